This design comes from an exercise in tuning for small area on the open sky130 flow, not from production work. At most, simulation tests tie the RTL to the original design; equivalence was not proved. The runs stand in the order in which they began. Some may have run side by side, so a run need not build on the results above it, and the first need not be the original design. Some runs may be left out. An edit can pass the tests and still lose a function that they never use. The RTL of run 20 was laid out without a check of its function. No activity file was given, so power comes from the tool's default toggle rates.

==> flow/design.v <==
`timescale 1ns/1ns
module cpx_multiply #(parameter xi_bits = 12,
		                  parameter xq_bits = 12,
		                  parameter yi_bits = 12,
		                  parameter yq_bits = 12,
		                  parameter i_bits = 24,
		                  parameter q_bits = 24
		                  )
   (input clk,
    input                      rst,
    input                      m_axis_tready,
    input                      m_axis_tvalid,
    input signed [xi_bits-1:0] xi,
    input signed [xq_bits-1:0] xq,
    input signed [yi_bits-1:0] yi,
    input signed [yq_bits-1:0] yq,
    output reg                 s_axis_tready,
    output signed [i_bits-1:0] i,
    output signed [q_bits-1:0] q,
    output reg                 s_axis_tvalid
    );
   reg [2:0]                   pipeline;
   reg signed [(xi_bits + yi_bits)-1:0] 	   i_sub;
   reg signed [(xi_bits + yi_bits)-1:0]      i_sub_out;
   reg signed [(xq_bits + yq_bits)-1:0]      q_add;
   reg signed [(xq_bits + yq_bits)-1:0]      q_add_out;
   reg signed [(xi_bits + yi_bits)-1:0]      xu;
   reg signed [(xi_bits + yi_bits)-1:0]      xu_out;
   reg signed [(xq_bits + yq_bits)-1:0]      yv;
   reg signed [(xq_bits + yq_bits)-1:0]      yv_out;
   reg signed [(xi_bits + yq_bits)-1:0]      xv;
   reg signed [(xi_bits + yq_bits)-1:0]      xv_out;
   reg signed [(xq_bits + yi_bits)-1:0]      yu;
   reg signed [(xq_bits + yi_bits)-1:0]      yu_out;
   assign i = i_sub_out[(xi_bits+yi_bits)-1: (xi_bits+yi_bits-i_bits)];
   assign q = q_add_out[(xq_bits+yq_bits)-1: (xq_bits+yq_bits-q_bits)];
   always @(posedge clk) begin
      if (rst) begin
         xu <= 'd0;
         yv <= 'd0;
         xv <= 'd0;
         yu <= 'd0;
      end else if (m_axis_tvalid & s_axis_tready) begin
         xu <= xi * yi;
         yv <= xq * yq;
         xv <= xi * yq;
         yu <= xq * yi;
      end else begin
         xu <= xu;
         yv <= yv;
         xv <= xv;
         yu <= yu;
      end  
   end
   always @(posedge clk) begin
      if (rst) begin
         xu_out <= 'd0;
         yv_out <= 'd0;
         xv_out <= 'd0;
         yu_out <= 'd0;
         i_sub <= 'd0;
         i_sub_out <= 'd0;
         q_add <= 'd0;
         q_add_out <= 'd0;
      end else if(m_axis_tready) begin
         xu_out <= xu;
         yv_out <= yv;
         xv_out <= xv;
         yu_out <= yu;
         i_sub <= xu_out - yv_out;
         i_sub_out <= i_sub;
         q_add <= xv_out + yu_out;
         q_add_out <= q_add;
      end  
      else begin
         xu_out <= xu_out;
         yv_out <= yv_out;
         xv_out <= xv_out;
         yu_out <= yu_out;
         i_sub <= i_sub;
         i_sub_out <= i_sub_out;
         q_add <= q_add;
         q_add_out <= q_add_out;
      end  
   end  
   always @(posedge clk) begin
      if (rst) begin
         pipeline <= 3'b0;
         s_axis_tvalid <= 1'b0;
      end else begin
         if(m_axis_tvalid & s_axis_tready) begin
            pipeline <= (pipeline << 1) | {2'b00, m_axis_tready};
         end else if (m_axis_tready) begin
            pipeline <= (pipeline << 1);
         end
         s_axis_tvalid <= pipeline[2];
      end
   end  
   always @(posedge clk) begin
      if (rst) begin
         s_axis_tready <= 1'b0;
      end else begin
         s_axis_tready <= m_axis_tready | ~pipeline[0];
      end
   end
endmodule  
`timescale 1ns/1ns
module dot_prod_pip #(parameter xi_bits = 12,
                      parameter xq_bits = 12,
                      parameter yi_bits = 12,
                      parameter yq_bits = 12,
                      parameter i_bits = 24,
                      parameter q_bits = 24,
                      parameter dot_length = 5,
                      parameter dot_length_counter_bits = 3,
                      parameter sum_i_bits = 24,
                      parameter sum_q_bits = 24
                      )
   (input clk,
    input                          rst,
    input                          m_axis_product_tready,
    input                          m_axis_x_tvalid,
    input [xi_bits - 1:0]          xi,
    input [xq_bits - 1:0]          xq,
    input                          m_axis_y_tvalid,
    input [yi_bits - 1:0]          yi,
    input [yq_bits - 1:0]          yq,
    output reg                     s_axis_product_tvalid,
    output reg signed [i_bits-1:0] i,
    output reg signed [q_bits-1:0] q
    );
   wire                            cpx_m_axis_tvalid;
   wire signed [xi_bits + yi_bits -1:0] mult_out_i;
   wire signed [xq_bits + yq_bits -1:0] mult_out_q;
   wire signed [sum_i_bits - 1:0]       mult_out_i_extended;
   wire signed [sum_q_bits - 1:0]       mult_out_q_extended;
   reg signed [sum_i_bits - 1:0]        sum_i;
   reg signed [sum_q_bits - 1:0]        sum_q;
   reg [dot_length_counter_bits:0]      dot_length_counter;
   wire [31:0]                          dot_length_counter_extended;
   wire                                 s_axis_cpx_tvalid;
   wire                                 s_axis_cpx_tready;
   assign cpx_m_axis_tvalid = m_axis_x_tvalid & m_axis_y_tvalid;
   assign mult_out_i_extended = { {(sum_i_bits - (xi_bits + yi_bits)){mult_out_i[xi_bits + yi_bits - 1]}}, mult_out_i};
   assign mult_out_q_extended = { {(sum_q_bits - (xq_bits + yq_bits)){mult_out_q[xq_bits + yq_bits - 1]}}, mult_out_q};
   assign dot_length_counter_extended = { {(31 - dot_length_counter_bits){dot_length_counter[dot_length_counter_bits]}}, dot_length_counter};
   cpx_multiply #(.xi_bits(xi_bits),
                  .xq_bits(xq_bits),
                  .yi_bits(yi_bits),
                  .yq_bits(yq_bits),
                  .i_bits(xi_bits + yi_bits),
                  .q_bits(xq_bits + yq_bits)) cpx_multiply_dot_pip(.clk(clk),
                                                                   .rst(rst),
                                                                   .m_axis_tready(m_axis_product_tready),
                                                                   .m_axis_tvalid(cpx_m_axis_tvalid),
                                                                   .xi(xi),
                                                                   .xq(xq),
                                                                   .yi(yi),
                                                                   .yq(yq),
                                                                   .i(mult_out_i),
                                                                   .q(mult_out_q),
                                                                   .s_axis_tready(s_axis_cpx_tready),
                                                                   .s_axis_tvalid(s_axis_cpx_tvalid));
   always @(posedge clk) begin
      if (rst) begin
         dot_length_counter <= -'d1;
         sum_i <= 'd0;
         sum_q <= 'd0;
      end
      else if (s_axis_cpx_tvalid && m_axis_product_tready) begin
         if (dot_length_counter_extended < (dot_length - 1)) begin
            dot_length_counter <= dot_length_counter + 1'b1;
            sum_i <= sum_i + mult_out_i_extended;
            sum_q <= sum_q + mult_out_q_extended;
         end
         else begin
            dot_length_counter <= 'd0;
            sum_i <= mult_out_i_extended;
            sum_q <= mult_out_q_extended;
         end  
      end  
      else if (m_axis_product_tready) begin
         if(dot_length_counter_extended == (dot_length - 1)) begin
            dot_length_counter <= 'd0;
            sum_i <= 'd0;
            sum_q <= 'd0;
         end
      end
   end  
   always @(posedge clk) begin
      if (rst) begin
         s_axis_product_tvalid <= 1'b0;
         i <= 'd0;
         q <= 'd0;
      end
      else if(dot_length_counter_extended == (dot_length - 1)) begin
         s_axis_product_tvalid <= 1'b1;
         i <= sum_i[sum_i_bits - 1:(sum_i_bits - i_bits)];
         q <= sum_q[sum_q_bits - 1:(sum_q_bits - q_bits)];
      end
      else begin
         s_axis_product_tvalid <= 1'b0;
         i <= i;
         q <= q;
      end
   end
endmodule  
`timescale 1ns/1ns
module arg_max #(parameter buffer_length = 10,
                 parameter index_bits = 4,
                 parameter out_max_bits = 4,
                 parameter i_bits = 12,
                 parameter q_bits = 12
                 )
   (input clk,
    input                           rst,
    input                           m_axis_tvalid,
    input signed [i_bits - 1:0]     xi,
    input signed [q_bits - 1:0]     xq,
    output reg                      s_axis_tready,
    input                           m_axis_tready,
    output reg [out_max_bits - 1:0] out_max,
    output reg [index_bits-1:0]     index,
    output reg                      s_axis_tvalid
    );
   reg signed [index_bits:0]        icounter;
   wire signed [31:0]               icounter_extended;
   reg [i_bits + i_bits - 2:0]      i_square;
   reg [q_bits + q_bits - 2:0]      q_square;
   reg [out_max_bits - 1:0]         argsum;
   reg                              sq_stage_valid;
   reg                              sum_stage_valid;
   reg                              cmp_stage_valid;
   wire                             result_collected;
   reg                              result_collected_buff;
   wire                             result_collected_cond;
   assign icounter_extended = { {(31 - index_bits){icounter[index_bits]}}, icounter};
   assign result_collected = s_axis_tvalid & m_axis_tready;
   assign result_collected_cond = result_collected | result_collected_buff;
   always @(posedge clk) begin
      if (rst) begin
         s_axis_tready <= 1'b0;
      end
      else if (icounter_extended < buffer_length) begin
         s_axis_tready <= 1'b1;
      end
      else if ((icounter_extended == buffer_length) | result_collected_cond) begin
         s_axis_tready <= 1'b1;
      end
      else begin
         s_axis_tready <= 1'b0;
      end
   end
   always @(posedge clk) begin
      if (rst) begin
         i_square <= 'd0;
         q_square <= 'd0;
         sq_stage_valid <= 1'b0;
      end
      else if (m_axis_tvalid & (s_axis_tready)) begin
         i_square <= xi * xi;
         q_square <= xq * xq;
         sq_stage_valid <= 1'b1;
      end else begin
         i_square <= i_square;
         q_square <= q_square;
         sq_stage_valid <= 1'b0;
      end
   end
   always @(posedge clk) begin
      if (rst) begin
         argsum <= 'd0;
         sum_stage_valid <= 1'b0;
      end
      else if (sq_stage_valid) begin
         argsum <= i_square + q_square;
         sum_stage_valid <= 1'b1;
      end
      else if ((icounter_extended == buffer_length -1) && !sq_stage_valid) begin
         argsum <= 'd0;
         sum_stage_valid <= 1'b0;
      end
      else begin
         argsum <= argsum;
         sum_stage_valid <= 1'b0;
      end
   end
   always @(posedge clk) begin
      if (rst) begin
         index <= 'd0;
         out_max <= 'd0;
         cmp_stage_valid <= 1'b0;
      end
      else if ((icounter_extended == 'd0) && !sum_stage_valid && result_collected_cond) begin
         index <= 'd0;
         out_max <= argsum;
         cmp_stage_valid <= 1'b0;
      end
      else if ((argsum > out_max) && sum_stage_valid) begin
         index <= icounter[index_bits - 1:0];
         out_max <= argsum;
         cmp_stage_valid <= 1'b1;
      end
      else if (sum_stage_valid) begin
         index <= index;
         out_max <= out_max;
         cmp_stage_valid <= 1'b1;
      end
      else begin
         index <= index;
         out_max <= out_max;
         cmp_stage_valid <= 1'b0;
      end
   end  
   always @(posedge clk) begin
      if (rst) begin
         icounter <= 'd0;
      end
      else if (icounter_extended < (buffer_length - 1)) begin
         if (sum_stage_valid) begin
            icounter <= icounter + 1'b1;
         end else begin
            icounter <= icounter;
         end
      end
      else if (icounter_extended == (buffer_length - 1)) begin
         icounter <= 'd0;
      end else begin
         icounter <= icounter;
      end
   end  
   always @(posedge clk) begin
      if (rst) begin
         result_collected_buff <= 1'b0;
         s_axis_tvalid <= 1'b0;
      end
      else begin
         result_collected_buff <= result_collected;
         if (result_collected_cond) begin
            s_axis_tvalid <= 1'b0;
         end
         else if (icounter_extended == (buffer_length - 1)) begin
            s_axis_tvalid <= 1'b1;
         end
         else begin
            s_axis_tvalid <= s_axis_tvalid;
         end
      end
   end
endmodule  
`timescale 1ns/1ns
module x_corr #(parameter xi_bits = 12,
                parameter xq_bits = 12,
                parameter yi_bits = 12,
                parameter yq_bits = 12,
                parameter i_bits = 31,
                parameter q_bits = 31,
                parameter length = 102,
                parameter length_counter_bits = 7,
                parameter out_max_bits = 62
                )
   (input clk,
    input                              rst,
    output                             s_axis_tready,
    input [xi_bits - 1:0]              xi,
    input [xq_bits - 1:0]              xq,
    input [yi_bits - 1:0]              yi,
    input [yq_bits - 1:0]              yq,
    input                              m_axis_tvalid,
    input                              m_axis_tready,
    output [out_max_bits - 1:0]        out_max,
    output [length_counter_bits - 1:0] index,
    output                             s_axis_tvalid
    );
   wire                                s_axis_product_tvalid;
   wire                                m_axis_x_tvalid;
   wire                                m_axis_y_tvalid;
   wire                                m_axis_product_tready;
   wire signed [31 - 1:0] i;
   wire signed [31 - 1:0] q;
   assign m_axis_x_tvalid = m_axis_tvalid;
   assign m_axis_y_tvalid = m_axis_tvalid;
   assign m_axis_product_tready = s_axis_tready;
   dot_prod_pip #(.xi_bits(12),
                  .xq_bits(12),
                  .yi_bits(12),
                  .yq_bits(12),
                  .i_bits(31),
                  .q_bits(31),
                  .dot_length(100),
                  .dot_length_counter_bits(7),
                  .sum_i_bits(31),
                  .sum_q_bits(31)
                  ) dp_x_corr (.clk(clk),
                               .rst(rst),
                               .m_axis_product_tready(m_axis_product_tready),
                               .m_axis_x_tvalid(m_axis_x_tvalid),
                               .xi(xi),
                               .xq(xq),
                               .m_axis_y_tvalid(m_axis_y_tvalid),
                               .yi(yi),
                               .yq(yq),
                               .s_axis_product_tvalid(s_axis_product_tvalid),
                               .i(i),
                               .q(q)
                               );
                                  arg_max #(.buffer_length(length),
                                            .index_bits(length_counter_bits),
                                            .out_max_bits(out_max_bits),
                                            .i_bits(31),
                                            .q_bits(31)) arg_max_xc(.clk(clk),
                                                                    .rst(rst),
                                                                    .m_axis_tvalid(s_axis_product_tvalid),
                                                                    .xi(i),
                                                                    .xq(q),
                                                                    .s_axis_tready(s_axis_tready),
                                                                    .m_axis_tready(m_axis_tready),
                                                                    .out_max(out_max),
                                                                    .index(index),
                                                                    .s_axis_tvalid(s_axis_tvalid)
                                                                    );
endmodule  
==> flow/run.sh <==
#!/bin/bash
# synth_recipe.tcl (not shown) runs the flow's synth.tcl, then flattens the netlist and writes it again
# the make line also repeats each setting of config.mk as NAME=value (left out here)
make -C /OpenROAD-flow-scripts/flow DESIGN_CONFIG=/design/flow/config.mk WORK_HOME=/design/flow/orfs CLKGATE_MAP_FILE= SYNTH_SCRIPT=/design/flow/synth_recipe.tcl finish
==> flow/config.mk <==
export PLATFORM = sky130hd
export DESIGN_NAME = x_corr
export DESIGN_NICKNAME = x_corr
export VERILOG_FILES = /design/flow/design.v
export SDC_FILE = /design/flow/constraint.sdc
export NUM_CORES = 4
export LEC_CHECK = 0
export CAP_MARGIN = 20
export CORE_MARGIN = 2
export CORE_UTILIZATION = 40
export SLEW_MARGIN = 20
==> flow/constraint.sdc <==
create_clock -name core_clock -period 10.0 [get_ports {clk}]
set_input_delay 2.0000 -clock core_clock [delete_from_list [all_inputs] [get_ports {clk}]]
set_output_delay 2.0000 -clock core_clock [all_outputs]
set_load 0.01 [all_outputs]
==> flow_results.xml, run 1 <==
<?xml version="1.0" encoding="UTF-8"?>
<metrics>
  <group name="cts">
    <metric name="root_buffer" unit="">clkbuf_16</metric>
    <metric name="clock_tree_from_tritoncts" unit="">yes</metric>
    <metric name="post_cts.resized_instances" unit="">0</metric>
    <metric name="cts-hold-fix-buffers" unit="">0</metric>
    <metric name="worst_skew_pair.late_latency" unit="ns">0.73</metric>
    <metric name="cts.sinks" unit="">690</metric>
    <metric name="cts_max_level" unit="">3</metric>
    <metric name="clockBufferDepth" unit="">3</metric>
    <metric name="total_clock_buffers_created_by_cts" unit="">83</metric>
    <metric name="clock_transition_time_at_the_flip_flop_clock_pins_of_the_worst_setup_and_hold_paths" unit="ns">0.06</metric>
    <metric name="post_cts.repair.setup_buffers" unit="">0</metric>
  </group>
  <group name="final_layout">
    <metric name="nets" unit="">15960</metric>
    <metric name="syn2layout_area_growth" unit="%">7.064</metric>
    <metric name="instances_no_fill" unit="">16520</metric>
    <metric name="nFillCells" unit="">28420</metric>
    <metric name="finish.instance_area" unit="um^2">124000</metric>
    <metric name="fin_util" unit="%">43.03</metric>
    <metric name="layout-drive-gt1-share" unit="%">3.211</metric>
  </group>
  <group name="timing">
    <metric name="max_slew_violations" unit="">0</metric>
    <metric name="final-hold-violation-count" unit="">0</metric>
    <metric name="finalSetupViolations" unit="">0</metric>
    <metric name="period_minus_slack" unit="ns">8.925</metric>
    <metric name="setup-tns-final" unit="ns">0</metric>
    <metric name="worstMarginPinSlew" unit="ns">1.148</metric>
    <metric name="setup_repair_after_global_routing_missed_its_margin" unit="">no</metric>
    <metric name="timing.final.ws_setup" unit="ns">1.075</metric>
    <metric name="finalCritPeriodShare" unit="%">89.25</metric>
    <metric name="finalClockSkew" unit="ns">0.04641</metric>
    <metric name="relSlewSlack" unit="%">23.34</metric>
    <metric name="fmaxAchievable" unit="MHz">112.0</metric>
  </group>
  <group name="critical_path">
    <metric name="worstPathMaxFanout" unit="">9</metric>
    <metric name="setup.worst_path.class" unit="">reg -&gt; reg</metric>
    <metric name="worstPathRequired" unit="ns">10.60</metric>
    <metric name="worst_setup_path_startpoint" unit="">dp_x_corr.q[4]$_SDFFE_PP0P_</metric>
    <metric name="cp.arrival" unit="ns">9.52</metric>
    <metric name="crit-reg2reg-launch" unit="">dp_x_corr.q[4]$_SDFFE_PP0P_</metric>
    <metric name="crit_path_end_kind" unit="">register</metric>
    <metric name="critPathLaunchType" unit="">register</metric>
  </group>
  <group name="grt">
    <metric name="groute.usage.overall" unit="%">20.90</metric>
    <metric name="grt_pass1_vias" unit="">86570</metric>
    <metric name="globalRoute.totalOverflow" unit="">0</metric>
    <metric name="grt_antenna_before_repair" unit="">9</metric>
    <metric name="grt_start_max_net_pins" unit="">155</metric>
    <metric name="grt_pass1_wl" unit="um">486400</metric>
  </group>
  <group name="routing">
    <metric name="drt_drc_violations_left" unit="">0</metric>
    <metric name="drt_pre_antenna_iters" unit="">6</metric>
    <metric name="number_of_nets_with_antenna_violations_after_detailed_routing" unit="">0</metric>
    <metric name="drt-total-wl" unit="um">299300</metric>
    <metric name="post_drt_wl_per_cell" unit="um">18.12</metric>
    <metric name="vias_after_detailed_routing" unit="">81890</metric>
    <metric name="drt_first_iter_violations" unit="">4797</metric>
    <metric name="avgViaCountPerCell" unit="">4.957</metric>
  </group>
  <group name="placed_design">
    <metric name="hpwlAfterDp" unit="um">243900</metric>
    <metric name="place.gp.congestion" unit="">0.9056</metric>
    <metric name="place_ws" unit="ns">1.078</metric>
    <metric name="numPortBuffers" unit="">122</metric>
    <metric name="placed_cell_area" unit="um^2">121100</metric>
    <metric name="numPlacedInstances" unit="">16370</metric>
  </group>
  <group name="floorplan">
    <metric name="die_w" unit="um">542.1</metric>
    <metric name="io_pins" unit="">123</metric>
    <metric name="row_count" unit="">197</metric>
    <metric name="core_area" unit="um^2">288100</metric>
    <metric name="die-area" unit="um^2">293800</metric>
    <metric name="initial_utilization" unit="%">40.19</metric>
    <metric name="die_boundary_height" unit="um">542.1</metric>
  </group>
  <group name="pwr">
    <metric name="power_density" unit="nW/um^2">123.2</metric>
    <metric name="power.leakage" unit="nW">63.98</metric>
    <metric name="worst_ir_drop_vdd" unit="mV">0.2833</metric>
  </group>
  <group name="yosys">
    <metric name="synth_area_leaders" unit="">fa_1 42%, dfxtp_1 12%, inv_1 9.5%</metric>
    <metric name="synth_cells" unit="">12820</metric>
    <metric name="synth_top_area_share" unit="%">41.84</metric>
    <metric name="mappedNetlistArea" unit="um^2">115800</metric>
    <metric name="synth_sequential_area_ratio" unit="%">11.93</metric>
    <metric name="synth.avg_cell_area" unit="um^2">9.032</metric>
    <metric name="synth_enable_flop_cells" unit="">0</metric>
    <metric name="ys_warn_count" unit="">3</metric>
    <metric name="synth_seq_cells" unit="">690</metric>
    <metric name="cell_accounting_for_the_most_synthesized_area" unit="">fa_1</metric>
    <metric name="ys_types" unit="">100</metric>
    <metric name="ys.flop_type" unit="">dfxtp_1</metric>
    <metric name="synth-async-reset-ratio" unit="%">0</metric>
  </group>
  <group name="run">
    <metric name="drv_cap" unit="">0</metric>
  </group>
  <group name="hold_path">
    <metric name="hold_path_class" unit="">reg -&gt; reg</metric>
    <metric name="hold_startpoint" unit="">arg_max_xc.result_collected_buff$_SDFF_PP0_</metric>
  </group>
  <group name="status">
    <metric name="run_status" unit="">timing/DRC/antenna clean</metric>
  </group>
</metrics>
## cell families after synthesis
| group | count (synthesis) | share of synthesized area [%] |
|---|---|---|
| buffers and inverters | 3466 | 11.25 |
| and+or+nand+nor | 3345 | 13.09 |
| adders and majority gates | 3241 | 50.71 |
| AOI/OAI and AO/OA | 1460 | 8.072 |
| DFF | 690 | 11.93 |
| xor gates and xnor gates | 373 | 2.821 |
| muxes | 247 | 2.137 |
## metal layers
metal / share of wire [%] / global-route usage, % / vias to the layer above
met3: 4.7 / 2.473 / 354
met4: 2.8 / 5.334 / 6
met2: 47 / 34.78 / 1714
met5: 0.014 / 0 / -
met1: 45 / 28.84 / 41210
li1: - / - / 38610
## sequential cells by signal, summed over array words and instances, names as in the netlist, 31 cells and up
name                 flops
arg_max_xc.out_max      62
arg_max_xc.i_square     60
arg_max_xc.q_square     60
dp_x_corr.sum_q         31
dp_x_corr.i             31
arg_max_xc.argsum       62
dp_x_corr.sum_i         31
dp_x_corr.q             31
## stage by stage
stage	power (mW)	hold slack, ns
floorplan	9.712	0.3980
global placement	12.07	0.4083
detailed placement	12.11	0.4091
CTS	15.34	0.4205
global route	16.59	0.4477
finish	15.28	0.4176
## critical path, stage by stage (launching register included)
cell       delay (ns)
dfxtp_1          0.33
clkinv_1         0.39
nor2_1           0.49
fa_1             0.46
inv_1            0.23
fa_1             0.50
inv_1            0.20
fa_1             0.48
inv_1            0.09
fa_1             0.62
inv_1            0.43
fa_1             0.53
fa_1             0.42
inv_1            0.08
fa_1             0.43
fa_1             0.49
inv_1            0.04
ha_1             0.35
a21oi_1          0.26
nand2b_1         0.08
o31a_1           0.34
or3_1            0.40
a22oi_2          0.17
nand2_2          0.09
o41ai_4          0.29
o311a_2          0.27
nor2_1           0.06
a2111oi_2        0.31
## cell usage in the layout (no fill, tap or decap), types with 17 or more instances in the layout
cell type        instances
o21bai_1                38
a22oi_1                 44
nand3_1                 88
buf_4                  172
nand2_1               1527
a21oi_1                555
nor3_1                  75
or2_2                   21
clkbuf_16               83
mux2i_1                245
nor2_1                 737
o21ai_0                239
inv_1                 2920
o211ai_1                23
nand2b_1                89
clkbuf_1                23
and3_1                  35
o31ai_1                 20
a211oi_1                59
clkbuf_8                17
o21a_1                  54
nor2b_1                 61
clkdlybuf4s50_1        115
fa_1                  2420
dfxtp_1                686
and2_1                 553
nand4_1                 50
a31oi_1                 40
a21o_1                 172
ha_1                   821
xnor2_1                254
xor2_1                 119
or3_1                   38
## where the power goes
group / switching [mW] / leakage, nW / total [mW] / internal [mW]
Combinational: 5.25 / 57.0 / 9.06 / 3.82
Clock: 1.31 / 1.36 / 3.14 / 1.83
Sequential: 0.139 / 5.58 / 3.07 / 2.93
Total: 6.70 / 64.0 / 15.3 / 8.58
## final cells by class
class | count | area (um^2) | area share (%)
diodes | 1 | 2.502 | 0.002018
well taps | 3781 | 4731 | 3.816
repair buffers | 298 | 2575 | 2.077
clock inverters | 29 | 425.4 | 0.3431
clock buffers | 123 | 2397 | 1.934
inverters | 2931 | 11000 | 8.874
flip-flops and latches | 690 | 13820 | 11.15
multi-input cells | 8666 | 89030 | 71.81
## cells in the mapped netlist, drive strengths merged, types with 11 or more instances
master  count
inv      2922
fa       2420
nand2    1530
ha        821
nor2      739
dfxtp     690
a21oi     560
and2      558
clkbuf    502
xnor2     254
o21ai     250
mux2i     245
a21o      172
xor2      119
nand2b     89
nand3      88
nor3       78
a211oi     63
nor2b      62
o21a       54
nand4      50
a22oi      45
a31oi      41
or3        39
o21bai     38
and3       36
buf        33
o211ai     24
o31ai      24
or2        21
a31o       15
a211o      13
nand3b     13
a21boi     12
a41oi      11
## path summary, 6_finish.rpt
path	slack, ns	cells past startpoint	end
hold reg to reg	0.42	1	arg_max_xc.s_axis_tvalid$_SDFFE_PP0P_
hold / removal	0.42	1	arg_max_xc.s_axis_tvalid$_SDFFE_PP0P_
setup / recovery	1.07	27	arg_max_xc.q_square[60]$_SDFFE_PP0P_
setup reg to reg	1.07	27	arg_max_xc.q_square[60]$_SDFFE_PP0P_
## Run 2: large edit since run 1, in outline
flow/design.v: 422 -> 1860 lines; modules unchanged: 0
  cpx_multiply: edited, 105 -> 1102 lines, shown in part
  dot_prod_pip: edited, 100 -> 632 lines, not shown
  arg_max: edited, 142 -> 53 lines
  x_corr: edited, 71 -> 69 lines
==> module cpx_multiply as of run 2, first 42 of 1102 lines <==
module cpx_multiply
  (input [11:0]  a, input [11:0] b, input [11:0] c, input [11:0] d,
   input         w,
   input [30:0]  bre, input [30:0] bim,
   output [30:0] nre, output [30:0] nim);
   wire rec0_one = c[0] ^ 1'b0;
   wire rec0_two = (c[1] & ~c[0] & ~1'b0) | (~c[1] & c[0] & 1'b0);
   wire rec0_neg = c[1];
   wire rec1_one = c[2] ^ c[1];
   wire rec1_two = (c[3] & ~c[2] & ~c[1]) | (~c[3] & c[2] & c[1]);
   wire rec1_neg = c[3];
   wire rec2_one = c[4] ^ c[3];
   wire rec2_two = (c[5] & ~c[4] & ~c[3]) | (~c[5] & c[4] & c[3]);
   wire rec2_neg = c[5];
   wire rec3_one = c[6] ^ c[5];
   wire rec3_two = (c[7] & ~c[6] & ~c[5]) | (~c[7] & c[6] & c[5]);
   wire rec3_neg = c[7];
   wire rec4_one = c[8] ^ c[7];
   wire rec4_two = (c[9] & ~c[8] & ~c[7]) | (~c[9] & c[8] & c[7]);
   wire rec4_neg = c[9];
   wire rec5_one = c[10] ^ c[9];
   wire rec5_two = (c[11] & ~c[10] & ~c[9]) | (~c[11] & c[10] & c[9]);
   wire rec5_neg = c[11];
   wire red0_one = d[0] ^ 1'b0;
   wire red0_two = (d[1] & ~d[0] & ~1'b0) | (~d[1] & d[0] & 1'b0);
   wire red0_neg = d[1];
   wire red1_one = d[2] ^ d[1];
   wire red1_two = (d[3] & ~d[2] & ~d[1]) | (~d[3] & d[2] & d[1]);
   wire red1_neg = d[3];
   wire red2_one = d[4] ^ d[3];
   wire red2_two = (d[5] & ~d[4] & ~d[3]) | (~d[5] & d[4] & d[3]);
   wire red2_neg = d[5];
   wire red3_one = d[6] ^ d[5];
   wire red3_two = (d[7] & ~d[6] & ~d[5]) | (~d[7] & d[6] & d[5]);
   wire red3_neg = d[7];
   wire red4_one = d[8] ^ d[7];
   wire red4_two = (d[9] & ~d[8] & ~d[7]) | (~d[9] & d[8] & d[7]);
   wire red4_neg = d[9];
   wire red5_one = d[10] ^ d[9];
   wire red5_two = (d[11] & ~d[10] & ~d[9]) | (~d[11] & d[10] & d[9]);
   wire red5_neg = d[11];
   wire rpac0_q0 = (rec0_one & a[0]) ^ rec0_neg;
==> module arg_max as of run 2 <==
module arg_max
  (input             clk,
   input             rst,
   input             sum_valid,
   input [59:0]      mag,
   input             m_axis_tready,
   output [61:0]     out_max,
   output reg [6:0]  index,
   output reg        s_axis_tvalid
   );
   reg [6:0]  icounter;
   reg [59:0] omax;
   reg        result_collected_buff;
   wire       result_collected = s_axis_tvalid & m_axis_tready;
   wire       result_collected_cond = result_collected | result_collected_buff;
   wire       last = (icounter == 7'd101);
   assign out_max = {2'b00, omax};
   always @(posedge clk) begin
      if (rst) begin
         index <= 7'd0;
         omax <= 60'd0;
      end
      else if ((icounter == 7'd0) && !sum_valid && result_collected_cond) begin
         index <= 7'd0;
         omax <= 60'd0;
      end
      else if (sum_valid && (mag > omax)) begin
         index <= icounter;
         omax <= mag;
      end
   end
   always @(posedge clk) begin
      if (rst)
        icounter <= 7'd0;
      else if (last)
        icounter <= 7'd0;
      else if (sum_valid)
        icounter <= icounter + 7'd1;
   end
   always @(posedge clk) begin
      if (rst) begin
         result_collected_buff <= 1'b0;
         s_axis_tvalid <= 1'b0;
      end
      else begin
         result_collected_buff <= result_collected;
         if (result_collected_cond)
           s_axis_tvalid <= 1'b0;
         else if (last)
           s_axis_tvalid <= 1'b1;
      end
   end
endmodule  
==> module x_corr as of run 2 <==
module x_corr #(parameter xi_bits = 12,
                parameter xq_bits = 12,
                parameter yi_bits = 12,
                parameter yq_bits = 12,
                parameter i_bits = 31,
                parameter q_bits = 31,
                parameter length = 102,
                parameter length_counter_bits = 7,
                parameter out_max_bits = 62
                )
   (input clk,
    input                              rst,
    output                             s_axis_tready,
    input [xi_bits - 1:0]              xi,
    input [xq_bits - 1:0]              xq,
    input [yi_bits - 1:0]              yi,
    input [yq_bits - 1:0]              yq,
    input                              m_axis_tvalid,
    input                              m_axis_tready,
    output [out_max_bits - 1:0]        out_max,
    output [length_counter_bits - 1:0] index,
    output                             s_axis_tvalid
    );
   reg rdy;
   always @(posedge clk) rdy <= ~rst;
   assign s_axis_tready = rdy;
   wire v = m_axis_tvalid & rdy;
   reg [6:0]  cnt;
   reg [30:0] sre, sim;
   wire       cnt_lt = (cnt < 7'd99);
   wire       cnt_end = (cnt == 7'd99);
   wire       keep = v ? cnt_lt : ~cnt_end;
   always @(posedge clk) begin
      if (rst)
        cnt <= 7'd127;
      else if (v)
        cnt <= cnt_lt ? cnt + 7'd1 : 7'd0;
      else if (cnt_end)
        cnt <= 7'd0;
   end
   wire [11:0] a = v ? xi : 12'd0;
   wire [11:0] b = v ? xq : 12'd0;
   wire        w = v & (xi == 12'h800) & (xq == 12'h800) &
                   (yi == 12'h800) & (yq == 12'h800);
   wire [30:0] nre, nim;
   cpx_multiply cm (.a(a), .b(b), .c(yi), .d(yq), .w(w),
                    .bre(keep ? sre : 31'd0), .bim(keep ? sim : 31'd0),
                    .nre(nre), .nim(nim));
   always @(posedge clk) begin
      sre <= nre;
      sim <= nim;
   end
   reg [2:0]   st;
   wire [59:0] mag;
   wire        start = cnt_end & ~rst;
   always @(posedge clk) begin
      if (rst)
        st <= 3'd0;
      else if (start)
        st <= 3'd1;
      else if (st != 3'd0)
        st <= st + 3'd1;
   end
   dot_prod_pip mg (.clk(clk), .load(cnt_end), .st(st), .re(sre), .im(sim),
                    .mag(mag));
   arg_max am (.clk(clk), .rst(rst), .sum_valid(st == 3'd7), .mag(mag),
               .m_axis_tready(m_axis_tready), .out_max(out_max),
               .index(index), .s_axis_tvalid(s_axis_tvalid));
endmodule  
==> flow_results.xml, run 2 <==
<?xml version="1.0" encoding="UTF-8"?>
<metrics>
  <group name="cts">
    <metric name="worst_skew_pair.late_latency" unit="ns">0.60</metric>
    <metric name="total_clock_buffers_created_by_cts" unit="">31</metric>
    <metric name="root_buffer" unit="">clkbuf_16</metric>
    <metric name="cts_max_level" unit="">1</metric>
    <metric name="cts-hold-fix-buffers" unit="">0</metric>
    <metric name="clock_transition_time_at_the_flip_flop_clock_pins_of_the_worst_setup_and_hold_paths" unit="ns">0.07</metric>
    <metric name="post_cts.resized_instances" unit="">0</metric>
    <metric name="clock_tree_from_tritoncts" unit="">yes</metric>
    <metric name="cts.sinks" unit="">271</metric>
    <metric name="clockBufferDepth" unit="">3</metric>
    <metric name="post_cts.repair.setup_buffers" unit="">0</metric>
  </group>
  <group name="yosys">
    <metric name="synth.avg_cell_area" unit="um^2">7.605</metric>
    <metric name="mappedNetlistArea" unit="um^2">43470</metric>
    <metric name="yosys.cell_count.top_type" unit="">nand2_1</metric>
    <metric name="synth.top_cells.by_count" unit="">622 x nand2_1, 585 x inv_1, 528 x a21oi_1, 524 x nor2_1, 488 x clkbuf_1</metric>
    <metric name="ys_warn_count" unit="">3</metric>
    <metric name="synth-async-reset-ratio" unit="%">0</metric>
    <metric name="synth_enable_flop_cells" unit="">62</metric>
    <metric name="cell_accounting_for_the_most_synthesized_area" unit="">fa_1</metric>
    <metric name="synth_sequential_area_ratio" unit="%">13.91</metric>
    <metric name="synth_top_area_share" unit="%">19.94</metric>
    <metric name="ys_types" unit="">90</metric>
    <metric name="synth_area_leaders" unit="">fa_1 20%, dfxtp_1 9.6%, ha_1 7.3%</metric>
    <metric name="ys.flop_type" unit="">dfxtp_1</metric>
    <metric name="synth_cells" unit="">5716</metric>
    <metric name="synth_seq_cells" unit="">271</metric>
  </group>
  <group name="critical_path">
    <metric name="reg2reg_setup_slack" unit="ns">1.55</metric>
    <metric name="crit_path_frequent_cell" unit="">fa_1</metric>
    <metric name="crit-reg2reg-launch" unit="">st[0]$_SDFFE_PP0P_</metric>
    <metric name="reg2regPathDepth" unit="">27</metric>
    <metric name="worstPathMaxFanout" unit="">28</metric>
    <metric name="setup.worst_path.class" unit="">in -&gt; reg</metric>
    <metric name="slowest_delay" unit="ns">0.94</metric>
    <metric name="cp.arrival" unit="ns">9.56</metric>
    <metric name="timing.rr.end" unit="">mg.mag[55]$_DFF_P_</metric>
    <metric name="worstPathRequired" unit="ns">10.52</metric>
    <metric name="crit_chain" unit="">clkdlybuf4s50_1 &gt; and3_2 &gt; buf_4 &gt; o221ai_1 &gt; a222oi_1 &gt; fa_1 &gt; inv_1 &gt; fa_1 &gt; fa_1 &gt; inv_1 &gt; fa_1 &gt; fa_1 &gt; ha_1 &gt; o21a_1 &gt; o21ai_0 &gt; o31ai_2 &gt; a211oi_2 &gt; o21ai_1 &gt; a21oi_1 &gt; nand3b_1 &gt; or3_1 &gt; a311oi_1</metric>
    <metric name="critPathLaunchType" unit="">input port</metric>
    <metric name="crit_path_end_kind" unit="">register</metric>
    <metric name="crit_slowest_cell" unit="">clkdlybuf4s50_1</metric>
  </group>
  <group name="final_layout">
    <metric name="diodes" unit="">0</metric>
    <metric name="mostFrequentLayoutCell" unit="">nand2_1</metric>
    <metric name="finish.instance_area" unit="um^2">46460</metric>
    <metric name="registers_with_the_most_flip_flops" unit="">am.omax x60, mg.mag x60</metric>
    <metric name="nets" unit="">6175</metric>
    <metric name="layout-drive-gt1-share" unit="%">6.409</metric>
    <metric name="nFillCells" unit="">10930</metric>
    <metric name="instances_no_fill" unit="">6864</metric>
    <metric name="layout_common_cells" unit="">621 x nand2_1, 584 x inv_1, 528 x a21oi_1, 514 x nor2_1, 433 x fa_1</metric>
    <metric name="syn2layout_area_growth" unit="%">6.868</metric>
  </group>
  <group name="timing">
    <metric name="worstMarginPinSlew" unit="ns">1.176</metric>
    <metric name="finalClockSkew" unit="ns">0.01768</metric>
    <metric name="relSlewSlack" unit="%">21.00</metric>
    <metric name="fin_worst_hold_slack" unit="ns">0.4322</metric>
    <metric name="period_minus_slack" unit="ns">9.047</metric>
    <metric name="setup_repair_after_global_routing_missed_its_margin" unit="">no</metric>
    <metric name="finalSetupViolations" unit="">0</metric>
    <metric name="max_slew_violations" unit="">0</metric>
    <metric name="final-hold-violation-count" unit="">0</metric>
    <metric name="fmaxAchievable" unit="MHz">110.5</metric>
    <metric name="finalCritPeriodShare" unit="%">90.47</metric>
    <metric name="setup-tns-final" unit="ns">0</metric>
  </group>
  <group name="routing">
    <metric name="number_of_nets_with_antenna_violations_after_detailed_routing" unit="">0</metric>
    <metric name="drt_first_iter_violations" unit="">5211</metric>
    <metric name="vias_after_detailed_routing" unit="">41620</metric>
    <metric name="post_drt_wl_per_cell" unit="um">21.59</metric>
    <metric name="drt-total-wl" unit="um">148200</metric>
    <metric name="drt_pre_antenna_iters" unit="">8</metric>
    <metric name="avgViaCountPerCell" unit="">6.064</metric>
    <metric name="drt_drc_violations_left" unit="">0</metric>
  </group>
  <group name="grt">
    <metric name="grt_start_max_net_pins" unit="">73</metric>
    <metric name="grt_pass1_vias" unit="">38300</metric>
    <metric name="groute.usage.overall" unit="%">25.89</metric>
    <metric name="grt_antenna_before_repair" unit="">2</metric>
    <metric name="grt_pass1_wl" unit="um">229900</metric>
    <metric name="globalRoute.totalOverflow" unit="">0</metric>
  </group>
  <group name="placed_design">
    <metric name="place.gp.congestion" unit="">0.9440</metric>
    <metric name="hpwlAfterDp" unit="um">111600</metric>
    <metric name="numPortBuffers" unit="">120</metric>
    <metric name="placed_cell_area" unit="um^2">45350</metric>
    <metric name="numPlacedInstances" unit="">6806</metric>
  </group>
  <group name="floorplan">
    <metric name="initial_utilization" unit="%">40.44</metric>
    <metric name="die_w" unit="um">333.7</metric>
    <metric name="die-area" unit="um^2">111300</metric>
    <metric name="die_boundary_height" unit="um">333.7</metric>
    <metric name="io_pins" unit="">123</metric>
    <metric name="row_count" unit="">120</metric>
    <metric name="core_area" unit="um^2">107500</metric>
  </group>
  <group name="hold_path">
    <metric name="hold-path-cell-count" unit="">0</metric>
    <metric name="hold_startpoint" unit="">sre[17]$_DFF_P_</metric>
    <metric name="whs_endpoint" unit="">mg.ore[17]$_DFFE_PP_</metric>
    <metric name="hold_path_class" unit="">reg -&gt; reg</metric>
  </group>
  <group name="status">
    <metric name="run_status" unit="">timing/DRC/antenna clean</metric>
  </group>
  <group name="run">
    <metric name="drv_cap" unit="">0</metric>
  </group>
</metrics>
==> run 2: layer usage <==
layer,wire length (um),part of all wire [%],global-route usage (%)
met5,26,0.018,0
met4,4647,3.1,7.054
met3,15070,10,3.948
met2,64940,44,40.82
met1,63520,43,36.77
==> run 2: area by class of cell <==
cell class | count | area (um^2) | area share (%)
well taps | 1403 | 1755 | 3.779
clock buffers | 35 | 820.8 | 1.767
repair buffers | 273 | 2335 | 5.026
inverters | 587 | 2203 | 4.743
flip-flops and latches | 271 | 6046 | 13.01
multi-input cells | 4273 | 33030 | 71.10
clock inverters | 22 | 265.3 | 0.5710
==> run 2: cell families (layout without fill, tap and decap cells) <==
family                     after synthesis  in the layout  synth area share, %
buffers and inverters                 1173            917                10.34
adders and majority gates              729            729                28.21
muxes                                  130            130                3.134
other                                    1              2             0.008627
AOI/OAI and AO/OA                     1832           1832                27.36
and+or+nand+nor                       1416           1416                13.70
DFF                                    271            271                13.91
xor gates and xnor gates               164            164                3.336
==> run 2: metrics by stage <==
stage,worst slack (ns),util [%]
2_1_floorplan,1.385,-
3_3_place_gp,0.5678,42.18
3_5_place_dp,0.4494,42.18
4_1_cts,1.070,43.19
5_1_grt,0.5654,43.21
6_report,0.9526,43.21
==> run 2: worst max-delay path by stage <==
stage             startpoint              end
2_1_floorplan  m_axis_tvalid  sre[30]$_DFF_P_
3_3_place_gp   m_axis_tvalid  sre[30]$_DFF_P_
3_5_place_dp   m_axis_tvalid  sre[30]$_DFF_P_
4_1_cts        m_axis_tvalid  sre[30]$_DFF_P_
5_1_grt        m_axis_tvalid  sre[30]$_DFF_P_
6_report       m_axis_tvalid  sim[27]$_DFF_P_
==> run 2: worst max-delay path, delay by kind of cell <==
| kind | cells | cell delay, ns |
|---|---|---|
| adder cells (fa/ha/maj) | 6 | 2.69 |
| AO/OA/AOI/OAI | 9 | 2.20 |
| buffers and inverters | 4 | 1.39 |
| AND/OR/NAND/NOR | 3 | 1.26 |
Power of run 2 is not shown: the default activity estimate is doubtful for this run.
==> inputs of run 3 (changes only) <==
--- a/flow/design.v
+++ b/flow/design.v
@@ -553,7 +553,171 @@
    wire rs175 = bre[30] ^ 1'b1;
    wire rc175 = bre[30] & 1'b1;
-   wire [30:0] rra = {rc174, rc173, rc172, rc171, rc170, rc169, rc168, rc167, rc166, rc165, rc164, rc163, rc162, rc161, rc160, rc159, rc158, rc157, rc156, rc155, rc154, rc153, rc152, rc151, rc150, rc149, rc148, rc147, rc146, rc145, rs145};
-   wire [30:0] rrb = {rs175, rs174, rs173, rs172, rs171, rs170, rs169, rs168, rs167, rs166, rs165, rs164, rs163, rs162, rs161, rs160, rs159, rs158, rs157, rs156, rs155, rs154, rs153, rs152, rs151, rs150, rs149, rs148, rs147, rs146, rpbd0_nneg};
-   assign nre = rra + rrb;
+   wire rkg0_0 = rs145 & rpbd0_nneg;
+   wire rkp0_0 = rs145 ^ rpbd0_nneg;
+   wire rkg1_0 = rc145 & rs146;
+   wire rkp1_0 = rc145 ^ rs146;
+   wire rkg2_0 = rc146 & rs147;
+   wire rkp2_0 = rc146 ^ rs147;
+   wire rkg3_0 = rc147 & rs148;
+   wire rkp3_0 = rc147 ^ rs148;
+   wire rkg4_0 = rc148 & rs149;
+   wire rkp4_0 = rc148 ^ rs149;
+   wire rkg5_0 = rc149 & rs150;
+   wire rkp5_0 = rc149 ^ rs150;
+   wire rkg6_0 = rc150 & rs151;
+   wire rkp6_0 = rc150 ^ rs151;
+   wire rkg7_0 = rc151 & rs152;
+   wire rkp7_0 = rc151 ^ rs152;
+   wire rkg8_0 = rc152 & rs153;
+   wire rkp8_0 = rc152 ^ rs153;
+   wire rkg9_0 = rc153 & rs154;
+   wire rkp9_0 = rc153 ^ rs154;
+   wire rkg10_0 = rc154 & rs155;
+   wire rkp10_0 = rc154 ^ rs155;
+   wire rkg11_0 = rc155 & rs156;
+   wire rkp11_0 = rc155 ^ rs156;
+   wire rkg12_0 = rc156 & rs157;
+   wire rkp12_0 = rc156 ^ rs157;
+   wire rkg13_0 = rc157 & rs158;
+   wire rkp13_0 = rc157 ^ rs158;
+   wire rkg14_0 = rc158 & rs159;
+   wire rkp14_0 = rc158 ^ rs159;
+   wire rkg15_0 = rc159 & rs160;
+   wire rkp15_0 = rc159 ^ rs160;
+   wire rkg16_0 = rc160 & rs161;
+   wire rkp16_0 = rc160 ^ rs161;
+   wire rkg17_0 = rc161 & rs162;
+   wire rkp17_0 = rc161 ^ rs162;
+   wire rkg18_0 = rc162 & rs163;
+   wire rkp18_0 = rc162 ^ rs163;
+   wire rkg19_0 = rc163 & rs164;
+   wire rkp19_0 = rc163 ^ rs164;
+   wire rkg20_0 = rc164 & rs165;
+   wire rkp20_0 = rc164 ^ rs165;
+   wire rkg21_0 = rc165 & rs166;
+   wire rkp21_0 = rc165 ^ rs166;
+   wire rkg22_0 = rc166 & rs167;
+   wire rkp22_0 = rc166 ^ rs167;
+   wire rkg23_0 = rc167 & rs168;
+   wire rkp23_0 = rc167 ^ rs168;
+   wire rkg24_0 = rc168 & rs169;
+   wire rkp24_0 = rc168 ^ rs169;
+   wire rkg25_0 = rc169 & rs170;
+   wire rkp25_0 = rc169 ^ rs170;
+   wire rkg26_0 = rc170 & rs171;
+   wire rkp26_0 = rc170 ^ rs171;
+   wire rkg27_0 = rc171 & rs172;
+   wire rkp27_0 = rc171 ^ rs172;
+   wire rkg28_0 = rc172 & rs173;
+   wire rkp28_0 = rc172 ^ rs173;
+   wire rkg29_0 = rc173 & rs174;
+   wire rkp29_0 = rc173 ^ rs174;
+   wire rkg30_0 = rc174 & rs175;
+   wire rkp30_0 = rc174 ^ rs175;
+   wire rkG1 = rkg1_0 | (rkp1_0 & rkg0_0);
+   wire rkP1 = rkp1_0 & rkp0_0;
+   wire rkG2 = rkg3_0 | (rkp3_0 & rkg2_0);
+   wire rkP2 = rkp3_0 & rkp2_0;
+   wire rkG3 = rkg5_0 | (rkp5_0 & rkg4_0);
+   wire rkP3 = rkp5_0 & rkp4_0;
+   wire rkG4 = rkg7_0 | (rkp7_0 & rkg6_0);
+   wire rkP4 = rkp7_0 & rkp6_0;
+   wire rkG5 = rkg9_0 | (rkp9_0 & rkg8_0);
+   wire rkP5 = rkp9_0 & rkp8_0;
+   wire rkG6 = rkg11_0 | (rkp11_0 & rkg10_0);
+   wire rkP6 = rkp11_0 & rkp10_0;
+   wire rkG7 = rkg13_0 | (rkp13_0 & rkg12_0);
+   wire rkP7 = rkp13_0 & rkp12_0;
+   wire rkG8 = rkg15_0 | (rkp15_0 & rkg14_0);
+   wire rkP8 = rkp15_0 & rkp14_0;
+   wire rkG9 = rkg17_0 | (rkp17_0 & rkg16_0);
+   wire rkP9 = rkp17_0 & rkp16_0;
+   wire rkG10 = rkg19_0 | (rkp19_0 & rkg18_0);
+   wire rkP10 = rkp19_0 & rkp18_0;
+   wire rkG11 = rkg21_0 | (rkp21_0 & rkg20_0);
+   wire rkP11 = rkp21_0 & rkp20_0;
+   wire rkG12 = rkg23_0 | (rkp23_0 & rkg22_0);
+   wire rkP12 = rkp23_0 & rkp22_0;
+   wire rkG13 = rkg25_0 | (rkp25_0 & rkg24_0);
+   wire rkP13 = rkp25_0 & rkp24_0;
+   wire rkG14 = rkg27_0 | (rkp27_0 & rkg26_0);
+   wire rkP14 = rkp27_0 & rkp26_0;
+   wire rkG15 = rkg29_0 | (rkp29_0 & rkg28_0);
+   wire rkP15 = rkp29_0 & rkp28_0;
+   wire rkG16 = rkG2 | (rkP2 & rkG1);
+   wire rkP16 = rkP2 & rkP1;
+   wire rkG17 = rkG4 | (rkP4 & rkG3);
+   wire rkP17 = rkP4 & rkP3;
+   wire rkG18 = rkG6 | (rkP6 & rkG5);
+   wire rkP18 = rkP6 & rkP5;
+   wire rkG19 = rkG8 | (rkP8 & rkG7);
+   wire rkP19 = rkP8 & rkP7;
+   wire rkG20 = rkG10 | (rkP10 & rkG9);
+   wire rkP20 = rkP10 & rkP9;
+   wire rkG21 = rkG12 | (rkP12 & rkG11);
+   wire rkP21 = rkP12 & rkP11;
+   wire rkG22 = rkG14 | (rkP14 & rkG13);
+   wire rkP22 = rkP14 & rkP13;
+   wire rkG23 = rkG17 | (rkP17 & rkG16);
+   wire rkP23 = rkP17 & rkP16;
+   wire rkG24 = rkG19 | (rkP19 & rkG18);
+   wire rkP24 = rkP19 & rkP18;
+   wire rkG25 = rkG21 | (rkP21 & rkG20);
+   wire rkP25 = rkP21 & rkP20;
+   wire rkG26 = rkG24 | (rkP24 & rkG23);
+   wire rkP26 = rkP24 & rkP23;
+   wire rkG27 = rkG25 | (rkP25 & rkG26);
+   wire rkP27 = rkP25 & rkP26;
+   wire rkG28 = rkG18 | (rkP18 & rkG23);
+   wire rkP28 = rkP18 & rkP23;
+   wire rkG29 = rkG20 | (rkP20 & rkG26);
+   wire rkP29 = rkP20 & rkP26;
+   wire rkG30 = rkG22 | (rkP22 & rkG27);
+   wire rkP30 = rkP22 & rkP27;
+   wire rkG31 = rkG3 | (rkP3 & rkG16);
+   wire rkP31 = rkP3 & rkP16;
+   wire rkG32 = rkG5 | (rkP5 & rkG23);
+   wire rkP32 = rkP5 & rkP23;
+   wire rkG33 = rkG7 | (rkP7 & rkG28);
+   wire rkP33 = rkP7 & rkP28;
+   wire rkG34 = rkG9 | (rkP9 & rkG26);
+   wire rkP34 = rkP9 & rkP26;
+   wire rkG35 = rkG11 | (rkP11 & rkG29);
+   wire rkP35 = rkP11 & rkP29;
+   wire rkG36 = rkG13 | (rkP13 & rkG27);
+   wire rkP36 = rkP13 & rkP27;
+   wire rkG37 = rkG15 | (rkP15 & rkG30);
+   wire rkP37 = rkP15 & rkP30;
+   wire rkG38 = rkg2_0 | (rkp2_0 & rkG1);
+   wire rkP38 = rkp2_0 & rkP1;
+   wire rkG39 = rkg4_0 | (rkp4_0 & rkG16);
+   wire rkP39 = rkp4_0 & rkP16;
+   wire rkG40 = rkg6_0 | (rkp6_0 & rkG31);
+   wire rkP40 = rkp6_0 & rkP31;
+   wire rkG41 = rkg8_0 | (rkp8_0 & rkG23);
+   wire rkP41 = rkp8_0 & rkP23;
+   wire rkG42 = rkg10_0 | (rkp10_0 & rkG32);
+   wire rkP42 = rkp10_0 & rkP32;
+   wire rkG43 = rkg12_0 | (rkp12_0 & rkG28);
+   wire rkP43 = rkp12_0 & rkP28;
+   wire rkG44 = rkg14_0 | (rkp14_0 & rkG33);
+   wire rkP44 = rkp14_0 & rkP33;
+   wire rkG45 = rkg16_0 | (rkp16_0 & rkG26);
+   wire rkP45 = rkp16_0 & rkP26;
+   wire rkG46 = rkg18_0 | (rkp18_0 & rkG34);
+   wire rkP46 = rkp18_0 & rkP34;
+   wire rkG47 = rkg20_0 | (rkp20_0 & rkG29);
+   wire rkP47 = rkp20_0 & rkP29;
+   wire rkG48 = rkg22_0 | (rkp22_0 & rkG35);
+   wire rkP48 = rkp22_0 & rkP35;
+   wire rkG49 = rkg24_0 | (rkp24_0 & rkG27);
+   wire rkP49 = rkp24_0 & rkP27;
+   wire rkG50 = rkg26_0 | (rkp26_0 & rkG36);
+   wire rkP50 = rkp26_0 & rkP36;
+   wire rkG51 = rkg28_0 | (rkp28_0 & rkG30);
+   wire rkP51 = rkp28_0 & rkP30;
+   wire rkG52 = rkg30_0 | (rkp30_0 & rkG37);
+   wire rkP52 = rkp30_0 & rkP37;
+   assign nre = {(rkp30_0 ^ rkG37), (rkp29_0 ^ rkG51), (rkp28_0 ^ rkG30), (rkp27_0 ^ rkG50), (rkp26_0 ^ rkG36), (rkp25_0 ^ rkG49), (rkp24_0 ^ rkG27), (rkp23_0 ^ rkG48), (rkp22_0 ^ rkG35), (rkp21_0 ^ rkG47), (rkp20_0 ^ rkG29), (rkp19_0 ^ rkG46), (rkp18_0 ^ rkG34), (rkp17_0 ^ rkG45), (rkp16_0 ^ rkG26), (rkp15_0 ^ rkG44), (rkp14_0 ^ rkG33), (rkp13_0 ^ rkG43), (rkp12_0 ^ rkG28), (rkp11_0 ^ rkG42), (rkp10_0 ^ rkG32), (rkp9_0 ^ rkG41), (rkp8_0 ^ rkG23), (rkp7_0 ^ rkG40), (rkp6_0 ^ rkG31), (rkp5_0 ^ rkG39), (rkp4_0 ^ rkG16), (rkp3_0 ^ rkG38), (rkp2_0 ^ rkG1), (rkp1_0 ^ rkg0_0), rkp0_0};
    wire iec0_one = c[0] ^ 1'b0;
    wire iec0_two = (c[1] & ~c[0] & ~1'b0) | (~c[1] & c[0] & 1'b0);
@@ -1098,7 +1262,171 @@
    wire is175 = bim[30] ^ w ^ 1'b1;
    wire ic175 = (bim[30] & w) | (bim[30] & 1'b1) | (w & 1'b1);
-   wire [30:0] ira = {ic174, ic173, ic172, ic171, ic170, ic169, ic168, ic167, ic166, ic165, ic164, ic163, ic162, ic161, ic160, ic159, ic158, ic157, ic156, ic155, ic154, ic153, ic152, ic151, ic150, ic149, ic148, ic147, ic146, ic145, is145};
-   wire [30:0] irb = {is175, is174, is173, is172, is171, is170, is169, is168, is167, is166, is165, is164, is163, is162, is161, is160, is159, is158, is157, is156, is155, is154, is153, is152, is151, is150, is149, is148, is147, is146, iec0_neg};
-   assign nim = ira + irb;
+   wire ikg0_0 = is145 & iec0_neg;
+   wire ikp0_0 = is145 ^ iec0_neg;
+   wire ikg1_0 = ic145 & is146;
+   wire ikp1_0 = ic145 ^ is146;
+   wire ikg2_0 = ic146 & is147;
+   wire ikp2_0 = ic146 ^ is147;
+   wire ikg3_0 = ic147 & is148;
+   wire ikp3_0 = ic147 ^ is148;
+   wire ikg4_0 = ic148 & is149;
+   wire ikp4_0 = ic148 ^ is149;
+   wire ikg5_0 = ic149 & is150;
+   wire ikp5_0 = ic149 ^ is150;
+   wire ikg6_0 = ic150 & is151;
+   wire ikp6_0 = ic150 ^ is151;
+   wire ikg7_0 = ic151 & is152;
+   wire ikp7_0 = ic151 ^ is152;
+   wire ikg8_0 = ic152 & is153;
+   wire ikp8_0 = ic152 ^ is153;
+   wire ikg9_0 = ic153 & is154;
+   wire ikp9_0 = ic153 ^ is154;
+   wire ikg10_0 = ic154 & is155;
+   wire ikp10_0 = ic154 ^ is155;
+   wire ikg11_0 = ic155 & is156;
+   wire ikp11_0 = ic155 ^ is156;
+   wire ikg12_0 = ic156 & is157;
+   wire ikp12_0 = ic156 ^ is157;
+   wire ikg13_0 = ic157 & is158;
+   wire ikp13_0 = ic157 ^ is158;
+   wire ikg14_0 = ic158 & is159;
+   wire ikp14_0 = ic158 ^ is159;
+   wire ikg15_0 = ic159 & is160;
+   wire ikp15_0 = ic159 ^ is160;
+   wire ikg16_0 = ic160 & is161;
+   wire ikp16_0 = ic160 ^ is161;
+   wire ikg17_0 = ic161 & is162;
+   wire ikp17_0 = ic161 ^ is162;
+   wire ikg18_0 = ic162 & is163;
+   wire ikp18_0 = ic162 ^ is163;
+   wire ikg19_0 = ic163 & is164;
+   wire ikp19_0 = ic163 ^ is164;
+   wire ikg20_0 = ic164 & is165;
+   wire ikp20_0 = ic164 ^ is165;
+   wire ikg21_0 = ic165 & is166;
+   wire ikp21_0 = ic165 ^ is166;
+   wire ikg22_0 = ic166 & is167;
+   wire ikp22_0 = ic166 ^ is167;
+   wire ikg23_0 = ic167 & is168;
+   wire ikp23_0 = ic167 ^ is168;
+   wire ikg24_0 = ic168 & is169;
+   wire ikp24_0 = ic168 ^ is169;
+   wire ikg25_0 = ic169 & is170;
+   wire ikp25_0 = ic169 ^ is170;
+   wire ikg26_0 = ic170 & is171;
+   wire ikp26_0 = ic170 ^ is171;
+   wire ikg27_0 = ic171 & is172;
+   wire ikp27_0 = ic171 ^ is172;
+   wire ikg28_0 = ic172 & is173;
+   wire ikp28_0 = ic172 ^ is173;
+   wire ikg29_0 = ic173 & is174;
+   wire ikp29_0 = ic173 ^ is174;
+   wire ikg30_0 = ic174 & is175;
+   wire ikp30_0 = ic174 ^ is175;
+   wire ikG1 = ikg1_0 | (ikp1_0 & ikg0_0);
+   wire ikP1 = ikp1_0 & ikp0_0;
+   wire ikG2 = ikg3_0 | (ikp3_0 & ikg2_0);
+   wire ikP2 = ikp3_0 & ikp2_0;
+   wire ikG3 = ikg5_0 | (ikp5_0 & ikg4_0);
+   wire ikP3 = ikp5_0 & ikp4_0;
+   wire ikG4 = ikg7_0 | (ikp7_0 & ikg6_0);
+   wire ikP4 = ikp7_0 & ikp6_0;
+   wire ikG5 = ikg9_0 | (ikp9_0 & ikg8_0);
+   wire ikP5 = ikp9_0 & ikp8_0;
+   wire ikG6 = ikg11_0 | (ikp11_0 & ikg10_0);
+   wire ikP6 = ikp11_0 & ikp10_0;
+   wire ikG7 = ikg13_0 | (ikp13_0 & ikg12_0);
+   wire ikP7 = ikp13_0 & ikp12_0;
+   wire ikG8 = ikg15_0 | (ikp15_0 & ikg14_0);
+   wire ikP8 = ikp15_0 & ikp14_0;
+   wire ikG9 = ikg17_0 | (ikp17_0 & ikg16_0);
+   wire ikP9 = ikp17_0 & ikp16_0;
+   wire ikG10 = ikg19_0 | (ikp19_0 & ikg18_0);
+   wire ikP10 = ikp19_0 & ikp18_0;
+   wire ikG11 = ikg21_0 | (ikp21_0 & ikg20_0);
+   wire ikP11 = ikp21_0 & ikp20_0;
+   wire ikG12 = ikg23_0 | (ikp23_0 & ikg22_0);
+   wire ikP12 = ikp23_0 & ikp22_0;
+   wire ikG13 = ikg25_0 | (ikp25_0 & ikg24_0);
+   wire ikP13 = ikp25_0 & ikp24_0;
+   wire ikG14 = ikg27_0 | (ikp27_0 & ikg26_0);
+   wire ikP14 = ikp27_0 & ikp26_0;
+   wire ikG15 = ikg29_0 | (ikp29_0 & ikg28_0);
+   wire ikP15 = ikp29_0 & ikp28_0;
+   wire ikG16 = ikG2 | (ikP2 & ikG1);
+   wire ikP16 = ikP2 & ikP1;
+   wire ikG17 = ikG4 | (ikP4 & ikG3);
+   wire ikP17 = ikP4 & ikP3;
+   wire ikG18 = ikG6 | (ikP6 & ikG5);
+   wire ikP18 = ikP6 & ikP5;
+   wire ikG19 = ikG8 | (ikP8 & ikG7);
+   wire ikP19 = ikP8 & ikP7;
+   wire ikG20 = ikG10 | (ikP10 & ikG9);
+   wire ikP20 = ikP10 & ikP9;
+   wire ikG21 = ikG12 | (ikP12 & ikG11);
+   wire ikP21 = ikP12 & ikP11;
+   wire ikG22 = ikG14 | (ikP14 & ikG13);
+   wire ikP22 = ikP14 & ikP13;
+   wire ikG23 = ikG17 | (ikP17 & ikG16);
+   wire ikP23 = ikP17 & ikP16;
+   wire ikG24 = ikG19 | (ikP19 & ikG18);
+   wire ikP24 = ikP19 & ikP18;
+   wire ikG25 = ikG21 | (ikP21 & ikG20);
+   wire ikP25 = ikP21 & ikP20;
+   wire ikG26 = ikG24 | (ikP24 & ikG23);
+   wire ikP26 = ikP24 & ikP23;
+   wire ikG27 = ikG25 | (ikP25 & ikG26);
+   wire ikP27 = ikP25 & ikP26;
+   wire ikG28 = ikG18 | (ikP18 & ikG23);
+   wire ikP28 = ikP18 & ikP23;
+   wire ikG29 = ikG20 | (ikP20 & ikG26);
+   wire ikP29 = ikP20 & ikP26;
+   wire ikG30 = ikG22 | (ikP22 & ikG27);
+   wire ikP30 = ikP22 & ikP27;
+   wire ikG31 = ikG3 | (ikP3 & ikG16);
+   wire ikP31 = ikP3 & ikP16;
+   wire ikG32 = ikG5 | (ikP5 & ikG23);
+   wire ikP32 = ikP5 & ikP23;
+   wire ikG33 = ikG7 | (ikP7 & ikG28);
+   wire ikP33 = ikP7 & ikP28;
+   wire ikG34 = ikG9 | (ikP9 & ikG26);
+   wire ikP34 = ikP9 & ikP26;
+   wire ikG35 = ikG11 | (ikP11 & ikG29);
+   wire ikP35 = ikP11 & ikP29;
+   wire ikG36 = ikG13 | (ikP13 & ikG27);
+   wire ikP36 = ikP13 & ikP27;
+   wire ikG37 = ikG15 | (ikP15 & ikG30);
+   wire ikP37 = ikP15 & ikP30;
+   wire ikG38 = ikg2_0 | (ikp2_0 & ikG1);
+   wire ikP38 = ikp2_0 & ikP1;
+   wire ikG39 = ikg4_0 | (ikp4_0 & ikG16);
+   wire ikP39 = ikp4_0 & ikP16;
+   wire ikG40 = ikg6_0 | (ikp6_0 & ikG31);
+   wire ikP40 = ikp6_0 & ikP31;
+   wire ikG41 = ikg8_0 | (ikp8_0 & ikG23);
+   wire ikP41 = ikp8_0 & ikP23;
+   wire ikG42 = ikg10_0 | (ikp10_0 & ikG32);
+   wire ikP42 = ikp10_0 & ikP32;
+   wire ikG43 = ikg12_0 | (ikp12_0 & ikG28);
+   wire ikP43 = ikp12_0 & ikP28;
+   wire ikG44 = ikg14_0 | (ikp14_0 & ikG33);
+   wire ikP44 = ikp14_0 & ikP33;
+   wire ikG45 = ikg16_0 | (ikp16_0 & ikG26);
+   wire ikP45 = ikp16_0 & ikP26;
+   wire ikG46 = ikg18_0 | (ikp18_0 & ikG34);
+   wire ikP46 = ikp18_0 & ikP34;
+   wire ikG47 = ikg20_0 | (ikp20_0 & ikG29);
+   wire ikP47 = ikp20_0 & ikP29;
+   wire ikG48 = ikg22_0 | (ikp22_0 & ikG35);
+   wire ikP48 = ikp22_0 & ikP35;
+   wire ikG49 = ikg24_0 | (ikp24_0 & ikG27);
+   wire ikP49 = ikp24_0 & ikP27;
+   wire ikG50 = ikg26_0 | (ikp26_0 & ikG36);
+   wire ikP50 = ikp26_0 & ikP36;
+   wire ikG51 = ikg28_0 | (ikp28_0 & ikG30);
+   wire ikP51 = ikp28_0 & ikP30;
+   wire ikG52 = ikg30_0 | (ikp30_0 & ikG37);
+   wire ikP52 = ikp30_0 & ikP37;
+   assign nim = {(ikp30_0 ^ ikG37), (ikp29_0 ^ ikG51), (ikp28_0 ^ ikG30), (ikp27_0 ^ ikG50), (ikp26_0 ^ ikG36), (ikp25_0 ^ ikG49), (ikp24_0 ^ ikG27), (ikp23_0 ^ ikG48), (ikp22_0 ^ ikG35), (ikp21_0 ^ ikG47), (ikp20_0 ^ ikG29), (ikp19_0 ^ ikG46), (ikp18_0 ^ ikG34), (ikp17_0 ^ ikG45), (ikp16_0 ^ ikG26), (ikp15_0 ^ ikG44), (ikp14_0 ^ ikG33), (ikp13_0 ^ ikG43), (ikp12_0 ^ ikG28), (ikp11_0 ^ ikG42), (ikp10_0 ^ ikG32), (ikp9_0 ^ ikG41), (ikp8_0 ^ ikG23), (ikp7_0 ^ ikG40), (ikp6_0 ^ ikG31), (ikp5_0 ^ ikG39), (ikp4_0 ^ ikG16), (ikp3_0 ^ ikG38), (ikp2_0 ^ ikG1), (ikp1_0 ^ ikg0_0), ikp0_0};
 endmodule  
 `timescale 1ns/1ns
@@ -1729,7 +2057,345 @@
    wire ms189 = mag[53] ^ 1'b1;
    wire mc189 = mag[53] & 1'b1;
-   wire [59:0] mra = {mc188, mc187, mc186, mc185, mc184, mc183, mc182, mc181, mc180, mc179, mc178, mc177, mc176, mc175, mc174, mc173, mc172, mc171, mc170, mc169, mc168, mc167, mc166, mc165, mc164, mc163, mc162, mc161, mc160, mc159, mc158, mc157, mc156, mc155, mc154, mc153, mc152, mc151, mc150, mc149, mc148, mc147, mc146, mc145, mc144, mc143, mc142, mc141, mc140, mc139, mc138, mc137, mc136, mc135, mc134, mc133, mc132, mc131, mc130, ms130};
-   wire [59:0] mrb = {ms189, ms188, ms187, ms186, ms185, ms184, ms183, ms182, ms181, ms180, ms179, ms178, ms177, ms176, ms175, ms174, ms173, ms172, ms171, ms170, ms169, ms168, ms167, ms166, ms165, ms164, ms163, ms162, ms161, ms160, ms159, ms158, ms157, ms156, ms155, ms154, ms153, ms152, ms151, ms150, ms149, ms148, ms147, ms146, ms145, ms144, ms143, ms142, ms141, ms140, ms139, ms138, ms137, ms136, ms135, ms134, ms133, ms132, ms131, oime0_neg};
-   assign nmag = mra + mrb;
+   wire mkg0_0 = ms130 & oime0_neg;
+   wire mkp0_0 = ms130 ^ oime0_neg;
+   wire mkg1_0 = mc130 & ms131;
+   wire mkp1_0 = mc130 ^ ms131;
+   wire mkg2_0 = mc131 & ms132;
+   wire mkp2_0 = mc131 ^ ms132;
+   wire mkg3_0 = mc132 & ms133;
+   wire mkp3_0 = mc132 ^ ms133;
+   wire mkg4_0 = mc133 & ms134;
+   wire mkp4_0 = mc133 ^ ms134;
+   wire mkg5_0 = mc134 & ms135;
+   wire mkp5_0 = mc134 ^ ms135;
+   wire mkg6_0 = mc135 & ms136;
+   wire mkp6_0 = mc135 ^ ms136;
+   wire mkg7_0 = mc136 & ms137;
+   wire mkp7_0 = mc136 ^ ms137;
+   wire mkg8_0 = mc137 & ms138;
+   wire mkp8_0 = mc137 ^ ms138;
+   wire mkg9_0 = mc138 & ms139;
+   wire mkp9_0 = mc138 ^ ms139;
+   wire mkg10_0 = mc139 & ms140;
+   wire mkp10_0 = mc139 ^ ms140;
+   wire mkg11_0 = mc140 & ms141;
+   wire mkp11_0 = mc140 ^ ms141;
+   wire mkg12_0 = mc141 & ms142;
+   wire mkp12_0 = mc141 ^ ms142;
+   wire mkg13_0 = mc142 & ms143;
+   wire mkp13_0 = mc142 ^ ms143;
+   wire mkg14_0 = mc143 & ms144;
+   wire mkp14_0 = mc143 ^ ms144;
+   wire mkg15_0 = mc144 & ms145;
+   wire mkp15_0 = mc144 ^ ms145;
+   wire mkg16_0 = mc145 & ms146;
+   wire mkp16_0 = mc145 ^ ms146;
+   wire mkg17_0 = mc146 & ms147;
+   wire mkp17_0 = mc146 ^ ms147;
+   wire mkg18_0 = mc147 & ms148;
+   wire mkp18_0 = mc147 ^ ms148;
+   wire mkg19_0 = mc148 & ms149;
+   wire mkp19_0 = mc148 ^ ms149;
+   wire mkg20_0 = mc149 & ms150;
+   wire mkp20_0 = mc149 ^ ms150;
+   wire mkg21_0 = mc150 & ms151;
+   wire mkp21_0 = mc150 ^ ms151;
+   wire mkg22_0 = mc151 & ms152;
+   wire mkp22_0 = mc151 ^ ms152;
+   wire mkg23_0 = mc152 & ms153;
+   wire mkp23_0 = mc152 ^ ms153;
+   wire mkg24_0 = mc153 & ms154;
+   wire mkp24_0 = mc153 ^ ms154;
+   wire mkg25_0 = mc154 & ms155;
+   wire mkp25_0 = mc154 ^ ms155;
+   wire mkg26_0 = mc155 & ms156;
+   wire mkp26_0 = mc155 ^ ms156;
+   wire mkg27_0 = mc156 & ms157;
+   wire mkp27_0 = mc156 ^ ms157;
+   wire mkg28_0 = mc157 & ms158;
+   wire mkp28_0 = mc157 ^ ms158;
+   wire mkg29_0 = mc158 & ms159;
+   wire mkp29_0 = mc158 ^ ms159;
+   wire mkg30_0 = mc159 & ms160;
+   wire mkp30_0 = mc159 ^ ms160;
+   wire mkg31_0 = mc160 & ms161;
+   wire mkp31_0 = mc160 ^ ms161;
+   wire mkg32_0 = mc161 & ms162;
+   wire mkp32_0 = mc161 ^ ms162;
+   wire mkg33_0 = mc162 & ms163;
+   wire mkp33_0 = mc162 ^ ms163;
+   wire mkg34_0 = mc163 & ms164;
+   wire mkp34_0 = mc163 ^ ms164;
+   wire mkg35_0 = mc164 & ms165;
+   wire mkp35_0 = mc164 ^ ms165;
+   wire mkg36_0 = mc165 & ms166;
+   wire mkp36_0 = mc165 ^ ms166;
+   wire mkg37_0 = mc166 & ms167;
+   wire mkp37_0 = mc166 ^ ms167;
+   wire mkg38_0 = mc167 & ms168;
+   wire mkp38_0 = mc167 ^ ms168;
+   wire mkg39_0 = mc168 & ms169;
+   wire mkp39_0 = mc168 ^ ms169;
+   wire mkg40_0 = mc169 & ms170;
+   wire mkp40_0 = mc169 ^ ms170;
+   wire mkg41_0 = mc170 & ms171;
+   wire mkp41_0 = mc170 ^ ms171;
+   wire mkg42_0 = mc171 & ms172;
+   wire mkp42_0 = mc171 ^ ms172;
+   wire mkg43_0 = mc172 & ms173;
+   wire mkp43_0 = mc172 ^ ms173;
+   wire mkg44_0 = mc173 & ms174;
+   wire mkp44_0 = mc173 ^ ms174;
+   wire mkg45_0 = mc174 & ms175;
+   wire mkp45_0 = mc174 ^ ms175;
+   wire mkg46_0 = mc175 & ms176;
+   wire mkp46_0 = mc175 ^ ms176;
+   wire mkg47_0 = mc176 & ms177;
+   wire mkp47_0 = mc176 ^ ms177;
+   wire mkg48_0 = mc177 & ms178;
+   wire mkp48_0 = mc177 ^ ms178;
+   wire mkg49_0 = mc178 & ms179;
+   wire mkp49_0 = mc178 ^ ms179;
+   wire mkg50_0 = mc179 & ms180;
+   wire mkp50_0 = mc179 ^ ms180;
+   wire mkg51_0 = mc180 & ms181;
+   wire mkp51_0 = mc180 ^ ms181;
+   wire mkg52_0 = mc181 & ms182;
+   wire mkp52_0 = mc181 ^ ms182;
+   wire mkg53_0 = mc182 & ms183;
+   wire mkp53_0 = mc182 ^ ms183;
+   wire mkg54_0 = mc183 & ms184;
+   wire mkp54_0 = mc183 ^ ms184;
+   wire mkg55_0 = mc184 & ms185;
+   wire mkp55_0 = mc184 ^ ms185;
+   wire mkg56_0 = mc185 & ms186;
+   wire mkp56_0 = mc185 ^ ms186;
+   wire mkg57_0 = mc186 & ms187;
+   wire mkp57_0 = mc186 ^ ms187;
+   wire mkg58_0 = mc187 & ms188;
+   wire mkp58_0 = mc187 ^ ms188;
+   wire mkg59_0 = mc188 & ms189;
+   wire mkp59_0 = mc188 ^ ms189;
+   wire mkG1 = mkg1_0 | (mkp1_0 & mkg0_0);
+   wire mkP1 = mkp1_0 & mkp0_0;
+   wire mkG2 = mkg3_0 | (mkp3_0 & mkg2_0);
+   wire mkP2 = mkp3_0 & mkp2_0;
+   wire mkG3 = mkg5_0 | (mkp5_0 & mkg4_0);
+   wire mkP3 = mkp5_0 & mkp4_0;
+   wire mkG4 = mkg7_0 | (mkp7_0 & mkg6_0);
+   wire mkP4 = mkp7_0 & mkp6_0;
+   wire mkG5 = mkg9_0 | (mkp9_0 & mkg8_0);
+   wire mkP5 = mkp9_0 & mkp8_0;
+   wire mkG6 = mkg11_0 | (mkp11_0 & mkg10_0);
+   wire mkP6 = mkp11_0 & mkp10_0;
+   wire mkG7 = mkg13_0 | (mkp13_0 & mkg12_0);
+   wire mkP7 = mkp13_0 & mkp12_0;
+   wire mkG8 = mkg15_0 | (mkp15_0 & mkg14_0);
+   wire mkP8 = mkp15_0 & mkp14_0;
+   wire mkG9 = mkg17_0 | (mkp17_0 & mkg16_0);
+   wire mkP9 = mkp17_0 & mkp16_0;
+   wire mkG10 = mkg19_0 | (mkp19_0 & mkg18_0);
+   wire mkP10 = mkp19_0 & mkp18_0;
+   wire mkG11 = mkg21_0 | (mkp21_0 & mkg20_0);
+   wire mkP11 = mkp21_0 & mkp20_0;
+   wire mkG12 = mkg23_0 | (mkp23_0 & mkg22_0);
+   wire mkP12 = mkp23_0 & mkp22_0;
+   wire mkG13 = mkg25_0 | (mkp25_0 & mkg24_0);
+   wire mkP13 = mkp25_0 & mkp24_0;
+   wire mkG14 = mkg27_0 | (mkp27_0 & mkg26_0);
+   wire mkP14 = mkp27_0 & mkp26_0;
+   wire mkG15 = mkg29_0 | (mkp29_0 & mkg28_0);
+   wire mkP15 = mkp29_0 & mkp28_0;
+   wire mkG16 = mkg31_0 | (mkp31_0 & mkg30_0);
+   wire mkP16 = mkp31_0 & mkp30_0;
+   wire mkG17 = mkg33_0 | (mkp33_0 & mkg32_0);
+   wire mkP17 = mkp33_0 & mkp32_0;
+   wire mkG18 = mkg35_0 | (mkp35_0 & mkg34_0);
+   wire mkP18 = mkp35_0 & mkp34_0;
+   wire mkG19 = mkg37_0 | (mkp37_0 & mkg36_0);
+   wire mkP19 = mkp37_0 & mkp36_0;
+   wire mkG20 = mkg39_0 | (mkp39_0 & mkg38_0);
+   wire mkP20 = mkp39_0 & mkp38_0;
+   wire mkG21 = mkg41_0 | (mkp41_0 & mkg40_0);
+   wire mkP21 = mkp41_0 & mkp40_0;
+   wire mkG22 = mkg43_0 | (mkp43_0 & mkg42_0);
+   wire mkP22 = mkp43_0 & mkp42_0;
+   wire mkG23 = mkg45_0 | (mkp45_0 & mkg44_0);
+   wire mkP23 = mkp45_0 & mkp44_0;
+   wire mkG24 = mkg47_0 | (mkp47_0 & mkg46_0);
+   wire mkP24 = mkp47_0 & mkp46_0;
+   wire mkG25 = mkg49_0 | (mkp49_0 & mkg48_0);
+   wire mkP25 = mkp49_0 & mkp48_0;
+   wire mkG26 = mkg51_0 | (mkp51_0 & mkg50_0);
+   wire mkP26 = mkp51_0 & mkp50_0;
+   wire mkG27 = mkg53_0 | (mkp53_0 & mkg52_0);
+   wire mkP27 = mkp53_0 & mkp52_0;
+   wire mkG28 = mkg55_0 | (mkp55_0 & mkg54_0);
+   wire mkP28 = mkp55_0 & mkp54_0;
+   wire mkG29 = mkg57_0 | (mkp57_0 & mkg56_0);
+   wire mkP29 = mkp57_0 & mkp56_0;
+   wire mkG30 = mkg59_0 | (mkp59_0 & mkg58_0);
+   wire mkP30 = mkp59_0 & mkp58_0;
+   wire mkG31 = mkG2 | (mkP2 & mkG1);
+   wire mkP31 = mkP2 & mkP1;
+   wire mkG32 = mkG4 | (mkP4 & mkG3);
+   wire mkP32 = mkP4 & mkP3;
+   wire mkG33 = mkG6 | (mkP6 & mkG5);
+   wire mkP33 = mkP6 & mkP5;
+   wire mkG34 = mkG8 | (mkP8 & mkG7);
+   wire mkP34 = mkP8 & mkP7;
+   wire mkG35 = mkG10 | (mkP10 & mkG9);
+   wire mkP35 = mkP10 & mkP9;
+   wire mkG36 = mkG12 | (mkP12 & mkG11);
+   wire mkP36 = mkP12 & mkP11;
+   wire mkG37 = mkG14 | (mkP14 & mkG13);
+   wire mkP37 = mkP14 & mkP13;
+   wire mkG38 = mkG16 | (mkP16 & mkG15);
+   wire mkP38 = mkP16 & mkP15;
+   wire mkG39 = mkG18 | (mkP18 & mkG17);
+   wire mkP39 = mkP18 & mkP17;
+   wire mkG40 = mkG20 | (mkP20 & mkG19);
+   wire mkP40 = mkP20 & mkP19;
+   wire mkG41 = mkG22 | (mkP22 & mkG21);
+   wire mkP41 = mkP22 & mkP21;
+   wire mkG42 = mkG24 | (mkP24 & mkG23);
+   wire mkP42 = mkP24 & mkP23;
+   wire mkG43 = mkG26 | (mkP26 & mkG25);
+   wire mkP43 = mkP26 & mkP25;
+   wire mkG44 = mkG28 | (mkP28 & mkG27);
+   wire mkP44 = mkP28 & mkP27;
+   wire mkG45 = mkG30 | (mkP30 & mkG29);
+   wire mkP45 = mkP30 & mkP29;
+   wire mkG46 = mkG32 | (mkP32 & mkG31);
+   wire mkP46 = mkP32 & mkP31;
+   wire mkG47 = mkG34 | (mkP34 & mkG33);
+   wire mkP47 = mkP34 & mkP33;
+   wire mkG48 = mkG36 | (mkP36 & mkG35);
+   wire mkP48 = mkP36 & mkP35;
+   wire mkG49 = mkG38 | (mkP38 & mkG37);
+   wire mkP49 = mkP38 & mkP37;
+   wire mkG50 = mkG40 | (mkP40 & mkG39);
+   wire mkP50 = mkP40 & mkP39;
+   wire mkG51 = mkG42 | (mkP42 & mkG41);
+   wire mkP51 = mkP42 & mkP41;
+   wire mkG52 = mkG44 | (mkP44 & mkG43);
+   wire mkP52 = mkP44 & mkP43;
+   wire mkG53 = mkG47 | (mkP47 & mkG46);
+   wire mkP53 = mkP47 & mkP46;
+   wire mkG54 = mkG49 | (mkP49 & mkG48);
+   wire mkP54 = mkP49 & mkP48;
+   wire mkG55 = mkG51 | (mkP51 & mkG50);
+   wire mkP55 = mkP51 & mkP50;
+   wire mkG56 = mkG54 | (mkP54 & mkG53);
+   wire mkP56 = mkP54 & mkP53;
+   wire mkG57 = mkG55 | (mkP55 & mkG56);
+   wire mkP57 = mkP55 & mkP56;
+   wire mkG58 = mkG48 | (mkP48 & mkG53);
+   wire mkP58 = mkP48 & mkP53;
+   wire mkG59 = mkG50 | (mkP50 & mkG56);
+   wire mkP59 = mkP50 & mkP56;
+   wire mkG60 = mkG52 | (mkP52 & mkG57);
+   wire mkP60 = mkP52 & mkP57;
+   wire mkG61 = mkG33 | (mkP33 & mkG46);
+   wire mkP61 = mkP33 & mkP46;
+   wire mkG62 = mkG35 | (mkP35 & mkG53);
+   wire mkP62 = mkP35 & mkP53;
+   wire mkG63 = mkG37 | (mkP37 & mkG58);
+   wire mkP63 = mkP37 & mkP58;
+   wire mkG64 = mkG39 | (mkP39 & mkG56);
+   wire mkP64 = mkP39 & mkP56;
+   wire mkG65 = mkG41 | (mkP41 & mkG59);
+   wire mkP65 = mkP41 & mkP59;
+   wire mkG66 = mkG43 | (mkP43 & mkG57);
+   wire mkP66 = mkP43 & mkP57;
+   wire mkG67 = mkG45 | (mkP45 & mkG60);
+   wire mkP67 = mkP45 & mkP60;
+   wire mkG68 = mkG3 | (mkP3 & mkG31);
+   wire mkP68 = mkP3 & mkP31;
+   wire mkG69 = mkG5 | (mkP5 & mkG46);
+   wire mkP69 = mkP5 & mkP46;
+   wire mkG70 = mkG7 | (mkP7 & mkG61);
+   wire mkP70 = mkP7 & mkP61;
+   wire mkG71 = mkG9 | (mkP9 & mkG53);
+   wire mkP71 = mkP9 & mkP53;
+   wire mkG72 = mkG11 | (mkP11 & mkG62);
+   wire mkP72 = mkP11 & mkP62;
+   wire mkG73 = mkG13 | (mkP13 & mkG58);
+   wire mkP73 = mkP13 & mkP58;
+   wire mkG74 = mkG15 | (mkP15 & mkG63);
+   wire mkP74 = mkP15 & mkP63;
+   wire mkG75 = mkG17 | (mkP17 & mkG56);
+   wire mkP75 = mkP17 & mkP56;
+   wire mkG76 = mkG19 | (mkP19 & mkG64);
+   wire mkP76 = mkP19 & mkP64;
+   wire mkG77 = mkG21 | (mkP21 & mkG59);
+   wire mkP77 = mkP21 & mkP59;
+   wire mkG78 = mkG23 | (mkP23 & mkG65);
+   wire mkP78 = mkP23 & mkP65;
+   wire mkG79 = mkG25 | (mkP25 & mkG57);
+   wire mkP79 = mkP25 & mkP57;
+   wire mkG80 = mkG27 | (mkP27 & mkG66);
+   wire mkP80 = mkP27 & mkP66;
+   wire mkG81 = mkG29 | (mkP29 & mkG60);
+   wire mkP81 = mkP29 & mkP60;
+   wire mkG82 = mkg2_0 | (mkp2_0 & mkG1);
+   wire mkP82 = mkp2_0 & mkP1;
+   wire mkG83 = mkg4_0 | (mkp4_0 & mkG31);
+   wire mkP83 = mkp4_0 & mkP31;
+   wire mkG84 = mkg6_0 | (mkp6_0 & mkG68);
+   wire mkP84 = mkp6_0 & mkP68;
+   wire mkG85 = mkg8_0 | (mkp8_0 & mkG46);
+   wire mkP85 = mkp8_0 & mkP46;
+   wire mkG86 = mkg10_0 | (mkp10_0 & mkG69);
+   wire mkP86 = mkp10_0 & mkP69;
+   wire mkG87 = mkg12_0 | (mkp12_0 & mkG61);
+   wire mkP87 = mkp12_0 & mkP61;
+   wire mkG88 = mkg14_0 | (mkp14_0 & mkG70);
+   wire mkP88 = mkp14_0 & mkP70;
+   wire mkG89 = mkg16_0 | (mkp16_0 & mkG53);
+   wire mkP89 = mkp16_0 & mkP53;
+   wire mkG90 = mkg18_0 | (mkp18_0 & mkG71);
+   wire mkP90 = mkp18_0 & mkP71;
+   wire mkG91 = mkg20_0 | (mkp20_0 & mkG62);
+   wire mkP91 = mkp20_0 & mkP62;
+   wire mkG92 = mkg22_0 | (mkp22_0 & mkG72);
+   wire mkP92 = mkp22_0 & mkP72;
+   wire mkG93 = mkg24_0 | (mkp24_0 & mkG58);
+   wire mkP93 = mkp24_0 & mkP58;
+   wire mkG94 = mkg26_0 | (mkp26_0 & mkG73);
+   wire mkP94 = mkp26_0 & mkP73;
+   wire mkG95 = mkg28_0 | (mkp28_0 & mkG63);
+   wire mkP95 = mkp28_0 & mkP63;
+   wire mkG96 = mkg30_0 | (mkp30_0 & mkG74);
+   wire mkP96 = mkp30_0 & mkP74;
+   wire mkG97 = mkg32_0 | (mkp32_0 & mkG56);
+   wire mkP97 = mkp32_0 & mkP56;
+   wire mkG98 = mkg34_0 | (mkp34_0 & mkG75);
+   wire mkP98 = mkp34_0 & mkP75;
+   wire mkG99 = mkg36_0 | (mkp36_0 & mkG64);
+   wire mkP99 = mkp36_0 & mkP64;
+   wire mkG100 = mkg38_0 | (mkp38_0 & mkG76);
+   wire mkP100 = mkp38_0 & mkP76;
+   wire mkG101 = mkg40_0 | (mkp40_0 & mkG59);
+   wire mkP101 = mkp40_0 & mkP59;
+   wire mkG102 = mkg42_0 | (mkp42_0 & mkG77);
+   wire mkP102 = mkp42_0 & mkP77;
+   wire mkG103 = mkg44_0 | (mkp44_0 & mkG65);
+   wire mkP103 = mkp44_0 & mkP65;
+   wire mkG104 = mkg46_0 | (mkp46_0 & mkG78);
+   wire mkP104 = mkp46_0 & mkP78;
+   wire mkG105 = mkg48_0 | (mkp48_0 & mkG57);
+   wire mkP105 = mkp48_0 & mkP57;
+   wire mkG106 = mkg50_0 | (mkp50_0 & mkG79);
+   wire mkP106 = mkp50_0 & mkP79;
+   wire mkG107 = mkg52_0 | (mkp52_0 & mkG66);
+   wire mkP107 = mkp52_0 & mkP66;
+   wire mkG108 = mkg54_0 | (mkp54_0 & mkG80);
+   wire mkP108 = mkp54_0 & mkP80;
+   wire mkG109 = mkg56_0 | (mkp56_0 & mkG60);
+   wire mkP109 = mkp56_0 & mkP60;
+   wire mkG110 = mkg58_0 | (mkp58_0 & mkG81);
+   wire mkP110 = mkp58_0 & mkP81;
+   assign nmag = {(mkp59_0 ^ mkG110), (mkp58_0 ^ mkG81), (mkp57_0 ^ mkG109), (mkp56_0 ^ mkG60), (mkp55_0 ^ mkG108), (mkp54_0 ^ mkG80), (mkp53_0 ^ mkG107), (mkp52_0 ^ mkG66), (mkp51_0 ^ mkG106), (mkp50_0 ^ mkG79), (mkp49_0 ^ mkG105), (mkp48_0 ^ mkG57), (mkp47_0 ^ mkG104), (mkp46_0 ^ mkG78), (mkp45_0 ^ mkG103), (mkp44_0 ^ mkG65), (mkp43_0 ^ mkG102), (mkp42_0 ^ mkG77), (mkp41_0 ^ mkG101), (mkp40_0 ^ mkG59), (mkp39_0 ^ mkG100), (mkp38_0 ^ mkG76), (mkp37_0 ^ mkG99), (mkp36_0 ^ mkG64), (mkp35_0 ^ mkG98), (mkp34_0 ^ mkG75), (mkp33_0 ^ mkG97), (mkp32_0 ^ mkG56), (mkp31_0 ^ mkG96), (mkp30_0 ^ mkG74), (mkp29_0 ^ mkG95), (mkp28_0 ^ mkG63), (mkp27_0 ^ mkG94), (mkp26_0 ^ mkG73), (mkp25_0 ^ mkG93), (mkp24_0 ^ mkG58), (mkp23_0 ^ mkG92), (mkp22_0 ^ mkG72), (mkp21_0 ^ mkG91), (mkp20_0 ^ mkG62), (mkp19_0 ^ mkG90), (mkp18_0 ^ mkG71), (mkp17_0 ^ mkG89), (mkp16_0 ^ mkG53), (mkp15_0 ^ mkG88), (mkp14_0 ^ mkG70), (mkp13_0 ^ mkG87), (mkp12_0 ^ mkG61), (mkp11_0 ^ mkG86), (mkp10_0 ^ mkG69), (mkp9_0 ^ mkG85), (mkp8_0 ^ mkG46), (mkp7_0 ^ mkG84), (mkp6_0 ^ mkG68), (mkp5_0 ^ mkG83), (mkp4_0 ^ mkG31), (mkp3_0 ^ mkG82), (mkp2_0 ^ mkG1), (mkp1_0 ^ mkg0_0), mkp0_0};
    always @(posedge clk)
      mag <= nmag;
@@ -1752,4 +2418,6 @@
    wire       result_collected_cond = result_collected | result_collected_buff;
    wire       last = (icounter == 7'd101);
+   wire       gt;
+   arg_max_gt cmp (.a(mag), .b(omax), .gt(gt));
    assign out_max = {2'b00, omax};
    always @(posedge clk) begin
@@ -1762,5 +2430,5 @@
          omax <= 60'd0;
       end
-      else if (sum_valid && (mag > omax)) begin
+      else if (sum_valid && gt) begin
          index <= icounter;
          omax <= mag;
@@ -1789,4 +2457,246 @@
    end
 endmodule  
+module arg_max_gt
+  (input [59:0] a, input [59:0] b, output gt);
+   wire qg0 = a[0] & ~b[0];
+   wire qe0 = ~(a[0] ^ b[0]);
+   wire qg1 = a[1] & ~b[1];
+   wire qe1 = ~(a[1] ^ b[1]);
+   wire qg2 = a[2] & ~b[2];
+   wire qe2 = ~(a[2] ^ b[2]);
+   wire qg3 = a[3] & ~b[3];
+   wire qe3 = ~(a[3] ^ b[3]);
+   wire qg4 = a[4] & ~b[4];
+   wire qe4 = ~(a[4] ^ b[4]);
+   wire qg5 = a[5] & ~b[5];
+   wire qe5 = ~(a[5] ^ b[5]);
+   wire qg6 = a[6] & ~b[6];
+   wire qe6 = ~(a[6] ^ b[6]);
+   wire qg7 = a[7] & ~b[7];
+   wire qe7 = ~(a[7] ^ b[7]);
+   wire qg8 = a[8] & ~b[8];
+   wire qe8 = ~(a[8] ^ b[8]);
+   wire qg9 = a[9] & ~b[9];
+   wire qe9 = ~(a[9] ^ b[9]);
+   wire qg10 = a[10] & ~b[10];
+   wire qe10 = ~(a[10] ^ b[10]);
+   wire qg11 = a[11] & ~b[11];
+   wire qe11 = ~(a[11] ^ b[11]);
+   wire qg12 = a[12] & ~b[12];
+   wire qe12 = ~(a[12] ^ b[12]);
+   wire qg13 = a[13] & ~b[13];
+   wire qe13 = ~(a[13] ^ b[13]);
+   wire qg14 = a[14] & ~b[14];
+   wire qe14 = ~(a[14] ^ b[14]);
+   wire qg15 = a[15] & ~b[15];
+   wire qe15 = ~(a[15] ^ b[15]);
+   wire qg16 = a[16] & ~b[16];
+   wire qe16 = ~(a[16] ^ b[16]);
+   wire qg17 = a[17] & ~b[17];
+   wire qe17 = ~(a[17] ^ b[17]);
+   wire qg18 = a[18] & ~b[18];
+   wire qe18 = ~(a[18] ^ b[18]);
+   wire qg19 = a[19] & ~b[19];
+   wire qe19 = ~(a[19] ^ b[19]);
+   wire qg20 = a[20] & ~b[20];
+   wire qe20 = ~(a[20] ^ b[20]);
+   wire qg21 = a[21] & ~b[21];
+   wire qe21 = ~(a[21] ^ b[21]);
+   wire qg22 = a[22] & ~b[22];
+   wire qe22 = ~(a[22] ^ b[22]);
+   wire qg23 = a[23] & ~b[23];
+   wire qe23 = ~(a[23] ^ b[23]);
+   wire qg24 = a[24] & ~b[24];
+   wire qe24 = ~(a[24] ^ b[24]);
+   wire qg25 = a[25] & ~b[25];
+   wire qe25 = ~(a[25] ^ b[25]);
+   wire qg26 = a[26] & ~b[26];
+   wire qe26 = ~(a[26] ^ b[26]);
+   wire qg27 = a[27] & ~b[27];
+   wire qe27 = ~(a[27] ^ b[27]);
+   wire qg28 = a[28] & ~b[28];
+   wire qe28 = ~(a[28] ^ b[28]);
+   wire qg29 = a[29] & ~b[29];
+   wire qe29 = ~(a[29] ^ b[29]);
+   wire qg30 = a[30] & ~b[30];
+   wire qe30 = ~(a[30] ^ b[30]);
+   wire qg31 = a[31] & ~b[31];
+   wire qe31 = ~(a[31] ^ b[31]);
+   wire qg32 = a[32] & ~b[32];
+   wire qe32 = ~(a[32] ^ b[32]);
+   wire qg33 = a[33] & ~b[33];
+   wire qe33 = ~(a[33] ^ b[33]);
+   wire qg34 = a[34] & ~b[34];
+   wire qe34 = ~(a[34] ^ b[34]);
+   wire qg35 = a[35] & ~b[35];
+   wire qe35 = ~(a[35] ^ b[35]);
+   wire qg36 = a[36] & ~b[36];
+   wire qe36 = ~(a[36] ^ b[36]);
+   wire qg37 = a[37] & ~b[37];
+   wire qe37 = ~(a[37] ^ b[37]);
+   wire qg38 = a[38] & ~b[38];
+   wire qe38 = ~(a[38] ^ b[38]);
+   wire qg39 = a[39] & ~b[39];
+   wire qe39 = ~(a[39] ^ b[39]);
+   wire qg40 = a[40] & ~b[40];
+   wire qe40 = ~(a[40] ^ b[40]);
+   wire qg41 = a[41] & ~b[41];
+   wire qe41 = ~(a[41] ^ b[41]);
+   wire qg42 = a[42] & ~b[42];
+   wire qe42 = ~(a[42] ^ b[42]);
+   wire qg43 = a[43] & ~b[43];
+   wire qe43 = ~(a[43] ^ b[43]);
+   wire qg44 = a[44] & ~b[44];
+   wire qe44 = ~(a[44] ^ b[44]);
+   wire qg45 = a[45] & ~b[45];
+   wire qe45 = ~(a[45] ^ b[45]);
+   wire qg46 = a[46] & ~b[46];
+   wire qe46 = ~(a[46] ^ b[46]);
+   wire qg47 = a[47] & ~b[47];
+   wire qe47 = ~(a[47] ^ b[47]);
+   wire qg48 = a[48] & ~b[48];
+   wire qe48 = ~(a[48] ^ b[48]);
+   wire qg49 = a[49] & ~b[49];
+   wire qe49 = ~(a[49] ^ b[49]);
+   wire qg50 = a[50] & ~b[50];
+   wire qe50 = ~(a[50] ^ b[50]);
+   wire qg51 = a[51] & ~b[51];
+   wire qe51 = ~(a[51] ^ b[51]);
+   wire qg52 = a[52] & ~b[52];
+   wire qe52 = ~(a[52] ^ b[52]);
+   wire qg53 = a[53] & ~b[53];
+   wire qe53 = ~(a[53] ^ b[53]);
+   wire qg54 = a[54] & ~b[54];
+   wire qe54 = ~(a[54] ^ b[54]);
+   wire qg55 = a[55] & ~b[55];
+   wire qe55 = ~(a[55] ^ b[55]);
+   wire qg56 = a[56] & ~b[56];
+   wire qe56 = ~(a[56] ^ b[56]);
+   wire qg57 = a[57] & ~b[57];
+   wire qe57 = ~(a[57] ^ b[57]);
+   wire qg58 = a[58] & ~b[58];
+   wire qe58 = ~(a[58] ^ b[58]);
+   wire qg59 = a[59] & ~b[59];
+   wire qe59 = ~(a[59] ^ b[59]);
+   wire qG1 = qg1 | (qe1 & qg0);
+   wire qE1 = qe1 & qe0;
+   wire qG2 = qg3 | (qe3 & qg2);
+   wire qE2 = qe3 & qe2;
+   wire qG3 = qg5 | (qe5 & qg4);
+   wire qE3 = qe5 & qe4;
+   wire qG4 = qg7 | (qe7 & qg6);
+   wire qE4 = qe7 & qe6;
+   wire qG5 = qg9 | (qe9 & qg8);
+   wire qE5 = qe9 & qe8;
+   wire qG6 = qg11 | (qe11 & qg10);
+   wire qE6 = qe11 & qe10;
+   wire qG7 = qg13 | (qe13 & qg12);
+   wire qE7 = qe13 & qe12;
+   wire qG8 = qg15 | (qe15 & qg14);
+   wire qE8 = qe15 & qe14;
+   wire qG9 = qg17 | (qe17 & qg16);
+   wire qE9 = qe17 & qe16;
+   wire qG10 = qg19 | (qe19 & qg18);
+   wire qE10 = qe19 & qe18;
+   wire qG11 = qg21 | (qe21 & qg20);
+   wire qE11 = qe21 & qe20;
+   wire qG12 = qg23 | (qe23 & qg22);
+   wire qE12 = qe23 & qe22;
+   wire qG13 = qg25 | (qe25 & qg24);
+   wire qE13 = qe25 & qe24;
+   wire qG14 = qg27 | (qe27 & qg26);
+   wire qE14 = qe27 & qe26;
+   wire qG15 = qg29 | (qe29 & qg28);
+   wire qE15 = qe29 & qe28;
+   wire qG16 = qg31 | (qe31 & qg30);
+   wire qE16 = qe31 & qe30;
+   wire qG17 = qg33 | (qe33 & qg32);
+   wire qE17 = qe33 & qe32;
+   wire qG18 = qg35 | (qe35 & qg34);
+   wire qE18 = qe35 & qe34;
+   wire qG19 = qg37 | (qe37 & qg36);
+   wire qE19 = qe37 & qe36;
+   wire qG20 = qg39 | (qe39 & qg38);
+   wire qE20 = qe39 & qe38;
+   wire qG21 = qg41 | (qe41 & qg40);
+   wire qE21 = qe41 & qe40;
+   wire qG22 = qg43 | (qe43 & qg42);
+   wire qE22 = qe43 & qe42;
+   wire qG23 = qg45 | (qe45 & qg44);
+   wire qE23 = qe45 & qe44;
+   wire qG24 = qg47 | (qe47 & qg46);
+   wire qE24 = qe47 & qe46;
+   wire qG25 = qg49 | (qe49 & qg48);
+   wire qE25 = qe49 & qe48;
+   wire qG26 = qg51 | (qe51 & qg50);
+   wire qE26 = qe51 & qe50;
+   wire qG27 = qg53 | (qe53 & qg52);
+   wire qE27 = qe53 & qe52;
+   wire qG28 = qg55 | (qe55 & qg54);
+   wire qE28 = qe55 & qe54;
+   wire qG29 = qg57 | (qe57 & qg56);
+   wire qE29 = qe57 & qe56;
+   wire qG30 = qg59 | (qe59 & qg58);
+   wire qE30 = qe59 & qe58;
+   wire qG31 = qG2 | (qE2 & qG1);
+   wire qE31 = qE2 & qE1;
+   wire qG32 = qG4 | (qE4 & qG3);
+   wire qE32 = qE4 & qE3;
+   wire qG33 = qG6 | (qE6 & qG5);
+   wire qE33 = qE6 & qE5;
+   wire qG34 = qG8 | (qE8 & qG7);
+   wire qE34 = qE8 & qE7;
+   wire qG35 = qG10 | (qE10 & qG9);
+   wire qE35 = qE10 & qE9;
+   wire qG36 = qG12 | (qE12 & qG11);
+   wire qE36 = qE12 & qE11;
+   wire qG37 = qG14 | (qE14 & qG13);
+   wire qE37 = qE14 & qE13;
+   wire qG38 = qG16 | (qE16 & qG15);
+   wire qE38 = qE16 & qE15;
+   wire qG39 = qG18 | (qE18 & qG17);
+   wire qE39 = qE18 & qE17;
+   wire qG40 = qG20 | (qE20 & qG19);
+   wire qE40 = qE20 & qE19;
+   wire qG41 = qG22 | (qE22 & qG21);
+   wire qE41 = qE22 & qE21;
+   wire qG42 = qG24 | (qE24 & qG23);
+   wire qE42 = qE24 & qE23;
+   wire qG43 = qG26 | (qE26 & qG25);
+   wire qE43 = qE26 & qE25;
+   wire qG44 = qG28 | (qE28 & qG27);
+   wire qE44 = qE28 & qE27;
+   wire qG45 = qG30 | (qE30 & qG29);
+   wire qE45 = qE30 & qE29;
+   wire qG46 = qG32 | (qE32 & qG31);
+   wire qE46 = qE32 & qE31;
+   wire qG47 = qG34 | (qE34 & qG33);
+   wire qE47 = qE34 & qE33;
+   wire qG48 = qG36 | (qE36 & qG35);
+   wire qE48 = qE36 & qE35;
+   wire qG49 = qG38 | (qE38 & qG37);
+   wire qE49 = qE38 & qE37;
+   wire qG50 = qG40 | (qE40 & qG39);
+   wire qE50 = qE40 & qE39;
+   wire qG51 = qG42 | (qE42 & qG41);
+   wire qE51 = qE42 & qE41;
+   wire qG52 = qG44 | (qE44 & qG43);
+   wire qE52 = qE44 & qE43;
+   wire qG53 = qG47 | (qE47 & qG46);
+   wire qE53 = qE47 & qE46;
+   wire qG54 = qG49 | (qE49 & qG48);
+   wire qE54 = qE49 & qE48;
+   wire qG55 = qG51 | (qE51 & qG50);
+   wire qE55 = qE51 & qE50;
+   wire qG56 = qG45 | (qE45 & qG52);
+   wire qE56 = qE45 & qE52;
+   wire qG57 = qG54 | (qE54 & qG53);
+   wire qE57 = qE54 & qE53;
+   wire qG58 = qG56 | (qE56 & qG55);
+   wire qE58 = qE56 & qE55;
+   wire qG59 = qG58 | (qE58 & qG57);
+   wire qE59 = qE58 & qE57;
+   assign gt = qG59;
+endmodule  
 `timescale 1ns/1ns
 module x_corr #(parameter xi_bits = 12,
--- a/flow/config.mk
+++ b/flow/config.mk
@@ -6,4 +6,5 @@
 export NUM_CORES = 4
 export LEC_CHECK = 0
+export ABC_AREA = 1
 export CAP_MARGIN = 20
 export CORE_MARGIN = 2
==> flow_results.xml, run 3 <==
<?xml version="1.0" encoding="UTF-8"?>
<metrics>
  <group name="floorplan">
    <metric name="die-area" unit="um^2">96080</metric>
    <metric name="die_boundary_height" unit="um">310.0</metric>
    <metric name="row_count" unit="">112</metric>
    <metric name="core_area" unit="um^2">93050</metric>
    <metric name="io_pins" unit="">123</metric>
    <metric name="initial_utilization" unit="%">40.24</metric>
    <metric name="die_w" unit="um">310.0</metric>
  </group>
  <group name="critical_path">
    <metric name="worstPathRequired" unit="ns">10.50</metric>
    <metric name="cp.arrival" unit="ns">8.99</metric>
    <metric name="reg2regPathDepth" unit="">33</metric>
    <metric name="crit_path_end_kind" unit="">register</metric>
    <metric name="crit_slowest_cell" unit="">fa_1</metric>
    <metric name="reg2reg_setup_slack" unit="ns">1.51</metric>
    <metric name="critPathLaunchType" unit="">register</metric>
    <metric name="crit_path_frequent_cell" unit="">nand2_1</metric>
    <metric name="worstPathMaxFanout" unit="">17</metric>
    <metric name="slowest_delay" unit="ns">0.64</metric>
    <metric name="setup.worst_path.class" unit="">reg -&gt; reg</metric>
  </group>
  <group name="yosys">
    <metric name="mappedNetlistArea" unit="um^2">37440</metric>
    <metric name="synth.avg_cell_area" unit="um^2">7.858</metric>
    <metric name="synth_cells" unit="">4765</metric>
    <metric name="synth_enable_flop_cells" unit="">62</metric>
    <metric name="synth_seq_cells" unit="">271</metric>
    <metric name="ys.flop_type" unit="">dfxtp_1</metric>
    <metric name="yosys.cell_count.top_type" unit="">inv_1</metric>
    <metric name="synth-async-reset-ratio" unit="%">0</metric>
    <metric name="synth_sequential_area_ratio" unit="%">16.15</metric>
    <metric name="ys_types" unit="">47</metric>
    <metric name="synth.top_cells.by_count" unit="">946 x inv_1, 788 x nand2_1, 490 x fa_1, 390 x xor2_1, 268 x o22ai_1</metric>
    <metric name="synth_area_leaders" unit="">fa_1 26%, dfxtp_1 11%, inv_1 9.5%</metric>
    <metric name="synth_top_area_share" unit="%">26.20</metric>
    <metric name="cell_accounting_for_the_most_synthesized_area" unit="">fa_1</metric>
    <metric name="ys_warn_count" unit="">3</metric>
  </group>
  <group name="timing">
    <metric name="worstMarginPinSlew" unit="ns">1.113</metric>
    <metric name="setup_repair_after_global_routing_missed_its_margin" unit="">no</metric>
    <metric name="timing.final.ws_setup" unit="ns">1.514</metric>
    <metric name="period_minus_slack" unit="ns">8.486</metric>
    <metric name="final-hold-violation-count" unit="">0</metric>
    <metric name="max_slew_violations" unit="">0</metric>
    <metric name="relSlewSlack" unit="%">25.70</metric>
    <metric name="setup-tns-final" unit="ns">0</metric>
    <metric name="finalClockSkew" unit="ns">0.03465</metric>
    <metric name="finalCritPeriodShare" unit="%">84.86</metric>
    <metric name="fmaxAchievable" unit="MHz">117.8</metric>
    <metric name="finalSetupViolations" unit="">0</metric>
  </group>
  <group name="grt">
    <metric name="grt_antenna_before_repair" unit="">3</metric>
    <metric name="globalRoute.totalOverflow" unit="">0</metric>
    <metric name="grt_start_max_net_pins" unit="">85</metric>
    <metric name="grt_pass1_vias" unit="">31570</metric>
    <metric name="groute.usage.overall" unit="%">24.41</metric>
    <metric name="grt_pass1_wl" unit="um">181500</metric>
  </group>
  <group name="run">
    <metric name="drv_cap" unit="">0</metric>
  </group>
  <group name="final_layout">
    <metric name="syn2layout_area_growth" unit="%">10.67</metric>
    <metric name="seq_area" unit="um^2">6046</metric>
    <metric name="layout-drive-gt1-share" unit="%">4.560</metric>
    <metric name="nFillCells" unit="">9434</metric>
    <metric name="diodes" unit="">0</metric>
    <metric name="nets" unit="">5563</metric>
    <metric name="mostFrequentLayoutCell" unit="">inv_1</metric>
    <metric name="finish.instance_area" unit="um^2">41440</metric>
    <metric name="registers_with_the_most_flip_flops" unit="">am.omax x60, mg.mag x60</metric>
    <metric name="layout_common_cells" unit="">945 x inv_1, 785 x nand2_1, 490 x fa_1, 390 x xor2_1, 268 x o22ai_1</metric>
    <metric name="total_area_of_multi_input_combinational_cells" unit="um^2">26820</metric>
  </group>
  <group name="cts">
    <metric name="clock_transition_time_at_the_flip_flop_clock_pins_of_the_worst_setup_and_hold_paths" unit="ns">0.07</metric>
    <metric name="worst_skew_pair.late_latency" unit="ns">0.60</metric>
    <metric name="total_clock_buffers_created_by_cts" unit="">38</metric>
    <metric name="root_buffer" unit="">clkbuf_16</metric>
    <metric name="clock_tree_from_tritoncts" unit="">yes</metric>
    <metric name="post_cts.repair.setup_buffers" unit="">0</metric>
    <metric name="post_cts.resized_instances" unit="">0</metric>
    <metric name="cts_max_level" unit="">2</metric>
    <metric name="cts-hold-fix-buffers" unit="">0</metric>
    <metric name="clockBufferDepth" unit="">3</metric>
    <metric name="cts.sinks" unit="">271</metric>
  </group>
  <group name="placed_design">
    <metric name="place.gp.congestion" unit="">0.9961</metric>
    <metric name="hpwlAfterDp" unit="um">90830</metric>
    <metric name="placed_cell_area" unit="um^2">40060</metric>
    <metric name="numPortBuffers" unit="">120</metric>
    <metric name="place_ws" unit="ns">1.072</metric>
  </group>
  <group name="routing">
    <metric name="drt_drc_violations_left" unit="">0</metric>
    <metric name="vias_after_detailed_routing" unit="">31980</metric>
    <metric name="post_drt_wl_per_cell" unit="um">19.18</metric>
    <metric name="drt-total-wl" unit="um">116100</metric>
    <metric name="number_of_nets_with_antenna_violations_after_detailed_routing" unit="">0</metric>
    <metric name="drt_pre_antenna_iters" unit="">8</metric>
    <metric name="avgViaCountPerCell" unit="">5.281</metric>
    <metric name="drt_first_iter_violations" unit="">2771</metric>
  </group>
  <group name="hold_path">
    <metric name="hold_path_class" unit="">reg -&gt; reg</metric>
    <metric name="hold-path-cell-count" unit="">0</metric>
  </group>
  <group name="status">
    <metric name="run_status" unit="">timing/DRC/antenna clean</metric>
  </group>
</metrics>
-- run 3: changes by cell type after synthesis, moves of 133 or more --
cell | before | now
nor2_1 | 524 | 254
inv_1 | 585 | 946
nand2_1 | 622 | 788
a21oi_1 | 528 | 168
o21ai_0 | 344 | 211
xor2_1 | 59 | 390
a22oi_1 | 168 | 2
a221oi_1 | 174 | 0
clkbuf_1 | 488 | 189
-- run 3: kinds of logic (layout without fill, tap and decap cells) --
logic type | after synthesis | in the layout | share of synthesized area (%)
AOI/OAI and AO/OA | 868 | 868 | 13.67
xor gates and xnor gates | 421 | 421 | 9.847
muxes | 3 | 3 | 0.08020
adders and majority gates | 738 | 738 | 34.48
DFF | 271 | 271 | 16.15
buffers and inverters | 1224 | 1261 | 12.42
and+or+nand+nor | 1239 | 1239 | 13.34
other | 1 | 2 | 0.01001
-- run 3: critical path: cells and delay by family, from the launching register on --
kind / cells / cell delay (ns)
compound gates: 4 / 0.82
xor+xnor: 3 / 0.59
fa+ha+maj: 7 / 3.21
buf+inv: 4 / 0.43
flops: 1 / 0.34
simple gates: 15 / 2.97
-- run 3: routing by layer --
layer	up-vias	GRT usage, %	routed length [um]
met5	-	0	50
met4	4	11.36	5930
met3	321	3.944	9021
met2	1412	39.75	52570
met1	15220	31.78	48580
li1	15030	-	-
-- run 3: final cells by class --
type                    instances  area share (%)
repair buffers                227           4.855
clock buffers                  45           2.509
clock inverters                25          0.7971
well taps                    1254           3.786
inverters                     964           8.732
multi-input cells            3271           64.73
flip-flops and latches        271           14.59
-- run 3: path summary, 6_finish.rpt --
path / startpoint / to
worst max-delay path: st[1]$_SDFFE_PP0P_ / mg.mag[59]$_DFF_P_
worst min-delay path: sre[14]$_DFF_P_ / mg.ore[14]$_DFFE_PP_
worst max register to register: st[1]$_SDFFE_PP0P_ / mg.mag[59]$_DFF_P_
worst min register to register: sre[14]$_DFF_P_ / mg.ore[14]$_DFFE_PP_
-- run 3: metrics by stage --
step / utilization, % / cells / hold slack [ns]
CTS: 44.53 / 6057 / 0.4104
finish: 44.53 / 6057 / 0.4033
floorplan: - / 4766 / 0.4082
global placement: 43.04 / 5986 / 0.4121
detailed placement: 43.05 / 5987 / 0.4161
global route: 44.53 / 6057 / 0.4394
Power of run 3 is left out: the tool's default activity adds up to more than one toggle a clock period on the data nets, which glitch-free logic cannot reach.
==> inputs of run 4 (changes only) <==
--- a/flow/design.v
+++ b/flow/design.v
@@ -1434,7 +1434,8 @@
   (input             clk,
    input             load,
-   input [2:0]       st,
+   input [3:0]       st,
    input [30:0]      re,
    input [30:0]      im,
+   output [59:0]     nmag,
    output reg [59:0] mag);
    reg [30:0] ore, oim;
@@ -1444,29 +1445,32 @@
         oim <= im;
      end
-   reg [6:0] ore_w;
+   reg [4:0] ore_w;
    always @(*) begin
       case (st)
-        3'd1: ore_w = {ore[30], ore[30], ore[30], ore[30], ore[30], ore[30], ore[29]};
-        3'd2: ore_w = {ore[29], ore[28], ore[27], ore[26], ore[25], ore[24], ore[23]};
-        3'd3: ore_w = {ore[23], ore[22], ore[21], ore[20], ore[19], ore[18], ore[17]};
-        3'd4: ore_w = {ore[17], ore[16], ore[15], ore[14], ore[13], ore[12], ore[11]};
-        3'd5: ore_w = {ore[11], ore[10], ore[9], ore[8], ore[7], ore[6], ore[5]};
-        3'd6: ore_w = {ore[5], ore[4], ore[3], ore[2], ore[1], ore[0], 1'b0};
-        default: ore_w = 7'd0;
+        4'd1: ore_w = {ore[30], ore[30], ore[29], ore[28], ore[27]};
+        4'd2: ore_w = {ore[27], ore[26], ore[25], ore[24], ore[23]};
+        4'd3: ore_w = {ore[23], ore[22], ore[21], ore[20], ore[19]};
+        4'd4: ore_w = {ore[19], ore[18], ore[17], ore[16], ore[15]};
+        4'd5: ore_w = {ore[15], ore[14], ore[13], ore[12], ore[11]};
+        4'd6: ore_w = {ore[11], ore[10], ore[9], ore[8], ore[7]};
+        4'd7: ore_w = {ore[7], ore[6], ore[5], ore[4], ore[3]};
+        4'd8: ore_w = {ore[3], ore[2], ore[1], ore[0], 1'b0};
+        default: ore_w = 5'd0;
       endcase
    end
-   reg [6:0] oim_w;
+   reg [4:0] oim_w;
    always @(*) begin
       case (st)
-        3'd1: oim_w = {oim[30], oim[30], oim[30], oim[30], oim[30], oim[30], oim[29]};
-        3'd2: oim_w = {oim[29], oim[28], oim[27], oim[26], oim[25], oim[24], oim[23]};
-        3'd3: oim_w = {oim[23], oim[22], oim[21], oim[20], oim[19], oim[18], oim[17]};
-        3'd4: oim_w = {oim[17], oim[16], oim[15], oim[14], oim[13], oim[12], oim[11]};
-        3'd5: oim_w = {oim[11], oim[10], oim[9], oim[8], oim[7], oim[6], oim[5]};
-        3'd6: oim_w = {oim[5], oim[4], oim[3], oim[2], oim[1], oim[0], 1'b0};
-        default: oim_w = 7'd0;
+        4'd1: oim_w = {oim[30], oim[30], oim[29], oim[28], oim[27]};
+        4'd2: oim_w = {oim[27], oim[26], oim[25], oim[24], oim[23]};
+        4'd3: oim_w = {oim[23], oim[22], oim[21], oim[20], oim[19]};
+        4'd4: oim_w = {oim[19], oim[18], oim[17], oim[16], oim[15]};
+        4'd5: oim_w = {oim[15], oim[14], oim[13], oim[12], oim[11]};
+        4'd6: oim_w = {oim[11], oim[10], oim[9], oim[8], oim[7]};
+        4'd7: oim_w = {oim[7], oim[6], oim[5], oim[4], oim[3]};
+        4'd8: oim_w = {oim[3], oim[2], oim[1], oim[0], 1'b0};
+        default: oim_w = 5'd0;
       endcase
    end
-   wire [59:0] nmag;
    wire oree0_one = ore_w[1] ^ ore_w[0];
    wire oree0_two = (ore_w[2] & ~ore_w[1] & ~ore_w[0]) | (~ore_w[2] & ore_w[1] & ore_w[0]);
@@ -1539,39 +1543,4 @@
    wire orep1_q30 = ((oree1_one & ore[30]) | (oree1_two & ore[29])) ^ oree1_neg;
    wire orep1_q31 = ((oree1_one & ore[30]) | (oree1_two & ore[30])) ^ oree1_neg;
-   wire oree2_one = ore_w[5] ^ ore_w[4];
-   wire oree2_two = (ore_w[6] & ~ore_w[5] & ~ore_w[4]) | (~ore_w[6] & ore_w[5] & ore_w[4]);
-   wire oree2_neg = ore_w[6];
-   wire orep2_q0 = (oree2_one & ore[0]) ^ oree2_neg;
-   wire orep2_q1 = ((oree2_one & ore[1]) | (oree2_two & ore[0])) ^ oree2_neg;
-   wire orep2_q2 = ((oree2_one & ore[2]) | (oree2_two & ore[1])) ^ oree2_neg;
-   wire orep2_q3 = ((oree2_one & ore[3]) | (oree2_two & ore[2])) ^ oree2_neg;
-   wire orep2_q4 = ((oree2_one & ore[4]) | (oree2_two & ore[3])) ^ oree2_neg;
-   wire orep2_q5 = ((oree2_one & ore[5]) | (oree2_two & ore[4])) ^ oree2_neg;
-   wire orep2_q6 = ((oree2_one & ore[6]) | (oree2_two & ore[5])) ^ oree2_neg;
-   wire orep2_q7 = ((oree2_one & ore[7]) | (oree2_two & ore[6])) ^ oree2_neg;
-   wire orep2_q8 = ((oree2_one & ore[8]) | (oree2_two & ore[7])) ^ oree2_neg;
-   wire orep2_q9 = ((oree2_one & ore[9]) | (oree2_two & ore[8])) ^ oree2_neg;
-   wire orep2_q10 = ((oree2_one & ore[10]) | (oree2_two & ore[9])) ^ oree2_neg;
-   wire orep2_q11 = ((oree2_one & ore[11]) | (oree2_two & ore[10])) ^ oree2_neg;
-   wire orep2_q12 = ((oree2_one & ore[12]) | (oree2_two & ore[11])) ^ oree2_neg;
-   wire orep2_q13 = ((oree2_one & ore[13]) | (oree2_two & ore[12])) ^ oree2_neg;
-   wire orep2_q14 = ((oree2_one & ore[14]) | (oree2_two & ore[13])) ^ oree2_neg;
-   wire orep2_q15 = ((oree2_one & ore[15]) | (oree2_two & ore[14])) ^ oree2_neg;
-   wire orep2_q16 = ((oree2_one & ore[16]) | (oree2_two & ore[15])) ^ oree2_neg;
-   wire orep2_q17 = ((oree2_one & ore[17]) | (oree2_two & ore[16])) ^ oree2_neg;
-   wire orep2_q18 = ((oree2_one & ore[18]) | (oree2_two & ore[17])) ^ oree2_neg;
-   wire orep2_q19 = ((oree2_one & ore[19]) | (oree2_two & ore[18])) ^ oree2_neg;
-   wire orep2_q20 = ((oree2_one & ore[20]) | (oree2_two & ore[19])) ^ oree2_neg;
-   wire orep2_q21 = ((oree2_one & ore[21]) | (oree2_two & ore[20])) ^ oree2_neg;
-   wire orep2_q22 = ((oree2_one & ore[22]) | (oree2_two & ore[21])) ^ oree2_neg;
-   wire orep2_q23 = ((oree2_one & ore[23]) | (oree2_two & ore[22])) ^ oree2_neg;
-   wire orep2_q24 = ((oree2_one & ore[24]) | (oree2_two & ore[23])) ^ oree2_neg;
-   wire orep2_q25 = ((oree2_one & ore[25]) | (oree2_two & ore[24])) ^ oree2_neg;
-   wire orep2_q26 = ((oree2_one & ore[26]) | (oree2_two & ore[25])) ^ oree2_neg;
-   wire orep2_q27 = ((oree2_one & ore[27]) | (oree2_two & ore[26])) ^ oree2_neg;
-   wire orep2_q28 = ((oree2_one & ore[28]) | (oree2_two & ore[27])) ^ oree2_neg;
-   wire orep2_q29 = ((oree2_one & ore[29]) | (oree2_two & ore[28])) ^ oree2_neg;
-   wire orep2_q30 = ((oree2_one & ore[30]) | (oree2_two & ore[29])) ^ oree2_neg;
-   wire orep2_q31 = ((oree2_one & ore[30]) | (oree2_two & ore[30])) ^ oree2_neg;
    wire oime0_one = oim_w[1] ^ oim_w[0];
    wire oime0_two = (oim_w[2] & ~oim_w[1] & ~oim_w[0]) | (~oim_w[2] & oim_w[1] & oim_w[0]);
@@ -1644,537 +1613,374 @@
    wire oimp1_q30 = ((oime1_one & oim[30]) | (oime1_two & oim[29])) ^ oime1_neg;
    wire oimp1_q31 = ((oime1_one & oim[30]) | (oime1_two & oim[30])) ^ oime1_neg;
-   wire oime2_one = oim_w[5] ^ oim_w[4];
-   wire oime2_two = (oim_w[6] & ~oim_w[5] & ~oim_w[4]) | (~oim_w[6] & oim_w[5] & oim_w[4]);
-   wire oime2_neg = oim_w[6];
-   wire oimp2_q0 = (oime2_one & oim[0]) ^ oime2_neg;
-   wire oimp2_q1 = ((oime2_one & oim[1]) | (oime2_two & oim[0])) ^ oime2_neg;
-   wire oimp2_q2 = ((oime2_one & oim[2]) | (oime2_two & oim[1])) ^ oime2_neg;
-   wire oimp2_q3 = ((oime2_one & oim[3]) | (oime2_two & oim[2])) ^ oime2_neg;
-   wire oimp2_q4 = ((oime2_one & oim[4]) | (oime2_two & oim[3])) ^ oime2_neg;
-   wire oimp2_q5 = ((oime2_one & oim[5]) | (oime2_two & oim[4])) ^ oime2_neg;
-   wire oimp2_q6 = ((oime2_one & oim[6]) | (oime2_two & oim[5])) ^ oime2_neg;
-   wire oimp2_q7 = ((oime2_one & oim[7]) | (oime2_two & oim[6])) ^ oime2_neg;
-   wire oimp2_q8 = ((oime2_one & oim[8]) | (oime2_two & oim[7])) ^ oime2_neg;
-   wire oimp2_q9 = ((oime2_one & oim[9]) | (oime2_two & oim[8])) ^ oime2_neg;
-   wire oimp2_q10 = ((oime2_one & oim[10]) | (oime2_two & oim[9])) ^ oime2_neg;
-   wire oimp2_q11 = ((oime2_one & oim[11]) | (oime2_two & oim[10])) ^ oime2_neg;
-   wire oimp2_q12 = ((oime2_one & oim[12]) | (oime2_two & oim[11])) ^ oime2_neg;
-   wire oimp2_q13 = ((oime2_one & oim[13]) | (oime2_two & oim[12])) ^ oime2_neg;
-   wire oimp2_q14 = ((oime2_one & oim[14]) | (oime2_two & oim[13])) ^ oime2_neg;
-   wire oimp2_q15 = ((oime2_one & oim[15]) | (oime2_two & oim[14])) ^ oime2_neg;
-   wire oimp2_q16 = ((oime2_one & oim[16]) | (oime2_two & oim[15])) ^ oime2_neg;
-   wire oimp2_q17 = ((oime2_one & oim[17]) | (oime2_two & oim[16])) ^ oime2_neg;
-   wire oimp2_q18 = ((oime2_one & oim[18]) | (oime2_two & oim[17])) ^ oime2_neg;
-   wire oimp2_q19 = ((oime2_one & oim[19]) | (oime2_two & oim[18])) ^ oime2_neg;
-   wire oimp2_q20 = ((oime2_one & oim[20]) | (oime2_two & oim[19])) ^ oime2_neg;
-   wire oimp2_q21 = ((oime2_one & oim[21]) | (oime2_two & oim[20])) ^ oime2_neg;
-   wire oimp2_q22 = ((oime2_one & oim[22]) | (oime2_two & oim[21])) ^ oime2_neg;
-   wire oimp2_q23 = ((oime2_one & oim[23]) | (oime2_two & oim[22])) ^ oime2_neg;
-   wire oimp2_q24 = ((oime2_one & oim[24]) | (oime2_two & oim[23])) ^ oime2_neg;
-   wire oimp2_q25 = ((oime2_one & oim[25]) | (oime2_two & oim[24])) ^ oime2_neg;
-   wire oimp2_q26 = ((oime2_one & oim[26]) | (oime2_two & oim[25])) ^ oime2_neg;
-   wire oimp2_q27 = ((oime2_one & oim[27]) | (oime2_two & oim[26])) ^ oime2_neg;
-   wire oimp2_q28 = ((oime2_one & oim[28]) | (oime2_two & oim[27])) ^ oime2_neg;
-   wire oimp2_q29 = ((oime2_one & oim[29]) | (oime2_two & oim[28])) ^ oime2_neg;
-   wire oimp2_q30 = ((oime2_one & oim[30]) | (oime2_two & oim[29])) ^ oime2_neg;
-   wire oimp2_q31 = ((oime2_one & oim[30]) | (oime2_two & oim[30])) ^ oime2_neg;
-   wire ms1 = orep0_q4 ^ orep1_q2 ^ orep2_q0;
-   wire mc1 = (orep0_q4 & orep1_q2) | (orep0_q4 & orep2_q0) | (orep1_q2 & orep2_q0);
-   wire ms2 = orep0_q5 ^ orep1_q3;
-   wire mc2 = orep0_q5 & orep1_q3;
-   wire ms3 = mag[0] ^ orep0_q6 ^ orep1_q4;
-   wire mc3 = (mag[0] & orep0_q6) | (mag[0] & orep1_q4) | (orep0_q6 & orep1_q4);
-   wire ms4 = mag[1] ^ orep0_q7 ^ orep1_q5;
-   wire mc4 = (mag[1] & orep0_q7) | (mag[1] & orep1_q5) | (orep0_q7 & orep1_q5);
-   wire ms5 = mag[2] ^ orep0_q8 ^ orep1_q6;
-   wire mc5 = (mag[2] & orep0_q8) | (mag[2] & orep1_q6) | (orep0_q8 & orep1_q6);
-   wire ms6 = mag[3] ^ orep0_q9 ^ orep1_q7;
-   wire mc6 = (mag[3] & orep0_q9) | (mag[3] & orep1_q7) | (orep0_q9 & orep1_q7);
-   wire ms7 = mag[4] ^ orep0_q10 ^ orep1_q8;
-   wire mc7 = (mag[4] & orep0_q10) | (mag[4] & orep1_q8) | (orep0_q10 & orep1_q8);
-   wire ms8 = mag[5] ^ orep0_q11 ^ orep1_q9;
-   wire mc8 = (mag[5] & orep0_q11) | (mag[5] & orep1_q9) | (orep0_q11 & orep1_q9);
-   wire ms9 = mag[6] ^ orep0_q12 ^ orep1_q10;
-   wire mc9 = (mag[6] & orep0_q12) | (mag[6] & orep1_q10) | (orep0_q12 & orep1_q10);
-   wire ms10 = mag[7] ^ orep0_q13 ^ orep1_q11;
-   wire mc10 = (mag[7] & orep0_q13) | (mag[7] & orep1_q11) | (orep0_q13 & orep1_q11);
-   wire ms11 = mag[8] ^ orep0_q14 ^ orep1_q12;
-   wire mc11 = (mag[8] & orep0_q14) | (mag[8] & orep1_q12) | (orep0_q14 & orep1_q12);
-   wire ms12 = mag[9] ^ orep0_q15 ^ orep1_q13;
-   wire mc12 = (mag[9] & orep0_q15) | (mag[9] & orep1_q13) | (orep0_q15 & orep1_q13);
-   wire ms13 = mag[10] ^ orep0_q16 ^ orep1_q14;
-   wire mc13 = (mag[10] & orep0_q16) | (mag[10] & orep1_q14) | (orep0_q16 & orep1_q14);
-   wire ms14 = mag[11] ^ orep0_q17 ^ orep1_q15;
-   wire mc14 = (mag[11] & orep0_q17) | (mag[11] & orep1_q15) | (orep0_q17 & orep1_q15);
-   wire ms15 = mag[12] ^ orep0_q18 ^ orep1_q16;
-   wire mc15 = (mag[12] & orep0_q18) | (mag[12] & orep1_q16) | (orep0_q18 & orep1_q16);
-   wire ms16 = mag[13] ^ orep0_q19 ^ orep1_q17;
-   wire mc16 = (mag[13] & orep0_q19) | (mag[13] & orep1_q17) | (orep0_q19 & orep1_q17);
-   wire ms17 = mag[14] ^ orep0_q20 ^ orep1_q18;
-   wire mc17 = (mag[14] & orep0_q20) | (mag[14] & orep1_q18) | (orep0_q20 & orep1_q18);
-   wire ms18 = mag[15] ^ orep0_q21 ^ orep1_q19;
-   wire mc18 = (mag[15] & orep0_q21) | (mag[15] & orep1_q19) | (orep0_q21 & orep1_q19);
-   wire ms19 = mag[16] ^ orep0_q22 ^ orep1_q20;
-   wire mc19 = (mag[16] & orep0_q22) | (mag[16] & orep1_q20) | (orep0_q22 & orep1_q20);
-   wire ms20 = mag[17] ^ orep0_q23 ^ orep1_q21;
-   wire mc20 = (mag[17] & orep0_q23) | (mag[17] & orep1_q21) | (orep0_q23 & orep1_q21);
-   wire ms21 = mag[18] ^ orep0_q24 ^ orep1_q22;
-   wire mc21 = (mag[18] & orep0_q24) | (mag[18] & orep1_q22) | (orep0_q24 & orep1_q22);
-   wire ms22 = mag[19] ^ orep0_q25 ^ orep1_q23;
-   wire mc22 = (mag[19] & orep0_q25) | (mag[19] & orep1_q23) | (orep0_q25 & orep1_q23);
-   wire ms23 = mag[20] ^ orep0_q26 ^ orep1_q24;
-   wire mc23 = (mag[20] & orep0_q26) | (mag[20] & orep1_q24) | (orep0_q26 & orep1_q24);
-   wire ms24 = mag[21] ^ orep0_q27 ^ orep1_q25;
-   wire mc24 = (mag[21] & orep0_q27) | (mag[21] & orep1_q25) | (orep0_q27 & orep1_q25);
-   wire ms25 = mag[22] ^ orep0_q28 ^ orep1_q26;
-   wire mc25 = (mag[22] & orep0_q28) | (mag[22] & orep1_q26) | (orep0_q28 & orep1_q26);
-   wire ms26 = mag[23] ^ orep0_q29 ^ orep1_q27;
-   wire mc26 = (mag[23] & orep0_q29) | (mag[23] & orep1_q27) | (orep0_q29 & orep1_q27);
-   wire ms27 = mag[24] ^ orep0_q30 ^ orep1_q28;
-   wire mc27 = (mag[24] & orep0_q30) | (mag[24] & orep1_q28) | (orep0_q30 & orep1_q28);
-   wire ms28 = mag[25] ^ ~orep0_q31 ^ orep1_q29;
-   wire mc28 = (mag[25] & ~orep0_q31) | (mag[25] & orep1_q29) | (~orep0_q31 & orep1_q29);
-   wire ms29 = mag[26] ^ orep1_q30;
-   wire mc29 = mag[26] & orep1_q30;
-   wire ms30 = mag[27] ^ ~orep1_q31;
-   wire mc30 = mag[27] & ~orep1_q31;
-   wire ms31 = orep0_q2 ^ orep1_q0 ^ oree1_neg;
-   wire mc31 = (orep0_q2 & orep1_q0) | (orep0_q2 & oree1_neg) | (orep1_q0 & oree1_neg);
-   wire ms32 = orep0_q3 ^ orep1_q1;
-   wire mc32 = orep0_q3 & orep1_q1;
-   wire ms33 = ms1 ^ oree2_neg ^ oimp0_q4;
-   wire mc33 = (ms1 & oree2_neg) | (ms1 & oimp0_q4) | (oree2_neg & oimp0_q4);
-   wire ms34 = oimp1_q2 ^ oimp2_q0;
-   wire mc34 = oimp1_q2 & oimp2_q0;
-   wire ms35 = mc1 ^ ms2 ^ orep2_q1;
-   wire mc35 = (mc1 & ms2) | (mc1 & orep2_q1) | (ms2 & orep2_q1);
-   wire ms36 = oimp0_q5 ^ oimp1_q3 ^ oimp2_q1;
-   wire mc36 = (oimp0_q5 & oimp1_q3) | (oimp0_q5 & oimp2_q1) | (oimp1_q3 & oimp2_q1);
-   wire ms37 = mc2 ^ ms3 ^ orep2_q2;
-   wire mc37 = (mc2 & ms3) | (mc2 & orep2_q2) | (ms3 & orep2_q2);
-   wire ms38 = oimp0_q6 ^ oimp1_q4 ^ oimp2_q2;
-   wire mc38 = (oimp0_q6 & oimp1_q4) | (oimp0_q6 & oimp2_q2) | (oimp1_q4 & oimp2_q2);
-   wire ms39 = mc3 ^ ms4 ^ orep2_q3;
-   wire mc39 = (mc3 & ms4) | (mc3 & orep2_q3) | (ms4 & orep2_q3);
-   wire ms40 = oimp0_q7 ^ oimp1_q5 ^ oimp2_q3;
-   wire mc40 = (oimp0_q7 & oimp1_q5) | (oimp0_q7 & oimp2_q3) | (oimp1_q5 & oimp2_q3);
-   wire ms41 = mc4 ^ ms5 ^ orep2_q4;
-   wire mc41 = (mc4 & ms5) | (mc4 & orep2_q4) | (ms5 & orep2_q4);
-   wire ms42 = oimp0_q8 ^ oimp1_q6 ^ oimp2_q4;
-   wire mc42 = (oimp0_q8 & oimp1_q6) | (oimp0_q8 & oimp2_q4) | (oimp1_q6 & oimp2_q4);
-   wire ms43 = mc5 ^ ms6 ^ orep2_q5;
-   wire mc43 = (mc5 & ms6) | (mc5 & orep2_q5) | (ms6 & orep2_q5);
-   wire ms44 = oimp0_q9 ^ oimp1_q7 ^ oimp2_q5;
-   wire mc44 = (oimp0_q9 & oimp1_q7) | (oimp0_q9 & oimp2_q5) | (oimp1_q7 & oimp2_q5);
-   wire ms45 = mc6 ^ ms7 ^ orep2_q6;
-   wire mc45 = (mc6 & ms7) | (mc6 & orep2_q6) | (ms7 & orep2_q6);
-   wire ms46 = oimp0_q10 ^ oimp1_q8 ^ oimp2_q6;
-   wire mc46 = (oimp0_q10 & oimp1_q8) | (oimp0_q10 & oimp2_q6) | (oimp1_q8 & oimp2_q6);
-   wire ms47 = mc7 ^ ms8 ^ orep2_q7;
-   wire mc47 = (mc7 & ms8) | (mc7 & orep2_q7) | (ms8 & orep2_q7);
-   wire ms48 = oimp0_q11 ^ oimp1_q9 ^ oimp2_q7;
-   wire mc48 = (oimp0_q11 & oimp1_q9) | (oimp0_q11 & oimp2_q7) | (oimp1_q9 & oimp2_q7);
-   wire ms49 = mc8 ^ ms9 ^ orep2_q8;
-   wire mc49 = (mc8 & ms9) | (mc8 & orep2_q8) | (ms9 & orep2_q8);
-   wire ms50 = oimp0_q12 ^ oimp1_q10 ^ oimp2_q8;
-   wire mc50 = (oimp0_q12 & oimp1_q10) | (oimp0_q12 & oimp2_q8) | (oimp1_q10 & oimp2_q8);
-   wire ms51 = mc9 ^ ms10 ^ orep2_q9;
-   wire mc51 = (mc9 & ms10) | (mc9 & orep2_q9) | (ms10 & orep2_q9);
-   wire ms52 = oimp0_q13 ^ oimp1_q11 ^ oimp2_q9;
-   wire mc52 = (oimp0_q13 & oimp1_q11) | (oimp0_q13 & oimp2_q9) | (oimp1_q11 & oimp2_q9);
-   wire ms53 = mc10 ^ ms11 ^ orep2_q10;
-   wire mc53 = (mc10 & ms11) | (mc10 & orep2_q10) | (ms11 & orep2_q10);
-   wire ms54 = oimp0_q14 ^ oimp1_q12 ^ oimp2_q10;
-   wire mc54 = (oimp0_q14 & oimp1_q12) | (oimp0_q14 & oimp2_q10) | (oimp1_q12 & oimp2_q10);
-   wire ms55 = mc11 ^ ms12 ^ orep2_q11;
-   wire mc55 = (mc11 & ms12) | (mc11 & orep2_q11) | (ms12 & orep2_q11);
-   wire ms56 = oimp0_q15 ^ oimp1_q13 ^ oimp2_q11;
-   wire mc56 = (oimp0_q15 & oimp1_q13) | (oimp0_q15 & oimp2_q11) | (oimp1_q13 & oimp2_q11);
-   wire ms57 = mc12 ^ ms13 ^ orep2_q12;
-   wire mc57 = (mc12 & ms13) | (mc12 & orep2_q12) | (ms13 & orep2_q12);
-   wire ms58 = oimp0_q16 ^ oimp1_q14 ^ oimp2_q12;
-   wire mc58 = (oimp0_q16 & oimp1_q14) | (oimp0_q16 & oimp2_q12) | (oimp1_q14 & oimp2_q12);
-   wire ms59 = mc13 ^ ms14 ^ orep2_q13;
-   wire mc59 = (mc13 & ms14) | (mc13 & orep2_q13) | (ms14 & orep2_q13);
-   wire ms60 = oimp0_q17 ^ oimp1_q15 ^ oimp2_q13;
-   wire mc60 = (oimp0_q17 & oimp1_q15) | (oimp0_q17 & oimp2_q13) | (oimp1_q15 & oimp2_q13);
-   wire ms61 = mc14 ^ ms15 ^ orep2_q14;
-   wire mc61 = (mc14 & ms15) | (mc14 & orep2_q14) | (ms15 & orep2_q14);
-   wire ms62 = oimp0_q18 ^ oimp1_q16 ^ oimp2_q14;
-   wire mc62 = (oimp0_q18 & oimp1_q16) | (oimp0_q18 & oimp2_q14) | (oimp1_q16 & oimp2_q14);
-   wire ms63 = mc15 ^ ms16 ^ orep2_q15;
-   wire mc63 = (mc15 & ms16) | (mc15 & orep2_q15) | (ms16 & orep2_q15);
-   wire ms64 = oimp0_q19 ^ oimp1_q17 ^ oimp2_q15;
-   wire mc64 = (oimp0_q19 & oimp1_q17) | (oimp0_q19 & oimp2_q15) | (oimp1_q17 & oimp2_q15);
-   wire ms65 = mc16 ^ ms17 ^ orep2_q16;
-   wire mc65 = (mc16 & ms17) | (mc16 & orep2_q16) | (ms17 & orep2_q16);
-   wire ms66 = oimp0_q20 ^ oimp1_q18 ^ oimp2_q16;
-   wire mc66 = (oimp0_q20 & oimp1_q18) | (oimp0_q20 & oimp2_q16) | (oimp1_q18 & oimp2_q16);
-   wire ms67 = mc17 ^ ms18 ^ orep2_q17;
-   wire mc67 = (mc17 & ms18) | (mc17 & orep2_q17) | (ms18 & orep2_q17);
-   wire ms68 = oimp0_q21 ^ oimp1_q19 ^ oimp2_q17;
-   wire mc68 = (oimp0_q21 & oimp1_q19) | (oimp0_q21 & oimp2_q17) | (oimp1_q19 & oimp2_q17);
-   wire ms69 = mc18 ^ ms19 ^ orep2_q18;
-   wire mc69 = (mc18 & ms19) | (mc18 & orep2_q18) | (ms19 & orep2_q18);
-   wire ms70 = oimp0_q22 ^ oimp1_q20 ^ oimp2_q18;
-   wire mc70 = (oimp0_q22 & oimp1_q20) | (oimp0_q22 & oimp2_q18) | (oimp1_q20 & oimp2_q18);
-   wire ms71 = mc19 ^ ms20 ^ orep2_q19;
-   wire mc71 = (mc19 & ms20) | (mc19 & orep2_q19) | (ms20 & orep2_q19);
-   wire ms72 = oimp0_q23 ^ oimp1_q21 ^ oimp2_q19;
-   wire mc72 = (oimp0_q23 & oimp1_q21) | (oimp0_q23 & oimp2_q19) | (oimp1_q21 & oimp2_q19);
-   wire ms73 = mc20 ^ ms21 ^ orep2_q20;
-   wire mc73 = (mc20 & ms21) | (mc20 & orep2_q20) | (ms21 & orep2_q20);
-   wire ms74 = oimp0_q24 ^ oimp1_q22 ^ oimp2_q20;
-   wire mc74 = (oimp0_q24 & oimp1_q22) | (oimp0_q24 & oimp2_q20) | (oimp1_q22 & oimp2_q20);
-   wire ms75 = mc21 ^ ms22 ^ orep2_q21;
-   wire mc75 = (mc21 & ms22) | (mc21 & orep2_q21) | (ms22 & orep2_q21);
-   wire ms76 = oimp0_q25 ^ oimp1_q23 ^ oimp2_q21;
-   wire mc76 = (oimp0_q25 & oimp1_q23) | (oimp0_q25 & oimp2_q21) | (oimp1_q23 & oimp2_q21);
-   wire ms77 = mc22 ^ ms23 ^ orep2_q22;
-   wire mc77 = (mc22 & ms23) | (mc22 & orep2_q22) | (ms23 & orep2_q22);
-   wire ms78 = oimp0_q26 ^ oimp1_q24 ^ oimp2_q22;
-   wire mc78 = (oimp0_q26 & oimp1_q24) | (oimp0_q26 & oimp2_q22) | (oimp1_q24 & oimp2_q22);
-   wire ms79 = mc23 ^ ms24 ^ orep2_q23;
-   wire mc79 = (mc23 & ms24) | (mc23 & orep2_q23) | (ms24 & orep2_q23);
-   wire ms80 = oimp0_q27 ^ oimp1_q25 ^ oimp2_q23;
-   wire mc80 = (oimp0_q27 & oimp1_q25) | (oimp0_q27 & oimp2_q23) | (oimp1_q25 & oimp2_q23);
-   wire ms81 = mc24 ^ ms25 ^ orep2_q24;
-   wire mc81 = (mc24 & ms25) | (mc24 & orep2_q24) | (ms25 & orep2_q24);
-   wire ms82 = oimp0_q28 ^ oimp1_q26 ^ oimp2_q24;
-   wire mc82 = (oimp0_q28 & oimp1_q26) | (oimp0_q28 & oimp2_q24) | (oimp1_q26 & oimp2_q24);
-   wire ms83 = mc25 ^ ms26 ^ orep2_q25;
-   wire mc83 = (mc25 & ms26) | (mc25 & orep2_q25) | (ms26 & orep2_q25);
-   wire ms84 = oimp0_q29 ^ oimp1_q27 ^ oimp2_q25;
-   wire mc84 = (oimp0_q29 & oimp1_q27) | (oimp0_q29 & oimp2_q25) | (oimp1_q27 & oimp2_q25);
-   wire ms85 = mc26 ^ ms27 ^ orep2_q26;
-   wire mc85 = (mc26 & ms27) | (mc26 & orep2_q26) | (ms27 & orep2_q26);
-   wire ms86 = oimp0_q30 ^ oimp1_q28 ^ oimp2_q26;
-   wire mc86 = (oimp0_q30 & oimp1_q28) | (oimp0_q30 & oimp2_q26) | (oimp1_q28 & oimp2_q26);
-   wire ms87 = mc27 ^ ms28 ^ orep2_q27;
-   wire mc87 = (mc27 & ms28) | (mc27 & orep2_q27) | (ms28 & orep2_q27);
-   wire ms88 = ~oimp0_q31 ^ oimp1_q29 ^ oimp2_q27;
-   wire mc88 = (~oimp0_q31 & oimp1_q29) | (~oimp0_q31 & oimp2_q27) | (oimp1_q29 & oimp2_q27);
-   wire ms89 = mc28 ^ ms29 ^ orep2_q28;
-   wire mc89 = (mc28 & ms29) | (mc28 & orep2_q28) | (ms29 & orep2_q28);
-   wire ms90 = oimp1_q30 ^ oimp2_q28 ^ 1'b1;
-   wire mc90 = (oimp1_q30 & oimp2_q28) | (oimp1_q30 & 1'b1) | (oimp2_q28 & 1'b1);
-   wire ms91 = mc29 ^ ms30 ^ orep2_q29;
-   wire mc91 = (mc29 & ms30) | (mc29 & orep2_q29) | (ms30 & orep2_q29);
-   wire ms92 = ~oimp1_q31 ^ oimp2_q29 ^ 1'b1;
-   wire mc92 = (~oimp1_q31 & oimp2_q29) | (~oimp1_q31 & 1'b1) | (oimp2_q29 & 1'b1);
-   wire ms93 = mc30 ^ mag[28] ^ orep2_q30;
-   wire mc93 = (mc30 & mag[28]) | (mc30 & orep2_q30) | (mag[28] & orep2_q30);
-   wire ms94 = mag[29] ^ ~orep2_q31;
-   wire mc94 = mag[29] & ~orep2_q31;
-   wire ms95 = orep0_q0 ^ oree0_neg;
-   wire mc95 = orep0_q0 & oree0_neg;
-   wire ms96 = ms31 ^ oimp0_q2;
-   wire mc96 = ms31 & oimp0_q2;
-   wire ms97 = mc31 ^ ms32 ^ oimp0_q3;
-   wire mc97 = (mc31 & ms32) | (mc31 & oimp0_q3) | (ms32 & oimp0_q3);
-   wire ms98 = mc32 ^ ms33 ^ ms34;
-   wire mc98 = (mc32 & ms33) | (mc32 & ms34) | (ms33 & ms34);
-   wire ms99 = mc33 ^ mc34 ^ ms35;
-   wire mc99 = (mc33 & mc34) | (mc33 & ms35) | (mc34 & ms35);
-   wire ms100 = mc35 ^ mc36 ^ ms37;
-   wire mc100 = (mc35 & mc36) | (mc35 & ms37) | (mc36 & ms37);
-   wire ms101 = mc37 ^ mc38 ^ ms39;
-   wire mc101 = (mc37 & mc38) | (mc37 & ms39) | (mc38 & ms39);
-   wire ms102 = mc39 ^ mc40 ^ ms41;
-   wire mc102 = (mc39 & mc40) | (mc39 & ms41) | (mc40 & ms41);
-   wire ms103 = mc41 ^ mc42 ^ ms43;
-   wire mc103 = (mc41 & mc42) | (mc41 & ms43) | (mc42 & ms43);
-   wire ms104 = mc43 ^ mc44 ^ ms45;
-   wire mc104 = (mc43 & mc44) | (mc43 & ms45) | (mc44 & ms45);
-   wire ms105 = mc45 ^ mc46 ^ ms47;
-   wire mc105 = (mc45 & mc46) | (mc45 & ms47) | (mc46 & ms47);
-   wire ms106 = mc47 ^ mc48 ^ ms49;
-   wire mc106 = (mc47 & mc48) | (mc47 & ms49) | (mc48 & ms49);
-   wire ms107 = mc49 ^ mc50 ^ ms51;
-   wire mc107 = (mc49 & mc50) | (mc49 & ms51) | (mc50 & ms51);
-   wire ms108 = mc51 ^ mc52 ^ ms53;
-   wire mc108 = (mc51 & mc52) | (mc51 & ms53) | (mc52 & ms53);
-   wire ms109 = mc53 ^ mc54 ^ ms55;
-   wire mc109 = (mc53 & mc54) | (mc53 & ms55) | (mc54 & ms55);
-   wire ms110 = mc55 ^ mc56 ^ ms57;
-   wire mc110 = (mc55 & mc56) | (mc55 & ms57) | (mc56 & ms57);
-   wire ms111 = mc57 ^ mc58 ^ ms59;
-   wire mc111 = (mc57 & mc58) | (mc57 & ms59) | (mc58 & ms59);
-   wire ms112 = mc59 ^ mc60 ^ ms61;
-   wire mc112 = (mc59 & mc60) | (mc59 & ms61) | (mc60 & ms61);
-   wire ms113 = mc61 ^ mc62 ^ ms63;
-   wire mc113 = (mc61 & mc62) | (mc61 & ms63) | (mc62 & ms63);
-   wire ms114 = mc63 ^ mc64 ^ ms65;
-   wire mc114 = (mc63 & mc64) | (mc63 & ms65) | (mc64 & ms65);
-   wire ms115 = mc65 ^ mc66 ^ ms67;
-   wire mc115 = (mc65 & mc66) | (mc65 & ms67) | (mc66 & ms67);
-   wire ms116 = mc67 ^ mc68 ^ ms69;
-   wire mc116 = (mc67 & mc68) | (mc67 & ms69) | (mc68 & ms69);
-   wire ms117 = mc69 ^ mc70 ^ ms71;
-   wire mc117 = (mc69 & mc70) | (mc69 & ms71) | (mc70 & ms71);
-   wire ms118 = mc71 ^ mc72 ^ ms73;
-   wire mc118 = (mc71 & mc72) | (mc71 & ms73) | (mc72 & ms73);
-   wire ms119 = mc73 ^ mc74 ^ ms75;
-   wire mc119 = (mc73 & mc74) | (mc73 & ms75) | (mc74 & ms75);
-   wire ms120 = mc75 ^ mc76 ^ ms77;
-   wire mc120 = (mc75 & mc76) | (mc75 & ms77) | (mc76 & ms77);
-   wire ms121 = mc77 ^ mc78 ^ ms79;
-   wire mc121 = (mc77 & mc78) | (mc77 & ms79) | (mc78 & ms79);
-   wire ms122 = mc79 ^ mc80 ^ ms81;
-   wire mc122 = (mc79 & mc80) | (mc79 & ms81) | (mc80 & ms81);
-   wire ms123 = mc81 ^ mc82 ^ ms83;
-   wire mc123 = (mc81 & mc82) | (mc81 & ms83) | (mc82 & ms83);
-   wire ms124 = mc83 ^ mc84 ^ ms85;
-   wire mc124 = (mc83 & mc84) | (mc83 & ms85) | (mc84 & ms85);
-   wire ms125 = mc85 ^ mc86 ^ ms87;
-   wire mc125 = (mc85 & mc86) | (mc85 & ms87) | (mc86 & ms87);
-   wire ms126 = mc87 ^ mc88 ^ ms89;
-   wire mc126 = (mc87 & mc88) | (mc87 & ms89) | (mc88 & ms89);
-   wire ms127 = mc89 ^ mc90 ^ ms91;
-   wire mc127 = (mc89 & mc90) | (mc89 & ms91) | (mc90 & ms91);
-   wire ms128 = mc91 ^ mc92 ^ ms93;
-   wire mc128 = (mc91 & mc92) | (mc91 & ms93) | (mc92 & ms93);
-   wire ms129 = mc93 ^ ms94 ^ ~oimp2_q31;
-   wire mc129 = (mc93 & ms94) | (mc93 & ~oimp2_q31) | (ms94 & ~oimp2_q31);
-   wire ms130 = ms95 ^ oimp0_q0;
-   wire mc130 = ms95 & oimp0_q0;
-   wire ms131 = mc95 ^ orep0_q1 ^ oimp0_q1;
-   wire mc131 = (mc95 & orep0_q1) | (mc95 & oimp0_q1) | (orep0_q1 & oimp0_q1);
-   wire ms132 = ms96 ^ oimp1_q0 ^ oime1_neg;
-   wire mc132 = (ms96 & oimp1_q0) | (ms96 & oime1_neg) | (oimp1_q0 & oime1_neg);
-   wire ms133 = mc96 ^ ms97 ^ oimp1_q1;
-   wire mc133 = (mc96 & ms97) | (mc96 & oimp1_q1) | (ms97 & oimp1_q1);
-   wire ms134 = mc97 ^ ms98 ^ oime2_neg;
-   wire mc134 = (mc97 & ms98) | (mc97 & oime2_neg) | (ms98 & oime2_neg);
-   wire ms135 = mc98 ^ ms99 ^ ms36;
-   wire mc135 = (mc98 & ms99) | (mc98 & ms36) | (ms99 & ms36);
-   wire ms136 = mc99 ^ ms100 ^ ms38;
-   wire mc136 = (mc99 & ms100) | (mc99 & ms38) | (ms100 & ms38);
-   wire ms137 = mc100 ^ ms101 ^ ms40;
-   wire mc137 = (mc100 & ms101) | (mc100 & ms40) | (ms101 & ms40);
-   wire ms138 = mc101 ^ ms102 ^ ms42;
-   wire mc138 = (mc101 & ms102) | (mc101 & ms42) | (ms102 & ms42);
-   wire ms139 = mc102 ^ ms103 ^ ms44;
-   wire mc139 = (mc102 & ms103) | (mc102 & ms44) | (ms103 & ms44);
-   wire ms140 = mc103 ^ ms104 ^ ms46;
-   wire mc140 = (mc103 & ms104) | (mc103 & ms46) | (ms104 & ms46);
-   wire ms141 = mc104 ^ ms105 ^ ms48;
-   wire mc141 = (mc104 & ms105) | (mc104 & ms48) | (ms105 & ms48);
-   wire ms142 = mc105 ^ ms106 ^ ms50;
-   wire mc142 = (mc105 & ms106) | (mc105 & ms50) | (ms106 & ms50);
-   wire ms143 = mc106 ^ ms107 ^ ms52;
-   wire mc143 = (mc106 & ms107) | (mc106 & ms52) | (ms107 & ms52);
-   wire ms144 = mc107 ^ ms108 ^ ms54;
-   wire mc144 = (mc107 & ms108) | (mc107 & ms54) | (ms108 & ms54);
-   wire ms145 = mc108 ^ ms109 ^ ms56;
-   wire mc145 = (mc108 & ms109) | (mc108 & ms56) | (ms109 & ms56);
-   wire ms146 = mc109 ^ ms110 ^ ms58;
-   wire mc146 = (mc109 & ms110) | (mc109 & ms58) | (ms110 & ms58);
-   wire ms147 = mc110 ^ ms111 ^ ms60;
-   wire mc147 = (mc110 & ms111) | (mc110 & ms60) | (ms111 & ms60);
-   wire ms148 = mc111 ^ ms112 ^ ms62;
-   wire mc148 = (mc111 & ms112) | (mc111 & ms62) | (ms112 & ms62);
-   wire ms149 = mc112 ^ ms113 ^ ms64;
-   wire mc149 = (mc112 & ms113) | (mc112 & ms64) | (ms113 & ms64);
-   wire ms150 = mc113 ^ ms114 ^ ms66;
-   wire mc150 = (mc113 & ms114) | (mc113 & ms66) | (ms114 & ms66);
-   wire ms151 = mc114 ^ ms115 ^ ms68;
-   wire mc151 = (mc114 & ms115) | (mc114 & ms68) | (ms115 & ms68);
-   wire ms152 = mc115 ^ ms116 ^ ms70;
-   wire mc152 = (mc115 & ms116) | (mc115 & ms70) | (ms116 & ms70);
-   wire ms153 = mc116 ^ ms117 ^ ms72;
-   wire mc153 = (mc116 & ms117) | (mc116 & ms72) | (ms117 & ms72);
-   wire ms154 = mc117 ^ ms118 ^ ms74;
-   wire mc154 = (mc117 & ms118) | (mc117 & ms74) | (ms118 & ms74);
-   wire ms155 = mc118 ^ ms119 ^ ms76;
-   wire mc155 = (mc118 & ms119) | (mc118 & ms76) | (ms119 & ms76);
-   wire ms156 = mc119 ^ ms120 ^ ms78;
-   wire mc156 = (mc119 & ms120) | (mc119 & ms78) | (ms120 & ms78);
-   wire ms157 = mc120 ^ ms121 ^ ms80;
-   wire mc157 = (mc120 & ms121) | (mc120 & ms80) | (ms121 & ms80);
-   wire ms158 = mc121 ^ ms122 ^ ms82;
-   wire mc158 = (mc121 & ms122) | (mc121 & ms82) | (ms122 & ms82);
-   wire ms159 = mc122 ^ ms123 ^ ms84;
-   wire mc159 = (mc122 & ms123) | (mc122 & ms84) | (ms123 & ms84);
-   wire ms160 = mc123 ^ ms124 ^ ms86;
-   wire mc160 = (mc123 & ms124) | (mc123 & ms86) | (ms124 & ms86);
-   wire ms161 = mc124 ^ ms125 ^ ms88;
-   wire mc161 = (mc124 & ms125) | (mc124 & ms88) | (ms125 & ms88);
-   wire ms162 = mc125 ^ ms126 ^ ms90;
-   wire mc162 = (mc125 & ms126) | (mc125 & ms90) | (ms126 & ms90);
-   wire ms163 = mc126 ^ ms127 ^ ms92;
-   wire mc163 = (mc126 & ms127) | (mc126 & ms92) | (ms127 & ms92);
-   wire ms164 = mc127 ^ ms128 ^ oimp2_q30;
-   wire mc164 = (mc127 & ms128) | (mc127 & oimp2_q30) | (ms128 & oimp2_q30);
-   wire ms165 = mc128 ^ ms129 ^ 1'b1;
-   wire mc165 = (mc128 & ms129) | (mc128 & 1'b1) | (ms129 & 1'b1);
-   wire ms166 = mc129 ^ mc94 ^ mag[30];
-   wire mc166 = (mc129 & mc94) | (mc129 & mag[30]) | (mc94 & mag[30]);
-   wire ms167 = mag[31] ^ 1'b1;
-   wire mc167 = mag[31] & 1'b1;
-   wire ms168 = mag[32] ^ 1'b1;
-   wire mc168 = mag[32] & 1'b1;
-   wire ms169 = mag[33] ^ 1'b1;
-   wire mc169 = mag[33] & 1'b1;
-   wire ms170 = mag[34] ^ 1'b1;
-   wire mc170 = mag[34] & 1'b1;
-   wire ms171 = mag[35] ^ 1'b1;
-   wire mc171 = mag[35] & 1'b1;
-   wire ms172 = mag[36] ^ 1'b1;
-   wire mc172 = mag[36] & 1'b1;
-   wire ms173 = mag[37] ^ 1'b1;
-   wire mc173 = mag[37] & 1'b1;
-   wire ms174 = mag[38] ^ 1'b1;
-   wire mc174 = mag[38] & 1'b1;
-   wire ms175 = mag[39] ^ 1'b1;
-   wire mc175 = mag[39] & 1'b1;
-   wire ms176 = mag[40] ^ 1'b1;
-   wire mc176 = mag[40] & 1'b1;
-   wire ms177 = mag[41] ^ 1'b1;
-   wire mc177 = mag[41] & 1'b1;
-   wire ms178 = mag[42] ^ 1'b1;
-   wire mc178 = mag[42] & 1'b1;
-   wire ms179 = mag[43] ^ 1'b1;
-   wire mc179 = mag[43] & 1'b1;
-   wire ms180 = mag[44] ^ 1'b1;
-   wire mc180 = mag[44] & 1'b1;
-   wire ms181 = mag[45] ^ 1'b1;
-   wire mc181 = mag[45] & 1'b1;
-   wire ms182 = mag[46] ^ 1'b1;
-   wire mc182 = mag[46] & 1'b1;
-   wire ms183 = mag[47] ^ 1'b1;
-   wire mc183 = mag[47] & 1'b1;
-   wire ms184 = mag[48] ^ 1'b1;
-   wire mc184 = mag[48] & 1'b1;
-   wire ms185 = mag[49] ^ 1'b1;
-   wire mc185 = mag[49] & 1'b1;
-   wire ms186 = mag[50] ^ 1'b1;
-   wire mc186 = mag[50] & 1'b1;
-   wire ms187 = mag[51] ^ 1'b1;
-   wire mc187 = mag[51] & 1'b1;
-   wire ms188 = mag[52] ^ 1'b1;
-   wire mc188 = mag[52] & 1'b1;
-   wire ms189 = mag[53] ^ 1'b1;
-   wire mc189 = mag[53] & 1'b1;
-   wire mkg0_0 = ms130 & oime0_neg;
-   wire mkp0_0 = ms130 ^ oime0_neg;
-   wire mkg1_0 = mc130 & ms131;
-   wire mkp1_0 = mc130 ^ ms131;
-   wire mkg2_0 = mc131 & ms132;
-   wire mkp2_0 = mc131 ^ ms132;
-   wire mkg3_0 = mc132 & ms133;
-   wire mkp3_0 = mc132 ^ ms133;
-   wire mkg4_0 = mc133 & ms134;
-   wire mkp4_0 = mc133 ^ ms134;
-   wire mkg5_0 = mc134 & ms135;
-   wire mkp5_0 = mc134 ^ ms135;
-   wire mkg6_0 = mc135 & ms136;
-   wire mkp6_0 = mc135 ^ ms136;
-   wire mkg7_0 = mc136 & ms137;
-   wire mkp7_0 = mc136 ^ ms137;
-   wire mkg8_0 = mc137 & ms138;
-   wire mkp8_0 = mc137 ^ ms138;
-   wire mkg9_0 = mc138 & ms139;
-   wire mkp9_0 = mc138 ^ ms139;
-   wire mkg10_0 = mc139 & ms140;
-   wire mkp10_0 = mc139 ^ ms140;
-   wire mkg11_0 = mc140 & ms141;
-   wire mkp11_0 = mc140 ^ ms141;
-   wire mkg12_0 = mc141 & ms142;
-   wire mkp12_0 = mc141 ^ ms142;
-   wire mkg13_0 = mc142 & ms143;
-   wire mkp13_0 = mc142 ^ ms143;
-   wire mkg14_0 = mc143 & ms144;
-   wire mkp14_0 = mc143 ^ ms144;
-   wire mkg15_0 = mc144 & ms145;
-   wire mkp15_0 = mc144 ^ ms145;
-   wire mkg16_0 = mc145 & ms146;
-   wire mkp16_0 = mc145 ^ ms146;
-   wire mkg17_0 = mc146 & ms147;
-   wire mkp17_0 = mc146 ^ ms147;
-   wire mkg18_0 = mc147 & ms148;
-   wire mkp18_0 = mc147 ^ ms148;
-   wire mkg19_0 = mc148 & ms149;
-   wire mkp19_0 = mc148 ^ ms149;
-   wire mkg20_0 = mc149 & ms150;
-   wire mkp20_0 = mc149 ^ ms150;
-   wire mkg21_0 = mc150 & ms151;
-   wire mkp21_0 = mc150 ^ ms151;
-   wire mkg22_0 = mc151 & ms152;
-   wire mkp22_0 = mc151 ^ ms152;
-   wire mkg23_0 = mc152 & ms153;
-   wire mkp23_0 = mc152 ^ ms153;
-   wire mkg24_0 = mc153 & ms154;
-   wire mkp24_0 = mc153 ^ ms154;
-   wire mkg25_0 = mc154 & ms155;
-   wire mkp25_0 = mc154 ^ ms155;
-   wire mkg26_0 = mc155 & ms156;
-   wire mkp26_0 = mc155 ^ ms156;
-   wire mkg27_0 = mc156 & ms157;
-   wire mkp27_0 = mc156 ^ ms157;
-   wire mkg28_0 = mc157 & ms158;
-   wire mkp28_0 = mc157 ^ ms158;
-   wire mkg29_0 = mc158 & ms159;
-   wire mkp29_0 = mc158 ^ ms159;
-   wire mkg30_0 = mc159 & ms160;
-   wire mkp30_0 = mc159 ^ ms160;
-   wire mkg31_0 = mc160 & ms161;
-   wire mkp31_0 = mc160 ^ ms161;
-   wire mkg32_0 = mc161 & ms162;
-   wire mkp32_0 = mc161 ^ ms162;
-   wire mkg33_0 = mc162 & ms163;
-   wire mkp33_0 = mc162 ^ ms163;
-   wire mkg34_0 = mc163 & ms164;
-   wire mkp34_0 = mc163 ^ ms164;
-   wire mkg35_0 = mc164 & ms165;
-   wire mkp35_0 = mc164 ^ ms165;
-   wire mkg36_0 = mc165 & ms166;
-   wire mkp36_0 = mc165 ^ ms166;
-   wire mkg37_0 = mc166 & ms167;
-   wire mkp37_0 = mc166 ^ ms167;
-   wire mkg38_0 = mc167 & ms168;
-   wire mkp38_0 = mc167 ^ ms168;
-   wire mkg39_0 = mc168 & ms169;
-   wire mkp39_0 = mc168 ^ ms169;
-   wire mkg40_0 = mc169 & ms170;
-   wire mkp40_0 = mc169 ^ ms170;
-   wire mkg41_0 = mc170 & ms171;
-   wire mkp41_0 = mc170 ^ ms171;
-   wire mkg42_0 = mc171 & ms172;
-   wire mkp42_0 = mc171 ^ ms172;
-   wire mkg43_0 = mc172 & ms173;
-   wire mkp43_0 = mc172 ^ ms173;
-   wire mkg44_0 = mc173 & ms174;
-   wire mkp44_0 = mc173 ^ ms174;
-   wire mkg45_0 = mc174 & ms175;
-   wire mkp45_0 = mc174 ^ ms175;
-   wire mkg46_0 = mc175 & ms176;
-   wire mkp46_0 = mc175 ^ ms176;
-   wire mkg47_0 = mc176 & ms177;
-   wire mkp47_0 = mc176 ^ ms177;
-   wire mkg48_0 = mc177 & ms178;
-   wire mkp48_0 = mc177 ^ ms178;
-   wire mkg49_0 = mc178 & ms179;
-   wire mkp49_0 = mc178 ^ ms179;
-   wire mkg50_0 = mc179 & ms180;
-   wire mkp50_0 = mc179 ^ ms180;
-   wire mkg51_0 = mc180 & ms181;
-   wire mkp51_0 = mc180 ^ ms181;
-   wire mkg52_0 = mc181 & ms182;
-   wire mkp52_0 = mc181 ^ ms182;
-   wire mkg53_0 = mc182 & ms183;
-   wire mkp53_0 = mc182 ^ ms183;
-   wire mkg54_0 = mc183 & ms184;
-   wire mkp54_0 = mc183 ^ ms184;
-   wire mkg55_0 = mc184 & ms185;
-   wire mkp55_0 = mc184 ^ ms185;
-   wire mkg56_0 = mc185 & ms186;
-   wire mkp56_0 = mc185 ^ ms186;
-   wire mkg57_0 = mc186 & ms187;
-   wire mkp57_0 = mc186 ^ ms187;
-   wire mkg58_0 = mc187 & ms188;
-   wire mkp58_0 = mc187 ^ ms188;
-   wire mkg59_0 = mc188 & ms189;
-   wire mkp59_0 = mc188 ^ ms189;
+   wire ms1 = orep0_q2 ^ orep1_q0 ^ oree1_neg;
+   wire mc1 = (orep0_q2 & orep1_q0) | (orep0_q2 & oree1_neg) | (orep1_q0 & oree1_neg);
+   wire ms2 = orep0_q3 ^ orep1_q1;
+   wire mc2 = orep0_q3 & orep1_q1;
+   wire ms3 = mag[0] ^ orep0_q4 ^ orep1_q2;
+   wire mc3 = (mag[0] & orep0_q4) | (mag[0] & orep1_q2) | (orep0_q4 & orep1_q2);
+   wire ms4 = mag[1] ^ orep0_q5 ^ orep1_q3;
+   wire mc4 = (mag[1] & orep0_q5) | (mag[1] & orep1_q3) | (orep0_q5 & orep1_q3);
+   wire ms5 = mag[2] ^ orep0_q6 ^ orep1_q4;
+   wire mc5 = (mag[2] & orep0_q6) | (mag[2] & orep1_q4) | (orep0_q6 & orep1_q4);
+   wire ms6 = mag[3] ^ orep0_q7 ^ orep1_q5;
+   wire mc6 = (mag[3] & orep0_q7) | (mag[3] & orep1_q5) | (orep0_q7 & orep1_q5);
+   wire ms7 = mag[4] ^ orep0_q8 ^ orep1_q6;
+   wire mc7 = (mag[4] & orep0_q8) | (mag[4] & orep1_q6) | (orep0_q8 & orep1_q6);
+   wire ms8 = mag[5] ^ orep0_q9 ^ orep1_q7;
+   wire mc8 = (mag[5] & orep0_q9) | (mag[5] & orep1_q7) | (orep0_q9 & orep1_q7);
+   wire ms9 = mag[6] ^ orep0_q10 ^ orep1_q8;
+   wire mc9 = (mag[6] & orep0_q10) | (mag[6] & orep1_q8) | (orep0_q10 & orep1_q8);
+   wire ms10 = mag[7] ^ orep0_q11 ^ orep1_q9;
+   wire mc10 = (mag[7] & orep0_q11) | (mag[7] & orep1_q9) | (orep0_q11 & orep1_q9);
+   wire ms11 = mag[8] ^ orep0_q12 ^ orep1_q10;
+   wire mc11 = (mag[8] & orep0_q12) | (mag[8] & orep1_q10) | (orep0_q12 & orep1_q10);
+   wire ms12 = mag[9] ^ orep0_q13 ^ orep1_q11;
+   wire mc12 = (mag[9] & orep0_q13) | (mag[9] & orep1_q11) | (orep0_q13 & orep1_q11);
+   wire ms13 = mag[10] ^ orep0_q14 ^ orep1_q12;
+   wire mc13 = (mag[10] & orep0_q14) | (mag[10] & orep1_q12) | (orep0_q14 & orep1_q12);
+   wire ms14 = mag[11] ^ orep0_q15 ^ orep1_q13;
+   wire mc14 = (mag[11] & orep0_q15) | (mag[11] & orep1_q13) | (orep0_q15 & orep1_q13);
+   wire ms15 = mag[12] ^ orep0_q16 ^ orep1_q14;
+   wire mc15 = (mag[12] & orep0_q16) | (mag[12] & orep1_q14) | (orep0_q16 & orep1_q14);
+   wire ms16 = mag[13] ^ orep0_q17 ^ orep1_q15;
+   wire mc16 = (mag[13] & orep0_q17) | (mag[13] & orep1_q15) | (orep0_q17 & orep1_q15);
+   wire ms17 = mag[14] ^ orep0_q18 ^ orep1_q16;
+   wire mc17 = (mag[14] & orep0_q18) | (mag[14] & orep1_q16) | (orep0_q18 & orep1_q16);
+   wire ms18 = mag[15] ^ orep0_q19 ^ orep1_q17;
+   wire mc18 = (mag[15] & orep0_q19) | (mag[15] & orep1_q17) | (orep0_q19 & orep1_q17);
+   wire ms19 = mag[16] ^ orep0_q20 ^ orep1_q18;
+   wire mc19 = (mag[16] & orep0_q20) | (mag[16] & orep1_q18) | (orep0_q20 & orep1_q18);
+   wire ms20 = mag[17] ^ orep0_q21 ^ orep1_q19;
+   wire mc20 = (mag[17] & orep0_q21) | (mag[17] & orep1_q19) | (orep0_q21 & orep1_q19);
+   wire ms21 = mag[18] ^ orep0_q22 ^ orep1_q20;
+   wire mc21 = (mag[18] & orep0_q22) | (mag[18] & orep1_q20) | (orep0_q22 & orep1_q20);
+   wire ms22 = mag[19] ^ orep0_q23 ^ orep1_q21;
+   wire mc22 = (mag[19] & orep0_q23) | (mag[19] & orep1_q21) | (orep0_q23 & orep1_q21);
+   wire ms23 = mag[20] ^ orep0_q24 ^ orep1_q22;
+   wire mc23 = (mag[20] & orep0_q24) | (mag[20] & orep1_q22) | (orep0_q24 & orep1_q22);
+   wire ms24 = mag[21] ^ orep0_q25 ^ orep1_q23;
+   wire mc24 = (mag[21] & orep0_q25) | (mag[21] & orep1_q23) | (orep0_q25 & orep1_q23);
+   wire ms25 = mag[22] ^ orep0_q26 ^ orep1_q24;
+   wire mc25 = (mag[22] & orep0_q26) | (mag[22] & orep1_q24) | (orep0_q26 & orep1_q24);
+   wire ms26 = mag[23] ^ orep0_q27 ^ orep1_q25;
+   wire mc26 = (mag[23] & orep0_q27) | (mag[23] & orep1_q25) | (orep0_q27 & orep1_q25);
+   wire ms27 = mag[24] ^ orep0_q28 ^ orep1_q26;
+   wire mc27 = (mag[24] & orep0_q28) | (mag[24] & orep1_q26) | (orep0_q28 & orep1_q26);
+   wire ms28 = mag[25] ^ orep0_q29 ^ orep1_q27;
+   wire mc28 = (mag[25] & orep0_q29) | (mag[25] & orep1_q27) | (orep0_q29 & orep1_q27);
+   wire ms29 = mag[26] ^ orep0_q30 ^ orep1_q28;
+   wire mc29 = (mag[26] & orep0_q30) | (mag[26] & orep1_q28) | (orep0_q30 & orep1_q28);
+   wire ms30 = mag[27] ^ ~orep0_q31 ^ orep1_q29;
+   wire mc30 = (mag[27] & ~orep0_q31) | (mag[27] & orep1_q29) | (~orep0_q31 & orep1_q29);
+   wire ms31 = mag[28] ^ orep1_q30;
+   wire mc31 = mag[28] & orep1_q30;
+   wire ms32 = mag[29] ^ ~orep1_q31;
+   wire mc32 = mag[29] & ~orep1_q31;
+   wire ms33 = orep0_q0 ^ oree0_neg;
+   wire mc33 = orep0_q0 & oree0_neg;
+   wire ms34 = ms1 ^ oimp0_q2;
+   wire mc34 = ms1 & oimp0_q2;
+   wire ms35 = mc1 ^ ms2 ^ oimp0_q3;
+   wire mc35 = (mc1 & ms2) | (mc1 & oimp0_q3) | (ms2 & oimp0_q3);
+   wire ms36 = mc2 ^ ms3 ^ oimp0_q4;
+   wire mc36 = (mc2 & ms3) | (mc2 & oimp0_q4) | (ms3 & oimp0_q4);
+   wire ms37 = mc3 ^ ms4 ^ oimp0_q5;
+   wire mc37 = (mc3 & ms4) | (mc3 & oimp0_q5) | (ms4 & oimp0_q5);
+   wire ms38 = mc4 ^ ms5 ^ oimp0_q6;
+   wire mc38 = (mc4 & ms5) | (mc4 & oimp0_q6) | (ms5 & oimp0_q6);
+   wire ms39 = mc5 ^ ms6 ^ oimp0_q7;
+   wire mc39 = (mc5 & ms6) | (mc5 & oimp0_q7) | (ms6 & oimp0_q7);
+   wire ms40 = mc6 ^ ms7 ^ oimp0_q8;
+   wire mc40 = (mc6 & ms7) | (mc6 & oimp0_q8) | (ms7 & oimp0_q8);
+   wire ms41 = mc7 ^ ms8 ^ oimp0_q9;
+   wire mc41 = (mc7 & ms8) | (mc7 & oimp0_q9) | (ms8 & oimp0_q9);
+   wire ms42 = mc8 ^ ms9 ^ oimp0_q10;
+   wire mc42 = (mc8 & ms9) | (mc8 & oimp0_q10) | (ms9 & oimp0_q10);
+   wire ms43 = mc9 ^ ms10 ^ oimp0_q11;
+   wire mc43 = (mc9 & ms10) | (mc9 & oimp0_q11) | (ms10 & oimp0_q11);
+   wire ms44 = mc10 ^ ms11 ^ oimp0_q12;
+   wire mc44 = (mc10 & ms11) | (mc10 & oimp0_q12) | (ms11 & oimp0_q12);
+   wire ms45 = mc11 ^ ms12 ^ oimp0_q13;
+   wire mc45 = (mc11 & ms12) | (mc11 & oimp0_q13) | (ms12 & oimp0_q13);
+   wire ms46 = mc12 ^ ms13 ^ oimp0_q14;
+   wire mc46 = (mc12 & ms13) | (mc12 & oimp0_q14) | (ms13 & oimp0_q14);
+   wire ms47 = mc13 ^ ms14 ^ oimp0_q15;
+   wire mc47 = (mc13 & ms14) | (mc13 & oimp0_q15) | (ms14 & oimp0_q15);
+   wire ms48 = mc14 ^ ms15 ^ oimp0_q16;
+   wire mc48 = (mc14 & ms15) | (mc14 & oimp0_q16) | (ms15 & oimp0_q16);
+   wire ms49 = mc15 ^ ms16 ^ oimp0_q17;
+   wire mc49 = (mc15 & ms16) | (mc15 & oimp0_q17) | (ms16 & oimp0_q17);
+   wire ms50 = mc16 ^ ms17 ^ oimp0_q18;
+   wire mc50 = (mc16 & ms17) | (mc16 & oimp0_q18) | (ms17 & oimp0_q18);
+   wire ms51 = mc17 ^ ms18 ^ oimp0_q19;
+   wire mc51 = (mc17 & ms18) | (mc17 & oimp0_q19) | (ms18 & oimp0_q19);
+   wire ms52 = mc18 ^ ms19 ^ oimp0_q20;
+   wire mc52 = (mc18 & ms19) | (mc18 & oimp0_q20) | (ms19 & oimp0_q20);
+   wire ms53 = mc19 ^ ms20 ^ oimp0_q21;
+   wire mc53 = (mc19 & ms20) | (mc19 & oimp0_q21) | (ms20 & oimp0_q21);
+   wire ms54 = mc20 ^ ms21 ^ oimp0_q22;
+   wire mc54 = (mc20 & ms21) | (mc20 & oimp0_q22) | (ms21 & oimp0_q22);
+   wire ms55 = mc21 ^ ms22 ^ oimp0_q23;
+   wire mc55 = (mc21 & ms22) | (mc21 & oimp0_q23) | (ms22 & oimp0_q23);
+   wire ms56 = mc22 ^ ms23 ^ oimp0_q24;
+   wire mc56 = (mc22 & ms23) | (mc22 & oimp0_q24) | (ms23 & oimp0_q24);
+   wire ms57 = mc23 ^ ms24 ^ oimp0_q25;
+   wire mc57 = (mc23 & ms24) | (mc23 & oimp0_q25) | (ms24 & oimp0_q25);
+   wire ms58 = mc24 ^ ms25 ^ oimp0_q26;
+   wire mc58 = (mc24 & ms25) | (mc24 & oimp0_q26) | (ms25 & oimp0_q26);
+   wire ms59 = mc25 ^ ms26 ^ oimp0_q27;
+   wire mc59 = (mc25 & ms26) | (mc25 & oimp0_q27) | (ms26 & oimp0_q27);
+   wire ms60 = mc26 ^ ms27 ^ oimp0_q28;
+   wire mc60 = (mc26 & ms27) | (mc26 & oimp0_q28) | (ms27 & oimp0_q28);
+   wire ms61 = mc27 ^ ms28 ^ oimp0_q29;
+   wire mc61 = (mc27 & ms28) | (mc27 & oimp0_q29) | (ms28 & oimp0_q29);
+   wire ms62 = mc28 ^ ms29 ^ oimp0_q30;
+   wire mc62 = (mc28 & ms29) | (mc28 & oimp0_q30) | (ms29 & oimp0_q30);
+   wire ms63 = mc29 ^ ms30 ^ ~oimp0_q31;
+   wire mc63 = (mc29 & ms30) | (mc29 & ~oimp0_q31) | (ms30 & ~oimp0_q31);
+   wire ms64 = mc30 ^ ms31 ^ oimp1_q30;
+   wire mc64 = (mc30 & ms31) | (mc30 & oimp1_q30) | (ms31 & oimp1_q30);
+   wire ms65 = mc31 ^ ms32 ^ ~oimp1_q31;
+   wire mc65 = (mc31 & ms32) | (mc31 & ~oimp1_q31) | (ms32 & ~oimp1_q31);
+   wire ms66 = ms33 ^ oimp0_q0;
+   wire mc66 = ms33 & oimp0_q0;
+   wire ms67 = mc33 ^ orep0_q1 ^ oimp0_q1;
+   wire mc67 = (mc33 & orep0_q1) | (mc33 & oimp0_q1) | (orep0_q1 & oimp0_q1);
+   wire ms68 = ms34 ^ oimp1_q0 ^ oime1_neg;
+   wire mc68 = (ms34 & oimp1_q0) | (ms34 & oime1_neg) | (oimp1_q0 & oime1_neg);
+   wire ms69 = mc34 ^ ms35 ^ oimp1_q1;
+   wire mc69 = (mc34 & ms35) | (mc34 & oimp1_q1) | (ms35 & oimp1_q1);
+   wire ms70 = mc35 ^ ms36 ^ oimp1_q2;
+   wire mc70 = (mc35 & ms36) | (mc35 & oimp1_q2) | (ms36 & oimp1_q2);
+   wire ms71 = mc36 ^ ms37 ^ oimp1_q3;
+   wire mc71 = (mc36 & ms37) | (mc36 & oimp1_q3) | (ms37 & oimp1_q3);
+   wire ms72 = mc37 ^ ms38 ^ oimp1_q4;
+   wire mc72 = (mc37 & ms38) | (mc37 & oimp1_q4) | (ms38 & oimp1_q4);
+   wire ms73 = mc38 ^ ms39 ^ oimp1_q5;
+   wire mc73 = (mc38 & ms39) | (mc38 & oimp1_q5) | (ms39 & oimp1_q5);
+   wire ms74 = mc39 ^ ms40 ^ oimp1_q6;
+   wire mc74 = (mc39 & ms40) | (mc39 & oimp1_q6) | (ms40 & oimp1_q6);
+   wire ms75 = mc40 ^ ms41 ^ oimp1_q7;
+   wire mc75 = (mc40 & ms41) | (mc40 & oimp1_q7) | (ms41 & oimp1_q7);
+   wire ms76 = mc41 ^ ms42 ^ oimp1_q8;
+   wire mc76 = (mc41 & ms42) | (mc41 & oimp1_q8) | (ms42 & oimp1_q8);
+   wire ms77 = mc42 ^ ms43 ^ oimp1_q9;
+   wire mc77 = (mc42 & ms43) | (mc42 & oimp1_q9) | (ms43 & oimp1_q9);
+   wire ms78 = mc43 ^ ms44 ^ oimp1_q10;
+   wire mc78 = (mc43 & ms44) | (mc43 & oimp1_q10) | (ms44 & oimp1_q10);
+   wire ms79 = mc44 ^ ms45 ^ oimp1_q11;
+   wire mc79 = (mc44 & ms45) | (mc44 & oimp1_q11) | (ms45 & oimp1_q11);
+   wire ms80 = mc45 ^ ms46 ^ oimp1_q12;
+   wire mc80 = (mc45 & ms46) | (mc45 & oimp1_q12) | (ms46 & oimp1_q12);
+   wire ms81 = mc46 ^ ms47 ^ oimp1_q13;
+   wire mc81 = (mc46 & ms47) | (mc46 & oimp1_q13) | (ms47 & oimp1_q13);
+   wire ms82 = mc47 ^ ms48 ^ oimp1_q14;
+   wire mc82 = (mc47 & ms48) | (mc47 & oimp1_q14) | (ms48 & oimp1_q14);
+   wire ms83 = mc48 ^ ms49 ^ oimp1_q15;
+   wire mc83 = (mc48 & ms49) | (mc48 & oimp1_q15) | (ms49 & oimp1_q15);
+   wire ms84 = mc49 ^ ms50 ^ oimp1_q16;
+   wire mc84 = (mc49 & ms50) | (mc49 & oimp1_q16) | (ms50 & oimp1_q16);
+   wire ms85 = mc50 ^ ms51 ^ oimp1_q17;
+   wire mc85 = (mc50 & ms51) | (mc50 & oimp1_q17) | (ms51 & oimp1_q17);
+   wire ms86 = mc51 ^ ms52 ^ oimp1_q18;
+   wire mc86 = (mc51 & ms52) | (mc51 & oimp1_q18) | (ms52 & oimp1_q18);
+   wire ms87 = mc52 ^ ms53 ^ oimp1_q19;
+   wire mc87 = (mc52 & ms53) | (mc52 & oimp1_q19) | (ms53 & oimp1_q19);
+   wire ms88 = mc53 ^ ms54 ^ oimp1_q20;
+   wire mc88 = (mc53 & ms54) | (mc53 & oimp1_q20) | (ms54 & oimp1_q20);
+   wire ms89 = mc54 ^ ms55 ^ oimp1_q21;
+   wire mc89 = (mc54 & ms55) | (mc54 & oimp1_q21) | (ms55 & oimp1_q21);
+   wire ms90 = mc55 ^ ms56 ^ oimp1_q22;
+   wire mc90 = (mc55 & ms56) | (mc55 & oimp1_q22) | (ms56 & oimp1_q22);
+   wire ms91 = mc56 ^ ms57 ^ oimp1_q23;
+   wire mc91 = (mc56 & ms57) | (mc56 & oimp1_q23) | (ms57 & oimp1_q23);
+   wire ms92 = mc57 ^ ms58 ^ oimp1_q24;
+   wire mc92 = (mc57 & ms58) | (mc57 & oimp1_q24) | (ms58 & oimp1_q24);
+   wire ms93 = mc58 ^ ms59 ^ oimp1_q25;
+   wire mc93 = (mc58 & ms59) | (mc58 & oimp1_q25) | (ms59 & oimp1_q25);
+   wire ms94 = mc59 ^ ms60 ^ oimp1_q26;
+   wire mc94 = (mc59 & ms60) | (mc59 & oimp1_q26) | (ms60 & oimp1_q26);
+   wire ms95 = mc60 ^ ms61 ^ oimp1_q27;
+   wire mc95 = (mc60 & ms61) | (mc60 & oimp1_q27) | (ms61 & oimp1_q27);
+   wire ms96 = mc61 ^ ms62 ^ oimp1_q28;
+   wire mc96 = (mc61 & ms62) | (mc61 & oimp1_q28) | (ms62 & oimp1_q28);
+   wire ms97 = mc62 ^ ms63 ^ oimp1_q29;
+   wire mc97 = (mc62 & ms63) | (mc62 & oimp1_q29) | (ms63 & oimp1_q29);
+   wire ms98 = mc63 ^ ms64 ^ 1'b1;
+   wire mc98 = (mc63 & ms64) | (mc63 & 1'b1) | (ms64 & 1'b1);
+   wire ms99 = mc64 ^ ms65 ^ 1'b1;
+   wire mc99 = (mc64 & ms65) | (mc64 & 1'b1) | (ms65 & 1'b1);
+   wire ms100 = mc65 ^ mc32 ^ mag[30];
+   wire mc100 = (mc65 & mc32) | (mc65 & mag[30]) | (mc32 & mag[30]);
+   wire ms101 = mag[31] ^ 1'b1;
+   wire mc101 = mag[31] & 1'b1;
+   wire ms102 = mag[32] ^ 1'b1;
+   wire mc102 = mag[32] & 1'b1;
+   wire ms103 = mag[33] ^ 1'b1;
+   wire mc103 = mag[33] & 1'b1;
+   wire ms104 = mag[34] ^ 1'b1;
+   wire mc104 = mag[34] & 1'b1;
+   wire ms105 = mag[35] ^ 1'b1;
+   wire mc105 = mag[35] & 1'b1;
+   wire ms106 = mag[36] ^ 1'b1;
+   wire mc106 = mag[36] & 1'b1;
+   wire ms107 = mag[37] ^ 1'b1;
+   wire mc107 = mag[37] & 1'b1;
+   wire ms108 = mag[38] ^ 1'b1;
+   wire mc108 = mag[38] & 1'b1;
+   wire ms109 = mag[39] ^ 1'b1;
+   wire mc109 = mag[39] & 1'b1;
+   wire ms110 = mag[40] ^ 1'b1;
+   wire mc110 = mag[40] & 1'b1;
+   wire ms111 = mag[41] ^ 1'b1;
+   wire mc111 = mag[41] & 1'b1;
+   wire ms112 = mag[42] ^ 1'b1;
+   wire mc112 = mag[42] & 1'b1;
+   wire ms113 = mag[43] ^ 1'b1;
+   wire mc113 = mag[43] & 1'b1;
+   wire ms114 = mag[44] ^ 1'b1;
+   wire mc114 = mag[44] & 1'b1;
+   wire ms115 = mag[45] ^ 1'b1;
+   wire mc115 = mag[45] & 1'b1;
+   wire ms116 = mag[46] ^ 1'b1;
+   wire mc116 = mag[46] & 1'b1;
+   wire ms117 = mag[47] ^ 1'b1;
+   wire mc117 = mag[47] & 1'b1;
+   wire ms118 = mag[48] ^ 1'b1;
+   wire mc118 = mag[48] & 1'b1;
+   wire ms119 = mag[49] ^ 1'b1;
+   wire mc119 = mag[49] & 1'b1;
+   wire ms120 = mag[50] ^ 1'b1;
+   wire mc120 = mag[50] & 1'b1;
+   wire ms121 = mag[51] ^ 1'b1;
+   wire mc121 = mag[51] & 1'b1;
+   wire ms122 = mag[52] ^ 1'b1;
+   wire mc122 = mag[52] & 1'b1;
+   wire ms123 = mag[53] ^ 1'b1;
+   wire mc123 = mag[53] & 1'b1;
+   wire ms124 = mag[54] ^ 1'b1;
+   wire mc124 = mag[54] & 1'b1;
+   wire ms125 = mag[55] ^ 1'b1;
+   wire mc125 = mag[55] & 1'b1;
+   wire mkg0_0 = ms66 & oime0_neg;
+   wire mkp0_0 = ms66 ^ oime0_neg;
+   wire mkg1_0 = mc66 & ms67;
+   wire mkp1_0 = mc66 ^ ms67;
+   wire mkg2_0 = mc67 & ms68;
+   wire mkp2_0 = mc67 ^ ms68;
+   wire mkg3_0 = mc68 & ms69;
+   wire mkp3_0 = mc68 ^ ms69;
+   wire mkg4_0 = mc69 & ms70;
+   wire mkp4_0 = mc69 ^ ms70;
+   wire mkg5_0 = mc70 & ms71;
+   wire mkp5_0 = mc70 ^ ms71;
+   wire mkg6_0 = mc71 & ms72;
+   wire mkp6_0 = mc71 ^ ms72;
+   wire mkg7_0 = mc72 & ms73;
+   wire mkp7_0 = mc72 ^ ms73;
+   wire mkg8_0 = mc73 & ms74;
+   wire mkp8_0 = mc73 ^ ms74;
+   wire mkg9_0 = mc74 & ms75;
+   wire mkp9_0 = mc74 ^ ms75;
+   wire mkg10_0 = mc75 & ms76;
+   wire mkp10_0 = mc75 ^ ms76;
+   wire mkg11_0 = mc76 & ms77;
+   wire mkp11_0 = mc76 ^ ms77;
+   wire mkg12_0 = mc77 & ms78;
+   wire mkp12_0 = mc77 ^ ms78;
+   wire mkg13_0 = mc78 & ms79;
+   wire mkp13_0 = mc78 ^ ms79;
+   wire mkg14_0 = mc79 & ms80;
+   wire mkp14_0 = mc79 ^ ms80;
+   wire mkg15_0 = mc80 & ms81;
+   wire mkp15_0 = mc80 ^ ms81;
+   wire mkg16_0 = mc81 & ms82;
+   wire mkp16_0 = mc81 ^ ms82;
+   wire mkg17_0 = mc82 & ms83;
+   wire mkp17_0 = mc82 ^ ms83;
+   wire mkg18_0 = mc83 & ms84;
+   wire mkp18_0 = mc83 ^ ms84;
+   wire mkg19_0 = mc84 & ms85;
+   wire mkp19_0 = mc84 ^ ms85;
+   wire mkg20_0 = mc85 & ms86;
+   wire mkp20_0 = mc85 ^ ms86;
+   wire mkg21_0 = mc86 & ms87;
+   wire mkp21_0 = mc86 ^ ms87;
+   wire mkg22_0 = mc87 & ms88;
+   wire mkp22_0 = mc87 ^ ms88;
+   wire mkg23_0 = mc88 & ms89;
+   wire mkp23_0 = mc88 ^ ms89;
+   wire mkg24_0 = mc89 & ms90;
+   wire mkp24_0 = mc89 ^ ms90;
+   wire mkg25_0 = mc90 & ms91;
+   wire mkp25_0 = mc90 ^ ms91;
+   wire mkg26_0 = mc91 & ms92;
+   wire mkp26_0 = mc91 ^ ms92;
+   wire mkg27_0 = mc92 & ms93;
+   wire mkp27_0 = mc92 ^ ms93;
+   wire mkg28_0 = mc93 & ms94;
+   wire mkp28_0 = mc93 ^ ms94;
+   wire mkg29_0 = mc94 & ms95;
+   wire mkp29_0 = mc94 ^ ms95;
+   wire mkg30_0 = mc95 & ms96;
+   wire mkp30_0 = mc95 ^ ms96;
+   wire mkg31_0 = mc96 & ms97;
+   wire mkp31_0 = mc96 ^ ms97;
+   wire mkg32_0 = mc97 & ms98;
+   wire mkp32_0 = mc97 ^ ms98;
+   wire mkg33_0 = mc98 & ms99;
+   wire mkp33_0 = mc98 ^ ms99;
+   wire mkg34_0 = mc99 & ms100;
+   wire mkp34_0 = mc99 ^ ms100;
+   wire mkg35_0 = mc100 & ms101;
+   wire mkp35_0 = mc100 ^ ms101;
+   wire mkg36_0 = mc101 & ms102;
+   wire mkp36_0 = mc101 ^ ms102;
+   wire mkg37_0 = mc102 & ms103;
+   wire mkp37_0 = mc102 ^ ms103;
+   wire mkg38_0 = mc103 & ms104;
+   wire mkp38_0 = mc103 ^ ms104;
+   wire mkg39_0 = mc104 & ms105;
+   wire mkp39_0 = mc104 ^ ms105;
+   wire mkg40_0 = mc105 & ms106;
+   wire mkp40_0 = mc105 ^ ms106;
+   wire mkg41_0 = mc106 & ms107;
+   wire mkp41_0 = mc106 ^ ms107;
+   wire mkg42_0 = mc107 & ms108;
+   wire mkp42_0 = mc107 ^ ms108;
+   wire mkg43_0 = mc108 & ms109;
+   wire mkp43_0 = mc108 ^ ms109;
+   wire mkg44_0 = mc109 & ms110;
+   wire mkp44_0 = mc109 ^ ms110;
+   wire mkg45_0 = mc110 & ms111;
+   wire mkp45_0 = mc110 ^ ms111;
+   wire mkg46_0 = mc111 & ms112;
+   wire mkp46_0 = mc111 ^ ms112;
+   wire mkg47_0 = mc112 & ms113;
+   wire mkp47_0 = mc112 ^ ms113;
+   wire mkg48_0 = mc113 & ms114;
+   wire mkp48_0 = mc113 ^ ms114;
+   wire mkg49_0 = mc114 & ms115;
+   wire mkp49_0 = mc114 ^ ms115;
+   wire mkg50_0 = mc115 & ms116;
+   wire mkp50_0 = mc115 ^ ms116;
+   wire mkg51_0 = mc116 & ms117;
+   wire mkp51_0 = mc116 ^ ms117;
+   wire mkg52_0 = mc117 & ms118;
+   wire mkp52_0 = mc117 ^ ms118;
+   wire mkg53_0 = mc118 & ms119;
+   wire mkp53_0 = mc118 ^ ms119;
+   wire mkg54_0 = mc119 & ms120;
+   wire mkp54_0 = mc119 ^ ms120;
+   wire mkg55_0 = mc120 & ms121;
+   wire mkp55_0 = mc120 ^ ms121;
+   wire mkg56_0 = mc121 & ms122;
+   wire mkp56_0 = mc121 ^ ms122;
+   wire mkg57_0 = mc122 & ms123;
+   wire mkp57_0 = mc122 ^ ms123;
+   wire mkg58_0 = mc123 & ms124;
+   wire mkp58_0 = mc123 ^ ms124;
+   wire mkg59_0 = mc124 & ms125;
+   wire mkp59_0 = mc124 ^ ms125;
    wire mkG1 = mkg1_0 | (mkp1_0 & mkg0_0);
    wire mkP1 = mkp1_0 & mkp0_0;
@@ -2752,18 +2558,20 @@
       sim <= nim;
    end
-   reg [2:0]   st;
-   wire [59:0] mag;
-   wire        start = cnt_end & ~rst;
+   reg [3:0]   st;
+   wire [59:0] mag, nmag;
+   wire        ld = v & (cnt == 7'd98);
    always @(posedge clk) begin
       if (rst)
-        st <= 3'd0;
-      else if (start)
-        st <= 3'd1;
-      else if (st != 3'd0)
-        st <= st + 3'd1;
+        st <= 4'd0;
+      else if (ld)
+        st <= 4'd1;
+      else if (st == 4'd8)
+        st <= 4'd0;
+      else if (st != 4'd0)
+        st <= st + 4'd1;
    end
-   dot_prod_pip mg (.clk(clk), .load(cnt_end), .st(st), .re(sre), .im(sim),
-                    .mag(mag));
-   arg_max am (.clk(clk), .rst(rst), .sum_valid(st == 3'd7), .mag(mag),
+   dot_prod_pip mg (.clk(clk), .load(ld), .st(st), .re(nre), .im(nim),
+                    .nmag(nmag), .mag(mag));
+   arg_max am (.clk(clk), .rst(rst), .sum_valid(st == 4'd8), .mag(nmag),
                .m_axis_tready(m_axis_tready), .out_max(out_max),
                .index(index), .s_axis_tvalid(s_axis_tvalid));
==> flow_results.xml, run 4 <==
<?xml version="1.0" encoding="UTF-8"?>
<metrics>
  <group name="yosys">
    <metric name="synth_cells" unit="">4601</metric>
    <metric name="yosys.cell_count.top_type" unit="">nand2_1</metric>
    <metric name="ys_types" unit="">48</metric>
    <metric name="ys_warn_count" unit="">3</metric>
    <metric name="synth-async-reset-ratio" unit="%">0</metric>
    <metric name="cell_accounting_for_the_most_synthesized_area" unit="">fa_1</metric>
    <metric name="synth_sequential_area_ratio" unit="%">17.08</metric>
    <metric name="synth_top_area_share" unit="%">24.45</metric>
    <metric name="synth_enable_flop_cells" unit="">62</metric>
    <metric name="synth_seq_cells" unit="">268</metric>
    <metric name="synth_area_leaders" unit="">fa_1 24%, dfxtp_1 12%, nand2_1 11%</metric>
    <metric name="ys.flop_type" unit="">dfxtp_1</metric>
    <metric name="synth.top_cells.by_count" unit="">986 x nand2_1, 924 x inv_1, 428 x fa_1, 321 x xor2_1, 274 x o22ai_1</metric>
    <metric name="synth.avg_cell_area" unit="um^2">7.617</metric>
    <metric name="mappedNetlistArea" unit="um^2">35040</metric>
  </group>
  <group name="routing">
    <metric name="drt_pre_antenna_iters" unit="">6</metric>
    <metric name="drt-total-wl" unit="um">109600</metric>
    <metric name="number_of_nets_with_antenna_violations_after_detailed_routing" unit="">0</metric>
    <metric name="drt_first_iter_violations" unit="">2536</metric>
    <metric name="drt_drc_violations_left" unit="">0</metric>
    <metric name="avgViaCountPerCell" unit="">5.182</metric>
    <metric name="vias_after_detailed_routing" unit="">30240</metric>
    <metric name="post_drt_wl_per_cell" unit="um">18.78</metric>
  </group>
  <group name="grt">
    <metric name="globalRoute.totalOverflow" unit="">0</metric>
    <metric name="globalRouteMet2Util" unit="%">39.37</metric>
    <metric name="grt_antenna_before_repair" unit="">3</metric>
    <metric name="grt_pass1_vias" unit="">29960</metric>
    <metric name="grt_pass1_wl" unit="um">171800</metric>
    <metric name="globalRouteMet3Util" unit="%">3.656</metric>
    <metric name="grtUsageMet1" unit="%">32.34</metric>
    <metric name="groute.usage.overall" unit="%">24.34</metric>
    <metric name="globalRoute.busiestLayer" unit="">met2</metric>
    <metric name="grt_start_max_net_pins" unit="">89</metric>
  </group>
  <group name="final_layout">
    <metric name="total_area_of_multi_input_combinational_cells" unit="um^2">24620</metric>
    <metric name="max_reg_flops" unit="">60</metric>
    <metric name="instances_no_fill" unit="">5835</metric>
    <metric name="seq_area" unit="um^2">5986</metric>
    <metric name="nFillCells" unit="">8833</metric>
    <metric name="layout-drive-gt1-share" unit="%">4.659</metric>
    <metric name="mostFrequentLayoutCell" unit="">nand2_1</metric>
    <metric name="registers_with_the_most_flip_flops" unit="">am.omax x60, mg.mag x56</metric>
    <metric name="layout_common_cells" unit="">985 x nand2_1, 923 x inv_1, 428 x fa_1, 321 x xor2_1, 274 x o22ai_1</metric>
    <metric name="fin_util" unit="%">44.75</metric>
    <metric name="top_register" unit="">am.omax</metric>
    <metric name="syn2layout_area_growth" unit="%">10.77</metric>
    <metric name="nets" unit="">5378</metric>
  </group>
  <group name="critical_path">
    <metric name="crit_slowest_cell" unit="">fa_1</metric>
    <metric name="timing.rr.end" unit="">am.omax[20]$_SDFFE_PP0P_</metric>
    <metric name="slowest_delay" unit="ns">0.50</metric>
    <metric name="worstPathMaxFanout" unit="">52</metric>
    <metric name="critPathLaunchType" unit="">register</metric>
    <metric name="reg2regPathDepth" unit="">48</metric>
    <metric name="worstPathRequired" unit="ns">10.47</metric>
    <metric name="crit-reg2reg-launch" unit="">st[0]$_SDFFE_PP0P_</metric>
    <metric name="crit_path_frequent_cell" unit="">nand2_1</metric>
    <metric name="crit_path_end_kind" unit="">register</metric>
    <metric name="reg2reg_setup_slack" unit="ns">1.01</metric>
    <metric name="cp.arrival" unit="ns">9.47</metric>
    <metric name="setup.worst_path.class" unit="">reg -&gt; reg</metric>
  </group>
  <group name="placed_design">
    <metric name="hpwlAfterDp" unit="um">85350</metric>
    <metric name="numPlacedInstances" unit="">5777</metric>
    <metric name="numPortBuffers" unit="">120</metric>
    <metric name="place.gp.congestion" unit="">1.011</metric>
  </group>
  <group name="timing">
    <metric name="finalSetupViolations" unit="">0</metric>
    <metric name="fmaxAchievable" unit="MHz">111.2</metric>
    <metric name="relSlewSlack" unit="%">28.58</metric>
    <metric name="setup_repair_after_global_routing_missed_its_margin" unit="">no</metric>
    <metric name="setup-tns-final" unit="ns">0</metric>
    <metric name="finalClockSkew" unit="ns">0.01594</metric>
    <metric name="finalCritPeriodShare" unit="%">89.94</metric>
    <metric name="max_slew_violations" unit="">0</metric>
    <metric name="final-hold-violation-count" unit="">0</metric>
    <metric name="worstMarginPinSlew" unit="ns">1.070</metric>
    <metric name="period_minus_slack" unit="ns">8.994</metric>
  </group>
  <group name="cts">
    <metric name="post_cts.resized_instances" unit="">0</metric>
    <metric name="worst_skew_pair.late_latency" unit="ns">0.58</metric>
    <metric name="cts.sinks" unit="">268</metric>
    <metric name="clock_transition_time_at_the_flip_flop_clock_pins_of_the_worst_setup_and_hold_paths" unit="ns">0.06</metric>
    <metric name="cts-hold-fix-buffers" unit="">0</metric>
    <metric name="clockBufferDepth" unit="">3</metric>
    <metric name="clock_tree_from_tritoncts" unit="">yes</metric>
    <metric name="total_clock_buffers_created_by_cts" unit="">31</metric>
    <metric name="post_cts.repair.setup_buffers" unit="">0</metric>
    <metric name="root_buffer" unit="">clkbuf_16</metric>
    <metric name="cts_max_level" unit="">1</metric>
  </group>
  <group name="hold_path">
    <metric name="hold_path_class" unit="">reg -&gt; reg</metric>
    <metric name="whs_endpoint" unit="">am.icounter[3]$_SDFFE_PP0N_</metric>
    <metric name="hold-path-cell-count" unit="">2</metric>
    <metric name="hold_startpoint" unit="">am.icounter[3]$_SDFFE_PP0N_</metric>
  </group>
  <group name="status">
    <metric name="run_status" unit="">timing/DRC/antenna clean</metric>
  </group>
  <group name="floorplan">
    <metric name="initial_utilization" unit="%">40.40</metric>
    <metric name="die_w" unit="um">300.0</metric>
    <metric name="die-area" unit="um^2">90000</metric>
    <metric name="core_area" unit="um^2">86750</metric>
    <metric name="die_boundary_height" unit="um">300.0</metric>
    <metric name="io_pins" unit="">123</metric>
    <metric name="row_count" unit="">108</metric>
  </group>
  <group name="run">
    <metric name="drv_cap" unit="">0</metric>
  </group>
</metrics>
[run 4: changes by cell type in the layout (fill, tap and decap cells not counted), moves of 21 or more]
cell,previous run,this run
nor2_1,253,232
nand3_1,133,213
xor2_1,390,321
fa_1,490,428
o21ai_0,205,88
o21ai_1,56,10
inv_1,945,923
buf_4,106,127
nand2_1,785,985
o211ai_1,95,33
[run 4: stage by stage]
stage	instance area [um^2]	hold WS, ns	worst slack, ns
final	38820	0.4809	1.006
after global routing	38820	0.5068	0.2593
after CTS	38820	0.4858	0.9763
after detailed placement	37820	0.4735	0.8487
after floorplan	35050	0.4572	1.767
after global placement	37820	0.4704	0.9115
[run 4: layout make-up]
type	instances	area share, %
flip-flops and latches	268	15.42
inverters	945	9.144
clock buffers	41	2.198
repair buffers	250	5.705
diodes	1	0.006446
well taps	1155	3.723
multi-input cells	3159	63.43
clock inverters	16	0.3771
[run 4: layer usage]
| metal | up-vias | wire, um |
|---|---|---|
| li1 | 14440 | - |
| met1 | 14170 | 46660 |
| met2 | 1278 | 49110 |
| met3 | 345 | 8348 |
| met4 | 4 | 5407 |
| met5 | - | 27 |
[run 4: critical path, delay by kind of cell (launching register included)]
family          cells  cell delay, ns
compound gates      4            0.93
flops               1            0.35
buf+inv             6            0.86
simple gates       29            3.53
xor+xnor            2            0.40
fa+ha+maj           7            2.76
[run 4: worst max-delay path by stage]
stage | from | end | slack [ns] | cells after the start
global placement | yq[7] | mg.ore[23]$_DFFE_PP_ | 0.91 | 25
floorplan | yi[1] | mg.ore[23]$_DFFE_PP_ | 1.77 | 29
global route | st[0]$_SDFFE_PP0P_ | am.omax[23]$_SDFFE_PP0P_ | 0.26 | 50
detailed placement | yq[7] | mg.ore[23]$_DFFE_PP_ | 0.85 | 25
CTS | st[0]$_SDFFE_PP0P_ | am.omax[23]$_SDFFE_PP0P_ | 0.98 | 48
finish | st[0]$_SDFFE_PP0P_ | am.omax[20]$_SDFFE_PP0P_ | 1.01 | 48
[run 4: cell families after synthesis]
family                   after synthesis  share of synthesized area, %
buffers and inverters               1175                         12.79
AND/OR/NAND/NOR                     1504                         17.42
multiplexers                           4                        0.1143
XOR/XNOR                             352                         8.797
flip-flops                           268                         17.08
adder cells (fa/ha/maj)              671                         33.13
AO/OA/AOI/OAI                        626                         10.66
other                                  1                       0.01070
Power of run 4 is left out for the same reason.
==> inputs of run 5 (changes only) <==
==> flow/flow/run.sh (new file) <==
#!/bin/bash
# Layout flow: the standard synthesis, then a polarity clean-up of the
# mapped netlist (flow/polarity.py: full adders built on complemented
# signals where that saves inverters; registers untouched), then the standard flow's
# standard ORFS layout with one-drive port buffers and a clock tree without
# dummy loads. Each tool's output goes to a log file in this folder.
set -euo pipefail
W=$(pwd)
R=$W/orfs/results/$FLOW_PLATFORM/x_corr/base

bash standard.sh synth > synth.log 2>&1

cp "$R/1_2_yosys.v" "$W/netlist_standard.v"
python3 flow/polarity.py "$W/netlist_standard.v" "$W/netlist_polarity.v" > polarity.log 2>&1
cp "$W/netlist_polarity.v" "$R/1_2_yosys.v"
rm -f "$R/1_synth.odb" "$R/1_synth.sdc"

bash standard.sh \
  BUFFER_PORTS_ARGS="-buffer_cell sky130_fd_sc_hd__buf_1" \
  CTS_ARGS="-sink_clustering_enable -repair_clock_nets -dont_use_dummy_load" \
  finish > layout.log 2>&1
==> flow/flow/polarity.py (new file) <==
#!/usr/bin/env python3
"""Polarity clean-up of a mapped sky130 netlist (Yosys write_verilog output).

Full adders are self-dual: FA(~a,~b,~c) = (~sum, ~cout). Yosys's full-adder
extraction leaves many inverters between adders. This script chooses, per
full adder, whether to build it on complemented signals, and per XOR/XNOR
gate which of the two to use, so that as few inverters as possible remain.
Registers, ports and all other cells are left as they are. The result is
logically identical to the input netlist.

usage: polarity.py IN.v OUT.v
"""
import re, sys, random
from collections import defaultdict

P = "sky130_fd_sc_hd__"
OUTPINS = {"X", "Y", "Q", "Q_N", "SUM", "COUT", "HI", "LO"}

def main(src, dst):
    text = open(src).read()
    m = re.search(r"^\s*module\s", text, re.M)
    head_end = None
    cell_re = re.compile(r"^  (\S+) (\S+) \((.*?)\n  \);\n", re.S | re.M)
    pin_re = re.compile(r"\.(\w+)\(([^()]*)\)")
    cells = []
    spans = []
    for mm in cell_re.finditer(text):
        typ, name, body = mm.group(1), mm.group(2), mm.group(3)
        pins = [(p, n.strip()) for p, n in pin_re.findall(body)]
        cells.append([typ, name, pins])
        spans.append((mm.start(), mm.end()))
    if not cells:
        sys.exit("no cells parsed")
    # ports
    ports = set()
    for mm in re.finditer(r"^\s*(input|output)\s+(\[(\d+):(\d+)\]\s*)?(\S+);", text, re.M):
        if mm.group(1) != "output":
            continue
        nm = mm.group(5)
        if mm.group(2):
            hi, lo = int(mm.group(3)), int(mm.group(4))
            for i in range(min(hi, lo), max(hi, lo) + 1):
                ports.add(f"{nm}[{i}]")
        else:
            ports.add(nm)
    isinv = lambda t: t.startswith(P + "inv_") or t.startswith(P + "clkinv_")
    isfa = lambda t: t.startswith(P + "fa_")
    isxor = lambda t: t.startswith(P + "xor2_") or t.startswith(P + "xnor2_")
    driver = {}
    loads = defaultdict(list)
    for ci, (typ, name, pins) in enumerate(cells):
        for p, n in pins:
            if p in OUTPINS:
                driver[n] = (ci, p)
            else:
                loads[n].append((ci, p))
    # root resolution through inverters
    memo = {}
    def root(n):
        if n in memo:
            return memo[n]
        d = driver.get(n)
        if d is not None and isinv(cells[d[0]][0]):
            inp = dict(cells[d[0]][2])["A"]
            r, q = root(inp)
            res = (r, q ^ 1)
        else:
            res = (n, 0)
        memo[n] = res
        return res
    # inverters that drive ports stay; everything else is rebuilt
    keep_inv = set()
    for ci, (typ, name, pins) in enumerate(cells):
        if isinv(typ):
            out = dict(pins)["Y"]
            if out in ports:
                keep_inv.add(ci)
    # flippable cells: FA (not driving ports), XOR/XNOR (free)
    flip = {}
    fa_cells = []
    for ci, (typ, name, pins) in enumerate(cells):
        if isfa(typ):
            outs = [n for p, n in pins if p in OUTPINS]
            if not any(o in ports for o in outs):
                flip[ci] = 0
                fa_cells.append(ci)
        elif isxor(typ):
            outs = [n for p, n in pins if p in OUTPINS]
            if not any(o in ports for o in outs):
                flip[ci] = 0
    # load requirements: list of (ci, pin, root, parity) for non-inverter loads
    # and kept inverters (which need parity on their input)
    reqs = defaultdict(list)     # root -> list of (ci, pin, q)
    cell_in_roots = defaultdict(list)
    for ci, (typ, name, pins) in enumerate(cells):
        if isinv(typ) and ci not in keep_inv:
            continue
        for p, n in pins:
            if p in OUTPINS:
                continue
            if n.startswith("1'") or n.startswith("0'"):
                continue
            r, q = root(n)
            reqs[r].append((ci, p, q))
            cell_in_roots[ci].append(r)
    for n in ports:
        r, q = root(n)
        d = driver.get(n)
        if d is not None and isinv(cells[d[0]][0]):
            continue  # handled by kept inverter
        if n != r:
            print("port through buffer?", n, r)
    def phys(r):
        d = driver.get(r)
        if d is not None and d[0] in flip and isfa(cells[d[0]][0]):
            return flip[d[0]]
        if d is not None and d[0] in flip and isxor(cells[d[0]][0]):
            return flip[d[0]]
        return 0
    def need_inv(r):
        pr = phys(r)
        for ci, p, q in reqs[r]:
            t = cells[ci][0]
            if ci in flip and isxor(t):
                continue  # absorbed
            f = flip.get(ci, 0) if isfa(t) else 0
            if (q ^ f) != pr:
                return 1
        return 0
    def cost_roots(rs):
        return sum(need_inv(r) for r in rs)
    def touched(ci):
        rs = set(cell_in_roots[ci])
        for p, n in cells[ci][2]:
            if p in OUTPINS:
                rs.add(n)
        return rs
    allroots = set(reqs.keys())
    before = cost_roots(allroots)
    flippable = list(flip.keys())
    tt = {ci: touched(ci) for ci in flippable}
    # greedy passes, then simulated annealing, keeping the best assignment
    random.seed(1)
    cur = before
    best = cur
    best_flip = dict(flip)
    it = 0
    T = 0.6
    steps = 400 * len(flippable)
    for step in range(steps):
        ci = flippable[random.randrange(len(flippable))]
        rs = tt[ci]
        c0 = cost_roots(rs)
        flip[ci] ^= 1
        c1 = cost_roots(rs)
        d = c1 - c0
        if d <= 0 or random.random() < pow(2.718, -d / T):
            cur += d
            if cur < best:
                best = cur
                best_flip = dict(flip)
        else:
            flip[ci] ^= 1
        T = max(0.05, 0.6 * (1 - step / steps))
    flip.update(best_flip)
    improved = True
    while improved:
        improved = False
        it += 1
        for ci in flippable:
            rs = tt[ci]
            c0 = cost_roots(rs)
            flip[ci] ^= 1
            if cost_roots(rs) < c0:
                improved = True
            else:
                flip[ci] ^= 1
    after = cost_roots(allroots)
    # rebuild: for each root needing an inverter, one new inverter
    invnet = {}
    newcells = []
    k = 0
    for r in sorted(allroots):
        if need_inv(r):
            k += 1
            nn = f"_pol{k}_"
            invnet[r] = nn
            newcells.append((P + "inv_1", f"_polinv{k}_", [("A", r), ("Y", nn)]))
    def conn(ci, p, n):
        r, q = root(n)
        t = cells[ci][0]
        if ci in flip and isxor(t):
            return r
        f = flip.get(ci, 0) if isfa(t) else 0
        if (q ^ f) != phys(r):
            return invnet[r]
        return r
    out_cells = []
    for ci, (typ, name, pins) in enumerate(cells):
        if isinv(typ) and ci not in keep_inv:
            continue
        newpins = []
        if ci in flip and isxor(typ):
            # parity absorbed: xor of physical inputs vs wanted
            par = flip[ci]
            for p, n in pins:
                if p in OUTPINS:
                    newpins.append((p, n))
                    continue
                r, q = root(n)
                par ^= q ^ phys(r)
                newpins.append((p, r))
            base = "xor2_" if typ.startswith(P + "xor2_") else "xnor2_"
            # cell value = base(phys inputs); wanted output physical = true ^ flip
            # true = base(true inputs) = base(phys) ^ (q^phys parity sum)
            isx = (base == "xor2_")
            want_x = isx ^ bool(par)
            drive = typ.split("_")[-1]
            typ2 = P + ("xor2_" if want_x else "xnor2_") + drive
            opin = "X" if want_x else "Y"
            newpins = [((opin if p in OUTPINS else p), n) for p, n in newpins]
            out_cells.append((typ2, name, newpins))
            continue
        for p, n in pins:
            if p in OUTPINS or n.startswith("1'") or n.startswith("0'"):
                newpins.append((p, n))
            else:
                newpins.append((p, conn(ci, p, n)))
        out_cells.append((typ, name, newpins))
    out_cells.extend(newcells)
    # write: header (everything before first cell), declare new wires, cells, endmodule
    first = spans[0][0]
    last = spans[-1][1]
    head = text[:first]
    tail = text[last:]
    decl = "".join(f"  wire _pol{i}_;\n" for i in range(1, k + 1))
    body = []
    for typ, name, pins in out_cells:
        body.append(f"  {typ} {name} (\n" + ",\n".join(f"    .{p}({n})" for p, n in pins) + "\n  );\n")
    open(dst, "w").write(head + decl + "".join(body) + tail)
    ninv0 = sum(1 for c in cells if isinv(c[0]))
    print(f"cells {len(cells)}; inverters {ninv0} -> {len(keep_inv) + k}; roots needing inverter {before} -> {after}; passes {it}")
    nfl = sum(1 for ci in fa_cells if flip[ci])
    print(f"full adders flipped: {nfl} of {len(fa_cells)}")

if __name__ == "__main__":
    main(sys.argv[1], sys.argv[2])
==> flow/standard.sh (new file) <==
#!/bin/bash
# synth_recipe.tcl (not shown) runs the flow's synth.tcl, then flattens the netlist and writes it again
# the make line also repeats each setting of config.mk as NAME=value (left out here)
make -C /OpenROAD-flow-scripts/flow DESIGN_CONFIG=/design/flow/config.mk WORK_HOME=/design/flow/orfs CLKGATE_MAP_FILE= SYNTH_SCRIPT=/design/flow/synth_recipe.tcl "${@:-finish}"
removed: flow/run.sh
==> flow_results.xml, run 5 <==
<?xml version="1.0" encoding="UTF-8"?>
<metrics>
  <group name="status">
    <metric name="run_status" unit="">did not finish</metric>
    <metric name="stop_stage" unit="">1_synth</metric>
    <metric name="error_msg" unit="">[ERROR STA-0171] /design/flow/orfs/results/sky130hd/x_corr/base/1_2_yosys.v line 5958, syntax error</metric>
  </group>
  <group name="yosys">
    <metric name="ys_warn_count" unit="">3</metric>
  </group>
</metrics>
==> inputs of run 6 (changes only) <==
--- a/flow/design.v
+++ b/flow/design.v
@@ -1248,18 +1248,18 @@
    wire is168 = ic144 ^ ic121 ^ bim[23];
    wire ic168 = (ic144 & ic121) | (ic144 & bim[23]) | (ic121 & bim[23]);
-   wire is169 = bim[24] ^ w ^ 1'b1;
-   wire ic169 = (bim[24] & w) | (bim[24] & 1'b1) | (w & 1'b1);
-   wire is170 = bim[25] ^ w ^ 1'b1;
-   wire ic170 = (bim[25] & w) | (bim[25] & 1'b1) | (w & 1'b1);
-   wire is171 = bim[26] ^ w ^ 1'b1;
-   wire ic171 = (bim[26] & w) | (bim[26] & 1'b1) | (w & 1'b1);
-   wire is172 = bim[27] ^ w ^ 1'b1;
-   wire ic172 = (bim[27] & w) | (bim[27] & 1'b1) | (w & 1'b1);
-   wire is173 = bim[28] ^ w ^ 1'b1;
-   wire ic173 = (bim[28] & w) | (bim[28] & 1'b1) | (w & 1'b1);
-   wire is174 = bim[29] ^ w ^ 1'b1;
-   wire ic174 = (bim[29] & w) | (bim[29] & 1'b1) | (w & 1'b1);
-   wire is175 = bim[30] ^ w ^ 1'b1;
-   wire ic175 = (bim[30] & w) | (bim[30] & 1'b1) | (w & 1'b1);
+   wire is169 = bim[24] ^ ~w;
+   wire ic169 = bim[24] & ~w;
+   wire is170 = bim[25] ^ 1'b1;
+   wire ic170 = bim[25] & 1'b1;
+   wire is171 = bim[26] ^ 1'b1;
+   wire ic171 = bim[26] & 1'b1;
+   wire is172 = bim[27] ^ 1'b1;
+   wire ic172 = bim[27] & 1'b1;
+   wire is173 = bim[28] ^ 1'b1;
+   wire ic173 = bim[28] & 1'b1;
+   wire is174 = bim[29] ^ 1'b1;
+   wire ic174 = bim[29] & 1'b1;
+   wire is175 = bim[30] ^ 1'b1;
+   wire ic175 = bim[30] & 1'b1;
    wire ikg0_0 = is145 & iec0_neg;
    wire ikp0_0 = is145 ^ iec0_neg;
@@ -1473,4 +1473,5 @@
       endcase
    end
+   wire [37:0] low;
    wire oree0_one = ore_w[1] ^ ore_w[0];
    wire oree0_two = (ore_w[2] & ~ore_w[1] & ~ore_w[0]) | (~ore_w[2] & ore_w[1] & ore_w[0]);
@@ -1815,52 +1816,4 @@
    wire ms101 = mag[31] ^ 1'b1;
    wire mc101 = mag[31] & 1'b1;
-   wire ms102 = mag[32] ^ 1'b1;
-   wire mc102 = mag[32] & 1'b1;
-   wire ms103 = mag[33] ^ 1'b1;
-   wire mc103 = mag[33] & 1'b1;
-   wire ms104 = mag[34] ^ 1'b1;
-   wire mc104 = mag[34] & 1'b1;
-   wire ms105 = mag[35] ^ 1'b1;
-   wire mc105 = mag[35] & 1'b1;
-   wire ms106 = mag[36] ^ 1'b1;
-   wire mc106 = mag[36] & 1'b1;
-   wire ms107 = mag[37] ^ 1'b1;
-   wire mc107 = mag[37] & 1'b1;
-   wire ms108 = mag[38] ^ 1'b1;
-   wire mc108 = mag[38] & 1'b1;
-   wire ms109 = mag[39] ^ 1'b1;
-   wire mc109 = mag[39] & 1'b1;
-   wire ms110 = mag[40] ^ 1'b1;
-   wire mc110 = mag[40] & 1'b1;
-   wire ms111 = mag[41] ^ 1'b1;
-   wire mc111 = mag[41] & 1'b1;
-   wire ms112 = mag[42] ^ 1'b1;
-   wire mc112 = mag[42] & 1'b1;
-   wire ms113 = mag[43] ^ 1'b1;
-   wire mc113 = mag[43] & 1'b1;
-   wire ms114 = mag[44] ^ 1'b1;
-   wire mc114 = mag[44] & 1'b1;
-   wire ms115 = mag[45] ^ 1'b1;
-   wire mc115 = mag[45] & 1'b1;
-   wire ms116 = mag[46] ^ 1'b1;
-   wire mc116 = mag[46] & 1'b1;
-   wire ms117 = mag[47] ^ 1'b1;
-   wire mc117 = mag[47] & 1'b1;
-   wire ms118 = mag[48] ^ 1'b1;
-   wire mc118 = mag[48] & 1'b1;
-   wire ms119 = mag[49] ^ 1'b1;
-   wire mc119 = mag[49] & 1'b1;
-   wire ms120 = mag[50] ^ 1'b1;
-   wire mc120 = mag[50] & 1'b1;
-   wire ms121 = mag[51] ^ 1'b1;
-   wire mc121 = mag[51] & 1'b1;
-   wire ms122 = mag[52] ^ 1'b1;
-   wire mc122 = mag[52] & 1'b1;
-   wire ms123 = mag[53] ^ 1'b1;
-   wire mc123 = mag[53] & 1'b1;
-   wire ms124 = mag[54] ^ 1'b1;
-   wire mc124 = mag[54] & 1'b1;
-   wire ms125 = mag[55] ^ 1'b1;
-   wire mc125 = mag[55] & 1'b1;
    wire mkg0_0 = ms66 & oime0_neg;
    wire mkp0_0 = ms66 ^ oime0_neg;
@@ -1935,52 +1888,6 @@
    wire mkg35_0 = mc100 & ms101;
    wire mkp35_0 = mc100 ^ ms101;
-   wire mkg36_0 = mc101 & ms102;
-   wire mkp36_0 = mc101 ^ ms102;
-   wire mkg37_0 = mc102 & ms103;
-   wire mkp37_0 = mc102 ^ ms103;
-   wire mkg38_0 = mc103 & ms104;
-   wire mkp38_0 = mc103 ^ ms104;
-   wire mkg39_0 = mc104 & ms105;
-   wire mkp39_0 = mc104 ^ ms105;
-   wire mkg40_0 = mc105 & ms106;
-   wire mkp40_0 = mc105 ^ ms106;
-   wire mkg41_0 = mc106 & ms107;
-   wire mkp41_0 = mc106 ^ ms107;
-   wire mkg42_0 = mc107 & ms108;
-   wire mkp42_0 = mc107 ^ ms108;
-   wire mkg43_0 = mc108 & ms109;
-   wire mkp43_0 = mc108 ^ ms109;
-   wire mkg44_0 = mc109 & ms110;
-   wire mkp44_0 = mc109 ^ ms110;
-   wire mkg45_0 = mc110 & ms111;
-   wire mkp45_0 = mc110 ^ ms111;
-   wire mkg46_0 = mc111 & ms112;
-   wire mkp46_0 = mc111 ^ ms112;
-   wire mkg47_0 = mc112 & ms113;
-   wire mkp47_0 = mc112 ^ ms113;
-   wire mkg48_0 = mc113 & ms114;
-   wire mkp48_0 = mc113 ^ ms114;
-   wire mkg49_0 = mc114 & ms115;
-   wire mkp49_0 = mc114 ^ ms115;
-   wire mkg50_0 = mc115 & ms116;
-   wire mkp50_0 = mc115 ^ ms116;
-   wire mkg51_0 = mc116 & ms117;
-   wire mkp51_0 = mc116 ^ ms117;
-   wire mkg52_0 = mc117 & ms118;
-   wire mkp52_0 = mc117 ^ ms118;
-   wire mkg53_0 = mc118 & ms119;
-   wire mkp53_0 = mc118 ^ ms119;
-   wire mkg54_0 = mc119 & ms120;
-   wire mkp54_0 = mc119 ^ ms120;
-   wire mkg55_0 = mc120 & ms121;
-   wire mkp55_0 = mc120 ^ ms121;
-   wire mkg56_0 = mc121 & ms122;
-   wire mkp56_0 = mc121 ^ ms122;
-   wire mkg57_0 = mc122 & ms123;
-   wire mkp57_0 = mc122 ^ ms123;
-   wire mkg58_0 = mc123 & ms124;
-   wire mkp58_0 = mc123 ^ ms124;
-   wire mkg59_0 = mc124 & ms125;
-   wire mkp59_0 = mc124 ^ ms125;
+   wire mkg36_0 = mc101 & 1'b1;
+   wire mkp36_0 = mc101 ^ 1'b1;
    wire mkG1 = mkg1_0 | (mkp1_0 & mkg0_0);
    wire mkP1 = mkp1_0 & mkp0_0;
@@ -2019,189 +1926,115 @@
    wire mkG18 = mkg35_0 | (mkp35_0 & mkg34_0);
    wire mkP18 = mkp35_0 & mkp34_0;
-   wire mkG19 = mkg37_0 | (mkp37_0 & mkg36_0);
-   wire mkP19 = mkp37_0 & mkp36_0;
-   wire mkG20 = mkg39_0 | (mkp39_0 & mkg38_0);
-   wire mkP20 = mkp39_0 & mkp38_0;
-   wire mkG21 = mkg41_0 | (mkp41_0 & mkg40_0);
-   wire mkP21 = mkp41_0 & mkp40_0;
-   wire mkG22 = mkg43_0 | (mkp43_0 & mkg42_0);
-   wire mkP22 = mkp43_0 & mkp42_0;
-   wire mkG23 = mkg45_0 | (mkp45_0 & mkg44_0);
-   wire mkP23 = mkp45_0 & mkp44_0;
-   wire mkG24 = mkg47_0 | (mkp47_0 & mkg46_0);
-   wire mkP24 = mkp47_0 & mkp46_0;
-   wire mkG25 = mkg49_0 | (mkp49_0 & mkg48_0);
-   wire mkP25 = mkp49_0 & mkp48_0;
-   wire mkG26 = mkg51_0 | (mkp51_0 & mkg50_0);
-   wire mkP26 = mkp51_0 & mkp50_0;
-   wire mkG27 = mkg53_0 | (mkp53_0 & mkg52_0);
-   wire mkP27 = mkp53_0 & mkp52_0;
-   wire mkG28 = mkg55_0 | (mkp55_0 & mkg54_0);
-   wire mkP28 = mkp55_0 & mkp54_0;
-   wire mkG29 = mkg57_0 | (mkp57_0 & mkg56_0);
-   wire mkP29 = mkp57_0 & mkp56_0;
-   wire mkG30 = mkg59_0 | (mkp59_0 & mkg58_0);
-   wire mkP30 = mkp59_0 & mkp58_0;
-   wire mkG31 = mkG2 | (mkP2 & mkG1);
-   wire mkP31 = mkP2 & mkP1;
-   wire mkG32 = mkG4 | (mkP4 & mkG3);
-   wire mkP32 = mkP4 & mkP3;
-   wire mkG33 = mkG6 | (mkP6 & mkG5);
-   wire mkP33 = mkP6 & mkP5;
-   wire mkG34 = mkG8 | (mkP8 & mkG7);
-   wire mkP34 = mkP8 & mkP7;
-   wire mkG35 = mkG10 | (mkP10 & mkG9);
-   wire mkP35 = mkP10 & mkP9;
-   wire mkG36 = mkG12 | (mkP12 & mkG11);
-   wire mkP36 = mkP12 & mkP11;
-   wire mkG37 = mkG14 | (mkP14 & mkG13);
-   wire mkP37 = mkP14 & mkP13;
-   wire mkG38 = mkG16 | (mkP16 & mkG15);
-   wire mkP38 = mkP16 & mkP15;
-   wire mkG39 = mkG18 | (mkP18 & mkG17);
-   wire mkP39 = mkP18 & mkP17;
-   wire mkG40 = mkG20 | (mkP20 & mkG19);
-   wire mkP40 = mkP20 & mkP19;
-   wire mkG41 = mkG22 | (mkP22 & mkG21);
-   wire mkP41 = mkP22 & mkP21;
-   wire mkG42 = mkG24 | (mkP24 & mkG23);
-   wire mkP42 = mkP24 & mkP23;
-   wire mkG43 = mkG26 | (mkP26 & mkG25);
-   wire mkP43 = mkP26 & mkP25;
-   wire mkG44 = mkG28 | (mkP28 & mkG27);
-   wire mkP44 = mkP28 & mkP27;
-   wire mkG45 = mkG30 | (mkP30 & mkG29);
-   wire mkP45 = mkP30 & mkP29;
-   wire mkG46 = mkG32 | (mkP32 & mkG31);
-   wire mkP46 = mkP32 & mkP31;
-   wire mkG47 = mkG34 | (mkP34 & mkG33);
-   wire mkP47 = mkP34 & mkP33;
-   wire mkG48 = mkG36 | (mkP36 & mkG35);
-   wire mkP48 = mkP36 & mkP35;
-   wire mkG49 = mkG38 | (mkP38 & mkG37);
-   wire mkP49 = mkP38 & mkP37;
-   wire mkG50 = mkG40 | (mkP40 & mkG39);
-   wire mkP50 = mkP40 & mkP39;
-   wire mkG51 = mkG42 | (mkP42 & mkG41);
-   wire mkP51 = mkP42 & mkP41;
-   wire mkG52 = mkG44 | (mkP44 & mkG43);
-   wire mkP52 = mkP44 & mkP43;
-   wire mkG53 = mkG47 | (mkP47 & mkG46);
-   wire mkP53 = mkP47 & mkP46;
-   wire mkG54 = mkG49 | (mkP49 & mkG48);
-   wire mkP54 = mkP49 & mkP48;
-   wire mkG55 = mkG51 | (mkP51 & mkG50);
-   wire mkP55 = mkP51 & mkP50;
-   wire mkG56 = mkG54 | (mkP54 & mkG53);
-   wire mkP56 = mkP54 & mkP53;
-   wire mkG57 = mkG55 | (mkP55 & mkG56);
-   wire mkP57 = mkP55 & mkP56;
-   wire mkG58 = mkG48 | (mkP48 & mkG53);
-   wire mkP58 = mkP48 & mkP53;
-   wire mkG59 = mkG50 | (mkP50 & mkG56);
-   wire mkP59 = mkP50 & mkP56;
-   wire mkG60 = mkG52 | (mkP52 & mkG57);
-   wire mkP60 = mkP52 & mkP57;
-   wire mkG61 = mkG33 | (mkP33 & mkG46);
-   wire mkP61 = mkP33 & mkP46;
-   wire mkG62 = mkG35 | (mkP35 & mkG53);
-   wire mkP62 = mkP35 & mkP53;
-   wire mkG63 = mkG37 | (mkP37 & mkG58);
-   wire mkP63 = mkP37 & mkP58;
-   wire mkG64 = mkG39 | (mkP39 & mkG56);
-   wire mkP64 = mkP39 & mkP56;
-   wire mkG65 = mkG41 | (mkP41 & mkG59);
-   wire mkP65 = mkP41 & mkP59;
-   wire mkG66 = mkG43 | (mkP43 & mkG57);
-   wire mkP66 = mkP43 & mkP57;
-   wire mkG67 = mkG45 | (mkP45 & mkG60);
-   wire mkP67 = mkP45 & mkP60;
-   wire mkG68 = mkG3 | (mkP3 & mkG31);
-   wire mkP68 = mkP3 & mkP31;
-   wire mkG69 = mkG5 | (mkP5 & mkG46);
-   wire mkP69 = mkP5 & mkP46;
-   wire mkG70 = mkG7 | (mkP7 & mkG61);
-   wire mkP70 = mkP7 & mkP61;
-   wire mkG71 = mkG9 | (mkP9 & mkG53);
-   wire mkP71 = mkP9 & mkP53;
-   wire mkG72 = mkG11 | (mkP11 & mkG62);
-   wire mkP72 = mkP11 & mkP62;
-   wire mkG73 = mkG13 | (mkP13 & mkG58);
-   wire mkP73 = mkP13 & mkP58;
-   wire mkG74 = mkG15 | (mkP15 & mkG63);
-   wire mkP74 = mkP15 & mkP63;
-   wire mkG75 = mkG17 | (mkP17 & mkG56);
-   wire mkP75 = mkP17 & mkP56;
-   wire mkG76 = mkG19 | (mkP19 & mkG64);
-   wire mkP76 = mkP19 & mkP64;
-   wire mkG77 = mkG21 | (mkP21 & mkG59);
-   wire mkP77 = mkP21 & mkP59;
-   wire mkG78 = mkG23 | (mkP23 & mkG65);
-   wire mkP78 = mkP23 & mkP65;
-   wire mkG79 = mkG25 | (mkP25 & mkG57);
-   wire mkP79 = mkP25 & mkP57;
-   wire mkG80 = mkG27 | (mkP27 & mkG66);
-   wire mkP80 = mkP27 & mkP66;
-   wire mkG81 = mkG29 | (mkP29 & mkG60);
-   wire mkP81 = mkP29 & mkP60;
-   wire mkG82 = mkg2_0 | (mkp2_0 & mkG1);
-   wire mkP82 = mkp2_0 & mkP1;
-   wire mkG83 = mkg4_0 | (mkp4_0 & mkG31);
-   wire mkP83 = mkp4_0 & mkP31;
-   wire mkG84 = mkg6_0 | (mkp6_0 & mkG68);
-   wire mkP84 = mkp6_0 & mkP68;
-   wire mkG85 = mkg8_0 | (mkp8_0 & mkG46);
-   wire mkP85 = mkp8_0 & mkP46;
-   wire mkG86 = mkg10_0 | (mkp10_0 & mkG69);
-   wire mkP86 = mkp10_0 & mkP69;
-   wire mkG87 = mkg12_0 | (mkp12_0 & mkG61);
-   wire mkP87 = mkp12_0 & mkP61;
-   wire mkG88 = mkg14_0 | (mkp14_0 & mkG70);
-   wire mkP88 = mkp14_0 & mkP70;
-   wire mkG89 = mkg16_0 | (mkp16_0 & mkG53);
-   wire mkP89 = mkp16_0 & mkP53;
-   wire mkG90 = mkg18_0 | (mkp18_0 & mkG71);
-   wire mkP90 = mkp18_0 & mkP71;
-   wire mkG91 = mkg20_0 | (mkp20_0 & mkG62);
-   wire mkP91 = mkp20_0 & mkP62;
-   wire mkG92 = mkg22_0 | (mkp22_0 & mkG72);
-   wire mkP92 = mkp22_0 & mkP72;
-   wire mkG93 = mkg24_0 | (mkp24_0 & mkG58);
-   wire mkP93 = mkp24_0 & mkP58;
-   wire mkG94 = mkg26_0 | (mkp26_0 & mkG73);
-   wire mkP94 = mkp26_0 & mkP73;
-   wire mkG95 = mkg28_0 | (mkp28_0 & mkG63);
-   wire mkP95 = mkp28_0 & mkP63;
-   wire mkG96 = mkg30_0 | (mkp30_0 & mkG74);
-   wire mkP96 = mkp30_0 & mkP74;
-   wire mkG97 = mkg32_0 | (mkp32_0 & mkG56);
-   wire mkP97 = mkp32_0 & mkP56;
-   wire mkG98 = mkg34_0 | (mkp34_0 & mkG75);
-   wire mkP98 = mkp34_0 & mkP75;
-   wire mkG99 = mkg36_0 | (mkp36_0 & mkG64);
-   wire mkP99 = mkp36_0 & mkP64;
-   wire mkG100 = mkg38_0 | (mkp38_0 & mkG76);
-   wire mkP100 = mkp38_0 & mkP76;
-   wire mkG101 = mkg40_0 | (mkp40_0 & mkG59);
-   wire mkP101 = mkp40_0 & mkP59;
-   wire mkG102 = mkg42_0 | (mkp42_0 & mkG77);
-   wire mkP102 = mkp42_0 & mkP77;
-   wire mkG103 = mkg44_0 | (mkp44_0 & mkG65);
-   wire mkP103 = mkp44_0 & mkP65;
-   wire mkG104 = mkg46_0 | (mkp46_0 & mkG78);
-   wire mkP104 = mkp46_0 & mkP78;
-   wire mkG105 = mkg48_0 | (mkp48_0 & mkG57);
-   wire mkP105 = mkp48_0 & mkP57;
-   wire mkG106 = mkg50_0 | (mkp50_0 & mkG79);
-   wire mkP106 = mkp50_0 & mkP79;
-   wire mkG107 = mkg52_0 | (mkp52_0 & mkG66);
-   wire mkP107 = mkp52_0 & mkP66;
-   wire mkG108 = mkg54_0 | (mkp54_0 & mkG80);
-   wire mkP108 = mkp54_0 & mkP80;
-   wire mkG109 = mkg56_0 | (mkp56_0 & mkG60);
-   wire mkP109 = mkp56_0 & mkP60;
-   wire mkG110 = mkg58_0 | (mkp58_0 & mkG81);
-   wire mkP110 = mkp58_0 & mkP81;
-   assign nmag = {(mkp59_0 ^ mkG110), (mkp58_0 ^ mkG81), (mkp57_0 ^ mkG109), (mkp56_0 ^ mkG60), (mkp55_0 ^ mkG108), (mkp54_0 ^ mkG80), (mkp53_0 ^ mkG107), (mkp52_0 ^ mkG66), (mkp51_0 ^ mkG106), (mkp50_0 ^ mkG79), (mkp49_0 ^ mkG105), (mkp48_0 ^ mkG57), (mkp47_0 ^ mkG104), (mkp46_0 ^ mkG78), (mkp45_0 ^ mkG103), (mkp44_0 ^ mkG65), (mkp43_0 ^ mkG102), (mkp42_0 ^ mkG77), (mkp41_0 ^ mkG101), (mkp40_0 ^ mkG59), (mkp39_0 ^ mkG100), (mkp38_0 ^ mkG76), (mkp37_0 ^ mkG99), (mkp36_0 ^ mkG64), (mkp35_0 ^ mkG98), (mkp34_0 ^ mkG75), (mkp33_0 ^ mkG97), (mkp32_0 ^ mkG56), (mkp31_0 ^ mkG96), (mkp30_0 ^ mkG74), (mkp29_0 ^ mkG95), (mkp28_0 ^ mkG63), (mkp27_0 ^ mkG94), (mkp26_0 ^ mkG73), (mkp25_0 ^ mkG93), (mkp24_0 ^ mkG58), (mkp23_0 ^ mkG92), (mkp22_0 ^ mkG72), (mkp21_0 ^ mkG91), (mkp20_0 ^ mkG62), (mkp19_0 ^ mkG90), (mkp18_0 ^ mkG71), (mkp17_0 ^ mkG89), (mkp16_0 ^ mkG53), (mkp15_0 ^ mkG88), (mkp14_0 ^ mkG70), (mkp13_0 ^ mkG87), (mkp12_0 ^ mkG61), (mkp11_0 ^ mkG86), (mkp10_0 ^ mkG69), (mkp9_0 ^ mkG85), (mkp8_0 ^ mkG46), (mkp7_0 ^ mkG84), (mkp6_0 ^ mkG68), (mkp5_0 ^ mkG83), (mkp4_0 ^ mkG31), (mkp3_0 ^ mkG82), (mkp2_0 ^ mkG1), (mkp1_0 ^ mkg0_0), mkp0_0};
+   wire mkG19 = 1'b0 | (1'b1 & mkg36_0);
+   wire mkP19 = 1'b1 & mkp36_0;
+   wire mkG20 = mkG2 | (mkP2 & mkG1);
+   wire mkP20 = mkP2 & mkP1;
+   wire mkG21 = mkG4 | (mkP4 & mkG3);
+   wire mkP21 = mkP4 & mkP3;
+   wire mkG22 = mkG6 | (mkP6 & mkG5);
+   wire mkP22 = mkP6 & mkP5;
+   wire mkG23 = mkG8 | (mkP8 & mkG7);
+   wire mkP23 = mkP8 & mkP7;
+   wire mkG24 = mkG10 | (mkP10 & mkG9);
+   wire mkP24 = mkP10 & mkP9;
+   wire mkG25 = mkG12 | (mkP12 & mkG11);
+   wire mkP25 = mkP12 & mkP11;
+   wire mkG26 = mkG14 | (mkP14 & mkG13);
+   wire mkP26 = mkP14 & mkP13;
+   wire mkG27 = mkG16 | (mkP16 & mkG15);
+   wire mkP27 = mkP16 & mkP15;
+   wire mkG28 = mkG18 | (mkP18 & mkG17);
+   wire mkP28 = mkP18 & mkP17;
+   wire mkG29 = mkG21 | (mkP21 & mkG20);
+   wire mkP29 = mkP21 & mkP20;
+   wire mkG30 = mkG23 | (mkP23 & mkG22);
+   wire mkP30 = mkP23 & mkP22;
+   wire mkG31 = mkG25 | (mkP25 & mkG24);
+   wire mkP31 = mkP25 & mkP24;
+   wire mkG32 = mkG27 | (mkP27 & mkG26);
+   wire mkP32 = mkP27 & mkP26;
+   wire mkG33 = mkG30 | (mkP30 & mkG29);
+   wire mkP33 = mkP30 & mkP29;
+   wire mkG34 = mkG32 | (mkP32 & mkG31);
+   wire mkP34 = mkP32 & mkP31;
+   wire mkG35 = mkG34 | (mkP34 & mkG33);
+   wire mkP35 = mkP34 & mkP33;
+   wire mkG36 = mkG31 | (mkP31 & mkG33);
+   wire mkP36 = mkP31 & mkP33;
+   wire mkG37 = mkG22 | (mkP22 & mkG29);
+   wire mkP37 = mkP22 & mkP29;
+   wire mkG38 = mkG24 | (mkP24 & mkG33);
+   wire mkP38 = mkP24 & mkP33;
+   wire mkG39 = mkG26 | (mkP26 & mkG36);
+   wire mkP39 = mkP26 & mkP36;
+   wire mkG40 = mkG28 | (mkP28 & mkG35);
+   wire mkP40 = mkP28 & mkP35;
+   wire mkG41 = mkG3 | (mkP3 & mkG20);
+   wire mkP41 = mkP3 & mkP20;
+   wire mkG42 = mkG5 | (mkP5 & mkG29);
+   wire mkP42 = mkP5 & mkP29;
+   wire mkG43 = mkG7 | (mkP7 & mkG37);
+   wire mkP43 = mkP7 & mkP37;
+   wire mkG44 = mkG9 | (mkP9 & mkG33);
+   wire mkP44 = mkP9 & mkP33;
+   wire mkG45 = mkG11 | (mkP11 & mkG38);
+   wire mkP45 = mkP11 & mkP38;
+   wire mkG46 = mkG13 | (mkP13 & mkG36);
+   wire mkP46 = mkP13 & mkP36;
+   wire mkG47 = mkG15 | (mkP15 & mkG39);
+   wire mkP47 = mkP15 & mkP39;
+   wire mkG48 = mkG17 | (mkP17 & mkG35);
+   wire mkP48 = mkP17 & mkP35;
+   wire mkG49 = mkG19 | (mkP19 & mkG40);
+   wire mkP49 = mkP19 & mkP40;
+   wire mkG50 = mkg2_0 | (mkp2_0 & mkG1);
+   wire mkP50 = mkp2_0 & mkP1;
+   wire mkG51 = mkg4_0 | (mkp4_0 & mkG20);
+   wire mkP51 = mkp4_0 & mkP20;
+   wire mkG52 = mkg6_0 | (mkp6_0 & mkG41);
+   wire mkP52 = mkp6_0 & mkP41;
+   wire mkG53 = mkg8_0 | (mkp8_0 & mkG29);
+   wire mkP53 = mkp8_0 & mkP29;
+   wire mkG54 = mkg10_0 | (mkp10_0 & mkG42);
+   wire mkP54 = mkp10_0 & mkP42;
+   wire mkG55 = mkg12_0 | (mkp12_0 & mkG37);
+   wire mkP55 = mkp12_0 & mkP37;
+   wire mkG56 = mkg14_0 | (mkp14_0 & mkG43);
+   wire mkP56 = mkp14_0 & mkP43;
+   wire mkG57 = mkg16_0 | (mkp16_0 & mkG33);
+   wire mkP57 = mkp16_0 & mkP33;
+   wire mkG58 = mkg18_0 | (mkp18_0 & mkG44);
+   wire mkP58 = mkp18_0 & mkP44;
+   wire mkG59 = mkg20_0 | (mkp20_0 & mkG38);
+   wire mkP59 = mkp20_0 & mkP38;
+   wire mkG60 = mkg22_0 | (mkp22_0 & mkG45);
+   wire mkP60 = mkp22_0 & mkP45;
+   wire mkG61 = mkg24_0 | (mkp24_0 & mkG36);
+   wire mkP61 = mkp24_0 & mkP36;
+   wire mkG62 = mkg26_0 | (mkp26_0 & mkG46);
+   wire mkP62 = mkp26_0 & mkP46;
+   wire mkG63 = mkg28_0 | (mkp28_0 & mkG39);
+   wire mkP63 = mkp28_0 & mkP39;
+   wire mkG64 = mkg30_0 | (mkp30_0 & mkG47);
+   wire mkP64 = mkp30_0 & mkP47;
+   wire mkG65 = mkg32_0 | (mkp32_0 & mkG35);
+   wire mkP65 = mkp32_0 & mkP35;
+   wire mkG66 = mkg34_0 | (mkp34_0 & mkG48);
+   wire mkP66 = mkp34_0 & mkP48;
+   wire mkG67 = mkg36_0 | (mkp36_0 & mkG40);
+   wire mkP67 = mkp36_0 & mkP40;
+   assign low = {(1'b1 ^ mkG67), (mkp36_0 ^ mkG40), (mkp35_0 ^ mkG66), (mkp34_0 ^ mkG48), (mkp33_0 ^ mkG65), (mkp32_0 ^ mkG35), (mkp31_0 ^ mkG64), (mkp30_0 ^ mkG47), (mkp29_0 ^ mkG63), (mkp28_0 ^ mkG39), (mkp27_0 ^ mkG62), (mkp26_0 ^ mkG46), (mkp25_0 ^ mkG61), (mkp24_0 ^ mkG36), (mkp23_0 ^ mkG60), (mkp22_0 ^ mkG45), (mkp21_0 ^ mkG59), (mkp20_0 ^ mkG38), (mkp19_0 ^ mkG58), (mkp18_0 ^ mkG44), (mkp17_0 ^ mkG57), (mkp16_0 ^ mkG33), (mkp15_0 ^ mkG56), (mkp14_0 ^ mkG43), (mkp13_0 ^ mkG55), (mkp12_0 ^ mkG37), (mkp11_0 ^ mkG54), (mkp10_0 ^ mkG42), (mkp9_0 ^ mkG53), (mkp8_0 ^ mkG29), (mkp7_0 ^ mkG52), (mkp6_0 ^ mkG41), (mkp5_0 ^ mkG51), (mkp4_0 ^ mkG20), (mkp3_0 ^ mkG50), (mkp2_0 ^ mkG1), (mkp1_0 ^ mkg0_0), mkp0_0};
+   wire [23:0] up = mag[55:32];
+   wire inc = ~low[37] & low[36];
+   wire dec = low[37];
+   wire [23:0] p1, p0;
+   assign p1[0] = 1'b1;
+   assign p0[0] = 1'b1;
+   genvar gi;
+   for (gi = 1; gi < 24; gi = gi + 1) begin : pre
+      assign p1[gi] = p1[gi-1] & up[gi-1];
+      assign p0[gi] = p0[gi-1] & ~up[gi-1];
+   end
+   assign nmag = {up ^ (({24{inc}} & p1) | ({24{dec}} & p0)), low[35:0]};
    always @(posedge clk)
      mag <= nmag;
==> flow/run.sh (new file) <==
#!/bin/bash
# synth_recipe.tcl (not shown) runs the flow's synth.tcl, then flattens the netlist and writes it again
# the make line also repeats each setting of config.mk as NAME=value (left out here)
make -C /OpenROAD-flow-scripts/flow DESIGN_CONFIG=/design/flow/config.mk WORK_HOME=/design/flow/orfs CLKGATE_MAP_FILE= SYNTH_SCRIPT=/design/flow/synth_recipe.tcl finish
removed: flow/flow/run.sh
removed: flow/flow/polarity.py
removed: flow/standard.sh
==> flow_results.xml, run 6 <==
<?xml version="1.0" encoding="UTF-8"?>
<metrics>
  <group name="status">
    <metric name="run_status" unit="">timing/DRC/antenna clean</metric>
  </group>
  <group name="run">
    <metric name="drv_cap" unit="">0</metric>
  </group>
  <group name="yosys">
    <metric name="synth_sequential_area_ratio" unit="%">18.45</metric>
    <metric name="ys_warn_count" unit="">3</metric>
    <metric name="synth_enable_flop_cells" unit="">62</metric>
    <metric name="cell_accounting_for_the_most_synthesized_area" unit="">fa_1</metric>
    <metric name="synth.top_cells.by_count" unit="">849 x inv_1, 416 x fa_1, 413 x o22ai_1, 406 x xor2_1, 299 x nand2_1</metric>
    <metric name="ys_types" unit="">57</metric>
    <metric name="synth_cells" unit="">3816</metric>
    <metric name="synth.avg_cell_area" unit="um^2">8.501</metric>
    <metric name="synth_top_area_share" unit="%">25.67</metric>
    <metric name="yosys.cell_count.top_type" unit="">inv_1</metric>
    <metric name="mappedNetlistArea" unit="um^2">32440</metric>
    <metric name="synth-async-reset-ratio" unit="%">0</metric>
    <metric name="synth_area_leaders" unit="">fa_1 26%, dfxtp_1 13%, xor2_1 11%</metric>
    <metric name="synth_seq_cells" unit="">268</metric>
    <metric name="ys.flop_type" unit="">dfxtp_1</metric>
  </group>
  <group name="critical_path">
    <metric name="cp.arrival" unit="ns">9.74</metric>
    <metric name="reg2regPathDepth" unit="">44</metric>
    <metric name="worstPathBufferInverterCount" unit="">6</metric>
    <metric name="critPathLaunchType" unit="">register</metric>
    <metric name="crit_slowest_cell" unit="">fa_1</metric>
    <metric name="critical_path_depth" unit="">44</metric>
    <metric name="slowest_delay" unit="ns">0.51</metric>
    <metric name="setup.worst_path.class" unit="">reg -&gt; reg</metric>
    <metric name="critical-path-top-delay-family" unit="">simple AND/OR/NAND/NOR gates</metric>
    <metric name="worstPathRequired" unit="ns">10.49</metric>
    <metric name="worstPathMaxFanout" unit="">52</metric>
    <metric name="crit_path_end_kind" unit="">register</metric>
  </group>
  <group name="cts">
    <metric name="total_clock_buffers_created_by_cts" unit="">30</metric>
    <metric name="clock_transition_time_at_the_flip_flop_clock_pins_of_the_worst_setup_and_hold_paths" unit="ns">0.06</metric>
    <metric name="worst_skew_pair.late_latency" unit="ns">0.60</metric>
    <metric name="root_buffer" unit="">clkbuf_16</metric>
    <metric name="cts-hold-fix-buffers" unit="">0</metric>
    <metric name="cts.sinks" unit="">268</metric>
    <metric name="clockBufferDepth" unit="">3</metric>
    <metric name="clock_tree_from_tritoncts" unit="">yes</metric>
    <metric name="cts_max_level" unit="">1</metric>
  </group>
  <group name="floorplan">
    <metric name="io_pins" unit="">123</metric>
    <metric name="initial_utilization" unit="%">40.34</metric>
    <metric name="die-area" unit="um^2">83400</metric>
    <metric name="row_count" unit="">104</metric>
    <metric name="die_w" unit="um">288.8</metric>
    <metric name="die_boundary_height" unit="um">288.8</metric>
    <metric name="core_area" unit="um^2">80420</metric>
  </group>
  <group name="final_layout">
    <metric name="seq_area" unit="um^2">5987</metric>
    <metric name="top_register" unit="">am.omax</metric>
    <metric name="registers_with_the_most_flip_flops" unit="">am.omax x60, mg.mag x56</metric>
    <metric name="nFillCells" unit="">7955</metric>
    <metric name="mostFrequentLayoutCell" unit="">inv_1</metric>
    <metric name="layout-drive-gt1-share" unit="%">6.371</metric>
    <metric name="layout_common_cells" unit="">848 x inv_1, 416 x fa_1, 413 x o22ai_1, 406 x xor2_1, 297 x nand2_1</metric>
    <metric name="max_reg_flops" unit="">60</metric>
    <metric name="syn2layout_area_growth" unit="%">12.31</metric>
    <metric name="total_area_of_multi_input_combinational_cells" unit="um^2">22450</metric>
    <metric name="nets" unit="">4603</metric>
  </group>
  <group name="timing">
    <metric name="max_slew_violations" unit="">0</metric>
    <metric name="worstMarginPinSlew" unit="ns">0.8909</metric>
    <metric name="period_minus_slack" unit="ns">9.258</metric>
    <metric name="final-hold-violation-count" unit="">0</metric>
    <metric name="finalCritPeriodShare" unit="%">92.58</metric>
    <metric name="relSlewSlack" unit="%">39.98</metric>
    <metric name="timing.final.ws_setup" unit="ns">0.7417</metric>
    <metric name="setup_repair_after_global_routing_missed_its_margin" unit="">no</metric>
    <metric name="fmaxAchievable" unit="MHz">108.0</metric>
    <metric name="finalSetupViolations" unit="">0</metric>
    <metric name="finalClockSkew" unit="ns">0.01774</metric>
  </group>
  <group name="hold_path">
    <metric name="hold_path_class" unit="">reg -&gt; reg</metric>
    <metric name="hold-path-cell-count" unit="">2</metric>
  </group>
  <group name="routing">
    <metric name="post_drt_wl_per_cell" unit="um">19.91</metric>
    <metric name="vias_after_detailed_routing" unit="">26530</metric>
    <metric name="drt_first_iter_violations" unit="">2080</metric>
    <metric name="drt_pre_antenna_iters" unit="">6</metric>
    <metric name="drt-total-wl" unit="um">99560</metric>
    <metric name="number_of_nets_with_antenna_violations_after_detailed_routing" unit="">0</metric>
    <metric name="drt_drc_violations_left" unit="">0</metric>
    <metric name="avgViaCountPerCell" unit="">5.305</metric>
  </group>
  <group name="placed_design">
    <metric name="place_ws" unit="ns">-0.1165</metric>
    <metric name="numPortBuffers" unit="">120</metric>
    <metric name="hpwlAfterDp" unit="um">78310</metric>
    <metric name="place.gp.congestion" unit="">1.031</metric>
  </group>
  <group name="grt">
    <metric name="grt_pass1_wl" unit="um">152600</metric>
    <metric name="grt_antenna_before_repair" unit="">4</metric>
    <metric name="globalRoute.totalOverflow" unit="">0</metric>
    <metric name="grt_pass1_vias" unit="">26280</metric>
    <metric name="grt_start_max_net_pins" unit="">106</metric>
    <metric name="groute.usage.overall" unit="%">23.68</metric>
  </group>
</metrics>
-- run 6: worst min-delay path, delay by kind of cell (launching register included) --
family           cells  cell delay [ns]
flip-flops           1             0.32
AND/OR/NAND/NOR      2             0.09
-- run 6: worst paths after layout --
| path | startpoint | endpoint | slack [ns] |
|---|---|---|---|
| worst min-delay path | am.s_axis_tvalid$_SDFFE_PP0P_ | am.result_collected_buff$_SDFF_PP0_ | 0.46 |
| worst min register to register | am.s_axis_tvalid$_SDFFE_PP0P_ | am.result_collected_buff$_SDFF_PP0_ | 0.46 |
| worst max register to register | st[0]$_SDFFE_PP0P_ | am.omax[51]$_SDFFE_PP0P_ | 0.74 |
| worst max-delay path | st[0]$_SDFFE_PP0P_ | am.omax[51]$_SDFFE_PP0P_ | 0.74 |
-- run 6: final cells by class --
| class | count | share of cell area, % |
|---|---|---|
| multi-input combinational | 2480 | 61.62 |
| sequential | 268 | 16.43 |
| inverter | 870 | 8.973 |
| timing repair buffer | 266 | 6.576 |
| tap | 1060 | 3.640 |
| clock buffer | 33 | 2.091 |
| clock inverter | 23 | 0.6628 |
| antenna | 1 | 0.006868 |
-- run 6: logic make-up (layout without fill, tap and decap cells) --
kind of cell	after synthesis	in the layout	synth area share, %
AND/OR/NAND/NOR	585	585	7.714
multiplexers	3	3	0.09257
buffers and inverters	1069	1192	12.57
adder cells (fa/ha/maj)	635	635	34.12
AO/OA/AOI/OAI	781	781	14.25
flip-flops	268	268	18.45
XOR/XNOR	474	474	12.80
other	1	3	0.01156
-- run 6: repair_timing --
| action | CTS | global route |
|---|---|---|
| buffers inserted | 0 | 3 |
| gates resized for setup | 2 | 19 |
| setup endpoints to repair | 12 | 67 |
| pin swaps | 0 | 1 |
| cloned | 0 | 1 |
-- run 6: layer usage --
| metal | up-vias | routed length [um] | GRT usage, % |
|---|---|---|---|
| met3 | 287 | 8112 | 4.147 |
| li1 | 12400 | - | - |
| met1 | 12650 | 43120 | 32.39 |
| met2 | 1187 | 43770 | 37.32 |
| met4 | 4 | 4529 | 9.240 |
| met5 | - | 27 | 0 |
-- run 6: per-stage QoR --
step                      instances  utilization [%]  TNS (ns)  hold WS, ns  cell area [um^2]
after floorplan                3817                -         0       0.4567             32440
after global placement         4939            43.88         0       0.4500             35290
after detailed placement       4940            43.90   -0.7946       0.4544             35310
after CTS                      4996            45.15         0       0.4643             36310
after global routing           5000            45.31         0       0.4915             36430
final                          5001            45.31         0       0.4571             36440
Power of run 6 is left out for the same reason.
==> inputs of run 7 (changes only) <==
--- a/flow/design.v
+++ b/flow/design.v
@@ -5,4 +5,5 @@
    input [30:0]  bre, input [30:0] bim,
    output [30:0] nre, output [30:0] nim);
+   wire [26:0] rlow;
    wire rec0_one = c[0] ^ 1'b0;
    wire rec0_two = (c[1] & ~c[0] & ~1'b0) | (~c[1] & c[0] & 1'b0);
@@ -541,16 +542,4 @@
    wire rs169 = bre[24] ^ 1'b1;
    wire rc169 = bre[24] & 1'b1;
-   wire rs170 = bre[25] ^ 1'b1;
-   wire rc170 = bre[25] & 1'b1;
-   wire rs171 = bre[26] ^ 1'b1;
-   wire rc171 = bre[26] & 1'b1;
-   wire rs172 = bre[27] ^ 1'b1;
-   wire rc172 = bre[27] & 1'b1;
-   wire rs173 = bre[28] ^ 1'b1;
-   wire rc173 = bre[28] & 1'b1;
-   wire rs174 = bre[29] ^ 1'b1;
-   wire rc174 = bre[29] & 1'b1;
-   wire rs175 = bre[30] ^ 1'b1;
-   wire rc175 = bre[30] & 1'b1;
    wire rkg0_0 = rs145 & rpbd0_nneg;
    wire rkp0_0 = rs145 ^ rpbd0_nneg;
@@ -603,16 +592,6 @@
    wire rkg24_0 = rc168 & rs169;
    wire rkp24_0 = rc168 ^ rs169;
-   wire rkg25_0 = rc169 & rs170;
-   wire rkp25_0 = rc169 ^ rs170;
-   wire rkg26_0 = rc170 & rs171;
-   wire rkp26_0 = rc170 ^ rs171;
-   wire rkg27_0 = rc171 & rs172;
-   wire rkp27_0 = rc171 ^ rs172;
-   wire rkg28_0 = rc172 & rs173;
-   wire rkp28_0 = rc172 ^ rs173;
-   wire rkg29_0 = rc173 & rs174;
-   wire rkp29_0 = rc173 ^ rs174;
-   wire rkg30_0 = rc174 & rs175;
-   wire rkp30_0 = rc174 ^ rs175;
+   wire rkg25_0 = rc169 & 1'b1;
+   wire rkp25_0 = rc169 ^ 1'b1;
    wire rkG1 = rkg1_0 | (rkp1_0 & rkg0_0);
    wire rkP1 = rkp1_0 & rkp0_0;
@@ -641,83 +620,87 @@
    wire rkG13 = rkg25_0 | (rkp25_0 & rkg24_0);
    wire rkP13 = rkp25_0 & rkp24_0;
-   wire rkG14 = rkg27_0 | (rkp27_0 & rkg26_0);
-   wire rkP14 = rkp27_0 & rkp26_0;
-   wire rkG15 = rkg29_0 | (rkp29_0 & rkg28_0);
-   wire rkP15 = rkp29_0 & rkp28_0;
-   wire rkG16 = rkG2 | (rkP2 & rkG1);
-   wire rkP16 = rkP2 & rkP1;
-   wire rkG17 = rkG4 | (rkP4 & rkG3);
-   wire rkP17 = rkP4 & rkP3;
-   wire rkG18 = rkG6 | (rkP6 & rkG5);
-   wire rkP18 = rkP6 & rkP5;
-   wire rkG19 = rkG8 | (rkP8 & rkG7);
-   wire rkP19 = rkP8 & rkP7;
-   wire rkG20 = rkG10 | (rkP10 & rkG9);
-   wire rkP20 = rkP10 & rkP9;
-   wire rkG21 = rkG12 | (rkP12 & rkG11);
-   wire rkP21 = rkP12 & rkP11;
-   wire rkG22 = rkG14 | (rkP14 & rkG13);
-   wire rkP22 = rkP14 & rkP13;
-   wire rkG23 = rkG17 | (rkP17 & rkG16);
-   wire rkP23 = rkP17 & rkP16;
-   wire rkG24 = rkG19 | (rkP19 & rkG18);
-   wire rkP24 = rkP19 & rkP18;
-   wire rkG25 = rkG21 | (rkP21 & rkG20);
-   wire rkP25 = rkP21 & rkP20;
-   wire rkG26 = rkG24 | (rkP24 & rkG23);
-   wire rkP26 = rkP24 & rkP23;
-   wire rkG27 = rkG25 | (rkP25 & rkG26);
-   wire rkP27 = rkP25 & rkP26;
-   wire rkG28 = rkG18 | (rkP18 & rkG23);
-   wire rkP28 = rkP18 & rkP23;
-   wire rkG29 = rkG20 | (rkP20 & rkG26);
-   wire rkP29 = rkP20 & rkP26;
-   wire rkG30 = rkG22 | (rkP22 & rkG27);
-   wire rkP30 = rkP22 & rkP27;
-   wire rkG31 = rkG3 | (rkP3 & rkG16);
-   wire rkP31 = rkP3 & rkP16;
-   wire rkG32 = rkG5 | (rkP5 & rkG23);
-   wire rkP32 = rkP5 & rkP23;
-   wire rkG33 = rkG7 | (rkP7 & rkG28);
-   wire rkP33 = rkP7 & rkP28;
-   wire rkG34 = rkG9 | (rkP9 & rkG26);
-   wire rkP34 = rkP9 & rkP26;
-   wire rkG35 = rkG11 | (rkP11 & rkG29);
-   wire rkP35 = rkP11 & rkP29;
-   wire rkG36 = rkG13 | (rkP13 & rkG27);
-   wire rkP36 = rkP13 & rkP27;
-   wire rkG37 = rkG15 | (rkP15 & rkG30);
-   wire rkP37 = rkP15 & rkP30;
-   wire rkG38 = rkg2_0 | (rkp2_0 & rkG1);
-   wire rkP38 = rkp2_0 & rkP1;
-   wire rkG39 = rkg4_0 | (rkp4_0 & rkG16);
-   wire rkP39 = rkp4_0 & rkP16;
-   wire rkG40 = rkg6_0 | (rkp6_0 & rkG31);
-   wire rkP40 = rkp6_0 & rkP31;
-   wire rkG41 = rkg8_0 | (rkp8_0 & rkG23);
-   wire rkP41 = rkp8_0 & rkP23;
-   wire rkG42 = rkg10_0 | (rkp10_0 & rkG32);
-   wire rkP42 = rkp10_0 & rkP32;
-   wire rkG43 = rkg12_0 | (rkp12_0 & rkG28);
-   wire rkP43 = rkp12_0 & rkP28;
-   wire rkG44 = rkg14_0 | (rkp14_0 & rkG33);
-   wire rkP44 = rkp14_0 & rkP33;
-   wire rkG45 = rkg16_0 | (rkp16_0 & rkG26);
-   wire rkP45 = rkp16_0 & rkP26;
-   wire rkG46 = rkg18_0 | (rkp18_0 & rkG34);
-   wire rkP46 = rkp18_0 & rkP34;
-   wire rkG47 = rkg20_0 | (rkp20_0 & rkG29);
-   wire rkP47 = rkp20_0 & rkP29;
-   wire rkG48 = rkg22_0 | (rkp22_0 & rkG35);
-   wire rkP48 = rkp22_0 & rkP35;
-   wire rkG49 = rkg24_0 | (rkp24_0 & rkG27);
-   wire rkP49 = rkp24_0 & rkP27;
-   wire rkG50 = rkg26_0 | (rkp26_0 & rkG36);
-   wire rkP50 = rkp26_0 & rkP36;
-   wire rkG51 = rkg28_0 | (rkp28_0 & rkG30);
-   wire rkP51 = rkp28_0 & rkP30;
-   wire rkG52 = rkg30_0 | (rkp30_0 & rkG37);
-   wire rkP52 = rkp30_0 & rkP37;
-   assign nre = {(rkp30_0 ^ rkG37), (rkp29_0 ^ rkG51), (rkp28_0 ^ rkG30), (rkp27_0 ^ rkG50), (rkp26_0 ^ rkG36), (rkp25_0 ^ rkG49), (rkp24_0 ^ rkG27), (rkp23_0 ^ rkG48), (rkp22_0 ^ rkG35), (rkp21_0 ^ rkG47), (rkp20_0 ^ rkG29), (rkp19_0 ^ rkG46), (rkp18_0 ^ rkG34), (rkp17_0 ^ rkG45), (rkp16_0 ^ rkG26), (rkp15_0 ^ rkG44), (rkp14_0 ^ rkG33), (rkp13_0 ^ rkG43), (rkp12_0 ^ rkG28), (rkp11_0 ^ rkG42), (rkp10_0 ^ rkG32), (rkp9_0 ^ rkG41), (rkp8_0 ^ rkG23), (rkp7_0 ^ rkG40), (rkp6_0 ^ rkG31), (rkp5_0 ^ rkG39), (rkp4_0 ^ rkG16), (rkp3_0 ^ rkG38), (rkp2_0 ^ rkG1), (rkp1_0 ^ rkg0_0), rkp0_0};
+   wire rkG14 = rkG2 | (rkP2 & rkG1);
+   wire rkP14 = rkP2 & rkP1;
+   wire rkG15 = rkG4 | (rkP4 & rkG3);
+   wire rkP15 = rkP4 & rkP3;
+   wire rkG16 = rkG6 | (rkP6 & rkG5);
+   wire rkP16 = rkP6 & rkP5;
+   wire rkG17 = rkG8 | (rkP8 & rkG7);
+   wire rkP17 = rkP8 & rkP7;
+   wire rkG18 = rkG10 | (rkP10 & rkG9);
+   wire rkP18 = rkP10 & rkP9;
+   wire rkG19 = rkG12 | (rkP12 & rkG11);
+   wire rkP19 = rkP12 & rkP11;
+   wire rkG20 = rkG15 | (rkP15 & rkG14);
+   wire rkP20 = rkP15 & rkP14;
+   wire rkG21 = rkG17 | (rkP17 & rkG16);
+   wire rkP21 = rkP17 & rkP16;
+   wire rkG22 = rkG19 | (rkP19 & rkG18);
+   wire rkP22 = rkP19 & rkP18;
+   wire rkG23 = rkG21 | (rkP21 & rkG20);
+   wire rkP23 = rkP21 & rkP20;
+   wire rkG24 = rkG22 | (rkP22 & rkG23);
+   wire rkP24 = rkP22 & rkP23;
+   wire rkG25 = rkG16 | (rkP16 & rkG20);
+   wire rkP25 = rkP16 & rkP20;
+   wire rkG26 = rkG18 | (rkP18 & rkG23);
+   wire rkP26 = rkP18 & rkP23;
+   wire rkG27 = rkG3 | (rkP3 & rkG14);
+   wire rkP27 = rkP3 & rkP14;
+   wire rkG28 = rkG5 | (rkP5 & rkG20);
+   wire rkP28 = rkP5 & rkP20;
+   wire rkG29 = rkG7 | (rkP7 & rkG25);
+   wire rkP29 = rkP7 & rkP25;
+   wire rkG30 = rkG9 | (rkP9 & rkG23);
+   wire rkP30 = rkP9 & rkP23;
+   wire rkG31 = rkG11 | (rkP11 & rkG26);
+   wire rkP31 = rkP11 & rkP26;
+   wire rkG32 = rkG13 | (rkP13 & rkG24);
+   wire rkP32 = rkP13 & rkP24;
+   wire rkG33 = rkg2_0 | (rkp2_0 & rkG1);
+   wire rkP33 = rkp2_0 & rkP1;
+   wire rkG34 = rkg4_0 | (rkp4_0 & rkG14);
+   wire rkP34 = rkp4_0 & rkP14;
+   wire rkG35 = rkg6_0 | (rkp6_0 & rkG27);
+   wire rkP35 = rkp6_0 & rkP27;
+   wire rkG36 = rkg8_0 | (rkp8_0 & rkG20);
+   wire rkP36 = rkp8_0 & rkP20;
+   wire rkG37 = rkg10_0 | (rkp10_0 & rkG28);
+   wire rkP37 = rkp10_0 & rkP28;
+   wire rkG38 = rkg12_0 | (rkp12_0 & rkG25);
+   wire rkP38 = rkp12_0 & rkP25;
+   wire rkG39 = rkg14_0 | (rkp14_0 & rkG29);
+   wire rkP39 = rkp14_0 & rkP29;
+   wire rkG40 = rkg16_0 | (rkp16_0 & rkG23);
+   wire rkP40 = rkp16_0 & rkP23;
+   wire rkG41 = rkg18_0 | (rkp18_0 & rkG30);
+   wire rkP41 = rkp18_0 & rkP30;
+   wire rkG42 = rkg20_0 | (rkp20_0 & rkG26);
+   wire rkP42 = rkp20_0 & rkP26;
+   wire rkG43 = rkg22_0 | (rkp22_0 & rkG31);
+   wire rkP43 = rkp22_0 & rkP31;
+   wire rkG44 = rkg24_0 | (rkp24_0 & rkG24);
+   wire rkP44 = rkp24_0 & rkP24;
+   wire rkG45 = 1'b0 | (1'b1 & rkG32);
+   wire rkP45 = 1'b1 & rkP32;
+   assign rlow = {(1'b1 ^ rkG32), (rkp25_0 ^ rkG44), (rkp24_0 ^ rkG24), (rkp23_0 ^ rkG43), (rkp22_0 ^ rkG31), (rkp21_0 ^ rkG42), (rkp20_0 ^ rkG26), (rkp19_0 ^ rkG41), (rkp18_0 ^ rkG30), (rkp17_0 ^ rkG40), (rkp16_0 ^ rkG23), (rkp15_0 ^ rkG39), (rkp14_0 ^ rkG29), (rkp13_0 ^ rkG38), (rkp12_0 ^ rkG25), (rkp11_0 ^ rkG37), (rkp10_0 ^ rkG28), (rkp9_0 ^ rkG36), (rkp8_0 ^ rkG20), (rkp7_0 ^ rkG35), (rkp6_0 ^ rkG27), (rkp5_0 ^ rkG34), (rkp4_0 ^ rkG14), (rkp3_0 ^ rkG33), (rkp2_0 ^ rkG1), (rkp1_0 ^ rkg0_0), rkp0_0};
+   wire [5:0] rup = bre[30:25];
+   wire rinc = ~rlow[26] & rlow[25];
+   wire rdec = rlow[26];
+   wire [5:0] rp1, rp0;
+   assign rp1[0] = 1'b1;
+   assign rp0[0] = 1'b1;
+   assign rp1[1] = rp1[0] & rup[0];
+   assign rp0[1] = rp0[0] & ~rup[0];
+   assign rp1[2] = rp1[1] & rup[1];
+   assign rp0[2] = rp0[1] & ~rup[1];
+   assign rp1[3] = rp1[2] & rup[2];
+   assign rp0[3] = rp0[2] & ~rup[2];
+   assign rp1[4] = rp1[3] & rup[3];
+   assign rp0[4] = rp0[3] & ~rup[3];
+   assign rp1[5] = rp1[4] & rup[4];
+   assign rp0[5] = rp0[4] & ~rup[4];
+   assign nre = {rup ^ (({6{rinc}} & rp1) | ({6{rdec}} & rp0)), rlow[24:0]};
+   wire [26:0] ilow;
    wire iec0_one = c[0] ^ 1'b0;
    wire iec0_two = (c[1] & ~c[0] & ~1'b0) | (~c[1] & c[0] & 1'b0);
@@ -1250,16 +1233,4 @@
    wire is169 = bim[24] ^ ~w;
    wire ic169 = bim[24] & ~w;
-   wire is170 = bim[25] ^ 1'b1;
-   wire ic170 = bim[25] & 1'b1;
-   wire is171 = bim[26] ^ 1'b1;
-   wire ic171 = bim[26] & 1'b1;
-   wire is172 = bim[27] ^ 1'b1;
-   wire ic172 = bim[27] & 1'b1;
-   wire is173 = bim[28] ^ 1'b1;
-   wire ic173 = bim[28] & 1'b1;
-   wire is174 = bim[29] ^ 1'b1;
-   wire ic174 = bim[29] & 1'b1;
-   wire is175 = bim[30] ^ 1'b1;
-   wire ic175 = bim[30] & 1'b1;
    wire ikg0_0 = is145 & iec0_neg;
    wire ikp0_0 = is145 ^ iec0_neg;
@@ -1312,16 +1283,6 @@
    wire ikg24_0 = ic168 & is169;
    wire ikp24_0 = ic168 ^ is169;
-   wire ikg25_0 = ic169 & is170;
-   wire ikp25_0 = ic169 ^ is170;
-   wire ikg26_0 = ic170 & is171;
-   wire ikp26_0 = ic170 ^ is171;
-   wire ikg27_0 = ic171 & is172;
-   wire ikp27_0 = ic171 ^ is172;
-   wire ikg28_0 = ic172 & is173;
-   wire ikp28_0 = ic172 ^ is173;
-   wire ikg29_0 = ic173 & is174;
-   wire ikp29_0 = ic173 ^ is174;
-   wire ikg30_0 = ic174 & is175;
-   wire ikp30_0 = ic174 ^ is175;
+   wire ikg25_0 = ic169 & 1'b1;
+   wire ikp25_0 = ic169 ^ 1'b1;
    wire ikG1 = ikg1_0 | (ikp1_0 & ikg0_0);
    wire ikP1 = ikp1_0 & ikp0_0;
@@ -1350,83 +1311,86 @@
    wire ikG13 = ikg25_0 | (ikp25_0 & ikg24_0);
    wire ikP13 = ikp25_0 & ikp24_0;
-   wire ikG14 = ikg27_0 | (ikp27_0 & ikg26_0);
-   wire ikP14 = ikp27_0 & ikp26_0;
-   wire ikG15 = ikg29_0 | (ikp29_0 & ikg28_0);
-   wire ikP15 = ikp29_0 & ikp28_0;
-   wire ikG16 = ikG2 | (ikP2 & ikG1);
-   wire ikP16 = ikP2 & ikP1;
-   wire ikG17 = ikG4 | (ikP4 & ikG3);
-   wire ikP17 = ikP4 & ikP3;
-   wire ikG18 = ikG6 | (ikP6 & ikG5);
-   wire ikP18 = ikP6 & ikP5;
-   wire ikG19 = ikG8 | (ikP8 & ikG7);
-   wire ikP19 = ikP8 & ikP7;
-   wire ikG20 = ikG10 | (ikP10 & ikG9);
-   wire ikP20 = ikP10 & ikP9;
-   wire ikG21 = ikG12 | (ikP12 & ikG11);
-   wire ikP21 = ikP12 & ikP11;
-   wire ikG22 = ikG14 | (ikP14 & ikG13);
-   wire ikP22 = ikP14 & ikP13;
-   wire ikG23 = ikG17 | (ikP17 & ikG16);
-   wire ikP23 = ikP17 & ikP16;
-   wire ikG24 = ikG19 | (ikP19 & ikG18);
-   wire ikP24 = ikP19 & ikP18;
-   wire ikG25 = ikG21 | (ikP21 & ikG20);
-   wire ikP25 = ikP21 & ikP20;
-   wire ikG26 = ikG24 | (ikP24 & ikG23);
-   wire ikP26 = ikP24 & ikP23;
-   wire ikG27 = ikG25 | (ikP25 & ikG26);
-   wire ikP27 = ikP25 & ikP26;
-   wire ikG28 = ikG18 | (ikP18 & ikG23);
-   wire ikP28 = ikP18 & ikP23;
-   wire ikG29 = ikG20 | (ikP20 & ikG26);
-   wire ikP29 = ikP20 & ikP26;
-   wire ikG30 = ikG22 | (ikP22 & ikG27);
-   wire ikP30 = ikP22 & ikP27;
-   wire ikG31 = ikG3 | (ikP3 & ikG16);
-   wire ikP31 = ikP3 & ikP16;
-   wire ikG32 = ikG5 | (ikP5 & ikG23);
-   wire ikP32 = ikP5 & ikP23;
-   wire ikG33 = ikG7 | (ikP7 & ikG28);
-   wire ikP33 = ikP7 & ikP28;
-   wire ikG34 = ikG9 | (ikP9 & ikG26);
-   wire ikP34 = ikP9 & ikP26;
-   wire ikG35 = ikG11 | (ikP11 & ikG29);
-   wire ikP35 = ikP11 & ikP29;
-   wire ikG36 = ikG13 | (ikP13 & ikG27);
-   wire ikP36 = ikP13 & ikP27;
-   wire ikG37 = ikG15 | (ikP15 & ikG30);
-   wire ikP37 = ikP15 & ikP30;
-   wire ikG38 = ikg2_0 | (ikp2_0 & ikG1);
-   wire ikP38 = ikp2_0 & ikP1;
-   wire ikG39 = ikg4_0 | (ikp4_0 & ikG16);
-   wire ikP39 = ikp4_0 & ikP16;
-   wire ikG40 = ikg6_0 | (ikp6_0 & ikG31);
-   wire ikP40 = ikp6_0 & ikP31;
-   wire ikG41 = ikg8_0 | (ikp8_0 & ikG23);
-   wire ikP41 = ikp8_0 & ikP23;
-   wire ikG42 = ikg10_0 | (ikp10_0 & ikG32);
-   wire ikP42 = ikp10_0 & ikP32;
-   wire ikG43 = ikg12_0 | (ikp12_0 & ikG28);
-   wire ikP43 = ikp12_0 & ikP28;
-   wire ikG44 = ikg14_0 | (ikp14_0 & ikG33);
-   wire ikP44 = ikp14_0 & ikP33;
-   wire ikG45 = ikg16_0 | (ikp16_0 & ikG26);
-   wire ikP45 = ikp16_0 & ikP26;
-   wire ikG46 = ikg18_0 | (ikp18_0 & ikG34);
-   wire ikP46 = ikp18_0 & ikP34;
-   wire ikG47 = ikg20_0 | (ikp20_0 & ikG29);
-   wire ikP47 = ikp20_0 & ikP29;
-   wire ikG48 = ikg22_0 | (ikp22_0 & ikG35);
-   wire ikP48 = ikp22_0 & ikP35;
-   wire ikG49 = ikg24_0 | (ikp24_0 & ikG27);
-   wire ikP49 = ikp24_0 & ikP27;
-   wire ikG50 = ikg26_0 | (ikp26_0 & ikG36);
-   wire ikP50 = ikp26_0 & ikP36;
-   wire ikG51 = ikg28_0 | (ikp28_0 & ikG30);
-   wire ikP51 = ikp28_0 & ikP30;
-   wire ikG52 = ikg30_0 | (ikp30_0 & ikG37);
-   wire ikP52 = ikp30_0 & ikP37;
-   assign nim = {(ikp30_0 ^ ikG37), (ikp29_0 ^ ikG51), (ikp28_0 ^ ikG30), (ikp27_0 ^ ikG50), (ikp26_0 ^ ikG36), (ikp25_0 ^ ikG49), (ikp24_0 ^ ikG27), (ikp23_0 ^ ikG48), (ikp22_0 ^ ikG35), (ikp21_0 ^ ikG47), (ikp20_0 ^ ikG29), (ikp19_0 ^ ikG46), (ikp18_0 ^ ikG34), (ikp17_0 ^ ikG45), (ikp16_0 ^ ikG26), (ikp15_0 ^ ikG44), (ikp14_0 ^ ikG33), (ikp13_0 ^ ikG43), (ikp12_0 ^ ikG28), (ikp11_0 ^ ikG42), (ikp10_0 ^ ikG32), (ikp9_0 ^ ikG41), (ikp8_0 ^ ikG23), (ikp7_0 ^ ikG40), (ikp6_0 ^ ikG31), (ikp5_0 ^ ikG39), (ikp4_0 ^ ikG16), (ikp3_0 ^ ikG38), (ikp2_0 ^ ikG1), (ikp1_0 ^ ikg0_0), ikp0_0};
+   wire ikG14 = ikG2 | (ikP2 & ikG1);
+   wire ikP14 = ikP2 & ikP1;
+   wire ikG15 = ikG4 | (ikP4 & ikG3);
+   wire ikP15 = ikP4 & ikP3;
+   wire ikG16 = ikG6 | (ikP6 & ikG5);
+   wire ikP16 = ikP6 & ikP5;
+   wire ikG17 = ikG8 | (ikP8 & ikG7);
+   wire ikP17 = ikP8 & ikP7;
+   wire ikG18 = ikG10 | (ikP10 & ikG9);
+   wire ikP18 = ikP10 & ikP9;
+   wire ikG19 = ikG12 | (ikP12 & ikG11);
+   wire ikP19 = ikP12 & ikP11;
+   wire ikG20 = ikG15 | (ikP15 & ikG14);
+   wire ikP20 = ikP15 & ikP14;
+   wire ikG21 = ikG17 | (ikP17 & ikG16);
+   wire ikP21 = ikP17 & ikP16;
+   wire ikG22 = ikG19 | (ikP19 & ikG18);
+   wire ikP22 = ikP19 & ikP18;
+   wire ikG23 = ikG21 | (ikP21 & ikG20);
+   wire ikP23 = ikP21 & ikP20;
+   wire ikG24 = ikG22 | (ikP22 & ikG23);
+   wire ikP24 = ikP22 & ikP23;
+   wire ikG25 = ikG16 | (ikP16 & ikG20);
+   wire ikP25 = ikP16 & ikP20;
+   wire ikG26 = ikG18 | (ikP18 & ikG23);
+   wire ikP26 = ikP18 & ikP23;
+   wire ikG27 = ikG3 | (ikP3 & ikG14);
+   wire ikP27 = ikP3 & ikP14;
+   wire ikG28 = ikG5 | (ikP5 & ikG20);
+   wire ikP28 = ikP5 & ikP20;
+   wire ikG29 = ikG7 | (ikP7 & ikG25);
+   wire ikP29 = ikP7 & ikP25;
+   wire ikG30 = ikG9 | (ikP9 & ikG23);
+   wire ikP30 = ikP9 & ikP23;
+   wire ikG31 = ikG11 | (ikP11 & ikG26);
+   wire ikP31 = ikP11 & ikP26;
+   wire ikG32 = ikG13 | (ikP13 & ikG24);
+   wire ikP32 = ikP13 & ikP24;
+   wire ikG33 = ikg2_0 | (ikp2_0 & ikG1);
+   wire ikP33 = ikp2_0 & ikP1;
+   wire ikG34 = ikg4_0 | (ikp4_0 & ikG14);
+   wire ikP34 = ikp4_0 & ikP14;
+   wire ikG35 = ikg6_0 | (ikp6_0 & ikG27);
+   wire ikP35 = ikp6_0 & ikP27;
+   wire ikG36 = ikg8_0 | (ikp8_0 & ikG20);
+   wire ikP36 = ikp8_0 & ikP20;
+   wire ikG37 = ikg10_0 | (ikp10_0 & ikG28);
+   wire ikP37 = ikp10_0 & ikP28;
+   wire ikG38 = ikg12_0 | (ikp12_0 & ikG25);
+   wire ikP38 = ikp12_0 & ikP25;
+   wire ikG39 = ikg14_0 | (ikp14_0 & ikG29);
+   wire ikP39 = ikp14_0 & ikP29;
+   wire ikG40 = ikg16_0 | (ikp16_0 & ikG23);
+   wire ikP40 = ikp16_0 & ikP23;
+   wire ikG41 = ikg18_0 | (ikp18_0 & ikG30);
+   wire ikP41 = ikp18_0 & ikP30;
+   wire ikG42 = ikg20_0 | (ikp20_0 & ikG26);
+   wire ikP42 = ikp20_0 & ikP26;
+   wire ikG43 = ikg22_0 | (ikp22_0 & ikG31);
+   wire ikP43 = ikp22_0 & ikP31;
+   wire ikG44 = ikg24_0 | (ikp24_0 & ikG24);
+   wire ikP44 = ikp24_0 & ikP24;
+   wire ikG45 = 1'b0 | (1'b1 & ikG32);
+   wire ikP45 = 1'b1 & ikP32;
+   assign ilow = {(1'b1 ^ ikG32), (ikp25_0 ^ ikG44), (ikp24_0 ^ ikG24), (ikp23_0 ^ ikG43), (ikp22_0 ^ ikG31), (ikp21_0 ^ ikG42), (ikp20_0 ^ ikG26), (ikp19_0 ^ ikG41), (ikp18_0 ^ ikG30), (ikp17_0 ^ ikG40), (ikp16_0 ^ ikG23), (ikp15_0 ^ ikG39), (ikp14_0 ^ ikG29), (ikp13_0 ^ ikG38), (ikp12_0 ^ ikG25), (ikp11_0 ^ ikG37), (ikp10_0 ^ ikG28), (ikp9_0 ^ ikG36), (ikp8_0 ^ ikG20), (ikp7_0 ^ ikG35), (ikp6_0 ^ ikG27), (ikp5_0 ^ ikG34), (ikp4_0 ^ ikG14), (ikp3_0 ^ ikG33), (ikp2_0 ^ ikG1), (ikp1_0 ^ ikg0_0), ikp0_0};
+   wire [5:0] iup = bim[30:25];
+   wire iinc = ~ilow[26] & ilow[25];
+   wire idec = ilow[26];
+   wire [5:0] ip1, ip0;
+   assign ip1[0] = 1'b1;
+   assign ip0[0] = 1'b1;
+   assign ip1[1] = ip1[0] & iup[0];
+   assign ip0[1] = ip0[0] & ~iup[0];
+   assign ip1[2] = ip1[1] & iup[1];
+   assign ip0[2] = ip0[1] & ~iup[1];
+   assign ip1[3] = ip1[2] & iup[2];
+   assign ip0[3] = ip0[2] & ~iup[2];
+   assign ip1[4] = ip1[3] & iup[3];
+   assign ip0[4] = ip0[3] & ~iup[3];
+   assign ip1[5] = ip1[4] & iup[4];
+   assign ip0[5] = ip0[4] & ~iup[4];
+   assign nim = {iup ^ (({6{iinc}} & ip1) | ({6{idec}} & ip0)), ilow[24:0]};
 endmodule  
 `timescale 1ns/1ns
--- a/flow/config.mk
+++ b/flow/config.mk
@@ -10,3 +10,4 @@
 export CORE_MARGIN = 2
 export CORE_UTILIZATION = 40
+export CTS_BUF_LIST = sky130_fd_sc_hd__clkbuf_4 sky130_fd_sc_hd__clkbuf_8
 export SLEW_MARGIN = 20
==> flow_results.xml, run 7 <==
<?xml version="1.0" encoding="UTF-8"?>
<metrics>
  <group name="status">
    <metric name="run_status" unit="">timing/DRC/antenna clean</metric>
  </group>
  <group name="placed_design">
    <metric name="hpwlAfterDp" unit="um">77770</metric>
    <metric name="place.gp.congestion" unit="">0.9712</metric>
    <metric name="place_ws" unit="ns">-0.1355</metric>
    <metric name="numPlacedInstances" unit="">4932</metric>
    <metric name="numPortBuffers" unit="">120</metric>
  </group>
  <group name="cts">
    <metric name="cts.sinks" unit="">268</metric>
    <metric name="worst_skew_pair.late_latency" unit="ns">0.64</metric>
    <metric name="total_clock_buffers_created_by_cts" unit="">50</metric>
    <metric name="cts_max_level" unit="">2</metric>
    <metric name="clockBufferDepth" unit="">3</metric>
    <metric name="clock_transition_time_at_the_flip_flop_clock_pins_of_the_worst_setup_and_hold_paths" unit="ns">0.06</metric>
    <metric name="root_buffer" unit="">clkbuf_8</metric>
    <metric name="clock_tree_from_tritoncts" unit="">yes</metric>
  </group>
  <group name="grt">
    <metric name="grt_antenna_before_repair" unit="">7</metric>
    <metric name="groute.usage.overall" unit="%">23.86</metric>
    <metric name="grt_pass1_vias" unit="">27160</metric>
    <metric name="globalRoute.totalOverflow" unit="">0</metric>
    <metric name="grt_pass1_wl" unit="um">157100</metric>
    <metric name="grt_start_max_net_pins" unit="">71</metric>
  </group>
  <group name="yosys">
    <metric name="synth_area_leaders" unit="">fa_1 25%, dfxtp_1 13%, xor2_1 11%</metric>
    <metric name="synth_sequential_area_ratio" unit="%">18.29</metric>
    <metric name="yosys.cell_count.top_type" unit="">inv_1</metric>
    <metric name="synth_cells" unit="">3789</metric>
    <metric name="synth_top_area_share" unit="%">25.26</metric>
    <metric name="synth_seq_cells" unit="">268</metric>
    <metric name="mappedNetlistArea" unit="um^2">32730</metric>
    <metric name="synth-async-reset-ratio" unit="%">0</metric>
    <metric name="cell_accounting_for_the_most_synthesized_area" unit="">fa_1</metric>
    <metric name="synth.avg_cell_area" unit="um^2">8.637</metric>
    <metric name="synth.top_cells.by_count" unit="">813 x inv_1, 413 x fa_1, 411 x xor2_1, 365 x o22ai_1, 298 x nand2_1</metric>
    <metric name="synth_enable_flop_cells" unit="">62</metric>
    <metric name="ys_warn_count" unit="">3</metric>
    <metric name="ys.flop_type" unit="">dfxtp_1</metric>
    <metric name="ys_types" unit="">61</metric>
  </group>
  <group name="final_layout">
    <metric name="layout-drive-gt1-share" unit="%">10.72</metric>
    <metric name="syn2layout_area_growth" unit="%">13.71</metric>
    <metric name="nets" unit="">4618</metric>
    <metric name="layout_common_cells" unit="">811 x inv_1, 412 x fa_1, 409 x xor2_1, 362 x o22ai_1, 293 x nand2_1</metric>
    <metric name="max_reg_flops" unit="">60</metric>
    <metric name="nFillCells" unit="">7882</metric>
    <metric name="mostFrequentLayoutCell" unit="">inv_1</metric>
    <metric name="instances_no_fill" unit="">5037</metric>
    <metric name="registers_with_the_most_flip_flops" unit="">am.omax x60, mg.mag x56</metric>
    <metric name="top_register" unit="">am.omax</metric>
  </group>
  <group name="routing">
    <metric name="drt-total-wl" unit="um">102100</metric>
    <metric name="drt_pre_antenna_iters" unit="">28</metric>
    <metric name="drt_first_iter_violations" unit="">2047</metric>
    <metric name="drt_drc_violations_left" unit="">0</metric>
    <metric name="avgViaCountPerCell" unit="">5.335</metric>
    <metric name="number_of_nets_with_antenna_violations_after_detailed_routing" unit="">0</metric>
    <metric name="post_drt_wl_per_cell" unit="um">20.27</metric>
    <metric name="vias_after_detailed_routing" unit="">26870</metric>
  </group>
  <group name="run">
    <metric name="drv_cap" unit="">0</metric>
  </group>
  <group name="critical_path">
    <metric name="setup.worst_path.class" unit="">reg -&gt; reg</metric>
    <metric name="worstPathRequired" unit="ns">10.51</metric>
    <metric name="crit_path_frequent_cell" unit="">nand2_1</metric>
    <metric name="crit_path_end_kind" unit="">register</metric>
    <metric name="worstPathMaxFanout" unit="">20</metric>
    <metric name="critPathLaunchType" unit="">register</metric>
    <metric name="slowest_delay" unit="ns">0.55</metric>
    <metric name="cp.arrival" unit="ns">10.04</metric>
    <metric name="crit_slowest_cell" unit="">fa_1</metric>
  </group>
  <group name="hold_path">
    <metric name="hold_path_class" unit="">reg -&gt; reg</metric>
  </group>
  <group name="timing">
    <metric name="finalClockSkew" unit="ns">0.04413</metric>
    <metric name="period_minus_slack" unit="ns">9.531</metric>
    <metric name="final-hold-violation-count" unit="">0</metric>
    <metric name="worstMarginPinSlew" unit="ns">0.8447</metric>
    <metric name="finalSetupViolations" unit="">0</metric>
    <metric name="timing.final.ws_setup" unit="ns">0.4687</metric>
    <metric name="finalCritPeriodShare" unit="%">95.31</metric>
    <metric name="relSlewSlack" unit="%">43.62</metric>
    <metric name="fmaxAchievable" unit="MHz">104.9</metric>
    <metric name="max_slew_violations" unit="">0</metric>
  </group>
  <group name="floorplan">
    <metric name="die_boundary_height" unit="um">290.0</metric>
    <metric name="die_w" unit="um">290.0</metric>
    <metric name="initial_utilization" unit="%">40.50</metric>
    <metric name="row_count" unit="">104</metric>
    <metric name="core_area" unit="um^2">80810</metric>
    <metric name="io_pins" unit="">123</metric>
    <metric name="die-area" unit="um^2">84120</metric>
  </group>
</metrics>
==> run 7: final timing paths <==
kind                                          to                          start  cells past startpoint  slack (ns)
max reg2reg             am.omax[15]$_SDFFE_PP0P_             st[0]$_SDFFE_PP0P_                     54        0.47
min          am.result_collected_buff$_SDFF_PP0_  am.s_axis_tvalid$_SDFFE_PP0P_                      2        0.46
min reg2reg  am.result_collected_buff$_SDFF_PP0_  am.s_axis_tvalid$_SDFFE_PP0P_                      2        0.46
max                     am.omax[15]$_SDFFE_PP0P_             st[0]$_SDFFE_PP0P_                     54        0.47
==> run 7: area by class of cell <==
type	instances	area [um^2]	area share, %
diodes	2	5.005	0.01345
clock buffers	68	848.3	2.280
clock inverters	14	192.7	0.5178
inverters	837	3154	8.476
multi-input cells	2488	23010	61.83
flip-flops and latches	268	5988	16.09
well taps	1060	1326	3.564
repair buffers	298	2670	7.175
repair inverters	2	20.02	0.05380
==> run 7: kinds of logic after synthesis <==
group,Yosys count,share of synthesized area (%)
adder cells (fa/ha/maj),621,33.22
multiplexers,1,0.04587
buffers and inverters,1034,12.19
flip-flops,268,18.29
XOR/XNOR,470,12.58
AO/OA/AOI/OAI,767,15.05
other,1,0.01146
AND/OR/NAND/NOR,627,8.618
==> run 7: repair_timing <==
action / CTS / global route
pin swaps: 0 / 28
setup endpoints to repair: 57 / 67
hold buffers: 0 / 0
hold endpoints to repair: 0 / 0
gates cloned: 0 / 6
gates resized for setup: 2 / 66
setup buffers: 0 / 15
==> run 7: worst max-delay path: cells and delay by family, from the launching register on <==
| family | cells | cell delay (ns) |
|---|---|---|
| buffers and inverters | 10 | 1.15 |
| and+or+nand+nor | 28 | 3.49 |
| DFF | 1 | 0.34 |
| AOI/OAI and AO/OA | 8 | 1.67 |
| adders and majority gates | 7 | 2.51 |
| xor gates and xnor gates | 1 | 0.18 |
==> run 7: per-stage QoR <==
stage / hold WS, ns / instance area (um^2) / util (%) / TNS [ns]
after floorplan: 0.4566 / 32730 / - / 0
after global placement: 0.4580 / 35660 / 44.12 / 0
after detailed placement: 0.4608 / 35660 / 44.12 / -3.628
after CTS: 0.4705 / 36700 / 45.42 / 0
after global routing: 0.4885 / 37210 / 46.05 / -2.874
final: 0.4627 / 37210 / 46.05 / 0
==> run 7: metal layers <==
| metal | routed length, um | up-vias | global-route usage [%] |
|---|---|---|---|
| met5 | 13 | - | 0 |
| met4 | 5304 | 2 | 11.14 |
| li1 | - | 12450 | - |
| met1 | 43460 | 12970 | 31.77 |
| met2 | 45410 | 1142 | 37.52 |
| met3 | 7894 | 308 | 4.534 |
Power of run 7 is left out for the same reason.
==> inputs of run 8 (changes only) <==
==> flow/flow/run.sh (new file) <==
#!/bin/bash
# Layout flow: the standard synthesis, then a polarity clean-up of the
# mapped netlist (flow/polarity.py: full adders built on complemented
# signals, and XOR/XNOR swapped, where that saves inverters; registers and
# ports untouched), then the standard ORFS layout with one-drive port
# buffers and a clock tree of small buffers without dummy loads.
# Each tool's output goes to a log file in this folder.
set -euo pipefail
W=$(pwd)
R=$W/orfs/results/$FLOW_PLATFORM/x_corr/base

bash standard.sh synth > synth.log 2>&1

cp "$R/1_2_yosys.v" "$W/netlist_standard.v"
python3 flow/polarity.py "$W/netlist_standard.v" "$W/netlist_polarity.v" > polarity.log 2>&1
cp "$W/netlist_polarity.v" "$R/1_2_yosys.v"
rm -f "$R/1_synth.odb" "$R/1_synth.sdc"

bash standard.sh \
  BUFFER_PORTS_ARGS="-buffer_cell sky130_fd_sc_hd__buf_1" \
  CTS_ARGS="-sink_clustering_enable -repair_clock_nets -dont_use_dummy_load -buf_list {sky130_fd_sc_hd__clkbuf_4 sky130_fd_sc_hd__clkbuf_8}" \
  finish > layout.log 2>&1
==> flow/flow/polarity.py (new file) <==
#!/usr/bin/env python3
"""Polarity clean-up of a mapped sky130 netlist (Yosys write_verilog output).

Full adders are self-dual: FA(~a,~b,~c) = (~sum, ~cout). Yosys's full-adder
extraction leaves many inverters between adders. This script chooses, per
full adder, whether to build it on complemented signals, and per XOR/XNOR
gate which of the two to use, so that as few inverters as possible remain.
Registers, ports and all other cells are left as they are. The result is
logically identical to the input netlist.

usage: polarity.py IN.v OUT.v
"""
import re, sys, random
from collections import defaultdict

P = "sky130_fd_sc_hd__"
OUTPINS = {"X", "Y", "Q", "Q_N", "SUM", "COUT", "HI", "LO"}

def esc(n):
    # escaped identifiers end at white space
    return n + " " if n.startswith("\\") else n

def main(src, dst):
    text = open(src).read()
    m = re.search(r"^\s*module\s", text, re.M)
    head_end = None
    cell_re = re.compile(r"^  (\S+) (\\\S+ |\S+) ?\((.*?)\n  \);\n", re.S | re.M)
    pin_re = re.compile(r"\.(\w+)\(([^()]*)\)")
    cells = []
    spans = []
    for mm in cell_re.finditer(text):
        typ, name, body = mm.group(1), mm.group(2).strip(), mm.group(3)
        pins = [(p, n.strip()) for p, n in pin_re.findall(body)]
        cells.append([typ, name, pins])
        spans.append((mm.start(), mm.end()))
    ncell_lines = len(re.findall(r"^  sky130_fd_sc_hd__", text, re.M))
    if not cells or ncell_lines != len(cells):
        # not the netlist format this script knows: leave it unchanged
        print(f"parsed {len(cells)} of {ncell_lines} cells; netlist left unchanged")
        open(dst, "w").write(text)
        return
    # the cells must form one contiguous block
    for (a, b), (c, d) in zip(spans, spans[1:]):
        if text[b:c].strip():
            print("text between cells; netlist left unchanged")
            open(dst, "w").write(text)
            return
    # ports
    ports = set()
    for mm in re.finditer(r"^\s*(input|output)\s+(\[(\d+):(\d+)\]\s*)?(\S+);", text, re.M):
        if mm.group(1) != "output":
            continue
        nm = mm.group(5)
        if mm.group(2):
            hi, lo = int(mm.group(3)), int(mm.group(4))
            for i in range(min(hi, lo), max(hi, lo) + 1):
                ports.add(f"{nm}[{i}]")
        else:
            ports.add(nm)
    isinv = lambda t: t.startswith(P + "inv_") or t.startswith(P + "clkinv_")
    isfa = lambda t: t.startswith(P + "fa_")
    isxor = lambda t: t.startswith(P + "xor2_") or t.startswith(P + "xnor2_")
    driver = {}
    loads = defaultdict(list)
    for ci, (typ, name, pins) in enumerate(cells):
        for p, n in pins:
            if p in OUTPINS:
                driver[n] = (ci, p)
            else:
                loads[n].append((ci, p))
    # root resolution through inverters
    memo = {}
    def root(n):
        if n in memo:
            return memo[n]
        d = driver.get(n)
        if d is not None and isinv(cells[d[0]][0]):
            inp = dict(cells[d[0]][2])["A"]
            r, q = root(inp)
            res = (r, q ^ 1)
        else:
            res = (n, 0)
        memo[n] = res
        return res
    # inverters that drive ports stay; everything else is rebuilt
    keep_inv = set()
    for ci, (typ, name, pins) in enumerate(cells):
        if isinv(typ):
            out = dict(pins)["Y"]
            if out in ports:
                keep_inv.add(ci)
    # flippable cells: FA (not driving ports), XOR/XNOR (free)
    flip = {}
    fa_cells = []
    for ci, (typ, name, pins) in enumerate(cells):
        if isfa(typ):
            outs = [n for p, n in pins if p in OUTPINS]
            if not any(o in ports for o in outs):
                flip[ci] = 0
                fa_cells.append(ci)
        elif isxor(typ):
            outs = [n for p, n in pins if p in OUTPINS]
            if not any(o in ports for o in outs):
                flip[ci] = 0
    # load requirements: list of (ci, pin, root, parity) for non-inverter loads
    # and kept inverters (which need parity on their input)
    reqs = defaultdict(list)     # root -> list of (ci, pin, q)
    cell_in_roots = defaultdict(list)
    for ci, (typ, name, pins) in enumerate(cells):
        if isinv(typ) and ci not in keep_inv:
            continue
        for p, n in pins:
            if p in OUTPINS:
                continue
            if n.startswith("1'") or n.startswith("0'"):
                continue
            r, q = root(n)
            reqs[r].append((ci, p, q))
            cell_in_roots[ci].append(r)
    for n in ports:
        r, q = root(n)
        d = driver.get(n)
        if d is not None and isinv(cells[d[0]][0]):
            continue  # handled by kept inverter
        if n != r:
            print("port through buffer?", n, r)
    def phys(r):
        d = driver.get(r)
        if d is not None and d[0] in flip and isfa(cells[d[0]][0]):
            return flip[d[0]]
        if d is not None and d[0] in flip and isxor(cells[d[0]][0]):
            return flip[d[0]]
        return 0
    def need_inv(r):
        pr = phys(r)
        for ci, p, q in reqs[r]:
            t = cells[ci][0]
            if ci in flip and isxor(t):
                continue  # absorbed
            f = flip.get(ci, 0) if isfa(t) else 0
            if (q ^ f) != pr:
                return 1
        return 0
    def cost_roots(rs):
        return sum(need_inv(r) for r in rs)
    def touched(ci):
        rs = set(cell_in_roots[ci])
        for p, n in cells[ci][2]:
            if p in OUTPINS:
                rs.add(n)
        return rs
    allroots = set(reqs.keys())
    before = cost_roots(allroots)
    flippable = list(flip.keys())
    tt = {ci: touched(ci) for ci in flippable}
    # greedy passes, then simulated annealing, keeping the best assignment
    random.seed(1)
    cur = before
    best = cur
    best_flip = dict(flip)
    it = 0
    T = 0.6
    steps = 400 * len(flippable)
    for step in range(steps):
        ci = flippable[random.randrange(len(flippable))]
        rs = tt[ci]
        c0 = cost_roots(rs)
        flip[ci] ^= 1
        c1 = cost_roots(rs)
        d = c1 - c0
        if d <= 0 or random.random() < pow(2.718, -d / T):
            cur += d
            if cur < best:
                best = cur
                best_flip = dict(flip)
        else:
            flip[ci] ^= 1
        T = max(0.05, 0.6 * (1 - step / steps))
    flip.update(best_flip)
    improved = True
    while improved:
        improved = False
        it += 1
        for ci in flippable:
            rs = tt[ci]
            c0 = cost_roots(rs)
            flip[ci] ^= 1
            if cost_roots(rs) < c0:
                improved = True
            else:
                flip[ci] ^= 1
    after = cost_roots(allroots)
    # rebuild: for each root needing an inverter, one new inverter
    invnet = {}
    newcells = []
    k = 0
    for r in sorted(allroots):
        if need_inv(r):
            k += 1
            nn = f"_pol{k}_"
            invnet[r] = nn
            newcells.append((P + "inv_1", f"_polinv{k}_", [("A", r), ("Y", nn)]))
    def conn(ci, p, n):
        r, q = root(n)
        t = cells[ci][0]
        if ci in flip and isxor(t):
            return r
        f = flip.get(ci, 0) if isfa(t) else 0
        if (q ^ f) != phys(r):
            return invnet[r]
        return r
    out_cells = []
    for ci, (typ, name, pins) in enumerate(cells):
        if isinv(typ) and ci not in keep_inv:
            continue
        newpins = []
        if ci in flip and isxor(typ):
            # parity absorbed: xor of physical inputs vs wanted
            par = flip[ci]
            for p, n in pins:
                if p in OUTPINS:
                    newpins.append((p, n))
                    continue
                r, q = root(n)
                par ^= q ^ phys(r)
                newpins.append((p, r))
            base = "xor2_" if typ.startswith(P + "xor2_") else "xnor2_"
            # cell value = base(phys inputs); wanted output physical = true ^ flip
            # true = base(true inputs) = base(phys) ^ (q^phys parity sum)
            isx = (base == "xor2_")
            want_x = isx ^ bool(par)
            drive = typ.split("_")[-1]
            typ2 = P + ("xor2_" if want_x else "xnor2_") + drive
            opin = "X" if want_x else "Y"
            newpins = [((opin if p in OUTPINS else p), n) for p, n in newpins]
            out_cells.append((typ2, name, newpins))
            continue
        for p, n in pins:
            if p in OUTPINS or n.startswith("1'") or n.startswith("0'"):
                newpins.append((p, n))
            else:
                newpins.append((p, conn(ci, p, n)))
        out_cells.append((typ, name, newpins))
    out_cells.extend(newcells)
    # write: header (everything before first cell), declare new wires, cells, endmodule
    first = spans[0][0]
    last = spans[-1][1]
    head = text[:first]
    tail = text[last:]
    decl = "".join(f"  wire _pol{i}_;\n" for i in range(1, k + 1))
    body = []
    for typ, name, pins in out_cells:
        body.append(f"  {typ} {esc(name)} (\n" + ",\n".join(f"    .{p}({esc(n)})" for p, n in pins) + "\n  );\n")
    open(dst, "w").write(head + decl + "".join(body) + tail)
    ninv0 = sum(1 for c in cells if isinv(c[0]))
    print(f"cells {len(cells)}; inverters {ninv0} -> {len(keep_inv) + k}; roots needing inverter {before} -> {after}; passes {it}")
    nfl = sum(1 for ci in fa_cells if flip[ci])
    print(f"full adders flipped: {nfl} of {len(fa_cells)}")

if __name__ == "__main__":
    main(sys.argv[1], sys.argv[2])
==> flow/standard.sh (new file) <==
#!/bin/bash
# synth_recipe.tcl (not shown) runs the flow's synth.tcl, then flattens the netlist and writes it again
# the make line also repeats each setting of config.mk as NAME=value (left out here)
make -C /OpenROAD-flow-scripts/flow DESIGN_CONFIG=/design/flow/config.mk WORK_HOME=/design/flow/orfs CLKGATE_MAP_FILE= SYNTH_SCRIPT=/design/flow/synth_recipe.tcl "${@:-finish}"
--- a/flow/config.mk
+++ b/flow/config.mk
@@ -10,4 +10,3 @@
 export CORE_MARGIN = 2
 export CORE_UTILIZATION = 40
-export CTS_BUF_LIST = sky130_fd_sc_hd__clkbuf_4 sky130_fd_sc_hd__clkbuf_8
 export SLEW_MARGIN = 20
removed: flow/run.sh
==> flow_results.xml, run 8 <==
<?xml version="1.0" encoding="UTF-8"?>
<metrics>
  <group name="status">
    <metric name="run_status" unit="">timing/DRC/antenna clean</metric>
  </group>
  <group name="cts">
    <metric name="clock_tree_from_tritoncts" unit="">yes</metric>
    <metric name="cts.sinks" unit="">268</metric>
    <metric name="cts_max_level" unit="">2</metric>
    <metric name="clockBufferDepth" unit="">3</metric>
    <metric name="worst_skew_pair.late_latency" unit="ns">0.64</metric>
    <metric name="clock_transition_time_at_the_flip_flop_clock_pins_of_the_worst_setup_and_hold_paths" unit="ns">0.06</metric>
    <metric name="total_clock_buffers_created_by_cts" unit="">50</metric>
    <metric name="cts-hold-fix-buffers" unit="">0</metric>
    <metric name="root_buffer" unit="">clkbuf_8</metric>
  </group>
  <group name="run">
    <metric name="drv_cap" unit="">0</metric>
  </group>
  <group name="hold_path">
    <metric name="hold_startpoint" unit="">am.s_axis_tvalid$_SDFFE_PP0P_</metric>
    <metric name="whs_endpoint" unit="">am.result_collected_buff$_SDFF_PP0_</metric>
    <metric name="hold_path_class" unit="">reg -&gt; reg</metric>
    <metric name="hold-path-cell-count" unit="">2</metric>
  </group>
  <group name="critical_path">
    <metric name="worstPathRequired" unit="ns">10.46</metric>
    <metric name="crit_path_frequent_cell" unit="">nand2_1</metric>
    <metric name="worstPathMaxFanout" unit="">70</metric>
    <metric name="crit_path_end_kind" unit="">register</metric>
    <metric name="critical-path-top-delay-family" unit="">simple AND/OR/NAND/NOR gates</metric>
    <metric name="timing.rr.end" unit="">am.omax[9]$_SDFFE_PP0P_</metric>
    <metric name="crit_slowest_cell" unit="">fa_1</metric>
    <metric name="reg2reg_setup_slack" unit="ns">0.71</metric>
    <metric name="cp.arrival" unit="ns">9.75</metric>
    <metric name="crit-reg2reg-launch" unit="">st[0]$_SDFFE_PP0P_</metric>
    <metric name="reg2regPathDepth" unit="">56</metric>
    <metric name="worstPathBufferInverterCount" unit="">7</metric>
    <metric name="setup.worst_path.class" unit="">reg -&gt; reg</metric>
    <metric name="critPathLaunchType" unit="">register</metric>
    <metric name="critical_path_depth" unit="">56</metric>
    <metric name="slowest_delay" unit="ns">0.54</metric>
  </group>
  <group name="floorplan">
    <metric name="row_count" unit="">102</metric>
    <metric name="die-area" unit="um^2">81010</metric>
    <metric name="die_boundary_height" unit="um">284.6</metric>
    <metric name="core_area" unit="um^2">77720</metric>
    <metric name="die_w" unit="um">284.6</metric>
    <metric name="initial_utilization" unit="%">40.53</metric>
    <metric name="io_pins" unit="">123</metric>
  </group>
  <group name="final_layout">
    <metric name="nFillCells" unit="">7611</metric>
    <metric name="registers_with_the_most_flip_flops" unit="">am.omax x60, mg.mag x56</metric>
    <metric name="finish.instance_area" unit="um^2">34480</metric>
    <metric name="syn2layout_area_growth" unit="%">9.445</metric>
    <metric name="nets" unit="">4251</metric>
    <metric name="total_area_of_multi_input_combinational_cells" unit="um^2">22980</metric>
    <metric name="top_register" unit="">am.omax</metric>
    <metric name="layout_common_cells" unit="">507 x inv_1, 413 x fa_1, 364 x o22ai_1, 296 x nand2_1</metric>
    <metric name="max_reg_flops" unit="">60</metric>
    <metric name="mostFrequentLayoutCell" unit="">inv_1</metric>
    <metric name="seq_area" unit="um^2">5989</metric>
    <metric name="layout-drive-gt1-share" unit="%">9.312</metric>
  </group>
  <group name="grt">
    <metric name="grt_pass1_vias" unit="">25680</metric>
    <metric name="groute.usage.overall" unit="%">23.79</metric>
    <metric name="globalRoute.totalOverflow" unit="">0</metric>
    <metric name="grt_start_max_net_pins" unit="">71</metric>
    <metric name="grt_antenna_before_repair" unit="">5</metric>
    <metric name="grt_pass1_wl" unit="um">149800</metric>
  </group>
  <group name="timing">
    <metric name="worstMarginPinSlew" unit="ns">0.8511</metric>
    <metric name="finalCritPeriodShare" unit="%">92.94</metric>
    <metric name="finalSetupViolations" unit="">0</metric>
    <metric name="setup-tns-final" unit="ns">0</metric>
    <metric name="fmaxAchievable" unit="MHz">107.6</metric>
    <metric name="fin_worst_hold_slack" unit="ns">0.4586</metric>
    <metric name="final-hold-violation-count" unit="">0</metric>
    <metric name="relSlewSlack" unit="%">43.07</metric>
    <metric name="finalClockSkew" unit="ns">0.07837</metric>
    <metric name="period_minus_slack" unit="ns">9.294</metric>
    <metric name="max_slew_violations" unit="">0</metric>
  </group>
  <group name="yosys">
    <metric name="ys_warn_count" unit="">3</metric>
    <metric name="synth_cells" unit="">3463</metric>
    <metric name="synth.avg_cell_area" unit="um^2">9.097</metric>
    <metric name="mappedNetlistArea" unit="um^2">31500</metric>
  </group>
  <group name="routing">
    <metric name="vias_after_detailed_routing" unit="">25250</metric>
    <metric name="drt-total-wl" unit="um">96730</metric>
    <metric name="avgViaCountPerCell" unit="">5.466</metric>
    <metric name="drt_drc_violations_left" unit="">0</metric>
    <metric name="drt_pre_antenna_iters" unit="">5</metric>
    <metric name="number_of_nets_with_antenna_violations_after_detailed_routing" unit="">0</metric>
    <metric name="post_drt_wl_per_cell" unit="um">20.94</metric>
    <metric name="drt_first_iter_violations" unit="">2121</metric>
  </group>
  <group name="placed_design">
    <metric name="place.gp.congestion" unit="">0.9906</metric>
    <metric name="placed_cell_area" unit="um^2">33470</metric>
    <metric name="hpwlAfterDp" unit="um">75120</metric>
    <metric name="numPortBuffers" unit="">120</metric>
  </group>
</metrics>
-- run 8: changes by cell type in the layout (fill, tap and decap cells not counted), sizes merged --
cell and delta:
bufinv -4, clkinvlp -1, inv -320, buf +83, clkinv -17, clkbuf -20, xnor2 +178, xor2 -178
clkdlybuf4s50 -120, diode +2
-- run 8: worst max path at each step --
stage | startpoint | endpoint | slack [ns]
CTS | st[0]$_SDFFE_PP0P_ | am.omax[9]$_SDFFE_PP0P_ | 0.10
global placement | st[0]$_SDFFE_PP0P_ | am.omax[0]$_SDFFE_PP0P_ | 0.42
detailed placement | st[0]$_SDFFE_PP0P_ | am.omax[11]$_SDFFE_PP0P_ | 0.13
floorplan | st[0]$_SDFFE_PP0P_ | am.index[0]$_SDFFE_PP0P_ | 1.22
global route | st[3]$_SDFFE_PP0P_ | am.omax[7]$_SDFFE_PP0P_ | -0.05
finish | st[0]$_SDFFE_PP0P_ | am.omax[9]$_SDFFE_PP0P_ | 0.71
-- run 8: per-layer routing --
layer	global-route usage [%]	vias up	share of wire (%)
met2	37.46	1079	45
met5	0	-	0
met1	32.02	12220	43
li1	-	11680	-
met3	4.478	267	7.9
met4	9.934	0	4.5
-- run 8: repair_timing --
action / 4_1_cts / 5_1_grt
resized for setup: 0 / 51
setup endpoints to repair: 0 / 67
setup buffers: 0 / 8
-- run 8: layout make-up --
cell class / count / share of cell area [%]
Sequential cell: 268 / 17.37
Inverter: 511 / 5.563
Timing Repair Buffer: 259 / 4.616
Tap cell: 1040 / 3.774
Antenna cell: 4 / 0.02903
Clock buffer: 50 / 1.996
Multi-Input combinational cell: 2488 / 66.65
-- run 8: worst register-to-register path: cells and delay by family (launching register included) --
family | cells | cell delay (ns)
xor gates and xnor gates | 1 | 0.24
adders and majority gates | 7 | 2.49
and+or+nand+nor | 32 | 3.92
DFF | 1 | 0.35
buffers and inverters | 7 | 0.80
AOI/OAI and AO/OA | 9 | 1.39
-- run 8: stage by stage --
| stage | util, % | std cells | setup WS (ns) |
|---|---|---|---|
| 5_1_grt | 44.35 | 4617 | -0.05272 |
| 6_report | 44.36 | 4620 | 0.7058 |
| 2_1_floorplan | - | 3464 | 1.216 |
| 3_5_place_dp | 43.06 | 4557 | 0.1320 |
| 3_3_place_gp | 43.06 | 4557 | 0.4199 |
| 4_1_cts | 43.95 | 4607 | 0.1002 |
Power of run 8 is left out for the same reason.
==> inputs of run 9 (changes only) <==
--- a/flow/config.mk
+++ b/flow/config.mk
@@ -9,4 +9,4 @@
 export CAP_MARGIN = 20
 export CORE_MARGIN = 2
-export CORE_UTILIZATION = 40
+export CORE_UTILIZATION = 65
 export SLEW_MARGIN = 20
==> flow_results.xml, run 9 <==
<?xml version="1.0" encoding="UTF-8"?>
<metrics>
  <group name="routing">
    <metric name="m1WireLength" unit="um">37050</metric>
    <metric name="drt-total-wl" unit="um">102300</metric>
    <metric name="vias_after_detailed_routing" unit="">26770</metric>
    <metric name="drt_first_iter_violations" unit="">2497</metric>
    <metric name="number_of_nets_with_antenna_violations_after_detailed_routing" unit="">0</metric>
    <metric name="wl_met3" unit="um">9278</metric>
    <metric name="post_drt_wl_per_cell" unit="um">24.33</metric>
    <metric name="drt_pre_antenna_iters" unit="">7</metric>
    <metric name="met2_length" unit="um">48570</metric>
    <metric name="drt_drc_violations_left" unit="">0</metric>
    <metric name="top_layer" unit="">met5</metric>
    <metric name="avgViaCountPerCell" unit="">6.369</metric>
  </group>
  <group name="grt">
    <metric name="grt_pass1_vias" unit="">27940</metric>
    <metric name="grt_pass1_wl" unit="um">156200</metric>
    <metric name="grt_antenna_before_repair" unit="">6</metric>
    <metric name="globalRoute.totalOverflow" unit="">0</metric>
    <metric name="grt_start_max_net_pins" unit="">64</metric>
    <metric name="groute.usage.overall" unit="%">40.85</metric>
  </group>
  <group name="critical_path">
    <metric name="critical-path-top-delay-family" unit="">simple AND/OR/NAND/NOR gates</metric>
    <metric name="cp.arrival" unit="ns">10.09</metric>
    <metric name="reg2reg_setup_slack" unit="ns">0.40</metric>
    <metric name="critPathLaunchType" unit="">register</metric>
    <metric name="crit_path_frequent_cell" unit="">nand2_2</metric>
    <metric name="worstPathRequired" unit="ns">10.49</metric>
    <metric name="critical_path_depth" unit="">53</metric>
    <metric name="slowest_delay" unit="ns">0.59</metric>
    <metric name="setup.worst_path.class" unit="">reg -&gt; reg</metric>
    <metric name="worstPathBufferInverterCount" unit="">7</metric>
    <metric name="reg2regPathDepth" unit="">53</metric>
    <metric name="crit_path_end_kind" unit="">register</metric>
    <metric name="crit_slowest_cell" unit="">fa_1</metric>
    <metric name="worstPathMaxFanout" unit="">10</metric>
  </group>
  <group name="final_layout">
    <metric name="max_reg_flops" unit="">60</metric>
    <metric name="mostFrequentLayoutCell" unit="">inv_1</metric>
    <metric name="syn2layout_area_growth" unit="%">8.583</metric>
    <metric name="layout-drive-gt1-share" unit="%">9.902</metric>
    <metric name="top_register" unit="">am.omax</metric>
    <metric name="fin_util" unit="%">71.64</metric>
    <metric name="layout_common_cells" unit="">506 x inv_1, 413 x fa_1, 365 x o22ai_1, 289 x nand2_1, 233 x xor2_1</metric>
    <metric name="registers_with_the_most_flip_flops" unit="">am.omax x60, mg.mag x56</metric>
    <metric name="nFillCells" unit="">3609</metric>
    <metric name="nets" unit="">4260</metric>
  </group>
  <group name="floorplan">
    <metric name="row_count" unit="">80</metric>
    <metric name="core_area" unit="um^2">47750</metric>
    <metric name="initial_utilization" unit="%">65.98</metric>
    <metric name="die_boundary_height" unit="um">224.1</metric>
    <metric name="io_pins" unit="">123</metric>
    <metric name="die-area" unit="um^2">50240</metric>
    <metric name="die_w" unit="um">224.1</metric>
  </group>
  <group name="timing">
    <metric name="max_slew_violations" unit="">0</metric>
    <metric name="final-hold-violation-count" unit="">0</metric>
    <metric name="fmaxAchievable" unit="MHz">104.2</metric>
    <metric name="finalClockSkew" unit="ns">0.08974</metric>
    <metric name="finalSetupViolations" unit="">0</metric>
    <metric name="relSlewSlack" unit="%">32.91</metric>
    <metric name="timing.final.ws_setup" unit="ns">0.4035</metric>
    <metric name="finalCritPeriodShare" unit="%">95.96</metric>
    <metric name="period_minus_slack" unit="ns">9.596</metric>
    <metric name="worstMarginPinSlew" unit="ns">0.9972</metric>
  </group>
  <group name="cts">
    <metric name="root_buffer" unit="">clkbuf_8</metric>
    <metric name="clockBufferDepth" unit="">3</metric>
    <metric name="clock_transition_time_at_the_flip_flop_clock_pins_of_the_worst_setup_and_hold_paths" unit="ns">0.06</metric>
    <metric name="total_clock_buffers_created_by_cts" unit="">48</metric>
    <metric name="worst_skew_pair.late_latency" unit="ns">0.64</metric>
    <metric name="clock_tree_from_tritoncts" unit="">yes</metric>
    <metric name="cts_max_level" unit="">2</metric>
    <metric name="cts.sinks" unit="">268</metric>
  </group>
  <group name="yosys">
    <metric name="mappedNetlistArea" unit="um^2">31500</metric>
    <metric name="synth.avg_cell_area" unit="um^2">9.097</metric>
    <metric name="ys_warn_count" unit="">3</metric>
    <metric name="synth_cells" unit="">3463</metric>
  </group>
  <group name="status">
    <metric name="run_status" unit="">timing/DRC/antenna clean</metric>
  </group>
  <group name="placed_design">
    <metric name="numPortBuffers" unit="">120</metric>
    <metric name="place.gp.congestion" unit="">1.047</metric>
    <metric name="hpwlAfterDp" unit="um">78700</metric>
    <metric name="place_ws" unit="ns">-0.1613</metric>
  </group>
  <group name="hold_path">
    <metric name="hold_path_class" unit="">reg -&gt; reg</metric>
    <metric name="hold-path-cell-count" unit="">2</metric>
  </group>
  <group name="run">
    <metric name="drv_cap" unit="">0</metric>
  </group>
</metrics>
-- run 9: final timing paths --
| kind | start | end |
|---|---|---|
| worst max-delay path | st[1]$_SDFFE_PP0P_ | am.omax[5]$_SDFFE_PP0P_ |
| worst min-delay path | am.s_axis_tvalid$_SDFFE_PP0P_ | am.result_collected_buff$_SDFF_PP0_ |
| worst max register to register | st[1]$_SDFFE_PP0P_ | am.omax[5]$_SDFFE_PP0P_ |
| worst min register to register | am.s_axis_tvalid$_SDFFE_PP0P_ | am.result_collected_buff$_SDFF_PP0_ |
-- run 9: final cells by class --
class	count	area, um^2	share of cell area, %
clock buffer	48	660.6	1.931
tap	615	769.5	2.250
inverter	511	1926	5.630
antenna	3	7.507	0.02195
multi-input combinational	2488	23070	67.46
sequential	268	5996	17.53
timing repair buffer	270	1772	5.180
-- run 9: timing repair --
item                                    CTS  global route
pin swaps                                 0            26
setup buffers                             0            27
hold endpoints to repair                  0             0
gates cloned                              0             4
endpoints found under the setup margin   65            67
hold buffers                              0             0
gates resized for setup                   3           109
-- run 9: layer usage --
metal / up-vias / track usage (%)
li1: 11710 / -
met1: 13020 / 48.52
met2: 1582 / 67.86
met3: 452 / 9.024
met4: 4 / 25.12
met5: - / 0
-- run 9: metrics by stage --
| step | area (um^2) | TNS [ns] | hold WS (ns) | cells |
|---|---|---|---|---|
| floorplan | 31510 | 0 | 0.4566 | 3464 |
| global placement | 32810 | 0 | 0.4527 | 4121 |
| detailed placement | 32810 | -7.306 | 0.4573 | 4121 |
| CTS | 33480 | 0 | 0.4652 | 4169 |
| global route | 34200 | -2.318 | 0.5032 | 4201 |
| finish | 34210 | 0 | 0.4607 | 4203 |
-- run 9: worst reg2reg max path: cells and delay by family (launching register included) --
family                   cells  cell delay [ns]
AND/OR/NAND/NOR             28             3.88
adder cells (fa/ha/maj)      7             2.59
AO/OA/AOI/OAI               10             1.61
buffers and inverters        7             0.83
flip-flops                   1             0.37
XOR/XNOR                     1             0.16
Power of run 9 is left out for the same reason.
==> inputs of run 10 (changes only) <==
--- a/flow/design.v
+++ b/flow/design.v
@@ -1409,32 +1409,42 @@
         oim <= im;
      end
-   reg [4:0] ore_w;
+   reg [4:0] ore_nw;
    always @(*) begin
-      case (st)
-        4'd1: ore_w = {ore[30], ore[30], ore[29], ore[28], ore[27]};
-        4'd2: ore_w = {ore[27], ore[26], ore[25], ore[24], ore[23]};
-        4'd3: ore_w = {ore[23], ore[22], ore[21], ore[20], ore[19]};
-        4'd4: ore_w = {ore[19], ore[18], ore[17], ore[16], ore[15]};
-        4'd5: ore_w = {ore[15], ore[14], ore[13], ore[12], ore[11]};
-        4'd6: ore_w = {ore[11], ore[10], ore[9], ore[8], ore[7]};
-        4'd7: ore_w = {ore[7], ore[6], ore[5], ore[4], ore[3]};
-        4'd8: ore_w = {ore[3], ore[2], ore[1], ore[0], 1'b0};
-        default: ore_w = 5'd0;
-      endcase
+      if (load)
+        ore_nw = {re[30], re[30], re[29], re[28], re[27]};
+      else
+        case (st)
+          4'd1: ore_nw = {ore[27], ore[26], ore[25], ore[24], ore[23]};
+          4'd2: ore_nw = {ore[23], ore[22], ore[21], ore[20], ore[19]};
+          4'd3: ore_nw = {ore[19], ore[18], ore[17], ore[16], ore[15]};
+          4'd4: ore_nw = {ore[15], ore[14], ore[13], ore[12], ore[11]};
+          4'd5: ore_nw = {ore[11], ore[10], ore[9], ore[8], ore[7]};
+          4'd6: ore_nw = {ore[7], ore[6], ore[5], ore[4], ore[3]};
+          4'd7: ore_nw = {ore[3], ore[2], ore[1], ore[0], 1'b0};
+          default: ore_nw = 5'd0;
+        endcase
    end
-   reg [4:0] oim_w;
+   reg [4:0] ore_w;
+   always @(posedge clk)
+     ore_w <= ore_nw;
+   reg [4:0] oim_nw;
    always @(*) begin
-      case (st)
-        4'd1: oim_w = {oim[30], oim[30], oim[29], oim[28], oim[27]};
-        4'd2: oim_w = {oim[27], oim[26], oim[25], oim[24], oim[23]};
-        4'd3: oim_w = {oim[23], oim[22], oim[21], oim[20], oim[19]};
-        4'd4: oim_w = {oim[19], oim[18], oim[17], oim[16], oim[15]};
-        4'd5: oim_w = {oim[15], oim[14], oim[13], oim[12], oim[11]};
-        4'd6: oim_w = {oim[11], oim[10], oim[9], oim[8], oim[7]};
-        4'd7: oim_w = {oim[7], oim[6], oim[5], oim[4], oim[3]};
-        4'd8: oim_w = {oim[3], oim[2], oim[1], oim[0], 1'b0};
-        default: oim_w = 5'd0;
-      endcase
+      if (load)
+        oim_nw = {im[30], im[30], im[29], im[28], im[27]};
+      else
+        case (st)
+          4'd1: oim_nw = {oim[27], oim[26], oim[25], oim[24], oim[23]};
+          4'd2: oim_nw = {oim[23], oim[22], oim[21], oim[20], oim[19]};
+          4'd3: oim_nw = {oim[19], oim[18], oim[17], oim[16], oim[15]};
+          4'd4: oim_nw = {oim[15], oim[14], oim[13], oim[12], oim[11]};
+          4'd5: oim_nw = {oim[11], oim[10], oim[9], oim[8], oim[7]};
+          4'd6: oim_nw = {oim[7], oim[6], oim[5], oim[4], oim[3]};
+          4'd7: oim_nw = {oim[3], oim[2], oim[1], oim[0], 1'b0};
+          default: oim_nw = 5'd0;
+        endcase
    end
+   reg [4:0] oim_w;
+   always @(posedge clk)
+     oim_w <= oim_nw;
    wire [37:0] low;
    wire oree0_one = ore_w[1] ^ ore_w[0];
--- a/flow/flow/run.sh
+++ b/flow/flow/run.sh
@@ -4,5 +4,6 @@
 # signals, and XOR/XNOR swapped, where that saves inverters; registers and
 # ports untouched), then the standard ORFS layout with one-drive port
-# buffers and a clock tree of small buffers without dummy loads.
+# buffers, a clock tree of small buffers without dummy loads, and
+# downsizing of non-critical cells after global routing.
 # Each tool's output goes to a log file in this folder.
 set -euo pipefail
@@ -19,4 +20,5 @@
 bash standard.sh \
   BUFFER_PORTS_ARGS="-buffer_cell sky130_fd_sc_hd__buf_1" \
-  CTS_ARGS="-sink_clustering_enable -repair_clock_nets -dont_use_dummy_load -buf_list {sky130_fd_sc_hd__clkbuf_4 sky130_fd_sc_hd__clkbuf_8}" \
+  CTS_ARGS="-sink_clustering_enable -repair_clock_nets -dont_use_dummy_load -sink_clustering_size 24 -buf_list {sky130_fd_sc_hd__clkbuf_4 sky130_fd_sc_hd__clkbuf_8}" \
+  RECOVER_POWER=100 \
   finish > layout.log 2>&1
--- a/flow/config.mk
+++ b/flow/config.mk
@@ -9,4 +9,4 @@
 export CAP_MARGIN = 20
 export CORE_MARGIN = 2
-export CORE_UTILIZATION = 65
+export CORE_UTILIZATION = 40
 export SLEW_MARGIN = 20
==> flow_results.xml, run 10 <==
<?xml version="1.0" encoding="UTF-8"?>
<metrics>
  <group name="routing">
    <metric name="post_drt_wl_per_cell" unit="um">20.83</metric>
    <metric name="drt_pre_antenna_iters" unit="">8</metric>
    <metric name="drt_first_iter_violations" unit="">2337</metric>
    <metric name="number_of_nets_with_antenna_violations_after_detailed_routing" unit="">0</metric>
    <metric name="drt_drc_violations_left" unit="">0</metric>
    <metric name="drt-total-wl" unit="um">98470</metric>
    <metric name="vias_after_detailed_routing" unit="">25980</metric>
    <metric name="avgViaCountPerCell" unit="">5.496</metric>
  </group>
  <group name="cts">
    <metric name="clockBufferDepth" unit="">3</metric>
    <metric name="cts_max_level" unit="">2</metric>
    <metric name="cts-hold-fix-buffers" unit="">0</metric>
    <metric name="total_clock_buffers_created_by_cts" unit="">52</metric>
    <metric name="clock_transition_time_at_the_flip_flop_clock_pins_of_the_worst_setup_and_hold_paths" unit="ns">0.05</metric>
    <metric name="root_buffer" unit="">clkbuf_8</metric>
    <metric name="worst_skew_pair.late_latency" unit="ns">0.65</metric>
    <metric name="post_cts.resized_instances" unit="">0</metric>
    <metric name="clock_tree_from_tritoncts" unit="">yes</metric>
    <metric name="post_cts.repair.setup_buffers" unit="">0</metric>
    <metric name="cts.sinks" unit="">278</metric>
  </group>
  <group name="timing">
    <metric name="setup_repair_after_global_routing_missed_its_margin" unit="">no</metric>
    <metric name="finalCritPeriodShare" unit="%">89.82</metric>
    <metric name="final-hold-violation-count" unit="">0</metric>
    <metric name="worstMarginPinSlew" unit="ns">1.865</metric>
    <metric name="finalClockSkew" unit="ns">0.07697</metric>
    <metric name="fmaxAchievable" unit="MHz">111.3</metric>
    <metric name="relSlewSlack" unit="%">-24.34</metric>
    <metric name="setup-tns-final" unit="ns">0</metric>
    <metric name="period_minus_slack" unit="ns">8.982</metric>
    <metric name="max_slew_violations" unit="">37</metric>
    <metric name="finalSetupViolations" unit="">0</metric>
  </group>
  <group name="floorplan">
    <metric name="io_pins" unit="">123</metric>
    <metric name="die-area" unit="um^2">81560</metric>
    <metric name="die_w" unit="um">285.6</metric>
    <metric name="row_count" unit="">103</metric>
    <metric name="die_boundary_height" unit="um">285.6</metric>
    <metric name="core_area" unit="um^2">78740</metric>
    <metric name="initial_utilization" unit="%">40.28</metric>
  </group>
  <group name="critical_path">
    <metric name="worstSetupEndpoint" unit="">mg.oim[30]$_DFFE_PP_</metric>
    <metric name="reg2reg_setup_slack" unit="ns">1.20</metric>
    <metric name="critical_path_depth" unit="">29</metric>
    <metric name="worstPathMaxFanout" unit="">14</metric>
    <metric name="slowest_delay" unit="ns">0.70</metric>
    <metric name="crit_path_end_kind" unit="">register</metric>
    <metric name="reg2regPathDepth" unit="">45</metric>
    <metric name="timing.rr.end" unit="">am.omax[2]$_SDFFE_PP0P_</metric>
    <metric name="worstPathRequired" unit="ns">10.33</metric>
    <metric name="worst_setup_path_startpoint" unit="">m_axis_tvalid</metric>
    <metric name="worstPathBufferInverterCount" unit="">4</metric>
    <metric name="cp.arrival" unit="ns">9.31</metric>
    <metric name="crit_path_frequent_cell" unit="">nand2_1</metric>
    <metric name="crit-reg2reg-launch" unit="">mg.ore_w[2]$_DFF_P_</metric>
    <metric name="critPathLaunchType" unit="">input port</metric>
    <metric name="crit_slowest_cell" unit="">clkbuf_1</metric>
    <metric name="critical-path-top-delay-family" unit="">adder cells</metric>
    <metric name="setup.worst_path.class" unit="">in -&gt; reg</metric>
  </group>
  <group name="hold_path">
    <metric name="hold_path_class" unit="">reg -&gt; reg</metric>
  </group>
  <group name="final_layout">
    <metric name="instances_no_fill" unit="">4727</metric>
    <metric name="registers_with_the_most_flip_flops" unit="">am.omax x60, mg.mag x56</metric>
    <metric name="layout_common_cells" unit="">487 x inv_1, 413 x fa_1, 398 x o22ai_1, 370 x nand2_1, 245 x xor2_1</metric>
    <metric name="syn2layout_area_growth" unit="%">7.479</metric>
    <metric name="layout-drive-gt1-share" unit="%">5.391</metric>
    <metric name="total_area_of_multi_input_combinational_cells" unit="um^2">22800</metric>
    <metric name="max_reg_flops" unit="">60</metric>
    <metric name="nets" unit="">4348</metric>
    <metric name="mostFrequentLayoutCell" unit="">inv_1</metric>
    <metric name="finish.instance_area" unit="um^2">34090</metric>
    <metric name="top_register" unit="">am.omax</metric>
    <metric name="nFillCells" unit="">7815</metric>
    <metric name="seq_area" unit="um^2">6187</metric>
  </group>
  <group name="placed_design">
    <metric name="placed_cell_area" unit="um^2">33440</metric>
    <metric name="numPlacedInstances" unit="">4671</metric>
    <metric name="place.gp.congestion" unit="">1.026</metric>
    <metric name="hpwlAfterDp" unit="um">77040</metric>
    <metric name="numPortBuffers" unit="">120</metric>
  </group>
  <group name="grt">
    <metric name="grt_pass1_wl" unit="um">153400</metric>
    <metric name="grt_pass1_vias" unit="">26040</metric>
    <metric name="globalRoute.totalOverflow" unit="">0</metric>
    <metric name="groute.usage.overall" unit="%">24.23</metric>
    <metric name="grt_start_max_net_pins" unit="">94</metric>
    <metric name="grt_antenna_before_repair" unit="">6</metric>
  </group>
  <group name="yosys">
    <metric name="synth_cells" unit="">3603</metric>
    <metric name="synth.avg_cell_area" unit="um^2">8.803</metric>
    <metric name="ys_warn_count" unit="">3</metric>
    <metric name="mappedNetlistArea" unit="um^2">31720</metric>
  </group>
  <group name="status">
    <metric name="list_of_failed_layout_checks" unit="">capacitance limit, slew limit</metric>
    <metric name="run_status" unit="">failed layout checks</metric>
  </group>
  <group name="run">
    <metric name="drv_cap" unit="">1</metric>
  </group>
</metrics>
-- run 10: worst min-delay path by stage --
stage,start,endpoint,slack (ns),depth (start not counted)
2_1_floorplan,cnt[6]$_SDFFE_PP1P_,cnt[6]$_SDFFE_PP1P_,0.46,2
3_3_place_gp,am.s_axis_tvalid$_SDFFE_PP0P_,am.result_collected_buff$_SDFF_PP0_,0.46,2
3_5_place_dp,am.omax[22]$_SDFFE_PP0P_,am.omax[22]$_SDFFE_PP0P_,0.47,2
4_1_cts,am.omax[22]$_SDFFE_PP0P_,am.omax[22]$_SDFFE_PP0P_,0.48,2
5_1_grt,am.omax[44]$_SDFFE_PP0P_,am.omax[44]$_SDFFE_PP0P_,0.50,2
6_report,am.omax[38]$_SDFFE_PP0P_,am.omax[38]$_SDFFE_PP0P_,0.47,2
-- run 10: area by class of cell --
class / count / area share (%)
inverters: 487 / 5.362
clock buffers: 52 / 2.099
repair buffers: 224 / 3.608
diodes: 4 / 0.02936
well taps: 1050 / 3.854
flip-flops and latches: 278 / 18.15
multi-input cells: 2632 / 66.90
-- run 10: routing by layer --
layer	up-vias	track usage [%]	part of all wire, %
li1	12030	-	-
met1	12480	32.49	42
met2	1162	37.49	44
met3	304	4.561	8.3
met4	6	12.19	5.4
met5	-	0	0.036
-- run 10: worst reg2reg max path: cells and delay by family, from the launching register on --
family	cells	cell delay, ns
simple gates	24	3.03
fa+ha+maj	6	2.48
compound gates	8	1.71
buf+inv	6	0.95
flops	1	0.31
xor+xnor	1	0.23
-- run 10: metrics by stage --
step | utilization (%) | hold WS (ns) | setup WS, ns
after floorplan | - | 0.4590 | 1.458
after global placement | 42.46 | 0.4624 | 0.6588
after detailed placement | 42.47 | 0.4667 | 0.6900
after CTS | 43.38 | 0.4754 | 1.300
after global routing | 43.28 | 0.4957 | 0.3814
final | 43.29 | 0.4719 | 1.019
Power of run 10 is left out for the same reason.
==> inputs of run 11 (changes only) <==
--- a/flow/flow/run.sh
+++ b/flow/flow/run.sh
@@ -4,6 +4,5 @@
 # signals, and XOR/XNOR swapped, where that saves inverters; registers and
 # ports untouched), then the standard ORFS layout with one-drive port
-# buffers, a clock tree of small buffers without dummy loads, and
-# downsizing of non-critical cells after global routing.
+# buffers and a clock tree of small buffers without dummy loads.
 # Each tool's output goes to a log file in this folder.
 set -euo pipefail
@@ -20,5 +19,4 @@
 bash standard.sh \
   BUFFER_PORTS_ARGS="-buffer_cell sky130_fd_sc_hd__buf_1" \
-  CTS_ARGS="-sink_clustering_enable -repair_clock_nets -dont_use_dummy_load -sink_clustering_size 24 -buf_list {sky130_fd_sc_hd__clkbuf_4 sky130_fd_sc_hd__clkbuf_8}" \
-  RECOVER_POWER=100 \
+  CTS_ARGS="-sink_clustering_enable -repair_clock_nets -dont_use_dummy_load -buf_list {sky130_fd_sc_hd__clkbuf_4 sky130_fd_sc_hd__clkbuf_8}" \
   finish > layout.log 2>&1
==> flow_results.xml, run 11 <==
<?xml version="1.0" encoding="UTF-8"?>
<metrics>
  <group name="critical_path">
    <metric name="critPathLaunchType" unit="">input port</metric>
    <metric name="cp.arrival" unit="ns">9.13</metric>
    <metric name="worstPathRequired" unit="ns">10.33</metric>
    <metric name="crit-reg2reg-launch" unit="">mg.ore_w[2]$_DFF_P_</metric>
    <metric name="reg2regPathDepth" unit="">45</metric>
    <metric name="timing.rr.end" unit="">am.omax[2]$_SDFFE_PP0P_</metric>
    <metric name="crit_path_end_kind" unit="">register</metric>
    <metric name="reg2reg_setup_slack" unit="ns">1.29</metric>
    <metric name="worstPathMaxFanout" unit="">12</metric>
    <metric name="setup.worst_path.class" unit="">in -&gt; reg</metric>
  </group>
  <group name="cts">
    <metric name="clock_tree_from_tritoncts" unit="">yes</metric>
    <metric name="cts.sinks" unit="">278</metric>
    <metric name="clock_transition_time_at_the_flip_flop_clock_pins_of_the_worst_setup_and_hold_paths" unit="ns">0.05</metric>
    <metric name="worst_skew_pair.late_latency" unit="ns">0.65</metric>
    <metric name="clockBufferDepth" unit="">3</metric>
    <metric name="cts_max_level" unit="">2</metric>
    <metric name="total_clock_buffers_created_by_cts" unit="">52</metric>
    <metric name="cts-hold-fix-buffers" unit="">0</metric>
    <metric name="post_cts.repair.setup_buffers" unit="">0</metric>
    <metric name="root_buffer" unit="">clkbuf_8</metric>
    <metric name="post_cts.resized_instances" unit="">0</metric>
  </group>
  <group name="final_layout">
    <metric name="registers_with_the_most_flip_flops" unit="">am.omax x60, mg.mag x56</metric>
    <metric name="max_reg_flops" unit="">60</metric>
    <metric name="nets" unit="">4348</metric>
    <metric name="layout-drive-gt1-share" unit="%">5.881</metric>
    <metric name="top_register" unit="">am.omax</metric>
    <metric name="layout_common_cells" unit="">486 x inv_1, 413 x fa_1, 398 x o22ai_1, 366 x nand2_1, 242 x xor2_1</metric>
    <metric name="syn2layout_area_growth" unit="%">7.736</metric>
    <metric name="mostFrequentLayoutCell" unit="">inv_1</metric>
  </group>
  <group name="routing">
    <metric name="drt_pre_antenna_iters" unit="">6</metric>
    <metric name="drt_drc_violations_left" unit="">0</metric>
    <metric name="drt-total-wl" unit="um">98470</metric>
    <metric name="post_drt_wl_per_cell" unit="um">20.83</metric>
    <metric name="number_of_nets_with_antenna_violations_after_detailed_routing" unit="">0</metric>
    <metric name="drt_first_iter_violations" unit="">2261</metric>
    <metric name="avgViaCountPerCell" unit="">5.481</metric>
    <metric name="vias_after_detailed_routing" unit="">25910</metric>
  </group>
  <group name="hold_path">
    <metric name="hold_path_class" unit="">reg -&gt; reg</metric>
    <metric name="hold-path-cell-count" unit="">2</metric>
    <metric name="whs_endpoint" unit="">am.omax[38]$_SDFFE_PP0P_</metric>
    <metric name="hold_startpoint" unit="">am.omax[38]$_SDFFE_PP0P_</metric>
  </group>
  <group name="placed_design">
    <metric name="hpwlAfterDp" unit="um">77040</metric>
    <metric name="place.gp.congestion" unit="">1.026</metric>
    <metric name="numPortBuffers" unit="">120</metric>
  </group>
  <group name="floorplan">
    <metric name="core_area" unit="um^2">78740</metric>
    <metric name="die-area" unit="um^2">81560</metric>
    <metric name="initial_utilization" unit="%">40.28</metric>
    <metric name="die_boundary_height" unit="um">285.6</metric>
    <metric name="die_w" unit="um">285.6</metric>
    <metric name="row_count" unit="">103</metric>
    <metric name="io_pins" unit="">123</metric>
  </group>
  <group name="timing">
    <metric name="final-hold-violation-count" unit="">0</metric>
    <metric name="fmaxAchievable" unit="MHz">113.7</metric>
    <metric name="max_slew_violations" unit="">0</metric>
    <metric name="finalSetupViolations" unit="">0</metric>
    <metric name="setup-tns-final" unit="ns">0</metric>
    <metric name="finalCritPeriodShare" unit="%">87.97</metric>
    <metric name="finalClockSkew" unit="ns">0.07588</metric>
    <metric name="relSlewSlack" unit="%">33.04</metric>
    <metric name="period_minus_slack" unit="ns">8.797</metric>
    <metric name="setup_repair_after_global_routing_missed_its_margin" unit="">no</metric>
    <metric name="worstMarginPinSlew" unit="ns">1.003</metric>
  </group>
  <group name="grt">
    <metric name="grt_pass1_vias" unit="">26040</metric>
    <metric name="grt_pass1_wl" unit="um">153400</metric>
    <metric name="groute.usage.overall" unit="%">24.23</metric>
    <metric name="grt_start_max_net_pins" unit="">94</metric>
    <metric name="globalRoute.totalOverflow" unit="">0</metric>
    <metric name="grt_antenna_before_repair" unit="">6</metric>
  </group>
  <group name="yosys">
    <metric name="synth.avg_cell_area" unit="um^2">8.803</metric>
    <metric name="synth_cells" unit="">3603</metric>
    <metric name="mappedNetlistArea" unit="um^2">31720</metric>
    <metric name="ys_warn_count" unit="">3</metric>
  </group>
  <group name="status">
    <metric name="run_status" unit="">timing/DRC/antenna clean</metric>
  </group>
  <group name="run">
    <metric name="drv_cap" unit="">0</metric>
  </group>
</metrics>
## run 11: cell types whose count changed in the layout (fill, tap and decap cells not counted), sizes merged
cell and change:
clkbuf -5, buf +5
## run 11: through the flow
step | worst slack [ns] | hold WS, ns | util, % | std cells | cell area [um^2]
floorplan | 1.458 | 0.4590 | - | 3604 | 31720
global placement | 0.6588 | 0.4624 | 42.46 | 4671 | 33440
detailed placement | 0.6900 | 0.4667 | 42.47 | 4671 | 33440
CTS | 1.300 | 0.4754 | 43.38 | 4723 | 34160
global route | 0.4379 | 0.4957 | 43.39 | 4724 | 34160
finish | 1.203 | 0.4719 | 43.40 | 4727 | 34170
## run 11: layer usage
| layer | routed length [um] | GRT usage (%) |
|---|---|---|
| met1 | 41420 | 32.49 |
| met2 | 43400 | 37.49 |
| met3 | 8342 | 4.561 |
| met4 | 5270 | 12.19 |
| met5 | 35 | 0 |
## run 11: worst max path at each step
stage,depth (start not counted),from,end
global placement,26,yq[3],mg.oim[30]$_DFFE_PP_
detailed placement,26,yq[3],mg.oim[30]$_DFFE_PP_
floorplan,25,yq[1],mg.oim[27]$_DFFE_PP_
finish,26,yq[3],mg.oim[30]$_DFFE_PP_
global route,45,mg.ore_w[2]$_DFF_P_,am.omax[7]$_SDFFE_PP0P_
CTS,26,yq[3],mg.oim[30]$_DFFE_PP_
## run 11: area by class of cell
type	instances	area (um^2)
repair buffers	224	1245
fillers	7795	44570
diodes	4	10.01
flip-flops and latches	278	6187
well taps	1050	1314
multi-input cells	2632	22870
clock buffers	52	715.7
inverters	487	1828
## run 11: critical path, stage by stage
cell     delay (ns)
buf_1          0.44
inv_1          0.34
nand2_1        0.14
o21ai_1        0.08
buf_4          0.19
o22ai_1        0.17
xor2_1         0.23
fa_1           0.50
fa_1           0.53
fa_1           0.51
fa_1           0.44
fa_1           0.54
fa_1           0.43
ha_1           0.34
a21oi_1        0.16
nand2_1        0.08
a21oi_1        0.12
nand2_1        0.19
nand2_1        0.11
nand2_1        0.18
fa_1           0.44
xnor2_1        0.47
nand3_1        0.18
nand2_1        0.09
nand2_1        0.06
and2_1         0.14
Power of run 11 is left out for the same reason.
==> inputs of run 12 (changes only) <==
--- a/flow/flow/run.sh
+++ b/flow/flow/run.sh
@@ -19,4 +19,4 @@
 bash standard.sh \
   BUFFER_PORTS_ARGS="-buffer_cell sky130_fd_sc_hd__buf_1" \
-  CTS_ARGS="-sink_clustering_enable -repair_clock_nets -dont_use_dummy_load -buf_list {sky130_fd_sc_hd__clkbuf_4 sky130_fd_sc_hd__clkbuf_8}" \
+  CTS_ARGS="-sink_clustering_enable -repair_clock_nets -dont_use_dummy_load -sink_clustering_size 24 -buf_list {sky130_fd_sc_hd__clkbuf_4 sky130_fd_sc_hd__clkbuf_8}" \
   finish > layout.log 2>&1
--- a/flow/config.mk
+++ b/flow/config.mk
@@ -7,6 +7,6 @@
 export LEC_CHECK = 0
 export ABC_AREA = 1
-export CAP_MARGIN = 20
+export CAP_MARGIN = 10
 export CORE_MARGIN = 2
 export CORE_UTILIZATION = 40
-export SLEW_MARGIN = 20
+export SLEW_MARGIN = 10
==> flow_results.xml, run 12 <==
<?xml version="1.0" encoding="UTF-8"?>
<metrics>
  <group name="floorplan">
    <metric name="core_area" unit="um^2">78740</metric>
    <metric name="row_count" unit="">103</metric>
    <metric name="initial_utilization" unit="%">40.28</metric>
    <metric name="die-area" unit="um^2">81560</metric>
    <metric name="die_w" unit="um">285.6</metric>
    <metric name="io_pins" unit="">123</metric>
    <metric name="die_boundary_height" unit="um">285.6</metric>
  </group>
  <group name="yosys">
    <metric name="ys_warn_count" unit="">3</metric>
    <metric name="synth_cells" unit="">3603</metric>
    <metric name="mappedNetlistArea" unit="um^2">31720</metric>
    <metric name="synth.avg_cell_area" unit="um^2">8.803</metric>
  </group>
  <group name="cts">
    <metric name="cts-hold-fix-buffers" unit="">0</metric>
    <metric name="root_buffer" unit="">clkbuf_8</metric>
    <metric name="cts_max_level" unit="">2</metric>
    <metric name="post_cts.repair.setup_buffers" unit="">0</metric>
    <metric name="post_cts.resized_instances" unit="">0</metric>
    <metric name="worst_skew_pair.late_latency" unit="ns">0.64</metric>
    <metric name="total_clock_buffers_created_by_cts" unit="">53</metric>
    <metric name="clock_transition_time_at_the_flip_flop_clock_pins_of_the_worst_setup_and_hold_paths" unit="ns">0.05</metric>
    <metric name="clockBufferDepth" unit="">3</metric>
    <metric name="clock_tree_from_tritoncts" unit="">yes</metric>
    <metric name="cts.sinks" unit="">278</metric>
  </group>
  <group name="hold_path">
    <metric name="whs_endpoint" unit="">am.result_collected_buff$_SDFF_PP0_</metric>
    <metric name="hold_path_class" unit="">reg -&gt; reg</metric>
    <metric name="hold-path-cell-count" unit="">2</metric>
    <metric name="hold_startpoint" unit="">am.s_axis_tvalid$_SDFFE_PP0P_</metric>
  </group>
  <group name="grt">
    <metric name="grt_antenna_before_repair" unit="">5</metric>
    <metric name="groute.usage.overall" unit="%">24.25</metric>
    <metric name="grt_pass1_vias" unit="">26030</metric>
    <metric name="grt_start_max_net_pins" unit="">94</metric>
    <metric name="globalRoute.totalOverflow" unit="">0</metric>
    <metric name="grt_pass1_wl" unit="um">153400</metric>
  </group>
  <group name="placed_design">
    <metric name="placed_cell_area" unit="um^2">33440</metric>
    <metric name="place.gp.congestion" unit="">1.026</metric>
    <metric name="hpwlAfterDp" unit="um">77060</metric>
    <metric name="numPortBuffers" unit="">120</metric>
    <metric name="place_ws" unit="ns">0.6488</metric>
    <metric name="numPlacedInstances" unit="">4671</metric>
  </group>
  <group name="critical_path">
    <metric name="critPathLaunchType" unit="">register</metric>
    <metric name="worstPathMaxFanout" unit="">30</metric>
    <metric name="crit_path_end_kind" unit="">register</metric>
    <metric name="reg2regPathDepth" unit="">42</metric>
    <metric name="slowest_delay" unit="ns">0.94</metric>
    <metric name="cp.arrival" unit="ns">9.42</metric>
    <metric name="timing.rr.end" unit="">am.omax[58]$_SDFFE_PP0P_</metric>
    <metric name="worst_setup_path_startpoint" unit="">mg.ore_w[0]$_DFF_P_</metric>
    <metric name="crit_slowest_cell" unit="">o21ai_2</metric>
    <metric name="setup.worst_path.class" unit="">reg -&gt; reg</metric>
    <metric name="worstPathRequired" unit="ns">10.52</metric>
    <metric name="crit_path_frequent_cell" unit="">nand2_1</metric>
    <metric name="crit-reg2reg-launch" unit="">mg.ore_w[0]$_DFF_P_</metric>
    <metric name="reg2reg_setup_slack" unit="ns">1.10</metric>
  </group>
  <group name="timing">
    <metric name="fmaxAchievable" unit="MHz">112.3</metric>
    <metric name="setup_repair_after_global_routing_missed_its_margin" unit="">no</metric>
    <metric name="period_minus_slack" unit="ns">8.902</metric>
    <metric name="max_slew_violations" unit="">0</metric>
    <metric name="final-hold-violation-count" unit="">0</metric>
    <metric name="worstMarginPinSlew" unit="ns">1.223</metric>
    <metric name="finalCritPeriodShare" unit="%">89.02</metric>
    <metric name="finalSetupViolations" unit="">0</metric>
    <metric name="finalClockSkew" unit="ns">0.04913</metric>
    <metric name="relSlewSlack" unit="%">18.48</metric>
    <metric name="timing.final.ws_setup" unit="ns">1.098</metric>
    <metric name="setup-tns-final" unit="ns">0</metric>
  </group>
  <group name="routing">
    <metric name="drt_drc_violations_left" unit="">0</metric>
    <metric name="post_drt_wl_per_cell" unit="um">20.73</metric>
    <metric name="number_of_nets_with_antenna_violations_after_detailed_routing" unit="">0</metric>
    <metric name="avgViaCountPerCell" unit="">5.473</metric>
    <metric name="vias_after_detailed_routing" unit="">25870</metric>
    <metric name="drt-total-wl" unit="um">98010</metric>
    <metric name="drt_first_iter_violations" unit="">2243</metric>
    <metric name="drt_pre_antenna_iters" unit="">6</metric>
  </group>
  <group name="final_layout">
    <metric name="layout_common_cells" unit="">486 x inv_1, 413 x fa_1, 398 x o22ai_1, 366 x nand2_1, 242 x xor2_1</metric>
    <metric name="total_area_of_multi_input_combinational_cells" unit="um^2">22860</metric>
    <metric name="layout-drive-gt1-share" unit="%">5.906</metric>
    <metric name="syn2layout_area_growth" unit="%">7.748</metric>
    <metric name="instances_no_fill" unit="">4727</metric>
    <metric name="seq_area" unit="um^2">6187</metric>
    <metric name="nets" unit="">4349</metric>
    <metric name="top_register" unit="">am.omax</metric>
    <metric name="finish.instance_area" unit="um^2">34170</metric>
    <metric name="max_reg_flops" unit="">60</metric>
    <metric name="registers_with_the_most_flip_flops" unit="">am.omax x60, mg.mag x56</metric>
    <metric name="mostFrequentLayoutCell" unit="">inv_1</metric>
    <metric name="nFillCells" unit="">7773</metric>
  </group>
  <group name="run">
    <metric name="drv_cap" unit="">0</metric>
  </group>
  <group name="status">
    <metric name="run_status" unit="">timing/DRC/antenna clean</metric>
  </group>
</metrics>
## run 12: worst max path at each step
stage                                    end  slack [ns]  cells past startpoint
floorplan               mg.oim[27]$_DFFE_PP_        1.46                     25
global placement        mg.oim[30]$_DFFE_PP_        0.66                     26
detailed placement      mg.oim[30]$_DFFE_PP_        0.65                     26
CTS                 am.omax[58]$_SDFFE_PP0P_        1.07                     42
global route        am.omax[58]$_SDFFE_PP0P_        0.17                     42
finish              am.omax[58]$_SDFFE_PP0P_        1.10                     42
## run 12: stage by stage
step	hold WS [ns]	utilization, %
floorplan	0.4590	-
global route	0.4951	43.39
global placement	0.4624	42.46
CTS	0.4742	43.39
finish	0.4703	43.40
detailed placement	0.4660	42.46
## run 12: final cells by class
cell class,instances,area share (%)
clock buffer,53,2.135
timing repair buffer,224,3.643
antenna,3,0.02197
inverter,487,5.349
sequential,278,18.10
tap,1050,3.844
multi-input combinational,2632,66.90
## run 12: layer usage
layer	wire length [um]	vias up	track usage, %
met5	49	-	0
met4	5334	8	11.68
met3	8393	293	4.234
met2	43040	1213	37.71
met1	41200	12330	32.75
li1	-	12030	-
## run 12: critical path: cells and delay by family (launching register included)
family | cells | cell delay, ns
xor+xnor | 1 | 0.22
buf+inv | 3 | 0.23
fa+ha+maj | 6 | 2.49
simple gates | 25 | 2.95
flops | 1 | 0.32
compound gates | 7 | 2.62
Power of run 12 is left out for the same reason.
==> inputs of run 13 (changes only) <==
--- a/flow/flow/run.sh
+++ b/flow/flow/run.sh
@@ -19,4 +19,4 @@
 bash standard.sh \
   BUFFER_PORTS_ARGS="-buffer_cell sky130_fd_sc_hd__buf_1" \
-  CTS_ARGS="-sink_clustering_enable -repair_clock_nets -dont_use_dummy_load -sink_clustering_size 24 -buf_list {sky130_fd_sc_hd__clkbuf_4 sky130_fd_sc_hd__clkbuf_8}" \
+  CTS_ARGS="-sink_clustering_enable -repair_clock_nets -dont_use_dummy_load -buf_list {sky130_fd_sc_hd__clkbuf_2 sky130_fd_sc_hd__clkbuf_4}" \
   finish > layout.log 2>&1
--- a/flow/config.mk
+++ b/flow/config.mk
@@ -7,6 +7,6 @@
 export LEC_CHECK = 0
 export ABC_AREA = 1
-export CAP_MARGIN = 10
+export CAP_MARGIN = 20
 export CORE_MARGIN = 2
 export CORE_UTILIZATION = 40
-export SLEW_MARGIN = 10
+export SLEW_MARGIN = 20
==> flow_results.xml, run 13 <==
<?xml version="1.0" encoding="UTF-8"?>
<metrics>
  <group name="final_layout">
    <metric name="mostFrequentLayoutCell" unit="">inv_1</metric>
    <metric name="top_register" unit="">am.omax</metric>
    <metric name="max_reg_flops" unit="">60</metric>
    <metric name="layout-drive-gt1-share" unit="%">6.618</metric>
    <metric name="layout_common_cells" unit="">486 x inv_1, 413 x fa_1, 398 x o22ai_1, 366 x nand2_1, 242 x xor2_1</metric>
    <metric name="syn2layout_area_growth" unit="%">7.373</metric>
    <metric name="nets" unit="">4377</metric>
    <metric name="registers_with_the_most_flip_flops" unit="">am.omax x60, mg.mag x56</metric>
  </group>
  <group name="critical_path">
    <metric name="crit_path_end_kind" unit="">register</metric>
    <metric name="reg2regPathDepth" unit="">44</metric>
    <metric name="worstPathRequired" unit="ns">10.71</metric>
    <metric name="cp.arrival" unit="ns">9.44</metric>
    <metric name="crit_slowest_cell" unit="">a21oi_2</metric>
    <metric name="worstPathMaxFanout" unit="">30</metric>
    <metric name="slowest_delay" unit="ns">0.69</metric>
    <metric name="crit_path_frequent_cell" unit="">nand2_1</metric>
    <metric name="setup.worst_path.class" unit="">reg -&gt; reg</metric>
    <metric name="critPathLaunchType" unit="">register</metric>
  </group>
  <group name="timing">
    <metric name="setup_repair_after_global_routing_missed_its_margin" unit="">no</metric>
    <metric name="setup-tns-final" unit="ns">0</metric>
    <metric name="max_slew_violations" unit="">0</metric>
    <metric name="finalClockSkew" unit="ns">0.08831</metric>
    <metric name="fmaxAchievable" unit="MHz">114.5</metric>
    <metric name="final-hold-violation-count" unit="">0</metric>
    <metric name="worstMarginPinSlew" unit="ns">1.002</metric>
    <metric name="finalCritPeriodShare" unit="%">87.35</metric>
    <metric name="period_minus_slack" unit="ns">8.735</metric>
    <metric name="relSlewSlack" unit="%">33.15</metric>
    <metric name="finalSetupViolations" unit="">0</metric>
  </group>
  <group name="hold_path">
    <metric name="hold_path_class" unit="">reg -&gt; reg</metric>
    <metric name="hold-path-cell-count" unit="">2</metric>
  </group>
  <group name="grt">
    <metric name="grt_antenna_before_repair" unit="">5</metric>
    <metric name="grt_pass1_wl" unit="um">153700</metric>
    <metric name="grt_start_max_net_pins" unit="">94</metric>
    <metric name="groute.usage.overall" unit="%">24.39</metric>
    <metric name="grt_pass1_vias" unit="">26300</metric>
    <metric name="globalRoute.totalOverflow" unit="">0</metric>
  </group>
  <group name="floorplan">
    <metric name="row_count" unit="">103</metric>
    <metric name="initial_utilization" unit="%">40.28</metric>
    <metric name="die-area" unit="um^2">81560</metric>
    <metric name="io_pins" unit="">123</metric>
    <metric name="core_area" unit="um^2">78740</metric>
    <metric name="die_boundary_height" unit="um">285.6</metric>
    <metric name="die_w" unit="um">285.6</metric>
  </group>
  <group name="routing">
    <metric name="drt_pre_antenna_iters" unit="">6</metric>
    <metric name="avgViaCountPerCell" unit="">5.473</metric>
    <metric name="m1WireLength" unit="um">41340</metric>
    <metric name="vias_after_detailed_routing" unit="">26020</metric>
    <metric name="drt_first_iter_violations" unit="">2373</metric>
    <metric name="wl_met3" unit="um">8648</metric>
    <metric name="top_layer" unit="">met5</metric>
    <metric name="drt_drc_violations_left" unit="">0</metric>
    <metric name="met2_length" unit="um">43490</metric>
    <metric name="number_of_nets_with_antenna_violations_after_detailed_routing" unit="">0</metric>
    <metric name="post_drt_wl_per_cell" unit="um">20.77</metric>
    <metric name="drt-total-wl" unit="um">98700</metric>
  </group>
  <group name="cts">
    <metric name="clockBufferDepth" unit="">3</metric>
    <metric name="clock_transition_time_at_the_flip_flop_clock_pins_of_the_worst_setup_and_hold_paths" unit="ns">0.07</metric>
    <metric name="post_cts.repair.setup_buffers" unit="">0</metric>
    <metric name="total_clock_buffers_created_by_cts" unit="">81</metric>
    <metric name="cts.sinks" unit="">278</metric>
    <metric name="root_buffer" unit="">clkbuf_4</metric>
    <metric name="worst_skew_pair.late_latency" unit="ns">0.86</metric>
    <metric name="clock_tree_from_tritoncts" unit="">yes</metric>
    <metric name="post_cts.resized_instances" unit="">0</metric>
    <metric name="cts-hold-fix-buffers" unit="">0</metric>
    <metric name="cts_max_level" unit="">3</metric>
  </group>
  <group name="yosys">
    <metric name="synth_cells" unit="">3603</metric>
    <metric name="synth.avg_cell_area" unit="um^2">8.803</metric>
    <metric name="ys_warn_count" unit="">3</metric>
    <metric name="mappedNetlistArea" unit="um^2">31720</metric>
  </group>
  <group name="status">
    <metric name="run_status" unit="">timing/DRC/antenna clean</metric>
  </group>
  <group name="placed_design">
    <metric name="numPortBuffers" unit="">120</metric>
    <metric name="hpwlAfterDp" unit="um">77040</metric>
    <metric name="place.gp.congestion" unit="">1.026</metric>
  </group>
  <group name="run">
    <metric name="drv_cap" unit="">0</metric>
  </group>
</metrics>
run 13: cell types whose count changed in the layout (fill, tap and decap cells not counted):
cell / delta
diode_2: -2
clkbuf_8: -53
clkbuf_4: +81
o21ai_4: +1
o21ai_2: -1
run 13: stage by stage:
stage / hold WS (ns) / utilization (%) / instances / setup slack [ns] / area (um^2)
3_5_place_dp: 0.4667 / 42.47 / 4671 / 0.6900 / 33440
4_1_cts: 0.4781 / 43.25 / 4752 / 1.226 / 34050
3_3_place_gp: 0.4624 / 42.46 / 4671 / 0.6588 / 33440
5_1_grt: 0.4954 / 43.25 / 4753 / 0.4223 / 34060
6_report: 0.4727 / 43.25 / 4753 / 1.265 / 34060
2_1_floorplan: 0.4590 / - / 3604 / 1.458 / 31720
run 13: per-layer routing:
metal  vias up  global-route usage, %
li1      12100                      -
met1     12420                  32.43
met2      1189                  37.45
met3       302                  4.984
met4         4                  12.93
met5         -                      0
run 13: cell type report:
cell class	count	area, um^2
Inverter	487	1828
Antenna cell	1	2.502
Clock buffer	81	608.1
Multi-Input combinational cell	2632	22870
Tap cell	1050	1314
Timing Repair Buffer	224	1245
Sequential cell	278	6187
Fill cell	7833	44690
run 13: worst paths after layout:
check	endpoint	slack (ns)	startpoint
worst min register to register	am.omax[38]$_SDFFE_PP0P_	0.47	am.omax[38]$_SDFFE_PP0P_
worst min-delay path	am.omax[38]$_SDFFE_PP0P_	0.47	am.omax[38]$_SDFFE_PP0P_
worst max-delay path	am.omax[58]$_SDFFE_PP0P_	1.27	mg.ore_w[2]$_DFF_P_
worst max register to register	am.omax[58]$_SDFFE_PP0P_	1.27	mg.ore_w[2]$_DFF_P_
run 13: worst max-delay path: cells and delay by family (launching register included):
kind	cells	cell delay, ns
flip-flops	1	0.31
AO/OA/AOI/OAI	7	1.98
AND/OR/NAND/NOR	25	2.97
adder cells (fa/ha/maj)	6	2.47
XOR/XNOR	1	0.23
buffers and inverters	5	0.67
Power of run 13 is left out for the same reason.
==> inputs of run 14 (changes only) <==
==> flow/flow/run.sh (replaced) <==
#!/bin/bash
# Layout flow:
#  1. the standard synthesis (standard.sh synth), unchanged;
#  2. the combinational logic of that netlist re-mapped for area by ABC
#     (flow/remap.ys, flow/remap.abc); registers, full/half adders and tie
#     cells keep their instances and names;
#  3. a polarity clean-up (flow/polarity.py): full adders built on
#     complemented signals, and XOR/XNOR swapped, where that saves inverters;
#  4. the standard ORFS layout from that netlist, with one-drive port
#     buffers and a clock tree of small buffers without dummy loads.
# Each tool's output goes to a log file in this folder.
set -euo pipefail
W=$(pwd)
R=$W/orfs/results/$FLOW_PLATFORM/x_corr/base
LIB=$FLOW_HOME/platforms/$FLOW_PLATFORM/lib/sky130_fd_sc_hd__tt_025C_1v80.lib
YOSYS=$(command -v yosys || echo "$FLOW_HOME/../tools/install/yosys/bin/yosys")
PERIOD_PS=$(python3 -c "print(int(round(float('$FLOW_PERIOD_NS') * 1000)))")

bash standard.sh synth > synth.log 2>&1
cp "$R/1_2_yosys.v" "$W/netlist_standard.v"

sed -e "s|LIBFILE|$LIB|g" -e "s|IN_NETLIST|$W/netlist_standard.v|" \
    -e "s|OUT_NETLIST|$W/netlist_remap.v|" -e "s|TOPNAME|$FLOW_TOP|" \
    -e "s|ABCSCRIPT|$W/flow/remap.abc|" -e "s|PERIOD_PS|$PERIOD_PS|" \
    flow/remap.ys > remap_run.ys
"$YOSYS" -s remap_run.ys > remap.log 2>&1

python3 flow/polarity.py "$W/netlist_remap.v" "$W/netlist_polarity.v" > polarity.log 2>&1
cp "$W/netlist_polarity.v" "$R/1_2_yosys.v"
rm -f "$R/1_synth.odb" "$R/1_synth.sdc"

bash standard.sh \
  BUFFER_PORTS_ARGS="-buffer_cell sky130_fd_sc_hd__buf_1" \
  CTS_ARGS="-sink_clustering_enable -repair_clock_nets -dont_use_dummy_load -sink_clustering_size 12 -sink_clustering_max_diameter 40 -buf_list {sky130_fd_sc_hd__clkbuf_4}" \
  finish > layout.log 2>&1
==> flow/flow/remap.abc (new file) <==
strash
dch
map -a
topo
stime -c
buffer -c
upsize -c
dnsize -c
==> flow/flow/remap.ys (new file) <==
# Re-map the combinational logic of the standard synthesis netlist for area.
# Registers, full and half adders and tie cells are kept as they are (same
# instances and names); everything else is flattened to gates and mapped
# again by ABC with an area-first script (flow/remap.abc).
read_liberty -ignore_miss_func LIBFILE
read_verilog IN_NETLIST
hierarchy -top TOPNAME
blackbox sky130_fd_sc_hd__fa_1 sky130_fd_sc_hd__ha_1 sky130_fd_sc_hd__dfxtp_1 sky130_fd_sc_hd__edfxtp_1 sky130_fd_sc_hd__conb_1
flatten
rename -hide w:_*
opt_clean -purge
stat
abc -liberty LIBFILE -script ABCSCRIPT -D PERIOD_PS -dont_use sky130_fd_sc_hd__probe_p_8 -dont_use sky130_fd_sc_hd__probec_p_8 -dont_use sky130_fd_sc_hd__lpflow_*
rename -hide w:_*
opt_clean -purge
insbuf -buf sky130_fd_sc_hd__buf_4 A X
stat -liberty LIBFILE
write_verilog -noattr OUT_NETLIST
==> flow_results.xml, run 14 <==
<?xml version="1.0" encoding="UTF-8"?>
<metrics>
  <group name="cts">
    <metric name="clock_transition_time_at_the_flip_flop_clock_pins_of_the_worst_setup_and_hold_paths" unit="ns">0.10</metric>
    <metric name="worst_skew_pair.late_latency" unit="ns">0.87</metric>
    <metric name="post_cts.repair.setup_buffers" unit="">0</metric>
    <metric name="post_cts.resized_instances" unit="">0</metric>
    <metric name="cts.sinks" unit="">278</metric>
    <metric name="cts_max_level" unit="">2</metric>
    <metric name="clock_tree_from_tritoncts" unit="">yes</metric>
    <metric name="total_clock_buffers_created_by_cts" unit="">53</metric>
    <metric name="root_buffer" unit="">clkbuf_4</metric>
    <metric name="clockBufferDepth" unit="">3</metric>
    <metric name="cts-hold-fix-buffers" unit="">0</metric>
  </group>
  <group name="timing">
    <metric name="finalCritPeriodShare" unit="%">90.83</metric>
    <metric name="fmaxAchievable" unit="MHz">110.1</metric>
    <metric name="finalClockSkew" unit="ns">0.1011</metric>
    <metric name="setup_repair_after_global_routing_missed_its_margin" unit="">no</metric>
    <metric name="period_minus_slack" unit="ns">9.083</metric>
    <metric name="worstMarginPinSlew" unit="ns">0.9047</metric>
    <metric name="setup-tns-final" unit="ns">0</metric>
    <metric name="final-hold-violation-count" unit="">0</metric>
    <metric name="max_slew_violations" unit="">0</metric>
    <metric name="relSlewSlack" unit="%">39.13</metric>
    <metric name="finalSetupViolations" unit="">0</metric>
  </group>
  <group name="critical_path">
    <metric name="crit_slowest_cell" unit="">fa_1</metric>
    <metric name="reg2reg_setup_slack" unit="ns">0.92</metric>
    <metric name="cp.arrival" unit="ns">9.86</metric>
    <metric name="setup.worst_path.class" unit="">reg -&gt; reg</metric>
    <metric name="crit_path_frequent_cell" unit="">inv_1</metric>
    <metric name="worstPathRequired" unit="ns">10.77</metric>
    <metric name="worstPathMaxFanout" unit="">53</metric>
    <metric name="critPathLaunchType" unit="">register</metric>
    <metric name="slowest_delay" unit="ns">0.53</metric>
    <metric name="worst_setup_path_startpoint" unit="">mg.ore_w[1]$_DFF_P_</metric>
    <metric name="crit-reg2reg-launch" unit="">mg.ore_w[1]$_DFF_P_</metric>
    <metric name="crit_path_end_kind" unit="">register</metric>
  </group>
  <group name="placed_design">
    <metric name="place.gp.congestion" unit="">1.010</metric>
    <metric name="numPortBuffers" unit="">120</metric>
    <metric name="placed_cell_area" unit="um^2">32950</metric>
    <metric name="numPlacedInstances" unit="">4484</metric>
    <metric name="hpwlAfterDp" unit="um">75830</metric>
  </group>
  <group name="routing">
    <metric name="drt_pre_antenna_iters" unit="">5</metric>
    <metric name="avgViaCountPerCell" unit="">5.517</metric>
    <metric name="drt_drc_violations_left" unit="">0</metric>
    <metric name="vias_after_detailed_routing" unit="">25070</metric>
    <metric name="post_drt_wl_per_cell" unit="um">21.17</metric>
    <metric name="number_of_nets_with_antenna_violations_after_detailed_routing" unit="">0</metric>
    <metric name="drt_first_iter_violations" unit="">1683</metric>
    <metric name="drt-total-wl" unit="um">96180</metric>
  </group>
  <group name="final_layout">
    <metric name="max_reg_flops" unit="">60</metric>
    <metric name="instances_no_fill" unit="">4544</metric>
    <metric name="nets" unit="">4182</metric>
    <metric name="finish.instance_area" unit="um^2">33400</metric>
    <metric name="registers_with_the_most_flip_flops" unit="">am.omax x60, mg.mag x56</metric>
    <metric name="mostFrequentLayoutCell" unit="">inv_1</metric>
    <metric name="top_register" unit="">am.omax</metric>
    <metric name="syn2layout_area_growth" unit="%">8.038</metric>
    <metric name="seq_area" unit="um^2">6187</metric>
    <metric name="layout_common_cells" unit="">484 x inv_1, 413 x fa_1, 391 x o22ai_1, 248 x xor2_1, 215 x dfxtp_1</metric>
    <metric name="layout-drive-gt1-share" unit="%">6.302</metric>
    <metric name="total_area_of_multi_input_combinational_cells" unit="um^2">22300</metric>
    <metric name="nFillCells" unit="">7606</metric>
  </group>
  <group name="yosys">
    <metric name="ys_warn_count" unit="">3</metric>
    <metric name="synth.avg_cell_area" unit="um^2">9.136</metric>
    <metric name="mappedNetlistArea" unit="um^2">30920</metric>
    <metric name="synth_cells" unit="">3384</metric>
  </group>
  <group name="floorplan">
    <metric name="io_pins" unit="">123</metric>
    <metric name="die_w" unit="um">282.0</metric>
    <metric name="initial_utilization" unit="%">40.57</metric>
    <metric name="die-area" unit="um^2">79530</metric>
    <metric name="die_boundary_height" unit="um">282.0</metric>
    <metric name="core_area" unit="um^2">76200</metric>
    <metric name="row_count" unit="">101</metric>
  </group>
  <group name="grt">
    <metric name="grt_pass1_wl" unit="um">149700</metric>
    <metric name="grt_start_max_net_pins" unit="">70</metric>
    <metric name="grt_pass1_vias" unit="">25730</metric>
    <metric name="globalRoute.totalOverflow" unit="">0</metric>
    <metric name="grt_antenna_before_repair" unit="">2</metric>
    <metric name="groute.usage.overall" unit="%">24.64</metric>
  </group>
  <group name="hold_path">
    <metric name="hold_startpoint" unit="">am.s_axis_tvalid$_SDFFE_PP0P_</metric>
    <metric name="hold_path_class" unit="">reg -&gt; reg</metric>
  </group>
  <group name="status">
    <metric name="run_status" unit="">timing/DRC/antenna clean</metric>
  </group>
  <group name="run">
    <metric name="drv_cap" unit="">0</metric>
  </group>
</metrics>
-- run 14: cell types whose count changed in the layout (fill, tap and decap cells not counted), moves of 9 or more --
cell,before,now
nand2_1,366,213
nand3_1,82,44
clkbuf_4,81,53
nor2_1,214,192
a211oi_1,3,21
a31oi_1,10,22
buf_4,103,114
o221ai_1,1,11
nand2_2,13,4
nand4_1,31,22
-- run 14: metrics by stage --
step	setup slack [ns]	hold WS, ns	utilization (%)
after global routing	0.02896	0.4831	43.82
after detailed placement	0.3281	0.4677	43.24
after floorplan	1.106	0.4574	-
after CTS	0.5486	0.4362	43.76
final	0.9170	0.4341	43.83
after global placement	0.5002	0.4649	43.23
-- run 14: layout make-up --
class	count	area share, %
timing repair buffer	239	4.158
inverter	485	5.465
tap	1030	3.858
antenna	7	0.05244
multi-input combinational	2452	66.75
sequential	278	18.52
clock buffer	53	1.191
-- run 14: worst max-delay path, delay by kind of cell (launching register included) --
family	cells	cell delay [ns]
buffers and inverters	8	1.05
adder cells (fa/ha/maj)	6	2.32
XOR/XNOR	2	0.39
flip-flops	1	0.36
AND/OR/NAND/NOR	20	3.22
AO/OA/AOI/OAI	11	1.61
-- run 14: final timing paths --
kind                                                       endpoint  cells after the start
worst max-delay path                       am.omax[34]$_SDFFE_PP0P_                     47
worst min-delay path            am.result_collected_buff$_SDFF_PP0_                      2
worst max register to register             am.omax[34]$_SDFFE_PP0P_                     47
worst min register to register  am.result_collected_buff$_SDFF_PP0_                      2
-- run 14: metal layers --
metal  GRT usage [%]  routed length (um)  vias up
li1                -                   -    11620
met1           31.81               40090    12200
met2           40.09               44160      996
met3           4.617                7341      261
met4           11.24                4587        0
met5               0                   0        -
Power of run 14 is left out for the same reason.
==> inputs of run 15 (changes only) <==
--- a/flow/flow/run.sh
+++ b/flow/flow/run.sh
@@ -32,4 +32,4 @@
 bash standard.sh \
   BUFFER_PORTS_ARGS="-buffer_cell sky130_fd_sc_hd__buf_1" \
-  CTS_ARGS="-sink_clustering_enable -repair_clock_nets -dont_use_dummy_load -sink_clustering_size 12 -sink_clustering_max_diameter 40 -buf_list {sky130_fd_sc_hd__clkbuf_4}" \
+  CTS_ARGS="-sink_clustering_enable -repair_clock_nets -dont_use_dummy_load -sink_clustering_size 16 -sink_clustering_max_diameter 50 -buf_list {sky130_fd_sc_hd__clkbuf_8}" \
   finish > layout.log 2>&1
==> flow_results.xml, run 15 <==
<?xml version="1.0" encoding="UTF-8"?>
<metrics>
  <group name="status">
    <metric name="run_status" unit="">timing/DRC/antenna clean</metric>
  </group>
  <group name="critical_path">
    <metric name="crit_path_end_kind" unit="">register</metric>
    <metric name="worstPathRequired" unit="ns">10.55</metric>
    <metric name="cp.arrival" unit="ns">9.63</metric>
    <metric name="setup.worst_path.class" unit="">reg -&gt; reg</metric>
    <metric name="slowest_delay" unit="ns">0.53</metric>
    <metric name="worstPathMaxFanout" unit="">53</metric>
    <metric name="crit_slowest_cell" unit="">fa_1</metric>
    <metric name="critPathLaunchType" unit="">register</metric>
    <metric name="crit_path_frequent_cell" unit="">inv_1</metric>
  </group>
  <group name="final_layout">
    <metric name="fin_util" unit="%">44.01</metric>
    <metric name="mostFrequentLayoutCell" unit="">inv_1</metric>
    <metric name="layout-drive-gt1-share" unit="%">5.953</metric>
    <metric name="syn2layout_area_growth" unit="%">8.483</metric>
    <metric name="layout_common_cells" unit="">484 x inv_1, 413 x fa_1, 391 x o22ai_1, 248 x xor2_1, 215 x dfxtp_1</metric>
    <metric name="max_reg_flops" unit="">60</metric>
    <metric name="nets" unit="">4169</metric>
    <metric name="total_area_of_multi_input_combinational_cells" unit="um^2">22300</metric>
    <metric name="seq_area" unit="um^2">6187</metric>
    <metric name="registers_with_the_most_flip_flops" unit="">am.omax x60, mg.mag x56</metric>
    <metric name="top_register" unit="">am.omax</metric>
    <metric name="nFillCells" unit="">7588</metric>
  </group>
  <group name="floorplan">
    <metric name="die-area" unit="um^2">79530</metric>
    <metric name="die_boundary_height" unit="um">282.0</metric>
    <metric name="core_area" unit="um^2">76200</metric>
    <metric name="die_w" unit="um">282.0</metric>
    <metric name="row_count" unit="">101</metric>
    <metric name="io_pins" unit="">123</metric>
    <metric name="initial_utilization" unit="%">40.57</metric>
  </group>
  <group name="timing">
    <metric name="final-hold-violation-count" unit="">0</metric>
    <metric name="fin_worst_hold_slack" unit="ns">0.4745</metric>
    <metric name="max_slew_violations" unit="">0</metric>
    <metric name="worstMarginPinSlew" unit="ns">0.9019</metric>
    <metric name="setup_repair_after_global_routing_missed_its_margin" unit="">no</metric>
    <metric name="finalSetupViolations" unit="">0</metric>
    <metric name="finalClockSkew" unit="ns">0.08697</metric>
    <metric name="period_minus_slack" unit="ns">9.076</metric>
    <metric name="timing.final.ws_setup" unit="ns">0.9236</metric>
    <metric name="fmaxAchievable" unit="MHz">110.2</metric>
    <metric name="relSlewSlack" unit="%">39.32</metric>
    <metric name="setup-tns-final" unit="ns">0</metric>
    <metric name="finalCritPeriodShare" unit="%">90.76</metric>
  </group>
  <group name="grt">
    <metric name="globalRoute.totalOverflow" unit="">0</metric>
    <metric name="groute.usage.overall" unit="%">24.62</metric>
    <metric name="grt_pass1_vias" unit="">25610</metric>
    <metric name="grt_start_max_net_pins" unit="">70</metric>
    <metric name="grt_antenna_before_repair" unit="">3</metric>
    <metric name="grt_pass1_wl" unit="um">149400</metric>
  </group>
  <group name="cts">
    <metric name="post_cts.repair.setup_buffers" unit="">0</metric>
    <metric name="clock_tree_from_tritoncts" unit="">yes</metric>
    <metric name="cts_max_level" unit="">2</metric>
    <metric name="clockBufferDepth" unit="">3</metric>
    <metric name="root_buffer" unit="">clkbuf_8</metric>
    <metric name="cts-hold-fix-buffers" unit="">0</metric>
    <metric name="clock_transition_time_at_the_flip_flop_clock_pins_of_the_worst_setup_and_hold_paths" unit="ns">0.09</metric>
    <metric name="cts.sinks" unit="">278</metric>
    <metric name="total_clock_buffers_created_by_cts" unit="">40</metric>
    <metric name="worst_skew_pair.late_latency" unit="ns">0.67</metric>
  </group>
  <group name="routing">
    <metric name="drt_pre_antenna_iters" unit="">6</metric>
    <metric name="number_of_nets_with_antenna_violations_after_detailed_routing" unit="">0</metric>
    <metric name="drt_first_iter_violations" unit="">1854</metric>
    <metric name="avgViaCountPerCell" unit="">5.522</metric>
    <metric name="drt-total-wl" unit="um">96190</metric>
    <metric name="vias_after_detailed_routing" unit="">25010</metric>
    <metric name="drt_drc_violations_left" unit="">0</metric>
    <metric name="post_drt_wl_per_cell" unit="um">21.24</metric>
  </group>
  <group name="hold_path">
    <metric name="hold_path_class" unit="">reg -&gt; reg</metric>
  </group>
  <group name="placed_design">
    <metric name="place_ws" unit="ns">0.3281</metric>
    <metric name="hpwlAfterDp" unit="um">75830</metric>
    <metric name="place.gp.congestion" unit="">1.010</metric>
    <metric name="numPortBuffers" unit="">120</metric>
  </group>
  <group name="yosys">
    <metric name="synth_cells" unit="">3384</metric>
    <metric name="synth.avg_cell_area" unit="um^2">9.136</metric>
    <metric name="ys_warn_count" unit="">3</metric>
    <metric name="mappedNetlistArea" unit="um^2">30920</metric>
  </group>
  <group name="run">
    <metric name="drv_cap" unit="">0</metric>
  </group>
</metrics>
[run 15: cell type report]
| class | count | area share, % |
|---|---|---|
| flip-flops and latches | 278 | 18.45 |
| well taps | 1030 | 3.843 |
| multi-input cells | 2452 | 66.48 |
| inverters | 485 | 5.436 |
| clock buffers | 40 | 1.641 |
| repair buffers | 239 | 4.119 |
| diodes | 5 | 0.03731 |
[run 15: per-stage QoR]
step	instance area [um^2]	instances
6_report	33540	4529
3_5_place_dp	32950	4484
2_1_floorplan	30920	3385
3_3_place_gp	32940	4483
5_1_grt	33540	4528
4_1_cts	33500	4524
[run 15: path summary, 6_finish.rpt]
path                            startpoint                        to  cells after the start  slack [ns]
hold reg to reg   am.omax[38]$_SDFFE_PP0P_  am.omax[38]$_SDFFE_PP0P_                      2        0.47
hold / removal    am.omax[38]$_SDFFE_PP0P_  am.omax[38]$_SDFFE_PP0P_                      2        0.47
setup / recovery       mg.ore_w[0]$_DFF_P_  am.omax[30]$_SDFFE_PP0P_                     47        0.92
setup reg to reg       mg.ore_w[0]$_DFF_P_  am.omax[30]$_SDFFE_PP0P_                     47        0.92
[run 15: critical path: cells and delay by family, from the launching register on]
| kind | cells | cell delay, ns |
|---|---|---|
| simple gates | 20 | 3.22 |
| compound gates | 11 | 1.59 |
| xor+xnor | 2 | 0.39 |
| fa+ha+maj | 6 | 2.32 |
| buf+inv | 8 | 1.04 |
| flops | 1 | 0.36 |
[run 15: timing repair]
| item | 4_1_cts | 5_1_grt |
|---|---|---|
| hold endpoints to repair | 0 | 0 |
| resized for setup | 0 | 7 |
| setup endpoints to repair | 0 | 58 |
[run 15: metal layers]
layer / track usage [%] / up-vias / routed length (um)
met4: 11.06 / 0 / 4603
met3: 4.361 / 261 / 6915
met1: 31.93 / 12150 / 40320
li1: - / 11580 / -
met5: 0 / - / 0
met2: 40.18 / 1016 / 44350
Power of run 15 is left out for the same reason.
==> inputs of run 16 (changes only) <==
--- a/flow/flow/run.sh
+++ b/flow/flow/run.sh
@@ -32,4 +32,4 @@
 bash standard.sh \
   BUFFER_PORTS_ARGS="-buffer_cell sky130_fd_sc_hd__buf_1" \
-  CTS_ARGS="-sink_clustering_enable -repair_clock_nets -dont_use_dummy_load -sink_clustering_size 16 -sink_clustering_max_diameter 50 -buf_list {sky130_fd_sc_hd__clkbuf_8}" \
+  CTS_ARGS="-sink_clustering_enable -repair_clock_nets -dont_use_dummy_load -sink_clustering_size 10 -sink_clustering_max_diameter 35 -buf_list {sky130_fd_sc_hd__clkbuf_4}" \
   finish > layout.log 2>&1
==> flow_results.xml, run 16 <==
<?xml version="1.0" encoding="UTF-8"?>
<metrics>
  <group name="status">
    <metric name="run_status" unit="">timing/DRC/antenna clean</metric>
  </group>
  <group name="placed_design">
    <metric name="place.gp.congestion" unit="">1.010</metric>
    <metric name="hpwlAfterDp" unit="um">75830</metric>
    <metric name="numPortBuffers" unit="">120</metric>
  </group>
  <group name="grt">
    <metric name="globalRoute.totalOverflow" unit="">0</metric>
    <metric name="grt_pass1_vias" unit="">25780</metric>
    <metric name="grt_start_max_net_pins" unit="">70</metric>
    <metric name="grt_pass1_wl" unit="um">149700</metric>
    <metric name="grt_antenna_before_repair" unit="">3</metric>
    <metric name="groute.usage.overall" unit="%">24.62</metric>
  </group>
  <group name="timing">
    <metric name="relSlewSlack" unit="%">37.79</metric>
    <metric name="finalCritPeriodShare" unit="%">90.90</metric>
    <metric name="finalSetupViolations" unit="">0</metric>
    <metric name="fmaxAchievable" unit="MHz">110.0</metric>
    <metric name="worstMarginPinSlew" unit="ns">0.9246</metric>
    <metric name="finalClockSkew" unit="ns">0.08071</metric>
    <metric name="setup_repair_after_global_routing_missed_its_margin" unit="">no</metric>
    <metric name="max_slew_violations" unit="">0</metric>
    <metric name="period_minus_slack" unit="ns">9.090</metric>
    <metric name="setup-tns-final" unit="ns">0</metric>
    <metric name="final-hold-violation-count" unit="">0</metric>
  </group>
  <group name="cts">
    <metric name="clock_transition_time_at_the_flip_flop_clock_pins_of_the_worst_setup_and_hold_paths" unit="ns">0.10</metric>
    <metric name="total_clock_buffers_created_by_cts" unit="">60</metric>
    <metric name="cts_max_level" unit="">2</metric>
    <metric name="cts-hold-fix-buffers" unit="">0</metric>
    <metric name="post_cts.repair.setup_buffers" unit="">0</metric>
    <metric name="clock_tree_from_tritoncts" unit="">yes</metric>
    <metric name="clockBufferDepth" unit="">3</metric>
    <metric name="post_cts.resized_instances" unit="">0</metric>
    <metric name="root_buffer" unit="">clkbuf_4</metric>
    <metric name="worst_skew_pair.late_latency" unit="ns">0.87</metric>
    <metric name="cts.sinks" unit="">278</metric>
  </group>
  <group name="hold_path">
    <metric name="hold_path_class" unit="">reg -&gt; reg</metric>
    <metric name="hold-path-cell-count" unit="">2</metric>
  </group>
  <group name="critical_path">
    <metric name="slowest_delay" unit="ns">0.53</metric>
    <metric name="worstPathMaxFanout" unit="">53</metric>
    <metric name="setup.worst_path.class" unit="">reg -&gt; reg</metric>
    <metric name="reg2reg_setup_slack" unit="ns">0.91</metric>
    <metric name="crit_path_end_kind" unit="">register</metric>
    <metric name="critical_path_depth" unit="">47</metric>
    <metric name="timing.rr.end" unit="">am.omax[18]$_SDFFE_PP0P_</metric>
    <metric name="crit_slowest_cell" unit="">fa_1</metric>
    <metric name="worstPathBufferInverterCount" unit="">8</metric>
    <metric name="cp.arrival" unit="ns">9.84</metric>
    <metric name="crit_path_frequent_cell" unit="">inv_1</metric>
    <metric name="critical-path-top-delay-family" unit="">simple AND/OR/NAND/NOR gates</metric>
    <metric name="worstSetupEndpoint" unit="">am.omax[18]$_SDFFE_PP0P_</metric>
    <metric name="crit-reg2reg-launch" unit="">mg.ore_w[1]$_DFF_P_</metric>
    <metric name="worstPathRequired" unit="ns">10.75</metric>
    <metric name="worst_setup_path_startpoint" unit="">mg.ore_w[1]$_DFF_P_</metric>
    <metric name="reg2regPathDepth" unit="">47</metric>
    <metric name="critPathLaunchType" unit="">register</metric>
  </group>
  <group name="routing">
    <metric name="drt_drc_violations_left" unit="">0</metric>
    <metric name="vias_after_detailed_routing" unit="">25160</metric>
    <metric name="drt_first_iter_violations" unit="">1850</metric>
    <metric name="drt-total-wl" unit="um">96570</metric>
    <metric name="post_drt_wl_per_cell" unit="um">21.24</metric>
    <metric name="drt_pre_antenna_iters" unit="">5</metric>
    <metric name="avgViaCountPerCell" unit="">5.534</metric>
    <metric name="number_of_nets_with_antenna_violations_after_detailed_routing" unit="">0</metric>
  </group>
  <group name="floorplan">
    <metric name="die_boundary_height" unit="um">282.0</metric>
    <metric name="io_pins" unit="">123</metric>
    <metric name="die_w" unit="um">282.0</metric>
    <metric name="initial_utilization" unit="%">40.57</metric>
    <metric name="core_area" unit="um^2">76200</metric>
    <metric name="row_count" unit="">101</metric>
    <metric name="die-area" unit="um^2">79530</metric>
  </group>
  <group name="final_layout">
    <metric name="layout_common_cells" unit="">484 x inv_1, 413 x fa_1, 391 x o22ai_1, 248 x xor2_1, 215 x dfxtp_1</metric>
    <metric name="layout-drive-gt1-share" unit="%">6.488</metric>
    <metric name="mostFrequentLayoutCell" unit="">inv_1</metric>
    <metric name="syn2layout_area_growth" unit="%">8.143</metric>
    <metric name="max_reg_flops" unit="">60</metric>
    <metric name="top_register" unit="">am.omax</metric>
    <metric name="registers_with_the_most_flip_flops" unit="">am.omax x60, mg.mag x56</metric>
    <metric name="nFillCells" unit="">7598</metric>
    <metric name="nets" unit="">4189</metric>
  </group>
  <group name="yosys">
    <metric name="mappedNetlistArea" unit="um^2">30920</metric>
    <metric name="synth_cells" unit="">3384</metric>
    <metric name="synth.avg_cell_area" unit="um^2">9.136</metric>
    <metric name="ys_warn_count" unit="">3</metric>
  </group>
  <group name="run">
    <metric name="drv_cap" unit="">0</metric>
  </group>
</metrics>
[run 16: tightest hold or removal path, delay by kind of cell, from the launching register on]
kind / cells / cell delay, ns
DFF: 1 / 0.30
buffers and inverters: 1 / 0.07
AOI/OAI and AO/OA: 1 / 0.06
[run 16: routing by layer]
layer | part of all wire, % | track usage (%)
met5 | 0.013 | 0
met4 | 4.8 | 11.40
met3 | 7.5 | 4.601
met2 | 46 | 40.02
met1 | 42 | 31.78
[run 16: layout make-up]
type	count	area [um^2]	share of cell area, %
Sequential cell	278	6187	18.51
Tap cell	1030	1289	3.855
Clock buffer	60	450.4	1.347
Multi-Input combinational cell	2452	22300	66.69
Timing Repair Buffer	239	1381	4.132
Antenna cell	3	7.507	0.02245
Inverter	485	1823	5.453
[run 16: worst min-delay path by stage]
stage,start,end
after floorplan,am.icounter[6]$_SDFFE_PP0P_,am.index[6]$_SDFFE_PP0P_
after CTS,am.omax[37]$_SDFFE_PP0P_,am.omax[37]$_SDFFE_PP0P_
after global placement,am.omax[38]$_SDFFE_PP0P_,am.omax[38]$_SDFFE_PP0P_
final,am.omax[19]$_SDFFE_PP0P_,am.omax[19]$_SDFFE_PP0P_
after global routing,am.omax[39]$_SDFFE_PP0P_,am.omax[39]$_SDFFE_PP0P_
after detailed placement,am.omax[37]$_SDFFE_PP0P_,am.omax[37]$_SDFFE_PP0P_
[run 16: through the flow]
| stage | util, % | hold WS (ns) | cell area (um^2) | cells | setup slack [ns] |
|---|---|---|---|---|---|
| finish | 43.87 | 0.4721 | 33430 | 4547 | 0.9105 |
| global route | 43.87 | 0.5041 | 33430 | 4545 | 0.01068 |
| detailed placement | 43.24 | 0.4677 | 32950 | 4484 | 0.3281 |
| CTS | 43.83 | 0.4773 | 33400 | 4544 | 0.4947 |
| floorplan | - | 0.4574 | 30920 | 3385 | 1.106 |
| global placement | 43.23 | 0.4649 | 32940 | 4483 | 0.5002 |
Power of run 16 is left out for the same reason.
==> inputs of run 17 (changes only) <==
--- a/flow/flow/run.sh
+++ b/flow/flow/run.sh
@@ -32,4 +32,4 @@
 bash standard.sh \
   BUFFER_PORTS_ARGS="-buffer_cell sky130_fd_sc_hd__buf_1" \
-  CTS_ARGS="-sink_clustering_enable -repair_clock_nets -dont_use_dummy_load -sink_clustering_size 10 -sink_clustering_max_diameter 35 -buf_list {sky130_fd_sc_hd__clkbuf_4}" \
+  CTS_ARGS="-sink_clustering_enable -repair_clock_nets -dont_use_dummy_load -sink_clustering_size 16 -sink_clustering_max_diameter 50 -buf_list {sky130_fd_sc_hd__clkbuf_8}" \
   finish > layout.log 2>&1
==> flow/flow/remap.abc (replaced) <==
strash
dch
amap
topo
stime -c
buffer -c
upsize -c
dnsize -c
==> flow_results.xml, run 17 <==
<?xml version="1.0" encoding="UTF-8"?>
<metrics>
  <group name="status">
    <metric name="run_status" unit="">timing/DRC/antenna clean</metric>
  </group>
  <group name="run">
    <metric name="drv_cap" unit="">0</metric>
  </group>
  <group name="critical_path">
    <metric name="crit_path_end_kind" unit="">register</metric>
    <metric name="cp.arrival" unit="ns">10.14</metric>
    <metric name="worstPathRequired" unit="ns">10.55</metric>
    <metric name="crit_slowest_cell" unit="">fa_1</metric>
    <metric name="worstPathMaxFanout" unit="">30</metric>
    <metric name="worst_setup_path_startpoint" unit="">mg.ore_w[2]$_DFF_P_</metric>
    <metric name="setup.worst_path.class" unit="">reg -&gt; reg</metric>
    <metric name="critPathLaunchType" unit="">register</metric>
    <metric name="slowest_delay" unit="ns">0.58</metric>
    <metric name="crit-reg2reg-launch" unit="">mg.ore_w[2]$_DFF_P_</metric>
    <metric name="reg2regPathDepth" unit="">48</metric>
  </group>
  <group name="yosys">
    <metric name="synth_cells" unit="">3818</metric>
    <metric name="ys_warn_count" unit="">3</metric>
    <metric name="synth.avg_cell_area" unit="um^2">8.239</metric>
    <metric name="mappedNetlistArea" unit="um^2">31460</metric>
  </group>
  <group name="routing">
    <metric name="drt_pre_antenna_iters" unit="">9</metric>
    <metric name="post_drt_wl_per_cell" unit="um">21.13</metric>
    <metric name="drt_first_iter_violations" unit="">2822</metric>
    <metric name="avgViaCountPerCell" unit="">5.675</metric>
    <metric name="number_of_nets_with_antenna_violations_after_detailed_routing" unit="">0</metric>
    <metric name="drt-total-wl" unit="um">105600</metric>
    <metric name="vias_after_detailed_routing" unit="">28370</metric>
    <metric name="drt_drc_violations_left" unit="">0</metric>
  </group>
  <group name="timing">
    <metric name="finalCritPeriodShare" unit="%">95.92</metric>
    <metric name="finalClockSkew" unit="ns">0.1017</metric>
    <metric name="max_slew_violations" unit="">0</metric>
    <metric name="fmaxAchievable" unit="MHz">104.3</metric>
    <metric name="fin_worst_hold_slack" unit="ns">0.4796</metric>
    <metric name="relSlewSlack" unit="%">17.09</metric>
    <metric name="period_minus_slack" unit="ns">9.592</metric>
    <metric name="worstMarginPinSlew" unit="ns">1.242</metric>
    <metric name="finalSetupViolations" unit="">0</metric>
    <metric name="setup_repair_after_global_routing_missed_its_margin" unit="">yes</metric>
    <metric name="final-hold-violation-count" unit="">0</metric>
  </group>
  <group name="cts">
    <metric name="cts.sinks" unit="">278</metric>
    <metric name="clock_tree_from_tritoncts" unit="">yes</metric>
    <metric name="clockBufferDepth" unit="">3</metric>
    <metric name="clock_transition_time_at_the_flip_flop_clock_pins_of_the_worst_setup_and_hold_paths" unit="ns">0.07</metric>
    <metric name="worst_skew_pair.late_latency" unit="ns">0.67</metric>
    <metric name="cts_max_level" unit="">2</metric>
    <metric name="total_clock_buffers_created_by_cts" unit="">43</metric>
    <metric name="root_buffer" unit="">clkbuf_8</metric>
  </group>
  <group name="floorplan">
    <metric name="initial_utilization" unit="%">40.54</metric>
    <metric name="die_boundary_height" unit="um">284.4</metric>
    <metric name="die_w" unit="um">284.4</metric>
    <metric name="io_pins" unit="">123</metric>
    <metric name="core_area" unit="um^2">77590</metric>
    <metric name="die-area" unit="um^2">80900</metric>
    <metric name="row_count" unit="">102</metric>
  </group>
  <group name="grt">
    <metric name="groute.usage.overall" unit="%">25.63</metric>
    <metric name="grt_antenna_before_repair" unit="">2</metric>
    <metric name="grt_pass1_vias" unit="">27510</metric>
    <metric name="grt_pass1_wl" unit="um">161600</metric>
    <metric name="grt_start_max_net_pins" unit="">59</metric>
    <metric name="globalRoute.totalOverflow" unit="">0</metric>
  </group>
  <group name="placed_design">
    <metric name="placed_cell_area" unit="um^2">33610</metric>
    <metric name="numPlacedInstances" unit="">4921</metric>
    <metric name="place.gp.congestion" unit="">1.006</metric>
    <metric name="hpwlAfterDp" unit="um">80870</metric>
    <metric name="numPortBuffers" unit="">120</metric>
  </group>
  <group name="hold_path">
    <metric name="hold_path_class" unit="">reg -&gt; reg</metric>
    <metric name="hold-path-cell-count" unit="">2</metric>
    <metric name="hold_startpoint" unit="">am.s_axis_tvalid$_SDFFE_PP0P_</metric>
  </group>
  <group name="final_layout">
    <metric name="max_reg_flops" unit="">60</metric>
    <metric name="layout_common_cells" unit="">564 x nor2_1, 564 x inv_1, 468 x a21oi_1, 413 x fa_1, 409 x o22ai_1</metric>
    <metric name="finish.instance_area" unit="um^2">35080</metric>
    <metric name="nets" unit="">4632</metric>
    <metric name="instances_no_fill" unit="">4999</metric>
    <metric name="top_register" unit="">am.omax</metric>
    <metric name="registers_with_the_most_flip_flops" unit="">am.omax x60, mg.mag x56</metric>
    <metric name="syn2layout_area_growth" unit="%">11.51</metric>
    <metric name="layout-drive-gt1-share" unit="%">8.542</metric>
  </group>
</metrics>
-- run 17: stage by stage --
step           TNS [ns]  util, %  setup slack, ns
2_1_floorplan         0        -           0.4711
5_1_grt          -9.427    45.21          -0.2040
6_report              0    45.21           0.4084
4_1_cts               0    44.17          0.04876
3_3_place_gp          0    43.32          0.06560
3_5_place_dp     -2.714    43.32          -0.1145
-- run 17: final cells by class --
cell class,instances,area (um^2)
fillers,7758,42510
diodes,2,5.005
multi-input cells,2766,22740
inverters,571,2165
well taps,1040,1301
repair inverters,1,8.758
repair buffers,298,2076
clock buffers,43,591.8
flip-flops and latches,278,6193
-- run 17: per-layer routing --
metal | share of wire [%] | global-route usage (%) | wire, um
met1 | 41 | 34.06 | 43290
met2 | 46 | 41.71 | 48230
met3 | 8.3 | 4.021 | 8751
met4 | 5.1 | 10.45 | 5377
met5 | 0 | 0 | 0
-- run 17: worst max-delay path, delay by kind of cell, from the launching register on --
family / cells / cell delay, ns
AO/OA/AOI/OAI: 12 / 2.42
adder cells (fa/ha/maj): 6 / 2.36
buffers and inverters: 8 / 0.92
flip-flops: 1 / 0.37
AND/OR/NAND/NOR: 22 / 3.44
-- run 17: path summary, 6_finish.rpt --
path / endpoint / slack (ns)
max reg2reg: am.omax[4]$_SDFFE_PP0P_ / 0.41
min reg2reg: am.result_collected_buff$_SDFF_PP0_ / 0.48
min: am.result_collected_buff$_SDFF_PP0_ / 0.48
max: am.omax[4]$_SDFFE_PP0P_ / 0.41
-- run 17: repair_timing --
action	4_1_cts	5_1_grt
hold endpoints to repair	0	0
setup endpoints to repair	42	67
buffers inserted	2	20
cloned	1	10
hold buffers	0	0
pin swaps	3	57
gates resized for setup	6	99
Power of run 17 is left out for the same reason.
==> inputs of run 18 (changes only) <==
==> flow/design.v: back to that of run 7 <==
--- a/flow/flow/run.sh
+++ b/flow/flow/run.sh
@@ -2,5 +2,7 @@
 # Layout flow:
 #  1. the standard synthesis (standard.sh synth), unchanged;
-#  2. the combinational logic of that netlist re-mapped for area by ABC
+#  2. full adders of that netlist given the polarity that needs the fewest
+#     inverters between adders, registers and ports (flow/polarity.py --pre),
+#     then the combinational logic re-mapped for area by ABC
 #     (flow/remap.ys, flow/remap.abc); registers, full/half adders and tie
 #     cells keep their instances and names;
@@ -19,6 +21,7 @@
 bash standard.sh synth > synth.log 2>&1
 cp "$R/1_2_yosys.v" "$W/netlist_standard.v"
+python3 flow/polarity.py --pre "$W/netlist_standard.v" "$W/netlist_prepol.v" > prepolarity.log 2>&1
 
-sed -e "s|LIBFILE|$LIB|g" -e "s|IN_NETLIST|$W/netlist_standard.v|" \
+sed -e "s|LIBFILE|$LIB|g" -e "s|IN_NETLIST|$W/netlist_prepol.v|" \
     -e "s|OUT_NETLIST|$W/netlist_remap.v|" -e "s|TOPNAME|$FLOW_TOP|" \
     -e "s|ABCSCRIPT|$W/flow/remap.abc|" -e "s|PERIOD_PS|$PERIOD_PS|" \
@@ -32,4 +35,4 @@
 bash standard.sh \
   BUFFER_PORTS_ARGS="-buffer_cell sky130_fd_sc_hd__buf_1" \
-  CTS_ARGS="-sink_clustering_enable -repair_clock_nets -dont_use_dummy_load -sink_clustering_size 16 -sink_clustering_max_diameter 50 -buf_list {sky130_fd_sc_hd__clkbuf_8}" \
+  CTS_ARGS="-sink_clustering_enable -repair_clock_nets -dont_use_dummy_load -sink_clustering_size 10 -sink_clustering_max_diameter 35 -buf_list {sky130_fd_sc_hd__clkbuf_4}" \
   finish > layout.log 2>&1
--- a/flow/flow/polarity.py
+++ b/flow/flow/polarity.py
@@ -20,4 +20,6 @@
     # escaped identifiers end at white space
     return n + " " if n.startswith("\\") else n
+
+PRE = False
 
 def main(src, dst):
@@ -61,4 +63,6 @@
     isfa = lambda t: t.startswith(P + "fa_")
     isxor = lambda t: t.startswith(P + "xor2_") or t.startswith(P + "xnor2_")
+    isfixed = lambda t: (t.startswith(P + "fa_") or t.startswith(P + "ha_") or
+                         "dfxtp" in t or "conb" in t)
     driver = {}
     loads = defaultdict(list)
@@ -99,5 +103,5 @@
                 flip[ci] = 0
                 fa_cells.append(ci)
-        elif isxor(typ):
+        elif isxor(typ) and not PRE:
             outs = [n for p, n in pins if p in OUTPINS]
             if not any(o in ports for o in outs):
@@ -132,6 +136,19 @@
             return flip[d[0]]
         return 0
-    def need_inv(r):
+    def need_inv(r, cost=True):
         pr = phys(r)
+        if PRE and cost:
+            d = driver.get(r)
+            free_drv = d is not None and not isfixed(cells[d[0]][0])
+            seen = set()
+            for ci, p, q in reqs[r]:
+                t = cells[ci][0]
+                if not isfixed(t) and not (ci in keep_inv):
+                    continue  # plain logic: absorbs an inversion when mapped again
+                f = flip.get(ci, 0) if isfa(t) else 0
+                seen.add((q ^ f) != pr)
+            if free_drv:
+                return 1 if len(seen) == 2 else 0
+            return 1 if True in seen else 0
         for ci, p, q in reqs[r]:
             t = cells[ci][0]
@@ -196,5 +213,5 @@
     k = 0
     for r in sorted(allroots):
-        if need_inv(r):
+        if need_inv(r, cost=False):
             k += 1
             nn = f"_pol{k}_"
@@ -204,5 +221,5 @@
         r, q = root(n)
         t = cells[ci][0]
-        if ci in flip and isxor(t):
+        if ci in flip and isxor(t) and not PRE:
             return r
         f = flip.get(ci, 0) if isfa(t) else 0
@@ -259,3 +276,5 @@
 
 if __name__ == "__main__":
-    main(sys.argv[1], sys.argv[2])
+    args = [a for a in sys.argv[1:] if not a.startswith("--")]
+    PRE = "--pre" in sys.argv
+    main(args[0], args[1])
==> flow/flow/remap.abc (replaced) <==
strash
dch
map -a
topo
stime -c
buffer -c
upsize -c
dnsize -c
==> flow_results.xml, run 18 <==
<?xml version="1.0" encoding="UTF-8"?>
<metrics>
  <group name="run">
    <metric name="drv_cap" unit="">0</metric>
  </group>
  <group name="critical_path">
    <metric name="crit-reg2reg-launch" unit="">st[0]$_SDFFE_PP0P_</metric>
    <metric name="worstPathMaxFanout" unit="">7</metric>
    <metric name="cp.arrival" unit="ns">11.10</metric>
    <metric name="crit_slowest_cell" unit="">fa_1</metric>
    <metric name="crit_path_end_kind" unit="">register</metric>
    <metric name="reg2regPathDepth" unit="">69</metric>
    <metric name="reg2reg_setup_slack" unit="ns">-0.37</metric>
    <metric name="critPathLaunchType" unit="">register</metric>
    <metric name="setup.worst_path.class" unit="">reg -&gt; reg</metric>
    <metric name="slowest_delay" unit="ns">0.56</metric>
    <metric name="worstPathRequired" unit="ns">10.73</metric>
    <metric name="timing.rr.end" unit="">am.omax[17]$_SDFFE_PP0P_</metric>
  </group>
  <group name="cts">
    <metric name="clock_tree_from_tritoncts" unit="">yes</metric>
    <metric name="clock_transition_time_at_the_flip_flop_clock_pins_of_the_worst_setup_and_hold_paths" unit="ns">0.10</metric>
    <metric name="cts_max_level" unit="">3</metric>
    <metric name="root_buffer" unit="">clkbuf_4</metric>
    <metric name="clockBufferDepth" unit="">3</metric>
    <metric name="worst_skew_pair.late_latency" unit="ns">0.83</metric>
    <metric name="cts.sinks" unit="">268</metric>
    <metric name="total_clock_buffers_created_by_cts" unit="">66</metric>
  </group>
  <group name="routing">
    <metric name="number_of_nets_with_antenna_violations_after_detailed_routing" unit="">0</metric>
    <metric name="avgViaCountPerCell" unit="">5.529</metric>
    <metric name="drt_pre_antenna_iters" unit="">6</metric>
    <metric name="drt-total-wl" unit="um">98050</metric>
    <metric name="drt_first_iter_violations" unit="">1888</metric>
    <metric name="vias_after_detailed_routing" unit="">25650</metric>
    <metric name="drt_drc_violations_left" unit="">0</metric>
    <metric name="post_drt_wl_per_cell" unit="um">21.13</metric>
  </group>
  <group name="grt">
    <metric name="grt_start_max_net_pins" unit="">63</metric>
    <metric name="globalRoute.totalOverflow" unit="">0</metric>
    <metric name="grt_antenna_before_repair" unit="">3</metric>
    <metric name="grt_pass1_wl" unit="um">148500</metric>
    <metric name="groute.usage.overall" unit="%">24.77</metric>
    <metric name="grt_pass1_vias" unit="">25950</metric>
  </group>
  <group name="timing">
    <metric name="setup-tns-final" unit="ns">-18.61</metric>
    <metric name="setup_repair_after_global_routing_missed_its_margin" unit="">yes</metric>
    <metric name="max_slew_violations" unit="">0</metric>
    <metric name="fmaxAchievable" unit="MHz">96.40</metric>
    <metric name="worstMarginPinSlew" unit="ns">0.9439</metric>
    <metric name="period_minus_slack" unit="ns">10.37</metric>
    <metric name="finalSetupViolations" unit="">67</metric>
    <metric name="finalClockSkew" unit="ns">0.1096</metric>
    <metric name="finalCritPeriodShare" unit="%">103.7</metric>
    <metric name="timing.final.ws_setup" unit="ns">-0.3733</metric>
    <metric name="relSlewSlack" unit="%">36.65</metric>
    <metric name="final-hold-violation-count" unit="">0</metric>
  </group>
  <group name="final_layout">
    <metric name="registers_with_the_most_flip_flops" unit="">am.omax x60, mg.mag x56</metric>
    <metric name="nets" unit="">4340</metric>
    <metric name="finish.instance_area" unit="um^2">36070</metric>
    <metric name="fin_util" unit="%">48.37</metric>
    <metric name="max_reg_flops" unit="">60</metric>
    <metric name="mostFrequentLayoutCell" unit="">xor2_1</metric>
    <metric name="layout-drive-gt1-share" unit="%">18.12</metric>
    <metric name="top_register" unit="">am.omax</metric>
    <metric name="syn2layout_area_growth" unit="%">19.59</metric>
    <metric name="layout_common_cells" unit="">436 x xor2_1, 412 x fa_1, 390 x o22ai_1, 389 x inv_1, 353 x buf_4</metric>
  </group>
  <group name="placed_design">
    <metric name="hpwlAfterDp" unit="um">74210</metric>
    <metric name="placed_cell_area" unit="um^2">33560</metric>
    <metric name="numPortBuffers" unit="">120</metric>
    <metric name="place.gp.congestion" unit="">0.9585</metric>
  </group>
  <group name="floorplan">
    <metric name="row_count" unit="">100</metric>
    <metric name="die_w" unit="um">278.6</metric>
    <metric name="core_area" unit="um^2">74570</metric>
    <metric name="die_boundary_height" unit="um">278.6</metric>
    <metric name="io_pins" unit="">123</metric>
    <metric name="die-area" unit="um^2">77620</metric>
    <metric name="initial_utilization" unit="%">40.45</metric>
  </group>
  <group name="hold_path">
    <metric name="hold_path_class" unit="">reg -&gt; reg</metric>
    <metric name="whs_endpoint" unit="">am.omax[13]$_SDFFE_PP0P_</metric>
    <metric name="hold-path-cell-count" unit="">2</metric>
    <metric name="hold_startpoint" unit="">am.omax[13]$_SDFFE_PP0P_</metric>
  </group>
  <group name="status">
    <metric name="run_status" unit="">failed layout checks</metric>
    <metric name="list_of_failed_layout_checks" unit="">setup timing</metric>
  </group>
  <group name="yosys">
    <metric name="mappedNetlistArea" unit="um^2">30160</metric>
    <metric name="ys_warn_count" unit="">3</metric>
    <metric name="synth_cells" unit="">3249</metric>
    <metric name="synth.avg_cell_area" unit="um^2">9.284</metric>
  </group>
</metrics>
run 18: worst max path at each step:
stage,start,end,slack [ns],cells past startpoint
finish,st[0]$_SDFFE_PP0P_,am.omax[17]$_SDFFE_PP0P_,-0.37,69
global route,st[0]$_SDFFE_PP0P_,am.omax[17]$_SDFFE_PP0P_,-0.89,69
CTS,st[0]$_SDFFE_PP0P_,am.omax[10]$_SDFFE_PP0P_,-0.16,75
detailed placement,st[0]$_SDFFE_PP0P_,am.omax[27]$_SDFFE_PP0P_,-0.72,70
global placement,st[0]$_SDFFE_PP0P_,am.omax[21]$_SDFFE_PP0P_,-0.58,63
floorplan,st[0]$_SDFFE_PP0P_,am.omax[25]$_SDFFE_PP0P_,0.01,73
run 18: final cells by class:
class / instances / area (um^2)
diodes: 5 / 12.51
multi-input cells: 2405 / 22900
well taps: 969 / 1212
repair buffers: 513 / 3892
fillers: 7122 / 38500
inverters: 413 / 1560
flip-flops and latches: 268 / 5993
clock buffers: 66 / 495.5
run 18: timing repair:
action | in CTS | in global routing
gates cloned | 9 | 9
setup endpoints to repair | 67 | 67
resized for setup | 98 | 163
setup buffers | 59 | 26
pin swaps | 37 | 61
hold buffers | 0 | 0
run 18: worst max-delay path, delay by kind of cell, from the launching register on:
kind                       cells  cell delay [ns]
and+or+nand+nor               30             3.55
adders and majority gates      7             2.23
AOI/OAI and AO/OA             13             2.10
buffers and inverters         18             1.85
DFF                            1             0.37
xor gates and xnor gates       1             0.28
run 18: layer usage:
metal	up-vias	track usage (%)	share of wire [%]
met5	-	0	0
met2	1131	41.31	47
met1	12480	31.87	41
met4	0	10.12	4.8
met3	272	4.223	7.1
li1	11760	-	-
run 18: stage by stage:
step | worst slack [ns] | std cells | hold WS (ns)
after floorplan | 0.01033 | 3250 | 0.4437
after global placement | -0.5800 | 4470 | 0.4609
after detailed placement | -0.7193 | 4470 | 0.4769
after CTS | -0.1641 | 4604 | 0.4838
after global routing | -0.8906 | 4637 | 0.4932
final | -0.3733 | 4639 | 0.4785
Power of run 18 is left out for the same reason.
==> inputs of run 19 (changes only) <==
==> flow/design.v: back to that of run 10 <==
==> flow_results.xml, run 19 <==
<?xml version="1.0" encoding="UTF-8"?>
<metrics>
  <group name="status">
    <metric name="run_status" unit="">timing/DRC/antenna clean</metric>
  </group>
  <group name="routing">
    <metric name="post_drt_wl_per_cell" unit="um">20.83</metric>
    <metric name="drt_drc_violations_left" unit="">0</metric>
    <metric name="avgViaCountPerCell" unit="">5.534</metric>
    <metric name="drt-total-wl" unit="um">93460</metric>
    <metric name="vias_after_detailed_routing" unit="">24830</metric>
    <metric name="number_of_nets_with_antenna_violations_after_detailed_routing" unit="">0</metric>
    <metric name="drt_first_iter_violations" unit="">2037</metric>
    <metric name="drt_pre_antenna_iters" unit="">6</metric>
  </group>
  <group name="cts">
    <metric name="cts.sinks" unit="">278</metric>
    <metric name="post_cts.resized_instances" unit="">0</metric>
    <metric name="root_buffer" unit="">clkbuf_4</metric>
    <metric name="post_cts.repair.setup_buffers" unit="">0</metric>
    <metric name="total_clock_buffers_created_by_cts" unit="">70</metric>
    <metric name="clock_transition_time_at_the_flip_flop_clock_pins_of_the_worst_setup_and_hold_paths" unit="ns">0.07</metric>
    <metric name="cts_max_level" unit="">3</metric>
    <metric name="cts-hold-fix-buffers" unit="">0</metric>
    <metric name="clockBufferDepth" unit="">3</metric>
    <metric name="clock_tree_from_tritoncts" unit="">yes</metric>
    <metric name="worst_skew_pair.late_latency" unit="ns">0.85</metric>
  </group>
  <group name="timing">
    <metric name="finalSetupViolations" unit="">0</metric>
    <metric name="period_minus_slack" unit="ns">9.081</metric>
    <metric name="max_slew_violations" unit="">0</metric>
    <metric name="finalClockSkew" unit="ns">0.09104</metric>
    <metric name="worstMarginPinSlew" unit="ns">0.9755</metric>
    <metric name="finalCritPeriodShare" unit="%">90.81</metric>
    <metric name="final-hold-violation-count" unit="">0</metric>
    <metric name="setup_repair_after_global_routing_missed_its_margin" unit="">no</metric>
    <metric name="fmaxAchievable" unit="MHz">110.1</metric>
    <metric name="setup-tns-final" unit="ns">0</metric>
    <metric name="relSlewSlack" unit="%">34.11</metric>
  </group>
  <group name="yosys">
    <metric name="ys_warn_count" unit="">3</metric>
    <metric name="synth.avg_cell_area" unit="um^2">9.302</metric>
    <metric name="mappedNetlistArea" unit="um^2">30780</metric>
    <metric name="synth_cells" unit="">3309</metric>
  </group>
  <group name="critical_path">
    <metric name="cp.arrival" unit="ns">9.79</metric>
    <metric name="timing.rr.end" unit="">am.omax[0]$_SDFFE_PP0P_</metric>
    <metric name="worstPathRequired" unit="ns">10.71</metric>
    <metric name="setup.worst_path.class" unit="">reg -&gt; reg</metric>
    <metric name="worstSetupEndpoint" unit="">am.omax[0]$_SDFFE_PP0P_</metric>
    <metric name="worst_setup_path_startpoint" unit="">mg.ore_w[2]$_DFF_P_</metric>
    <metric name="crit-reg2reg-launch" unit="">mg.ore_w[2]$_DFF_P_</metric>
    <metric name="reg2regPathDepth" unit="">47</metric>
    <metric name="critical-path-top-delay-family" unit="">compound AO/OA/AOI/OAI gates</metric>
    <metric name="crit_slowest_cell" unit="">fa_1</metric>
    <metric name="reg2reg_setup_slack" unit="ns">0.92</metric>
    <metric name="worstPathBufferInverterCount" unit="">10</metric>
    <metric name="slowest_delay" unit="ns">0.54</metric>
    <metric name="worstPathMaxFanout" unit="">32</metric>
    <metric name="critPathLaunchType" unit="">register</metric>
    <metric name="crit_path_frequent_cell" unit="">inv_1</metric>
    <metric name="critical_path_depth" unit="">47</metric>
    <metric name="crit_path_end_kind" unit="">register</metric>
  </group>
  <group name="final_layout">
    <metric name="layout_common_cells" unit="">413 x fa_1, 409 x inv_1, 390 x o22ai_1, 388 x xor2_1, 213 x dfxtp_1</metric>
    <metric name="top_register" unit="">am.omax</metric>
    <metric name="max_reg_flops" unit="">60</metric>
    <metric name="layout-drive-gt1-share" unit="%">7.298</metric>
    <metric name="nets" unit="">4128</metric>
    <metric name="syn2layout_area_growth" unit="%">8.309</metric>
    <metric name="registers_with_the_most_flip_flops" unit="">am.omax x60, mg.mag x56</metric>
    <metric name="mostFrequentLayoutCell" unit="">fa_1</metric>
  </group>
  <group name="floorplan">
    <metric name="die-area" unit="um^2">79190</metric>
    <metric name="die_w" unit="um">281.4</metric>
    <metric name="initial_utilization" unit="%">40.46</metric>
    <metric name="die_boundary_height" unit="um">281.4</metric>
    <metric name="row_count" unit="">101</metric>
    <metric name="io_pins" unit="">123</metric>
    <metric name="core_area" unit="um^2">76080</metric>
  </group>
  <group name="hold_path">
    <metric name="hold_path_class" unit="">reg -&gt; reg</metric>
    <metric name="hold_startpoint" unit="">am.omax[30]$_SDFFE_PP0P_</metric>
  </group>
  <group name="placed_design">
    <metric name="hpwlAfterDp" unit="um">73960</metric>
    <metric name="place.gp.congestion" unit="">0.9810</metric>
    <metric name="numPortBuffers" unit="">120</metric>
  </group>
  <group name="grt">
    <metric name="groute.usage.overall" unit="%">23.92</metric>
    <metric name="grt_start_max_net_pins" unit="">78</metric>
    <metric name="grt_antenna_before_repair" unit="">8</metric>
    <metric name="globalRoute.totalOverflow" unit="">0</metric>
    <metric name="grt_pass1_vias" unit="">25190</metric>
    <metric name="grt_pass1_wl" unit="um">145700</metric>
  </group>
  <group name="run">
    <metric name="drv_cap" unit="">0</metric>
  </group>
</metrics>
run 19: changes by cell type in the layout (fill, tap and decap cells not counted), sizes merged, moves of 7 or more:
cell    change
o21ai      +28
nor2       +13
nand4       +7
nand2      -56
xnor2      +31
a221oi      -9
a21oi      +71
buf       -275
nand3      +14
o22ai      -16
dfxtp      +10
xor2       -50
run 19: worst min-delay path by stage:
stage | to | cells after the start
after global placement | am.omax[36]$_SDFFE_PP0P_ | 2
after global routing | am.omax[46]$_SDFFE_PP0P_ | 2
after CTS | am.omax[38]$_SDFFE_PP0P_ | 2
after detailed placement | am.omax[38]$_SDFFE_PP0P_ | 2
final | am.omax[30]$_SDFFE_PP0P_ | 2
after floorplan | am.icounter[6]$_SDFFE_PP0P_ | 2
run 19: layout make-up:
type                    count  area [um^2]
inverters                 411         1543
diodes                      4        10.01
fillers                  7510        42740
well taps                1030         1289
multi-input cells        2462        22450
repair buffers            232         1328
clock buffers              70        525.5
flip-flops and latches    278         6190
run 19: worst register-to-register path, delay by kind of cell, from the launching register on:
kind                       cells  cell delay (ns)
AOI/OAI and AO/OA             14             2.86
xor gates and xnor gates       2             0.47
adders and majority gates      6             2.41
buffers and inverters         10             1.29
DFF                            1             0.35
and+or+nand+nor               15             1.67
run 19: routing by layer:
| metal | vias to the layer above | wire, um | global-route usage [%] | part of all wire, % |
|---|---|---|---|---|
| met4 | 0 | 4205 | 10.04 | 4.5 |
| met2 | 1082 | 43600 | 39.45 | 47 |
| met5 | - | 0 | 0 | 0 |
| met1 | 11950 | 38960 | 30.91 | 42 |
| li1 | 11540 | - | - | - |
| met3 | 266 | 6693 | 4.317 | 7.2 |
run 19: per-stage QoR:
stage	instances	area (um^2)	setup WS, ns	hold slack, ns	utilization (%)
floorplan	3310	30780	0.6209	0.4672	-
global placement	4413	32800	0.3006	0.4648	43.11
detailed placement	4413	32800	0.2441	0.4664	43.12
CTS	4483	33330	0.8482	0.4765	43.81
global route	4486	33340	0.03280	0.4950	43.82
finish	4487	33340	0.9191	0.4732	43.82
Power of run 19 is left out for the same reason.
==> inputs of run 20 (changes only) <==
--- a/flow/design.v
+++ b/flow/design.v
@@ -1425,7 +1425,4 @@
         endcase
    end
-   reg [4:0] ore_w;
-   always @(posedge clk)
-     ore_w <= ore_nw;
    reg [4:0] oim_nw;
    always @(*) begin
@@ -1444,150 +1441,171 @@
         endcase
    end
-   reg [4:0] oim_w;
-   always @(posedge clk)
-     oim_w <= oim_nw;
    wire [37:0] low;
-   wire oree0_one = ore_w[1] ^ ore_w[0];
-   wire oree0_two = (ore_w[2] & ~ore_w[1] & ~ore_w[0]) | (~ore_w[2] & ore_w[1] & ore_w[0]);
-   wire oree0_neg = ore_w[2];
-   wire orep0_q0 = (oree0_one & ore[0]) ^ oree0_neg;
-   wire orep0_q1 = ((oree0_one & ore[1]) | (oree0_two & ore[0])) ^ oree0_neg;
-   wire orep0_q2 = ((oree0_one & ore[2]) | (oree0_two & ore[1])) ^ oree0_neg;
-   wire orep0_q3 = ((oree0_one & ore[3]) | (oree0_two & ore[2])) ^ oree0_neg;
-   wire orep0_q4 = ((oree0_one & ore[4]) | (oree0_two & ore[3])) ^ oree0_neg;
-   wire orep0_q5 = ((oree0_one & ore[5]) | (oree0_two & ore[4])) ^ oree0_neg;
-   wire orep0_q6 = ((oree0_one & ore[6]) | (oree0_two & ore[5])) ^ oree0_neg;
-   wire orep0_q7 = ((oree0_one & ore[7]) | (oree0_two & ore[6])) ^ oree0_neg;
-   wire orep0_q8 = ((oree0_one & ore[8]) | (oree0_two & ore[7])) ^ oree0_neg;
-   wire orep0_q9 = ((oree0_one & ore[9]) | (oree0_two & ore[8])) ^ oree0_neg;
-   wire orep0_q10 = ((oree0_one & ore[10]) | (oree0_two & ore[9])) ^ oree0_neg;
-   wire orep0_q11 = ((oree0_one & ore[11]) | (oree0_two & ore[10])) ^ oree0_neg;
-   wire orep0_q12 = ((oree0_one & ore[12]) | (oree0_two & ore[11])) ^ oree0_neg;
-   wire orep0_q13 = ((oree0_one & ore[13]) | (oree0_two & ore[12])) ^ oree0_neg;
-   wire orep0_q14 = ((oree0_one & ore[14]) | (oree0_two & ore[13])) ^ oree0_neg;
-   wire orep0_q15 = ((oree0_one & ore[15]) | (oree0_two & ore[14])) ^ oree0_neg;
-   wire orep0_q16 = ((oree0_one & ore[16]) | (oree0_two & ore[15])) ^ oree0_neg;
-   wire orep0_q17 = ((oree0_one & ore[17]) | (oree0_two & ore[16])) ^ oree0_neg;
-   wire orep0_q18 = ((oree0_one & ore[18]) | (oree0_two & ore[17])) ^ oree0_neg;
-   wire orep0_q19 = ((oree0_one & ore[19]) | (oree0_two & ore[18])) ^ oree0_neg;
-   wire orep0_q20 = ((oree0_one & ore[20]) | (oree0_two & ore[19])) ^ oree0_neg;
-   wire orep0_q21 = ((oree0_one & ore[21]) | (oree0_two & ore[20])) ^ oree0_neg;
-   wire orep0_q22 = ((oree0_one & ore[22]) | (oree0_two & ore[21])) ^ oree0_neg;
-   wire orep0_q23 = ((oree0_one & ore[23]) | (oree0_two & ore[22])) ^ oree0_neg;
-   wire orep0_q24 = ((oree0_one & ore[24]) | (oree0_two & ore[23])) ^ oree0_neg;
-   wire orep0_q25 = ((oree0_one & ore[25]) | (oree0_two & ore[24])) ^ oree0_neg;
-   wire orep0_q26 = ((oree0_one & ore[26]) | (oree0_two & ore[25])) ^ oree0_neg;
-   wire orep0_q27 = ((oree0_one & ore[27]) | (oree0_two & ore[26])) ^ oree0_neg;
-   wire orep0_q28 = ((oree0_one & ore[28]) | (oree0_two & ore[27])) ^ oree0_neg;
-   wire orep0_q29 = ((oree0_one & ore[29]) | (oree0_two & ore[28])) ^ oree0_neg;
-   wire orep0_q30 = ((oree0_one & ore[30]) | (oree0_two & ore[29])) ^ oree0_neg;
-   wire orep0_q31 = ((oree0_one & ore[30]) | (oree0_two & ore[30])) ^ oree0_neg;
-   wire oree1_one = ore_w[3] ^ ore_w[2];
-   wire oree1_two = (ore_w[4] & ~ore_w[3] & ~ore_w[2]) | (~ore_w[4] & ore_w[3] & ore_w[2]);
-   wire oree1_neg = ore_w[4];
-   wire orep1_q0 = (oree1_one & ore[0]) ^ oree1_neg;
-   wire orep1_q1 = ((oree1_one & ore[1]) | (oree1_two & ore[0])) ^ oree1_neg;
-   wire orep1_q2 = ((oree1_one & ore[2]) | (oree1_two & ore[1])) ^ oree1_neg;
-   wire orep1_q3 = ((oree1_one & ore[3]) | (oree1_two & ore[2])) ^ oree1_neg;
-   wire orep1_q4 = ((oree1_one & ore[4]) | (oree1_two & ore[3])) ^ oree1_neg;
-   wire orep1_q5 = ((oree1_one & ore[5]) | (oree1_two & ore[4])) ^ oree1_neg;
-   wire orep1_q6 = ((oree1_one & ore[6]) | (oree1_two & ore[5])) ^ oree1_neg;
-   wire orep1_q7 = ((oree1_one & ore[7]) | (oree1_two & ore[6])) ^ oree1_neg;
-   wire orep1_q8 = ((oree1_one & ore[8]) | (oree1_two & ore[7])) ^ oree1_neg;
-   wire orep1_q9 = ((oree1_one & ore[9]) | (oree1_two & ore[8])) ^ oree1_neg;
-   wire orep1_q10 = ((oree1_one & ore[10]) | (oree1_two & ore[9])) ^ oree1_neg;
-   wire orep1_q11 = ((oree1_one & ore[11]) | (oree1_two & ore[10])) ^ oree1_neg;
-   wire orep1_q12 = ((oree1_one & ore[12]) | (oree1_two & ore[11])) ^ oree1_neg;
-   wire orep1_q13 = ((oree1_one & ore[13]) | (oree1_two & ore[12])) ^ oree1_neg;
-   wire orep1_q14 = ((oree1_one & ore[14]) | (oree1_two & ore[13])) ^ oree1_neg;
-   wire orep1_q15 = ((oree1_one & ore[15]) | (oree1_two & ore[14])) ^ oree1_neg;
-   wire orep1_q16 = ((oree1_one & ore[16]) | (oree1_two & ore[15])) ^ oree1_neg;
-   wire orep1_q17 = ((oree1_one & ore[17]) | (oree1_two & ore[16])) ^ oree1_neg;
-   wire orep1_q18 = ((oree1_one & ore[18]) | (oree1_two & ore[17])) ^ oree1_neg;
-   wire orep1_q19 = ((oree1_one & ore[19]) | (oree1_two & ore[18])) ^ oree1_neg;
-   wire orep1_q20 = ((oree1_one & ore[20]) | (oree1_two & ore[19])) ^ oree1_neg;
-   wire orep1_q21 = ((oree1_one & ore[21]) | (oree1_two & ore[20])) ^ oree1_neg;
-   wire orep1_q22 = ((oree1_one & ore[22]) | (oree1_two & ore[21])) ^ oree1_neg;
-   wire orep1_q23 = ((oree1_one & ore[23]) | (oree1_two & ore[22])) ^ oree1_neg;
-   wire orep1_q24 = ((oree1_one & ore[24]) | (oree1_two & ore[23])) ^ oree1_neg;
-   wire orep1_q25 = ((oree1_one & ore[25]) | (oree1_two & ore[24])) ^ oree1_neg;
-   wire orep1_q26 = ((oree1_one & ore[26]) | (oree1_two & ore[25])) ^ oree1_neg;
-   wire orep1_q27 = ((oree1_one & ore[27]) | (oree1_two & ore[26])) ^ oree1_neg;
-   wire orep1_q28 = ((oree1_one & ore[28]) | (oree1_two & ore[27])) ^ oree1_neg;
-   wire orep1_q29 = ((oree1_one & ore[29]) | (oree1_two & ore[28])) ^ oree1_neg;
-   wire orep1_q30 = ((oree1_one & ore[30]) | (oree1_two & ore[29])) ^ oree1_neg;
-   wire orep1_q31 = ((oree1_one & ore[30]) | (oree1_two & ore[30])) ^ oree1_neg;
-   wire oime0_one = oim_w[1] ^ oim_w[0];
-   wire oime0_two = (oim_w[2] & ~oim_w[1] & ~oim_w[0]) | (~oim_w[2] & oim_w[1] & oim_w[0]);
-   wire oime0_neg = oim_w[2];
-   wire oimp0_q0 = (oime0_one & oim[0]) ^ oime0_neg;
-   wire oimp0_q1 = ((oime0_one & oim[1]) | (oime0_two & oim[0])) ^ oime0_neg;
-   wire oimp0_q2 = ((oime0_one & oim[2]) | (oime0_two & oim[1])) ^ oime0_neg;
-   wire oimp0_q3 = ((oime0_one & oim[3]) | (oime0_two & oim[2])) ^ oime0_neg;
-   wire oimp0_q4 = ((oime0_one & oim[4]) | (oime0_two & oim[3])) ^ oime0_neg;
-   wire oimp0_q5 = ((oime0_one & oim[5]) | (oime0_two & oim[4])) ^ oime0_neg;
-   wire oimp0_q6 = ((oime0_one & oim[6]) | (oime0_two & oim[5])) ^ oime0_neg;
-   wire oimp0_q7 = ((oime0_one & oim[7]) | (oime0_two & oim[6])) ^ oime0_neg;
-   wire oimp0_q8 = ((oime0_one & oim[8]) | (oime0_two & oim[7])) ^ oime0_neg;
-   wire oimp0_q9 = ((oime0_one & oim[9]) | (oime0_two & oim[8])) ^ oime0_neg;
-   wire oimp0_q10 = ((oime0_one & oim[10]) | (oime0_two & oim[9])) ^ oime0_neg;
-   wire oimp0_q11 = ((oime0_one & oim[11]) | (oime0_two & oim[10])) ^ oime0_neg;
-   wire oimp0_q12 = ((oime0_one & oim[12]) | (oime0_two & oim[11])) ^ oime0_neg;
-   wire oimp0_q13 = ((oime0_one & oim[13]) | (oime0_two & oim[12])) ^ oime0_neg;
-   wire oimp0_q14 = ((oime0_one & oim[14]) | (oime0_two & oim[13])) ^ oime0_neg;
-   wire oimp0_q15 = ((oime0_one & oim[15]) | (oime0_two & oim[14])) ^ oime0_neg;
-   wire oimp0_q16 = ((oime0_one & oim[16]) | (oime0_two & oim[15])) ^ oime0_neg;
-   wire oimp0_q17 = ((oime0_one & oim[17]) | (oime0_two & oim[16])) ^ oime0_neg;
-   wire oimp0_q18 = ((oime0_one & oim[18]) | (oime0_two & oim[17])) ^ oime0_neg;
-   wire oimp0_q19 = ((oime0_one & oim[19]) | (oime0_two & oim[18])) ^ oime0_neg;
-   wire oimp0_q20 = ((oime0_one & oim[20]) | (oime0_two & oim[19])) ^ oime0_neg;
-   wire oimp0_q21 = ((oime0_one & oim[21]) | (oime0_two & oim[20])) ^ oime0_neg;
-   wire oimp0_q22 = ((oime0_one & oim[22]) | (oime0_two & oim[21])) ^ oime0_neg;
-   wire oimp0_q23 = ((oime0_one & oim[23]) | (oime0_two & oim[22])) ^ oime0_neg;
-   wire oimp0_q24 = ((oime0_one & oim[24]) | (oime0_two & oim[23])) ^ oime0_neg;
-   wire oimp0_q25 = ((oime0_one & oim[25]) | (oime0_two & oim[24])) ^ oime0_neg;
-   wire oimp0_q26 = ((oime0_one & oim[26]) | (oime0_two & oim[25])) ^ oime0_neg;
-   wire oimp0_q27 = ((oime0_one & oim[27]) | (oime0_two & oim[26])) ^ oime0_neg;
-   wire oimp0_q28 = ((oime0_one & oim[28]) | (oime0_two & oim[27])) ^ oime0_neg;
-   wire oimp0_q29 = ((oime0_one & oim[29]) | (oime0_two & oim[28])) ^ oime0_neg;
-   wire oimp0_q30 = ((oime0_one & oim[30]) | (oime0_two & oim[29])) ^ oime0_neg;
-   wire oimp0_q31 = ((oime0_one & oim[30]) | (oime0_two & oim[30])) ^ oime0_neg;
-   wire oime1_one = oim_w[3] ^ oim_w[2];
-   wire oime1_two = (oim_w[4] & ~oim_w[3] & ~oim_w[2]) | (~oim_w[4] & oim_w[3] & oim_w[2]);
-   wire oime1_neg = oim_w[4];
-   wire oimp1_q0 = (oime1_one & oim[0]) ^ oime1_neg;
-   wire oimp1_q1 = ((oime1_one & oim[1]) | (oime1_two & oim[0])) ^ oime1_neg;
-   wire oimp1_q2 = ((oime1_one & oim[2]) | (oime1_two & oim[1])) ^ oime1_neg;
-   wire oimp1_q3 = ((oime1_one & oim[3]) | (oime1_two & oim[2])) ^ oime1_neg;
-   wire oimp1_q4 = ((oime1_one & oim[4]) | (oime1_two & oim[3])) ^ oime1_neg;
-   wire oimp1_q5 = ((oime1_one & oim[5]) | (oime1_two & oim[4])) ^ oime1_neg;
-   wire oimp1_q6 = ((oime1_one & oim[6]) | (oime1_two & oim[5])) ^ oime1_neg;
-   wire oimp1_q7 = ((oime1_one & oim[7]) | (oime1_two & oim[6])) ^ oime1_neg;
-   wire oimp1_q8 = ((oime1_one & oim[8]) | (oime1_two & oim[7])) ^ oime1_neg;
-   wire oimp1_q9 = ((oime1_one & oim[9]) | (oime1_two & oim[8])) ^ oime1_neg;
-   wire oimp1_q10 = ((oime1_one & oim[10]) | (oime1_two & oim[9])) ^ oime1_neg;
-   wire oimp1_q11 = ((oime1_one & oim[11]) | (oime1_two & oim[10])) ^ oime1_neg;
-   wire oimp1_q12 = ((oime1_one & oim[12]) | (oime1_two & oim[11])) ^ oime1_neg;
-   wire oimp1_q13 = ((oime1_one & oim[13]) | (oime1_two & oim[12])) ^ oime1_neg;
-   wire oimp1_q14 = ((oime1_one & oim[14]) | (oime1_two & oim[13])) ^ oime1_neg;
-   wire oimp1_q15 = ((oime1_one & oim[15]) | (oime1_two & oim[14])) ^ oime1_neg;
-   wire oimp1_q16 = ((oime1_one & oim[16]) | (oime1_two & oim[15])) ^ oime1_neg;
-   wire oimp1_q17 = ((oime1_one & oim[17]) | (oime1_two & oim[16])) ^ oime1_neg;
-   wire oimp1_q18 = ((oime1_one & oim[18]) | (oime1_two & oim[17])) ^ oime1_neg;
-   wire oimp1_q19 = ((oime1_one & oim[19]) | (oime1_two & oim[18])) ^ oime1_neg;
-   wire oimp1_q20 = ((oime1_one & oim[20]) | (oime1_two & oim[19])) ^ oime1_neg;
-   wire oimp1_q21 = ((oime1_one & oim[21]) | (oime1_two & oim[20])) ^ oime1_neg;
-   wire oimp1_q22 = ((oime1_one & oim[22]) | (oime1_two & oim[21])) ^ oime1_neg;
-   wire oimp1_q23 = ((oime1_one & oim[23]) | (oime1_two & oim[22])) ^ oime1_neg;
-   wire oimp1_q24 = ((oime1_one & oim[24]) | (oime1_two & oim[23])) ^ oime1_neg;
-   wire oimp1_q25 = ((oime1_one & oim[25]) | (oime1_two & oim[24])) ^ oime1_neg;
-   wire oimp1_q26 = ((oime1_one & oim[26]) | (oime1_two & oim[25])) ^ oime1_neg;
-   wire oimp1_q27 = ((oime1_one & oim[27]) | (oime1_two & oim[26])) ^ oime1_neg;
-   wire oimp1_q28 = ((oime1_one & oim[28]) | (oime1_two & oim[27])) ^ oime1_neg;
-   wire oimp1_q29 = ((oime1_one & oim[29]) | (oime1_two & oim[28])) ^ oime1_neg;
-   wire oimp1_q30 = ((oime1_one & oim[30]) | (oime1_two & oim[29])) ^ oime1_neg;
-   wire oimp1_q31 = ((oime1_one & oim[30]) | (oime1_two & oim[30])) ^ oime1_neg;
-   wire ms1 = orep0_q2 ^ orep1_q0 ^ oree1_neg;
-   wire mc1 = (orep0_q2 & orep1_q0) | (orep0_q2 & oree1_neg) | (orep1_q0 & oree1_neg);
+   wire oren0_one = ore_nw[1] ^ ore_nw[0];
+   wire oren0_two = (ore_nw[2] & ~ore_nw[1] & ~ore_nw[0]) | (~ore_nw[2] & ore_nw[1] & ore_nw[0]);
+   wire oren0_neg = ore_nw[2];
+   reg orer0_one;
+   always @(posedge clk) orer0_one <= oren0_one;
+   reg orer0_two;
+   always @(posedge clk) orer0_two <= oren0_two;
+   reg orer0_neg;
+   always @(posedge clk) orer0_neg <= oren0_neg;
+   wire orep0_q0 = (orer0_one & ore[0]) ^ orer0_neg;
+   wire orep0_q1 = ((orer0_one & ore[1]) | (orer0_two & ore[0])) ^ orer0_neg;
+   wire orep0_q2 = ((orer0_one & ore[2]) | (orer0_two & ore[1])) ^ orer0_neg;
+   wire orep0_q3 = ((orer0_one & ore[3]) | (orer0_two & ore[2])) ^ orer0_neg;
+   wire orep0_q4 = ((orer0_one & ore[4]) | (orer0_two & ore[3])) ^ orer0_neg;
+   wire orep0_q5 = ((orer0_one & ore[5]) | (orer0_two & ore[4])) ^ orer0_neg;
+   wire orep0_q6 = ((orer0_one & ore[6]) | (orer0_two & ore[5])) ^ orer0_neg;
+   wire orep0_q7 = ((orer0_one & ore[7]) | (orer0_two & ore[6])) ^ orer0_neg;
+   wire orep0_q8 = ((orer0_one & ore[8]) | (orer0_two & ore[7])) ^ orer0_neg;
+   wire orep0_q9 = ((orer0_one & ore[9]) | (orer0_two & ore[8])) ^ orer0_neg;
+   wire orep0_q10 = ((orer0_one & ore[10]) | (orer0_two & ore[9])) ^ orer0_neg;
+   wire orep0_q11 = ((orer0_one & ore[11]) | (orer0_two & ore[10])) ^ orer0_neg;
+   wire orep0_q12 = ((orer0_one & ore[12]) | (orer0_two & ore[11])) ^ orer0_neg;
+   wire orep0_q13 = ((orer0_one & ore[13]) | (orer0_two & ore[12])) ^ orer0_neg;
+   wire orep0_q14 = ((orer0_one & ore[14]) | (orer0_two & ore[13])) ^ orer0_neg;
+   wire orep0_q15 = ((orer0_one & ore[15]) | (orer0_two & ore[14])) ^ orer0_neg;
+   wire orep0_q16 = ((orer0_one & ore[16]) | (orer0_two & ore[15])) ^ orer0_neg;
+   wire orep0_q17 = ((orer0_one & ore[17]) | (orer0_two & ore[16])) ^ orer0_neg;
+   wire orep0_q18 = ((orer0_one & ore[18]) | (orer0_two & ore[17])) ^ orer0_neg;
+   wire orep0_q19 = ((orer0_one & ore[19]) | (orer0_two & ore[18])) ^ orer0_neg;
+   wire orep0_q20 = ((orer0_one & ore[20]) | (orer0_two & ore[19])) ^ orer0_neg;
+   wire orep0_q21 = ((orer0_one & ore[21]) | (orer0_two & ore[20])) ^ orer0_neg;
+   wire orep0_q22 = ((orer0_one & ore[22]) | (orer0_two & ore[21])) ^ orer0_neg;
+   wire orep0_q23 = ((orer0_one & ore[23]) | (orer0_two & ore[22])) ^ orer0_neg;
+   wire orep0_q24 = ((orer0_one & ore[24]) | (orer0_two & ore[23])) ^ orer0_neg;
+   wire orep0_q25 = ((orer0_one & ore[25]) | (orer0_two & ore[24])) ^ orer0_neg;
+   wire orep0_q26 = ((orer0_one & ore[26]) | (orer0_two & ore[25])) ^ orer0_neg;
+   wire orep0_q27 = ((orer0_one & ore[27]) | (orer0_two & ore[26])) ^ orer0_neg;
+   wire orep0_q28 = ((orer0_one & ore[28]) | (orer0_two & ore[27])) ^ orer0_neg;
+   wire orep0_q29 = ((orer0_one & ore[29]) | (orer0_two & ore[28])) ^ orer0_neg;
+   wire orep0_q30 = ((orer0_one & ore[30]) | (orer0_two & ore[29])) ^ orer0_neg;
+   wire orep0_q31 = ((orer0_one & ore[30]) | (orer0_two & ore[30])) ^ orer0_neg;
+   wire oren1_one = ore_nw[3] ^ ore_nw[2];
+   wire oren1_two = (ore_nw[4] & ~ore_nw[3] & ~ore_nw[2]) | (~ore_nw[4] & ore_nw[3] & ore_nw[2]);
+   wire oren1_neg = ore_nw[4];
+   reg orer1_one;
+   always @(posedge clk) orer1_one <= oren1_one;
+   reg orer1_two;
+   always @(posedge clk) orer1_two <= oren1_two;
+   reg orer1_neg;
+   always @(posedge clk) orer1_neg <= oren1_neg;
+   wire orep1_q0 = (orer1_one & ore[0]) ^ orer1_neg;
+   wire orep1_q1 = ((orer1_one & ore[1]) | (orer1_two & ore[0])) ^ orer1_neg;
+   wire orep1_q2 = ((orer1_one & ore[2]) | (orer1_two & ore[1])) ^ orer1_neg;
+   wire orep1_q3 = ((orer1_one & ore[3]) | (orer1_two & ore[2])) ^ orer1_neg;
+   wire orep1_q4 = ((orer1_one & ore[4]) | (orer1_two & ore[3])) ^ orer1_neg;
+   wire orep1_q5 = ((orer1_one & ore[5]) | (orer1_two & ore[4])) ^ orer1_neg;
+   wire orep1_q6 = ((orer1_one & ore[6]) | (orer1_two & ore[5])) ^ orer1_neg;
+   wire orep1_q7 = ((orer1_one & ore[7]) | (orer1_two & ore[6])) ^ orer1_neg;
+   wire orep1_q8 = ((orer1_one & ore[8]) | (orer1_two & ore[7])) ^ orer1_neg;
+   wire orep1_q9 = ((orer1_one & ore[9]) | (orer1_two & ore[8])) ^ orer1_neg;
+   wire orep1_q10 = ((orer1_one & ore[10]) | (orer1_two & ore[9])) ^ orer1_neg;
+   wire orep1_q11 = ((orer1_one & ore[11]) | (orer1_two & ore[10])) ^ orer1_neg;
+   wire orep1_q12 = ((orer1_one & ore[12]) | (orer1_two & ore[11])) ^ orer1_neg;
+   wire orep1_q13 = ((orer1_one & ore[13]) | (orer1_two & ore[12])) ^ orer1_neg;
+   wire orep1_q14 = ((orer1_one & ore[14]) | (orer1_two & ore[13])) ^ orer1_neg;
+   wire orep1_q15 = ((orer1_one & ore[15]) | (orer1_two & ore[14])) ^ orer1_neg;
+   wire orep1_q16 = ((orer1_one & ore[16]) | (orer1_two & ore[15])) ^ orer1_neg;
+   wire orep1_q17 = ((orer1_one & ore[17]) | (orer1_two & ore[16])) ^ orer1_neg;
+   wire orep1_q18 = ((orer1_one & ore[18]) | (orer1_two & ore[17])) ^ orer1_neg;
+   wire orep1_q19 = ((orer1_one & ore[19]) | (orer1_two & ore[18])) ^ orer1_neg;
+   wire orep1_q20 = ((orer1_one & ore[20]) | (orer1_two & ore[19])) ^ orer1_neg;
+   wire orep1_q21 = ((orer1_one & ore[21]) | (orer1_two & ore[20])) ^ orer1_neg;
+   wire orep1_q22 = ((orer1_one & ore[22]) | (orer1_two & ore[21])) ^ orer1_neg;
+   wire orep1_q23 = ((orer1_one & ore[23]) | (orer1_two & ore[22])) ^ orer1_neg;
+   wire orep1_q24 = ((orer1_one & ore[24]) | (orer1_two & ore[23])) ^ orer1_neg;
+   wire orep1_q25 = ((orer1_one & ore[25]) | (orer1_two & ore[24])) ^ orer1_neg;
+   wire orep1_q26 = ((orer1_one & ore[26]) | (orer1_two & ore[25])) ^ orer1_neg;
+   wire orep1_q27 = ((orer1_one & ore[27]) | (orer1_two & ore[26])) ^ orer1_neg;
+   wire orep1_q28 = ((orer1_one & ore[28]) | (orer1_two & ore[27])) ^ orer1_neg;
+   wire orep1_q29 = ((orer1_one & ore[29]) | (orer1_two & ore[28])) ^ orer1_neg;
+   wire orep1_q30 = ((orer1_one & ore[30]) | (orer1_two & ore[29])) ^ orer1_neg;
+   wire orep1_q31 = ((orer1_one & ore[30]) | (orer1_two & ore[30])) ^ orer1_neg;
+   wire oimn0_one = oim_nw[1] ^ oim_nw[0];
+   wire oimn0_two = (oim_nw[2] & ~oim_nw[1] & ~oim_nw[0]) | (~oim_nw[2] & oim_nw[1] & oim_nw[0]);
+   wire oimn0_neg = oim_nw[2];
+   reg oimr0_one;
+   always @(posedge clk) oimr0_one <= oimn0_one;
+   reg oimr0_two;
+   always @(posedge clk) oimr0_two <= oimn0_two;
+   reg oimr0_neg;
+   always @(posedge clk) oimr0_neg <= oimn0_neg;
+   wire oimp0_q0 = (oimr0_one & oim[0]) ^ oimr0_neg;
+   wire oimp0_q1 = ((oimr0_one & oim[1]) | (oimr0_two & oim[0])) ^ oimr0_neg;
+   wire oimp0_q2 = ((oimr0_one & oim[2]) | (oimr0_two & oim[1])) ^ oimr0_neg;
+   wire oimp0_q3 = ((oimr0_one & oim[3]) | (oimr0_two & oim[2])) ^ oimr0_neg;
+   wire oimp0_q4 = ((oimr0_one & oim[4]) | (oimr0_two & oim[3])) ^ oimr0_neg;
+   wire oimp0_q5 = ((oimr0_one & oim[5]) | (oimr0_two & oim[4])) ^ oimr0_neg;
+   wire oimp0_q6 = ((oimr0_one & oim[6]) | (oimr0_two & oim[5])) ^ oimr0_neg;
+   wire oimp0_q7 = ((oimr0_one & oim[7]) | (oimr0_two & oim[6])) ^ oimr0_neg;
+   wire oimp0_q8 = ((oimr0_one & oim[8]) | (oimr0_two & oim[7])) ^ oimr0_neg;
+   wire oimp0_q9 = ((oimr0_one & oim[9]) | (oimr0_two & oim[8])) ^ oimr0_neg;
+   wire oimp0_q10 = ((oimr0_one & oim[10]) | (oimr0_two & oim[9])) ^ oimr0_neg;
+   wire oimp0_q11 = ((oimr0_one & oim[11]) | (oimr0_two & oim[10])) ^ oimr0_neg;
+   wire oimp0_q12 = ((oimr0_one & oim[12]) | (oimr0_two & oim[11])) ^ oimr0_neg;
+   wire oimp0_q13 = ((oimr0_one & oim[13]) | (oimr0_two & oim[12])) ^ oimr0_neg;
+   wire oimp0_q14 = ((oimr0_one & oim[14]) | (oimr0_two & oim[13])) ^ oimr0_neg;
+   wire oimp0_q15 = ((oimr0_one & oim[15]) | (oimr0_two & oim[14])) ^ oimr0_neg;
+   wire oimp0_q16 = ((oimr0_one & oim[16]) | (oimr0_two & oim[15])) ^ oimr0_neg;
+   wire oimp0_q17 = ((oimr0_one & oim[17]) | (oimr0_two & oim[16])) ^ oimr0_neg;
+   wire oimp0_q18 = ((oimr0_one & oim[18]) | (oimr0_two & oim[17])) ^ oimr0_neg;
+   wire oimp0_q19 = ((oimr0_one & oim[19]) | (oimr0_two & oim[18])) ^ oimr0_neg;
+   wire oimp0_q20 = ((oimr0_one & oim[20]) | (oimr0_two & oim[19])) ^ oimr0_neg;
+   wire oimp0_q21 = ((oimr0_one & oim[21]) | (oimr0_two & oim[20])) ^ oimr0_neg;
+   wire oimp0_q22 = ((oimr0_one & oim[22]) | (oimr0_two & oim[21])) ^ oimr0_neg;
+   wire oimp0_q23 = ((oimr0_one & oim[23]) | (oimr0_two & oim[22])) ^ oimr0_neg;
+   wire oimp0_q24 = ((oimr0_one & oim[24]) | (oimr0_two & oim[23])) ^ oimr0_neg;
+   wire oimp0_q25 = ((oimr0_one & oim[25]) | (oimr0_two & oim[24])) ^ oimr0_neg;
+   wire oimp0_q26 = ((oimr0_one & oim[26]) | (oimr0_two & oim[25])) ^ oimr0_neg;
+   wire oimp0_q27 = ((oimr0_one & oim[27]) | (oimr0_two & oim[26])) ^ oimr0_neg;
+   wire oimp0_q28 = ((oimr0_one & oim[28]) | (oimr0_two & oim[27])) ^ oimr0_neg;
+   wire oimp0_q29 = ((oimr0_one & oim[29]) | (oimr0_two & oim[28])) ^ oimr0_neg;
+   wire oimp0_q30 = ((oimr0_one & oim[30]) | (oimr0_two & oim[29])) ^ oimr0_neg;
+   wire oimp0_q31 = ((oimr0_one & oim[30]) | (oimr0_two & oim[30])) ^ oimr0_neg;
+   wire oimn1_one = oim_nw[3] ^ oim_nw[2];
+   wire oimn1_two = (oim_nw[4] & ~oim_nw[3] & ~oim_nw[2]) | (~oim_nw[4] & oim_nw[3] & oim_nw[2]);
+   wire oimn1_neg = oim_nw[4];
+   reg oimr1_one;
+   always @(posedge clk) oimr1_one <= oimn1_one;
+   reg oimr1_two;
+   always @(posedge clk) oimr1_two <= oimn1_two;
+   reg oimr1_neg;
+   always @(posedge clk) oimr1_neg <= oimn1_neg;
+   wire oimp1_q0 = (oimr1_one & oim[0]) ^ oimr1_neg;
+   wire oimp1_q1 = ((oimr1_one & oim[1]) | (oimr1_two & oim[0])) ^ oimr1_neg;
+   wire oimp1_q2 = ((oimr1_one & oim[2]) | (oimr1_two & oim[1])) ^ oimr1_neg;
+   wire oimp1_q3 = ((oimr1_one & oim[3]) | (oimr1_two & oim[2])) ^ oimr1_neg;
+   wire oimp1_q4 = ((oimr1_one & oim[4]) | (oimr1_two & oim[3])) ^ oimr1_neg;
+   wire oimp1_q5 = ((oimr1_one & oim[5]) | (oimr1_two & oim[4])) ^ oimr1_neg;
+   wire oimp1_q6 = ((oimr1_one & oim[6]) | (oimr1_two & oim[5])) ^ oimr1_neg;
+   wire oimp1_q7 = ((oimr1_one & oim[7]) | (oimr1_two & oim[6])) ^ oimr1_neg;
+   wire oimp1_q8 = ((oimr1_one & oim[8]) | (oimr1_two & oim[7])) ^ oimr1_neg;
+   wire oimp1_q9 = ((oimr1_one & oim[9]) | (oimr1_two & oim[8])) ^ oimr1_neg;
+   wire oimp1_q10 = ((oimr1_one & oim[10]) | (oimr1_two & oim[9])) ^ oimr1_neg;
+   wire oimp1_q11 = ((oimr1_one & oim[11]) | (oimr1_two & oim[10])) ^ oimr1_neg;
+   wire oimp1_q12 = ((oimr1_one & oim[12]) | (oimr1_two & oim[11])) ^ oimr1_neg;
+   wire oimp1_q13 = ((oimr1_one & oim[13]) | (oimr1_two & oim[12])) ^ oimr1_neg;
+   wire oimp1_q14 = ((oimr1_one & oim[14]) | (oimr1_two & oim[13])) ^ oimr1_neg;
+   wire oimp1_q15 = ((oimr1_one & oim[15]) | (oimr1_two & oim[14])) ^ oimr1_neg;
+   wire oimp1_q16 = ((oimr1_one & oim[16]) | (oimr1_two & oim[15])) ^ oimr1_neg;
+   wire oimp1_q17 = ((oimr1_one & oim[17]) | (oimr1_two & oim[16])) ^ oimr1_neg;
+   wire oimp1_q18 = ((oimr1_one & oim[18]) | (oimr1_two & oim[17])) ^ oimr1_neg;
+   wire oimp1_q19 = ((oimr1_one & oim[19]) | (oimr1_two & oim[18])) ^ oimr1_neg;
+   wire oimp1_q20 = ((oimr1_one & oim[20]) | (oimr1_two & oim[19])) ^ oimr1_neg;
+   wire oimp1_q21 = ((oimr1_one & oim[21]) | (oimr1_two & oim[20])) ^ oimr1_neg;
+   wire oimp1_q22 = ((oimr1_one & oim[22]) | (oimr1_two & oim[21])) ^ oimr1_neg;
+   wire oimp1_q23 = ((oimr1_one & oim[23]) | (oimr1_two & oim[22])) ^ oimr1_neg;
+   wire oimp1_q24 = ((oimr1_one & oim[24]) | (oimr1_two & oim[23])) ^ oimr1_neg;
+   wire oimp1_q25 = ((oimr1_one & oim[25]) | (oimr1_two & oim[24])) ^ oimr1_neg;
+   wire oimp1_q26 = ((oimr1_one & oim[26]) | (oimr1_two & oim[25])) ^ oimr1_neg;
+   wire oimp1_q27 = ((oimr1_one & oim[27]) | (oimr1_two & oim[26])) ^ oimr1_neg;
+   wire oimp1_q28 = ((oimr1_one & oim[28]) | (oimr1_two & oim[27])) ^ oimr1_neg;
+   wire oimp1_q29 = ((oimr1_one & oim[29]) | (oimr1_two & oim[28])) ^ oimr1_neg;
+   wire oimp1_q30 = ((oimr1_one & oim[30]) | (oimr1_two & oim[29])) ^ oimr1_neg;
+   wire oimp1_q31 = ((oimr1_one & oim[30]) | (oimr1_two & oim[30])) ^ oimr1_neg;
+   wire ms1 = orep0_q2 ^ orep1_q0 ^ orer1_neg;
+   wire mc1 = (orep0_q2 & orep1_q0) | (orep0_q2 & orer1_neg) | (orep1_q0 & orer1_neg);
    wire ms2 = orep0_q3 ^ orep1_q1;
    wire mc2 = orep0_q3 & orep1_q1;
@@ -1652,6 +1670,6 @@
    wire ms32 = mag[29] ^ ~orep1_q31;
    wire mc32 = mag[29] & ~orep1_q31;
-   wire ms33 = orep0_q0 ^ oree0_neg;
-   wire mc33 = orep0_q0 & oree0_neg;
+   wire ms33 = orep0_q0 ^ orer0_neg;
+   wire mc33 = orep0_q0 & orer0_neg;
    wire ms34 = ms1 ^ oimp0_q2;
    wire mc34 = ms1 & oimp0_q2;
@@ -1722,6 +1740,6 @@
    wire ms67 = mc33 ^ orep0_q1 ^ oimp0_q1;
    wire mc67 = (mc33 & orep0_q1) | (mc33 & oimp0_q1) | (orep0_q1 & oimp0_q1);
-   wire ms68 = ms34 ^ oimp1_q0 ^ oime1_neg;
-   wire mc68 = (ms34 & oimp1_q0) | (ms34 & oime1_neg) | (oimp1_q0 & oime1_neg);
+   wire ms68 = ms34 ^ oimp1_q0 ^ oimr1_neg;
+   wire mc68 = (ms34 & oimp1_q0) | (ms34 & oimr1_neg) | (oimp1_q0 & oimr1_neg);
    wire ms69 = mc34 ^ ms35 ^ oimp1_q1;
    wire mc69 = (mc34 & ms35) | (mc34 & oimp1_q1) | (ms35 & oimp1_q1);
@@ -1790,6 +1808,6 @@
    wire ms101 = mag[31] ^ 1'b1;
    wire mc101 = mag[31] & 1'b1;
-   wire mkg0_0 = ms66 & oime0_neg;
-   wire mkp0_0 = ms66 ^ oime0_neg;
+   wire mkg0_0 = ms66 & oimr0_neg;
+   wire mkp0_0 = ms66 ^ oimr0_neg;
    wire mkg1_0 = mc66 & ms67;
    wire mkp1_0 = mc66 ^ ms67;
==> flow_results.xml, run 20 <==
<?xml version="1.0" encoding="UTF-8"?>
<metrics>
  <group name="floorplan">
    <metric name="die_w" unit="um">280.8</metric>
    <metric name="row_count" unit="">101</metric>
    <metric name="die-area" unit="um^2">78870</metric>
    <metric name="io_pins" unit="">123</metric>
    <metric name="initial_utilization" unit="%">40.36</metric>
    <metric name="die_boundary_height" unit="um">280.8</metric>
    <metric name="core_area" unit="um^2">75950</metric>
  </group>
  <group name="status">
    <metric name="run_status" unit="">timing/DRC/antenna clean</metric>
  </group>
  <group name="yosys">
    <metric name="ys_warn_count" unit="">3</metric>
    <metric name="synth.avg_cell_area" unit="um^2">9.278</metric>
    <metric name="mappedNetlistArea" unit="um^2">30650</metric>
    <metric name="synth_cells" unit="">3304</metric>
  </group>
  <group name="critical_path">
    <metric name="crit_path_end_kind" unit="">register</metric>
    <metric name="setup.worst_path.class" unit="">reg -&gt; reg</metric>
    <metric name="crit_slowest_cell" unit="">fa_1</metric>
    <metric name="crit_path_frequent_cell" unit="">inv_1</metric>
    <metric name="worstPathMaxFanout" unit="">10</metric>
    <metric name="cp.arrival" unit="ns">9.90</metric>
    <metric name="worstPathRequired" unit="ns">10.68</metric>
    <metric name="critPathLaunchType" unit="">register</metric>
    <metric name="slowest_delay" unit="ns">0.55</metric>
  </group>
  <group name="cts">
    <metric name="root_buffer" unit="">clkbuf_4</metric>
    <metric name="clock_transition_time_at_the_flip_flop_clock_pins_of_the_worst_setup_and_hold_paths" unit="ns">0.09</metric>
    <metric name="clock_tree_from_tritoncts" unit="">yes</metric>
    <metric name="worst_skew_pair.late_latency" unit="ns">0.81</metric>
    <metric name="cts.sinks" unit="">280</metric>
    <metric name="total_clock_buffers_created_by_cts" unit="">72</metric>
    <metric name="cts_max_level" unit="">3</metric>
    <metric name="clockBufferDepth" unit="">3</metric>
  </group>
  <group name="final_layout">
    <metric name="layout_common_cells" unit="">426 x xor2_1, 426 x inv_1, 413 x fa_1, 394 x o22ai_1, 216 x dfxtp_1</metric>
    <metric name="top_register" unit="">am.omax</metric>
    <metric name="max_reg_flops" unit="">60</metric>
    <metric name="nets" unit="">4150</metric>
    <metric name="layout-drive-gt1-share" unit="%">8.024</metric>
    <metric name="registers_with_the_most_flip_flops" unit="">am.omax x60, mg.mag x56</metric>
    <metric name="nFillCells" unit="">7478</metric>
    <metric name="finish.instance_area" unit="um^2">33490</metric>
    <metric name="syn2layout_area_growth" unit="%">9.261</metric>
  </group>
  <group name="hold_path">
    <metric name="hold_path_class" unit="">reg -&gt; reg</metric>
  </group>
  <group name="grt">
    <metric name="grt_start_max_net_pins" unit="">75</metric>
    <metric name="grt_pass1_vias" unit="">25550</metric>
    <metric name="grt_pass1_wl" unit="um">147300</metric>
    <metric name="groute.usage.overall" unit="%">24.36</metric>
    <metric name="grt_antenna_before_repair" unit="">5</metric>
    <metric name="globalRoute.totalOverflow" unit="">0</metric>
  </group>
  <group name="timing">
    <metric name="worstMarginPinSlew" unit="ns">1.045</metric>
    <metric name="max_slew_violations" unit="">0</metric>
    <metric name="final-hold-violation-count" unit="">0</metric>
    <metric name="finalSetupViolations" unit="">0</metric>
    <metric name="setup_repair_after_global_routing_missed_its_margin" unit="">no</metric>
    <metric name="period_minus_slack" unit="ns">9.219</metric>
    <metric name="fmaxAchievable" unit="MHz">108.5</metric>
    <metric name="finalCritPeriodShare" unit="%">92.19</metric>
    <metric name="finalClockSkew" unit="ns">0.1202</metric>
    <metric name="relSlewSlack" unit="%">29.78</metric>
  </group>
  <group name="routing">
    <metric name="vias_after_detailed_routing" unit="">24760</metric>
    <metric name="drt_drc_violations_left" unit="">0</metric>
    <metric name="drt-total-wl" unit="um">94610</metric>
    <metric name="drt_first_iter_violations" unit="">1613</metric>
    <metric name="post_drt_wl_per_cell" unit="um">20.98</metric>
    <metric name="drt_pre_antenna_iters" unit="">14</metric>
    <metric name="avgViaCountPerCell" unit="">5.490</metric>
    <metric name="number_of_nets_with_antenna_violations_after_detailed_routing" unit="">0</metric>
  </group>
  <group name="run">
    <metric name="drv_cap" unit="">0</metric>
  </group>
  <group name="placed_design">
    <metric name="numPortBuffers" unit="">120</metric>
    <metric name="hpwlAfterDp" unit="um">73840</metric>
    <metric name="placed_cell_area" unit="um^2">32780</metric>
    <metric name="place.gp.congestion" unit="">0.9678</metric>
  </group>
</metrics>
## run 20: metrics by stage
stage	instances	util (%)	setup slack, ns	TNS [ns]	hold WS (ns)
6_report	4510	44.10	0.7815	0	0.4735
5_1_grt	4508	44.09	0.01864	0	0.4974
4_1_cts	4496	43.88	0.09338	0	0.4775
3_5_place_dp	4424	43.16	-0.02245	-0.02998	0.4656
3_3_place_gp	4424	43.16	0.1404	0	0.4494
2_1_floorplan	3305	-	0.9154	0	0.4563
## run 20: routing by layer
| metal | GRT usage (%) | share of wire, % | vias to the layer above |
|---|---|---|---|
| li1 | - | - | 11480 |
| met1 | 31.26 | 42 | 12040 |
| met2 | 39.87 | 47 | 1007 |
| met3 | 4.547 | 7.2 | 225 |
| met4 | 11.09 | 4.2 | 4 |
| met5 | 0 | 0.024 | - |
## run 20: area by class of cell
class | count | area (um^2) | share of cell area, %
Inverter | 432 | 1625 | 4.853
Timing Repair Buffer | 251 | 1475 | 4.404
Tap cell | 1030 | 1289 | 3.848
Timing Repair inverter | 1 | 7.507 | 0.02241
Clock buffer | 72 | 540.5 | 1.614
Antenna cell | 3 | 7.507 | 0.02241
Sequential cell | 280 | 6228 | 18.60
Multi-Input combinational cell | 2441 | 22320 | 66.64
## run 20: repair_timing
| item | CTS | global route |
|---|---|---|
| hold buffers | 0 | 0 |
| setup buffers | 0 | 10 |
| endpoints found under the setup margin | 12 | 67 |
| resized for setup | 1 | 24 |
| pin swaps | 0 | 6 |
| cloned | 0 | 1 |
## run 20: worst max-delay path, delay by kind of cell (launching register included)
| family | cells | cell delay [ns] |
|---|---|---|
| AOI/OAI and AO/OA | 13 | 1.94 |
| adders and majority gates | 6 | 2.08 |
| DFF | 1 | 0.40 |
| xor gates and xnor gates | 1 | 0.15 |
| buffers and inverters | 11 | 1.05 |
| and+or+nand+nor | 25 | 3.44 |
## run 20: path summary, 6_finish.rpt
kind	startpoint	to	slack, ns	cells after the start
hold / removal	am.omax[46]$_SDFFE_PP0P_	am.omax[46]$_SDFFE_PP0P_	0.47	2
setup reg to reg	mg.ore[3]$_DFFE_PP_	am.omax[59]$_SDFFE_PP0P_	0.78	56
hold reg to reg	am.omax[46]$_SDFFE_PP0P_	am.omax[46]$_SDFFE_PP0P_	0.47	2
setup / recovery	mg.ore[3]$_DFFE_PP_	am.omax[59]$_SDFFE_PP0P_	0.78	56
Power of run 20 is left out for the same reason.
==> inputs of run 21 (changes only) <==
==> flow/design.v: back to that of run 10 <==
==> flow/flow/remap.abc (replaced) <==
strash
dch -f
map -a
topo
stime -c
upsize -c
dnsize -c
--- a/flow/config.mk
+++ b/flow/config.mk
@@ -10,3 +10,4 @@
 export CORE_MARGIN = 2
 export CORE_UTILIZATION = 40
+export GPL_TIMING_DRIVEN = 0
 export SLEW_MARGIN = 20
==> flow_results.xml, run 21 <==
<?xml version="1.0" encoding="UTF-8"?>
<metrics>
  <group name="cts">
    <metric name="root_buffer" unit="">clkbuf_4</metric>
    <metric name="total_clock_buffers_created_by_cts" unit="">61</metric>
    <metric name="worst_skew_pair.late_latency" unit="ns">0.88</metric>
    <metric name="clock_tree_from_tritoncts" unit="">yes</metric>
    <metric name="cts.sinks" unit="">278</metric>
    <metric name="clockBufferDepth" unit="">3</metric>
    <metric name="cts-hold-fix-buffers" unit="">0</metric>
    <metric name="clock_transition_time_at_the_flip_flop_clock_pins_of_the_worst_setup_and_hold_paths" unit="ns">0.08</metric>
    <metric name="cts_max_level" unit="">2</metric>
  </group>
  <group name="critical_path">
    <metric name="reg2regPathDepth" unit="">45</metric>
    <metric name="timing.rr.end" unit="">am.omax[3]$_SDFFE_PP0P_</metric>
    <metric name="worstPathMaxFanout" unit="">24</metric>
    <metric name="critPathLaunchType" unit="">input port</metric>
    <metric name="crit_path_end_kind" unit="">register</metric>
    <metric name="crit-reg2reg-launch" unit="">mg.ore_w[2]$_DFF_P_</metric>
    <metric name="cp.arrival" unit="ns">10.40</metric>
    <metric name="worstPathRequired" unit="ns">10.75</metric>
    <metric name="reg2reg_setup_slack" unit="ns">0.64</metric>
    <metric name="setup.worst_path.class" unit="">in -&gt; reg</metric>
  </group>
  <group name="floorplan">
    <metric name="io_pins" unit="">123</metric>
    <metric name="initial_utilization" unit="%">40.34</metric>
    <metric name="die_w" unit="um">278.0</metric>
    <metric name="die-area" unit="um^2">77290</metric>
    <metric name="row_count" unit="">100</metric>
    <metric name="core_area" unit="um^2">74450</metric>
    <metric name="die_boundary_height" unit="um">278.0</metric>
  </group>
  <group name="timing">
    <metric name="finalCritPeriodShare" unit="%">96.42</metric>
    <metric name="finalSetupViolations" unit="">0</metric>
    <metric name="period_minus_slack" unit="ns">9.642</metric>
    <metric name="final-hold-violation-count" unit="">0</metric>
    <metric name="relSlewSlack" unit="%">18.14</metric>
    <metric name="worstMarginPinSlew" unit="ns">1.228</metric>
    <metric name="finalClockSkew" unit="ns">0.1436</metric>
    <metric name="max_slew_violations" unit="">0</metric>
    <metric name="fmaxAchievable" unit="MHz">103.7</metric>
    <metric name="fin_worst_hold_slack" unit="ns">0.4671</metric>
  </group>
  <group name="routing">
    <metric name="vias_after_detailed_routing" unit="">24640</metric>
    <metric name="m1WireLength" unit="um">37960</metric>
    <metric name="drt_first_iter_violations" unit="">1855</metric>
    <metric name="met2_length" unit="um">42160</metric>
    <metric name="avgViaCountPerCell" unit="">5.676</metric>
    <metric name="post_drt_wl_per_cell" unit="um">21.07</metric>
    <metric name="wl_met3" unit="um">7056</metric>
    <metric name="drt_drc_violations_left" unit="">0</metric>
    <metric name="drt_pre_antenna_iters" unit="">6</metric>
    <metric name="top_layer" unit="">met5</metric>
    <metric name="drt-total-wl" unit="um">91480</metric>
    <metric name="number_of_nets_with_antenna_violations_after_detailed_routing" unit="">0</metric>
  </group>
  <group name="placed_design">
    <metric name="numPortBuffers" unit="">120</metric>
    <metric name="hpwlAfterDp" unit="um">67650</metric>
    <metric name="place.gp.congestion" unit="">0.9189</metric>
  </group>
  <group name="final_layout">
    <metric name="nets" unit="">4046</metric>
    <metric name="registers_with_the_most_flip_flops" unit="">am.omax x60, mg.mag x56</metric>
    <metric name="max_reg_flops" unit="">60</metric>
    <metric name="nFillCells" unit="">7264</metric>
    <metric name="top_register" unit="">am.omax</metric>
    <metric name="mostFrequentLayoutCell" unit="">fa_1</metric>
    <metric name="layout_common_cells" unit="">413 x fa_1, 394 x inv_1, 389 x o22ai_1, 345 x xor2_1, 212 x dfxtp_1</metric>
    <metric name="syn2layout_area_growth" unit="%">10.73</metric>
    <metric name="layout-drive-gt1-share" unit="%">6.170</metric>
  </group>
  <group name="hold_path">
    <metric name="whs_endpoint" unit="">am.index[4]$_SDFFE_PP0P_</metric>
    <metric name="hold_startpoint" unit="">am.index[4]$_SDFFE_PP0P_</metric>
    <metric name="hold-path-cell-count" unit="">2</metric>
    <metric name="hold_path_class" unit="">reg -&gt; reg</metric>
  </group>
  <group name="grt">
    <metric name="groute.usage.overall" unit="%">23.77</metric>
    <metric name="grt_antenna_before_repair" unit="">3</metric>
    <metric name="grt_start_max_net_pins" unit="">54</metric>
    <metric name="grt_pass1_wl" unit="um">144400</metric>
    <metric name="grt_pass1_vias" unit="">25360</metric>
    <metric name="globalRoute.totalOverflow" unit="">0</metric>
  </group>
  <group name="yosys">
    <metric name="synth.avg_cell_area" unit="um^2">9.579</metric>
    <metric name="synth_cells" unit="">3135</metric>
    <metric name="mappedNetlistArea" unit="um^2">30030</metric>
    <metric name="ys_warn_count" unit="">3</metric>
  </group>
  <group name="run">
    <metric name="drv_cap" unit="">0</metric>
  </group>
  <group name="status">
    <metric name="run_status" unit="">timing/DRC/antenna clean</metric>
  </group>
</metrics>
-- run 21: layout make-up --
class	instances	area, um^2	area share (%)
Multi-Input combinational cell	2461	22620	68.02
Sequential cell	278	6198	18.64
Inverter	401	1523	4.579
Timing Repair Buffer	168	1226	3.687
Tap cell	969	1212	3.646
Clock buffer	61	457.9	1.377
Buffer	1	7.507	0.02258
Timing Repair inverter	1	5.005	0.01505
Antenna cell	1	2.502	0.007525
-- run 21: routing by layer --
metal / track usage (%) / vias to the layer above
li1: - / 11360
met3: 4.433 / 256
met2: 38.16 / 998
met1: 31.07 / 12030
met4: 11.10 / 2
met5: 0 / -
-- run 21: critical path, stage by stage --
cell	delay, ns
buf_1	0.64
clkinvlp_4	0.80
nand2_2	0.59
o22ai_1	0.15
xor2_1	0.22
fa_1	0.51
fa_1	0.47
fa_1	0.56
fa_1	0.44
fa_1	0.51
ha_1	0.36
a21oi_1	0.16
o21ai_0	0.10
nor2_1	0.30
inv_1	0.16
nand2_1	0.08
o211ai_1	0.25
nand2_1	0.14
o2111ai_1	0.28
fa_1	0.48
xor2_1	0.19
nor2_1	0.24
nand2_1	0.07
o21ai_0	0.10
xor2_1	0.28
nor2_1	0.12
a31oi_1	0.20
-- run 21: how the worst max path moves through the flow --
stage                                   start                       end  cells after the start
after floorplan           mg.ore_w[4]$_DFF_P_  am.omax[13]$_SDFFE_PP0P_                     43
after global placement    mg.oim_w[2]$_DFF_P_  am.omax[48]$_SDFFE_PP0P_                     44
after detailed placement  mg.ore_w[2]$_DFF_P_   am.omax[3]$_SDFFE_PP0P_                     44
after CTS                 mg.ore_w[2]$_DFF_P_   am.omax[3]$_SDFFE_PP0P_                     45
after global routing      mg.ore_w[2]$_DFF_P_   am.omax[0]$_SDFFE_PP0P_                     47
final                                   yq[0]       mg.oim_w[0]$_DFF_P_                     27
-- run 21: stage by stage --
stage          std cells  setup TNS (ns)  util [%]  worst slack (ns)  cell area (um^2)
2_1_floorplan       3136               0         -           0.04416             30040
3_3_place_gp        4225         -340.62     42.58            -3.513             31700
3_5_place_dp        4245         -102.90     43.35            -1.604             32270
4_1_cts             4313               0     44.14          0.002768             32860
5_1_grt             4341        -0.02015     44.67          -0.01738             33250
6_report            4341               0     44.67            0.3575             33250
-- run 21: what timing repair did --
| item | 4_1_cts | 5_1_grt |
|---|---|---|
| pin swaps | 4 | 9 |
| setup buffers | 4 | 20 |
| resized for setup | 13 | 30 |
| endpoints found under the hold margin | 0 | 0 |
| gates cloned | 3 | 3 |
| setup endpoints to repair | 67 | 81 |
Power of run 21 is left out for the same reason.
==> inputs of run 22 (changes only) <==
==> flow/flow/remap.abc (replaced) <==
strash
dch -f
map -a
topo
stime -c
buffer -c
upsize -c
dnsize -c
--- a/flow/config.mk
+++ b/flow/config.mk
@@ -10,4 +10,3 @@
 export CORE_MARGIN = 2
 export CORE_UTILIZATION = 40
-export GPL_TIMING_DRIVEN = 0
 export SLEW_MARGIN = 20
==> flow_results.xml, run 22 <==
<?xml version="1.0" encoding="UTF-8"?>
<metrics>
  <group name="status">
    <metric name="run_status" unit="">timing/DRC/antenna clean</metric>
  </group>
  <group name="routing">
    <metric name="drt-total-wl" unit="um">92250</metric>
    <metric name="avgViaCountPerCell" unit="">5.591</metric>
    <metric name="number_of_nets_with_antenna_violations_after_detailed_routing" unit="">0</metric>
    <metric name="post_drt_wl_per_cell" unit="um">20.95</metric>
    <metric name="drt_pre_antenna_iters" unit="">6</metric>
    <metric name="vias_after_detailed_routing" unit="">24620</metric>
    <metric name="drt_first_iter_violations" unit="">1880</metric>
    <metric name="drt_drc_violations_left" unit="">0</metric>
  </group>
  <group name="floorplan">
    <metric name="die_boundary_height" unit="um">280.5</metric>
    <metric name="core_area" unit="um^2">75820</metric>
    <metric name="initial_utilization" unit="%">40.33</metric>
    <metric name="die_w" unit="um">280.5</metric>
    <metric name="io_pins" unit="">123</metric>
    <metric name="row_count" unit="">101</metric>
    <metric name="die-area" unit="um^2">78670</metric>
  </group>
  <group name="timing">
    <metric name="setup-tns-final" unit="ns">0</metric>
    <metric name="finalClockSkew" unit="ns">0.1573</metric>
    <metric name="period_minus_slack" unit="ns">9.052</metric>
    <metric name="setup_repair_after_global_routing_missed_its_margin" unit="">no</metric>
    <metric name="fmaxAchievable" unit="MHz">110.5</metric>
    <metric name="max_slew_violations" unit="">0</metric>
    <metric name="timing.final.ws_setup" unit="ns">0.9477</metric>
    <metric name="final-hold-violation-count" unit="">0</metric>
    <metric name="worstMarginPinSlew" unit="ns">1.081</metric>
    <metric name="fin_worst_hold_slack" unit="ns">0.4247</metric>
    <metric name="relSlewSlack" unit="%">27.27</metric>
    <metric name="finalCritPeriodShare" unit="%">90.52</metric>
    <metric name="finalSetupViolations" unit="">0</metric>
  </group>
  <group name="run">
    <metric name="drv_cap" unit="">0</metric>
  </group>
  <group name="final_layout">
    <metric name="nets" unit="">4099</metric>
    <metric name="mostFrequentLayoutCell" unit="">fa_1</metric>
    <metric name="syn2layout_area_growth" unit="%">7.763</metric>
    <metric name="registers_with_the_most_flip_flops" unit="">am.omax x60, mg.mag x56</metric>
    <metric name="layout_common_cells" unit="">413 x fa_1, 404 x xor2_1, 399 x inv_1, 389 x o22ai_1</metric>
    <metric name="layout-drive-gt1-share" unit="%">6.133</metric>
    <metric name="max_reg_flops" unit="">60</metric>
    <metric name="top_register" unit="">am.omax</metric>
  </group>
  <group name="critical_path">
    <metric name="critPathLaunchType" unit="">register</metric>
    <metric name="worstPathMaxFanout" unit="">103</metric>
    <metric name="cp.arrival" unit="ns">9.71</metric>
    <metric name="crit_path_frequent_cell" unit="">nand2_1</metric>
    <metric name="crit_path_end_kind" unit="">register</metric>
    <metric name="setup.worst_path.class" unit="">reg -&gt; reg</metric>
    <metric name="slowest_delay" unit="ns">0.52</metric>
    <metric name="crit_slowest_cell" unit="">fa_1</metric>
    <metric name="worstPathRequired" unit="ns">10.66</metric>
  </group>
  <group name="cts">
    <metric name="clock_transition_time_at_the_flip_flop_clock_pins_of_the_worst_setup_and_hold_paths" unit="ns">0.07</metric>
    <metric name="root_buffer" unit="">clkbuf_4</metric>
    <metric name="cts_max_level" unit="">2</metric>
    <metric name="clockBufferDepth" unit="">3</metric>
    <metric name="cts.sinks" unit="">278</metric>
    <metric name="worst_skew_pair.late_latency" unit="ns">0.88</metric>
    <metric name="clock_tree_from_tritoncts" unit="">yes</metric>
    <metric name="total_clock_buffers_created_by_cts" unit="">61</metric>
    <metric name="cts-hold-fix-buffers" unit="">0</metric>
  </group>
  <group name="yosys">
    <metric name="ys_warn_count" unit="">3</metric>
    <metric name="synth_cells" unit="">3290</metric>
    <metric name="synth.avg_cell_area" unit="um^2">9.293</metric>
    <metric name="mappedNetlistArea" unit="um^2">30580</metric>
  </group>
  <group name="placed_design">
    <metric name="place.gp.congestion" unit="">0.9918</metric>
    <metric name="numPortBuffers" unit="">120</metric>
    <metric name="hpwlAfterDp" unit="um">73390</metric>
    <metric name="place_ws" unit="ns">0.3126</metric>
  </group>
  <group name="grt">
    <metric name="grt_antenna_before_repair" unit="">8</metric>
    <metric name="grt_start_max_net_pins" unit="">104</metric>
    <metric name="grt_pass1_wl" unit="um">144700</metric>
    <metric name="globalRoute.totalOverflow" unit="">0</metric>
    <metric name="groute.usage.overall" unit="%">23.73</metric>
    <metric name="grt_pass1_vias" unit="">24980</metric>
  </group>
  <group name="hold_path">
    <metric name="hold_path_class" unit="">reg -&gt; reg</metric>
  </group>
</metrics>
run 22: cell count changes in the layout (fill, tap and decap cells not counted), sizes merged:
cell	previous run	this run
xnor2	117	58
clkinvlp	5	0
clkbuf	61	68
xor2	345	404
o21ai	150	147
inv	397	401
nor2	201	200
diode	1	2
buf	169	221
nand2	216	215
run 22: what timing repair did:
item | 4_1_cts | 5_1_grt
setup endpoints to repair | 0 | 52
buffers inserted | 0 | 0
gates resized for setup | 0 | 4
run 22: worst paths after layout:
check,startpoint,endpoint,slack (ns),cells after the start
setup / recovery,mg.ore_w[2]$_DFF_P_,am.omax[4]$_SDFFE_PP0P_,0.95,45
hold / removal,am.icounter[6]$_SDFFE_PP0P_,am.index[6]$_SDFFE_PP0P_,0.42,2
setup reg to reg,mg.ore_w[2]$_DFF_P_,am.omax[4]$_SDFFE_PP0P_,0.95,45
hold reg to reg,am.icounter[6]$_SDFFE_PP0P_,am.index[6]$_SDFFE_PP0P_,0.42,2
run 22: through the flow:
stage / utilization [%] / std cells / area, um^2
after floorplan: - / 3291 / 30580
after global placement: 42.83 / 4341 / 32470
after detailed placement: 42.83 / 4341 / 32470
after CTS: 43.43 / 4402 / 32930
after global routing: 43.45 / 4403 / 32950
final: 43.46 / 4404 / 32950
run 22: worst max-delay path: cells and delay by family, from the launching register on:
kind | cells | cell delay [ns]
and+or+nand+nor | 22 | 3.12
adders and majority gates | 6 | 2.24
AOI/OAI and AO/OA | 10 | 1.92
buffers and inverters | 5 | 0.75
xor gates and xnor gates | 2 | 0.43
DFF | 1 | 0.41
run 22: cell type report:
type,count,area [um^2]
Fill cell,7545,42870
Multi-Input combinational cell,2456,22290
Sequential cell,278,6190
Inverter,401,1505
Timing Repair Buffer,228,1282
Tap cell,978,1224
Clock buffer,61,457.9
Antenna cell,2,5.005
run 22: layer usage:
metal	share of wire [%]	wire length, um	global-route usage (%)	vias up
li1	-	-	-	11450
met1	44	40220	32.42	11850
met2	45	41210	37.29	1073
met3	7.4	6830	3.997	251
met4	4.3	3953	9.735	6
met5	0.043	40	0	-
Power of run 22 is left out for the same reason.
==> inputs of run 23 (changes only) <==
==> flow/flow/remap.abc (replaced) <==
strash
dch -f
map -a
strash
dch -f
map -a
topo
stime -c
buffer -c
upsize -c
dnsize -c
==> flow_results.xml, run 23 <==
<?xml version="1.0" encoding="UTF-8"?>
<metrics>
  <group name="timing">
    <metric name="finalCritPeriodShare" unit="%">92.15</metric>
    <metric name="setup-tns-final" unit="ns">0</metric>
    <metric name="finalClockSkew" unit="ns">0.1166</metric>
    <metric name="max_slew_violations" unit="">0</metric>
    <metric name="finalSetupViolations" unit="">0</metric>
    <metric name="worstMarginPinSlew" unit="ns">0.8872</metric>
    <metric name="relSlewSlack" unit="%">40.40</metric>
    <metric name="fin_worst_hold_slack" unit="ns">0.4714</metric>
    <metric name="final-hold-violation-count" unit="">0</metric>
    <metric name="period_minus_slack" unit="ns">9.215</metric>
    <metric name="fmaxAchievable" unit="MHz">108.5</metric>
  </group>
  <group name="routing">
    <metric name="post_drt_wl_per_cell" unit="um">21.39</metric>
    <metric name="drt_pre_antenna_iters" unit="">7</metric>
    <metric name="drt-total-wl" unit="um">94780</metric>
    <metric name="avgViaCountPerCell" unit="">5.556</metric>
    <metric name="number_of_nets_with_antenna_violations_after_detailed_routing" unit="">0</metric>
    <metric name="vias_after_detailed_routing" unit="">24610</metric>
    <metric name="drt_first_iter_violations" unit="">1952</metric>
    <metric name="drt_drc_violations_left" unit="">0</metric>
  </group>
  <group name="cts">
    <metric name="cts-hold-fix-buffers" unit="">0</metric>
    <metric name="root_buffer" unit="">clkbuf_4</metric>
    <metric name="cts.sinks" unit="">278</metric>
    <metric name="clock_transition_time_at_the_flip_flop_clock_pins_of_the_worst_setup_and_hold_paths" unit="ns">0.05</metric>
    <metric name="cts_max_level" unit="">2</metric>
    <metric name="worst_skew_pair.late_latency" unit="ns">0.84</metric>
    <metric name="clock_tree_from_tritoncts" unit="">yes</metric>
    <metric name="clockBufferDepth" unit="">3</metric>
    <metric name="total_clock_buffers_created_by_cts" unit="">61</metric>
  </group>
  <group name="yosys">
    <metric name="ys_warn_count" unit="">3</metric>
    <metric name="synth.avg_cell_area" unit="um^2">9.221</metric>
    <metric name="synth_cells" unit="">3284</metric>
    <metric name="mappedNetlistArea" unit="um^2">30280</metric>
  </group>
  <group name="final_layout">
    <metric name="mostFrequentLayoutCell" unit="">inv_1</metric>
    <metric name="layout-drive-gt1-share" unit="%">6.854</metric>
    <metric name="layout_common_cells" unit="">422 x inv_1, 413 x fa_1, 402 x o22ai_1, 384 x xor2_1, 265 x nand2_1</metric>
    <metric name="top_register" unit="">am.omax</metric>
    <metric name="syn2layout_area_growth" unit="%">9.040</metric>
    <metric name="registers_with_the_most_flip_flops" unit="">am.omax x60, mg.mag x56</metric>
    <metric name="nets" unit="">4133</metric>
    <metric name="instances_no_fill" unit="">4430</metric>
    <metric name="max_reg_flops" unit="">60</metric>
  </group>
  <group name="hold_path">
    <metric name="hold_path_class" unit="">reg -&gt; reg</metric>
  </group>
  <group name="floorplan">
    <metric name="die_w" unit="um">279.2</metric>
    <metric name="core_area" unit="um^2">74700</metric>
    <metric name="initial_utilization" unit="%">40.54</metric>
    <metric name="row_count" unit="">100</metric>
    <metric name="io_pins" unit="">123</metric>
    <metric name="die-area" unit="um^2">77920</metric>
    <metric name="die_boundary_height" unit="um">279.2</metric>
  </group>
  <group name="status">
    <metric name="run_status" unit="">timing/DRC/antenna clean</metric>
  </group>
  <group name="critical_path">
    <metric name="crit_slowest_cell" unit="">fa_1</metric>
    <metric name="critical-path-top-delay-family" unit="">adder cells</metric>
    <metric name="setup.worst_path.class" unit="">in -&gt; reg</metric>
    <metric name="cp.arrival" unit="ns">9.85</metric>
    <metric name="crit_path_end_kind" unit="">register</metric>
    <metric name="crit_path_frequent_cell" unit="">fa_1</metric>
    <metric name="worstPathBufferInverterCount" unit="">4</metric>
    <metric name="worstPathRequired" unit="ns">10.64</metric>
    <metric name="critPathLaunchType" unit="">input port</metric>
    <metric name="slowest_delay" unit="ns">0.56</metric>
    <metric name="worstPathMaxFanout" unit="">17</metric>
  </group>
  <group name="grt">
    <metric name="grtUsageMet1" unit="%">32.53</metric>
    <metric name="globalRoute.totalOverflow" unit="">0</metric>
    <metric name="grt_pass1_wl" unit="um">147500</metric>
    <metric name="globalRouteMet2Util" unit="%">40.09</metric>
    <metric name="grt_pass1_vias" unit="">24890</metric>
    <metric name="globalRoute.busiestLayer" unit="">met2</metric>
    <metric name="globalRouteMet3Util" unit="%">3.899</metric>
    <metric name="groute.usage.overall" unit="%">24.52</metric>
    <metric name="grt_start_max_net_pins" unit="">72</metric>
    <metric name="grt_antenna_before_repair" unit="">4</metric>
  </group>
  <group name="placed_design">
    <metric name="place.gp.congestion" unit="">0.9590</metric>
    <metric name="hpwlAfterDp" unit="um">75530</metric>
    <metric name="numPlacedInstances" unit="">4366</metric>
    <metric name="numPortBuffers" unit="">120</metric>
  </group>
  <group name="run">
    <metric name="drv_cap" unit="">0</metric>
  </group>
</metrics>
-- run 23: what timing repair did --
action | in CTS | in global routing
setup buffers | 0 | 0
gates resized for setup | 0 | 7
endpoints found under the setup margin | 0 | 67
-- run 23: final timing paths --
kind,start,endpoint,slack (ns),cells past startpoint
max,m_axis_tvalid,mg.oim_w[3]$_DFF_P_,0.79,34
max reg2reg,mg.ore_w[1]$_DFF_P_,am.omax[15]$_SDFFE_PP0P_,0.93,52
min reg2reg,cnt[6]$_SDFFE_PP1P_,cnt[6]$_SDFFE_PP1P_,0.47,2
min,cnt[6]$_SDFFE_PP1P_,cnt[6]$_SDFFE_PP1P_,0.47,2
-- run 23: area by class of cell --
cell class	count	area, um^2
antenna	3	7.507
clock buffer	61	457.9
fill	7323	41680
inverter	423	1588
multi-input combinational	2438	22030
sequential	278	6191
tap	969	1212
timing repair buffer	258	1533
-- run 23: worst min-delay path: cells and delay by family (launching register included) --
family           cells  cell delay (ns)
DFF                  1             0.34
and+or+nand+nor      2             0.11
-- run 23: per-layer routing --
metal,share of wire [%],wire (um)
met1,42,39890
met2,47,44410
met3,7.1,6693
met4,4.0,3778
met5,0,0
-- run 23: metrics by stage --
stage	utilization (%)	setup WS [ns]	area, um^2
3_5_place_dp	43.54	0.05479	32520
6_report	44.21	0.7855	33020
4_1_cts	44.15	0.5703	32980
5_1_grt	44.21	-0.0006901	33020
2_1_floorplan	-	0.02226	30290
3_3_place_gp	43.54	0.06086	32520
Power of run 23 is left out for the same reason.
==> inputs of run 24 (changes only) <==
--- a/flow/flow/run.sh
+++ b/flow/flow/run.sh
@@ -33,5 +33,10 @@
 rm -f "$R/1_synth.odb" "$R/1_synth.sdc"
 
+# the platform's don't-use cells, plus the larger plain buffers, so that the
+# resizer buffers with one- and two-drive cells
+DONT_USE="sky130_fd_sc_hd__probe_p_8 sky130_fd_sc_hd__probec_p_8 sky130_fd_sc_hd__lpflow_bleeder_1 sky130_fd_sc_hd__lpflow_clkbufkapwr_1 sky130_fd_sc_hd__lpflow_clkbufkapwr_16 sky130_fd_sc_hd__lpflow_clkbufkapwr_2 sky130_fd_sc_hd__lpflow_clkbufkapwr_4 sky130_fd_sc_hd__lpflow_clkbufkapwr_8 sky130_fd_sc_hd__lpflow_clkinvkapwr_1 sky130_fd_sc_hd__lpflow_clkinvkapwr_16 sky130_fd_sc_hd__lpflow_clkinvkapwr_2 sky130_fd_sc_hd__lpflow_clkinvkapwr_4 sky130_fd_sc_hd__lpflow_clkinvkapwr_8 sky130_fd_sc_hd__lpflow_decapkapwr_12 sky130_fd_sc_hd__lpflow_decapkapwr_3 sky130_fd_sc_hd__lpflow_decapkapwr_4 sky130_fd_sc_hd__lpflow_decapkapwr_6 sky130_fd_sc_hd__lpflow_decapkapwr_8 sky130_fd_sc_hd__lpflow_inputiso0n_1 sky130_fd_sc_hd__lpflow_inputiso0p_1 sky130_fd_sc_hd__lpflow_inputiso1n_1 sky130_fd_sc_hd__lpflow_inputiso1p_1 sky130_fd_sc_hd__lpflow_inputisolatch_1 sky130_fd_sc_hd__lpflow_isobufsrc_1 sky130_fd_sc_hd__lpflow_isobufsrc_16 sky130_fd_sc_hd__lpflow_isobufsrc_2 sky130_fd_sc_hd__lpflow_isobufsrc_4 sky130_fd_sc_hd__lpflow_isobufsrc_8 sky130_fd_sc_hd__lpflow_isobufsrckapwr_16 sky130_fd_sc_hd__lpflow_lsbuf_lh_hl_isowell_tap_1 sky130_fd_sc_hd__lpflow_lsbuf_lh_hl_isowell_tap_2 sky130_fd_sc_hd__lpflow_lsbuf_lh_hl_isowell_tap_4 sky130_fd_sc_hd__lpflow_lsbuf_lh_isowell_4 sky130_fd_sc_hd__lpflow_lsbuf_lh_isowell_tap_1 sky130_fd_sc_hd__lpflow_lsbuf_lh_isowell_tap_2 sky130_fd_sc_hd__lpflow_lsbuf_lh_isowell_tap_4 sky130_fd_sc_hd__buf_4 sky130_fd_sc_hd__buf_6 sky130_fd_sc_hd__buf_8 sky130_fd_sc_hd__buf_12 sky130_fd_sc_hd__buf_16"
+
 bash standard.sh \
+  DONT_USE_CELLS="$DONT_USE" \
   BUFFER_PORTS_ARGS="-buffer_cell sky130_fd_sc_hd__buf_1" \
   CTS_ARGS="-sink_clustering_enable -repair_clock_nets -dont_use_dummy_load -sink_clustering_size 10 -sink_clustering_max_diameter 35 -buf_list {sky130_fd_sc_hd__clkbuf_4}" \
==> flow/flow/remap.abc (replaced) <==
strash
dch -f
map -a
topo
stime -c
buffer -c
upsize -c
dnsize -c
==> flow_results.xml, run 24 <==
<?xml version="1.0" encoding="UTF-8"?>
<metrics>
  <group name="status">
    <metric name="run_status" unit="">timing/DRC/antenna clean</metric>
  </group>
  <group name="placed_design">
    <metric name="numPortBuffers" unit="">120</metric>
    <metric name="place.gp.congestion" unit="">0.9764</metric>
    <metric name="place_ws" unit="ns">-0.2194</metric>
    <metric name="hpwlAfterDp" unit="um">74640</metric>
  </group>
  <group name="cts">
    <metric name="clock_transition_time_at_the_flip_flop_clock_pins_of_the_worst_setup_and_hold_paths" unit="ns">0.11</metric>
    <metric name="post_cts.repair.setup_buffers" unit="">0</metric>
    <metric name="clock_tree_from_tritoncts" unit="">yes</metric>
    <metric name="root_buffer" unit="">clkbuf_4</metric>
    <metric name="total_clock_buffers_created_by_cts" unit="">60</metric>
    <metric name="cts.sinks" unit="">278</metric>
    <metric name="cts_max_level" unit="">2</metric>
    <metric name="clockBufferDepth" unit="">3</metric>
    <metric name="cts-hold-fix-buffers" unit="">0</metric>
    <metric name="worst_skew_pair.late_latency" unit="ns">0.90</metric>
  </group>
  <group name="timing">
    <metric name="period_minus_slack" unit="ns">9.362</metric>
    <metric name="final-hold-violation-count" unit="">0</metric>
    <metric name="setup-tns-final" unit="ns">0</metric>
    <metric name="timing.final.ws_setup" unit="ns">0.6384</metric>
    <metric name="relSlewSlack" unit="%">31.09</metric>
    <metric name="setup_repair_after_global_routing_missed_its_margin" unit="">no</metric>
    <metric name="finalClockSkew" unit="ns">0.1441</metric>
    <metric name="fmaxAchievable" unit="MHz">106.8</metric>
    <metric name="max_slew_violations" unit="">0</metric>
    <metric name="fin_worst_hold_slack" unit="ns">0.4672</metric>
    <metric name="finalSetupViolations" unit="">0</metric>
    <metric name="worstMarginPinSlew" unit="ns">1.034</metric>
    <metric name="finalCritPeriodShare" unit="%">93.62</metric>
  </group>
  <group name="floorplan">
    <metric name="row_count" unit="">101</metric>
    <metric name="core_area" unit="um^2">75820</metric>
    <metric name="io_pins" unit="">123</metric>
    <metric name="die_w" unit="um">280.5</metric>
    <metric name="die_boundary_height" unit="um">280.5</metric>
    <metric name="die-area" unit="um^2">78670</metric>
    <metric name="initial_utilization" unit="%">40.33</metric>
  </group>
  <group name="critical_path">
    <metric name="slowest_delay" unit="ns">0.68</metric>
    <metric name="setup.worst_path.class" unit="">in -&gt; reg</metric>
    <metric name="critical-path-top-delay-family" unit="">adder cells</metric>
    <metric name="critPathLaunchType" unit="">input port</metric>
    <metric name="worstPathBufferInverterCount" unit="">5</metric>
    <metric name="crit_slowest_cell" unit="">nor2_1</metric>
    <metric name="reg2regPathDepth" unit="">45</metric>
    <metric name="timing.rr.end" unit="">am.omax[2]$_SDFFE_PP0P_</metric>
    <metric name="crit_path_end_kind" unit="">register</metric>
    <metric name="cp.arrival" unit="ns">10.07</metric>
    <metric name="worstPathRequired" unit="ns">10.71</metric>
    <metric name="crit-reg2reg-launch" unit="">mg.ore_w[2]$_DFF_P_</metric>
    <metric name="crit_path_frequent_cell" unit="">fa_1</metric>
    <metric name="worstPathMaxFanout" unit="">15</metric>
    <metric name="reg2reg_setup_slack" unit="ns">0.82</metric>
  </group>
  <group name="yosys">
    <metric name="mappedNetlistArea" unit="um^2">30580</metric>
    <metric name="ys_warn_count" unit="">3</metric>
    <metric name="synth_cells" unit="">3290</metric>
    <metric name="synth.avg_cell_area" unit="um^2">9.293</metric>
  </group>
  <group name="final_layout">
    <metric name="nFillCells" unit="">7456</metric>
    <metric name="total_area_of_multi_input_combinational_cells" unit="um^2">22290</metric>
    <metric name="seq_area" unit="um^2">6190</metric>
    <metric name="mostFrequentLayoutCell" unit="">fa_1</metric>
    <metric name="top_register" unit="">am.omax</metric>
    <metric name="layout-drive-gt1-share" unit="%">4.468</metric>
    <metric name="fin_util" unit="%">44.26</metric>
    <metric name="nets" unit="">4122</metric>
    <metric name="max_reg_flops" unit="">60</metric>
    <metric name="registers_with_the_most_flip_flops" unit="">am.omax x60, mg.mag x56</metric>
    <metric name="layout_common_cells" unit="">413 x fa_1, 404 x xor2_1, 399 x inv_1, 389 x o22ai_1</metric>
    <metric name="syn2layout_area_growth" unit="%">9.760</metric>
  </group>
  <group name="routing">
    <metric name="drt_drc_violations_left" unit="">0</metric>
    <metric name="drt_pre_antenna_iters" unit="">5</metric>
    <metric name="vias_after_detailed_routing" unit="">24760</metric>
    <metric name="avgViaCountPerCell" unit="">5.587</metric>
    <metric name="drt-total-wl" unit="um">93420</metric>
    <metric name="post_drt_wl_per_cell" unit="um">21.08</metric>
    <metric name="drt_first_iter_violations" unit="">2122</metric>
    <metric name="number_of_nets_with_antenna_violations_after_detailed_routing" unit="">0</metric>
  </group>
  <group name="hold_path">
    <metric name="hold_startpoint" unit="">am.index[4]$_SDFFE_PP0P_</metric>
    <metric name="whs_endpoint" unit="">am.index[4]$_SDFFE_PP0P_</metric>
    <metric name="hold_path_class" unit="">reg -&gt; reg</metric>
    <metric name="hold-path-cell-count" unit="">2</metric>
  </group>
  <group name="grt">
    <metric name="grt_pass1_wl" unit="um">146300</metric>
    <metric name="globalRoute.totalOverflow" unit="">0</metric>
    <metric name="grt_start_max_net_pins" unit="">48</metric>
    <metric name="grt_antenna_before_repair" unit="">8</metric>
    <metric name="groute.usage.overall" unit="%">24.12</metric>
    <metric name="grt_pass1_vias" unit="">25110</metric>
  </group>
  <group name="run">
    <metric name="drv_cap" unit="">0</metric>
  </group>
</metrics>
[run 24: worst max-delay path by stage]
stage,end,slack (ns),cells past startpoint,from
floorplan,am.omax[54]$_SDFFE_PP0P_,0.85,47,mg.ore_w[2]$_DFF_P_
global placement,mg.ore_w[3]$_DFF_P_,-0.06,30,m_axis_tvalid
detailed placement,mg.ore_w[3]$_DFF_P_,-0.22,30,m_axis_tvalid
CTS,mg.ore_w[3]$_DFF_P_,0.66,30,m_axis_tvalid
global route,am.omax[12]$_SDFFE_PP0P_,0.06,45,mg.ore_w[2]$_DFF_P_
finish,mg.ore_w[3]$_DFF_P_,0.64,30,m_axis_tvalid
[run 24: metrics by stage]
step | cell area, um^2 | cells
after CTS | 33560 | 4425
after global placement | 33100 | 4364
after detailed placement | 33110 | 4365
after global routing | 33550 | 4429
final | 33560 | 4431
after floorplan | 30580 | 3291
[run 24: layout make-up]
class / count / share of cell area, %
Antenna cell: 6 / 0.04474
Tap cell: 978 / 3.646
Multi-Input combinational cell: 2456 / 66.40
Sequential cell: 278 / 18.44
Timing Repair Buffer: 252 / 5.630
Inverter: 401 / 4.489
Clock buffer: 60 / 1.342
[run 24: worst register-to-register path, delay by kind of cell (launching register included)]
kind	cells	cell delay, ns
flip-flops	1	0.39
buffers and inverters	5	0.98
AND/OR/NAND/NOR	22	2.99
XOR/XNOR	2	0.45
adder cells (fa/ha/maj)	6	2.28
AO/OA/AOI/OAI	10	2.01
[run 24: what timing repair did]
item	4_1_cts	5_1_grt
hold endpoints to repair	0	0
gates resized for setup	0	3
endpoints found under the setup margin	0	11
[run 24: layer usage]
layer	track usage (%)	wire length, um
met3	4.555	7378
met4	10.31	4355
met1	32.72	40300
met2	37.62	41390
met5	0	0
Power of run 24 is left out for the same reason.
==> inputs of run 25 (changes only) <==
==> flow/flow/run.sh (replaced) <==
#!/bin/bash
# Layout flow:
#  1. the standard synthesis (standard.sh synth), unchanged;
#  2. full adders of that netlist given the polarity that needs the fewest
#     inverters between adders, registers and ports (flow/polarity.py --pre),
#     then the combinational logic re-mapped for area by ABC
#     (flow/remap.ys, flow/remap.abc); registers, full adders and tie
#     cells keep their instances and names;
#  3. a polarity clean-up (flow/polarity.py): full adders built on
#     complemented signals, and XOR/XNOR swapped, where that saves inverters;
#  4. the standard ORFS layout from that netlist, with one-drive port
#     buffers and a clock tree of small buffers without dummy loads.
# Each tool's output goes to a log file in this folder.
set -euo pipefail
W=$(pwd)
R=$W/orfs/results/$FLOW_PLATFORM/x_corr/base
LIB=$FLOW_HOME/platforms/$FLOW_PLATFORM/lib/sky130_fd_sc_hd__tt_025C_1v80.lib
YOSYS=$(command -v yosys || echo "$FLOW_HOME/../tools/install/yosys/bin/yosys")
PERIOD_PS=$(python3 -c "print(int(round(float('$FLOW_PERIOD_NS') * 1000)))")

bash standard.sh synth > synth.log 2>&1
cp "$R/1_2_yosys.v" "$W/netlist_standard.v"
python3 flow/polarity.py --pre "$W/netlist_standard.v" "$W/netlist_prepol.v" > prepolarity.log 2>&1

sed -e "s|LIBFILE|$LIB|g" -e "s|IN_NETLIST|$W/netlist_prepol.v|" \
    -e "s|OUT_NETLIST|$W/netlist_remap.v|" -e "s|TOPNAME|$FLOW_TOP|" \
    -e "s|ABCSCRIPT|$W/flow/remap.abc|" -e "s|PERIOD_PS|$PERIOD_PS|" \
    flow/remap.ys > remap_run.ys
"$YOSYS" -s remap_run.ys > remap.log 2>&1

python3 flow/polarity.py "$W/netlist_remap.v" "$W/netlist_polarity.v" > polarity.log 2>&1
cp "$W/netlist_polarity.v" "$R/1_2_yosys.v"
rm -f "$R/1_synth.odb" "$R/1_synth.sdc"

bash standard.sh \
  BUFFER_PORTS_ARGS="-buffer_cell sky130_fd_sc_hd__buf_1" \
  CTS_ARGS="-sink_clustering_enable -repair_clock_nets -dont_use_dummy_load -sink_clustering_size 10 -sink_clustering_max_diameter 35 -buf_list {sky130_fd_sc_hd__clkbuf_4}" \
  finish > layout.log 2>&1
--- a/flow/flow/remap.ys
+++ b/flow/flow/remap.ys
@@ -1,4 +1,4 @@
 # Re-map the combinational logic of the standard synthesis netlist for area.
-# Registers, full and half adders and tie cells are kept as they are (same
+# Registers, full adders and tie cells are kept as they are (same
 # instances and names); everything else is flattened to gates and mapped
 # again by ABC with an area-first script (flow/remap.abc).
@@ -6,5 +6,5 @@
 read_verilog IN_NETLIST
 hierarchy -top TOPNAME
-blackbox sky130_fd_sc_hd__fa_1 sky130_fd_sc_hd__ha_1 sky130_fd_sc_hd__dfxtp_1 sky130_fd_sc_hd__edfxtp_1 sky130_fd_sc_hd__conb_1
+blackbox sky130_fd_sc_hd__fa_1 sky130_fd_sc_hd__dfxtp_1 sky130_fd_sc_hd__edfxtp_1 sky130_fd_sc_hd__conb_1
 flatten
 rename -hide w:_*
==> flow_results.xml, run 25 <==
<?xml version="1.0" encoding="UTF-8"?>
<metrics>
  <group name="floorplan">
    <metric name="io_pins" unit="">123</metric>
    <metric name="die_w" unit="um">278.0</metric>
    <metric name="core_area" unit="um^2">74320</metric>
    <metric name="row_count" unit="">100</metric>
    <metric name="die_boundary_height" unit="um">278.0</metric>
    <metric name="initial_utilization" unit="%">40.40</metric>
    <metric name="die-area" unit="um^2">77260</metric>
  </group>
  <group name="timing">
    <metric name="fmaxAchievable" unit="MHz">110.5</metric>
    <metric name="final-hold-violation-count" unit="">0</metric>
    <metric name="max_slew_violations" unit="">0</metric>
    <metric name="relSlewSlack" unit="%">44.14</metric>
    <metric name="setup-tns-final" unit="ns">0</metric>
    <metric name="period_minus_slack" unit="ns">9.052</metric>
    <metric name="fin_worst_hold_slack" unit="ns">0.4629</metric>
    <metric name="finalSetupViolations" unit="">0</metric>
    <metric name="finalClockSkew" unit="ns">0.1197</metric>
    <metric name="worstMarginPinSlew" unit="ns">0.8370</metric>
    <metric name="finalCritPeriodShare" unit="%">90.52</metric>
    <metric name="setup_repair_after_global_routing_missed_its_margin" unit="">no</metric>
  </group>
  <group name="grt">
    <metric name="grt_pass1_wl" unit="um">148900</metric>
    <metric name="groute.usage.overall" unit="%">24.92</metric>
    <metric name="globalRoute.totalOverflow" unit="">0</metric>
    <metric name="grt_pass1_vias" unit="">25450</metric>
    <metric name="grt_antenna_before_repair" unit="">6</metric>
    <metric name="grt_start_max_net_pins" unit="">62</metric>
  </group>
  <group name="critical_path">
    <metric name="slowest_delay" unit="ns">0.59</metric>
    <metric name="cp.arrival" unit="ns">9.69</metric>
    <metric name="worstPathRequired" unit="ns">10.64</metric>
    <metric name="crit_path_frequent_cell" unit="">inv_1</metric>
    <metric name="crit_path_end_kind" unit="">register</metric>
    <metric name="crit-reg2reg-launch" unit="">mg.ore_w[2]$_DFF_P_</metric>
    <metric name="crit_slowest_cell" unit="">a2111oi_0</metric>
    <metric name="worstPathMaxFanout" unit="">24</metric>
    <metric name="worst_setup_path_startpoint" unit="">mg.ore_w[2]$_DFF_P_</metric>
    <metric name="setup.worst_path.class" unit="">reg -&gt; reg</metric>
    <metric name="critPathLaunchType" unit="">register</metric>
  </group>
  <group name="cts">
    <metric name="post_cts.resized_instances" unit="">0</metric>
    <metric name="clockBufferDepth" unit="">3</metric>
    <metric name="clock_tree_from_tritoncts" unit="">yes</metric>
    <metric name="cts-hold-fix-buffers" unit="">0</metric>
    <metric name="cts_max_level" unit="">3</metric>
    <metric name="clock_transition_time_at_the_flip_flop_clock_pins_of_the_worst_setup_and_hold_paths" unit="ns">0.07</metric>
    <metric name="cts.sinks" unit="">278</metric>
    <metric name="post_cts.repair.setup_buffers" unit="">0</metric>
    <metric name="root_buffer" unit="">clkbuf_4</metric>
    <metric name="total_clock_buffers_created_by_cts" unit="">66</metric>
    <metric name="worst_skew_pair.late_latency" unit="ns">0.85</metric>
  </group>
  <group name="routing">
    <metric name="drt_drc_violations_left" unit="">0</metric>
    <metric name="drt_pre_antenna_iters" unit="">8</metric>
    <metric name="vias_after_detailed_routing" unit="">25630</metric>
    <metric name="number_of_nets_with_antenna_violations_after_detailed_routing" unit="">0</metric>
    <metric name="post_drt_wl_per_cell" unit="um">20.67</metric>
    <metric name="drt_first_iter_violations" unit="">2041</metric>
    <metric name="avgViaCountPerCell" unit="">5.513</metric>
    <metric name="drt-total-wl" unit="um">96090</metric>
  </group>
  <group name="placed_design">
    <metric name="hpwlAfterDp" unit="um">75360</metric>
    <metric name="place.gp.congestion" unit="">0.9972</metric>
    <metric name="numPortBuffers" unit="">120</metric>
  </group>
  <group name="final_layout">
    <metric name="layout_common_cells" unit="">430 x nor2_1, 428 x xor2_1, 420 x inv_1, 413 x fa_1, 404 x o22ai_1</metric>
    <metric name="layout-drive-gt1-share" unit="%">7.182</metric>
    <metric name="max_reg_flops" unit="">60</metric>
    <metric name="top_register" unit="">am.omax</metric>
    <metric name="nets" unit="">4143</metric>
    <metric name="syn2layout_area_growth" unit="%">8.556</metric>
    <metric name="mostFrequentLayoutCell" unit="">nor2_1</metric>
    <metric name="registers_with_the_most_flip_flops" unit="">am.omax x60, mg.mag x56</metric>
    <metric name="fin_util" unit="%">43.85</metric>
  </group>
  <group name="yosys">
    <metric name="synth_cells" unit="">3510</metric>
    <metric name="synth.avg_cell_area" unit="um^2">8.553</metric>
    <metric name="mappedNetlistArea" unit="um^2">30020</metric>
    <metric name="ys_warn_count" unit="">3</metric>
  </group>
  <group name="run">
    <metric name="drv_cap" unit="">0</metric>
  </group>
  <group name="status">
    <metric name="run_status" unit="">timing/DRC/antenna clean</metric>
  </group>
  <group name="hold_path">
    <metric name="hold_path_class" unit="">reg -&gt; reg</metric>
    <metric name="hold_startpoint" unit="">am.index[4]$_SDFFE_PP0P_</metric>
  </group>
</metrics>
[run 25: final timing paths]
path,end,slack [ns],cells past startpoint
hold / removal,am.index[4]$_SDFFE_PP0P_,0.46,2
setup reg to reg,am.omax[16]$_SDFFE_PP0P_,0.95,46
setup / recovery,am.omax[16]$_SDFFE_PP0P_,0.95,46
hold reg to reg,am.index[4]$_SDFFE_PP0P_,0.46,2
[run 25: per-stage QoR]
| stage | instances | area (um^2) | worst slack, ns |
|---|---|---|---|
| 5_1_grt | 4648 | 32590 | 0.08967 |
| 4_1_cts | 4645 | 32580 | 0.9420 |
| 3_5_place_dp | 4579 | 32080 | 0.2111 |
| 2_1_floorplan | 3511 | 30030 | 0.6863 |
| 3_3_place_gp | 4579 | 32080 | 0.2523 |
| 6_report | 4649 | 32590 | 0.9483 |
[run 25: cell type report]
type                    instances  area (um^2)
diodes                          4        10.01
flip-flops and latches        278         6190
multi-input cells            2652        21590
clock buffers                  66        495.5
well taps                     969         1212
inverters                     422         1584
repair buffers                258         1505
fillers                      7405        41730
[run 25: critical path, delay by kind of cell, from the launching register on]
kind / cells / cell delay (ns)
fa+ha+maj: 3 / 1.45
flops: 1 / 0.51
xor+xnor: 2 / 0.50
buf+inv: 11 / 1.84
simple gates: 15 / 1.88
compound gates: 15 / 2.77
[run 25: per-layer routing]
metal  GRT usage [%]  wire [um]
met4           9.938       3909
met2           39.84      43610
met5               0         32
met1           33.45      41180
met3           4.533       7350
Power of run 25 is not shown: the default activity estimate is doubtful for this run.
==> inputs of run 26 (changes only) <==
==> flow/flow/remap.abc (replaced) <==
strash
dch -f
map -a
strash
dch -f
map -a
topo
stime -c
buffer -c
upsize -c
dnsize -c
==> flow_results.xml, run 26 <==
<?xml version="1.0" encoding="UTF-8"?>
<metrics>
  <group name="yosys">
    <metric name="mappedNetlistArea" unit="um^2">29790</metric>
    <metric name="synth_cells" unit="">3429</metric>
    <metric name="ys_warn_count" unit="">3</metric>
    <metric name="synth.avg_cell_area" unit="um^2">8.689</metric>
  </group>
  <group name="placed_design">
    <metric name="numPortBuffers" unit="">120</metric>
    <metric name="hpwlAfterDp" unit="um">75620</metric>
    <metric name="numPlacedInstances" unit="">4548</metric>
    <metric name="place.gp.congestion" unit="">1.001</metric>
  </group>
  <group name="timing">
    <metric name="worstMarginPinSlew" unit="ns">1.052</metric>
    <metric name="finalCritPeriodShare" unit="%">93.61</metric>
    <metric name="max_slew_violations" unit="">0</metric>
    <metric name="setup_repair_after_global_routing_missed_its_margin" unit="">no</metric>
    <metric name="fmaxAchievable" unit="MHz">106.8</metric>
    <metric name="period_minus_slack" unit="ns">9.361</metric>
    <metric name="final-hold-violation-count" unit="">0</metric>
    <metric name="finalClockSkew" unit="ns">0.1009</metric>
    <metric name="finalSetupViolations" unit="">0</metric>
    <metric name="setup-tns-final" unit="ns">0</metric>
    <metric name="relSlewSlack" unit="%">29.37</metric>
  </group>
  <group name="routing">
    <metric name="drt-total-wl" unit="um">97020</metric>
    <metric name="number_of_nets_with_antenna_violations_after_detailed_routing" unit="">0</metric>
    <metric name="drt_drc_violations_left" unit="">0</metric>
    <metric name="post_drt_wl_per_cell" unit="um">21.01</metric>
    <metric name="drt_pre_antenna_iters" unit="">6</metric>
    <metric name="drt_first_iter_violations" unit="">2575</metric>
    <metric name="vias_after_detailed_routing" unit="">25960</metric>
    <metric name="avgViaCountPerCell" unit="">5.621</metric>
  </group>
  <group name="grt">
    <metric name="grt_pass1_wl" unit="um">150200</metric>
    <metric name="grt_pass1_vias" unit="">25750</metric>
    <metric name="grt_start_max_net_pins" unit="">65</metric>
    <metric name="globalRoute.totalOverflow" unit="">0</metric>
    <metric name="grt_antenna_before_repair" unit="">11</metric>
    <metric name="groute.usage.overall" unit="%">25.26</metric>
  </group>
  <group name="final_layout">
    <metric name="top_register" unit="">am.omax</metric>
    <metric name="syn2layout_area_growth" unit="%">10.02</metric>
    <metric name="fin_util" unit="%">44.26</metric>
    <metric name="mostFrequentLayoutCell" unit="">xor2_1</metric>
    <metric name="nets" unit="">4110</metric>
    <metric name="layout_common_cells" unit="">419 x xor2_1, 414 x o22ai_1, 413 x fa_1, 376 x inv_1, 364 x nor2_1</metric>
    <metric name="registers_with_the_most_flip_flops" unit="">am.omax x60, mg.mag x56</metric>
    <metric name="nFillCells" unit="">7425</metric>
    <metric name="max_reg_flops" unit="">60</metric>
    <metric name="instances_no_fill" unit="">4618</metric>
    <metric name="layout-drive-gt1-share" unit="%">8.811</metric>
  </group>
  <group name="cts">
    <metric name="total_clock_buffers_created_by_cts" unit="">58</metric>
    <metric name="root_buffer" unit="">clkbuf_4</metric>
    <metric name="worst_skew_pair.late_latency" unit="ns">0.86</metric>
    <metric name="cts.sinks" unit="">278</metric>
    <metric name="clock_tree_from_tritoncts" unit="">yes</metric>
    <metric name="cts-hold-fix-buffers" unit="">0</metric>
    <metric name="clock_transition_time_at_the_flip_flop_clock_pins_of_the_worst_setup_and_hold_paths" unit="ns">0.08</metric>
    <metric name="cts_max_level" unit="">2</metric>
    <metric name="clockBufferDepth" unit="">3</metric>
  </group>
  <group name="run">
    <metric name="drv_cap" unit="">0</metric>
  </group>
  <group name="critical_path">
    <metric name="slowest_delay" unit="ns">0.54</metric>
    <metric name="critPathLaunchType" unit="">input port</metric>
    <metric name="crit_path_frequent_cell" unit="">fa_1</metric>
    <metric name="crit_slowest_cell" unit="">fa_1</metric>
    <metric name="crit_path_end_kind" unit="">register</metric>
    <metric name="worstPathMaxFanout" unit="">15</metric>
    <metric name="worstPathRequired" unit="ns">10.66</metric>
    <metric name="cp.arrival" unit="ns">10.02</metric>
    <metric name="setup.worst_path.class" unit="">in -&gt; reg</metric>
  </group>
  <group name="floorplan">
    <metric name="io_pins" unit="">123</metric>
    <metric name="initial_utilization" unit="%">40.22</metric>
    <metric name="die-area" unit="um^2">76690</metric>
    <metric name="core_area" unit="um^2">74070</metric>
    <metric name="row_count" unit="">100</metric>
    <metric name="die_boundary_height" unit="um">276.9</metric>
    <metric name="die_w" unit="um">276.9</metric>
  </group>
  <group name="status">
    <metric name="run_status" unit="">timing/DRC/antenna clean</metric>
  </group>
  <group name="hold_path">
    <metric name="hold_path_class" unit="">reg -&gt; reg</metric>
  </group>
</metrics>
==> run 26: layout make-up <==
cell class                 count  area, um^2  area share (%)
clock buffer                  58       435.4           1.328
multi-input combinational   2609       21460           65.47
antenna                        6       15.01         0.04580
sequential                   278        6192           18.89
timing repair inverter         1       5.005         0.01527
timing repair buffer         317        2014           6.145
inverter                     380        1444           4.405
tap                          969        1212           3.699
==> run 26: worst paths after layout <==
kind / to / depth (start not counted) / start / slack [ns]
hold reg to reg: am.result_collected_buff$_SDFF_PP0_ / 2 / am.s_axis_tvalid$_SDFFE_PP0P_ / 0.48
hold / removal: am.result_collected_buff$_SDFF_PP0_ / 2 / am.s_axis_tvalid$_SDFFE_PP0P_ / 0.48
setup reg to reg: am.omax[4]$_SDFFE_PP0P_ / 49 / mg.ore_w[1]$_DFF_P_ / 0.75
setup / recovery: mg.ore_w[4]$_DFF_P_ / 43 / m_axis_tvalid / 0.64
==> run 26: metrics by stage <==
step	instance area, um^2	setup WS [ns]	hold WS [ns]
floorplan	29800	0.4054	0.4360
global placement	32240	-0.07461	0.4552
finish	32780	0.6391	0.4799
CTS	32680	0.3955	0.4773
detailed placement	32240	-0.2124	0.4619
global route	32770	0.02538	0.4989
==> run 26: repair_timing <==
action                                  4_1_cts  5_1_grt
endpoints found under the setup margin        0       69
resized for setup                             0       10
buffers inserted                              0        5
==> run 26: per-layer routing <==
layer,routed length (um),GRT usage (%),up-vias
met5,39,0,-
met4,5787,13.15,6
met3,7401,3.662,366
met2,42900,39.71,1267
met1,40890,33.88,12420
li1,-,-,11890
==> run 26: critical path, delay by kind of cell <==
family / cells / cell delay (ns)
xor gates and xnor gates: 3 / 0.58
and+or+nand+nor: 14 / 1.64
AOI/OAI and AO/OA: 10 / 1.48
buffers and inverters: 9 / 1.06
adders and majority gates: 7 / 3.27
Power of run 26 is not shown: the default activity estimate is doubtful for this run.

afterwards: timing with drivers on the ports:
The flow's constraints put no driver on any port. The routed layouts listed below were extracted and timed again, unchanged, in two steps.
Step 1, drivers: a clkbuf_16 drives clk and a buf_2 each remaining input, both assumed.
Step 2 moves the port delays by t, midway between the first and last clock arrival at a register: inputs arrive t later, outputs are due t later. That takes back most of the time a late clock gives input paths.
Slacks: ideal ports / drivers / drivers and shift; pairs: ideal ports / drivers.
run | t, ns | slack for setup (ns) | clock arrival spread, ns | worst data-port slew with drivers (ns) | pins driven straight from the clock port
run 1 | 0.784 | 1.075 / 1.075 / 1.075 | 0.051 / 0.051 | 0.07 | 1
run 2 | 0.657 | 0.953 / 0.993 / 0.337 | 0.019 / 0.019 | 0.06 | 1
run 3 | 0.660 | 1.514 / 1.514 / 0.993 | 0.035 / 0.034 | 0.05 | 1
run 4 | 0.642 | 1.006 / 1.006 / 0.762 | 0.016 / 0.016 | 0.06 | 1
run 6 | 0.655 | 0.742 / 0.742 / 0.186 | 0.018 / 0.019 | 0.06 | 1
run 7 | 0.689 | 0.469 / 0.469 / 0.337 | 0.045 / 0.046 | 0.07 | 1
run 8 | 0.662 | 0.706 / 0.706 / 0.435 | 0.080 / 0.080 | 0.06 | 1
run 9 | 0.666 | 0.404 / 0.404 / 0.339 | 0.094 / 0.094 | 0.08 | 1
run 10 | 0.679 | 1.019 / 1.062 / 0.383 | 0.077 / 0.077 | 0.04 | 1
run 11 | 0.681 | 1.203 / 1.244 / 0.563 | 0.075 / 0.076 | 0.04 | 1
run 12 | 0.683 | 1.098 / 1.098 / 0.530 | 0.055 / 0.055 | 0.05 | 1
run 13 | 0.874 | 1.265 / 1.265 / 0.574 | 0.089 / 0.088 | 0.04 | 1
run 14 | 0.882 | 0.917 / 0.917 / 0.340 | 0.108 / 0.108 | 0.06 | 1
run 15 | 0.689 | 0.924 / 0.924 / 0.371 | 0.094 / 0.093 | 0.06 | 1
run 16 | 0.883 | 0.910 / 0.910 / 0.375 | 0.086 / 0.086 | 0.06 | 1
run 17 | 0.676 | 0.408 / 0.408 / 0.273 | 0.114 / 0.114 | 0.07 | 1
run 18 | 0.826 | -0.373 / -0.373 / -0.373 | 0.119 / 0.119 | 0.05 | 1
run 19 | 0.860 | 0.919 / 0.919 / 0.169 | 0.099 / 0.099 | 0.06 | 1
run 20 | 0.820 | 0.781 / 0.781 / 0.361 | 0.120 / 0.121 | 0.07 | 1
run 21 | 0.866 | 0.358 / 0.380 / -0.486 | 0.143 / 0.144 | 0.03 | 1
run 22 | 0.864 | 0.948 / 0.948 / 0.295 | 0.158 / 0.158 | 0.11 | 1
run 23 | 0.848 | 0.785 / 0.828 / -0.019 | 0.116 / 0.117 | 0.07 | 1
run 24 | 0.891 | 0.638 / 0.677 / -0.214 | 0.144 / 0.144 | 0.12 | 1
run 25 | 0.852 | 0.948 / 0.948 / 0.203 | 0.127 / 0.127 | 0.05 | 1
run 26 | 0.867 | 0.639 / 0.677 / -0.190 | 0.102 / 0.101 | 0.08 | 1
With both steps, setup timing fails in run 21, run 23, run 24 and run 26, where it was met with ideal ports. For run 24, which loses most, drivers alone change the setup slack by +0.039 ns; drivers and shift together by -0.852 ns.
